Source: an optimization exercise on an open RTL-to-GDS flow (aim: small area, a short achievable clock period and few clock cycles). Production flows keep margins and buffers that such runs may drop.
In this exercise RTL edits were held to simulation tests only and were not proved equivalent to the original.
The runs stand in the order in which they began. Some may have run side by side, so a run need not build on the results above it, and the first need not be the original design.
Not every run is shown, and edits may drop behaviour that the tests do not exercise.

==> design/flow/design.v <==
module csa_fa (
    input  logic a,
    input  logic b,
    input  logic c,
    output logic s,
    output logic k
);
    assign s = a ^ b ^ c;
    assign k = (a & b) | (a & c) | (b & c);
endmodule
module csa_ha (
    input  logic a,
    input  logic b,
    output logic s,
    output logic k
);
    assign s = a ^ b;
    assign k = a & b;
endmodule
module booth_enc (
    input  logic h,
    input  logic one,
    input  logic hm,
    output logic onp,
    output logic onn,
    output logic twp,
    output logic twn,
    output logic neg,
    output logic pos
);
    logic two;
    assign two = ~one & hm;              
    assign onp = one & ~h;
    assign onn = one & h;
    assign twp = two & ~h;
    assign twn = two & h;
    assign neg = h & (one | hm);         
    assign pos = ~neg;
endmodule
module matmul2x2 (
    input  logic         clk,
    input  logic         reset,
    input  logic [127:0] a,
    input  logic [127:0] b,
    output logic [255:0] c,
    output logic         ready
);
    reg [2:0] ph;
    reg rdy, pr, fin;
    reg [5:0] q;    
    reg nh0_0, no0_0, nx0_0;    
    reg nh0_1, no0_1, nx0_1;    
    reg nh0_2, no0_2, nx0_2;    
    reg nh1_0, no1_0, nx1_0;    
    reg nh1_1, no1_1, nx1_1;    
    reg nh1_2, no1_2, nx1_2;    
    reg nh2_0, no2_0, nx2_0;    
    reg nh2_1, no2_1, nx2_1;    
    reg nh2_2, no2_2, nx2_2;    
    reg nh3_0, no3_0, nx3_0;    
    reg nh3_1, no3_1, nx3_1;    
    reg nh3_2, no3_2, nx3_2;    
    wire q0 = q[0];
    wire q1 = q[1];
    wire q2 = q[2];
    wire q3 = q[3];
    wire q4 = q[4];
    wire q5 = q[5];
    wire ch0_0_0 = b[31];
    wire ch0_0_1 = b[25];
    wire ch0_0_2 = b[19];
    wire ch0_0_3 = b[13];
    wire ch0_0_4 = b[7];
    wire ch0_0_5 = b[1];
    wire dh0_0 = (q0 & ch0_0_0) | nh0_0;
    wire co0_0_0 = b[30] ^ b[29];
    wire co0_0_1 = b[24] ^ b[23];
    wire co0_0_2 = b[18] ^ b[17];
    wire co0_0_3 = b[12] ^ b[11];
    wire co0_0_4 = b[6] ^ b[5];
    wire co0_0_5 = b[0];
    wire do0_0 = (q0 & co0_0_0) | no0_0;
    wire cx0_0_0 = b[31] ^ b[30];
    wire cx0_0_1 = b[25] ^ b[24];
    wire cx0_0_2 = b[19] ^ b[18];
    wire cx0_0_3 = b[13] ^ b[12];
    wire cx0_0_4 = b[7] ^ b[6];
    wire cx0_0_5 = b[1] ^ b[0];
    wire dx0_0 = (q0 & cx0_0_0) | nx0_0;
    wire onp0_0_0_0, onn0_0_0_0, twp0_0_0_0, twn0_0_0_0, neg0_0_0_0, pqn0_0_0_0;
    booth_enc u_enc0_0_0_0 (.h(dh0_0), .one(do0_0), .hm(dx0_0), .onp(onp0_0_0_0), .onn(onn0_0_0_0), .twp(twp0_0_0_0), .twn(twn0_0_0_0), .neg(neg0_0_0_0), .pos(pqn0_0_0_0));
    wire onp0_0_1_0, onn0_0_1_0, twp0_0_1_0, twn0_0_1_0, neg0_0_1_0, pqn0_0_1_0;
    booth_enc u_enc0_0_1_0 (.h(dh0_0), .one(do0_0), .hm(dx0_0), .onp(onp0_0_1_0), .onn(onn0_0_1_0), .twp(twp0_0_1_0), .twn(twn0_0_1_0), .neg(neg0_0_1_0), .pos(pqn0_0_1_0));
    wire ch0_1_0 = 1'b0;
    wire ch0_1_1 = b[27];
    wire ch0_1_2 = b[21];
    wire ch0_1_3 = b[15];
    wire ch0_1_4 = b[9];
    wire ch0_1_5 = b[3];
    wire dh0_1 = (q0 & ch0_1_0) | nh0_1;
    wire co0_1_0 = b[31];
    wire co0_1_1 = b[26] ^ b[25];
    wire co0_1_2 = b[20] ^ b[19];
    wire co0_1_3 = b[14] ^ b[13];
    wire co0_1_4 = b[8] ^ b[7];
    wire co0_1_5 = b[2] ^ b[1];
    wire do0_1 = (q0 & co0_1_0) | no0_1;
    wire cx0_1_0 = 1'b0;
    wire cx0_1_1 = b[27] ^ b[26];
    wire cx0_1_2 = b[21] ^ b[20];
    wire cx0_1_3 = b[15] ^ b[14];
    wire cx0_1_4 = b[9] ^ b[8];
    wire cx0_1_5 = b[3] ^ b[2];
    wire dx0_1 = (q0 & cx0_1_0) | nx0_1;
    wire onp0_1_0_0, onn0_1_0_0, twp0_1_0_0, twn0_1_0_0, neg0_1_0_0, pqn0_1_0_0;
    booth_enc u_enc0_1_0_0 (.h(dh0_1), .one(do0_1), .hm(dx0_1), .onp(onp0_1_0_0), .onn(onn0_1_0_0), .twp(twp0_1_0_0), .twn(twn0_1_0_0), .neg(neg0_1_0_0), .pos(pqn0_1_0_0));
    wire onp0_1_1_0, onn0_1_1_0, twp0_1_1_0, twn0_1_1_0, neg0_1_1_0, pqn0_1_1_0;
    booth_enc u_enc0_1_1_0 (.h(dh0_1), .one(do0_1), .hm(dx0_1), .onp(onp0_1_1_0), .onn(onn0_1_1_0), .twp(twp0_1_1_0), .twn(twn0_1_1_0), .neg(neg0_1_1_0), .pos(pqn0_1_1_0));
    wire ch0_2_0 = 1'b0;
    wire ch0_2_1 = b[29];
    wire ch0_2_2 = b[23];
    wire ch0_2_3 = b[17];
    wire ch0_2_4 = b[11];
    wire ch0_2_5 = b[5];
    wire dh0_2 = (q0 & ch0_2_0) | nh0_2;
    wire co0_2_0 = 1'b0;
    wire co0_2_1 = b[28] ^ b[27];
    wire co0_2_2 = b[22] ^ b[21];
    wire co0_2_3 = b[16] ^ b[15];
    wire co0_2_4 = b[10] ^ b[9];
    wire co0_2_5 = b[4] ^ b[3];
    wire do0_2 = (q0 & co0_2_0) | no0_2;
    wire cx0_2_0 = 1'b0;
    wire cx0_2_1 = b[29] ^ b[28];
    wire cx0_2_2 = b[23] ^ b[22];
    wire cx0_2_3 = b[17] ^ b[16];
    wire cx0_2_4 = b[11] ^ b[10];
    wire cx0_2_5 = b[5] ^ b[4];
    wire dx0_2 = (q0 & cx0_2_0) | nx0_2;
    wire onp0_2_0_0, onn0_2_0_0, twp0_2_0_0, twn0_2_0_0, neg0_2_0_0, pqn0_2_0_0;
    booth_enc u_enc0_2_0_0 (.h(dh0_2), .one(do0_2), .hm(dx0_2), .onp(onp0_2_0_0), .onn(onn0_2_0_0), .twp(twp0_2_0_0), .twn(twn0_2_0_0), .neg(neg0_2_0_0), .pos(pqn0_2_0_0));
    wire onp0_2_1_0, onn0_2_1_0, twp0_2_1_0, twn0_2_1_0, neg0_2_1_0, pqn0_2_1_0;
    booth_enc u_enc0_2_1_0 (.h(dh0_2), .one(do0_2), .hm(dx0_2), .onp(onp0_2_1_0), .onn(onn0_2_1_0), .twp(twp0_2_1_0), .twn(twn0_2_1_0), .neg(neg0_2_1_0), .pos(pqn0_2_1_0));
    wire ch1_0_0 = b[63];
    wire ch1_0_1 = b[57];
    wire ch1_0_2 = b[51];
    wire ch1_0_3 = b[45];
    wire ch1_0_4 = b[39];
    wire ch1_0_5 = b[33];
    wire dh1_0 = (q0 & ch1_0_0) | nh1_0;
    wire co1_0_0 = b[62] ^ b[61];
    wire co1_0_1 = b[56] ^ b[55];
    wire co1_0_2 = b[50] ^ b[49];
    wire co1_0_3 = b[44] ^ b[43];
    wire co1_0_4 = b[38] ^ b[37];
    wire co1_0_5 = b[32];
    wire do1_0 = (q0 & co1_0_0) | no1_0;
    wire cx1_0_0 = b[63] ^ b[62];
    wire cx1_0_1 = b[57] ^ b[56];
    wire cx1_0_2 = b[51] ^ b[50];
    wire cx1_0_3 = b[45] ^ b[44];
    wire cx1_0_4 = b[39] ^ b[38];
    wire cx1_0_5 = b[33] ^ b[32];
    wire dx1_0 = (q0 & cx1_0_0) | nx1_0;
    wire onp1_0_0_0, onn1_0_0_0, twp1_0_0_0, twn1_0_0_0, neg1_0_0_0, pqn1_0_0_0;
    booth_enc u_enc1_0_0_0 (.h(dh1_0), .one(do1_0), .hm(dx1_0), .onp(onp1_0_0_0), .onn(onn1_0_0_0), .twp(twp1_0_0_0), .twn(twn1_0_0_0), .neg(neg1_0_0_0), .pos(pqn1_0_0_0));
    wire onp1_0_1_0, onn1_0_1_0, twp1_0_1_0, twn1_0_1_0, neg1_0_1_0, pqn1_0_1_0;
    booth_enc u_enc1_0_1_0 (.h(dh1_0), .one(do1_0), .hm(dx1_0), .onp(onp1_0_1_0), .onn(onn1_0_1_0), .twp(twp1_0_1_0), .twn(twn1_0_1_0), .neg(neg1_0_1_0), .pos(pqn1_0_1_0));
    wire ch1_1_0 = 1'b0;
    wire ch1_1_1 = b[59];
    wire ch1_1_2 = b[53];
    wire ch1_1_3 = b[47];
    wire ch1_1_4 = b[41];
    wire ch1_1_5 = b[35];
    wire dh1_1 = (q0 & ch1_1_0) | nh1_1;
    wire co1_1_0 = b[63];
    wire co1_1_1 = b[58] ^ b[57];
    wire co1_1_2 = b[52] ^ b[51];
    wire co1_1_3 = b[46] ^ b[45];
    wire co1_1_4 = b[40] ^ b[39];
    wire co1_1_5 = b[34] ^ b[33];
    wire do1_1 = (q0 & co1_1_0) | no1_1;
    wire cx1_1_0 = 1'b0;
    wire cx1_1_1 = b[59] ^ b[58];
    wire cx1_1_2 = b[53] ^ b[52];
    wire cx1_1_3 = b[47] ^ b[46];
    wire cx1_1_4 = b[41] ^ b[40];
    wire cx1_1_5 = b[35] ^ b[34];
    wire dx1_1 = (q0 & cx1_1_0) | nx1_1;
    wire onp1_1_0_0, onn1_1_0_0, twp1_1_0_0, twn1_1_0_0, neg1_1_0_0, pqn1_1_0_0;
    booth_enc u_enc1_1_0_0 (.h(dh1_1), .one(do1_1), .hm(dx1_1), .onp(onp1_1_0_0), .onn(onn1_1_0_0), .twp(twp1_1_0_0), .twn(twn1_1_0_0), .neg(neg1_1_0_0), .pos(pqn1_1_0_0));
    wire onp1_1_1_0, onn1_1_1_0, twp1_1_1_0, twn1_1_1_0, neg1_1_1_0, pqn1_1_1_0;
    booth_enc u_enc1_1_1_0 (.h(dh1_1), .one(do1_1), .hm(dx1_1), .onp(onp1_1_1_0), .onn(onn1_1_1_0), .twp(twp1_1_1_0), .twn(twn1_1_1_0), .neg(neg1_1_1_0), .pos(pqn1_1_1_0));
    wire ch1_2_0 = 1'b0;
    wire ch1_2_1 = b[61];
    wire ch1_2_2 = b[55];
    wire ch1_2_3 = b[49];
    wire ch1_2_4 = b[43];
    wire ch1_2_5 = b[37];
    wire dh1_2 = (q0 & ch1_2_0) | nh1_2;
    wire co1_2_0 = 1'b0;
    wire co1_2_1 = b[60] ^ b[59];
    wire co1_2_2 = b[54] ^ b[53];
    wire co1_2_3 = b[48] ^ b[47];
    wire co1_2_4 = b[42] ^ b[41];
    wire co1_2_5 = b[36] ^ b[35];
    wire do1_2 = (q0 & co1_2_0) | no1_2;
    wire cx1_2_0 = 1'b0;
    wire cx1_2_1 = b[61] ^ b[60];
    wire cx1_2_2 = b[55] ^ b[54];
    wire cx1_2_3 = b[49] ^ b[48];
    wire cx1_2_4 = b[43] ^ b[42];
    wire cx1_2_5 = b[37] ^ b[36];
    wire dx1_2 = (q0 & cx1_2_0) | nx1_2;
    wire onp1_2_0_0, onn1_2_0_0, twp1_2_0_0, twn1_2_0_0, neg1_2_0_0, pqn1_2_0_0;
    booth_enc u_enc1_2_0_0 (.h(dh1_2), .one(do1_2), .hm(dx1_2), .onp(onp1_2_0_0), .onn(onn1_2_0_0), .twp(twp1_2_0_0), .twn(twn1_2_0_0), .neg(neg1_2_0_0), .pos(pqn1_2_0_0));
    wire onp1_2_1_0, onn1_2_1_0, twp1_2_1_0, twn1_2_1_0, neg1_2_1_0, pqn1_2_1_0;
    booth_enc u_enc1_2_1_0 (.h(dh1_2), .one(do1_2), .hm(dx1_2), .onp(onp1_2_1_0), .onn(onn1_2_1_0), .twp(twp1_2_1_0), .twn(twn1_2_1_0), .neg(neg1_2_1_0), .pos(pqn1_2_1_0));
    wire ch2_0_0 = b[95];
    wire ch2_0_1 = b[89];
    wire ch2_0_2 = b[83];
    wire ch2_0_3 = b[77];
    wire ch2_0_4 = b[71];
    wire ch2_0_5 = b[65];
    wire dh2_0 = (q0 & ch2_0_0) | nh2_0;
    wire co2_0_0 = b[94] ^ b[93];
    wire co2_0_1 = b[88] ^ b[87];
    wire co2_0_2 = b[82] ^ b[81];
    wire co2_0_3 = b[76] ^ b[75];
    wire co2_0_4 = b[70] ^ b[69];
    wire co2_0_5 = b[64];
    wire do2_0 = (q0 & co2_0_0) | no2_0;
    wire cx2_0_0 = b[95] ^ b[94];
    wire cx2_0_1 = b[89] ^ b[88];
    wire cx2_0_2 = b[83] ^ b[82];
    wire cx2_0_3 = b[77] ^ b[76];
    wire cx2_0_4 = b[71] ^ b[70];
    wire cx2_0_5 = b[65] ^ b[64];
    wire dx2_0 = (q0 & cx2_0_0) | nx2_0;
    wire onp2_0_0_0, onn2_0_0_0, twp2_0_0_0, twn2_0_0_0, neg2_0_0_0, pqn2_0_0_0;
    booth_enc u_enc2_0_0_0 (.h(dh2_0), .one(do2_0), .hm(dx2_0), .onp(onp2_0_0_0), .onn(onn2_0_0_0), .twp(twp2_0_0_0), .twn(twn2_0_0_0), .neg(neg2_0_0_0), .pos(pqn2_0_0_0));
    wire onp2_0_1_0, onn2_0_1_0, twp2_0_1_0, twn2_0_1_0, neg2_0_1_0, pqn2_0_1_0;
    booth_enc u_enc2_0_1_0 (.h(dh2_0), .one(do2_0), .hm(dx2_0), .onp(onp2_0_1_0), .onn(onn2_0_1_0), .twp(twp2_0_1_0), .twn(twn2_0_1_0), .neg(neg2_0_1_0), .pos(pqn2_0_1_0));
    wire ch2_1_0 = 1'b0;
    wire ch2_1_1 = b[91];
    wire ch2_1_2 = b[85];
    wire ch2_1_3 = b[79];
    wire ch2_1_4 = b[73];
    wire ch2_1_5 = b[67];
    wire dh2_1 = (q0 & ch2_1_0) | nh2_1;
    wire co2_1_0 = b[95];
    wire co2_1_1 = b[90] ^ b[89];
    wire co2_1_2 = b[84] ^ b[83];
    wire co2_1_3 = b[78] ^ b[77];
    wire co2_1_4 = b[72] ^ b[71];
    wire co2_1_5 = b[66] ^ b[65];
    wire do2_1 = (q0 & co2_1_0) | no2_1;
    wire cx2_1_0 = 1'b0;
    wire cx2_1_1 = b[91] ^ b[90];
    wire cx2_1_2 = b[85] ^ b[84];
    wire cx2_1_3 = b[79] ^ b[78];
    wire cx2_1_4 = b[73] ^ b[72];
    wire cx2_1_5 = b[67] ^ b[66];
    wire dx2_1 = (q0 & cx2_1_0) | nx2_1;
    wire onp2_1_0_0, onn2_1_0_0, twp2_1_0_0, twn2_1_0_0, neg2_1_0_0, pqn2_1_0_0;
    booth_enc u_enc2_1_0_0 (.h(dh2_1), .one(do2_1), .hm(dx2_1), .onp(onp2_1_0_0), .onn(onn2_1_0_0), .twp(twp2_1_0_0), .twn(twn2_1_0_0), .neg(neg2_1_0_0), .pos(pqn2_1_0_0));
    wire onp2_1_1_0, onn2_1_1_0, twp2_1_1_0, twn2_1_1_0, neg2_1_1_0, pqn2_1_1_0;
    booth_enc u_enc2_1_1_0 (.h(dh2_1), .one(do2_1), .hm(dx2_1), .onp(onp2_1_1_0), .onn(onn2_1_1_0), .twp(twp2_1_1_0), .twn(twn2_1_1_0), .neg(neg2_1_1_0), .pos(pqn2_1_1_0));
    wire ch2_2_0 = 1'b0;
    wire ch2_2_1 = b[93];
    wire ch2_2_2 = b[87];
    wire ch2_2_3 = b[81];
    wire ch2_2_4 = b[75];
    wire ch2_2_5 = b[69];
    wire dh2_2 = (q0 & ch2_2_0) | nh2_2;
    wire co2_2_0 = 1'b0;
    wire co2_2_1 = b[92] ^ b[91];
    wire co2_2_2 = b[86] ^ b[85];
    wire co2_2_3 = b[80] ^ b[79];
    wire co2_2_4 = b[74] ^ b[73];
    wire co2_2_5 = b[68] ^ b[67];
    wire do2_2 = (q0 & co2_2_0) | no2_2;
    wire cx2_2_0 = 1'b0;
    wire cx2_2_1 = b[93] ^ b[92];
    wire cx2_2_2 = b[87] ^ b[86];
    wire cx2_2_3 = b[81] ^ b[80];
    wire cx2_2_4 = b[75] ^ b[74];
    wire cx2_2_5 = b[69] ^ b[68];
    wire dx2_2 = (q0 & cx2_2_0) | nx2_2;
    wire onp2_2_0_0, onn2_2_0_0, twp2_2_0_0, twn2_2_0_0, neg2_2_0_0, pqn2_2_0_0;
    booth_enc u_enc2_2_0_0 (.h(dh2_2), .one(do2_2), .hm(dx2_2), .onp(onp2_2_0_0), .onn(onn2_2_0_0), .twp(twp2_2_0_0), .twn(twn2_2_0_0), .neg(neg2_2_0_0), .pos(pqn2_2_0_0));
    wire onp2_2_1_0, onn2_2_1_0, twp2_2_1_0, twn2_2_1_0, neg2_2_1_0, pqn2_2_1_0;
    booth_enc u_enc2_2_1_0 (.h(dh2_2), .one(do2_2), .hm(dx2_2), .onp(onp2_2_1_0), .onn(onn2_2_1_0), .twp(twp2_2_1_0), .twn(twn2_2_1_0), .neg(neg2_2_1_0), .pos(pqn2_2_1_0));
    wire ch3_0_0 = b[127];
    wire ch3_0_1 = b[121];
    wire ch3_0_2 = b[115];
    wire ch3_0_3 = b[109];
    wire ch3_0_4 = b[103];
    wire ch3_0_5 = b[97];
    wire dh3_0 = (q0 & ch3_0_0) | nh3_0;
    wire co3_0_0 = b[126] ^ b[125];
    wire co3_0_1 = b[120] ^ b[119];
    wire co3_0_2 = b[114] ^ b[113];
    wire co3_0_3 = b[108] ^ b[107];
    wire co3_0_4 = b[102] ^ b[101];
    wire co3_0_5 = b[96];
    wire do3_0 = (q0 & co3_0_0) | no3_0;
    wire cx3_0_0 = b[127] ^ b[126];
    wire cx3_0_1 = b[121] ^ b[120];
    wire cx3_0_2 = b[115] ^ b[114];
    wire cx3_0_3 = b[109] ^ b[108];
    wire cx3_0_4 = b[103] ^ b[102];
    wire cx3_0_5 = b[97] ^ b[96];
    wire dx3_0 = (q0 & cx3_0_0) | nx3_0;
    wire onp3_0_0_0, onn3_0_0_0, twp3_0_0_0, twn3_0_0_0, neg3_0_0_0, pqn3_0_0_0;
    booth_enc u_enc3_0_0_0 (.h(dh3_0), .one(do3_0), .hm(dx3_0), .onp(onp3_0_0_0), .onn(onn3_0_0_0), .twp(twp3_0_0_0), .twn(twn3_0_0_0), .neg(neg3_0_0_0), .pos(pqn3_0_0_0));
    wire onp3_0_1_0, onn3_0_1_0, twp3_0_1_0, twn3_0_1_0, neg3_0_1_0, pqn3_0_1_0;
    booth_enc u_enc3_0_1_0 (.h(dh3_0), .one(do3_0), .hm(dx3_0), .onp(onp3_0_1_0), .onn(onn3_0_1_0), .twp(twp3_0_1_0), .twn(twn3_0_1_0), .neg(neg3_0_1_0), .pos(pqn3_0_1_0));
    wire ch3_1_0 = 1'b0;
    wire ch3_1_1 = b[123];
    wire ch3_1_2 = b[117];
    wire ch3_1_3 = b[111];
    wire ch3_1_4 = b[105];
    wire ch3_1_5 = b[99];
    wire dh3_1 = (q0 & ch3_1_0) | nh3_1;
    wire co3_1_0 = b[127];
    wire co3_1_1 = b[122] ^ b[121];
    wire co3_1_2 = b[116] ^ b[115];
    wire co3_1_3 = b[110] ^ b[109];
    wire co3_1_4 = b[104] ^ b[103];
    wire co3_1_5 = b[98] ^ b[97];
    wire do3_1 = (q0 & co3_1_0) | no3_1;
    wire cx3_1_0 = 1'b0;
    wire cx3_1_1 = b[123] ^ b[122];
    wire cx3_1_2 = b[117] ^ b[116];
    wire cx3_1_3 = b[111] ^ b[110];
    wire cx3_1_4 = b[105] ^ b[104];
    wire cx3_1_5 = b[99] ^ b[98];
    wire dx3_1 = (q0 & cx3_1_0) | nx3_1;
    wire onp3_1_0_0, onn3_1_0_0, twp3_1_0_0, twn3_1_0_0, neg3_1_0_0, pqn3_1_0_0;
    booth_enc u_enc3_1_0_0 (.h(dh3_1), .one(do3_1), .hm(dx3_1), .onp(onp3_1_0_0), .onn(onn3_1_0_0), .twp(twp3_1_0_0), .twn(twn3_1_0_0), .neg(neg3_1_0_0), .pos(pqn3_1_0_0));
    wire onp3_1_1_0, onn3_1_1_0, twp3_1_1_0, twn3_1_1_0, neg3_1_1_0, pqn3_1_1_0;
    booth_enc u_enc3_1_1_0 (.h(dh3_1), .one(do3_1), .hm(dx3_1), .onp(onp3_1_1_0), .onn(onn3_1_1_0), .twp(twp3_1_1_0), .twn(twn3_1_1_0), .neg(neg3_1_1_0), .pos(pqn3_1_1_0));
    wire ch3_2_0 = 1'b0;
    wire ch3_2_1 = b[125];
    wire ch3_2_2 = b[119];
    wire ch3_2_3 = b[113];
    wire ch3_2_4 = b[107];
    wire ch3_2_5 = b[101];
    wire dh3_2 = (q0 & ch3_2_0) | nh3_2;
    wire co3_2_0 = 1'b0;
    wire co3_2_1 = b[124] ^ b[123];
    wire co3_2_2 = b[118] ^ b[117];
    wire co3_2_3 = b[112] ^ b[111];
    wire co3_2_4 = b[106] ^ b[105];
    wire co3_2_5 = b[100] ^ b[99];
    wire do3_2 = (q0 & co3_2_0) | no3_2;
    wire cx3_2_0 = 1'b0;
    wire cx3_2_1 = b[125] ^ b[124];
    wire cx3_2_2 = b[119] ^ b[118];
    wire cx3_2_3 = b[113] ^ b[112];
    wire cx3_2_4 = b[107] ^ b[106];
    wire cx3_2_5 = b[101] ^ b[100];
    wire dx3_2 = (q0 & cx3_2_0) | nx3_2;
    wire onp3_2_0_0, onn3_2_0_0, twp3_2_0_0, twn3_2_0_0, neg3_2_0_0, pqn3_2_0_0;
    booth_enc u_enc3_2_0_0 (.h(dh3_2), .one(do3_2), .hm(dx3_2), .onp(onp3_2_0_0), .onn(onn3_2_0_0), .twp(twp3_2_0_0), .twn(twn3_2_0_0), .neg(neg3_2_0_0), .pos(pqn3_2_0_0));
    wire onp3_2_1_0, onn3_2_1_0, twp3_2_1_0, twn3_2_1_0, neg3_2_1_0, pqn3_2_1_0;
    booth_enc u_enc3_2_1_0 (.h(dh3_2), .one(do3_2), .hm(dx3_2), .onp(onp3_2_1_0), .onn(onn3_2_1_0), .twp(twp3_2_1_0), .twn(twn3_2_1_0), .neg(neg3_2_1_0), .pos(pqn3_2_1_0));
    reg [63:0] S0, C0;
    wire [63:0] sum0 = S0 + C0;
    reg [63:0] S1, C1;
    wire [63:0] sum1 = S1 + C1;
    reg [63:0] S2, C2;
    wire [63:0] sum2 = S2 + C2;
    reg [63:0] S3, C3;
    wire [63:0] sum3 = S3 + C3;
    wire pp1 = (onp0_0_0_0 & a[0]) | (onn0_0_0_0 & ~a[0]) | (twp0_0_0_0 & 1'b0) | (twn0_0_0_0 & 1'b1);
    wire pp2 = (onp0_0_0_0 & a[1]) | (onn0_0_0_0 & ~a[1]) | (twp0_0_0_0 & a[0]) | (twn0_0_0_0 & ~a[0]);
    wire pp3 = (onp0_0_0_0 & a[2]) | (onn0_0_0_0 & ~a[2]) | (twp0_0_0_0 & a[1]) | (twn0_0_0_0 & ~a[1]);
    wire pp4 = (onp0_0_0_0 & a[3]) | (onn0_0_0_0 & ~a[3]) | (twp0_0_0_0 & a[2]) | (twn0_0_0_0 & ~a[2]);
    wire pp5 = (onp0_0_0_0 & a[4]) | (onn0_0_0_0 & ~a[4]) | (twp0_0_0_0 & a[3]) | (twn0_0_0_0 & ~a[3]);
    wire pp6 = (onp0_0_0_0 & a[5]) | (onn0_0_0_0 & ~a[5]) | (twp0_0_0_0 & a[4]) | (twn0_0_0_0 & ~a[4]);
    wire pp7 = (onp0_0_0_0 & a[6]) | (onn0_0_0_0 & ~a[6]) | (twp0_0_0_0 & a[5]) | (twn0_0_0_0 & ~a[5]);
    wire pp8 = (onp0_0_0_0 & a[7]) | (onn0_0_0_0 & ~a[7]) | (twp0_0_0_0 & a[6]) | (twn0_0_0_0 & ~a[6]);
    wire pp9 = (onp0_0_0_0 & a[8]) | (onn0_0_0_0 & ~a[8]) | (twp0_0_0_0 & a[7]) | (twn0_0_0_0 & ~a[7]);
    wire pp10 = (onp0_0_0_0 & a[9]) | (onn0_0_0_0 & ~a[9]) | (twp0_0_0_0 & a[8]) | (twn0_0_0_0 & ~a[8]);
    wire pp11 = (onp0_0_0_0 & a[10]) | (onn0_0_0_0 & ~a[10]) | (twp0_0_0_0 & a[9]) | (twn0_0_0_0 & ~a[9]);
    wire pp12 = (onp0_0_0_0 & a[11]) | (onn0_0_0_0 & ~a[11]) | (twp0_0_0_0 & a[10]) | (twn0_0_0_0 & ~a[10]);
    wire pp13 = (onp0_0_0_0 & a[12]) | (onn0_0_0_0 & ~a[12]) | (twp0_0_0_0 & a[11]) | (twn0_0_0_0 & ~a[11]);
    wire pp14 = (onp0_0_0_0 & a[13]) | (onn0_0_0_0 & ~a[13]) | (twp0_0_0_0 & a[12]) | (twn0_0_0_0 & ~a[12]);
    wire pp15 = (onp0_0_0_0 & a[14]) | (onn0_0_0_0 & ~a[14]) | (twp0_0_0_0 & a[13]) | (twn0_0_0_0 & ~a[13]);
    wire pp16 = (onp0_0_0_0 & a[15]) | (onn0_0_0_0 & ~a[15]) | (twp0_0_0_0 & a[14]) | (twn0_0_0_0 & ~a[14]);
    wire pp17 = (onp0_0_0_0 & a[16]) | (onn0_0_0_0 & ~a[16]) | (twp0_0_0_0 & a[15]) | (twn0_0_0_0 & ~a[15]);
    wire pp18 = (onp0_0_0_0 & a[17]) | (onn0_0_0_0 & ~a[17]) | (twp0_0_0_0 & a[16]) | (twn0_0_0_0 & ~a[16]);
    wire pp19 = (onp0_0_0_0 & a[18]) | (onn0_0_0_0 & ~a[18]) | (twp0_0_0_0 & a[17]) | (twn0_0_0_0 & ~a[17]);
    wire pp20 = (onp0_0_0_0 & a[19]) | (onn0_0_0_0 & ~a[19]) | (twp0_0_0_0 & a[18]) | (twn0_0_0_0 & ~a[18]);
    wire pp21 = (onp0_0_0_0 & a[20]) | (onn0_0_0_0 & ~a[20]) | (twp0_0_0_0 & a[19]) | (twn0_0_0_0 & ~a[19]);
    wire pp22 = (onp0_0_0_0 & a[21]) | (onn0_0_0_0 & ~a[21]) | (twp0_0_0_0 & a[20]) | (twn0_0_0_0 & ~a[20]);
    wire pp23 = (onp0_0_0_0 & a[22]) | (onn0_0_0_0 & ~a[22]) | (twp0_0_0_0 & a[21]) | (twn0_0_0_0 & ~a[21]);
    wire pp24 = (onp0_0_0_0 & a[23]) | (onn0_0_0_0 & ~a[23]) | (twp0_0_0_0 & a[22]) | (twn0_0_0_0 & ~a[22]);
    wire pp25 = (onp0_0_0_0 & a[24]) | (onn0_0_0_0 & ~a[24]) | (twp0_0_0_0 & a[23]) | (twn0_0_0_0 & ~a[23]);
    wire pp26 = (onp0_0_0_0 & a[25]) | (onn0_0_0_0 & ~a[25]) | (twp0_0_0_0 & a[24]) | (twn0_0_0_0 & ~a[24]);
    wire pp27 = (onp0_0_0_0 & a[26]) | (onn0_0_0_0 & ~a[26]) | (twp0_0_0_0 & a[25]) | (twn0_0_0_0 & ~a[25]);
    wire pp28 = (onp0_0_0_0 & a[27]) | (onn0_0_0_0 & ~a[27]) | (twp0_0_0_0 & a[26]) | (twn0_0_0_0 & ~a[26]);
    wire pp29 = (onp0_0_0_0 & a[28]) | (onn0_0_0_0 & ~a[28]) | (twp0_0_0_0 & a[27]) | (twn0_0_0_0 & ~a[27]);
    wire pp30 = (onp0_0_0_0 & a[29]) | (onn0_0_0_0 & ~a[29]) | (twp0_0_0_0 & a[28]) | (twn0_0_0_0 & ~a[28]);
    wire pp31 = (onp0_0_0_0 & a[30]) | (onn0_0_0_0 & ~a[30]) | (twp0_0_0_0 & a[29]) | (twn0_0_0_0 & ~a[29]);
    wire pp32 = (onp0_0_0_0 & a[31]) | (onn0_0_0_0 & ~a[31]) | (twp0_0_0_0 & a[30]) | (twn0_0_0_0 & ~a[30]);
    wire pp33 = (onp0_0_0_0 & 1'b0) | (onn0_0_0_0 & 1'b1) | (twp0_0_0_0 & a[31]) | (twn0_0_0_0 & ~a[31]);
    wire pp34 = (onp0_1_0_0 & a[0]) | (onn0_1_0_0 & ~a[0]) | (twp0_1_0_0 & 1'b0) | (twn0_1_0_0 & 1'b1);
    wire pp35 = (onp0_1_0_0 & a[1]) | (onn0_1_0_0 & ~a[1]) | (twp0_1_0_0 & a[0]) | (twn0_1_0_0 & ~a[0]);
    wire pp36 = (onp0_1_0_0 & a[2]) | (onn0_1_0_0 & ~a[2]) | (twp0_1_0_0 & a[1]) | (twn0_1_0_0 & ~a[1]);
    wire pp37 = (onp0_1_0_0 & a[3]) | (onn0_1_0_0 & ~a[3]) | (twp0_1_0_0 & a[2]) | (twn0_1_0_0 & ~a[2]);
    wire pp38 = (onp0_1_0_0 & a[4]) | (onn0_1_0_0 & ~a[4]) | (twp0_1_0_0 & a[3]) | (twn0_1_0_0 & ~a[3]);
    wire pp39 = (onp0_1_0_0 & a[5]) | (onn0_1_0_0 & ~a[5]) | (twp0_1_0_0 & a[4]) | (twn0_1_0_0 & ~a[4]);
    wire pp40 = (onp0_1_0_0 & a[6]) | (onn0_1_0_0 & ~a[6]) | (twp0_1_0_0 & a[5]) | (twn0_1_0_0 & ~a[5]);
    wire pp41 = (onp0_1_0_0 & a[7]) | (onn0_1_0_0 & ~a[7]) | (twp0_1_0_0 & a[6]) | (twn0_1_0_0 & ~a[6]);
    wire pp42 = (onp0_1_0_0 & a[8]) | (onn0_1_0_0 & ~a[8]) | (twp0_1_0_0 & a[7]) | (twn0_1_0_0 & ~a[7]);
    wire pp43 = (onp0_1_0_0 & a[9]) | (onn0_1_0_0 & ~a[9]) | (twp0_1_0_0 & a[8]) | (twn0_1_0_0 & ~a[8]);
    wire pp44 = (onp0_1_0_0 & a[10]) | (onn0_1_0_0 & ~a[10]) | (twp0_1_0_0 & a[9]) | (twn0_1_0_0 & ~a[9]);
    wire pp45 = (onp0_1_0_0 & a[11]) | (onn0_1_0_0 & ~a[11]) | (twp0_1_0_0 & a[10]) | (twn0_1_0_0 & ~a[10]);
    wire pp46 = (onp0_1_0_0 & a[12]) | (onn0_1_0_0 & ~a[12]) | (twp0_1_0_0 & a[11]) | (twn0_1_0_0 & ~a[11]);
    wire pp47 = (onp0_1_0_0 & a[13]) | (onn0_1_0_0 & ~a[13]) | (twp0_1_0_0 & a[12]) | (twn0_1_0_0 & ~a[12]);
    wire pp48 = (onp0_1_0_0 & a[14]) | (onn0_1_0_0 & ~a[14]) | (twp0_1_0_0 & a[13]) | (twn0_1_0_0 & ~a[13]);
    wire pp49 = (onp0_1_0_0 & a[15]) | (onn0_1_0_0 & ~a[15]) | (twp0_1_0_0 & a[14]) | (twn0_1_0_0 & ~a[14]);
    wire pp50 = (onp0_1_0_0 & a[16]) | (onn0_1_0_0 & ~a[16]) | (twp0_1_0_0 & a[15]) | (twn0_1_0_0 & ~a[15]);
    wire pp51 = (onp0_1_0_0 & a[17]) | (onn0_1_0_0 & ~a[17]) | (twp0_1_0_0 & a[16]) | (twn0_1_0_0 & ~a[16]);
    wire pp52 = (onp0_1_0_0 & a[18]) | (onn0_1_0_0 & ~a[18]) | (twp0_1_0_0 & a[17]) | (twn0_1_0_0 & ~a[17]);
    wire pp53 = (onp0_1_0_0 & a[19]) | (onn0_1_0_0 & ~a[19]) | (twp0_1_0_0 & a[18]) | (twn0_1_0_0 & ~a[18]);
    wire pp54 = (onp0_1_0_0 & a[20]) | (onn0_1_0_0 & ~a[20]) | (twp0_1_0_0 & a[19]) | (twn0_1_0_0 & ~a[19]);
    wire pp55 = (onp0_1_0_0 & a[21]) | (onn0_1_0_0 & ~a[21]) | (twp0_1_0_0 & a[20]) | (twn0_1_0_0 & ~a[20]);
    wire pp56 = (onp0_1_0_0 & a[22]) | (onn0_1_0_0 & ~a[22]) | (twp0_1_0_0 & a[21]) | (twn0_1_0_0 & ~a[21]);
    wire pp57 = (onp0_1_0_0 & a[23]) | (onn0_1_0_0 & ~a[23]) | (twp0_1_0_0 & a[22]) | (twn0_1_0_0 & ~a[22]);
    wire pp58 = (onp0_1_0_0 & a[24]) | (onn0_1_0_0 & ~a[24]) | (twp0_1_0_0 & a[23]) | (twn0_1_0_0 & ~a[23]);
    wire pp59 = (onp0_1_0_0 & a[25]) | (onn0_1_0_0 & ~a[25]) | (twp0_1_0_0 & a[24]) | (twn0_1_0_0 & ~a[24]);
    wire pp60 = (onp0_1_0_0 & a[26]) | (onn0_1_0_0 & ~a[26]) | (twp0_1_0_0 & a[25]) | (twn0_1_0_0 & ~a[25]);
    wire pp61 = (onp0_1_0_0 & a[27]) | (onn0_1_0_0 & ~a[27]) | (twp0_1_0_0 & a[26]) | (twn0_1_0_0 & ~a[26]);
    wire pp62 = (onp0_1_0_0 & a[28]) | (onn0_1_0_0 & ~a[28]) | (twp0_1_0_0 & a[27]) | (twn0_1_0_0 & ~a[27]);
    wire pp63 = (onp0_1_0_0 & a[29]) | (onn0_1_0_0 & ~a[29]) | (twp0_1_0_0 & a[28]) | (twn0_1_0_0 & ~a[28]);
    wire pp64 = (onp0_1_0_0 & a[30]) | (onn0_1_0_0 & ~a[30]) | (twp0_1_0_0 & a[29]) | (twn0_1_0_0 & ~a[29]);
    wire pp65 = (onp0_1_0_0 & a[31]) | (onn0_1_0_0 & ~a[31]) | (twp0_1_0_0 & a[30]) | (twn0_1_0_0 & ~a[30]);
    wire pp66 = (onp0_1_0_0 & 1'b0) | (onn0_1_0_0 & 1'b1) | (twp0_1_0_0 & a[31]) | (twn0_1_0_0 & ~a[31]);
    wire pp67 = (onp0_2_0_0 & a[0]) | (onn0_2_0_0 & ~a[0]) | (twp0_2_0_0 & 1'b0) | (twn0_2_0_0 & 1'b1);
    wire pp68 = (onp0_2_0_0 & a[1]) | (onn0_2_0_0 & ~a[1]) | (twp0_2_0_0 & a[0]) | (twn0_2_0_0 & ~a[0]);
    wire pp69 = (onp0_2_0_0 & a[2]) | (onn0_2_0_0 & ~a[2]) | (twp0_2_0_0 & a[1]) | (twn0_2_0_0 & ~a[1]);
    wire pp70 = (onp0_2_0_0 & a[3]) | (onn0_2_0_0 & ~a[3]) | (twp0_2_0_0 & a[2]) | (twn0_2_0_0 & ~a[2]);
    wire pp71 = (onp0_2_0_0 & a[4]) | (onn0_2_0_0 & ~a[4]) | (twp0_2_0_0 & a[3]) | (twn0_2_0_0 & ~a[3]);
    wire pp72 = (onp0_2_0_0 & a[5]) | (onn0_2_0_0 & ~a[5]) | (twp0_2_0_0 & a[4]) | (twn0_2_0_0 & ~a[4]);
    wire pp73 = (onp0_2_0_0 & a[6]) | (onn0_2_0_0 & ~a[6]) | (twp0_2_0_0 & a[5]) | (twn0_2_0_0 & ~a[5]);
    wire pp74 = (onp0_2_0_0 & a[7]) | (onn0_2_0_0 & ~a[7]) | (twp0_2_0_0 & a[6]) | (twn0_2_0_0 & ~a[6]);
    wire pp75 = (onp0_2_0_0 & a[8]) | (onn0_2_0_0 & ~a[8]) | (twp0_2_0_0 & a[7]) | (twn0_2_0_0 & ~a[7]);
    wire pp76 = (onp0_2_0_0 & a[9]) | (onn0_2_0_0 & ~a[9]) | (twp0_2_0_0 & a[8]) | (twn0_2_0_0 & ~a[8]);
    wire pp77 = (onp0_2_0_0 & a[10]) | (onn0_2_0_0 & ~a[10]) | (twp0_2_0_0 & a[9]) | (twn0_2_0_0 & ~a[9]);
    wire pp78 = (onp0_2_0_0 & a[11]) | (onn0_2_0_0 & ~a[11]) | (twp0_2_0_0 & a[10]) | (twn0_2_0_0 & ~a[10]);
    wire pp79 = (onp0_2_0_0 & a[12]) | (onn0_2_0_0 & ~a[12]) | (twp0_2_0_0 & a[11]) | (twn0_2_0_0 & ~a[11]);
    wire pp80 = (onp0_2_0_0 & a[13]) | (onn0_2_0_0 & ~a[13]) | (twp0_2_0_0 & a[12]) | (twn0_2_0_0 & ~a[12]);
    wire pp81 = (onp0_2_0_0 & a[14]) | (onn0_2_0_0 & ~a[14]) | (twp0_2_0_0 & a[13]) | (twn0_2_0_0 & ~a[13]);
    wire pp82 = (onp0_2_0_0 & a[15]) | (onn0_2_0_0 & ~a[15]) | (twp0_2_0_0 & a[14]) | (twn0_2_0_0 & ~a[14]);
    wire pp83 = (onp0_2_0_0 & a[16]) | (onn0_2_0_0 & ~a[16]) | (twp0_2_0_0 & a[15]) | (twn0_2_0_0 & ~a[15]);
    wire pp84 = (onp0_2_0_0 & a[17]) | (onn0_2_0_0 & ~a[17]) | (twp0_2_0_0 & a[16]) | (twn0_2_0_0 & ~a[16]);
    wire pp85 = (onp0_2_0_0 & a[18]) | (onn0_2_0_0 & ~a[18]) | (twp0_2_0_0 & a[17]) | (twn0_2_0_0 & ~a[17]);
    wire pp86 = (onp0_2_0_0 & a[19]) | (onn0_2_0_0 & ~a[19]) | (twp0_2_0_0 & a[18]) | (twn0_2_0_0 & ~a[18]);
    wire pp87 = (onp0_2_0_0 & a[20]) | (onn0_2_0_0 & ~a[20]) | (twp0_2_0_0 & a[19]) | (twn0_2_0_0 & ~a[19]);
    wire pp88 = (onp0_2_0_0 & a[21]) | (onn0_2_0_0 & ~a[21]) | (twp0_2_0_0 & a[20]) | (twn0_2_0_0 & ~a[20]);
    wire pp89 = (onp0_2_0_0 & a[22]) | (onn0_2_0_0 & ~a[22]) | (twp0_2_0_0 & a[21]) | (twn0_2_0_0 & ~a[21]);
    wire pp90 = (onp0_2_0_0 & a[23]) | (onn0_2_0_0 & ~a[23]) | (twp0_2_0_0 & a[22]) | (twn0_2_0_0 & ~a[22]);
    wire pp91 = (onp0_2_0_0 & a[24]) | (onn0_2_0_0 & ~a[24]) | (twp0_2_0_0 & a[23]) | (twn0_2_0_0 & ~a[23]);
    wire pp92 = (onp0_2_0_0 & a[25]) | (onn0_2_0_0 & ~a[25]) | (twp0_2_0_0 & a[24]) | (twn0_2_0_0 & ~a[24]);
    wire pp93 = (onp0_2_0_0 & a[26]) | (onn0_2_0_0 & ~a[26]) | (twp0_2_0_0 & a[25]) | (twn0_2_0_0 & ~a[25]);
    wire pp94 = (onp0_2_0_0 & a[27]) | (onn0_2_0_0 & ~a[27]) | (twp0_2_0_0 & a[26]) | (twn0_2_0_0 & ~a[26]);
    wire pp95 = (onp0_2_0_0 & a[28]) | (onn0_2_0_0 & ~a[28]) | (twp0_2_0_0 & a[27]) | (twn0_2_0_0 & ~a[27]);
    wire pp96 = (onp0_2_0_0 & a[29]) | (onn0_2_0_0 & ~a[29]) | (twp0_2_0_0 & a[28]) | (twn0_2_0_0 & ~a[28]);
    wire pp97 = (onp0_2_0_0 & a[30]) | (onn0_2_0_0 & ~a[30]) | (twp0_2_0_0 & a[29]) | (twn0_2_0_0 & ~a[29]);
    wire pp98 = (onp0_2_0_0 & a[31]) | (onn0_2_0_0 & ~a[31]) | (twp0_2_0_0 & a[30]) | (twn0_2_0_0 & ~a[30]);
    wire pp99 = (onp0_2_0_0 & 1'b0) | (onn0_2_0_0 & 1'b1) | (twp0_2_0_0 & a[31]) | (twn0_2_0_0 & ~a[31]);
    wire pp100 = (onp2_0_0_0 & a[32]) | (onn2_0_0_0 & ~a[32]) | (twp2_0_0_0 & 1'b0) | (twn2_0_0_0 & 1'b1);
    wire pp101 = (onp2_0_0_0 & a[33]) | (onn2_0_0_0 & ~a[33]) | (twp2_0_0_0 & a[32]) | (twn2_0_0_0 & ~a[32]);
    wire pp102 = (onp2_0_0_0 & a[34]) | (onn2_0_0_0 & ~a[34]) | (twp2_0_0_0 & a[33]) | (twn2_0_0_0 & ~a[33]);
    wire pp103 = (onp2_0_0_0 & a[35]) | (onn2_0_0_0 & ~a[35]) | (twp2_0_0_0 & a[34]) | (twn2_0_0_0 & ~a[34]);
    wire pp104 = (onp2_0_0_0 & a[36]) | (onn2_0_0_0 & ~a[36]) | (twp2_0_0_0 & a[35]) | (twn2_0_0_0 & ~a[35]);
    wire pp105 = (onp2_0_0_0 & a[37]) | (onn2_0_0_0 & ~a[37]) | (twp2_0_0_0 & a[36]) | (twn2_0_0_0 & ~a[36]);
    wire pp106 = (onp2_0_0_0 & a[38]) | (onn2_0_0_0 & ~a[38]) | (twp2_0_0_0 & a[37]) | (twn2_0_0_0 & ~a[37]);
    wire pp107 = (onp2_0_0_0 & a[39]) | (onn2_0_0_0 & ~a[39]) | (twp2_0_0_0 & a[38]) | (twn2_0_0_0 & ~a[38]);
    wire pp108 = (onp2_0_0_0 & a[40]) | (onn2_0_0_0 & ~a[40]) | (twp2_0_0_0 & a[39]) | (twn2_0_0_0 & ~a[39]);
    wire pp109 = (onp2_0_0_0 & a[41]) | (onn2_0_0_0 & ~a[41]) | (twp2_0_0_0 & a[40]) | (twn2_0_0_0 & ~a[40]);
    wire pp110 = (onp2_0_0_0 & a[42]) | (onn2_0_0_0 & ~a[42]) | (twp2_0_0_0 & a[41]) | (twn2_0_0_0 & ~a[41]);
    wire pp111 = (onp2_0_0_0 & a[43]) | (onn2_0_0_0 & ~a[43]) | (twp2_0_0_0 & a[42]) | (twn2_0_0_0 & ~a[42]);
    wire pp112 = (onp2_0_0_0 & a[44]) | (onn2_0_0_0 & ~a[44]) | (twp2_0_0_0 & a[43]) | (twn2_0_0_0 & ~a[43]);
    wire pp113 = (onp2_0_0_0 & a[45]) | (onn2_0_0_0 & ~a[45]) | (twp2_0_0_0 & a[44]) | (twn2_0_0_0 & ~a[44]);
    wire pp114 = (onp2_0_0_0 & a[46]) | (onn2_0_0_0 & ~a[46]) | (twp2_0_0_0 & a[45]) | (twn2_0_0_0 & ~a[45]);
    wire pp115 = (onp2_0_0_0 & a[47]) | (onn2_0_0_0 & ~a[47]) | (twp2_0_0_0 & a[46]) | (twn2_0_0_0 & ~a[46]);
    wire pp116 = (onp2_0_0_0 & a[48]) | (onn2_0_0_0 & ~a[48]) | (twp2_0_0_0 & a[47]) | (twn2_0_0_0 & ~a[47]);
    wire pp117 = (onp2_0_0_0 & a[49]) | (onn2_0_0_0 & ~a[49]) | (twp2_0_0_0 & a[48]) | (twn2_0_0_0 & ~a[48]);
    wire pp118 = (onp2_0_0_0 & a[50]) | (onn2_0_0_0 & ~a[50]) | (twp2_0_0_0 & a[49]) | (twn2_0_0_0 & ~a[49]);
    wire pp119 = (onp2_0_0_0 & a[51]) | (onn2_0_0_0 & ~a[51]) | (twp2_0_0_0 & a[50]) | (twn2_0_0_0 & ~a[50]);
    wire pp120 = (onp2_0_0_0 & a[52]) | (onn2_0_0_0 & ~a[52]) | (twp2_0_0_0 & a[51]) | (twn2_0_0_0 & ~a[51]);
    wire pp121 = (onp2_0_0_0 & a[53]) | (onn2_0_0_0 & ~a[53]) | (twp2_0_0_0 & a[52]) | (twn2_0_0_0 & ~a[52]);
    wire pp122 = (onp2_0_0_0 & a[54]) | (onn2_0_0_0 & ~a[54]) | (twp2_0_0_0 & a[53]) | (twn2_0_0_0 & ~a[53]);
    wire pp123 = (onp2_0_0_0 & a[55]) | (onn2_0_0_0 & ~a[55]) | (twp2_0_0_0 & a[54]) | (twn2_0_0_0 & ~a[54]);
    wire pp124 = (onp2_0_0_0 & a[56]) | (onn2_0_0_0 & ~a[56]) | (twp2_0_0_0 & a[55]) | (twn2_0_0_0 & ~a[55]);
    wire pp125 = (onp2_0_0_0 & a[57]) | (onn2_0_0_0 & ~a[57]) | (twp2_0_0_0 & a[56]) | (twn2_0_0_0 & ~a[56]);
    wire pp126 = (onp2_0_0_0 & a[58]) | (onn2_0_0_0 & ~a[58]) | (twp2_0_0_0 & a[57]) | (twn2_0_0_0 & ~a[57]);
    wire pp127 = (onp2_0_0_0 & a[59]) | (onn2_0_0_0 & ~a[59]) | (twp2_0_0_0 & a[58]) | (twn2_0_0_0 & ~a[58]);
    wire pp128 = (onp2_0_0_0 & a[60]) | (onn2_0_0_0 & ~a[60]) | (twp2_0_0_0 & a[59]) | (twn2_0_0_0 & ~a[59]);
    wire pp129 = (onp2_0_0_0 & a[61]) | (onn2_0_0_0 & ~a[61]) | (twp2_0_0_0 & a[60]) | (twn2_0_0_0 & ~a[60]);
    wire pp130 = (onp2_0_0_0 & a[62]) | (onn2_0_0_0 & ~a[62]) | (twp2_0_0_0 & a[61]) | (twn2_0_0_0 & ~a[61]);
    wire pp131 = (onp2_0_0_0 & a[63]) | (onn2_0_0_0 & ~a[63]) | (twp2_0_0_0 & a[62]) | (twn2_0_0_0 & ~a[62]);
    wire pp132 = (onp2_0_0_0 & 1'b0) | (onn2_0_0_0 & 1'b1) | (twp2_0_0_0 & a[63]) | (twn2_0_0_0 & ~a[63]);
    wire pp133 = (onp2_1_0_0 & a[32]) | (onn2_1_0_0 & ~a[32]) | (twp2_1_0_0 & 1'b0) | (twn2_1_0_0 & 1'b1);
    wire pp134 = (onp2_1_0_0 & a[33]) | (onn2_1_0_0 & ~a[33]) | (twp2_1_0_0 & a[32]) | (twn2_1_0_0 & ~a[32]);
    wire pp135 = (onp2_1_0_0 & a[34]) | (onn2_1_0_0 & ~a[34]) | (twp2_1_0_0 & a[33]) | (twn2_1_0_0 & ~a[33]);
    wire pp136 = (onp2_1_0_0 & a[35]) | (onn2_1_0_0 & ~a[35]) | (twp2_1_0_0 & a[34]) | (twn2_1_0_0 & ~a[34]);
    wire pp137 = (onp2_1_0_0 & a[36]) | (onn2_1_0_0 & ~a[36]) | (twp2_1_0_0 & a[35]) | (twn2_1_0_0 & ~a[35]);
    wire pp138 = (onp2_1_0_0 & a[37]) | (onn2_1_0_0 & ~a[37]) | (twp2_1_0_0 & a[36]) | (twn2_1_0_0 & ~a[36]);
    wire pp139 = (onp2_1_0_0 & a[38]) | (onn2_1_0_0 & ~a[38]) | (twp2_1_0_0 & a[37]) | (twn2_1_0_0 & ~a[37]);
    wire pp140 = (onp2_1_0_0 & a[39]) | (onn2_1_0_0 & ~a[39]) | (twp2_1_0_0 & a[38]) | (twn2_1_0_0 & ~a[38]);
    wire pp141 = (onp2_1_0_0 & a[40]) | (onn2_1_0_0 & ~a[40]) | (twp2_1_0_0 & a[39]) | (twn2_1_0_0 & ~a[39]);
    wire pp142 = (onp2_1_0_0 & a[41]) | (onn2_1_0_0 & ~a[41]) | (twp2_1_0_0 & a[40]) | (twn2_1_0_0 & ~a[40]);
    wire pp143 = (onp2_1_0_0 & a[42]) | (onn2_1_0_0 & ~a[42]) | (twp2_1_0_0 & a[41]) | (twn2_1_0_0 & ~a[41]);
    wire pp144 = (onp2_1_0_0 & a[43]) | (onn2_1_0_0 & ~a[43]) | (twp2_1_0_0 & a[42]) | (twn2_1_0_0 & ~a[42]);
    wire pp145 = (onp2_1_0_0 & a[44]) | (onn2_1_0_0 & ~a[44]) | (twp2_1_0_0 & a[43]) | (twn2_1_0_0 & ~a[43]);
    wire pp146 = (onp2_1_0_0 & a[45]) | (onn2_1_0_0 & ~a[45]) | (twp2_1_0_0 & a[44]) | (twn2_1_0_0 & ~a[44]);
    wire pp147 = (onp2_1_0_0 & a[46]) | (onn2_1_0_0 & ~a[46]) | (twp2_1_0_0 & a[45]) | (twn2_1_0_0 & ~a[45]);
    wire pp148 = (onp2_1_0_0 & a[47]) | (onn2_1_0_0 & ~a[47]) | (twp2_1_0_0 & a[46]) | (twn2_1_0_0 & ~a[46]);
    wire pp149 = (onp2_1_0_0 & a[48]) | (onn2_1_0_0 & ~a[48]) | (twp2_1_0_0 & a[47]) | (twn2_1_0_0 & ~a[47]);
    wire pp150 = (onp2_1_0_0 & a[49]) | (onn2_1_0_0 & ~a[49]) | (twp2_1_0_0 & a[48]) | (twn2_1_0_0 & ~a[48]);
    wire pp151 = (onp2_1_0_0 & a[50]) | (onn2_1_0_0 & ~a[50]) | (twp2_1_0_0 & a[49]) | (twn2_1_0_0 & ~a[49]);
    wire pp152 = (onp2_1_0_0 & a[51]) | (onn2_1_0_0 & ~a[51]) | (twp2_1_0_0 & a[50]) | (twn2_1_0_0 & ~a[50]);
    wire pp153 = (onp2_1_0_0 & a[52]) | (onn2_1_0_0 & ~a[52]) | (twp2_1_0_0 & a[51]) | (twn2_1_0_0 & ~a[51]);
    wire pp154 = (onp2_1_0_0 & a[53]) | (onn2_1_0_0 & ~a[53]) | (twp2_1_0_0 & a[52]) | (twn2_1_0_0 & ~a[52]);
    wire pp155 = (onp2_1_0_0 & a[54]) | (onn2_1_0_0 & ~a[54]) | (twp2_1_0_0 & a[53]) | (twn2_1_0_0 & ~a[53]);
    wire pp156 = (onp2_1_0_0 & a[55]) | (onn2_1_0_0 & ~a[55]) | (twp2_1_0_0 & a[54]) | (twn2_1_0_0 & ~a[54]);
    wire pp157 = (onp2_1_0_0 & a[56]) | (onn2_1_0_0 & ~a[56]) | (twp2_1_0_0 & a[55]) | (twn2_1_0_0 & ~a[55]);
    wire pp158 = (onp2_1_0_0 & a[57]) | (onn2_1_0_0 & ~a[57]) | (twp2_1_0_0 & a[56]) | (twn2_1_0_0 & ~a[56]);
    wire pp159 = (onp2_1_0_0 & a[58]) | (onn2_1_0_0 & ~a[58]) | (twp2_1_0_0 & a[57]) | (twn2_1_0_0 & ~a[57]);
    wire pp160 = (onp2_1_0_0 & a[59]) | (onn2_1_0_0 & ~a[59]) | (twp2_1_0_0 & a[58]) | (twn2_1_0_0 & ~a[58]);
    wire pp161 = (onp2_1_0_0 & a[60]) | (onn2_1_0_0 & ~a[60]) | (twp2_1_0_0 & a[59]) | (twn2_1_0_0 & ~a[59]);
    wire pp162 = (onp2_1_0_0 & a[61]) | (onn2_1_0_0 & ~a[61]) | (twp2_1_0_0 & a[60]) | (twn2_1_0_0 & ~a[60]);
    wire pp163 = (onp2_1_0_0 & a[62]) | (onn2_1_0_0 & ~a[62]) | (twp2_1_0_0 & a[61]) | (twn2_1_0_0 & ~a[61]);
    wire pp164 = (onp2_1_0_0 & a[63]) | (onn2_1_0_0 & ~a[63]) | (twp2_1_0_0 & a[62]) | (twn2_1_0_0 & ~a[62]);
    wire pp165 = (onp2_1_0_0 & 1'b0) | (onn2_1_0_0 & 1'b1) | (twp2_1_0_0 & a[63]) | (twn2_1_0_0 & ~a[63]);
    wire pp166 = (onp2_2_0_0 & a[32]) | (onn2_2_0_0 & ~a[32]) | (twp2_2_0_0 & 1'b0) | (twn2_2_0_0 & 1'b1);
    wire pp167 = (onp2_2_0_0 & a[33]) | (onn2_2_0_0 & ~a[33]) | (twp2_2_0_0 & a[32]) | (twn2_2_0_0 & ~a[32]);
    wire pp168 = (onp2_2_0_0 & a[34]) | (onn2_2_0_0 & ~a[34]) | (twp2_2_0_0 & a[33]) | (twn2_2_0_0 & ~a[33]);
    wire pp169 = (onp2_2_0_0 & a[35]) | (onn2_2_0_0 & ~a[35]) | (twp2_2_0_0 & a[34]) | (twn2_2_0_0 & ~a[34]);
    wire pp170 = (onp2_2_0_0 & a[36]) | (onn2_2_0_0 & ~a[36]) | (twp2_2_0_0 & a[35]) | (twn2_2_0_0 & ~a[35]);
    wire pp171 = (onp2_2_0_0 & a[37]) | (onn2_2_0_0 & ~a[37]) | (twp2_2_0_0 & a[36]) | (twn2_2_0_0 & ~a[36]);
    wire pp172 = (onp2_2_0_0 & a[38]) | (onn2_2_0_0 & ~a[38]) | (twp2_2_0_0 & a[37]) | (twn2_2_0_0 & ~a[37]);
    wire pp173 = (onp2_2_0_0 & a[39]) | (onn2_2_0_0 & ~a[39]) | (twp2_2_0_0 & a[38]) | (twn2_2_0_0 & ~a[38]);
    wire pp174 = (onp2_2_0_0 & a[40]) | (onn2_2_0_0 & ~a[40]) | (twp2_2_0_0 & a[39]) | (twn2_2_0_0 & ~a[39]);
    wire pp175 = (onp2_2_0_0 & a[41]) | (onn2_2_0_0 & ~a[41]) | (twp2_2_0_0 & a[40]) | (twn2_2_0_0 & ~a[40]);
    wire pp176 = (onp2_2_0_0 & a[42]) | (onn2_2_0_0 & ~a[42]) | (twp2_2_0_0 & a[41]) | (twn2_2_0_0 & ~a[41]);
    wire pp177 = (onp2_2_0_0 & a[43]) | (onn2_2_0_0 & ~a[43]) | (twp2_2_0_0 & a[42]) | (twn2_2_0_0 & ~a[42]);
    wire pp178 = (onp2_2_0_0 & a[44]) | (onn2_2_0_0 & ~a[44]) | (twp2_2_0_0 & a[43]) | (twn2_2_0_0 & ~a[43]);
    wire pp179 = (onp2_2_0_0 & a[45]) | (onn2_2_0_0 & ~a[45]) | (twp2_2_0_0 & a[44]) | (twn2_2_0_0 & ~a[44]);
    wire pp180 = (onp2_2_0_0 & a[46]) | (onn2_2_0_0 & ~a[46]) | (twp2_2_0_0 & a[45]) | (twn2_2_0_0 & ~a[45]);
    wire pp181 = (onp2_2_0_0 & a[47]) | (onn2_2_0_0 & ~a[47]) | (twp2_2_0_0 & a[46]) | (twn2_2_0_0 & ~a[46]);
    wire pp182 = (onp2_2_0_0 & a[48]) | (onn2_2_0_0 & ~a[48]) | (twp2_2_0_0 & a[47]) | (twn2_2_0_0 & ~a[47]);
    wire pp183 = (onp2_2_0_0 & a[49]) | (onn2_2_0_0 & ~a[49]) | (twp2_2_0_0 & a[48]) | (twn2_2_0_0 & ~a[48]);
    wire pp184 = (onp2_2_0_0 & a[50]) | (onn2_2_0_0 & ~a[50]) | (twp2_2_0_0 & a[49]) | (twn2_2_0_0 & ~a[49]);
    wire pp185 = (onp2_2_0_0 & a[51]) | (onn2_2_0_0 & ~a[51]) | (twp2_2_0_0 & a[50]) | (twn2_2_0_0 & ~a[50]);
    wire pp186 = (onp2_2_0_0 & a[52]) | (onn2_2_0_0 & ~a[52]) | (twp2_2_0_0 & a[51]) | (twn2_2_0_0 & ~a[51]);
    wire pp187 = (onp2_2_0_0 & a[53]) | (onn2_2_0_0 & ~a[53]) | (twp2_2_0_0 & a[52]) | (twn2_2_0_0 & ~a[52]);
    wire pp188 = (onp2_2_0_0 & a[54]) | (onn2_2_0_0 & ~a[54]) | (twp2_2_0_0 & a[53]) | (twn2_2_0_0 & ~a[53]);
    wire pp189 = (onp2_2_0_0 & a[55]) | (onn2_2_0_0 & ~a[55]) | (twp2_2_0_0 & a[54]) | (twn2_2_0_0 & ~a[54]);
    wire pp190 = (onp2_2_0_0 & a[56]) | (onn2_2_0_0 & ~a[56]) | (twp2_2_0_0 & a[55]) | (twn2_2_0_0 & ~a[55]);
    wire pp191 = (onp2_2_0_0 & a[57]) | (onn2_2_0_0 & ~a[57]) | (twp2_2_0_0 & a[56]) | (twn2_2_0_0 & ~a[56]);
    wire pp192 = (onp2_2_0_0 & a[58]) | (onn2_2_0_0 & ~a[58]) | (twp2_2_0_0 & a[57]) | (twn2_2_0_0 & ~a[57]);
    wire pp193 = (onp2_2_0_0 & a[59]) | (onn2_2_0_0 & ~a[59]) | (twp2_2_0_0 & a[58]) | (twn2_2_0_0 & ~a[58]);
    wire pp194 = (onp2_2_0_0 & a[60]) | (onn2_2_0_0 & ~a[60]) | (twp2_2_0_0 & a[59]) | (twn2_2_0_0 & ~a[59]);
    wire pp195 = (onp2_2_0_0 & a[61]) | (onn2_2_0_0 & ~a[61]) | (twp2_2_0_0 & a[60]) | (twn2_2_0_0 & ~a[60]);
    wire pp196 = (onp2_2_0_0 & a[62]) | (onn2_2_0_0 & ~a[62]) | (twp2_2_0_0 & a[61]) | (twn2_2_0_0 & ~a[61]);
    wire pp197 = (onp2_2_0_0 & a[63]) | (onn2_2_0_0 & ~a[63]) | (twp2_2_0_0 & a[62]) | (twn2_2_0_0 & ~a[62]);
    wire pp198 = (onp2_2_0_0 & 1'b0) | (onn2_2_0_0 & 1'b1) | (twp2_2_0_0 & a[63]) | (twn2_2_0_0 & ~a[63]);
    wire ac199 = ~q0 & S0[0];
    wire ac200 = ~q0 & C0[0];
    wire ac201 = q0 | S0[1];
    wire ac202 = ~q0 & C0[1];
    wire ac203 = ~q0 & S0[2];
    wire ac204 = ~q0 & C0[2];
    wire ac205 = q0 | S0[3];
    wire ac206 = ~q0 & C0[3];
    wire ac207 = ~q0 & S0[4];
    wire ac208 = ~q0 & C0[4];
    wire ac209 = q0 | S0[5];
    wire ac210 = ~q0 & C0[5];
    wire ac211 = ~q0 & S0[6];
    wire ac212 = ~q0 & C0[6];
    wire ac213 = q0 | S0[7];
    wire ac214 = ~q0 & C0[7];
    wire ac215 = ~q0 & S0[8];
    wire ac216 = ~q0 & C0[8];
    wire ac217 = q0 | S0[9];
    wire ac218 = ~q0 & C0[9];
    wire ac219 = ~q0 & S0[10];
    wire ac220 = ~q0 & C0[10];
    wire ac221 = q0 | S0[11];
    wire ac222 = ~q0 & C0[11];
    wire ac223 = ~q0 & S0[12];
    wire ac224 = ~q0 & C0[12];
    wire ac225 = q0 | S0[13];
    wire ac226 = ~q0 & C0[13];
    wire ac227 = ~q0 & S0[14];
    wire ac228 = ~q0 & C0[14];
    wire ac229 = q0 | S0[15];
    wire ac230 = ~q0 & C0[15];
    wire ac231 = ~q0 & S0[16];
    wire ac232 = ~q0 & C0[16];
    wire ac233 = q0 | S0[17];
    wire ac234 = ~q0 & C0[17];
    wire ac235 = ~q0 & S0[18];
    wire ac236 = ~q0 & C0[18];
    wire ac237 = q0 | S0[19];
    wire ac238 = ~q0 & C0[19];
    wire ac239 = ~q0 & S0[20];
    wire ac240 = ~q0 & C0[20];
    wire ac241 = q0 | S0[21];
    wire ac242 = ~q0 & C0[21];
    wire ac243 = ~q0 & S0[22];
    wire ac244 = ~q0 & C0[22];
    wire ac245 = q0 | S0[23];
    wire ac246 = ~q0 & C0[23];
    wire ac247 = ~q0 & S0[24];
    wire ac248 = ~q0 & C0[24];
    wire ac249 = q0 | S0[25];
    wire ac250 = ~q0 & C0[25];
    wire ac251 = ~q0 & S0[26];
    wire ac252 = ~q0 & C0[26];
    wire ac253 = q0 | S0[27];
    wire ac254 = ~q0 & C0[27];
    wire ac255 = ~q0 & S0[28];
    wire ac256 = ~q0 & C0[28];
    wire ac257 = ~q0 & S0[29];
    wire ac258 = ~q0 & C0[29];
    wire ac259 = ~q0 & S0[30];
    wire ac260 = ~q0 & C0[30];
    wire ac261 = ~q0 & S0[31];
    wire ac262 = ~q0 & C0[31];
    wire ac263 = ~q0 & S0[32];
    wire ac264 = ~q0 & C0[32];
    wire ac265 = ~q0 & S0[33];
    wire ac266 = ~q0 & C0[33];
    wire ac267 = ~q0 & S0[34];
    wire ac268 = ~q0 & C0[34];
    wire ac269 = ~q0 & S0[35];
    wire ac270 = ~q0 & C0[35];
    wire ac271 = ~q0 & S0[36];
    wire ac272 = ~q0 & C0[36];
    wire ac273 = ~q0 & S0[37];
    wire ac274 = ~q0 & C0[37];
    wire ac275 = ~q0 & S0[38];
    wire ac276 = ~q0 & C0[38];
    wire ac277 = ~q0 & S0[39];
    wire ac278 = ~q0 & C0[39];
    wire ac279 = ~q0 & S0[40];
    wire ac280 = ~q0 & C0[40];
    wire ac281 = ~q0 & S0[41];
    wire ac282 = ~q0 & C0[41];
    wire ac283 = ~q0 & S0[42];
    wire ac284 = ~q0 & C0[42];
    wire ac285 = ~q0 & S0[43];
    wire ac286 = ~q0 & C0[43];
    wire ac287 = ~q0 & S0[44];
    wire ac288 = ~q0 & C0[44];
    wire ac289 = ~q0 & S0[45];
    wire ac290 = ~q0 & C0[45];
    wire ac291 = ~q0 & S0[46];
    wire ac292 = ~q0 & C0[46];
    wire ac293 = ~q0 & S0[47];
    wire ac294 = ~q0 & C0[47];
    wire ac295 = ~q0 & S0[48];
    wire ac296 = ~q0 & C0[48];
    wire ac297 = ~q0 & S0[49];
    wire ac298 = ~q0 & C0[49];
    wire ac299 = ~q0 & S0[50];
    wire ac300 = ~q0 & C0[50];
    wire ac301 = ~q0 & S0[51];
    wire ac302 = ~q0 & C0[51];
    wire ac303 = ~q0 & S0[52];
    wire ac304 = ~q0 & C0[52];
    wire ac305 = ~q0 & S0[53];
    wire ac306 = ~q0 & C0[53];
    wire ac307 = ~q0 & S0[54];
    wire ac308 = ~q0 & C0[54];
    wire ac309 = ~q0 & S0[55];
    wire ac310 = ~q0 & C0[55];
    wire ac311 = ~q0 & S0[56];
    wire ac312 = ~q0 & C0[56];
    wire ac313 = ~q0 & S0[57];
    wire ac314 = ~q0 & C0[57];
    wire fs315, fc316;
    csa_fa u_fs315 (.a(pp5), .b(pp36), .c(pp67), .s(fs315), .k(fc316));
    wire hs317, hc318;
    csa_ha u_hs317 (.a(pp6), .b(pp37), .s(hs317), .k(hc318));
    wire fs319, fc320;
    csa_fa u_fs319 (.a(pp7), .b(pp38), .c(pp69), .s(fs319), .k(fc320));
    wire hs321, hc322;
    csa_ha u_hs321 (.a(pp106), .b(pp137), .s(hs321), .k(hc322));
    wire fs323, fc324;
    csa_fa u_fs323 (.a(pp8), .b(pp39), .c(pp70), .s(fs323), .k(fc324));
    wire fs325, fc326;
    csa_fa u_fs325 (.a(pp107), .b(pp138), .c(pp169), .s(fs325), .k(fc326));
    wire fs327, fc328;
    csa_fa u_fs327 (.a(pp9), .b(pp40), .c(pp71), .s(fs327), .k(fc328));
    wire fs329, fc330;
    csa_fa u_fs329 (.a(pp108), .b(pp139), .c(pp170), .s(fs329), .k(fc330));
    wire fs331, fc332;
    csa_fa u_fs331 (.a(pp10), .b(pp41), .c(pp72), .s(fs331), .k(fc332));
    wire fs333, fc334;
    csa_fa u_fs333 (.a(pp109), .b(pp140), .c(pp171), .s(fs333), .k(fc334));
    wire fs335, fc336;
    csa_fa u_fs335 (.a(pp11), .b(pp42), .c(pp73), .s(fs335), .k(fc336));
    wire fs337, fc338;
    csa_fa u_fs337 (.a(pp110), .b(pp141), .c(pp172), .s(fs337), .k(fc338));
    wire fs339, fc340;
    csa_fa u_fs339 (.a(pp12), .b(pp43), .c(pp74), .s(fs339), .k(fc340));
    wire fs341, fc342;
    csa_fa u_fs341 (.a(pp111), .b(pp142), .c(pp173), .s(fs341), .k(fc342));
    wire fs343, fc344;
    csa_fa u_fs343 (.a(pp13), .b(pp44), .c(pp75), .s(fs343), .k(fc344));
    wire fs345, fc346;
    csa_fa u_fs345 (.a(pp112), .b(pp143), .c(pp174), .s(fs345), .k(fc346));
    wire fs347, fc348;
    csa_fa u_fs347 (.a(pp14), .b(pp45), .c(pp76), .s(fs347), .k(fc348));
    wire fs349, fc350;
    csa_fa u_fs349 (.a(pp113), .b(pp144), .c(pp175), .s(fs349), .k(fc350));
    wire fs351, fc352;
    csa_fa u_fs351 (.a(pp15), .b(pp46), .c(pp77), .s(fs351), .k(fc352));
    wire fs353, fc354;
    csa_fa u_fs353 (.a(pp114), .b(pp145), .c(pp176), .s(fs353), .k(fc354));
    wire fs355, fc356;
    csa_fa u_fs355 (.a(pp16), .b(pp47), .c(pp78), .s(fs355), .k(fc356));
    wire fs357, fc358;
    csa_fa u_fs357 (.a(pp115), .b(pp146), .c(pp177), .s(fs357), .k(fc358));
    wire fs359, fc360;
    csa_fa u_fs359 (.a(pp17), .b(pp48), .c(pp79), .s(fs359), .k(fc360));
    wire fs361, fc362;
    csa_fa u_fs361 (.a(pp116), .b(pp147), .c(pp178), .s(fs361), .k(fc362));
    wire fs363, fc364;
    csa_fa u_fs363 (.a(pp18), .b(pp49), .c(pp80), .s(fs363), .k(fc364));
    wire fs365, fc366;
    csa_fa u_fs365 (.a(pp117), .b(pp148), .c(pp179), .s(fs365), .k(fc366));
    wire fs367, fc368;
    csa_fa u_fs367 (.a(pp19), .b(pp50), .c(pp81), .s(fs367), .k(fc368));
    wire fs369, fc370;
    csa_fa u_fs369 (.a(pp118), .b(pp149), .c(pp180), .s(fs369), .k(fc370));
    wire fs371, fc372;
    csa_fa u_fs371 (.a(pp20), .b(pp51), .c(pp82), .s(fs371), .k(fc372));
    wire fs373, fc374;
    csa_fa u_fs373 (.a(pp119), .b(pp150), .c(pp181), .s(fs373), .k(fc374));
    wire fs375, fc376;
    csa_fa u_fs375 (.a(pp21), .b(pp52), .c(pp83), .s(fs375), .k(fc376));
    wire fs377, fc378;
    csa_fa u_fs377 (.a(pp120), .b(pp151), .c(pp182), .s(fs377), .k(fc378));
    wire fs379, fc380;
    csa_fa u_fs379 (.a(pp22), .b(pp53), .c(pp84), .s(fs379), .k(fc380));
    wire fs381, fc382;
    csa_fa u_fs381 (.a(pp121), .b(pp152), .c(pp183), .s(fs381), .k(fc382));
    wire fs383, fc384;
    csa_fa u_fs383 (.a(pp23), .b(pp54), .c(pp85), .s(fs383), .k(fc384));
    wire fs385, fc386;
    csa_fa u_fs385 (.a(pp122), .b(pp153), .c(pp184), .s(fs385), .k(fc386));
    wire fs387, fc388;
    csa_fa u_fs387 (.a(pp24), .b(pp55), .c(pp86), .s(fs387), .k(fc388));
    wire fs389, fc390;
    csa_fa u_fs389 (.a(pp123), .b(pp154), .c(pp185), .s(fs389), .k(fc390));
    wire fs391, fc392;
    csa_fa u_fs391 (.a(pp25), .b(pp56), .c(pp87), .s(fs391), .k(fc392));
    wire fs393, fc394;
    csa_fa u_fs393 (.a(pp124), .b(pp155), .c(pp186), .s(fs393), .k(fc394));
    wire fs395, fc396;
    csa_fa u_fs395 (.a(pp26), .b(pp57), .c(pp88), .s(fs395), .k(fc396));
    wire fs397, fc398;
    csa_fa u_fs397 (.a(pp125), .b(pp156), .c(pp187), .s(fs397), .k(fc398));
    wire fs399, fc400;
    csa_fa u_fs399 (.a(pp27), .b(pp58), .c(pp89), .s(fs399), .k(fc400));
    wire fs401, fc402;
    csa_fa u_fs401 (.a(pp126), .b(pp157), .c(pp188), .s(fs401), .k(fc402));
    wire fs403, fc404;
    csa_fa u_fs403 (.a(pp28), .b(pp59), .c(pp90), .s(fs403), .k(fc404));
    wire fs405, fc406;
    csa_fa u_fs405 (.a(pp127), .b(pp158), .c(pp189), .s(fs405), .k(fc406));
    wire fs407, fc408;
    csa_fa u_fs407 (.a(pp29), .b(pp60), .c(pp91), .s(fs407), .k(fc408));
    wire fs409, fc410;
    csa_fa u_fs409 (.a(pp128), .b(pp159), .c(pp190), .s(fs409), .k(fc410));
    wire fs411, fc412;
    csa_fa u_fs411 (.a(pp30), .b(pp61), .c(pp92), .s(fs411), .k(fc412));
    wire fs413, fc414;
    csa_fa u_fs413 (.a(pp129), .b(pp160), .c(pp191), .s(fs413), .k(fc414));
    wire fs415, fc416;
    csa_fa u_fs415 (.a(pp31), .b(pp62), .c(pp93), .s(fs415), .k(fc416));
    wire fs417, fc418;
    csa_fa u_fs417 (.a(pp130), .b(pp161), .c(pp192), .s(fs417), .k(fc418));
    wire fs419, fc420;
    csa_fa u_fs419 (.a(pp32), .b(pp63), .c(pp94), .s(fs419), .k(fc420));
    wire fs421, fc422;
    csa_fa u_fs421 (.a(pp131), .b(pp162), .c(pp193), .s(fs421), .k(fc422));
    wire fs423, fc424;
    csa_fa u_fs423 (.a(pp33), .b(pp64), .c(pp95), .s(fs423), .k(fc424));
    wire fs425, fc426;
    csa_fa u_fs425 (.a(pp132), .b(pp163), .c(pp194), .s(fs425), .k(fc426));
    wire fs427, fc428;
    csa_fa u_fs427 (.a(pqn0_0_0_0), .b(pp65), .c(pp96), .s(fs427), .k(fc428));
    wire fs429, fc430;
    csa_fa u_fs429 (.a(pqn2_0_0_0), .b(pp164), .c(pp195), .s(fs429), .k(fc430));
    wire fs431, fc432;
    csa_fa u_fs431 (.a(pp66), .b(pp97), .c(pp165), .s(fs431), .k(fc432));
    wire hs433, hc434;
    csa_ha u_hs433 (.a(pp196), .b(ac255), .s(hs433), .k(hc434));
    wire fs435, fc436;
    csa_fa u_fs435 (.a(pqn0_1_0_0), .b(pp98), .c(pqn2_1_0_0), .s(fs435), .k(fc436));
    wire hs437, hc438;
    csa_ha u_hs437 (.a(pp197), .b(ac257), .s(hs437), .k(hc438));
    wire fs439, fc440;
    csa_fa u_fs439 (.a(pp3), .b(pp34), .c(neg0_1_0_0), .s(fs439), .k(fc440));
    wire hs441, hc442;
    csa_ha u_hs441 (.a(pp4), .b(pp35), .s(hs441), .k(hc442));
    wire fs443, fc444;
    csa_fa u_fs443 (.a(neg0_2_0_0), .b(pp104), .c(pp135), .s(fs443), .k(fc444));
    wire hs445, hc446;
    csa_ha u_hs445 (.a(pp166), .b(neg2_2_0_0), .s(hs445), .k(hc446));
    wire fs447, fc448;
    csa_fa u_fs447 (.a(pp68), .b(pp105), .c(pp136), .s(fs447), .k(fc448));
    wire fs449, fc450;
    csa_fa u_fs449 (.a(pp167), .b(fc316), .c(hs317), .s(fs449), .k(fc450));
    wire fs451, fc452;
    csa_fa u_fs451 (.a(pp168), .b(ac199), .c(ac200), .s(fs451), .k(fc452));
    wire fs453, fc454;
    csa_fa u_fs453 (.a(hc318), .b(fs319), .c(hs321), .s(fs453), .k(fc454));
    wire fs455, fc456;
    csa_fa u_fs455 (.a(ac201), .b(ac202), .c(fc320), .s(fs455), .k(fc456));
    wire fs457, fc458;
    csa_fa u_fs457 (.a(hc322), .b(fs323), .c(fs325), .s(fs457), .k(fc458));
    wire fs459, fc460;
    csa_fa u_fs459 (.a(ac203), .b(ac204), .c(fc324), .s(fs459), .k(fc460));
    wire fs461, fc462;
    csa_fa u_fs461 (.a(fc326), .b(fs327), .c(fs329), .s(fs461), .k(fc462));
    wire fs463, fc464;
    csa_fa u_fs463 (.a(ac205), .b(ac206), .c(fc328), .s(fs463), .k(fc464));
    wire fs465, fc466;
    csa_fa u_fs465 (.a(fc330), .b(fs331), .c(fs333), .s(fs465), .k(fc466));
    wire fs467, fc468;
    csa_fa u_fs467 (.a(ac207), .b(ac208), .c(fc332), .s(fs467), .k(fc468));
    wire fs469, fc470;
    csa_fa u_fs469 (.a(fc334), .b(fs335), .c(fs337), .s(fs469), .k(fc470));
    wire fs471, fc472;
    csa_fa u_fs471 (.a(ac209), .b(ac210), .c(fc336), .s(fs471), .k(fc472));
    wire fs473, fc474;
    csa_fa u_fs473 (.a(fc338), .b(fs339), .c(fs341), .s(fs473), .k(fc474));
    wire fs475, fc476;
    csa_fa u_fs475 (.a(ac211), .b(ac212), .c(fc340), .s(fs475), .k(fc476));
    wire fs477, fc478;
    csa_fa u_fs477 (.a(fc342), .b(fs343), .c(fs345), .s(fs477), .k(fc478));
    wire fs479, fc480;
    csa_fa u_fs479 (.a(ac213), .b(ac214), .c(fc344), .s(fs479), .k(fc480));
    wire fs481, fc482;
    csa_fa u_fs481 (.a(fc346), .b(fs347), .c(fs349), .s(fs481), .k(fc482));
    wire fs483, fc484;
    csa_fa u_fs483 (.a(ac215), .b(ac216), .c(fc348), .s(fs483), .k(fc484));
    wire fs485, fc486;
    csa_fa u_fs485 (.a(fc350), .b(fs351), .c(fs353), .s(fs485), .k(fc486));
    wire fs487, fc488;
    csa_fa u_fs487 (.a(ac217), .b(ac218), .c(fc352), .s(fs487), .k(fc488));
    wire fs489, fc490;
    csa_fa u_fs489 (.a(fc354), .b(fs355), .c(fs357), .s(fs489), .k(fc490));
    wire fs491, fc492;
    csa_fa u_fs491 (.a(ac219), .b(ac220), .c(fc356), .s(fs491), .k(fc492));
    wire fs493, fc494;
    csa_fa u_fs493 (.a(fc358), .b(fs359), .c(fs361), .s(fs493), .k(fc494));
    wire fs495, fc496;
    csa_fa u_fs495 (.a(ac221), .b(ac222), .c(fc360), .s(fs495), .k(fc496));
    wire fs497, fc498;
    csa_fa u_fs497 (.a(fc362), .b(fs363), .c(fs365), .s(fs497), .k(fc498));
    wire fs499, fc500;
    csa_fa u_fs499 (.a(ac223), .b(ac224), .c(fc364), .s(fs499), .k(fc500));
    wire fs501, fc502;
    csa_fa u_fs501 (.a(fc366), .b(fs367), .c(fs369), .s(fs501), .k(fc502));
    wire fs503, fc504;
    csa_fa u_fs503 (.a(ac225), .b(ac226), .c(fc368), .s(fs503), .k(fc504));
    wire fs505, fc506;
    csa_fa u_fs505 (.a(fc370), .b(fs371), .c(fs373), .s(fs505), .k(fc506));
    wire fs507, fc508;
    csa_fa u_fs507 (.a(ac227), .b(ac228), .c(fc372), .s(fs507), .k(fc508));
    wire fs509, fc510;
    csa_fa u_fs509 (.a(fc374), .b(fs375), .c(fs377), .s(fs509), .k(fc510));
    wire fs511, fc512;
    csa_fa u_fs511 (.a(ac229), .b(ac230), .c(fc376), .s(fs511), .k(fc512));
    wire fs513, fc514;
    csa_fa u_fs513 (.a(fc378), .b(fs379), .c(fs381), .s(fs513), .k(fc514));
    wire fs515, fc516;
    csa_fa u_fs515 (.a(ac231), .b(ac232), .c(fc380), .s(fs515), .k(fc516));
    wire fs517, fc518;
    csa_fa u_fs517 (.a(fc382), .b(fs383), .c(fs385), .s(fs517), .k(fc518));
    wire fs519, fc520;
    csa_fa u_fs519 (.a(ac233), .b(ac234), .c(fc384), .s(fs519), .k(fc520));
    wire fs521, fc522;
    csa_fa u_fs521 (.a(fc386), .b(fs387), .c(fs389), .s(fs521), .k(fc522));
    wire fs523, fc524;
    csa_fa u_fs523 (.a(ac235), .b(ac236), .c(fc388), .s(fs523), .k(fc524));
    wire fs525, fc526;
    csa_fa u_fs525 (.a(fc390), .b(fs391), .c(fs393), .s(fs525), .k(fc526));
    wire fs527, fc528;
    csa_fa u_fs527 (.a(ac237), .b(ac238), .c(fc392), .s(fs527), .k(fc528));
    wire fs529, fc530;
    csa_fa u_fs529 (.a(fc394), .b(fs395), .c(fs397), .s(fs529), .k(fc530));
    wire fs531, fc532;
    csa_fa u_fs531 (.a(ac239), .b(ac240), .c(fc396), .s(fs531), .k(fc532));
    wire fs533, fc534;
    csa_fa u_fs533 (.a(fc398), .b(fs399), .c(fs401), .s(fs533), .k(fc534));
    wire fs535, fc536;
    csa_fa u_fs535 (.a(ac241), .b(ac242), .c(fc400), .s(fs535), .k(fc536));
    wire fs537, fc538;
    csa_fa u_fs537 (.a(fc402), .b(fs403), .c(fs405), .s(fs537), .k(fc538));
    wire fs539, fc540;
    csa_fa u_fs539 (.a(ac243), .b(ac244), .c(fc404), .s(fs539), .k(fc540));
    wire fs541, fc542;
    csa_fa u_fs541 (.a(fc406), .b(fs407), .c(fs409), .s(fs541), .k(fc542));
    wire fs543, fc544;
    csa_fa u_fs543 (.a(ac245), .b(ac246), .c(fc408), .s(fs543), .k(fc544));
    wire fs545, fc546;
    csa_fa u_fs545 (.a(fc410), .b(fs411), .c(fs413), .s(fs545), .k(fc546));
    wire fs547, fc548;
    csa_fa u_fs547 (.a(ac247), .b(ac248), .c(fc412), .s(fs547), .k(fc548));
    wire fs549, fc550;
    csa_fa u_fs549 (.a(fc414), .b(fs415), .c(fs417), .s(fs549), .k(fc550));
    wire fs551, fc552;
    csa_fa u_fs551 (.a(ac249), .b(ac250), .c(fc416), .s(fs551), .k(fc552));
    wire fs553, fc554;
    csa_fa u_fs553 (.a(fc418), .b(fs419), .c(fs421), .s(fs553), .k(fc554));
    wire fs555, fc556;
    csa_fa u_fs555 (.a(ac251), .b(ac252), .c(fc420), .s(fs555), .k(fc556));
    wire fs557, fc558;
    csa_fa u_fs557 (.a(fc422), .b(fs423), .c(fs425), .s(fs557), .k(fc558));
    wire fs559, fc560;
    csa_fa u_fs559 (.a(ac253), .b(ac254), .c(fc424), .s(fs559), .k(fc560));
    wire fs561, fc562;
    csa_fa u_fs561 (.a(fc426), .b(fs427), .c(fs429), .s(fs561), .k(fc562));
    wire fs563, fc564;
    csa_fa u_fs563 (.a(ac256), .b(q5), .c(fc428), .s(fs563), .k(fc564));
    wire fs565, fc566;
    csa_fa u_fs565 (.a(fc430), .b(fs431), .c(hs433), .s(fs565), .k(fc566));
    wire fs567, fc568;
    csa_fa u_fs567 (.a(ac258), .b(q5), .c(fc432), .s(fs567), .k(fc568));
    wire fs569, fc570;
    csa_fa u_fs569 (.a(hc434), .b(fs435), .c(hs437), .s(fs569), .k(fc570));
    wire fs571, fc572;
    csa_fa u_fs571 (.a(pp99), .b(pp198), .c(ac259), .s(fs571), .k(fc572));
    wire fs573, fc574;
    csa_fa u_fs573 (.a(ac260), .b(fc436), .c(hc438), .s(fs573), .k(fc574));
    wire fs575, fc576;
    csa_fa u_fs575 (.a(pqn0_2_0_0), .b(pqn2_2_0_0), .c(ac261), .s(fs575), .k(fc576));
    wire hs577, hc578;
    csa_ha u_hs577 (.a(pp1), .b(neg0_0_0_0), .s(hs577), .k(hc578));
    wire hs579, hc580;
    csa_ha u_hs579 (.a(pp102), .b(pp133), .s(hs579), .k(hc580));
    wire fs581, fc582;
    csa_fa u_fs581 (.a(pp103), .b(pp134), .c(fc440), .s(fs581), .k(fc582));
    wire fs583, fc584;
    csa_fa u_fs583 (.a(fs315), .b(hc442), .c(fs443), .s(fs583), .k(fc584));
    wire fs585, fc586;
    csa_fa u_fs585 (.a(fc444), .b(hc446), .c(fs447), .s(fs585), .k(fc586));
    wire fs587, fc588;
    csa_fa u_fs587 (.a(fc448), .b(fc450), .c(fs451), .s(fs587), .k(fc588));
    wire fs589, fc590;
    csa_fa u_fs589 (.a(fc452), .b(fc454), .c(fs455), .s(fs589), .k(fc590));
    wire fs591, fc592;
    csa_fa u_fs591 (.a(fc456), .b(fc458), .c(fs459), .s(fs591), .k(fc592));
    wire fs593, fc594;
    csa_fa u_fs593 (.a(fc460), .b(fc462), .c(fs463), .s(fs593), .k(fc594));
    wire fs595, fc596;
    csa_fa u_fs595 (.a(fc464), .b(fc466), .c(fs467), .s(fs595), .k(fc596));
    wire fs597, fc598;
    csa_fa u_fs597 (.a(fc468), .b(fc470), .c(fs471), .s(fs597), .k(fc598));
    wire fs599, fc600;
    csa_fa u_fs599 (.a(fc472), .b(fc474), .c(fs475), .s(fs599), .k(fc600));
    wire fs601, fc602;
    csa_fa u_fs601 (.a(fc476), .b(fc478), .c(fs479), .s(fs601), .k(fc602));
    wire fs603, fc604;
    csa_fa u_fs603 (.a(fc480), .b(fc482), .c(fs483), .s(fs603), .k(fc604));
    wire fs605, fc606;
    csa_fa u_fs605 (.a(fc484), .b(fc486), .c(fs487), .s(fs605), .k(fc606));
    wire fs607, fc608;
    csa_fa u_fs607 (.a(fc488), .b(fc490), .c(fs491), .s(fs607), .k(fc608));
    wire fs609, fc610;
    csa_fa u_fs609 (.a(fc492), .b(fc494), .c(fs495), .s(fs609), .k(fc610));
    wire fs611, fc612;
    csa_fa u_fs611 (.a(fc496), .b(fc498), .c(fs499), .s(fs611), .k(fc612));
    wire fs613, fc614;
    csa_fa u_fs613 (.a(fc500), .b(fc502), .c(fs503), .s(fs613), .k(fc614));
    wire fs615, fc616;
    csa_fa u_fs615 (.a(fc504), .b(fc506), .c(fs507), .s(fs615), .k(fc616));
    wire fs617, fc618;
    csa_fa u_fs617 (.a(fc508), .b(fc510), .c(fs511), .s(fs617), .k(fc618));
    wire fs619, fc620;
    csa_fa u_fs619 (.a(fc512), .b(fc514), .c(fs515), .s(fs619), .k(fc620));
    wire fs621, fc622;
    csa_fa u_fs621 (.a(fc516), .b(fc518), .c(fs519), .s(fs621), .k(fc622));
    wire fs623, fc624;
    csa_fa u_fs623 (.a(fc520), .b(fc522), .c(fs523), .s(fs623), .k(fc624));
    wire fs625, fc626;
    csa_fa u_fs625 (.a(fc524), .b(fc526), .c(fs527), .s(fs625), .k(fc626));
    wire fs627, fc628;
    csa_fa u_fs627 (.a(fc528), .b(fc530), .c(fs531), .s(fs627), .k(fc628));
    wire fs629, fc630;
    csa_fa u_fs629 (.a(fc532), .b(fc534), .c(fs535), .s(fs629), .k(fc630));
    wire fs631, fc632;
    csa_fa u_fs631 (.a(fc536), .b(fc538), .c(fs539), .s(fs631), .k(fc632));
    wire fs633, fc634;
    csa_fa u_fs633 (.a(fc540), .b(fc542), .c(fs543), .s(fs633), .k(fc634));
    wire fs635, fc636;
    csa_fa u_fs635 (.a(fc544), .b(fc546), .c(fs547), .s(fs635), .k(fc636));
    wire fs637, fc638;
    csa_fa u_fs637 (.a(fc548), .b(fc550), .c(fs551), .s(fs637), .k(fc638));
    wire fs639, fc640;
    csa_fa u_fs639 (.a(fc552), .b(fc554), .c(fs555), .s(fs639), .k(fc640));
    wire fs641, fc642;
    csa_fa u_fs641 (.a(fc556), .b(fc558), .c(fs559), .s(fs641), .k(fc642));
    wire fs643, fc644;
    csa_fa u_fs643 (.a(fc560), .b(fc562), .c(fs563), .s(fs643), .k(fc644));
    wire fs645, fc646;
    csa_fa u_fs645 (.a(fc564), .b(fc566), .c(fs567), .s(fs645), .k(fc646));
    wire fs647, fc648;
    csa_fa u_fs647 (.a(fc568), .b(fc570), .c(fs571), .s(fs647), .k(fc648));
    wire fs649, fc650;
    csa_fa u_fs649 (.a(ac262), .b(fc572), .c(fc574), .s(fs649), .k(fc650));
    wire hs651, hc652;
    csa_ha u_hs651 (.a(ac263), .b(ac264), .s(hs651), .k(hc652));
    wire hs653, hc654;
    csa_ha u_hs653 (.a(pp100), .b(neg2_0_0_0), .s(hs653), .k(hc654));
    wire fs655, fc656;
    csa_fa u_fs655 (.a(pp2), .b(pp101), .c(hc578), .s(fs655), .k(fc656));
    wire fs657, fc658;
    csa_fa u_fs657 (.a(neg2_1_0_0), .b(fs439), .c(hs579), .s(fs657), .k(fc658));
    wire fs659, fc660;
    csa_fa u_fs659 (.a(hs441), .b(hc580), .c(fs581), .s(fs659), .k(fc660));
    wire fs661, fc662;
    csa_fa u_fs661 (.a(hs445), .b(fc582), .c(fs583), .s(fs661), .k(fc662));
    wire fs663, fc664;
    csa_fa u_fs663 (.a(fs449), .b(fc584), .c(fs585), .s(fs663), .k(fc664));
    wire fs665, fc666;
    csa_fa u_fs665 (.a(fs453), .b(fc586), .c(fs587), .s(fs665), .k(fc666));
    wire fs667, fc668;
    csa_fa u_fs667 (.a(fs457), .b(fc588), .c(fs589), .s(fs667), .k(fc668));
    wire fs669, fc670;
    csa_fa u_fs669 (.a(fs461), .b(fc590), .c(fs591), .s(fs669), .k(fc670));
    wire fs671, fc672;
    csa_fa u_fs671 (.a(fs465), .b(fc592), .c(fs593), .s(fs671), .k(fc672));
    wire fs673, fc674;
    csa_fa u_fs673 (.a(fs469), .b(fc594), .c(fs595), .s(fs673), .k(fc674));
    wire fs675, fc676;
    csa_fa u_fs675 (.a(fs473), .b(fc596), .c(fs597), .s(fs675), .k(fc676));
    wire fs677, fc678;
    csa_fa u_fs677 (.a(fs477), .b(fc598), .c(fs599), .s(fs677), .k(fc678));
    wire fs679, fc680;
    csa_fa u_fs679 (.a(fs481), .b(fc600), .c(fs601), .s(fs679), .k(fc680));
    wire fs681, fc682;
    csa_fa u_fs681 (.a(fs485), .b(fc602), .c(fs603), .s(fs681), .k(fc682));
    wire fs683, fc684;
    csa_fa u_fs683 (.a(fs489), .b(fc604), .c(fs605), .s(fs683), .k(fc684));
    wire fs685, fc686;
    csa_fa u_fs685 (.a(fs493), .b(fc606), .c(fs607), .s(fs685), .k(fc686));
    wire fs687, fc688;
    csa_fa u_fs687 (.a(fs497), .b(fc608), .c(fs609), .s(fs687), .k(fc688));
    wire fs689, fc690;
    csa_fa u_fs689 (.a(fs501), .b(fc610), .c(fs611), .s(fs689), .k(fc690));
    wire fs691, fc692;
    csa_fa u_fs691 (.a(fs505), .b(fc612), .c(fs613), .s(fs691), .k(fc692));
    wire fs693, fc694;
    csa_fa u_fs693 (.a(fs509), .b(fc614), .c(fs615), .s(fs693), .k(fc694));
    wire fs695, fc696;
    csa_fa u_fs695 (.a(fs513), .b(fc616), .c(fs617), .s(fs695), .k(fc696));
    wire fs697, fc698;
    csa_fa u_fs697 (.a(fs517), .b(fc618), .c(fs619), .s(fs697), .k(fc698));
    wire fs699, fc700;
    csa_fa u_fs699 (.a(fs521), .b(fc620), .c(fs621), .s(fs699), .k(fc700));
    wire fs701, fc702;
    csa_fa u_fs701 (.a(fs525), .b(fc622), .c(fs623), .s(fs701), .k(fc702));
    wire fs703, fc704;
    csa_fa u_fs703 (.a(fs529), .b(fc624), .c(fs625), .s(fs703), .k(fc704));
    wire fs705, fc706;
    csa_fa u_fs705 (.a(fs533), .b(fc626), .c(fs627), .s(fs705), .k(fc706));
    wire fs707, fc708;
    csa_fa u_fs707 (.a(fs537), .b(fc628), .c(fs629), .s(fs707), .k(fc708));
    wire fs709, fc710;
    csa_fa u_fs709 (.a(fs541), .b(fc630), .c(fs631), .s(fs709), .k(fc710));
    wire fs711, fc712;
    csa_fa u_fs711 (.a(fs545), .b(fc632), .c(fs633), .s(fs711), .k(fc712));
    wire fs713, fc714;
    csa_fa u_fs713 (.a(fs549), .b(fc634), .c(fs635), .s(fs713), .k(fc714));
    wire fs715, fc716;
    csa_fa u_fs715 (.a(fs553), .b(fc636), .c(fs637), .s(fs715), .k(fc716));
    wire fs717, fc718;
    csa_fa u_fs717 (.a(fs557), .b(fc638), .c(fs639), .s(fs717), .k(fc718));
    wire fs719, fc720;
    csa_fa u_fs719 (.a(fs561), .b(fc640), .c(fs641), .s(fs719), .k(fc720));
    wire fs721, fc722;
    csa_fa u_fs721 (.a(fs565), .b(fc642), .c(fs643), .s(fs721), .k(fc722));
    wire fs723, fc724;
    csa_fa u_fs723 (.a(fs569), .b(fc644), .c(fs645), .s(fs723), .k(fc724));
    wire fs725, fc726;
    csa_fa u_fs725 (.a(fs573), .b(fc646), .c(fs647), .s(fs725), .k(fc726));
    wire fs727, fc728;
    csa_fa u_fs727 (.a(fs575), .b(fc648), .c(fs649), .s(fs727), .k(fc728));
    wire fs729, fc730;
    csa_fa u_fs729 (.a(fc576), .b(fc650), .c(hs651), .s(fs729), .k(fc730));
    wire fs731, fc732;
    csa_fa u_fs731 (.a(ac265), .b(ac266), .c(hc652), .s(fs731), .k(fc732));
    wire hs733, hc734;
    csa_ha u_hs733 (.a(ac267), .b(ac268), .s(hs733), .k(hc734));
    wire hs735, hc736;
    csa_ha u_hs735 (.a(ac269), .b(ac270), .s(hs735), .k(hc736));
    wire hs737, hc738;
    csa_ha u_hs737 (.a(ac271), .b(ac272), .s(hs737), .k(hc738));
    wire hs739, hc740;
    csa_ha u_hs739 (.a(ac273), .b(ac274), .s(hs739), .k(hc740));
    wire hs741, hc742;
    csa_ha u_hs741 (.a(ac275), .b(ac276), .s(hs741), .k(hc742));
    wire hs743, hc744;
    csa_ha u_hs743 (.a(ac277), .b(ac278), .s(hs743), .k(hc744));
    wire hs745, hc746;
    csa_ha u_hs745 (.a(ac279), .b(ac280), .s(hs745), .k(hc746));
    wire hs747, hc748;
    csa_ha u_hs747 (.a(ac281), .b(ac282), .s(hs747), .k(hc748));
    wire hs749, hc750;
    csa_ha u_hs749 (.a(ac283), .b(ac284), .s(hs749), .k(hc750));
    wire hs751, hc752;
    csa_ha u_hs751 (.a(ac285), .b(ac286), .s(hs751), .k(hc752));
    wire hs753, hc754;
    csa_ha u_hs753 (.a(ac287), .b(ac288), .s(hs753), .k(hc754));
    wire hs755, hc756;
    csa_ha u_hs755 (.a(ac289), .b(ac290), .s(hs755), .k(hc756));
    wire hs757, hc758;
    csa_ha u_hs757 (.a(ac291), .b(ac292), .s(hs757), .k(hc758));
    wire hs759, hc760;
    csa_ha u_hs759 (.a(ac293), .b(ac294), .s(hs759), .k(hc760));
    wire hs761, hc762;
    csa_ha u_hs761 (.a(ac295), .b(ac296), .s(hs761), .k(hc762));
    wire hs763, hc764;
    csa_ha u_hs763 (.a(ac297), .b(ac298), .s(hs763), .k(hc764));
    wire hs765, hc766;
    csa_ha u_hs765 (.a(ac299), .b(ac300), .s(hs765), .k(hc766));
    wire hs767, hc768;
    csa_ha u_hs767 (.a(ac301), .b(ac302), .s(hs767), .k(hc768));
    wire hs769, hc770;
    csa_ha u_hs769 (.a(ac303), .b(ac304), .s(hs769), .k(hc770));
    wire hs771, hc772;
    csa_ha u_hs771 (.a(ac305), .b(ac306), .s(hs771), .k(hc772));
    wire hs773, hc774;
    csa_ha u_hs773 (.a(ac307), .b(ac308), .s(hs773), .k(hc774));
    wire hs775, hc776;
    csa_ha u_hs775 (.a(ac309), .b(ac310), .s(hs775), .k(hc776));
    wire hs777, hc778;
    csa_ha u_hs777 (.a(ac311), .b(ac312), .s(hs777), .k(hc778));
    wire hs779, hc780;
    csa_ha u_hs779 (.a(ac313), .b(ac314), .s(hs779), .k(hc780));
    wire [63:0] ts0 = {hc778, hc776, hc774, hc772, hc770, hc768, hc766, hc764, hc762, hc760, hc758, hc756, hc754, hc752, hc750, hc748, hc746, hc744, hc742, hc740, hc738, hc736, hc734, fc732, fc730, fc728, fc726, fc724, fc722, fc720, fc718, fc716, fc714, fc712, fc710, fc708, fc706, fc704, fc702, fc700, fc698, fc696, fc694, fc692, fc690, fc688, fc686, fc684, fc682, fc680, fc678, fc676, fc674, fc672, fc670, fc668, fc666, fc664, fc662, fc660, fc658, fc656, hc654, hs577};
    wire [63:0] tc0 = {hs779, hs777, hs775, hs773, hs771, hs769, hs767, hs765, hs763, hs761, hs759, hs757, hs755, hs753, hs751, hs749, hs747, hs745, hs743, hs741, hs739, hs737, hs735, hs733, fs731, fs729, fs727, fs725, fs723, fs721, fs719, fs717, fs715, fs713, fs711, fs709, fs707, fs705, fs703, fs701, fs699, fs697, fs695, fs693, fs691, fs689, fs687, fs685, fs683, fs681, fs679, fs677, fs675, fs673, fs671, fs669, fs667, fs665, fs663, fs661, fs659, fs657, fs655, hs653};
    wire pp781 = (onp1_0_0_0 & a[0]) | (onn1_0_0_0 & ~a[0]) | (twp1_0_0_0 & 1'b0) | (twn1_0_0_0 & 1'b1);
    wire pp782 = (onp1_0_0_0 & a[1]) | (onn1_0_0_0 & ~a[1]) | (twp1_0_0_0 & a[0]) | (twn1_0_0_0 & ~a[0]);
    wire pp783 = (onp1_0_0_0 & a[2]) | (onn1_0_0_0 & ~a[2]) | (twp1_0_0_0 & a[1]) | (twn1_0_0_0 & ~a[1]);
    wire pp784 = (onp1_0_0_0 & a[3]) | (onn1_0_0_0 & ~a[3]) | (twp1_0_0_0 & a[2]) | (twn1_0_0_0 & ~a[2]);
    wire pp785 = (onp1_0_0_0 & a[4]) | (onn1_0_0_0 & ~a[4]) | (twp1_0_0_0 & a[3]) | (twn1_0_0_0 & ~a[3]);
    wire pp786 = (onp1_0_0_0 & a[5]) | (onn1_0_0_0 & ~a[5]) | (twp1_0_0_0 & a[4]) | (twn1_0_0_0 & ~a[4]);
    wire pp787 = (onp1_0_0_0 & a[6]) | (onn1_0_0_0 & ~a[6]) | (twp1_0_0_0 & a[5]) | (twn1_0_0_0 & ~a[5]);
    wire pp788 = (onp1_0_0_0 & a[7]) | (onn1_0_0_0 & ~a[7]) | (twp1_0_0_0 & a[6]) | (twn1_0_0_0 & ~a[6]);
    wire pp789 = (onp1_0_0_0 & a[8]) | (onn1_0_0_0 & ~a[8]) | (twp1_0_0_0 & a[7]) | (twn1_0_0_0 & ~a[7]);
    wire pp790 = (onp1_0_0_0 & a[9]) | (onn1_0_0_0 & ~a[9]) | (twp1_0_0_0 & a[8]) | (twn1_0_0_0 & ~a[8]);
    wire pp791 = (onp1_0_0_0 & a[10]) | (onn1_0_0_0 & ~a[10]) | (twp1_0_0_0 & a[9]) | (twn1_0_0_0 & ~a[9]);
    wire pp792 = (onp1_0_0_0 & a[11]) | (onn1_0_0_0 & ~a[11]) | (twp1_0_0_0 & a[10]) | (twn1_0_0_0 & ~a[10]);
    wire pp793 = (onp1_0_0_0 & a[12]) | (onn1_0_0_0 & ~a[12]) | (twp1_0_0_0 & a[11]) | (twn1_0_0_0 & ~a[11]);
    wire pp794 = (onp1_0_0_0 & a[13]) | (onn1_0_0_0 & ~a[13]) | (twp1_0_0_0 & a[12]) | (twn1_0_0_0 & ~a[12]);
    wire pp795 = (onp1_0_0_0 & a[14]) | (onn1_0_0_0 & ~a[14]) | (twp1_0_0_0 & a[13]) | (twn1_0_0_0 & ~a[13]);
    wire pp796 = (onp1_0_0_0 & a[15]) | (onn1_0_0_0 & ~a[15]) | (twp1_0_0_0 & a[14]) | (twn1_0_0_0 & ~a[14]);
    wire pp797 = (onp1_0_0_0 & a[16]) | (onn1_0_0_0 & ~a[16]) | (twp1_0_0_0 & a[15]) | (twn1_0_0_0 & ~a[15]);
    wire pp798 = (onp1_0_0_0 & a[17]) | (onn1_0_0_0 & ~a[17]) | (twp1_0_0_0 & a[16]) | (twn1_0_0_0 & ~a[16]);
    wire pp799 = (onp1_0_0_0 & a[18]) | (onn1_0_0_0 & ~a[18]) | (twp1_0_0_0 & a[17]) | (twn1_0_0_0 & ~a[17]);
    wire pp800 = (onp1_0_0_0 & a[19]) | (onn1_0_0_0 & ~a[19]) | (twp1_0_0_0 & a[18]) | (twn1_0_0_0 & ~a[18]);
    wire pp801 = (onp1_0_0_0 & a[20]) | (onn1_0_0_0 & ~a[20]) | (twp1_0_0_0 & a[19]) | (twn1_0_0_0 & ~a[19]);
    wire pp802 = (onp1_0_0_0 & a[21]) | (onn1_0_0_0 & ~a[21]) | (twp1_0_0_0 & a[20]) | (twn1_0_0_0 & ~a[20]);
    wire pp803 = (onp1_0_0_0 & a[22]) | (onn1_0_0_0 & ~a[22]) | (twp1_0_0_0 & a[21]) | (twn1_0_0_0 & ~a[21]);
    wire pp804 = (onp1_0_0_0 & a[23]) | (onn1_0_0_0 & ~a[23]) | (twp1_0_0_0 & a[22]) | (twn1_0_0_0 & ~a[22]);
    wire pp805 = (onp1_0_0_0 & a[24]) | (onn1_0_0_0 & ~a[24]) | (twp1_0_0_0 & a[23]) | (twn1_0_0_0 & ~a[23]);
    wire pp806 = (onp1_0_0_0 & a[25]) | (onn1_0_0_0 & ~a[25]) | (twp1_0_0_0 & a[24]) | (twn1_0_0_0 & ~a[24]);
    wire pp807 = (onp1_0_0_0 & a[26]) | (onn1_0_0_0 & ~a[26]) | (twp1_0_0_0 & a[25]) | (twn1_0_0_0 & ~a[25]);
    wire pp808 = (onp1_0_0_0 & a[27]) | (onn1_0_0_0 & ~a[27]) | (twp1_0_0_0 & a[26]) | (twn1_0_0_0 & ~a[26]);
    wire pp809 = (onp1_0_0_0 & a[28]) | (onn1_0_0_0 & ~a[28]) | (twp1_0_0_0 & a[27]) | (twn1_0_0_0 & ~a[27]);
    wire pp810 = (onp1_0_0_0 & a[29]) | (onn1_0_0_0 & ~a[29]) | (twp1_0_0_0 & a[28]) | (twn1_0_0_0 & ~a[28]);
    wire pp811 = (onp1_0_0_0 & a[30]) | (onn1_0_0_0 & ~a[30]) | (twp1_0_0_0 & a[29]) | (twn1_0_0_0 & ~a[29]);
    wire pp812 = (onp1_0_0_0 & a[31]) | (onn1_0_0_0 & ~a[31]) | (twp1_0_0_0 & a[30]) | (twn1_0_0_0 & ~a[30]);
    wire pp813 = (onp1_0_0_0 & 1'b0) | (onn1_0_0_0 & 1'b1) | (twp1_0_0_0 & a[31]) | (twn1_0_0_0 & ~a[31]);
    wire pp814 = (onp1_1_0_0 & a[0]) | (onn1_1_0_0 & ~a[0]) | (twp1_1_0_0 & 1'b0) | (twn1_1_0_0 & 1'b1);
    wire pp815 = (onp1_1_0_0 & a[1]) | (onn1_1_0_0 & ~a[1]) | (twp1_1_0_0 & a[0]) | (twn1_1_0_0 & ~a[0]);
    wire pp816 = (onp1_1_0_0 & a[2]) | (onn1_1_0_0 & ~a[2]) | (twp1_1_0_0 & a[1]) | (twn1_1_0_0 & ~a[1]);
    wire pp817 = (onp1_1_0_0 & a[3]) | (onn1_1_0_0 & ~a[3]) | (twp1_1_0_0 & a[2]) | (twn1_1_0_0 & ~a[2]);
    wire pp818 = (onp1_1_0_0 & a[4]) | (onn1_1_0_0 & ~a[4]) | (twp1_1_0_0 & a[3]) | (twn1_1_0_0 & ~a[3]);
    wire pp819 = (onp1_1_0_0 & a[5]) | (onn1_1_0_0 & ~a[5]) | (twp1_1_0_0 & a[4]) | (twn1_1_0_0 & ~a[4]);
    wire pp820 = (onp1_1_0_0 & a[6]) | (onn1_1_0_0 & ~a[6]) | (twp1_1_0_0 & a[5]) | (twn1_1_0_0 & ~a[5]);
    wire pp821 = (onp1_1_0_0 & a[7]) | (onn1_1_0_0 & ~a[7]) | (twp1_1_0_0 & a[6]) | (twn1_1_0_0 & ~a[6]);
    wire pp822 = (onp1_1_0_0 & a[8]) | (onn1_1_0_0 & ~a[8]) | (twp1_1_0_0 & a[7]) | (twn1_1_0_0 & ~a[7]);
    wire pp823 = (onp1_1_0_0 & a[9]) | (onn1_1_0_0 & ~a[9]) | (twp1_1_0_0 & a[8]) | (twn1_1_0_0 & ~a[8]);
    wire pp824 = (onp1_1_0_0 & a[10]) | (onn1_1_0_0 & ~a[10]) | (twp1_1_0_0 & a[9]) | (twn1_1_0_0 & ~a[9]);
    wire pp825 = (onp1_1_0_0 & a[11]) | (onn1_1_0_0 & ~a[11]) | (twp1_1_0_0 & a[10]) | (twn1_1_0_0 & ~a[10]);
    wire pp826 = (onp1_1_0_0 & a[12]) | (onn1_1_0_0 & ~a[12]) | (twp1_1_0_0 & a[11]) | (twn1_1_0_0 & ~a[11]);
    wire pp827 = (onp1_1_0_0 & a[13]) | (onn1_1_0_0 & ~a[13]) | (twp1_1_0_0 & a[12]) | (twn1_1_0_0 & ~a[12]);
    wire pp828 = (onp1_1_0_0 & a[14]) | (onn1_1_0_0 & ~a[14]) | (twp1_1_0_0 & a[13]) | (twn1_1_0_0 & ~a[13]);
    wire pp829 = (onp1_1_0_0 & a[15]) | (onn1_1_0_0 & ~a[15]) | (twp1_1_0_0 & a[14]) | (twn1_1_0_0 & ~a[14]);
    wire pp830 = (onp1_1_0_0 & a[16]) | (onn1_1_0_0 & ~a[16]) | (twp1_1_0_0 & a[15]) | (twn1_1_0_0 & ~a[15]);
    wire pp831 = (onp1_1_0_0 & a[17]) | (onn1_1_0_0 & ~a[17]) | (twp1_1_0_0 & a[16]) | (twn1_1_0_0 & ~a[16]);
    wire pp832 = (onp1_1_0_0 & a[18]) | (onn1_1_0_0 & ~a[18]) | (twp1_1_0_0 & a[17]) | (twn1_1_0_0 & ~a[17]);
    wire pp833 = (onp1_1_0_0 & a[19]) | (onn1_1_0_0 & ~a[19]) | (twp1_1_0_0 & a[18]) | (twn1_1_0_0 & ~a[18]);
    wire pp834 = (onp1_1_0_0 & a[20]) | (onn1_1_0_0 & ~a[20]) | (twp1_1_0_0 & a[19]) | (twn1_1_0_0 & ~a[19]);
    wire pp835 = (onp1_1_0_0 & a[21]) | (onn1_1_0_0 & ~a[21]) | (twp1_1_0_0 & a[20]) | (twn1_1_0_0 & ~a[20]);
    wire pp836 = (onp1_1_0_0 & a[22]) | (onn1_1_0_0 & ~a[22]) | (twp1_1_0_0 & a[21]) | (twn1_1_0_0 & ~a[21]);
    wire pp837 = (onp1_1_0_0 & a[23]) | (onn1_1_0_0 & ~a[23]) | (twp1_1_0_0 & a[22]) | (twn1_1_0_0 & ~a[22]);
    wire pp838 = (onp1_1_0_0 & a[24]) | (onn1_1_0_0 & ~a[24]) | (twp1_1_0_0 & a[23]) | (twn1_1_0_0 & ~a[23]);
    wire pp839 = (onp1_1_0_0 & a[25]) | (onn1_1_0_0 & ~a[25]) | (twp1_1_0_0 & a[24]) | (twn1_1_0_0 & ~a[24]);
    wire pp840 = (onp1_1_0_0 & a[26]) | (onn1_1_0_0 & ~a[26]) | (twp1_1_0_0 & a[25]) | (twn1_1_0_0 & ~a[25]);
    wire pp841 = (onp1_1_0_0 & a[27]) | (onn1_1_0_0 & ~a[27]) | (twp1_1_0_0 & a[26]) | (twn1_1_0_0 & ~a[26]);
    wire pp842 = (onp1_1_0_0 & a[28]) | (onn1_1_0_0 & ~a[28]) | (twp1_1_0_0 & a[27]) | (twn1_1_0_0 & ~a[27]);
    wire pp843 = (onp1_1_0_0 & a[29]) | (onn1_1_0_0 & ~a[29]) | (twp1_1_0_0 & a[28]) | (twn1_1_0_0 & ~a[28]);
    wire pp844 = (onp1_1_0_0 & a[30]) | (onn1_1_0_0 & ~a[30]) | (twp1_1_0_0 & a[29]) | (twn1_1_0_0 & ~a[29]);
    wire pp845 = (onp1_1_0_0 & a[31]) | (onn1_1_0_0 & ~a[31]) | (twp1_1_0_0 & a[30]) | (twn1_1_0_0 & ~a[30]);
    wire pp846 = (onp1_1_0_0 & 1'b0) | (onn1_1_0_0 & 1'b1) | (twp1_1_0_0 & a[31]) | (twn1_1_0_0 & ~a[31]);
    wire pp847 = (onp1_2_0_0 & a[0]) | (onn1_2_0_0 & ~a[0]) | (twp1_2_0_0 & 1'b0) | (twn1_2_0_0 & 1'b1);
    wire pp848 = (onp1_2_0_0 & a[1]) | (onn1_2_0_0 & ~a[1]) | (twp1_2_0_0 & a[0]) | (twn1_2_0_0 & ~a[0]);
    wire pp849 = (onp1_2_0_0 & a[2]) | (onn1_2_0_0 & ~a[2]) | (twp1_2_0_0 & a[1]) | (twn1_2_0_0 & ~a[1]);
    wire pp850 = (onp1_2_0_0 & a[3]) | (onn1_2_0_0 & ~a[3]) | (twp1_2_0_0 & a[2]) | (twn1_2_0_0 & ~a[2]);
    wire pp851 = (onp1_2_0_0 & a[4]) | (onn1_2_0_0 & ~a[4]) | (twp1_2_0_0 & a[3]) | (twn1_2_0_0 & ~a[3]);
    wire pp852 = (onp1_2_0_0 & a[5]) | (onn1_2_0_0 & ~a[5]) | (twp1_2_0_0 & a[4]) | (twn1_2_0_0 & ~a[4]);
    wire pp853 = (onp1_2_0_0 & a[6]) | (onn1_2_0_0 & ~a[6]) | (twp1_2_0_0 & a[5]) | (twn1_2_0_0 & ~a[5]);
    wire pp854 = (onp1_2_0_0 & a[7]) | (onn1_2_0_0 & ~a[7]) | (twp1_2_0_0 & a[6]) | (twn1_2_0_0 & ~a[6]);
    wire pp855 = (onp1_2_0_0 & a[8]) | (onn1_2_0_0 & ~a[8]) | (twp1_2_0_0 & a[7]) | (twn1_2_0_0 & ~a[7]);
    wire pp856 = (onp1_2_0_0 & a[9]) | (onn1_2_0_0 & ~a[9]) | (twp1_2_0_0 & a[8]) | (twn1_2_0_0 & ~a[8]);
    wire pp857 = (onp1_2_0_0 & a[10]) | (onn1_2_0_0 & ~a[10]) | (twp1_2_0_0 & a[9]) | (twn1_2_0_0 & ~a[9]);
    wire pp858 = (onp1_2_0_0 & a[11]) | (onn1_2_0_0 & ~a[11]) | (twp1_2_0_0 & a[10]) | (twn1_2_0_0 & ~a[10]);
    wire pp859 = (onp1_2_0_0 & a[12]) | (onn1_2_0_0 & ~a[12]) | (twp1_2_0_0 & a[11]) | (twn1_2_0_0 & ~a[11]);
    wire pp860 = (onp1_2_0_0 & a[13]) | (onn1_2_0_0 & ~a[13]) | (twp1_2_0_0 & a[12]) | (twn1_2_0_0 & ~a[12]);
    wire pp861 = (onp1_2_0_0 & a[14]) | (onn1_2_0_0 & ~a[14]) | (twp1_2_0_0 & a[13]) | (twn1_2_0_0 & ~a[13]);
    wire pp862 = (onp1_2_0_0 & a[15]) | (onn1_2_0_0 & ~a[15]) | (twp1_2_0_0 & a[14]) | (twn1_2_0_0 & ~a[14]);
    wire pp863 = (onp1_2_0_0 & a[16]) | (onn1_2_0_0 & ~a[16]) | (twp1_2_0_0 & a[15]) | (twn1_2_0_0 & ~a[15]);
    wire pp864 = (onp1_2_0_0 & a[17]) | (onn1_2_0_0 & ~a[17]) | (twp1_2_0_0 & a[16]) | (twn1_2_0_0 & ~a[16]);
    wire pp865 = (onp1_2_0_0 & a[18]) | (onn1_2_0_0 & ~a[18]) | (twp1_2_0_0 & a[17]) | (twn1_2_0_0 & ~a[17]);
    wire pp866 = (onp1_2_0_0 & a[19]) | (onn1_2_0_0 & ~a[19]) | (twp1_2_0_0 & a[18]) | (twn1_2_0_0 & ~a[18]);
    wire pp867 = (onp1_2_0_0 & a[20]) | (onn1_2_0_0 & ~a[20]) | (twp1_2_0_0 & a[19]) | (twn1_2_0_0 & ~a[19]);
    wire pp868 = (onp1_2_0_0 & a[21]) | (onn1_2_0_0 & ~a[21]) | (twp1_2_0_0 & a[20]) | (twn1_2_0_0 & ~a[20]);
    wire pp869 = (onp1_2_0_0 & a[22]) | (onn1_2_0_0 & ~a[22]) | (twp1_2_0_0 & a[21]) | (twn1_2_0_0 & ~a[21]);
    wire pp870 = (onp1_2_0_0 & a[23]) | (onn1_2_0_0 & ~a[23]) | (twp1_2_0_0 & a[22]) | (twn1_2_0_0 & ~a[22]);
    wire pp871 = (onp1_2_0_0 & a[24]) | (onn1_2_0_0 & ~a[24]) | (twp1_2_0_0 & a[23]) | (twn1_2_0_0 & ~a[23]);
    wire pp872 = (onp1_2_0_0 & a[25]) | (onn1_2_0_0 & ~a[25]) | (twp1_2_0_0 & a[24]) | (twn1_2_0_0 & ~a[24]);
    wire pp873 = (onp1_2_0_0 & a[26]) | (onn1_2_0_0 & ~a[26]) | (twp1_2_0_0 & a[25]) | (twn1_2_0_0 & ~a[25]);
    wire pp874 = (onp1_2_0_0 & a[27]) | (onn1_2_0_0 & ~a[27]) | (twp1_2_0_0 & a[26]) | (twn1_2_0_0 & ~a[26]);
    wire pp875 = (onp1_2_0_0 & a[28]) | (onn1_2_0_0 & ~a[28]) | (twp1_2_0_0 & a[27]) | (twn1_2_0_0 & ~a[27]);
    wire pp876 = (onp1_2_0_0 & a[29]) | (onn1_2_0_0 & ~a[29]) | (twp1_2_0_0 & a[28]) | (twn1_2_0_0 & ~a[28]);
    wire pp877 = (onp1_2_0_0 & a[30]) | (onn1_2_0_0 & ~a[30]) | (twp1_2_0_0 & a[29]) | (twn1_2_0_0 & ~a[29]);
    wire pp878 = (onp1_2_0_0 & a[31]) | (onn1_2_0_0 & ~a[31]) | (twp1_2_0_0 & a[30]) | (twn1_2_0_0 & ~a[30]);
    wire pp879 = (onp1_2_0_0 & 1'b0) | (onn1_2_0_0 & 1'b1) | (twp1_2_0_0 & a[31]) | (twn1_2_0_0 & ~a[31]);
    wire pp880 = (onp3_0_0_0 & a[32]) | (onn3_0_0_0 & ~a[32]) | (twp3_0_0_0 & 1'b0) | (twn3_0_0_0 & 1'b1);
    wire pp881 = (onp3_0_0_0 & a[33]) | (onn3_0_0_0 & ~a[33]) | (twp3_0_0_0 & a[32]) | (twn3_0_0_0 & ~a[32]);
    wire pp882 = (onp3_0_0_0 & a[34]) | (onn3_0_0_0 & ~a[34]) | (twp3_0_0_0 & a[33]) | (twn3_0_0_0 & ~a[33]);
    wire pp883 = (onp3_0_0_0 & a[35]) | (onn3_0_0_0 & ~a[35]) | (twp3_0_0_0 & a[34]) | (twn3_0_0_0 & ~a[34]);
    wire pp884 = (onp3_0_0_0 & a[36]) | (onn3_0_0_0 & ~a[36]) | (twp3_0_0_0 & a[35]) | (twn3_0_0_0 & ~a[35]);
    wire pp885 = (onp3_0_0_0 & a[37]) | (onn3_0_0_0 & ~a[37]) | (twp3_0_0_0 & a[36]) | (twn3_0_0_0 & ~a[36]);
    wire pp886 = (onp3_0_0_0 & a[38]) | (onn3_0_0_0 & ~a[38]) | (twp3_0_0_0 & a[37]) | (twn3_0_0_0 & ~a[37]);
    wire pp887 = (onp3_0_0_0 & a[39]) | (onn3_0_0_0 & ~a[39]) | (twp3_0_0_0 & a[38]) | (twn3_0_0_0 & ~a[38]);
    wire pp888 = (onp3_0_0_0 & a[40]) | (onn3_0_0_0 & ~a[40]) | (twp3_0_0_0 & a[39]) | (twn3_0_0_0 & ~a[39]);
    wire pp889 = (onp3_0_0_0 & a[41]) | (onn3_0_0_0 & ~a[41]) | (twp3_0_0_0 & a[40]) | (twn3_0_0_0 & ~a[40]);
    wire pp890 = (onp3_0_0_0 & a[42]) | (onn3_0_0_0 & ~a[42]) | (twp3_0_0_0 & a[41]) | (twn3_0_0_0 & ~a[41]);
    wire pp891 = (onp3_0_0_0 & a[43]) | (onn3_0_0_0 & ~a[43]) | (twp3_0_0_0 & a[42]) | (twn3_0_0_0 & ~a[42]);
    wire pp892 = (onp3_0_0_0 & a[44]) | (onn3_0_0_0 & ~a[44]) | (twp3_0_0_0 & a[43]) | (twn3_0_0_0 & ~a[43]);
    wire pp893 = (onp3_0_0_0 & a[45]) | (onn3_0_0_0 & ~a[45]) | (twp3_0_0_0 & a[44]) | (twn3_0_0_0 & ~a[44]);
    wire pp894 = (onp3_0_0_0 & a[46]) | (onn3_0_0_0 & ~a[46]) | (twp3_0_0_0 & a[45]) | (twn3_0_0_0 & ~a[45]);
    wire pp895 = (onp3_0_0_0 & a[47]) | (onn3_0_0_0 & ~a[47]) | (twp3_0_0_0 & a[46]) | (twn3_0_0_0 & ~a[46]);
    wire pp896 = (onp3_0_0_0 & a[48]) | (onn3_0_0_0 & ~a[48]) | (twp3_0_0_0 & a[47]) | (twn3_0_0_0 & ~a[47]);
    wire pp897 = (onp3_0_0_0 & a[49]) | (onn3_0_0_0 & ~a[49]) | (twp3_0_0_0 & a[48]) | (twn3_0_0_0 & ~a[48]);
    wire pp898 = (onp3_0_0_0 & a[50]) | (onn3_0_0_0 & ~a[50]) | (twp3_0_0_0 & a[49]) | (twn3_0_0_0 & ~a[49]);
    wire pp899 = (onp3_0_0_0 & a[51]) | (onn3_0_0_0 & ~a[51]) | (twp3_0_0_0 & a[50]) | (twn3_0_0_0 & ~a[50]);
    wire pp900 = (onp3_0_0_0 & a[52]) | (onn3_0_0_0 & ~a[52]) | (twp3_0_0_0 & a[51]) | (twn3_0_0_0 & ~a[51]);
    wire pp901 = (onp3_0_0_0 & a[53]) | (onn3_0_0_0 & ~a[53]) | (twp3_0_0_0 & a[52]) | (twn3_0_0_0 & ~a[52]);
    wire pp902 = (onp3_0_0_0 & a[54]) | (onn3_0_0_0 & ~a[54]) | (twp3_0_0_0 & a[53]) | (twn3_0_0_0 & ~a[53]);
    wire pp903 = (onp3_0_0_0 & a[55]) | (onn3_0_0_0 & ~a[55]) | (twp3_0_0_0 & a[54]) | (twn3_0_0_0 & ~a[54]);
    wire pp904 = (onp3_0_0_0 & a[56]) | (onn3_0_0_0 & ~a[56]) | (twp3_0_0_0 & a[55]) | (twn3_0_0_0 & ~a[55]);
    wire pp905 = (onp3_0_0_0 & a[57]) | (onn3_0_0_0 & ~a[57]) | (twp3_0_0_0 & a[56]) | (twn3_0_0_0 & ~a[56]);
    wire pp906 = (onp3_0_0_0 & a[58]) | (onn3_0_0_0 & ~a[58]) | (twp3_0_0_0 & a[57]) | (twn3_0_0_0 & ~a[57]);
    wire pp907 = (onp3_0_0_0 & a[59]) | (onn3_0_0_0 & ~a[59]) | (twp3_0_0_0 & a[58]) | (twn3_0_0_0 & ~a[58]);
    wire pp908 = (onp3_0_0_0 & a[60]) | (onn3_0_0_0 & ~a[60]) | (twp3_0_0_0 & a[59]) | (twn3_0_0_0 & ~a[59]);
    wire pp909 = (onp3_0_0_0 & a[61]) | (onn3_0_0_0 & ~a[61]) | (twp3_0_0_0 & a[60]) | (twn3_0_0_0 & ~a[60]);
    wire pp910 = (onp3_0_0_0 & a[62]) | (onn3_0_0_0 & ~a[62]) | (twp3_0_0_0 & a[61]) | (twn3_0_0_0 & ~a[61]);
    wire pp911 = (onp3_0_0_0 & a[63]) | (onn3_0_0_0 & ~a[63]) | (twp3_0_0_0 & a[62]) | (twn3_0_0_0 & ~a[62]);
    wire pp912 = (onp3_0_0_0 & 1'b0) | (onn3_0_0_0 & 1'b1) | (twp3_0_0_0 & a[63]) | (twn3_0_0_0 & ~a[63]);
    wire pp913 = (onp3_1_0_0 & a[32]) | (onn3_1_0_0 & ~a[32]) | (twp3_1_0_0 & 1'b0) | (twn3_1_0_0 & 1'b1);
    wire pp914 = (onp3_1_0_0 & a[33]) | (onn3_1_0_0 & ~a[33]) | (twp3_1_0_0 & a[32]) | (twn3_1_0_0 & ~a[32]);
    wire pp915 = (onp3_1_0_0 & a[34]) | (onn3_1_0_0 & ~a[34]) | (twp3_1_0_0 & a[33]) | (twn3_1_0_0 & ~a[33]);
    wire pp916 = (onp3_1_0_0 & a[35]) | (onn3_1_0_0 & ~a[35]) | (twp3_1_0_0 & a[34]) | (twn3_1_0_0 & ~a[34]);
    wire pp917 = (onp3_1_0_0 & a[36]) | (onn3_1_0_0 & ~a[36]) | (twp3_1_0_0 & a[35]) | (twn3_1_0_0 & ~a[35]);
    wire pp918 = (onp3_1_0_0 & a[37]) | (onn3_1_0_0 & ~a[37]) | (twp3_1_0_0 & a[36]) | (twn3_1_0_0 & ~a[36]);
    wire pp919 = (onp3_1_0_0 & a[38]) | (onn3_1_0_0 & ~a[38]) | (twp3_1_0_0 & a[37]) | (twn3_1_0_0 & ~a[37]);
    wire pp920 = (onp3_1_0_0 & a[39]) | (onn3_1_0_0 & ~a[39]) | (twp3_1_0_0 & a[38]) | (twn3_1_0_0 & ~a[38]);
    wire pp921 = (onp3_1_0_0 & a[40]) | (onn3_1_0_0 & ~a[40]) | (twp3_1_0_0 & a[39]) | (twn3_1_0_0 & ~a[39]);
    wire pp922 = (onp3_1_0_0 & a[41]) | (onn3_1_0_0 & ~a[41]) | (twp3_1_0_0 & a[40]) | (twn3_1_0_0 & ~a[40]);
    wire pp923 = (onp3_1_0_0 & a[42]) | (onn3_1_0_0 & ~a[42]) | (twp3_1_0_0 & a[41]) | (twn3_1_0_0 & ~a[41]);
    wire pp924 = (onp3_1_0_0 & a[43]) | (onn3_1_0_0 & ~a[43]) | (twp3_1_0_0 & a[42]) | (twn3_1_0_0 & ~a[42]);
    wire pp925 = (onp3_1_0_0 & a[44]) | (onn3_1_0_0 & ~a[44]) | (twp3_1_0_0 & a[43]) | (twn3_1_0_0 & ~a[43]);
    wire pp926 = (onp3_1_0_0 & a[45]) | (onn3_1_0_0 & ~a[45]) | (twp3_1_0_0 & a[44]) | (twn3_1_0_0 & ~a[44]);
    wire pp927 = (onp3_1_0_0 & a[46]) | (onn3_1_0_0 & ~a[46]) | (twp3_1_0_0 & a[45]) | (twn3_1_0_0 & ~a[45]);
    wire pp928 = (onp3_1_0_0 & a[47]) | (onn3_1_0_0 & ~a[47]) | (twp3_1_0_0 & a[46]) | (twn3_1_0_0 & ~a[46]);
    wire pp929 = (onp3_1_0_0 & a[48]) | (onn3_1_0_0 & ~a[48]) | (twp3_1_0_0 & a[47]) | (twn3_1_0_0 & ~a[47]);
    wire pp930 = (onp3_1_0_0 & a[49]) | (onn3_1_0_0 & ~a[49]) | (twp3_1_0_0 & a[48]) | (twn3_1_0_0 & ~a[48]);
    wire pp931 = (onp3_1_0_0 & a[50]) | (onn3_1_0_0 & ~a[50]) | (twp3_1_0_0 & a[49]) | (twn3_1_0_0 & ~a[49]);
    wire pp932 = (onp3_1_0_0 & a[51]) | (onn3_1_0_0 & ~a[51]) | (twp3_1_0_0 & a[50]) | (twn3_1_0_0 & ~a[50]);
    wire pp933 = (onp3_1_0_0 & a[52]) | (onn3_1_0_0 & ~a[52]) | (twp3_1_0_0 & a[51]) | (twn3_1_0_0 & ~a[51]);
    wire pp934 = (onp3_1_0_0 & a[53]) | (onn3_1_0_0 & ~a[53]) | (twp3_1_0_0 & a[52]) | (twn3_1_0_0 & ~a[52]);
    wire pp935 = (onp3_1_0_0 & a[54]) | (onn3_1_0_0 & ~a[54]) | (twp3_1_0_0 & a[53]) | (twn3_1_0_0 & ~a[53]);
    wire pp936 = (onp3_1_0_0 & a[55]) | (onn3_1_0_0 & ~a[55]) | (twp3_1_0_0 & a[54]) | (twn3_1_0_0 & ~a[54]);
    wire pp937 = (onp3_1_0_0 & a[56]) | (onn3_1_0_0 & ~a[56]) | (twp3_1_0_0 & a[55]) | (twn3_1_0_0 & ~a[55]);
    wire pp938 = (onp3_1_0_0 & a[57]) | (onn3_1_0_0 & ~a[57]) | (twp3_1_0_0 & a[56]) | (twn3_1_0_0 & ~a[56]);
    wire pp939 = (onp3_1_0_0 & a[58]) | (onn3_1_0_0 & ~a[58]) | (twp3_1_0_0 & a[57]) | (twn3_1_0_0 & ~a[57]);
    wire pp940 = (onp3_1_0_0 & a[59]) | (onn3_1_0_0 & ~a[59]) | (twp3_1_0_0 & a[58]) | (twn3_1_0_0 & ~a[58]);
    wire pp941 = (onp3_1_0_0 & a[60]) | (onn3_1_0_0 & ~a[60]) | (twp3_1_0_0 & a[59]) | (twn3_1_0_0 & ~a[59]);
    wire pp942 = (onp3_1_0_0 & a[61]) | (onn3_1_0_0 & ~a[61]) | (twp3_1_0_0 & a[60]) | (twn3_1_0_0 & ~a[60]);
    wire pp943 = (onp3_1_0_0 & a[62]) | (onn3_1_0_0 & ~a[62]) | (twp3_1_0_0 & a[61]) | (twn3_1_0_0 & ~a[61]);
    wire pp944 = (onp3_1_0_0 & a[63]) | (onn3_1_0_0 & ~a[63]) | (twp3_1_0_0 & a[62]) | (twn3_1_0_0 & ~a[62]);
    wire pp945 = (onp3_1_0_0 & 1'b0) | (onn3_1_0_0 & 1'b1) | (twp3_1_0_0 & a[63]) | (twn3_1_0_0 & ~a[63]);
    wire pp946 = (onp3_2_0_0 & a[32]) | (onn3_2_0_0 & ~a[32]) | (twp3_2_0_0 & 1'b0) | (twn3_2_0_0 & 1'b1);
    wire pp947 = (onp3_2_0_0 & a[33]) | (onn3_2_0_0 & ~a[33]) | (twp3_2_0_0 & a[32]) | (twn3_2_0_0 & ~a[32]);
    wire pp948 = (onp3_2_0_0 & a[34]) | (onn3_2_0_0 & ~a[34]) | (twp3_2_0_0 & a[33]) | (twn3_2_0_0 & ~a[33]);
    wire pp949 = (onp3_2_0_0 & a[35]) | (onn3_2_0_0 & ~a[35]) | (twp3_2_0_0 & a[34]) | (twn3_2_0_0 & ~a[34]);
    wire pp950 = (onp3_2_0_0 & a[36]) | (onn3_2_0_0 & ~a[36]) | (twp3_2_0_0 & a[35]) | (twn3_2_0_0 & ~a[35]);
    wire pp951 = (onp3_2_0_0 & a[37]) | (onn3_2_0_0 & ~a[37]) | (twp3_2_0_0 & a[36]) | (twn3_2_0_0 & ~a[36]);
    wire pp952 = (onp3_2_0_0 & a[38]) | (onn3_2_0_0 & ~a[38]) | (twp3_2_0_0 & a[37]) | (twn3_2_0_0 & ~a[37]);
    wire pp953 = (onp3_2_0_0 & a[39]) | (onn3_2_0_0 & ~a[39]) | (twp3_2_0_0 & a[38]) | (twn3_2_0_0 & ~a[38]);
    wire pp954 = (onp3_2_0_0 & a[40]) | (onn3_2_0_0 & ~a[40]) | (twp3_2_0_0 & a[39]) | (twn3_2_0_0 & ~a[39]);
    wire pp955 = (onp3_2_0_0 & a[41]) | (onn3_2_0_0 & ~a[41]) | (twp3_2_0_0 & a[40]) | (twn3_2_0_0 & ~a[40]);
    wire pp956 = (onp3_2_0_0 & a[42]) | (onn3_2_0_0 & ~a[42]) | (twp3_2_0_0 & a[41]) | (twn3_2_0_0 & ~a[41]);
    wire pp957 = (onp3_2_0_0 & a[43]) | (onn3_2_0_0 & ~a[43]) | (twp3_2_0_0 & a[42]) | (twn3_2_0_0 & ~a[42]);
    wire pp958 = (onp3_2_0_0 & a[44]) | (onn3_2_0_0 & ~a[44]) | (twp3_2_0_0 & a[43]) | (twn3_2_0_0 & ~a[43]);
    wire pp959 = (onp3_2_0_0 & a[45]) | (onn3_2_0_0 & ~a[45]) | (twp3_2_0_0 & a[44]) | (twn3_2_0_0 & ~a[44]);
    wire pp960 = (onp3_2_0_0 & a[46]) | (onn3_2_0_0 & ~a[46]) | (twp3_2_0_0 & a[45]) | (twn3_2_0_0 & ~a[45]);
    wire pp961 = (onp3_2_0_0 & a[47]) | (onn3_2_0_0 & ~a[47]) | (twp3_2_0_0 & a[46]) | (twn3_2_0_0 & ~a[46]);
    wire pp962 = (onp3_2_0_0 & a[48]) | (onn3_2_0_0 & ~a[48]) | (twp3_2_0_0 & a[47]) | (twn3_2_0_0 & ~a[47]);
    wire pp963 = (onp3_2_0_0 & a[49]) | (onn3_2_0_0 & ~a[49]) | (twp3_2_0_0 & a[48]) | (twn3_2_0_0 & ~a[48]);
    wire pp964 = (onp3_2_0_0 & a[50]) | (onn3_2_0_0 & ~a[50]) | (twp3_2_0_0 & a[49]) | (twn3_2_0_0 & ~a[49]);
    wire pp965 = (onp3_2_0_0 & a[51]) | (onn3_2_0_0 & ~a[51]) | (twp3_2_0_0 & a[50]) | (twn3_2_0_0 & ~a[50]);
    wire pp966 = (onp3_2_0_0 & a[52]) | (onn3_2_0_0 & ~a[52]) | (twp3_2_0_0 & a[51]) | (twn3_2_0_0 & ~a[51]);
    wire pp967 = (onp3_2_0_0 & a[53]) | (onn3_2_0_0 & ~a[53]) | (twp3_2_0_0 & a[52]) | (twn3_2_0_0 & ~a[52]);
    wire pp968 = (onp3_2_0_0 & a[54]) | (onn3_2_0_0 & ~a[54]) | (twp3_2_0_0 & a[53]) | (twn3_2_0_0 & ~a[53]);
    wire pp969 = (onp3_2_0_0 & a[55]) | (onn3_2_0_0 & ~a[55]) | (twp3_2_0_0 & a[54]) | (twn3_2_0_0 & ~a[54]);
    wire pp970 = (onp3_2_0_0 & a[56]) | (onn3_2_0_0 & ~a[56]) | (twp3_2_0_0 & a[55]) | (twn3_2_0_0 & ~a[55]);
    wire pp971 = (onp3_2_0_0 & a[57]) | (onn3_2_0_0 & ~a[57]) | (twp3_2_0_0 & a[56]) | (twn3_2_0_0 & ~a[56]);
    wire pp972 = (onp3_2_0_0 & a[58]) | (onn3_2_0_0 & ~a[58]) | (twp3_2_0_0 & a[57]) | (twn3_2_0_0 & ~a[57]);
    wire pp973 = (onp3_2_0_0 & a[59]) | (onn3_2_0_0 & ~a[59]) | (twp3_2_0_0 & a[58]) | (twn3_2_0_0 & ~a[58]);
    wire pp974 = (onp3_2_0_0 & a[60]) | (onn3_2_0_0 & ~a[60]) | (twp3_2_0_0 & a[59]) | (twn3_2_0_0 & ~a[59]);
    wire pp975 = (onp3_2_0_0 & a[61]) | (onn3_2_0_0 & ~a[61]) | (twp3_2_0_0 & a[60]) | (twn3_2_0_0 & ~a[60]);
    wire pp976 = (onp3_2_0_0 & a[62]) | (onn3_2_0_0 & ~a[62]) | (twp3_2_0_0 & a[61]) | (twn3_2_0_0 & ~a[61]);
    wire pp977 = (onp3_2_0_0 & a[63]) | (onn3_2_0_0 & ~a[63]) | (twp3_2_0_0 & a[62]) | (twn3_2_0_0 & ~a[62]);
    wire pp978 = (onp3_2_0_0 & 1'b0) | (onn3_2_0_0 & 1'b1) | (twp3_2_0_0 & a[63]) | (twn3_2_0_0 & ~a[63]);
    wire ac979 = ~q0 & S1[0];
    wire ac980 = ~q0 & C1[0];
    wire ac981 = q0 | S1[1];
    wire ac982 = ~q0 & C1[1];
    wire ac983 = ~q0 & S1[2];
    wire ac984 = ~q0 & C1[2];
    wire ac985 = q0 | S1[3];
    wire ac986 = ~q0 & C1[3];
    wire ac987 = ~q0 & S1[4];
    wire ac988 = ~q0 & C1[4];
    wire ac989 = q0 | S1[5];
    wire ac990 = ~q0 & C1[5];
    wire ac991 = ~q0 & S1[6];
    wire ac992 = ~q0 & C1[6];
    wire ac993 = q0 | S1[7];
    wire ac994 = ~q0 & C1[7];
    wire ac995 = ~q0 & S1[8];
    wire ac996 = ~q0 & C1[8];
    wire ac997 = q0 | S1[9];
    wire ac998 = ~q0 & C1[9];
    wire ac999 = ~q0 & S1[10];
    wire ac1000 = ~q0 & C1[10];
    wire ac1001 = q0 | S1[11];
    wire ac1002 = ~q0 & C1[11];
    wire ac1003 = ~q0 & S1[12];
    wire ac1004 = ~q0 & C1[12];
    wire ac1005 = q0 | S1[13];
    wire ac1006 = ~q0 & C1[13];
    wire ac1007 = ~q0 & S1[14];
    wire ac1008 = ~q0 & C1[14];
    wire ac1009 = q0 | S1[15];
    wire ac1010 = ~q0 & C1[15];
    wire ac1011 = ~q0 & S1[16];
    wire ac1012 = ~q0 & C1[16];
    wire ac1013 = q0 | S1[17];
    wire ac1014 = ~q0 & C1[17];
    wire ac1015 = ~q0 & S1[18];
    wire ac1016 = ~q0 & C1[18];
    wire ac1017 = q0 | S1[19];
    wire ac1018 = ~q0 & C1[19];
    wire ac1019 = ~q0 & S1[20];
    wire ac1020 = ~q0 & C1[20];
    wire ac1021 = q0 | S1[21];
    wire ac1022 = ~q0 & C1[21];
    wire ac1023 = ~q0 & S1[22];
    wire ac1024 = ~q0 & C1[22];
    wire ac1025 = q0 | S1[23];
    wire ac1026 = ~q0 & C1[23];
    wire ac1027 = ~q0 & S1[24];
    wire ac1028 = ~q0 & C1[24];
    wire ac1029 = q0 | S1[25];
    wire ac1030 = ~q0 & C1[25];
    wire ac1031 = ~q0 & S1[26];
    wire ac1032 = ~q0 & C1[26];
    wire ac1033 = q0 | S1[27];
    wire ac1034 = ~q0 & C1[27];
    wire ac1035 = ~q0 & S1[28];
    wire ac1036 = ~q0 & C1[28];
    wire ac1037 = ~q0 & S1[29];
    wire ac1038 = ~q0 & C1[29];
    wire ac1039 = ~q0 & S1[30];
    wire ac1040 = ~q0 & C1[30];
    wire ac1041 = ~q0 & S1[31];
    wire ac1042 = ~q0 & C1[31];
    wire ac1043 = ~q0 & S1[32];
    wire ac1044 = ~q0 & C1[32];
    wire ac1045 = ~q0 & S1[33];
    wire ac1046 = ~q0 & C1[33];
    wire ac1047 = ~q0 & S1[34];
    wire ac1048 = ~q0 & C1[34];
    wire ac1049 = ~q0 & S1[35];
    wire ac1050 = ~q0 & C1[35];
    wire ac1051 = ~q0 & S1[36];
    wire ac1052 = ~q0 & C1[36];
    wire ac1053 = ~q0 & S1[37];
    wire ac1054 = ~q0 & C1[37];
    wire ac1055 = ~q0 & S1[38];
    wire ac1056 = ~q0 & C1[38];
    wire ac1057 = ~q0 & S1[39];
    wire ac1058 = ~q0 & C1[39];
    wire ac1059 = ~q0 & S1[40];
    wire ac1060 = ~q0 & C1[40];
    wire ac1061 = ~q0 & S1[41];
    wire ac1062 = ~q0 & C1[41];
    wire ac1063 = ~q0 & S1[42];
    wire ac1064 = ~q0 & C1[42];
    wire ac1065 = ~q0 & S1[43];
    wire ac1066 = ~q0 & C1[43];
    wire ac1067 = ~q0 & S1[44];
    wire ac1068 = ~q0 & C1[44];
    wire ac1069 = ~q0 & S1[45];
    wire ac1070 = ~q0 & C1[45];
    wire ac1071 = ~q0 & S1[46];
    wire ac1072 = ~q0 & C1[46];
    wire ac1073 = ~q0 & S1[47];
    wire ac1074 = ~q0 & C1[47];
    wire ac1075 = ~q0 & S1[48];
    wire ac1076 = ~q0 & C1[48];
    wire ac1077 = ~q0 & S1[49];
    wire ac1078 = ~q0 & C1[49];
    wire ac1079 = ~q0 & S1[50];
    wire ac1080 = ~q0 & C1[50];
    wire ac1081 = ~q0 & S1[51];
    wire ac1082 = ~q0 & C1[51];
    wire ac1083 = ~q0 & S1[52];
    wire ac1084 = ~q0 & C1[52];
    wire ac1085 = ~q0 & S1[53];
    wire ac1086 = ~q0 & C1[53];
    wire ac1087 = ~q0 & S1[54];
    wire ac1088 = ~q0 & C1[54];
    wire ac1089 = ~q0 & S1[55];
    wire ac1090 = ~q0 & C1[55];
    wire ac1091 = ~q0 & S1[56];
    wire ac1092 = ~q0 & C1[56];
    wire ac1093 = ~q0 & S1[57];
    wire ac1094 = ~q0 & C1[57];
    wire fs1095, fc1096;
    csa_fa u_fs1095 (.a(pp785), .b(pp816), .c(pp847), .s(fs1095), .k(fc1096));
    wire hs1097, hc1098;
    csa_ha u_hs1097 (.a(pp786), .b(pp817), .s(hs1097), .k(hc1098));
    wire fs1099, fc1100;
    csa_fa u_fs1099 (.a(pp787), .b(pp818), .c(pp849), .s(fs1099), .k(fc1100));
    wire hs1101, hc1102;
    csa_ha u_hs1101 (.a(pp886), .b(pp917), .s(hs1101), .k(hc1102));
    wire fs1103, fc1104;
    csa_fa u_fs1103 (.a(pp788), .b(pp819), .c(pp850), .s(fs1103), .k(fc1104));
    wire fs1105, fc1106;
    csa_fa u_fs1105 (.a(pp887), .b(pp918), .c(pp949), .s(fs1105), .k(fc1106));
    wire fs1107, fc1108;
    csa_fa u_fs1107 (.a(pp789), .b(pp820), .c(pp851), .s(fs1107), .k(fc1108));
    wire fs1109, fc1110;
    csa_fa u_fs1109 (.a(pp888), .b(pp919), .c(pp950), .s(fs1109), .k(fc1110));
    wire fs1111, fc1112;
    csa_fa u_fs1111 (.a(pp790), .b(pp821), .c(pp852), .s(fs1111), .k(fc1112));
    wire fs1113, fc1114;
    csa_fa u_fs1113 (.a(pp889), .b(pp920), .c(pp951), .s(fs1113), .k(fc1114));
    wire fs1115, fc1116;
    csa_fa u_fs1115 (.a(pp791), .b(pp822), .c(pp853), .s(fs1115), .k(fc1116));
    wire fs1117, fc1118;
    csa_fa u_fs1117 (.a(pp890), .b(pp921), .c(pp952), .s(fs1117), .k(fc1118));
    wire fs1119, fc1120;
    csa_fa u_fs1119 (.a(pp792), .b(pp823), .c(pp854), .s(fs1119), .k(fc1120));
    wire fs1121, fc1122;
    csa_fa u_fs1121 (.a(pp891), .b(pp922), .c(pp953), .s(fs1121), .k(fc1122));
    wire fs1123, fc1124;
    csa_fa u_fs1123 (.a(pp793), .b(pp824), .c(pp855), .s(fs1123), .k(fc1124));
    wire fs1125, fc1126;
    csa_fa u_fs1125 (.a(pp892), .b(pp923), .c(pp954), .s(fs1125), .k(fc1126));
    wire fs1127, fc1128;
    csa_fa u_fs1127 (.a(pp794), .b(pp825), .c(pp856), .s(fs1127), .k(fc1128));
    wire fs1129, fc1130;
    csa_fa u_fs1129 (.a(pp893), .b(pp924), .c(pp955), .s(fs1129), .k(fc1130));
    wire fs1131, fc1132;
    csa_fa u_fs1131 (.a(pp795), .b(pp826), .c(pp857), .s(fs1131), .k(fc1132));
    wire fs1133, fc1134;
    csa_fa u_fs1133 (.a(pp894), .b(pp925), .c(pp956), .s(fs1133), .k(fc1134));
    wire fs1135, fc1136;
    csa_fa u_fs1135 (.a(pp796), .b(pp827), .c(pp858), .s(fs1135), .k(fc1136));
    wire fs1137, fc1138;
    csa_fa u_fs1137 (.a(pp895), .b(pp926), .c(pp957), .s(fs1137), .k(fc1138));
    wire fs1139, fc1140;
    csa_fa u_fs1139 (.a(pp797), .b(pp828), .c(pp859), .s(fs1139), .k(fc1140));
    wire fs1141, fc1142;
    csa_fa u_fs1141 (.a(pp896), .b(pp927), .c(pp958), .s(fs1141), .k(fc1142));
    wire fs1143, fc1144;
    csa_fa u_fs1143 (.a(pp798), .b(pp829), .c(pp860), .s(fs1143), .k(fc1144));
    wire fs1145, fc1146;
    csa_fa u_fs1145 (.a(pp897), .b(pp928), .c(pp959), .s(fs1145), .k(fc1146));
    wire fs1147, fc1148;
    csa_fa u_fs1147 (.a(pp799), .b(pp830), .c(pp861), .s(fs1147), .k(fc1148));
    wire fs1149, fc1150;
    csa_fa u_fs1149 (.a(pp898), .b(pp929), .c(pp960), .s(fs1149), .k(fc1150));
    wire fs1151, fc1152;
    csa_fa u_fs1151 (.a(pp800), .b(pp831), .c(pp862), .s(fs1151), .k(fc1152));
    wire fs1153, fc1154;
    csa_fa u_fs1153 (.a(pp899), .b(pp930), .c(pp961), .s(fs1153), .k(fc1154));
    wire fs1155, fc1156;
    csa_fa u_fs1155 (.a(pp801), .b(pp832), .c(pp863), .s(fs1155), .k(fc1156));
    wire fs1157, fc1158;
    csa_fa u_fs1157 (.a(pp900), .b(pp931), .c(pp962), .s(fs1157), .k(fc1158));
    wire fs1159, fc1160;
    csa_fa u_fs1159 (.a(pp802), .b(pp833), .c(pp864), .s(fs1159), .k(fc1160));
    wire fs1161, fc1162;
    csa_fa u_fs1161 (.a(pp901), .b(pp932), .c(pp963), .s(fs1161), .k(fc1162));
    wire fs1163, fc1164;
    csa_fa u_fs1163 (.a(pp803), .b(pp834), .c(pp865), .s(fs1163), .k(fc1164));
    wire fs1165, fc1166;
    csa_fa u_fs1165 (.a(pp902), .b(pp933), .c(pp964), .s(fs1165), .k(fc1166));
    wire fs1167, fc1168;
    csa_fa u_fs1167 (.a(pp804), .b(pp835), .c(pp866), .s(fs1167), .k(fc1168));
    wire fs1169, fc1170;
    csa_fa u_fs1169 (.a(pp903), .b(pp934), .c(pp965), .s(fs1169), .k(fc1170));
    wire fs1171, fc1172;
    csa_fa u_fs1171 (.a(pp805), .b(pp836), .c(pp867), .s(fs1171), .k(fc1172));
    wire fs1173, fc1174;
    csa_fa u_fs1173 (.a(pp904), .b(pp935), .c(pp966), .s(fs1173), .k(fc1174));
    wire fs1175, fc1176;
    csa_fa u_fs1175 (.a(pp806), .b(pp837), .c(pp868), .s(fs1175), .k(fc1176));
    wire fs1177, fc1178;
    csa_fa u_fs1177 (.a(pp905), .b(pp936), .c(pp967), .s(fs1177), .k(fc1178));
    wire fs1179, fc1180;
    csa_fa u_fs1179 (.a(pp807), .b(pp838), .c(pp869), .s(fs1179), .k(fc1180));
    wire fs1181, fc1182;
    csa_fa u_fs1181 (.a(pp906), .b(pp937), .c(pp968), .s(fs1181), .k(fc1182));
    wire fs1183, fc1184;
    csa_fa u_fs1183 (.a(pp808), .b(pp839), .c(pp870), .s(fs1183), .k(fc1184));
    wire fs1185, fc1186;
    csa_fa u_fs1185 (.a(pp907), .b(pp938), .c(pp969), .s(fs1185), .k(fc1186));
    wire fs1187, fc1188;
    csa_fa u_fs1187 (.a(pp809), .b(pp840), .c(pp871), .s(fs1187), .k(fc1188));
    wire fs1189, fc1190;
    csa_fa u_fs1189 (.a(pp908), .b(pp939), .c(pp970), .s(fs1189), .k(fc1190));
    wire fs1191, fc1192;
    csa_fa u_fs1191 (.a(pp810), .b(pp841), .c(pp872), .s(fs1191), .k(fc1192));
    wire fs1193, fc1194;
    csa_fa u_fs1193 (.a(pp909), .b(pp940), .c(pp971), .s(fs1193), .k(fc1194));
    wire fs1195, fc1196;
    csa_fa u_fs1195 (.a(pp811), .b(pp842), .c(pp873), .s(fs1195), .k(fc1196));
    wire fs1197, fc1198;
    csa_fa u_fs1197 (.a(pp910), .b(pp941), .c(pp972), .s(fs1197), .k(fc1198));
    wire fs1199, fc1200;
    csa_fa u_fs1199 (.a(pp812), .b(pp843), .c(pp874), .s(fs1199), .k(fc1200));
    wire fs1201, fc1202;
    csa_fa u_fs1201 (.a(pp911), .b(pp942), .c(pp973), .s(fs1201), .k(fc1202));
    wire fs1203, fc1204;
    csa_fa u_fs1203 (.a(pp813), .b(pp844), .c(pp875), .s(fs1203), .k(fc1204));
    wire fs1205, fc1206;
    csa_fa u_fs1205 (.a(pp912), .b(pp943), .c(pp974), .s(fs1205), .k(fc1206));
    wire fs1207, fc1208;
    csa_fa u_fs1207 (.a(pqn1_0_0_0), .b(pp845), .c(pp876), .s(fs1207), .k(fc1208));
    wire fs1209, fc1210;
    csa_fa u_fs1209 (.a(pqn3_0_0_0), .b(pp944), .c(pp975), .s(fs1209), .k(fc1210));
    wire fs1211, fc1212;
    csa_fa u_fs1211 (.a(pp846), .b(pp877), .c(pp945), .s(fs1211), .k(fc1212));
    wire hs1213, hc1214;
    csa_ha u_hs1213 (.a(pp976), .b(ac1035), .s(hs1213), .k(hc1214));
    wire fs1215, fc1216;
    csa_fa u_fs1215 (.a(pqn1_1_0_0), .b(pp878), .c(pqn3_1_0_0), .s(fs1215), .k(fc1216));
    wire hs1217, hc1218;
    csa_ha u_hs1217 (.a(pp977), .b(ac1037), .s(hs1217), .k(hc1218));
    wire fs1219, fc1220;
    csa_fa u_fs1219 (.a(pp783), .b(pp814), .c(neg1_1_0_0), .s(fs1219), .k(fc1220));
    wire hs1221, hc1222;
    csa_ha u_hs1221 (.a(pp784), .b(pp815), .s(hs1221), .k(hc1222));
    wire fs1223, fc1224;
    csa_fa u_fs1223 (.a(neg1_2_0_0), .b(pp884), .c(pp915), .s(fs1223), .k(fc1224));
    wire hs1225, hc1226;
    csa_ha u_hs1225 (.a(pp946), .b(neg3_2_0_0), .s(hs1225), .k(hc1226));
    wire fs1227, fc1228;
    csa_fa u_fs1227 (.a(pp848), .b(pp885), .c(pp916), .s(fs1227), .k(fc1228));
    wire fs1229, fc1230;
    csa_fa u_fs1229 (.a(pp947), .b(fc1096), .c(hs1097), .s(fs1229), .k(fc1230));
    wire fs1231, fc1232;
    csa_fa u_fs1231 (.a(pp948), .b(ac979), .c(ac980), .s(fs1231), .k(fc1232));
    wire fs1233, fc1234;
    csa_fa u_fs1233 (.a(hc1098), .b(fs1099), .c(hs1101), .s(fs1233), .k(fc1234));
    wire fs1235, fc1236;
    csa_fa u_fs1235 (.a(ac981), .b(ac982), .c(fc1100), .s(fs1235), .k(fc1236));
    wire fs1237, fc1238;
    csa_fa u_fs1237 (.a(hc1102), .b(fs1103), .c(fs1105), .s(fs1237), .k(fc1238));
    wire fs1239, fc1240;
    csa_fa u_fs1239 (.a(ac983), .b(ac984), .c(fc1104), .s(fs1239), .k(fc1240));
    wire fs1241, fc1242;
    csa_fa u_fs1241 (.a(fc1106), .b(fs1107), .c(fs1109), .s(fs1241), .k(fc1242));
    wire fs1243, fc1244;
    csa_fa u_fs1243 (.a(ac985), .b(ac986), .c(fc1108), .s(fs1243), .k(fc1244));
    wire fs1245, fc1246;
    csa_fa u_fs1245 (.a(fc1110), .b(fs1111), .c(fs1113), .s(fs1245), .k(fc1246));
    wire fs1247, fc1248;
    csa_fa u_fs1247 (.a(ac987), .b(ac988), .c(fc1112), .s(fs1247), .k(fc1248));
    wire fs1249, fc1250;
    csa_fa u_fs1249 (.a(fc1114), .b(fs1115), .c(fs1117), .s(fs1249), .k(fc1250));
    wire fs1251, fc1252;
    csa_fa u_fs1251 (.a(ac989), .b(ac990), .c(fc1116), .s(fs1251), .k(fc1252));
    wire fs1253, fc1254;
    csa_fa u_fs1253 (.a(fc1118), .b(fs1119), .c(fs1121), .s(fs1253), .k(fc1254));
    wire fs1255, fc1256;
    csa_fa u_fs1255 (.a(ac991), .b(ac992), .c(fc1120), .s(fs1255), .k(fc1256));
    wire fs1257, fc1258;
    csa_fa u_fs1257 (.a(fc1122), .b(fs1123), .c(fs1125), .s(fs1257), .k(fc1258));
    wire fs1259, fc1260;
    csa_fa u_fs1259 (.a(ac993), .b(ac994), .c(fc1124), .s(fs1259), .k(fc1260));
    wire fs1261, fc1262;
    csa_fa u_fs1261 (.a(fc1126), .b(fs1127), .c(fs1129), .s(fs1261), .k(fc1262));
    wire fs1263, fc1264;
    csa_fa u_fs1263 (.a(ac995), .b(ac996), .c(fc1128), .s(fs1263), .k(fc1264));
    wire fs1265, fc1266;
    csa_fa u_fs1265 (.a(fc1130), .b(fs1131), .c(fs1133), .s(fs1265), .k(fc1266));
    wire fs1267, fc1268;
    csa_fa u_fs1267 (.a(ac997), .b(ac998), .c(fc1132), .s(fs1267), .k(fc1268));
    wire fs1269, fc1270;
    csa_fa u_fs1269 (.a(fc1134), .b(fs1135), .c(fs1137), .s(fs1269), .k(fc1270));
    wire fs1271, fc1272;
    csa_fa u_fs1271 (.a(ac999), .b(ac1000), .c(fc1136), .s(fs1271), .k(fc1272));
    wire fs1273, fc1274;
    csa_fa u_fs1273 (.a(fc1138), .b(fs1139), .c(fs1141), .s(fs1273), .k(fc1274));
    wire fs1275, fc1276;
    csa_fa u_fs1275 (.a(ac1001), .b(ac1002), .c(fc1140), .s(fs1275), .k(fc1276));
    wire fs1277, fc1278;
    csa_fa u_fs1277 (.a(fc1142), .b(fs1143), .c(fs1145), .s(fs1277), .k(fc1278));
    wire fs1279, fc1280;
    csa_fa u_fs1279 (.a(ac1003), .b(ac1004), .c(fc1144), .s(fs1279), .k(fc1280));
    wire fs1281, fc1282;
    csa_fa u_fs1281 (.a(fc1146), .b(fs1147), .c(fs1149), .s(fs1281), .k(fc1282));
    wire fs1283, fc1284;
    csa_fa u_fs1283 (.a(ac1005), .b(ac1006), .c(fc1148), .s(fs1283), .k(fc1284));
    wire fs1285, fc1286;
    csa_fa u_fs1285 (.a(fc1150), .b(fs1151), .c(fs1153), .s(fs1285), .k(fc1286));
    wire fs1287, fc1288;
    csa_fa u_fs1287 (.a(ac1007), .b(ac1008), .c(fc1152), .s(fs1287), .k(fc1288));
    wire fs1289, fc1290;
    csa_fa u_fs1289 (.a(fc1154), .b(fs1155), .c(fs1157), .s(fs1289), .k(fc1290));
    wire fs1291, fc1292;
    csa_fa u_fs1291 (.a(ac1009), .b(ac1010), .c(fc1156), .s(fs1291), .k(fc1292));
    wire fs1293, fc1294;
    csa_fa u_fs1293 (.a(fc1158), .b(fs1159), .c(fs1161), .s(fs1293), .k(fc1294));
    wire fs1295, fc1296;
    csa_fa u_fs1295 (.a(ac1011), .b(ac1012), .c(fc1160), .s(fs1295), .k(fc1296));
    wire fs1297, fc1298;
    csa_fa u_fs1297 (.a(fc1162), .b(fs1163), .c(fs1165), .s(fs1297), .k(fc1298));
    wire fs1299, fc1300;
    csa_fa u_fs1299 (.a(ac1013), .b(ac1014), .c(fc1164), .s(fs1299), .k(fc1300));
    wire fs1301, fc1302;
    csa_fa u_fs1301 (.a(fc1166), .b(fs1167), .c(fs1169), .s(fs1301), .k(fc1302));
    wire fs1303, fc1304;
    csa_fa u_fs1303 (.a(ac1015), .b(ac1016), .c(fc1168), .s(fs1303), .k(fc1304));
    wire fs1305, fc1306;
    csa_fa u_fs1305 (.a(fc1170), .b(fs1171), .c(fs1173), .s(fs1305), .k(fc1306));
    wire fs1307, fc1308;
    csa_fa u_fs1307 (.a(ac1017), .b(ac1018), .c(fc1172), .s(fs1307), .k(fc1308));
    wire fs1309, fc1310;
    csa_fa u_fs1309 (.a(fc1174), .b(fs1175), .c(fs1177), .s(fs1309), .k(fc1310));
    wire fs1311, fc1312;
    csa_fa u_fs1311 (.a(ac1019), .b(ac1020), .c(fc1176), .s(fs1311), .k(fc1312));
    wire fs1313, fc1314;
    csa_fa u_fs1313 (.a(fc1178), .b(fs1179), .c(fs1181), .s(fs1313), .k(fc1314));
    wire fs1315, fc1316;
    csa_fa u_fs1315 (.a(ac1021), .b(ac1022), .c(fc1180), .s(fs1315), .k(fc1316));
    wire fs1317, fc1318;
    csa_fa u_fs1317 (.a(fc1182), .b(fs1183), .c(fs1185), .s(fs1317), .k(fc1318));
    wire fs1319, fc1320;
    csa_fa u_fs1319 (.a(ac1023), .b(ac1024), .c(fc1184), .s(fs1319), .k(fc1320));
    wire fs1321, fc1322;
    csa_fa u_fs1321 (.a(fc1186), .b(fs1187), .c(fs1189), .s(fs1321), .k(fc1322));
    wire fs1323, fc1324;
    csa_fa u_fs1323 (.a(ac1025), .b(ac1026), .c(fc1188), .s(fs1323), .k(fc1324));
    wire fs1325, fc1326;
    csa_fa u_fs1325 (.a(fc1190), .b(fs1191), .c(fs1193), .s(fs1325), .k(fc1326));
    wire fs1327, fc1328;
    csa_fa u_fs1327 (.a(ac1027), .b(ac1028), .c(fc1192), .s(fs1327), .k(fc1328));
    wire fs1329, fc1330;
    csa_fa u_fs1329 (.a(fc1194), .b(fs1195), .c(fs1197), .s(fs1329), .k(fc1330));
    wire fs1331, fc1332;
    csa_fa u_fs1331 (.a(ac1029), .b(ac1030), .c(fc1196), .s(fs1331), .k(fc1332));
    wire fs1333, fc1334;
    csa_fa u_fs1333 (.a(fc1198), .b(fs1199), .c(fs1201), .s(fs1333), .k(fc1334));
    wire fs1335, fc1336;
    csa_fa u_fs1335 (.a(ac1031), .b(ac1032), .c(fc1200), .s(fs1335), .k(fc1336));
    wire fs1337, fc1338;
    csa_fa u_fs1337 (.a(fc1202), .b(fs1203), .c(fs1205), .s(fs1337), .k(fc1338));
    wire fs1339, fc1340;
    csa_fa u_fs1339 (.a(ac1033), .b(ac1034), .c(fc1204), .s(fs1339), .k(fc1340));
    wire fs1341, fc1342;
    csa_fa u_fs1341 (.a(fc1206), .b(fs1207), .c(fs1209), .s(fs1341), .k(fc1342));
    wire fs1343, fc1344;
    csa_fa u_fs1343 (.a(ac1036), .b(q5), .c(fc1208), .s(fs1343), .k(fc1344));
    wire fs1345, fc1346;
    csa_fa u_fs1345 (.a(fc1210), .b(fs1211), .c(hs1213), .s(fs1345), .k(fc1346));
    wire fs1347, fc1348;
    csa_fa u_fs1347 (.a(ac1038), .b(q5), .c(fc1212), .s(fs1347), .k(fc1348));
    wire fs1349, fc1350;
    csa_fa u_fs1349 (.a(hc1214), .b(fs1215), .c(hs1217), .s(fs1349), .k(fc1350));
    wire fs1351, fc1352;
    csa_fa u_fs1351 (.a(pp879), .b(pp978), .c(ac1039), .s(fs1351), .k(fc1352));
    wire fs1353, fc1354;
    csa_fa u_fs1353 (.a(ac1040), .b(fc1216), .c(hc1218), .s(fs1353), .k(fc1354));
    wire fs1355, fc1356;
    csa_fa u_fs1355 (.a(pqn1_2_0_0), .b(pqn3_2_0_0), .c(ac1041), .s(fs1355), .k(fc1356));
    wire hs1357, hc1358;
    csa_ha u_hs1357 (.a(pp781), .b(neg1_0_0_0), .s(hs1357), .k(hc1358));
    wire hs1359, hc1360;
    csa_ha u_hs1359 (.a(pp882), .b(pp913), .s(hs1359), .k(hc1360));
    wire fs1361, fc1362;
    csa_fa u_fs1361 (.a(pp883), .b(pp914), .c(fc1220), .s(fs1361), .k(fc1362));
    wire fs1363, fc1364;
    csa_fa u_fs1363 (.a(fs1095), .b(hc1222), .c(fs1223), .s(fs1363), .k(fc1364));
    wire fs1365, fc1366;
    csa_fa u_fs1365 (.a(fc1224), .b(hc1226), .c(fs1227), .s(fs1365), .k(fc1366));
    wire fs1367, fc1368;
    csa_fa u_fs1367 (.a(fc1228), .b(fc1230), .c(fs1231), .s(fs1367), .k(fc1368));
    wire fs1369, fc1370;
    csa_fa u_fs1369 (.a(fc1232), .b(fc1234), .c(fs1235), .s(fs1369), .k(fc1370));
    wire fs1371, fc1372;
    csa_fa u_fs1371 (.a(fc1236), .b(fc1238), .c(fs1239), .s(fs1371), .k(fc1372));
    wire fs1373, fc1374;
    csa_fa u_fs1373 (.a(fc1240), .b(fc1242), .c(fs1243), .s(fs1373), .k(fc1374));
    wire fs1375, fc1376;
    csa_fa u_fs1375 (.a(fc1244), .b(fc1246), .c(fs1247), .s(fs1375), .k(fc1376));
    wire fs1377, fc1378;
    csa_fa u_fs1377 (.a(fc1248), .b(fc1250), .c(fs1251), .s(fs1377), .k(fc1378));
    wire fs1379, fc1380;
    csa_fa u_fs1379 (.a(fc1252), .b(fc1254), .c(fs1255), .s(fs1379), .k(fc1380));
    wire fs1381, fc1382;
    csa_fa u_fs1381 (.a(fc1256), .b(fc1258), .c(fs1259), .s(fs1381), .k(fc1382));
    wire fs1383, fc1384;
    csa_fa u_fs1383 (.a(fc1260), .b(fc1262), .c(fs1263), .s(fs1383), .k(fc1384));
    wire fs1385, fc1386;
    csa_fa u_fs1385 (.a(fc1264), .b(fc1266), .c(fs1267), .s(fs1385), .k(fc1386));
    wire fs1387, fc1388;
    csa_fa u_fs1387 (.a(fc1268), .b(fc1270), .c(fs1271), .s(fs1387), .k(fc1388));
    wire fs1389, fc1390;
    csa_fa u_fs1389 (.a(fc1272), .b(fc1274), .c(fs1275), .s(fs1389), .k(fc1390));
    wire fs1391, fc1392;
    csa_fa u_fs1391 (.a(fc1276), .b(fc1278), .c(fs1279), .s(fs1391), .k(fc1392));
    wire fs1393, fc1394;
    csa_fa u_fs1393 (.a(fc1280), .b(fc1282), .c(fs1283), .s(fs1393), .k(fc1394));
    wire fs1395, fc1396;
    csa_fa u_fs1395 (.a(fc1284), .b(fc1286), .c(fs1287), .s(fs1395), .k(fc1396));
    wire fs1397, fc1398;
    csa_fa u_fs1397 (.a(fc1288), .b(fc1290), .c(fs1291), .s(fs1397), .k(fc1398));
    wire fs1399, fc1400;
    csa_fa u_fs1399 (.a(fc1292), .b(fc1294), .c(fs1295), .s(fs1399), .k(fc1400));
    wire fs1401, fc1402;
    csa_fa u_fs1401 (.a(fc1296), .b(fc1298), .c(fs1299), .s(fs1401), .k(fc1402));
    wire fs1403, fc1404;
    csa_fa u_fs1403 (.a(fc1300), .b(fc1302), .c(fs1303), .s(fs1403), .k(fc1404));
    wire fs1405, fc1406;
    csa_fa u_fs1405 (.a(fc1304), .b(fc1306), .c(fs1307), .s(fs1405), .k(fc1406));
    wire fs1407, fc1408;
    csa_fa u_fs1407 (.a(fc1308), .b(fc1310), .c(fs1311), .s(fs1407), .k(fc1408));
    wire fs1409, fc1410;
    csa_fa u_fs1409 (.a(fc1312), .b(fc1314), .c(fs1315), .s(fs1409), .k(fc1410));
    wire fs1411, fc1412;
    csa_fa u_fs1411 (.a(fc1316), .b(fc1318), .c(fs1319), .s(fs1411), .k(fc1412));
    wire fs1413, fc1414;
    csa_fa u_fs1413 (.a(fc1320), .b(fc1322), .c(fs1323), .s(fs1413), .k(fc1414));
    wire fs1415, fc1416;
    csa_fa u_fs1415 (.a(fc1324), .b(fc1326), .c(fs1327), .s(fs1415), .k(fc1416));
    wire fs1417, fc1418;
    csa_fa u_fs1417 (.a(fc1328), .b(fc1330), .c(fs1331), .s(fs1417), .k(fc1418));
    wire fs1419, fc1420;
    csa_fa u_fs1419 (.a(fc1332), .b(fc1334), .c(fs1335), .s(fs1419), .k(fc1420));
    wire fs1421, fc1422;
    csa_fa u_fs1421 (.a(fc1336), .b(fc1338), .c(fs1339), .s(fs1421), .k(fc1422));
    wire fs1423, fc1424;
    csa_fa u_fs1423 (.a(fc1340), .b(fc1342), .c(fs1343), .s(fs1423), .k(fc1424));
    wire fs1425, fc1426;
    csa_fa u_fs1425 (.a(fc1344), .b(fc1346), .c(fs1347), .s(fs1425), .k(fc1426));
    wire fs1427, fc1428;
    csa_fa u_fs1427 (.a(fc1348), .b(fc1350), .c(fs1351), .s(fs1427), .k(fc1428));
    wire fs1429, fc1430;
    csa_fa u_fs1429 (.a(ac1042), .b(fc1352), .c(fc1354), .s(fs1429), .k(fc1430));
    wire hs1431, hc1432;
    csa_ha u_hs1431 (.a(ac1043), .b(ac1044), .s(hs1431), .k(hc1432));
    wire hs1433, hc1434;
    csa_ha u_hs1433 (.a(pp880), .b(neg3_0_0_0), .s(hs1433), .k(hc1434));
    wire fs1435, fc1436;
    csa_fa u_fs1435 (.a(pp782), .b(pp881), .c(hc1358), .s(fs1435), .k(fc1436));
    wire fs1437, fc1438;
    csa_fa u_fs1437 (.a(neg3_1_0_0), .b(fs1219), .c(hs1359), .s(fs1437), .k(fc1438));
    wire fs1439, fc1440;
    csa_fa u_fs1439 (.a(hs1221), .b(hc1360), .c(fs1361), .s(fs1439), .k(fc1440));
    wire fs1441, fc1442;
    csa_fa u_fs1441 (.a(hs1225), .b(fc1362), .c(fs1363), .s(fs1441), .k(fc1442));
    wire fs1443, fc1444;
    csa_fa u_fs1443 (.a(fs1229), .b(fc1364), .c(fs1365), .s(fs1443), .k(fc1444));
    wire fs1445, fc1446;
    csa_fa u_fs1445 (.a(fs1233), .b(fc1366), .c(fs1367), .s(fs1445), .k(fc1446));
    wire fs1447, fc1448;
    csa_fa u_fs1447 (.a(fs1237), .b(fc1368), .c(fs1369), .s(fs1447), .k(fc1448));
    wire fs1449, fc1450;
    csa_fa u_fs1449 (.a(fs1241), .b(fc1370), .c(fs1371), .s(fs1449), .k(fc1450));
    wire fs1451, fc1452;
    csa_fa u_fs1451 (.a(fs1245), .b(fc1372), .c(fs1373), .s(fs1451), .k(fc1452));
    wire fs1453, fc1454;
    csa_fa u_fs1453 (.a(fs1249), .b(fc1374), .c(fs1375), .s(fs1453), .k(fc1454));
    wire fs1455, fc1456;
    csa_fa u_fs1455 (.a(fs1253), .b(fc1376), .c(fs1377), .s(fs1455), .k(fc1456));
    wire fs1457, fc1458;
    csa_fa u_fs1457 (.a(fs1257), .b(fc1378), .c(fs1379), .s(fs1457), .k(fc1458));
    wire fs1459, fc1460;
    csa_fa u_fs1459 (.a(fs1261), .b(fc1380), .c(fs1381), .s(fs1459), .k(fc1460));
    wire fs1461, fc1462;
    csa_fa u_fs1461 (.a(fs1265), .b(fc1382), .c(fs1383), .s(fs1461), .k(fc1462));
    wire fs1463, fc1464;
    csa_fa u_fs1463 (.a(fs1269), .b(fc1384), .c(fs1385), .s(fs1463), .k(fc1464));
    wire fs1465, fc1466;
    csa_fa u_fs1465 (.a(fs1273), .b(fc1386), .c(fs1387), .s(fs1465), .k(fc1466));
    wire fs1467, fc1468;
    csa_fa u_fs1467 (.a(fs1277), .b(fc1388), .c(fs1389), .s(fs1467), .k(fc1468));
    wire fs1469, fc1470;
    csa_fa u_fs1469 (.a(fs1281), .b(fc1390), .c(fs1391), .s(fs1469), .k(fc1470));
    wire fs1471, fc1472;
    csa_fa u_fs1471 (.a(fs1285), .b(fc1392), .c(fs1393), .s(fs1471), .k(fc1472));
    wire fs1473, fc1474;
    csa_fa u_fs1473 (.a(fs1289), .b(fc1394), .c(fs1395), .s(fs1473), .k(fc1474));
    wire fs1475, fc1476;
    csa_fa u_fs1475 (.a(fs1293), .b(fc1396), .c(fs1397), .s(fs1475), .k(fc1476));
    wire fs1477, fc1478;
    csa_fa u_fs1477 (.a(fs1297), .b(fc1398), .c(fs1399), .s(fs1477), .k(fc1478));
    wire fs1479, fc1480;
    csa_fa u_fs1479 (.a(fs1301), .b(fc1400), .c(fs1401), .s(fs1479), .k(fc1480));
    wire fs1481, fc1482;
    csa_fa u_fs1481 (.a(fs1305), .b(fc1402), .c(fs1403), .s(fs1481), .k(fc1482));
    wire fs1483, fc1484;
    csa_fa u_fs1483 (.a(fs1309), .b(fc1404), .c(fs1405), .s(fs1483), .k(fc1484));
    wire fs1485, fc1486;
    csa_fa u_fs1485 (.a(fs1313), .b(fc1406), .c(fs1407), .s(fs1485), .k(fc1486));
    wire fs1487, fc1488;
    csa_fa u_fs1487 (.a(fs1317), .b(fc1408), .c(fs1409), .s(fs1487), .k(fc1488));
    wire fs1489, fc1490;
    csa_fa u_fs1489 (.a(fs1321), .b(fc1410), .c(fs1411), .s(fs1489), .k(fc1490));
    wire fs1491, fc1492;
    csa_fa u_fs1491 (.a(fs1325), .b(fc1412), .c(fs1413), .s(fs1491), .k(fc1492));
    wire fs1493, fc1494;
    csa_fa u_fs1493 (.a(fs1329), .b(fc1414), .c(fs1415), .s(fs1493), .k(fc1494));
    wire fs1495, fc1496;
    csa_fa u_fs1495 (.a(fs1333), .b(fc1416), .c(fs1417), .s(fs1495), .k(fc1496));
    wire fs1497, fc1498;
    csa_fa u_fs1497 (.a(fs1337), .b(fc1418), .c(fs1419), .s(fs1497), .k(fc1498));
    wire fs1499, fc1500;
    csa_fa u_fs1499 (.a(fs1341), .b(fc1420), .c(fs1421), .s(fs1499), .k(fc1500));
    wire fs1501, fc1502;
    csa_fa u_fs1501 (.a(fs1345), .b(fc1422), .c(fs1423), .s(fs1501), .k(fc1502));
    wire fs1503, fc1504;
    csa_fa u_fs1503 (.a(fs1349), .b(fc1424), .c(fs1425), .s(fs1503), .k(fc1504));
    wire fs1505, fc1506;
    csa_fa u_fs1505 (.a(fs1353), .b(fc1426), .c(fs1427), .s(fs1505), .k(fc1506));
    wire fs1507, fc1508;
    csa_fa u_fs1507 (.a(fs1355), .b(fc1428), .c(fs1429), .s(fs1507), .k(fc1508));
    wire fs1509, fc1510;
    csa_fa u_fs1509 (.a(fc1356), .b(fc1430), .c(hs1431), .s(fs1509), .k(fc1510));
    wire fs1511, fc1512;
    csa_fa u_fs1511 (.a(ac1045), .b(ac1046), .c(hc1432), .s(fs1511), .k(fc1512));
    wire hs1513, hc1514;
    csa_ha u_hs1513 (.a(ac1047), .b(ac1048), .s(hs1513), .k(hc1514));
    wire hs1515, hc1516;
    csa_ha u_hs1515 (.a(ac1049), .b(ac1050), .s(hs1515), .k(hc1516));
    wire hs1517, hc1518;
    csa_ha u_hs1517 (.a(ac1051), .b(ac1052), .s(hs1517), .k(hc1518));
    wire hs1519, hc1520;
    csa_ha u_hs1519 (.a(ac1053), .b(ac1054), .s(hs1519), .k(hc1520));
    wire hs1521, hc1522;
    csa_ha u_hs1521 (.a(ac1055), .b(ac1056), .s(hs1521), .k(hc1522));
    wire hs1523, hc1524;
    csa_ha u_hs1523 (.a(ac1057), .b(ac1058), .s(hs1523), .k(hc1524));
    wire hs1525, hc1526;
    csa_ha u_hs1525 (.a(ac1059), .b(ac1060), .s(hs1525), .k(hc1526));
    wire hs1527, hc1528;
    csa_ha u_hs1527 (.a(ac1061), .b(ac1062), .s(hs1527), .k(hc1528));
    wire hs1529, hc1530;
    csa_ha u_hs1529 (.a(ac1063), .b(ac1064), .s(hs1529), .k(hc1530));
    wire hs1531, hc1532;
    csa_ha u_hs1531 (.a(ac1065), .b(ac1066), .s(hs1531), .k(hc1532));
    wire hs1533, hc1534;
    csa_ha u_hs1533 (.a(ac1067), .b(ac1068), .s(hs1533), .k(hc1534));
    wire hs1535, hc1536;
    csa_ha u_hs1535 (.a(ac1069), .b(ac1070), .s(hs1535), .k(hc1536));
    wire hs1537, hc1538;
    csa_ha u_hs1537 (.a(ac1071), .b(ac1072), .s(hs1537), .k(hc1538));
    wire hs1539, hc1540;
    csa_ha u_hs1539 (.a(ac1073), .b(ac1074), .s(hs1539), .k(hc1540));
    wire hs1541, hc1542;
    csa_ha u_hs1541 (.a(ac1075), .b(ac1076), .s(hs1541), .k(hc1542));
    wire hs1543, hc1544;
    csa_ha u_hs1543 (.a(ac1077), .b(ac1078), .s(hs1543), .k(hc1544));
    wire hs1545, hc1546;
    csa_ha u_hs1545 (.a(ac1079), .b(ac1080), .s(hs1545), .k(hc1546));
    wire hs1547, hc1548;
    csa_ha u_hs1547 (.a(ac1081), .b(ac1082), .s(hs1547), .k(hc1548));
    wire hs1549, hc1550;
    csa_ha u_hs1549 (.a(ac1083), .b(ac1084), .s(hs1549), .k(hc1550));
    wire hs1551, hc1552;
    csa_ha u_hs1551 (.a(ac1085), .b(ac1086), .s(hs1551), .k(hc1552));
    wire hs1553, hc1554;
    csa_ha u_hs1553 (.a(ac1087), .b(ac1088), .s(hs1553), .k(hc1554));
    wire hs1555, hc1556;
    csa_ha u_hs1555 (.a(ac1089), .b(ac1090), .s(hs1555), .k(hc1556));
    wire hs1557, hc1558;
    csa_ha u_hs1557 (.a(ac1091), .b(ac1092), .s(hs1557), .k(hc1558));
    wire hs1559, hc1560;
    csa_ha u_hs1559 (.a(ac1093), .b(ac1094), .s(hs1559), .k(hc1560));
    wire [63:0] ts1 = {hc1558, hc1556, hc1554, hc1552, hc1550, hc1548, hc1546, hc1544, hc1542, hc1540, hc1538, hc1536, hc1534, hc1532, hc1530, hc1528, hc1526, hc1524, hc1522, hc1520, hc1518, hc1516, hc1514, fc1512, fc1510, fc1508, fc1506, fc1504, fc1502, fc1500, fc1498, fc1496, fc1494, fc1492, fc1490, fc1488, fc1486, fc1484, fc1482, fc1480, fc1478, fc1476, fc1474, fc1472, fc1470, fc1468, fc1466, fc1464, fc1462, fc1460, fc1458, fc1456, fc1454, fc1452, fc1450, fc1448, fc1446, fc1444, fc1442, fc1440, fc1438, fc1436, hc1434, hs1357};
    wire [63:0] tc1 = {hs1559, hs1557, hs1555, hs1553, hs1551, hs1549, hs1547, hs1545, hs1543, hs1541, hs1539, hs1537, hs1535, hs1533, hs1531, hs1529, hs1527, hs1525, hs1523, hs1521, hs1519, hs1517, hs1515, hs1513, fs1511, fs1509, fs1507, fs1505, fs1503, fs1501, fs1499, fs1497, fs1495, fs1493, fs1491, fs1489, fs1487, fs1485, fs1483, fs1481, fs1479, fs1477, fs1475, fs1473, fs1471, fs1469, fs1467, fs1465, fs1463, fs1461, fs1459, fs1457, fs1455, fs1453, fs1451, fs1449, fs1447, fs1445, fs1443, fs1441, fs1439, fs1437, fs1435, hs1433};
    wire pp1561 = (onp0_0_1_0 & a[64]) | (onn0_0_1_0 & ~a[64]) | (twp0_0_1_0 & 1'b0) | (twn0_0_1_0 & 1'b1);
    wire pp1562 = (onp0_0_1_0 & a[65]) | (onn0_0_1_0 & ~a[65]) | (twp0_0_1_0 & a[64]) | (twn0_0_1_0 & ~a[64]);
    wire pp1563 = (onp0_0_1_0 & a[66]) | (onn0_0_1_0 & ~a[66]) | (twp0_0_1_0 & a[65]) | (twn0_0_1_0 & ~a[65]);
    wire pp1564 = (onp0_0_1_0 & a[67]) | (onn0_0_1_0 & ~a[67]) | (twp0_0_1_0 & a[66]) | (twn0_0_1_0 & ~a[66]);
    wire pp1565 = (onp0_0_1_0 & a[68]) | (onn0_0_1_0 & ~a[68]) | (twp0_0_1_0 & a[67]) | (twn0_0_1_0 & ~a[67]);
    wire pp1566 = (onp0_0_1_0 & a[69]) | (onn0_0_1_0 & ~a[69]) | (twp0_0_1_0 & a[68]) | (twn0_0_1_0 & ~a[68]);
    wire pp1567 = (onp0_0_1_0 & a[70]) | (onn0_0_1_0 & ~a[70]) | (twp0_0_1_0 & a[69]) | (twn0_0_1_0 & ~a[69]);
    wire pp1568 = (onp0_0_1_0 & a[71]) | (onn0_0_1_0 & ~a[71]) | (twp0_0_1_0 & a[70]) | (twn0_0_1_0 & ~a[70]);
    wire pp1569 = (onp0_0_1_0 & a[72]) | (onn0_0_1_0 & ~a[72]) | (twp0_0_1_0 & a[71]) | (twn0_0_1_0 & ~a[71]);
    wire pp1570 = (onp0_0_1_0 & a[73]) | (onn0_0_1_0 & ~a[73]) | (twp0_0_1_0 & a[72]) | (twn0_0_1_0 & ~a[72]);
    wire pp1571 = (onp0_0_1_0 & a[74]) | (onn0_0_1_0 & ~a[74]) | (twp0_0_1_0 & a[73]) | (twn0_0_1_0 & ~a[73]);
    wire pp1572 = (onp0_0_1_0 & a[75]) | (onn0_0_1_0 & ~a[75]) | (twp0_0_1_0 & a[74]) | (twn0_0_1_0 & ~a[74]);
    wire pp1573 = (onp0_0_1_0 & a[76]) | (onn0_0_1_0 & ~a[76]) | (twp0_0_1_0 & a[75]) | (twn0_0_1_0 & ~a[75]);
    wire pp1574 = (onp0_0_1_0 & a[77]) | (onn0_0_1_0 & ~a[77]) | (twp0_0_1_0 & a[76]) | (twn0_0_1_0 & ~a[76]);
    wire pp1575 = (onp0_0_1_0 & a[78]) | (onn0_0_1_0 & ~a[78]) | (twp0_0_1_0 & a[77]) | (twn0_0_1_0 & ~a[77]);
    wire pp1576 = (onp0_0_1_0 & a[79]) | (onn0_0_1_0 & ~a[79]) | (twp0_0_1_0 & a[78]) | (twn0_0_1_0 & ~a[78]);
    wire pp1577 = (onp0_0_1_0 & a[80]) | (onn0_0_1_0 & ~a[80]) | (twp0_0_1_0 & a[79]) | (twn0_0_1_0 & ~a[79]);
    wire pp1578 = (onp0_0_1_0 & a[81]) | (onn0_0_1_0 & ~a[81]) | (twp0_0_1_0 & a[80]) | (twn0_0_1_0 & ~a[80]);
    wire pp1579 = (onp0_0_1_0 & a[82]) | (onn0_0_1_0 & ~a[82]) | (twp0_0_1_0 & a[81]) | (twn0_0_1_0 & ~a[81]);
    wire pp1580 = (onp0_0_1_0 & a[83]) | (onn0_0_1_0 & ~a[83]) | (twp0_0_1_0 & a[82]) | (twn0_0_1_0 & ~a[82]);
    wire pp1581 = (onp0_0_1_0 & a[84]) | (onn0_0_1_0 & ~a[84]) | (twp0_0_1_0 & a[83]) | (twn0_0_1_0 & ~a[83]);
    wire pp1582 = (onp0_0_1_0 & a[85]) | (onn0_0_1_0 & ~a[85]) | (twp0_0_1_0 & a[84]) | (twn0_0_1_0 & ~a[84]);
    wire pp1583 = (onp0_0_1_0 & a[86]) | (onn0_0_1_0 & ~a[86]) | (twp0_0_1_0 & a[85]) | (twn0_0_1_0 & ~a[85]);
    wire pp1584 = (onp0_0_1_0 & a[87]) | (onn0_0_1_0 & ~a[87]) | (twp0_0_1_0 & a[86]) | (twn0_0_1_0 & ~a[86]);
    wire pp1585 = (onp0_0_1_0 & a[88]) | (onn0_0_1_0 & ~a[88]) | (twp0_0_1_0 & a[87]) | (twn0_0_1_0 & ~a[87]);
    wire pp1586 = (onp0_0_1_0 & a[89]) | (onn0_0_1_0 & ~a[89]) | (twp0_0_1_0 & a[88]) | (twn0_0_1_0 & ~a[88]);
    wire pp1587 = (onp0_0_1_0 & a[90]) | (onn0_0_1_0 & ~a[90]) | (twp0_0_1_0 & a[89]) | (twn0_0_1_0 & ~a[89]);
    wire pp1588 = (onp0_0_1_0 & a[91]) | (onn0_0_1_0 & ~a[91]) | (twp0_0_1_0 & a[90]) | (twn0_0_1_0 & ~a[90]);
    wire pp1589 = (onp0_0_1_0 & a[92]) | (onn0_0_1_0 & ~a[92]) | (twp0_0_1_0 & a[91]) | (twn0_0_1_0 & ~a[91]);
    wire pp1590 = (onp0_0_1_0 & a[93]) | (onn0_0_1_0 & ~a[93]) | (twp0_0_1_0 & a[92]) | (twn0_0_1_0 & ~a[92]);
    wire pp1591 = (onp0_0_1_0 & a[94]) | (onn0_0_1_0 & ~a[94]) | (twp0_0_1_0 & a[93]) | (twn0_0_1_0 & ~a[93]);
    wire pp1592 = (onp0_0_1_0 & a[95]) | (onn0_0_1_0 & ~a[95]) | (twp0_0_1_0 & a[94]) | (twn0_0_1_0 & ~a[94]);
    wire pp1593 = (onp0_0_1_0 & 1'b0) | (onn0_0_1_0 & 1'b1) | (twp0_0_1_0 & a[95]) | (twn0_0_1_0 & ~a[95]);
    wire pp1594 = (onp0_1_1_0 & a[64]) | (onn0_1_1_0 & ~a[64]) | (twp0_1_1_0 & 1'b0) | (twn0_1_1_0 & 1'b1);
    wire pp1595 = (onp0_1_1_0 & a[65]) | (onn0_1_1_0 & ~a[65]) | (twp0_1_1_0 & a[64]) | (twn0_1_1_0 & ~a[64]);
    wire pp1596 = (onp0_1_1_0 & a[66]) | (onn0_1_1_0 & ~a[66]) | (twp0_1_1_0 & a[65]) | (twn0_1_1_0 & ~a[65]);
    wire pp1597 = (onp0_1_1_0 & a[67]) | (onn0_1_1_0 & ~a[67]) | (twp0_1_1_0 & a[66]) | (twn0_1_1_0 & ~a[66]);
    wire pp1598 = (onp0_1_1_0 & a[68]) | (onn0_1_1_0 & ~a[68]) | (twp0_1_1_0 & a[67]) | (twn0_1_1_0 & ~a[67]);
    wire pp1599 = (onp0_1_1_0 & a[69]) | (onn0_1_1_0 & ~a[69]) | (twp0_1_1_0 & a[68]) | (twn0_1_1_0 & ~a[68]);
    wire pp1600 = (onp0_1_1_0 & a[70]) | (onn0_1_1_0 & ~a[70]) | (twp0_1_1_0 & a[69]) | (twn0_1_1_0 & ~a[69]);
    wire pp1601 = (onp0_1_1_0 & a[71]) | (onn0_1_1_0 & ~a[71]) | (twp0_1_1_0 & a[70]) | (twn0_1_1_0 & ~a[70]);
    wire pp1602 = (onp0_1_1_0 & a[72]) | (onn0_1_1_0 & ~a[72]) | (twp0_1_1_0 & a[71]) | (twn0_1_1_0 & ~a[71]);
    wire pp1603 = (onp0_1_1_0 & a[73]) | (onn0_1_1_0 & ~a[73]) | (twp0_1_1_0 & a[72]) | (twn0_1_1_0 & ~a[72]);
    wire pp1604 = (onp0_1_1_0 & a[74]) | (onn0_1_1_0 & ~a[74]) | (twp0_1_1_0 & a[73]) | (twn0_1_1_0 & ~a[73]);
    wire pp1605 = (onp0_1_1_0 & a[75]) | (onn0_1_1_0 & ~a[75]) | (twp0_1_1_0 & a[74]) | (twn0_1_1_0 & ~a[74]);
    wire pp1606 = (onp0_1_1_0 & a[76]) | (onn0_1_1_0 & ~a[76]) | (twp0_1_1_0 & a[75]) | (twn0_1_1_0 & ~a[75]);
    wire pp1607 = (onp0_1_1_0 & a[77]) | (onn0_1_1_0 & ~a[77]) | (twp0_1_1_0 & a[76]) | (twn0_1_1_0 & ~a[76]);
    wire pp1608 = (onp0_1_1_0 & a[78]) | (onn0_1_1_0 & ~a[78]) | (twp0_1_1_0 & a[77]) | (twn0_1_1_0 & ~a[77]);
    wire pp1609 = (onp0_1_1_0 & a[79]) | (onn0_1_1_0 & ~a[79]) | (twp0_1_1_0 & a[78]) | (twn0_1_1_0 & ~a[78]);
    wire pp1610 = (onp0_1_1_0 & a[80]) | (onn0_1_1_0 & ~a[80]) | (twp0_1_1_0 & a[79]) | (twn0_1_1_0 & ~a[79]);
    wire pp1611 = (onp0_1_1_0 & a[81]) | (onn0_1_1_0 & ~a[81]) | (twp0_1_1_0 & a[80]) | (twn0_1_1_0 & ~a[80]);
    wire pp1612 = (onp0_1_1_0 & a[82]) | (onn0_1_1_0 & ~a[82]) | (twp0_1_1_0 & a[81]) | (twn0_1_1_0 & ~a[81]);
    wire pp1613 = (onp0_1_1_0 & a[83]) | (onn0_1_1_0 & ~a[83]) | (twp0_1_1_0 & a[82]) | (twn0_1_1_0 & ~a[82]);
    wire pp1614 = (onp0_1_1_0 & a[84]) | (onn0_1_1_0 & ~a[84]) | (twp0_1_1_0 & a[83]) | (twn0_1_1_0 & ~a[83]);
    wire pp1615 = (onp0_1_1_0 & a[85]) | (onn0_1_1_0 & ~a[85]) | (twp0_1_1_0 & a[84]) | (twn0_1_1_0 & ~a[84]);
    wire pp1616 = (onp0_1_1_0 & a[86]) | (onn0_1_1_0 & ~a[86]) | (twp0_1_1_0 & a[85]) | (twn0_1_1_0 & ~a[85]);
    wire pp1617 = (onp0_1_1_0 & a[87]) | (onn0_1_1_0 & ~a[87]) | (twp0_1_1_0 & a[86]) | (twn0_1_1_0 & ~a[86]);
    wire pp1618 = (onp0_1_1_0 & a[88]) | (onn0_1_1_0 & ~a[88]) | (twp0_1_1_0 & a[87]) | (twn0_1_1_0 & ~a[87]);
    wire pp1619 = (onp0_1_1_0 & a[89]) | (onn0_1_1_0 & ~a[89]) | (twp0_1_1_0 & a[88]) | (twn0_1_1_0 & ~a[88]);
    wire pp1620 = (onp0_1_1_0 & a[90]) | (onn0_1_1_0 & ~a[90]) | (twp0_1_1_0 & a[89]) | (twn0_1_1_0 & ~a[89]);
    wire pp1621 = (onp0_1_1_0 & a[91]) | (onn0_1_1_0 & ~a[91]) | (twp0_1_1_0 & a[90]) | (twn0_1_1_0 & ~a[90]);
    wire pp1622 = (onp0_1_1_0 & a[92]) | (onn0_1_1_0 & ~a[92]) | (twp0_1_1_0 & a[91]) | (twn0_1_1_0 & ~a[91]);
    wire pp1623 = (onp0_1_1_0 & a[93]) | (onn0_1_1_0 & ~a[93]) | (twp0_1_1_0 & a[92]) | (twn0_1_1_0 & ~a[92]);
    wire pp1624 = (onp0_1_1_0 & a[94]) | (onn0_1_1_0 & ~a[94]) | (twp0_1_1_0 & a[93]) | (twn0_1_1_0 & ~a[93]);
    wire pp1625 = (onp0_1_1_0 & a[95]) | (onn0_1_1_0 & ~a[95]) | (twp0_1_1_0 & a[94]) | (twn0_1_1_0 & ~a[94]);
    wire pp1626 = (onp0_1_1_0 & 1'b0) | (onn0_1_1_0 & 1'b1) | (twp0_1_1_0 & a[95]) | (twn0_1_1_0 & ~a[95]);
    wire pp1627 = (onp0_2_1_0 & a[64]) | (onn0_2_1_0 & ~a[64]) | (twp0_2_1_0 & 1'b0) | (twn0_2_1_0 & 1'b1);
    wire pp1628 = (onp0_2_1_0 & a[65]) | (onn0_2_1_0 & ~a[65]) | (twp0_2_1_0 & a[64]) | (twn0_2_1_0 & ~a[64]);
    wire pp1629 = (onp0_2_1_0 & a[66]) | (onn0_2_1_0 & ~a[66]) | (twp0_2_1_0 & a[65]) | (twn0_2_1_0 & ~a[65]);
    wire pp1630 = (onp0_2_1_0 & a[67]) | (onn0_2_1_0 & ~a[67]) | (twp0_2_1_0 & a[66]) | (twn0_2_1_0 & ~a[66]);
    wire pp1631 = (onp0_2_1_0 & a[68]) | (onn0_2_1_0 & ~a[68]) | (twp0_2_1_0 & a[67]) | (twn0_2_1_0 & ~a[67]);
    wire pp1632 = (onp0_2_1_0 & a[69]) | (onn0_2_1_0 & ~a[69]) | (twp0_2_1_0 & a[68]) | (twn0_2_1_0 & ~a[68]);
    wire pp1633 = (onp0_2_1_0 & a[70]) | (onn0_2_1_0 & ~a[70]) | (twp0_2_1_0 & a[69]) | (twn0_2_1_0 & ~a[69]);
    wire pp1634 = (onp0_2_1_0 & a[71]) | (onn0_2_1_0 & ~a[71]) | (twp0_2_1_0 & a[70]) | (twn0_2_1_0 & ~a[70]);
    wire pp1635 = (onp0_2_1_0 & a[72]) | (onn0_2_1_0 & ~a[72]) | (twp0_2_1_0 & a[71]) | (twn0_2_1_0 & ~a[71]);
    wire pp1636 = (onp0_2_1_0 & a[73]) | (onn0_2_1_0 & ~a[73]) | (twp0_2_1_0 & a[72]) | (twn0_2_1_0 & ~a[72]);
    wire pp1637 = (onp0_2_1_0 & a[74]) | (onn0_2_1_0 & ~a[74]) | (twp0_2_1_0 & a[73]) | (twn0_2_1_0 & ~a[73]);
    wire pp1638 = (onp0_2_1_0 & a[75]) | (onn0_2_1_0 & ~a[75]) | (twp0_2_1_0 & a[74]) | (twn0_2_1_0 & ~a[74]);
    wire pp1639 = (onp0_2_1_0 & a[76]) | (onn0_2_1_0 & ~a[76]) | (twp0_2_1_0 & a[75]) | (twn0_2_1_0 & ~a[75]);
    wire pp1640 = (onp0_2_1_0 & a[77]) | (onn0_2_1_0 & ~a[77]) | (twp0_2_1_0 & a[76]) | (twn0_2_1_0 & ~a[76]);
    wire pp1641 = (onp0_2_1_0 & a[78]) | (onn0_2_1_0 & ~a[78]) | (twp0_2_1_0 & a[77]) | (twn0_2_1_0 & ~a[77]);
    wire pp1642 = (onp0_2_1_0 & a[79]) | (onn0_2_1_0 & ~a[79]) | (twp0_2_1_0 & a[78]) | (twn0_2_1_0 & ~a[78]);
    wire pp1643 = (onp0_2_1_0 & a[80]) | (onn0_2_1_0 & ~a[80]) | (twp0_2_1_0 & a[79]) | (twn0_2_1_0 & ~a[79]);
    wire pp1644 = (onp0_2_1_0 & a[81]) | (onn0_2_1_0 & ~a[81]) | (twp0_2_1_0 & a[80]) | (twn0_2_1_0 & ~a[80]);
    wire pp1645 = (onp0_2_1_0 & a[82]) | (onn0_2_1_0 & ~a[82]) | (twp0_2_1_0 & a[81]) | (twn0_2_1_0 & ~a[81]);
    wire pp1646 = (onp0_2_1_0 & a[83]) | (onn0_2_1_0 & ~a[83]) | (twp0_2_1_0 & a[82]) | (twn0_2_1_0 & ~a[82]);
    wire pp1647 = (onp0_2_1_0 & a[84]) | (onn0_2_1_0 & ~a[84]) | (twp0_2_1_0 & a[83]) | (twn0_2_1_0 & ~a[83]);
    wire pp1648 = (onp0_2_1_0 & a[85]) | (onn0_2_1_0 & ~a[85]) | (twp0_2_1_0 & a[84]) | (twn0_2_1_0 & ~a[84]);
    wire pp1649 = (onp0_2_1_0 & a[86]) | (onn0_2_1_0 & ~a[86]) | (twp0_2_1_0 & a[85]) | (twn0_2_1_0 & ~a[85]);
    wire pp1650 = (onp0_2_1_0 & a[87]) | (onn0_2_1_0 & ~a[87]) | (twp0_2_1_0 & a[86]) | (twn0_2_1_0 & ~a[86]);
    wire pp1651 = (onp0_2_1_0 & a[88]) | (onn0_2_1_0 & ~a[88]) | (twp0_2_1_0 & a[87]) | (twn0_2_1_0 & ~a[87]);
    wire pp1652 = (onp0_2_1_0 & a[89]) | (onn0_2_1_0 & ~a[89]) | (twp0_2_1_0 & a[88]) | (twn0_2_1_0 & ~a[88]);
    wire pp1653 = (onp0_2_1_0 & a[90]) | (onn0_2_1_0 & ~a[90]) | (twp0_2_1_0 & a[89]) | (twn0_2_1_0 & ~a[89]);
    wire pp1654 = (onp0_2_1_0 & a[91]) | (onn0_2_1_0 & ~a[91]) | (twp0_2_1_0 & a[90]) | (twn0_2_1_0 & ~a[90]);
    wire pp1655 = (onp0_2_1_0 & a[92]) | (onn0_2_1_0 & ~a[92]) | (twp0_2_1_0 & a[91]) | (twn0_2_1_0 & ~a[91]);
    wire pp1656 = (onp0_2_1_0 & a[93]) | (onn0_2_1_0 & ~a[93]) | (twp0_2_1_0 & a[92]) | (twn0_2_1_0 & ~a[92]);
    wire pp1657 = (onp0_2_1_0 & a[94]) | (onn0_2_1_0 & ~a[94]) | (twp0_2_1_0 & a[93]) | (twn0_2_1_0 & ~a[93]);
    wire pp1658 = (onp0_2_1_0 & a[95]) | (onn0_2_1_0 & ~a[95]) | (twp0_2_1_0 & a[94]) | (twn0_2_1_0 & ~a[94]);
    wire pp1659 = (onp0_2_1_0 & 1'b0) | (onn0_2_1_0 & 1'b1) | (twp0_2_1_0 & a[95]) | (twn0_2_1_0 & ~a[95]);
    wire pp1660 = (onp2_0_1_0 & a[96]) | (onn2_0_1_0 & ~a[96]) | (twp2_0_1_0 & 1'b0) | (twn2_0_1_0 & 1'b1);
    wire pp1661 = (onp2_0_1_0 & a[97]) | (onn2_0_1_0 & ~a[97]) | (twp2_0_1_0 & a[96]) | (twn2_0_1_0 & ~a[96]);
    wire pp1662 = (onp2_0_1_0 & a[98]) | (onn2_0_1_0 & ~a[98]) | (twp2_0_1_0 & a[97]) | (twn2_0_1_0 & ~a[97]);
    wire pp1663 = (onp2_0_1_0 & a[99]) | (onn2_0_1_0 & ~a[99]) | (twp2_0_1_0 & a[98]) | (twn2_0_1_0 & ~a[98]);
    wire pp1664 = (onp2_0_1_0 & a[100]) | (onn2_0_1_0 & ~a[100]) | (twp2_0_1_0 & a[99]) | (twn2_0_1_0 & ~a[99]);
    wire pp1665 = (onp2_0_1_0 & a[101]) | (onn2_0_1_0 & ~a[101]) | (twp2_0_1_0 & a[100]) | (twn2_0_1_0 & ~a[100]);
    wire pp1666 = (onp2_0_1_0 & a[102]) | (onn2_0_1_0 & ~a[102]) | (twp2_0_1_0 & a[101]) | (twn2_0_1_0 & ~a[101]);
    wire pp1667 = (onp2_0_1_0 & a[103]) | (onn2_0_1_0 & ~a[103]) | (twp2_0_1_0 & a[102]) | (twn2_0_1_0 & ~a[102]);
    wire pp1668 = (onp2_0_1_0 & a[104]) | (onn2_0_1_0 & ~a[104]) | (twp2_0_1_0 & a[103]) | (twn2_0_1_0 & ~a[103]);
    wire pp1669 = (onp2_0_1_0 & a[105]) | (onn2_0_1_0 & ~a[105]) | (twp2_0_1_0 & a[104]) | (twn2_0_1_0 & ~a[104]);
    wire pp1670 = (onp2_0_1_0 & a[106]) | (onn2_0_1_0 & ~a[106]) | (twp2_0_1_0 & a[105]) | (twn2_0_1_0 & ~a[105]);
    wire pp1671 = (onp2_0_1_0 & a[107]) | (onn2_0_1_0 & ~a[107]) | (twp2_0_1_0 & a[106]) | (twn2_0_1_0 & ~a[106]);
    wire pp1672 = (onp2_0_1_0 & a[108]) | (onn2_0_1_0 & ~a[108]) | (twp2_0_1_0 & a[107]) | (twn2_0_1_0 & ~a[107]);
    wire pp1673 = (onp2_0_1_0 & a[109]) | (onn2_0_1_0 & ~a[109]) | (twp2_0_1_0 & a[108]) | (twn2_0_1_0 & ~a[108]);
    wire pp1674 = (onp2_0_1_0 & a[110]) | (onn2_0_1_0 & ~a[110]) | (twp2_0_1_0 & a[109]) | (twn2_0_1_0 & ~a[109]);
    wire pp1675 = (onp2_0_1_0 & a[111]) | (onn2_0_1_0 & ~a[111]) | (twp2_0_1_0 & a[110]) | (twn2_0_1_0 & ~a[110]);
    wire pp1676 = (onp2_0_1_0 & a[112]) | (onn2_0_1_0 & ~a[112]) | (twp2_0_1_0 & a[111]) | (twn2_0_1_0 & ~a[111]);
    wire pp1677 = (onp2_0_1_0 & a[113]) | (onn2_0_1_0 & ~a[113]) | (twp2_0_1_0 & a[112]) | (twn2_0_1_0 & ~a[112]);
    wire pp1678 = (onp2_0_1_0 & a[114]) | (onn2_0_1_0 & ~a[114]) | (twp2_0_1_0 & a[113]) | (twn2_0_1_0 & ~a[113]);
    wire pp1679 = (onp2_0_1_0 & a[115]) | (onn2_0_1_0 & ~a[115]) | (twp2_0_1_0 & a[114]) | (twn2_0_1_0 & ~a[114]);
    wire pp1680 = (onp2_0_1_0 & a[116]) | (onn2_0_1_0 & ~a[116]) | (twp2_0_1_0 & a[115]) | (twn2_0_1_0 & ~a[115]);
    wire pp1681 = (onp2_0_1_0 & a[117]) | (onn2_0_1_0 & ~a[117]) | (twp2_0_1_0 & a[116]) | (twn2_0_1_0 & ~a[116]);
    wire pp1682 = (onp2_0_1_0 & a[118]) | (onn2_0_1_0 & ~a[118]) | (twp2_0_1_0 & a[117]) | (twn2_0_1_0 & ~a[117]);
    wire pp1683 = (onp2_0_1_0 & a[119]) | (onn2_0_1_0 & ~a[119]) | (twp2_0_1_0 & a[118]) | (twn2_0_1_0 & ~a[118]);
    wire pp1684 = (onp2_0_1_0 & a[120]) | (onn2_0_1_0 & ~a[120]) | (twp2_0_1_0 & a[119]) | (twn2_0_1_0 & ~a[119]);
    wire pp1685 = (onp2_0_1_0 & a[121]) | (onn2_0_1_0 & ~a[121]) | (twp2_0_1_0 & a[120]) | (twn2_0_1_0 & ~a[120]);
    wire pp1686 = (onp2_0_1_0 & a[122]) | (onn2_0_1_0 & ~a[122]) | (twp2_0_1_0 & a[121]) | (twn2_0_1_0 & ~a[121]);
    wire pp1687 = (onp2_0_1_0 & a[123]) | (onn2_0_1_0 & ~a[123]) | (twp2_0_1_0 & a[122]) | (twn2_0_1_0 & ~a[122]);
    wire pp1688 = (onp2_0_1_0 & a[124]) | (onn2_0_1_0 & ~a[124]) | (twp2_0_1_0 & a[123]) | (twn2_0_1_0 & ~a[123]);
    wire pp1689 = (onp2_0_1_0 & a[125]) | (onn2_0_1_0 & ~a[125]) | (twp2_0_1_0 & a[124]) | (twn2_0_1_0 & ~a[124]);
    wire pp1690 = (onp2_0_1_0 & a[126]) | (onn2_0_1_0 & ~a[126]) | (twp2_0_1_0 & a[125]) | (twn2_0_1_0 & ~a[125]);
    wire pp1691 = (onp2_0_1_0 & a[127]) | (onn2_0_1_0 & ~a[127]) | (twp2_0_1_0 & a[126]) | (twn2_0_1_0 & ~a[126]);
    wire pp1692 = (onp2_0_1_0 & 1'b0) | (onn2_0_1_0 & 1'b1) | (twp2_0_1_0 & a[127]) | (twn2_0_1_0 & ~a[127]);
    wire pp1693 = (onp2_1_1_0 & a[96]) | (onn2_1_1_0 & ~a[96]) | (twp2_1_1_0 & 1'b0) | (twn2_1_1_0 & 1'b1);
    wire pp1694 = (onp2_1_1_0 & a[97]) | (onn2_1_1_0 & ~a[97]) | (twp2_1_1_0 & a[96]) | (twn2_1_1_0 & ~a[96]);
    wire pp1695 = (onp2_1_1_0 & a[98]) | (onn2_1_1_0 & ~a[98]) | (twp2_1_1_0 & a[97]) | (twn2_1_1_0 & ~a[97]);
    wire pp1696 = (onp2_1_1_0 & a[99]) | (onn2_1_1_0 & ~a[99]) | (twp2_1_1_0 & a[98]) | (twn2_1_1_0 & ~a[98]);
    wire pp1697 = (onp2_1_1_0 & a[100]) | (onn2_1_1_0 & ~a[100]) | (twp2_1_1_0 & a[99]) | (twn2_1_1_0 & ~a[99]);
    wire pp1698 = (onp2_1_1_0 & a[101]) | (onn2_1_1_0 & ~a[101]) | (twp2_1_1_0 & a[100]) | (twn2_1_1_0 & ~a[100]);
    wire pp1699 = (onp2_1_1_0 & a[102]) | (onn2_1_1_0 & ~a[102]) | (twp2_1_1_0 & a[101]) | (twn2_1_1_0 & ~a[101]);
    wire pp1700 = (onp2_1_1_0 & a[103]) | (onn2_1_1_0 & ~a[103]) | (twp2_1_1_0 & a[102]) | (twn2_1_1_0 & ~a[102]);
    wire pp1701 = (onp2_1_1_0 & a[104]) | (onn2_1_1_0 & ~a[104]) | (twp2_1_1_0 & a[103]) | (twn2_1_1_0 & ~a[103]);
    wire pp1702 = (onp2_1_1_0 & a[105]) | (onn2_1_1_0 & ~a[105]) | (twp2_1_1_0 & a[104]) | (twn2_1_1_0 & ~a[104]);
    wire pp1703 = (onp2_1_1_0 & a[106]) | (onn2_1_1_0 & ~a[106]) | (twp2_1_1_0 & a[105]) | (twn2_1_1_0 & ~a[105]);
    wire pp1704 = (onp2_1_1_0 & a[107]) | (onn2_1_1_0 & ~a[107]) | (twp2_1_1_0 & a[106]) | (twn2_1_1_0 & ~a[106]);
    wire pp1705 = (onp2_1_1_0 & a[108]) | (onn2_1_1_0 & ~a[108]) | (twp2_1_1_0 & a[107]) | (twn2_1_1_0 & ~a[107]);
    wire pp1706 = (onp2_1_1_0 & a[109]) | (onn2_1_1_0 & ~a[109]) | (twp2_1_1_0 & a[108]) | (twn2_1_1_0 & ~a[108]);
    wire pp1707 = (onp2_1_1_0 & a[110]) | (onn2_1_1_0 & ~a[110]) | (twp2_1_1_0 & a[109]) | (twn2_1_1_0 & ~a[109]);
    wire pp1708 = (onp2_1_1_0 & a[111]) | (onn2_1_1_0 & ~a[111]) | (twp2_1_1_0 & a[110]) | (twn2_1_1_0 & ~a[110]);
    wire pp1709 = (onp2_1_1_0 & a[112]) | (onn2_1_1_0 & ~a[112]) | (twp2_1_1_0 & a[111]) | (twn2_1_1_0 & ~a[111]);
    wire pp1710 = (onp2_1_1_0 & a[113]) | (onn2_1_1_0 & ~a[113]) | (twp2_1_1_0 & a[112]) | (twn2_1_1_0 & ~a[112]);
    wire pp1711 = (onp2_1_1_0 & a[114]) | (onn2_1_1_0 & ~a[114]) | (twp2_1_1_0 & a[113]) | (twn2_1_1_0 & ~a[113]);
    wire pp1712 = (onp2_1_1_0 & a[115]) | (onn2_1_1_0 & ~a[115]) | (twp2_1_1_0 & a[114]) | (twn2_1_1_0 & ~a[114]);
    wire pp1713 = (onp2_1_1_0 & a[116]) | (onn2_1_1_0 & ~a[116]) | (twp2_1_1_0 & a[115]) | (twn2_1_1_0 & ~a[115]);
    wire pp1714 = (onp2_1_1_0 & a[117]) | (onn2_1_1_0 & ~a[117]) | (twp2_1_1_0 & a[116]) | (twn2_1_1_0 & ~a[116]);
    wire pp1715 = (onp2_1_1_0 & a[118]) | (onn2_1_1_0 & ~a[118]) | (twp2_1_1_0 & a[117]) | (twn2_1_1_0 & ~a[117]);
    wire pp1716 = (onp2_1_1_0 & a[119]) | (onn2_1_1_0 & ~a[119]) | (twp2_1_1_0 & a[118]) | (twn2_1_1_0 & ~a[118]);
    wire pp1717 = (onp2_1_1_0 & a[120]) | (onn2_1_1_0 & ~a[120]) | (twp2_1_1_0 & a[119]) | (twn2_1_1_0 & ~a[119]);
    wire pp1718 = (onp2_1_1_0 & a[121]) | (onn2_1_1_0 & ~a[121]) | (twp2_1_1_0 & a[120]) | (twn2_1_1_0 & ~a[120]);
    wire pp1719 = (onp2_1_1_0 & a[122]) | (onn2_1_1_0 & ~a[122]) | (twp2_1_1_0 & a[121]) | (twn2_1_1_0 & ~a[121]);
    wire pp1720 = (onp2_1_1_0 & a[123]) | (onn2_1_1_0 & ~a[123]) | (twp2_1_1_0 & a[122]) | (twn2_1_1_0 & ~a[122]);
    wire pp1721 = (onp2_1_1_0 & a[124]) | (onn2_1_1_0 & ~a[124]) | (twp2_1_1_0 & a[123]) | (twn2_1_1_0 & ~a[123]);
    wire pp1722 = (onp2_1_1_0 & a[125]) | (onn2_1_1_0 & ~a[125]) | (twp2_1_1_0 & a[124]) | (twn2_1_1_0 & ~a[124]);
    wire pp1723 = (onp2_1_1_0 & a[126]) | (onn2_1_1_0 & ~a[126]) | (twp2_1_1_0 & a[125]) | (twn2_1_1_0 & ~a[125]);
    wire pp1724 = (onp2_1_1_0 & a[127]) | (onn2_1_1_0 & ~a[127]) | (twp2_1_1_0 & a[126]) | (twn2_1_1_0 & ~a[126]);
    wire pp1725 = (onp2_1_1_0 & 1'b0) | (onn2_1_1_0 & 1'b1) | (twp2_1_1_0 & a[127]) | (twn2_1_1_0 & ~a[127]);
    wire pp1726 = (onp2_2_1_0 & a[96]) | (onn2_2_1_0 & ~a[96]) | (twp2_2_1_0 & 1'b0) | (twn2_2_1_0 & 1'b1);
    wire pp1727 = (onp2_2_1_0 & a[97]) | (onn2_2_1_0 & ~a[97]) | (twp2_2_1_0 & a[96]) | (twn2_2_1_0 & ~a[96]);
    wire pp1728 = (onp2_2_1_0 & a[98]) | (onn2_2_1_0 & ~a[98]) | (twp2_2_1_0 & a[97]) | (twn2_2_1_0 & ~a[97]);
    wire pp1729 = (onp2_2_1_0 & a[99]) | (onn2_2_1_0 & ~a[99]) | (twp2_2_1_0 & a[98]) | (twn2_2_1_0 & ~a[98]);
    wire pp1730 = (onp2_2_1_0 & a[100]) | (onn2_2_1_0 & ~a[100]) | (twp2_2_1_0 & a[99]) | (twn2_2_1_0 & ~a[99]);
    wire pp1731 = (onp2_2_1_0 & a[101]) | (onn2_2_1_0 & ~a[101]) | (twp2_2_1_0 & a[100]) | (twn2_2_1_0 & ~a[100]);
    wire pp1732 = (onp2_2_1_0 & a[102]) | (onn2_2_1_0 & ~a[102]) | (twp2_2_1_0 & a[101]) | (twn2_2_1_0 & ~a[101]);
    wire pp1733 = (onp2_2_1_0 & a[103]) | (onn2_2_1_0 & ~a[103]) | (twp2_2_1_0 & a[102]) | (twn2_2_1_0 & ~a[102]);
    wire pp1734 = (onp2_2_1_0 & a[104]) | (onn2_2_1_0 & ~a[104]) | (twp2_2_1_0 & a[103]) | (twn2_2_1_0 & ~a[103]);
    wire pp1735 = (onp2_2_1_0 & a[105]) | (onn2_2_1_0 & ~a[105]) | (twp2_2_1_0 & a[104]) | (twn2_2_1_0 & ~a[104]);
    wire pp1736 = (onp2_2_1_0 & a[106]) | (onn2_2_1_0 & ~a[106]) | (twp2_2_1_0 & a[105]) | (twn2_2_1_0 & ~a[105]);
    wire pp1737 = (onp2_2_1_0 & a[107]) | (onn2_2_1_0 & ~a[107]) | (twp2_2_1_0 & a[106]) | (twn2_2_1_0 & ~a[106]);
    wire pp1738 = (onp2_2_1_0 & a[108]) | (onn2_2_1_0 & ~a[108]) | (twp2_2_1_0 & a[107]) | (twn2_2_1_0 & ~a[107]);
    wire pp1739 = (onp2_2_1_0 & a[109]) | (onn2_2_1_0 & ~a[109]) | (twp2_2_1_0 & a[108]) | (twn2_2_1_0 & ~a[108]);
    wire pp1740 = (onp2_2_1_0 & a[110]) | (onn2_2_1_0 & ~a[110]) | (twp2_2_1_0 & a[109]) | (twn2_2_1_0 & ~a[109]);
    wire pp1741 = (onp2_2_1_0 & a[111]) | (onn2_2_1_0 & ~a[111]) | (twp2_2_1_0 & a[110]) | (twn2_2_1_0 & ~a[110]);
    wire pp1742 = (onp2_2_1_0 & a[112]) | (onn2_2_1_0 & ~a[112]) | (twp2_2_1_0 & a[111]) | (twn2_2_1_0 & ~a[111]);
    wire pp1743 = (onp2_2_1_0 & a[113]) | (onn2_2_1_0 & ~a[113]) | (twp2_2_1_0 & a[112]) | (twn2_2_1_0 & ~a[112]);
    wire pp1744 = (onp2_2_1_0 & a[114]) | (onn2_2_1_0 & ~a[114]) | (twp2_2_1_0 & a[113]) | (twn2_2_1_0 & ~a[113]);
    wire pp1745 = (onp2_2_1_0 & a[115]) | (onn2_2_1_0 & ~a[115]) | (twp2_2_1_0 & a[114]) | (twn2_2_1_0 & ~a[114]);
    wire pp1746 = (onp2_2_1_0 & a[116]) | (onn2_2_1_0 & ~a[116]) | (twp2_2_1_0 & a[115]) | (twn2_2_1_0 & ~a[115]);
    wire pp1747 = (onp2_2_1_0 & a[117]) | (onn2_2_1_0 & ~a[117]) | (twp2_2_1_0 & a[116]) | (twn2_2_1_0 & ~a[116]);
    wire pp1748 = (onp2_2_1_0 & a[118]) | (onn2_2_1_0 & ~a[118]) | (twp2_2_1_0 & a[117]) | (twn2_2_1_0 & ~a[117]);
    wire pp1749 = (onp2_2_1_0 & a[119]) | (onn2_2_1_0 & ~a[119]) | (twp2_2_1_0 & a[118]) | (twn2_2_1_0 & ~a[118]);
    wire pp1750 = (onp2_2_1_0 & a[120]) | (onn2_2_1_0 & ~a[120]) | (twp2_2_1_0 & a[119]) | (twn2_2_1_0 & ~a[119]);
    wire pp1751 = (onp2_2_1_0 & a[121]) | (onn2_2_1_0 & ~a[121]) | (twp2_2_1_0 & a[120]) | (twn2_2_1_0 & ~a[120]);
    wire pp1752 = (onp2_2_1_0 & a[122]) | (onn2_2_1_0 & ~a[122]) | (twp2_2_1_0 & a[121]) | (twn2_2_1_0 & ~a[121]);
    wire pp1753 = (onp2_2_1_0 & a[123]) | (onn2_2_1_0 & ~a[123]) | (twp2_2_1_0 & a[122]) | (twn2_2_1_0 & ~a[122]);
    wire pp1754 = (onp2_2_1_0 & a[124]) | (onn2_2_1_0 & ~a[124]) | (twp2_2_1_0 & a[123]) | (twn2_2_1_0 & ~a[123]);
    wire pp1755 = (onp2_2_1_0 & a[125]) | (onn2_2_1_0 & ~a[125]) | (twp2_2_1_0 & a[124]) | (twn2_2_1_0 & ~a[124]);
    wire pp1756 = (onp2_2_1_0 & a[126]) | (onn2_2_1_0 & ~a[126]) | (twp2_2_1_0 & a[125]) | (twn2_2_1_0 & ~a[125]);
    wire pp1757 = (onp2_2_1_0 & a[127]) | (onn2_2_1_0 & ~a[127]) | (twp2_2_1_0 & a[126]) | (twn2_2_1_0 & ~a[126]);
    wire pp1758 = (onp2_2_1_0 & 1'b0) | (onn2_2_1_0 & 1'b1) | (twp2_2_1_0 & a[127]) | (twn2_2_1_0 & ~a[127]);
    wire ac1759 = ~q0 & S2[0];
    wire ac1760 = ~q0 & C2[0];
    wire ac1761 = q0 | S2[1];
    wire ac1762 = ~q0 & C2[1];
    wire ac1763 = ~q0 & S2[2];
    wire ac1764 = ~q0 & C2[2];
    wire ac1765 = q0 | S2[3];
    wire ac1766 = ~q0 & C2[3];
    wire ac1767 = ~q0 & S2[4];
    wire ac1768 = ~q0 & C2[4];
    wire ac1769 = q0 | S2[5];
    wire ac1770 = ~q0 & C2[5];
    wire ac1771 = ~q0 & S2[6];
    wire ac1772 = ~q0 & C2[6];
    wire ac1773 = q0 | S2[7];
    wire ac1774 = ~q0 & C2[7];
    wire ac1775 = ~q0 & S2[8];
    wire ac1776 = ~q0 & C2[8];
    wire ac1777 = q0 | S2[9];
    wire ac1778 = ~q0 & C2[9];
    wire ac1779 = ~q0 & S2[10];
    wire ac1780 = ~q0 & C2[10];
    wire ac1781 = q0 | S2[11];
    wire ac1782 = ~q0 & C2[11];
    wire ac1783 = ~q0 & S2[12];
    wire ac1784 = ~q0 & C2[12];
    wire ac1785 = q0 | S2[13];
    wire ac1786 = ~q0 & C2[13];
    wire ac1787 = ~q0 & S2[14];
    wire ac1788 = ~q0 & C2[14];
    wire ac1789 = q0 | S2[15];
    wire ac1790 = ~q0 & C2[15];
    wire ac1791 = ~q0 & S2[16];
    wire ac1792 = ~q0 & C2[16];
    wire ac1793 = q0 | S2[17];
    wire ac1794 = ~q0 & C2[17];
    wire ac1795 = ~q0 & S2[18];
    wire ac1796 = ~q0 & C2[18];
    wire ac1797 = q0 | S2[19];
    wire ac1798 = ~q0 & C2[19];
    wire ac1799 = ~q0 & S2[20];
    wire ac1800 = ~q0 & C2[20];
    wire ac1801 = q0 | S2[21];
    wire ac1802 = ~q0 & C2[21];
    wire ac1803 = ~q0 & S2[22];
    wire ac1804 = ~q0 & C2[22];
    wire ac1805 = q0 | S2[23];
    wire ac1806 = ~q0 & C2[23];
    wire ac1807 = ~q0 & S2[24];
    wire ac1808 = ~q0 & C2[24];
    wire ac1809 = q0 | S2[25];
    wire ac1810 = ~q0 & C2[25];
    wire ac1811 = ~q0 & S2[26];
    wire ac1812 = ~q0 & C2[26];
    wire ac1813 = q0 | S2[27];
    wire ac1814 = ~q0 & C2[27];
    wire ac1815 = ~q0 & S2[28];
    wire ac1816 = ~q0 & C2[28];
    wire ac1817 = ~q0 & S2[29];
    wire ac1818 = ~q0 & C2[29];
    wire ac1819 = ~q0 & S2[30];
    wire ac1820 = ~q0 & C2[30];
    wire ac1821 = ~q0 & S2[31];
    wire ac1822 = ~q0 & C2[31];
    wire ac1823 = ~q0 & S2[32];
    wire ac1824 = ~q0 & C2[32];
    wire ac1825 = ~q0 & S2[33];
    wire ac1826 = ~q0 & C2[33];
    wire ac1827 = ~q0 & S2[34];
    wire ac1828 = ~q0 & C2[34];
    wire ac1829 = ~q0 & S2[35];
    wire ac1830 = ~q0 & C2[35];
    wire ac1831 = ~q0 & S2[36];
    wire ac1832 = ~q0 & C2[36];
    wire ac1833 = ~q0 & S2[37];
    wire ac1834 = ~q0 & C2[37];
    wire ac1835 = ~q0 & S2[38];
    wire ac1836 = ~q0 & C2[38];
    wire ac1837 = ~q0 & S2[39];
    wire ac1838 = ~q0 & C2[39];
    wire ac1839 = ~q0 & S2[40];
    wire ac1840 = ~q0 & C2[40];
    wire ac1841 = ~q0 & S2[41];
    wire ac1842 = ~q0 & C2[41];
    wire ac1843 = ~q0 & S2[42];
    wire ac1844 = ~q0 & C2[42];
    wire ac1845 = ~q0 & S2[43];
    wire ac1846 = ~q0 & C2[43];
    wire ac1847 = ~q0 & S2[44];
    wire ac1848 = ~q0 & C2[44];
    wire ac1849 = ~q0 & S2[45];
    wire ac1850 = ~q0 & C2[45];
    wire ac1851 = ~q0 & S2[46];
    wire ac1852 = ~q0 & C2[46];
    wire ac1853 = ~q0 & S2[47];
    wire ac1854 = ~q0 & C2[47];
    wire ac1855 = ~q0 & S2[48];
    wire ac1856 = ~q0 & C2[48];
    wire ac1857 = ~q0 & S2[49];
    wire ac1858 = ~q0 & C2[49];
    wire ac1859 = ~q0 & S2[50];
    wire ac1860 = ~q0 & C2[50];
    wire ac1861 = ~q0 & S2[51];
    wire ac1862 = ~q0 & C2[51];
    wire ac1863 = ~q0 & S2[52];
    wire ac1864 = ~q0 & C2[52];
    wire ac1865 = ~q0 & S2[53];
    wire ac1866 = ~q0 & C2[53];
    wire ac1867 = ~q0 & S2[54];
    wire ac1868 = ~q0 & C2[54];
    wire ac1869 = ~q0 & S2[55];
    wire ac1870 = ~q0 & C2[55];
    wire ac1871 = ~q0 & S2[56];
    wire ac1872 = ~q0 & C2[56];
    wire ac1873 = ~q0 & S2[57];
    wire ac1874 = ~q0 & C2[57];
    wire fs1875, fc1876;
    csa_fa u_fs1875 (.a(pp1565), .b(pp1596), .c(pp1627), .s(fs1875), .k(fc1876));
    wire hs1877, hc1878;
    csa_ha u_hs1877 (.a(pp1566), .b(pp1597), .s(hs1877), .k(hc1878));
    wire fs1879, fc1880;
    csa_fa u_fs1879 (.a(pp1567), .b(pp1598), .c(pp1629), .s(fs1879), .k(fc1880));
    wire hs1881, hc1882;
    csa_ha u_hs1881 (.a(pp1666), .b(pp1697), .s(hs1881), .k(hc1882));
    wire fs1883, fc1884;
    csa_fa u_fs1883 (.a(pp1568), .b(pp1599), .c(pp1630), .s(fs1883), .k(fc1884));
    wire fs1885, fc1886;
    csa_fa u_fs1885 (.a(pp1667), .b(pp1698), .c(pp1729), .s(fs1885), .k(fc1886));
    wire fs1887, fc1888;
    csa_fa u_fs1887 (.a(pp1569), .b(pp1600), .c(pp1631), .s(fs1887), .k(fc1888));
    wire fs1889, fc1890;
    csa_fa u_fs1889 (.a(pp1668), .b(pp1699), .c(pp1730), .s(fs1889), .k(fc1890));
    wire fs1891, fc1892;
    csa_fa u_fs1891 (.a(pp1570), .b(pp1601), .c(pp1632), .s(fs1891), .k(fc1892));
    wire fs1893, fc1894;
    csa_fa u_fs1893 (.a(pp1669), .b(pp1700), .c(pp1731), .s(fs1893), .k(fc1894));
    wire fs1895, fc1896;
    csa_fa u_fs1895 (.a(pp1571), .b(pp1602), .c(pp1633), .s(fs1895), .k(fc1896));
    wire fs1897, fc1898;
    csa_fa u_fs1897 (.a(pp1670), .b(pp1701), .c(pp1732), .s(fs1897), .k(fc1898));
    wire fs1899, fc1900;
    csa_fa u_fs1899 (.a(pp1572), .b(pp1603), .c(pp1634), .s(fs1899), .k(fc1900));
    wire fs1901, fc1902;
    csa_fa u_fs1901 (.a(pp1671), .b(pp1702), .c(pp1733), .s(fs1901), .k(fc1902));
    wire fs1903, fc1904;
    csa_fa u_fs1903 (.a(pp1573), .b(pp1604), .c(pp1635), .s(fs1903), .k(fc1904));
    wire fs1905, fc1906;
    csa_fa u_fs1905 (.a(pp1672), .b(pp1703), .c(pp1734), .s(fs1905), .k(fc1906));
    wire fs1907, fc1908;
    csa_fa u_fs1907 (.a(pp1574), .b(pp1605), .c(pp1636), .s(fs1907), .k(fc1908));
    wire fs1909, fc1910;
    csa_fa u_fs1909 (.a(pp1673), .b(pp1704), .c(pp1735), .s(fs1909), .k(fc1910));
    wire fs1911, fc1912;
    csa_fa u_fs1911 (.a(pp1575), .b(pp1606), .c(pp1637), .s(fs1911), .k(fc1912));
    wire fs1913, fc1914;
    csa_fa u_fs1913 (.a(pp1674), .b(pp1705), .c(pp1736), .s(fs1913), .k(fc1914));
    wire fs1915, fc1916;
    csa_fa u_fs1915 (.a(pp1576), .b(pp1607), .c(pp1638), .s(fs1915), .k(fc1916));
    wire fs1917, fc1918;
    csa_fa u_fs1917 (.a(pp1675), .b(pp1706), .c(pp1737), .s(fs1917), .k(fc1918));
    wire fs1919, fc1920;
    csa_fa u_fs1919 (.a(pp1577), .b(pp1608), .c(pp1639), .s(fs1919), .k(fc1920));
    wire fs1921, fc1922;
    csa_fa u_fs1921 (.a(pp1676), .b(pp1707), .c(pp1738), .s(fs1921), .k(fc1922));
    wire fs1923, fc1924;
    csa_fa u_fs1923 (.a(pp1578), .b(pp1609), .c(pp1640), .s(fs1923), .k(fc1924));
    wire fs1925, fc1926;
    csa_fa u_fs1925 (.a(pp1677), .b(pp1708), .c(pp1739), .s(fs1925), .k(fc1926));
    wire fs1927, fc1928;
    csa_fa u_fs1927 (.a(pp1579), .b(pp1610), .c(pp1641), .s(fs1927), .k(fc1928));
    wire fs1929, fc1930;
    csa_fa u_fs1929 (.a(pp1678), .b(pp1709), .c(pp1740), .s(fs1929), .k(fc1930));
    wire fs1931, fc1932;
    csa_fa u_fs1931 (.a(pp1580), .b(pp1611), .c(pp1642), .s(fs1931), .k(fc1932));
    wire fs1933, fc1934;
    csa_fa u_fs1933 (.a(pp1679), .b(pp1710), .c(pp1741), .s(fs1933), .k(fc1934));
    wire fs1935, fc1936;
    csa_fa u_fs1935 (.a(pp1581), .b(pp1612), .c(pp1643), .s(fs1935), .k(fc1936));
    wire fs1937, fc1938;
    csa_fa u_fs1937 (.a(pp1680), .b(pp1711), .c(pp1742), .s(fs1937), .k(fc1938));
    wire fs1939, fc1940;
    csa_fa u_fs1939 (.a(pp1582), .b(pp1613), .c(pp1644), .s(fs1939), .k(fc1940));
    wire fs1941, fc1942;
    csa_fa u_fs1941 (.a(pp1681), .b(pp1712), .c(pp1743), .s(fs1941), .k(fc1942));
    wire fs1943, fc1944;
    csa_fa u_fs1943 (.a(pp1583), .b(pp1614), .c(pp1645), .s(fs1943), .k(fc1944));
    wire fs1945, fc1946;
    csa_fa u_fs1945 (.a(pp1682), .b(pp1713), .c(pp1744), .s(fs1945), .k(fc1946));
    wire fs1947, fc1948;
    csa_fa u_fs1947 (.a(pp1584), .b(pp1615), .c(pp1646), .s(fs1947), .k(fc1948));
    wire fs1949, fc1950;
    csa_fa u_fs1949 (.a(pp1683), .b(pp1714), .c(pp1745), .s(fs1949), .k(fc1950));
    wire fs1951, fc1952;
    csa_fa u_fs1951 (.a(pp1585), .b(pp1616), .c(pp1647), .s(fs1951), .k(fc1952));
    wire fs1953, fc1954;
    csa_fa u_fs1953 (.a(pp1684), .b(pp1715), .c(pp1746), .s(fs1953), .k(fc1954));
    wire fs1955, fc1956;
    csa_fa u_fs1955 (.a(pp1586), .b(pp1617), .c(pp1648), .s(fs1955), .k(fc1956));
    wire fs1957, fc1958;
    csa_fa u_fs1957 (.a(pp1685), .b(pp1716), .c(pp1747), .s(fs1957), .k(fc1958));
    wire fs1959, fc1960;
    csa_fa u_fs1959 (.a(pp1587), .b(pp1618), .c(pp1649), .s(fs1959), .k(fc1960));
    wire fs1961, fc1962;
    csa_fa u_fs1961 (.a(pp1686), .b(pp1717), .c(pp1748), .s(fs1961), .k(fc1962));
    wire fs1963, fc1964;
    csa_fa u_fs1963 (.a(pp1588), .b(pp1619), .c(pp1650), .s(fs1963), .k(fc1964));
    wire fs1965, fc1966;
    csa_fa u_fs1965 (.a(pp1687), .b(pp1718), .c(pp1749), .s(fs1965), .k(fc1966));
    wire fs1967, fc1968;
    csa_fa u_fs1967 (.a(pp1589), .b(pp1620), .c(pp1651), .s(fs1967), .k(fc1968));
    wire fs1969, fc1970;
    csa_fa u_fs1969 (.a(pp1688), .b(pp1719), .c(pp1750), .s(fs1969), .k(fc1970));
    wire fs1971, fc1972;
    csa_fa u_fs1971 (.a(pp1590), .b(pp1621), .c(pp1652), .s(fs1971), .k(fc1972));
    wire fs1973, fc1974;
    csa_fa u_fs1973 (.a(pp1689), .b(pp1720), .c(pp1751), .s(fs1973), .k(fc1974));
    wire fs1975, fc1976;
    csa_fa u_fs1975 (.a(pp1591), .b(pp1622), .c(pp1653), .s(fs1975), .k(fc1976));
    wire fs1977, fc1978;
    csa_fa u_fs1977 (.a(pp1690), .b(pp1721), .c(pp1752), .s(fs1977), .k(fc1978));
    wire fs1979, fc1980;
    csa_fa u_fs1979 (.a(pp1592), .b(pp1623), .c(pp1654), .s(fs1979), .k(fc1980));
    wire fs1981, fc1982;
    csa_fa u_fs1981 (.a(pp1691), .b(pp1722), .c(pp1753), .s(fs1981), .k(fc1982));
    wire fs1983, fc1984;
    csa_fa u_fs1983 (.a(pp1593), .b(pp1624), .c(pp1655), .s(fs1983), .k(fc1984));
    wire fs1985, fc1986;
    csa_fa u_fs1985 (.a(pp1692), .b(pp1723), .c(pp1754), .s(fs1985), .k(fc1986));
    wire fs1987, fc1988;
    csa_fa u_fs1987 (.a(pqn0_0_1_0), .b(pp1625), .c(pp1656), .s(fs1987), .k(fc1988));
    wire fs1989, fc1990;
    csa_fa u_fs1989 (.a(pqn2_0_1_0), .b(pp1724), .c(pp1755), .s(fs1989), .k(fc1990));
    wire fs1991, fc1992;
    csa_fa u_fs1991 (.a(pp1626), .b(pp1657), .c(pp1725), .s(fs1991), .k(fc1992));
    wire hs1993, hc1994;
    csa_ha u_hs1993 (.a(pp1756), .b(ac1815), .s(hs1993), .k(hc1994));
    wire fs1995, fc1996;
    csa_fa u_fs1995 (.a(pqn0_1_1_0), .b(pp1658), .c(pqn2_1_1_0), .s(fs1995), .k(fc1996));
    wire hs1997, hc1998;
    csa_ha u_hs1997 (.a(pp1757), .b(ac1817), .s(hs1997), .k(hc1998));
    wire fs1999, fc2000;
    csa_fa u_fs1999 (.a(pp1563), .b(pp1594), .c(neg0_1_1_0), .s(fs1999), .k(fc2000));
    wire hs2001, hc2002;
    csa_ha u_hs2001 (.a(pp1564), .b(pp1595), .s(hs2001), .k(hc2002));
    wire fs2003, fc2004;
    csa_fa u_fs2003 (.a(neg0_2_1_0), .b(pp1664), .c(pp1695), .s(fs2003), .k(fc2004));
    wire hs2005, hc2006;
    csa_ha u_hs2005 (.a(pp1726), .b(neg2_2_1_0), .s(hs2005), .k(hc2006));
    wire fs2007, fc2008;
    csa_fa u_fs2007 (.a(pp1628), .b(pp1665), .c(pp1696), .s(fs2007), .k(fc2008));
    wire fs2009, fc2010;
    csa_fa u_fs2009 (.a(pp1727), .b(fc1876), .c(hs1877), .s(fs2009), .k(fc2010));
    wire fs2011, fc2012;
    csa_fa u_fs2011 (.a(pp1728), .b(ac1759), .c(ac1760), .s(fs2011), .k(fc2012));
    wire fs2013, fc2014;
    csa_fa u_fs2013 (.a(hc1878), .b(fs1879), .c(hs1881), .s(fs2013), .k(fc2014));
    wire fs2015, fc2016;
    csa_fa u_fs2015 (.a(ac1761), .b(ac1762), .c(fc1880), .s(fs2015), .k(fc2016));
    wire fs2017, fc2018;
    csa_fa u_fs2017 (.a(hc1882), .b(fs1883), .c(fs1885), .s(fs2017), .k(fc2018));
    wire fs2019, fc2020;
    csa_fa u_fs2019 (.a(ac1763), .b(ac1764), .c(fc1884), .s(fs2019), .k(fc2020));
    wire fs2021, fc2022;
    csa_fa u_fs2021 (.a(fc1886), .b(fs1887), .c(fs1889), .s(fs2021), .k(fc2022));
    wire fs2023, fc2024;
    csa_fa u_fs2023 (.a(ac1765), .b(ac1766), .c(fc1888), .s(fs2023), .k(fc2024));
    wire fs2025, fc2026;
    csa_fa u_fs2025 (.a(fc1890), .b(fs1891), .c(fs1893), .s(fs2025), .k(fc2026));
    wire fs2027, fc2028;
    csa_fa u_fs2027 (.a(ac1767), .b(ac1768), .c(fc1892), .s(fs2027), .k(fc2028));
    wire fs2029, fc2030;
    csa_fa u_fs2029 (.a(fc1894), .b(fs1895), .c(fs1897), .s(fs2029), .k(fc2030));
    wire fs2031, fc2032;
    csa_fa u_fs2031 (.a(ac1769), .b(ac1770), .c(fc1896), .s(fs2031), .k(fc2032));
    wire fs2033, fc2034;
    csa_fa u_fs2033 (.a(fc1898), .b(fs1899), .c(fs1901), .s(fs2033), .k(fc2034));
    wire fs2035, fc2036;
    csa_fa u_fs2035 (.a(ac1771), .b(ac1772), .c(fc1900), .s(fs2035), .k(fc2036));
    wire fs2037, fc2038;
    csa_fa u_fs2037 (.a(fc1902), .b(fs1903), .c(fs1905), .s(fs2037), .k(fc2038));
    wire fs2039, fc2040;
    csa_fa u_fs2039 (.a(ac1773), .b(ac1774), .c(fc1904), .s(fs2039), .k(fc2040));
    wire fs2041, fc2042;
    csa_fa u_fs2041 (.a(fc1906), .b(fs1907), .c(fs1909), .s(fs2041), .k(fc2042));
    wire fs2043, fc2044;
    csa_fa u_fs2043 (.a(ac1775), .b(ac1776), .c(fc1908), .s(fs2043), .k(fc2044));
    wire fs2045, fc2046;
    csa_fa u_fs2045 (.a(fc1910), .b(fs1911), .c(fs1913), .s(fs2045), .k(fc2046));
    wire fs2047, fc2048;
    csa_fa u_fs2047 (.a(ac1777), .b(ac1778), .c(fc1912), .s(fs2047), .k(fc2048));
    wire fs2049, fc2050;
    csa_fa u_fs2049 (.a(fc1914), .b(fs1915), .c(fs1917), .s(fs2049), .k(fc2050));
    wire fs2051, fc2052;
    csa_fa u_fs2051 (.a(ac1779), .b(ac1780), .c(fc1916), .s(fs2051), .k(fc2052));
    wire fs2053, fc2054;
    csa_fa u_fs2053 (.a(fc1918), .b(fs1919), .c(fs1921), .s(fs2053), .k(fc2054));
    wire fs2055, fc2056;
    csa_fa u_fs2055 (.a(ac1781), .b(ac1782), .c(fc1920), .s(fs2055), .k(fc2056));
    wire fs2057, fc2058;
    csa_fa u_fs2057 (.a(fc1922), .b(fs1923), .c(fs1925), .s(fs2057), .k(fc2058));
    wire fs2059, fc2060;
    csa_fa u_fs2059 (.a(ac1783), .b(ac1784), .c(fc1924), .s(fs2059), .k(fc2060));
    wire fs2061, fc2062;
    csa_fa u_fs2061 (.a(fc1926), .b(fs1927), .c(fs1929), .s(fs2061), .k(fc2062));
    wire fs2063, fc2064;
    csa_fa u_fs2063 (.a(ac1785), .b(ac1786), .c(fc1928), .s(fs2063), .k(fc2064));
    wire fs2065, fc2066;
    csa_fa u_fs2065 (.a(fc1930), .b(fs1931), .c(fs1933), .s(fs2065), .k(fc2066));
    wire fs2067, fc2068;
    csa_fa u_fs2067 (.a(ac1787), .b(ac1788), .c(fc1932), .s(fs2067), .k(fc2068));
    wire fs2069, fc2070;
    csa_fa u_fs2069 (.a(fc1934), .b(fs1935), .c(fs1937), .s(fs2069), .k(fc2070));
    wire fs2071, fc2072;
    csa_fa u_fs2071 (.a(ac1789), .b(ac1790), .c(fc1936), .s(fs2071), .k(fc2072));
    wire fs2073, fc2074;
    csa_fa u_fs2073 (.a(fc1938), .b(fs1939), .c(fs1941), .s(fs2073), .k(fc2074));
    wire fs2075, fc2076;
    csa_fa u_fs2075 (.a(ac1791), .b(ac1792), .c(fc1940), .s(fs2075), .k(fc2076));
    wire fs2077, fc2078;
    csa_fa u_fs2077 (.a(fc1942), .b(fs1943), .c(fs1945), .s(fs2077), .k(fc2078));
    wire fs2079, fc2080;
    csa_fa u_fs2079 (.a(ac1793), .b(ac1794), .c(fc1944), .s(fs2079), .k(fc2080));
    wire fs2081, fc2082;
    csa_fa u_fs2081 (.a(fc1946), .b(fs1947), .c(fs1949), .s(fs2081), .k(fc2082));
    wire fs2083, fc2084;
    csa_fa u_fs2083 (.a(ac1795), .b(ac1796), .c(fc1948), .s(fs2083), .k(fc2084));
    wire fs2085, fc2086;
    csa_fa u_fs2085 (.a(fc1950), .b(fs1951), .c(fs1953), .s(fs2085), .k(fc2086));
    wire fs2087, fc2088;
    csa_fa u_fs2087 (.a(ac1797), .b(ac1798), .c(fc1952), .s(fs2087), .k(fc2088));
    wire fs2089, fc2090;
    csa_fa u_fs2089 (.a(fc1954), .b(fs1955), .c(fs1957), .s(fs2089), .k(fc2090));
    wire fs2091, fc2092;
    csa_fa u_fs2091 (.a(ac1799), .b(ac1800), .c(fc1956), .s(fs2091), .k(fc2092));
    wire fs2093, fc2094;
    csa_fa u_fs2093 (.a(fc1958), .b(fs1959), .c(fs1961), .s(fs2093), .k(fc2094));
    wire fs2095, fc2096;
    csa_fa u_fs2095 (.a(ac1801), .b(ac1802), .c(fc1960), .s(fs2095), .k(fc2096));
    wire fs2097, fc2098;
    csa_fa u_fs2097 (.a(fc1962), .b(fs1963), .c(fs1965), .s(fs2097), .k(fc2098));
    wire fs2099, fc2100;
    csa_fa u_fs2099 (.a(ac1803), .b(ac1804), .c(fc1964), .s(fs2099), .k(fc2100));
    wire fs2101, fc2102;
    csa_fa u_fs2101 (.a(fc1966), .b(fs1967), .c(fs1969), .s(fs2101), .k(fc2102));
    wire fs2103, fc2104;
    csa_fa u_fs2103 (.a(ac1805), .b(ac1806), .c(fc1968), .s(fs2103), .k(fc2104));
    wire fs2105, fc2106;
    csa_fa u_fs2105 (.a(fc1970), .b(fs1971), .c(fs1973), .s(fs2105), .k(fc2106));
    wire fs2107, fc2108;
    csa_fa u_fs2107 (.a(ac1807), .b(ac1808), .c(fc1972), .s(fs2107), .k(fc2108));
    wire fs2109, fc2110;
    csa_fa u_fs2109 (.a(fc1974), .b(fs1975), .c(fs1977), .s(fs2109), .k(fc2110));
    wire fs2111, fc2112;
    csa_fa u_fs2111 (.a(ac1809), .b(ac1810), .c(fc1976), .s(fs2111), .k(fc2112));
    wire fs2113, fc2114;
    csa_fa u_fs2113 (.a(fc1978), .b(fs1979), .c(fs1981), .s(fs2113), .k(fc2114));
    wire fs2115, fc2116;
    csa_fa u_fs2115 (.a(ac1811), .b(ac1812), .c(fc1980), .s(fs2115), .k(fc2116));
    wire fs2117, fc2118;
    csa_fa u_fs2117 (.a(fc1982), .b(fs1983), .c(fs1985), .s(fs2117), .k(fc2118));
    wire fs2119, fc2120;
    csa_fa u_fs2119 (.a(ac1813), .b(ac1814), .c(fc1984), .s(fs2119), .k(fc2120));
    wire fs2121, fc2122;
    csa_fa u_fs2121 (.a(fc1986), .b(fs1987), .c(fs1989), .s(fs2121), .k(fc2122));
    wire fs2123, fc2124;
    csa_fa u_fs2123 (.a(ac1816), .b(q5), .c(fc1988), .s(fs2123), .k(fc2124));
    wire fs2125, fc2126;
    csa_fa u_fs2125 (.a(fc1990), .b(fs1991), .c(hs1993), .s(fs2125), .k(fc2126));
    wire fs2127, fc2128;
    csa_fa u_fs2127 (.a(ac1818), .b(q5), .c(fc1992), .s(fs2127), .k(fc2128));
    wire fs2129, fc2130;
    csa_fa u_fs2129 (.a(hc1994), .b(fs1995), .c(hs1997), .s(fs2129), .k(fc2130));
    wire fs2131, fc2132;
    csa_fa u_fs2131 (.a(pp1659), .b(pp1758), .c(ac1819), .s(fs2131), .k(fc2132));
    wire fs2133, fc2134;
    csa_fa u_fs2133 (.a(ac1820), .b(fc1996), .c(hc1998), .s(fs2133), .k(fc2134));
    wire fs2135, fc2136;
    csa_fa u_fs2135 (.a(pqn0_2_1_0), .b(pqn2_2_1_0), .c(ac1821), .s(fs2135), .k(fc2136));
    wire hs2137, hc2138;
    csa_ha u_hs2137 (.a(pp1561), .b(neg0_0_1_0), .s(hs2137), .k(hc2138));
    wire hs2139, hc2140;
    csa_ha u_hs2139 (.a(pp1662), .b(pp1693), .s(hs2139), .k(hc2140));
    wire fs2141, fc2142;
    csa_fa u_fs2141 (.a(pp1663), .b(pp1694), .c(fc2000), .s(fs2141), .k(fc2142));
    wire fs2143, fc2144;
    csa_fa u_fs2143 (.a(fs1875), .b(hc2002), .c(fs2003), .s(fs2143), .k(fc2144));
    wire fs2145, fc2146;
    csa_fa u_fs2145 (.a(fc2004), .b(hc2006), .c(fs2007), .s(fs2145), .k(fc2146));
    wire fs2147, fc2148;
    csa_fa u_fs2147 (.a(fc2008), .b(fc2010), .c(fs2011), .s(fs2147), .k(fc2148));
    wire fs2149, fc2150;
    csa_fa u_fs2149 (.a(fc2012), .b(fc2014), .c(fs2015), .s(fs2149), .k(fc2150));
    wire fs2151, fc2152;
    csa_fa u_fs2151 (.a(fc2016), .b(fc2018), .c(fs2019), .s(fs2151), .k(fc2152));
    wire fs2153, fc2154;
    csa_fa u_fs2153 (.a(fc2020), .b(fc2022), .c(fs2023), .s(fs2153), .k(fc2154));
    wire fs2155, fc2156;
    csa_fa u_fs2155 (.a(fc2024), .b(fc2026), .c(fs2027), .s(fs2155), .k(fc2156));
    wire fs2157, fc2158;
    csa_fa u_fs2157 (.a(fc2028), .b(fc2030), .c(fs2031), .s(fs2157), .k(fc2158));
    wire fs2159, fc2160;
    csa_fa u_fs2159 (.a(fc2032), .b(fc2034), .c(fs2035), .s(fs2159), .k(fc2160));
    wire fs2161, fc2162;
    csa_fa u_fs2161 (.a(fc2036), .b(fc2038), .c(fs2039), .s(fs2161), .k(fc2162));
    wire fs2163, fc2164;
    csa_fa u_fs2163 (.a(fc2040), .b(fc2042), .c(fs2043), .s(fs2163), .k(fc2164));
    wire fs2165, fc2166;
    csa_fa u_fs2165 (.a(fc2044), .b(fc2046), .c(fs2047), .s(fs2165), .k(fc2166));
    wire fs2167, fc2168;
    csa_fa u_fs2167 (.a(fc2048), .b(fc2050), .c(fs2051), .s(fs2167), .k(fc2168));
    wire fs2169, fc2170;
    csa_fa u_fs2169 (.a(fc2052), .b(fc2054), .c(fs2055), .s(fs2169), .k(fc2170));
    wire fs2171, fc2172;
    csa_fa u_fs2171 (.a(fc2056), .b(fc2058), .c(fs2059), .s(fs2171), .k(fc2172));
    wire fs2173, fc2174;
    csa_fa u_fs2173 (.a(fc2060), .b(fc2062), .c(fs2063), .s(fs2173), .k(fc2174));
    wire fs2175, fc2176;
    csa_fa u_fs2175 (.a(fc2064), .b(fc2066), .c(fs2067), .s(fs2175), .k(fc2176));
    wire fs2177, fc2178;
    csa_fa u_fs2177 (.a(fc2068), .b(fc2070), .c(fs2071), .s(fs2177), .k(fc2178));
    wire fs2179, fc2180;
    csa_fa u_fs2179 (.a(fc2072), .b(fc2074), .c(fs2075), .s(fs2179), .k(fc2180));
    wire fs2181, fc2182;
    csa_fa u_fs2181 (.a(fc2076), .b(fc2078), .c(fs2079), .s(fs2181), .k(fc2182));
    wire fs2183, fc2184;
    csa_fa u_fs2183 (.a(fc2080), .b(fc2082), .c(fs2083), .s(fs2183), .k(fc2184));
    wire fs2185, fc2186;
    csa_fa u_fs2185 (.a(fc2084), .b(fc2086), .c(fs2087), .s(fs2185), .k(fc2186));
    wire fs2187, fc2188;
    csa_fa u_fs2187 (.a(fc2088), .b(fc2090), .c(fs2091), .s(fs2187), .k(fc2188));
    wire fs2189, fc2190;
    csa_fa u_fs2189 (.a(fc2092), .b(fc2094), .c(fs2095), .s(fs2189), .k(fc2190));
    wire fs2191, fc2192;
    csa_fa u_fs2191 (.a(fc2096), .b(fc2098), .c(fs2099), .s(fs2191), .k(fc2192));
    wire fs2193, fc2194;
    csa_fa u_fs2193 (.a(fc2100), .b(fc2102), .c(fs2103), .s(fs2193), .k(fc2194));
    wire fs2195, fc2196;
    csa_fa u_fs2195 (.a(fc2104), .b(fc2106), .c(fs2107), .s(fs2195), .k(fc2196));
    wire fs2197, fc2198;
    csa_fa u_fs2197 (.a(fc2108), .b(fc2110), .c(fs2111), .s(fs2197), .k(fc2198));
    wire fs2199, fc2200;
    csa_fa u_fs2199 (.a(fc2112), .b(fc2114), .c(fs2115), .s(fs2199), .k(fc2200));
    wire fs2201, fc2202;
    csa_fa u_fs2201 (.a(fc2116), .b(fc2118), .c(fs2119), .s(fs2201), .k(fc2202));
    wire fs2203, fc2204;
    csa_fa u_fs2203 (.a(fc2120), .b(fc2122), .c(fs2123), .s(fs2203), .k(fc2204));
    wire fs2205, fc2206;
    csa_fa u_fs2205 (.a(fc2124), .b(fc2126), .c(fs2127), .s(fs2205), .k(fc2206));
    wire fs2207, fc2208;
    csa_fa u_fs2207 (.a(fc2128), .b(fc2130), .c(fs2131), .s(fs2207), .k(fc2208));
    wire fs2209, fc2210;
    csa_fa u_fs2209 (.a(ac1822), .b(fc2132), .c(fc2134), .s(fs2209), .k(fc2210));
    wire hs2211, hc2212;
    csa_ha u_hs2211 (.a(ac1823), .b(ac1824), .s(hs2211), .k(hc2212));
    wire hs2213, hc2214;
    csa_ha u_hs2213 (.a(pp1660), .b(neg2_0_1_0), .s(hs2213), .k(hc2214));
    wire fs2215, fc2216;
    csa_fa u_fs2215 (.a(pp1562), .b(pp1661), .c(hc2138), .s(fs2215), .k(fc2216));
    wire fs2217, fc2218;
    csa_fa u_fs2217 (.a(neg2_1_1_0), .b(fs1999), .c(hs2139), .s(fs2217), .k(fc2218));
    wire fs2219, fc2220;
    csa_fa u_fs2219 (.a(hs2001), .b(hc2140), .c(fs2141), .s(fs2219), .k(fc2220));
    wire fs2221, fc2222;
    csa_fa u_fs2221 (.a(hs2005), .b(fc2142), .c(fs2143), .s(fs2221), .k(fc2222));
    wire fs2223, fc2224;
    csa_fa u_fs2223 (.a(fs2009), .b(fc2144), .c(fs2145), .s(fs2223), .k(fc2224));
    wire fs2225, fc2226;
    csa_fa u_fs2225 (.a(fs2013), .b(fc2146), .c(fs2147), .s(fs2225), .k(fc2226));
    wire fs2227, fc2228;
    csa_fa u_fs2227 (.a(fs2017), .b(fc2148), .c(fs2149), .s(fs2227), .k(fc2228));
    wire fs2229, fc2230;
    csa_fa u_fs2229 (.a(fs2021), .b(fc2150), .c(fs2151), .s(fs2229), .k(fc2230));
    wire fs2231, fc2232;
    csa_fa u_fs2231 (.a(fs2025), .b(fc2152), .c(fs2153), .s(fs2231), .k(fc2232));
    wire fs2233, fc2234;
    csa_fa u_fs2233 (.a(fs2029), .b(fc2154), .c(fs2155), .s(fs2233), .k(fc2234));
    wire fs2235, fc2236;
    csa_fa u_fs2235 (.a(fs2033), .b(fc2156), .c(fs2157), .s(fs2235), .k(fc2236));
    wire fs2237, fc2238;
    csa_fa u_fs2237 (.a(fs2037), .b(fc2158), .c(fs2159), .s(fs2237), .k(fc2238));
    wire fs2239, fc2240;
    csa_fa u_fs2239 (.a(fs2041), .b(fc2160), .c(fs2161), .s(fs2239), .k(fc2240));
    wire fs2241, fc2242;
    csa_fa u_fs2241 (.a(fs2045), .b(fc2162), .c(fs2163), .s(fs2241), .k(fc2242));
    wire fs2243, fc2244;
    csa_fa u_fs2243 (.a(fs2049), .b(fc2164), .c(fs2165), .s(fs2243), .k(fc2244));
    wire fs2245, fc2246;
    csa_fa u_fs2245 (.a(fs2053), .b(fc2166), .c(fs2167), .s(fs2245), .k(fc2246));
    wire fs2247, fc2248;
    csa_fa u_fs2247 (.a(fs2057), .b(fc2168), .c(fs2169), .s(fs2247), .k(fc2248));
    wire fs2249, fc2250;
    csa_fa u_fs2249 (.a(fs2061), .b(fc2170), .c(fs2171), .s(fs2249), .k(fc2250));
    wire fs2251, fc2252;
    csa_fa u_fs2251 (.a(fs2065), .b(fc2172), .c(fs2173), .s(fs2251), .k(fc2252));
    wire fs2253, fc2254;
    csa_fa u_fs2253 (.a(fs2069), .b(fc2174), .c(fs2175), .s(fs2253), .k(fc2254));
    wire fs2255, fc2256;
    csa_fa u_fs2255 (.a(fs2073), .b(fc2176), .c(fs2177), .s(fs2255), .k(fc2256));
    wire fs2257, fc2258;
    csa_fa u_fs2257 (.a(fs2077), .b(fc2178), .c(fs2179), .s(fs2257), .k(fc2258));
    wire fs2259, fc2260;
    csa_fa u_fs2259 (.a(fs2081), .b(fc2180), .c(fs2181), .s(fs2259), .k(fc2260));
    wire fs2261, fc2262;
    csa_fa u_fs2261 (.a(fs2085), .b(fc2182), .c(fs2183), .s(fs2261), .k(fc2262));
    wire fs2263, fc2264;
    csa_fa u_fs2263 (.a(fs2089), .b(fc2184), .c(fs2185), .s(fs2263), .k(fc2264));
    wire fs2265, fc2266;
    csa_fa u_fs2265 (.a(fs2093), .b(fc2186), .c(fs2187), .s(fs2265), .k(fc2266));
    wire fs2267, fc2268;
    csa_fa u_fs2267 (.a(fs2097), .b(fc2188), .c(fs2189), .s(fs2267), .k(fc2268));
    wire fs2269, fc2270;
    csa_fa u_fs2269 (.a(fs2101), .b(fc2190), .c(fs2191), .s(fs2269), .k(fc2270));
    wire fs2271, fc2272;
    csa_fa u_fs2271 (.a(fs2105), .b(fc2192), .c(fs2193), .s(fs2271), .k(fc2272));
    wire fs2273, fc2274;
    csa_fa u_fs2273 (.a(fs2109), .b(fc2194), .c(fs2195), .s(fs2273), .k(fc2274));
    wire fs2275, fc2276;
    csa_fa u_fs2275 (.a(fs2113), .b(fc2196), .c(fs2197), .s(fs2275), .k(fc2276));
    wire fs2277, fc2278;
    csa_fa u_fs2277 (.a(fs2117), .b(fc2198), .c(fs2199), .s(fs2277), .k(fc2278));
    wire fs2279, fc2280;
    csa_fa u_fs2279 (.a(fs2121), .b(fc2200), .c(fs2201), .s(fs2279), .k(fc2280));
    wire fs2281, fc2282;
    csa_fa u_fs2281 (.a(fs2125), .b(fc2202), .c(fs2203), .s(fs2281), .k(fc2282));
    wire fs2283, fc2284;
    csa_fa u_fs2283 (.a(fs2129), .b(fc2204), .c(fs2205), .s(fs2283), .k(fc2284));
    wire fs2285, fc2286;
    csa_fa u_fs2285 (.a(fs2133), .b(fc2206), .c(fs2207), .s(fs2285), .k(fc2286));
    wire fs2287, fc2288;
    csa_fa u_fs2287 (.a(fs2135), .b(fc2208), .c(fs2209), .s(fs2287), .k(fc2288));
    wire fs2289, fc2290;
    csa_fa u_fs2289 (.a(fc2136), .b(fc2210), .c(hs2211), .s(fs2289), .k(fc2290));
    wire fs2291, fc2292;
    csa_fa u_fs2291 (.a(ac1825), .b(ac1826), .c(hc2212), .s(fs2291), .k(fc2292));
    wire hs2293, hc2294;
    csa_ha u_hs2293 (.a(ac1827), .b(ac1828), .s(hs2293), .k(hc2294));
    wire hs2295, hc2296;
    csa_ha u_hs2295 (.a(ac1829), .b(ac1830), .s(hs2295), .k(hc2296));
    wire hs2297, hc2298;
    csa_ha u_hs2297 (.a(ac1831), .b(ac1832), .s(hs2297), .k(hc2298));
    wire hs2299, hc2300;
    csa_ha u_hs2299 (.a(ac1833), .b(ac1834), .s(hs2299), .k(hc2300));
    wire hs2301, hc2302;
    csa_ha u_hs2301 (.a(ac1835), .b(ac1836), .s(hs2301), .k(hc2302));
    wire hs2303, hc2304;
    csa_ha u_hs2303 (.a(ac1837), .b(ac1838), .s(hs2303), .k(hc2304));
    wire hs2305, hc2306;
    csa_ha u_hs2305 (.a(ac1839), .b(ac1840), .s(hs2305), .k(hc2306));
    wire hs2307, hc2308;
    csa_ha u_hs2307 (.a(ac1841), .b(ac1842), .s(hs2307), .k(hc2308));
    wire hs2309, hc2310;
    csa_ha u_hs2309 (.a(ac1843), .b(ac1844), .s(hs2309), .k(hc2310));
    wire hs2311, hc2312;
    csa_ha u_hs2311 (.a(ac1845), .b(ac1846), .s(hs2311), .k(hc2312));
    wire hs2313, hc2314;
    csa_ha u_hs2313 (.a(ac1847), .b(ac1848), .s(hs2313), .k(hc2314));
    wire hs2315, hc2316;
    csa_ha u_hs2315 (.a(ac1849), .b(ac1850), .s(hs2315), .k(hc2316));
    wire hs2317, hc2318;
    csa_ha u_hs2317 (.a(ac1851), .b(ac1852), .s(hs2317), .k(hc2318));
    wire hs2319, hc2320;
    csa_ha u_hs2319 (.a(ac1853), .b(ac1854), .s(hs2319), .k(hc2320));
    wire hs2321, hc2322;
    csa_ha u_hs2321 (.a(ac1855), .b(ac1856), .s(hs2321), .k(hc2322));
    wire hs2323, hc2324;
    csa_ha u_hs2323 (.a(ac1857), .b(ac1858), .s(hs2323), .k(hc2324));
    wire hs2325, hc2326;
    csa_ha u_hs2325 (.a(ac1859), .b(ac1860), .s(hs2325), .k(hc2326));
    wire hs2327, hc2328;
    csa_ha u_hs2327 (.a(ac1861), .b(ac1862), .s(hs2327), .k(hc2328));
    wire hs2329, hc2330;
    csa_ha u_hs2329 (.a(ac1863), .b(ac1864), .s(hs2329), .k(hc2330));
    wire hs2331, hc2332;
    csa_ha u_hs2331 (.a(ac1865), .b(ac1866), .s(hs2331), .k(hc2332));
    wire hs2333, hc2334;
    csa_ha u_hs2333 (.a(ac1867), .b(ac1868), .s(hs2333), .k(hc2334));
    wire hs2335, hc2336;
    csa_ha u_hs2335 (.a(ac1869), .b(ac1870), .s(hs2335), .k(hc2336));
    wire hs2337, hc2338;
    csa_ha u_hs2337 (.a(ac1871), .b(ac1872), .s(hs2337), .k(hc2338));
    wire hs2339, hc2340;
    csa_ha u_hs2339 (.a(ac1873), .b(ac1874), .s(hs2339), .k(hc2340));
    wire [63:0] ts2 = {hc2338, hc2336, hc2334, hc2332, hc2330, hc2328, hc2326, hc2324, hc2322, hc2320, hc2318, hc2316, hc2314, hc2312, hc2310, hc2308, hc2306, hc2304, hc2302, hc2300, hc2298, hc2296, hc2294, fc2292, fc2290, fc2288, fc2286, fc2284, fc2282, fc2280, fc2278, fc2276, fc2274, fc2272, fc2270, fc2268, fc2266, fc2264, fc2262, fc2260, fc2258, fc2256, fc2254, fc2252, fc2250, fc2248, fc2246, fc2244, fc2242, fc2240, fc2238, fc2236, fc2234, fc2232, fc2230, fc2228, fc2226, fc2224, fc2222, fc2220, fc2218, fc2216, hc2214, hs2137};
    wire [63:0] tc2 = {hs2339, hs2337, hs2335, hs2333, hs2331, hs2329, hs2327, hs2325, hs2323, hs2321, hs2319, hs2317, hs2315, hs2313, hs2311, hs2309, hs2307, hs2305, hs2303, hs2301, hs2299, hs2297, hs2295, hs2293, fs2291, fs2289, fs2287, fs2285, fs2283, fs2281, fs2279, fs2277, fs2275, fs2273, fs2271, fs2269, fs2267, fs2265, fs2263, fs2261, fs2259, fs2257, fs2255, fs2253, fs2251, fs2249, fs2247, fs2245, fs2243, fs2241, fs2239, fs2237, fs2235, fs2233, fs2231, fs2229, fs2227, fs2225, fs2223, fs2221, fs2219, fs2217, fs2215, hs2213};
    wire pp2341 = (onp1_0_1_0 & a[64]) | (onn1_0_1_0 & ~a[64]) | (twp1_0_1_0 & 1'b0) | (twn1_0_1_0 & 1'b1);
    wire pp2342 = (onp1_0_1_0 & a[65]) | (onn1_0_1_0 & ~a[65]) | (twp1_0_1_0 & a[64]) | (twn1_0_1_0 & ~a[64]);
    wire pp2343 = (onp1_0_1_0 & a[66]) | (onn1_0_1_0 & ~a[66]) | (twp1_0_1_0 & a[65]) | (twn1_0_1_0 & ~a[65]);
    wire pp2344 = (onp1_0_1_0 & a[67]) | (onn1_0_1_0 & ~a[67]) | (twp1_0_1_0 & a[66]) | (twn1_0_1_0 & ~a[66]);
    wire pp2345 = (onp1_0_1_0 & a[68]) | (onn1_0_1_0 & ~a[68]) | (twp1_0_1_0 & a[67]) | (twn1_0_1_0 & ~a[67]);
    wire pp2346 = (onp1_0_1_0 & a[69]) | (onn1_0_1_0 & ~a[69]) | (twp1_0_1_0 & a[68]) | (twn1_0_1_0 & ~a[68]);
    wire pp2347 = (onp1_0_1_0 & a[70]) | (onn1_0_1_0 & ~a[70]) | (twp1_0_1_0 & a[69]) | (twn1_0_1_0 & ~a[69]);
    wire pp2348 = (onp1_0_1_0 & a[71]) | (onn1_0_1_0 & ~a[71]) | (twp1_0_1_0 & a[70]) | (twn1_0_1_0 & ~a[70]);
    wire pp2349 = (onp1_0_1_0 & a[72]) | (onn1_0_1_0 & ~a[72]) | (twp1_0_1_0 & a[71]) | (twn1_0_1_0 & ~a[71]);
    wire pp2350 = (onp1_0_1_0 & a[73]) | (onn1_0_1_0 & ~a[73]) | (twp1_0_1_0 & a[72]) | (twn1_0_1_0 & ~a[72]);
    wire pp2351 = (onp1_0_1_0 & a[74]) | (onn1_0_1_0 & ~a[74]) | (twp1_0_1_0 & a[73]) | (twn1_0_1_0 & ~a[73]);
    wire pp2352 = (onp1_0_1_0 & a[75]) | (onn1_0_1_0 & ~a[75]) | (twp1_0_1_0 & a[74]) | (twn1_0_1_0 & ~a[74]);
    wire pp2353 = (onp1_0_1_0 & a[76]) | (onn1_0_1_0 & ~a[76]) | (twp1_0_1_0 & a[75]) | (twn1_0_1_0 & ~a[75]);
    wire pp2354 = (onp1_0_1_0 & a[77]) | (onn1_0_1_0 & ~a[77]) | (twp1_0_1_0 & a[76]) | (twn1_0_1_0 & ~a[76]);
    wire pp2355 = (onp1_0_1_0 & a[78]) | (onn1_0_1_0 & ~a[78]) | (twp1_0_1_0 & a[77]) | (twn1_0_1_0 & ~a[77]);
    wire pp2356 = (onp1_0_1_0 & a[79]) | (onn1_0_1_0 & ~a[79]) | (twp1_0_1_0 & a[78]) | (twn1_0_1_0 & ~a[78]);
    wire pp2357 = (onp1_0_1_0 & a[80]) | (onn1_0_1_0 & ~a[80]) | (twp1_0_1_0 & a[79]) | (twn1_0_1_0 & ~a[79]);
    wire pp2358 = (onp1_0_1_0 & a[81]) | (onn1_0_1_0 & ~a[81]) | (twp1_0_1_0 & a[80]) | (twn1_0_1_0 & ~a[80]);
    wire pp2359 = (onp1_0_1_0 & a[82]) | (onn1_0_1_0 & ~a[82]) | (twp1_0_1_0 & a[81]) | (twn1_0_1_0 & ~a[81]);
    wire pp2360 = (onp1_0_1_0 & a[83]) | (onn1_0_1_0 & ~a[83]) | (twp1_0_1_0 & a[82]) | (twn1_0_1_0 & ~a[82]);
    wire pp2361 = (onp1_0_1_0 & a[84]) | (onn1_0_1_0 & ~a[84]) | (twp1_0_1_0 & a[83]) | (twn1_0_1_0 & ~a[83]);
    wire pp2362 = (onp1_0_1_0 & a[85]) | (onn1_0_1_0 & ~a[85]) | (twp1_0_1_0 & a[84]) | (twn1_0_1_0 & ~a[84]);
    wire pp2363 = (onp1_0_1_0 & a[86]) | (onn1_0_1_0 & ~a[86]) | (twp1_0_1_0 & a[85]) | (twn1_0_1_0 & ~a[85]);
    wire pp2364 = (onp1_0_1_0 & a[87]) | (onn1_0_1_0 & ~a[87]) | (twp1_0_1_0 & a[86]) | (twn1_0_1_0 & ~a[86]);
    wire pp2365 = (onp1_0_1_0 & a[88]) | (onn1_0_1_0 & ~a[88]) | (twp1_0_1_0 & a[87]) | (twn1_0_1_0 & ~a[87]);
    wire pp2366 = (onp1_0_1_0 & a[89]) | (onn1_0_1_0 & ~a[89]) | (twp1_0_1_0 & a[88]) | (twn1_0_1_0 & ~a[88]);
    wire pp2367 = (onp1_0_1_0 & a[90]) | (onn1_0_1_0 & ~a[90]) | (twp1_0_1_0 & a[89]) | (twn1_0_1_0 & ~a[89]);
    wire pp2368 = (onp1_0_1_0 & a[91]) | (onn1_0_1_0 & ~a[91]) | (twp1_0_1_0 & a[90]) | (twn1_0_1_0 & ~a[90]);
    wire pp2369 = (onp1_0_1_0 & a[92]) | (onn1_0_1_0 & ~a[92]) | (twp1_0_1_0 & a[91]) | (twn1_0_1_0 & ~a[91]);
    wire pp2370 = (onp1_0_1_0 & a[93]) | (onn1_0_1_0 & ~a[93]) | (twp1_0_1_0 & a[92]) | (twn1_0_1_0 & ~a[92]);
    wire pp2371 = (onp1_0_1_0 & a[94]) | (onn1_0_1_0 & ~a[94]) | (twp1_0_1_0 & a[93]) | (twn1_0_1_0 & ~a[93]);
    wire pp2372 = (onp1_0_1_0 & a[95]) | (onn1_0_1_0 & ~a[95]) | (twp1_0_1_0 & a[94]) | (twn1_0_1_0 & ~a[94]);
    wire pp2373 = (onp1_0_1_0 & 1'b0) | (onn1_0_1_0 & 1'b1) | (twp1_0_1_0 & a[95]) | (twn1_0_1_0 & ~a[95]);
    wire pp2374 = (onp1_1_1_0 & a[64]) | (onn1_1_1_0 & ~a[64]) | (twp1_1_1_0 & 1'b0) | (twn1_1_1_0 & 1'b1);
    wire pp2375 = (onp1_1_1_0 & a[65]) | (onn1_1_1_0 & ~a[65]) | (twp1_1_1_0 & a[64]) | (twn1_1_1_0 & ~a[64]);
    wire pp2376 = (onp1_1_1_0 & a[66]) | (onn1_1_1_0 & ~a[66]) | (twp1_1_1_0 & a[65]) | (twn1_1_1_0 & ~a[65]);
    wire pp2377 = (onp1_1_1_0 & a[67]) | (onn1_1_1_0 & ~a[67]) | (twp1_1_1_0 & a[66]) | (twn1_1_1_0 & ~a[66]);
    wire pp2378 = (onp1_1_1_0 & a[68]) | (onn1_1_1_0 & ~a[68]) | (twp1_1_1_0 & a[67]) | (twn1_1_1_0 & ~a[67]);
    wire pp2379 = (onp1_1_1_0 & a[69]) | (onn1_1_1_0 & ~a[69]) | (twp1_1_1_0 & a[68]) | (twn1_1_1_0 & ~a[68]);
    wire pp2380 = (onp1_1_1_0 & a[70]) | (onn1_1_1_0 & ~a[70]) | (twp1_1_1_0 & a[69]) | (twn1_1_1_0 & ~a[69]);
    wire pp2381 = (onp1_1_1_0 & a[71]) | (onn1_1_1_0 & ~a[71]) | (twp1_1_1_0 & a[70]) | (twn1_1_1_0 & ~a[70]);
    wire pp2382 = (onp1_1_1_0 & a[72]) | (onn1_1_1_0 & ~a[72]) | (twp1_1_1_0 & a[71]) | (twn1_1_1_0 & ~a[71]);
    wire pp2383 = (onp1_1_1_0 & a[73]) | (onn1_1_1_0 & ~a[73]) | (twp1_1_1_0 & a[72]) | (twn1_1_1_0 & ~a[72]);
    wire pp2384 = (onp1_1_1_0 & a[74]) | (onn1_1_1_0 & ~a[74]) | (twp1_1_1_0 & a[73]) | (twn1_1_1_0 & ~a[73]);
    wire pp2385 = (onp1_1_1_0 & a[75]) | (onn1_1_1_0 & ~a[75]) | (twp1_1_1_0 & a[74]) | (twn1_1_1_0 & ~a[74]);
    wire pp2386 = (onp1_1_1_0 & a[76]) | (onn1_1_1_0 & ~a[76]) | (twp1_1_1_0 & a[75]) | (twn1_1_1_0 & ~a[75]);
    wire pp2387 = (onp1_1_1_0 & a[77]) | (onn1_1_1_0 & ~a[77]) | (twp1_1_1_0 & a[76]) | (twn1_1_1_0 & ~a[76]);
    wire pp2388 = (onp1_1_1_0 & a[78]) | (onn1_1_1_0 & ~a[78]) | (twp1_1_1_0 & a[77]) | (twn1_1_1_0 & ~a[77]);
    wire pp2389 = (onp1_1_1_0 & a[79]) | (onn1_1_1_0 & ~a[79]) | (twp1_1_1_0 & a[78]) | (twn1_1_1_0 & ~a[78]);
    wire pp2390 = (onp1_1_1_0 & a[80]) | (onn1_1_1_0 & ~a[80]) | (twp1_1_1_0 & a[79]) | (twn1_1_1_0 & ~a[79]);
    wire pp2391 = (onp1_1_1_0 & a[81]) | (onn1_1_1_0 & ~a[81]) | (twp1_1_1_0 & a[80]) | (twn1_1_1_0 & ~a[80]);
    wire pp2392 = (onp1_1_1_0 & a[82]) | (onn1_1_1_0 & ~a[82]) | (twp1_1_1_0 & a[81]) | (twn1_1_1_0 & ~a[81]);
    wire pp2393 = (onp1_1_1_0 & a[83]) | (onn1_1_1_0 & ~a[83]) | (twp1_1_1_0 & a[82]) | (twn1_1_1_0 & ~a[82]);
    wire pp2394 = (onp1_1_1_0 & a[84]) | (onn1_1_1_0 & ~a[84]) | (twp1_1_1_0 & a[83]) | (twn1_1_1_0 & ~a[83]);
    wire pp2395 = (onp1_1_1_0 & a[85]) | (onn1_1_1_0 & ~a[85]) | (twp1_1_1_0 & a[84]) | (twn1_1_1_0 & ~a[84]);
    wire pp2396 = (onp1_1_1_0 & a[86]) | (onn1_1_1_0 & ~a[86]) | (twp1_1_1_0 & a[85]) | (twn1_1_1_0 & ~a[85]);
    wire pp2397 = (onp1_1_1_0 & a[87]) | (onn1_1_1_0 & ~a[87]) | (twp1_1_1_0 & a[86]) | (twn1_1_1_0 & ~a[86]);
    wire pp2398 = (onp1_1_1_0 & a[88]) | (onn1_1_1_0 & ~a[88]) | (twp1_1_1_0 & a[87]) | (twn1_1_1_0 & ~a[87]);
    wire pp2399 = (onp1_1_1_0 & a[89]) | (onn1_1_1_0 & ~a[89]) | (twp1_1_1_0 & a[88]) | (twn1_1_1_0 & ~a[88]);
    wire pp2400 = (onp1_1_1_0 & a[90]) | (onn1_1_1_0 & ~a[90]) | (twp1_1_1_0 & a[89]) | (twn1_1_1_0 & ~a[89]);
    wire pp2401 = (onp1_1_1_0 & a[91]) | (onn1_1_1_0 & ~a[91]) | (twp1_1_1_0 & a[90]) | (twn1_1_1_0 & ~a[90]);
    wire pp2402 = (onp1_1_1_0 & a[92]) | (onn1_1_1_0 & ~a[92]) | (twp1_1_1_0 & a[91]) | (twn1_1_1_0 & ~a[91]);
    wire pp2403 = (onp1_1_1_0 & a[93]) | (onn1_1_1_0 & ~a[93]) | (twp1_1_1_0 & a[92]) | (twn1_1_1_0 & ~a[92]);
    wire pp2404 = (onp1_1_1_0 & a[94]) | (onn1_1_1_0 & ~a[94]) | (twp1_1_1_0 & a[93]) | (twn1_1_1_0 & ~a[93]);
    wire pp2405 = (onp1_1_1_0 & a[95]) | (onn1_1_1_0 & ~a[95]) | (twp1_1_1_0 & a[94]) | (twn1_1_1_0 & ~a[94]);
    wire pp2406 = (onp1_1_1_0 & 1'b0) | (onn1_1_1_0 & 1'b1) | (twp1_1_1_0 & a[95]) | (twn1_1_1_0 & ~a[95]);
    wire pp2407 = (onp1_2_1_0 & a[64]) | (onn1_2_1_0 & ~a[64]) | (twp1_2_1_0 & 1'b0) | (twn1_2_1_0 & 1'b1);
    wire pp2408 = (onp1_2_1_0 & a[65]) | (onn1_2_1_0 & ~a[65]) | (twp1_2_1_0 & a[64]) | (twn1_2_1_0 & ~a[64]);
    wire pp2409 = (onp1_2_1_0 & a[66]) | (onn1_2_1_0 & ~a[66]) | (twp1_2_1_0 & a[65]) | (twn1_2_1_0 & ~a[65]);
    wire pp2410 = (onp1_2_1_0 & a[67]) | (onn1_2_1_0 & ~a[67]) | (twp1_2_1_0 & a[66]) | (twn1_2_1_0 & ~a[66]);
    wire pp2411 = (onp1_2_1_0 & a[68]) | (onn1_2_1_0 & ~a[68]) | (twp1_2_1_0 & a[67]) | (twn1_2_1_0 & ~a[67]);
    wire pp2412 = (onp1_2_1_0 & a[69]) | (onn1_2_1_0 & ~a[69]) | (twp1_2_1_0 & a[68]) | (twn1_2_1_0 & ~a[68]);
    wire pp2413 = (onp1_2_1_0 & a[70]) | (onn1_2_1_0 & ~a[70]) | (twp1_2_1_0 & a[69]) | (twn1_2_1_0 & ~a[69]);
    wire pp2414 = (onp1_2_1_0 & a[71]) | (onn1_2_1_0 & ~a[71]) | (twp1_2_1_0 & a[70]) | (twn1_2_1_0 & ~a[70]);
    wire pp2415 = (onp1_2_1_0 & a[72]) | (onn1_2_1_0 & ~a[72]) | (twp1_2_1_0 & a[71]) | (twn1_2_1_0 & ~a[71]);
    wire pp2416 = (onp1_2_1_0 & a[73]) | (onn1_2_1_0 & ~a[73]) | (twp1_2_1_0 & a[72]) | (twn1_2_1_0 & ~a[72]);
    wire pp2417 = (onp1_2_1_0 & a[74]) | (onn1_2_1_0 & ~a[74]) | (twp1_2_1_0 & a[73]) | (twn1_2_1_0 & ~a[73]);
    wire pp2418 = (onp1_2_1_0 & a[75]) | (onn1_2_1_0 & ~a[75]) | (twp1_2_1_0 & a[74]) | (twn1_2_1_0 & ~a[74]);
    wire pp2419 = (onp1_2_1_0 & a[76]) | (onn1_2_1_0 & ~a[76]) | (twp1_2_1_0 & a[75]) | (twn1_2_1_0 & ~a[75]);
    wire pp2420 = (onp1_2_1_0 & a[77]) | (onn1_2_1_0 & ~a[77]) | (twp1_2_1_0 & a[76]) | (twn1_2_1_0 & ~a[76]);
    wire pp2421 = (onp1_2_1_0 & a[78]) | (onn1_2_1_0 & ~a[78]) | (twp1_2_1_0 & a[77]) | (twn1_2_1_0 & ~a[77]);
    wire pp2422 = (onp1_2_1_0 & a[79]) | (onn1_2_1_0 & ~a[79]) | (twp1_2_1_0 & a[78]) | (twn1_2_1_0 & ~a[78]);
    wire pp2423 = (onp1_2_1_0 & a[80]) | (onn1_2_1_0 & ~a[80]) | (twp1_2_1_0 & a[79]) | (twn1_2_1_0 & ~a[79]);
    wire pp2424 = (onp1_2_1_0 & a[81]) | (onn1_2_1_0 & ~a[81]) | (twp1_2_1_0 & a[80]) | (twn1_2_1_0 & ~a[80]);
    wire pp2425 = (onp1_2_1_0 & a[82]) | (onn1_2_1_0 & ~a[82]) | (twp1_2_1_0 & a[81]) | (twn1_2_1_0 & ~a[81]);
    wire pp2426 = (onp1_2_1_0 & a[83]) | (onn1_2_1_0 & ~a[83]) | (twp1_2_1_0 & a[82]) | (twn1_2_1_0 & ~a[82]);
    wire pp2427 = (onp1_2_1_0 & a[84]) | (onn1_2_1_0 & ~a[84]) | (twp1_2_1_0 & a[83]) | (twn1_2_1_0 & ~a[83]);
    wire pp2428 = (onp1_2_1_0 & a[85]) | (onn1_2_1_0 & ~a[85]) | (twp1_2_1_0 & a[84]) | (twn1_2_1_0 & ~a[84]);
    wire pp2429 = (onp1_2_1_0 & a[86]) | (onn1_2_1_0 & ~a[86]) | (twp1_2_1_0 & a[85]) | (twn1_2_1_0 & ~a[85]);
    wire pp2430 = (onp1_2_1_0 & a[87]) | (onn1_2_1_0 & ~a[87]) | (twp1_2_1_0 & a[86]) | (twn1_2_1_0 & ~a[86]);
    wire pp2431 = (onp1_2_1_0 & a[88]) | (onn1_2_1_0 & ~a[88]) | (twp1_2_1_0 & a[87]) | (twn1_2_1_0 & ~a[87]);
    wire pp2432 = (onp1_2_1_0 & a[89]) | (onn1_2_1_0 & ~a[89]) | (twp1_2_1_0 & a[88]) | (twn1_2_1_0 & ~a[88]);
    wire pp2433 = (onp1_2_1_0 & a[90]) | (onn1_2_1_0 & ~a[90]) | (twp1_2_1_0 & a[89]) | (twn1_2_1_0 & ~a[89]);
    wire pp2434 = (onp1_2_1_0 & a[91]) | (onn1_2_1_0 & ~a[91]) | (twp1_2_1_0 & a[90]) | (twn1_2_1_0 & ~a[90]);
    wire pp2435 = (onp1_2_1_0 & a[92]) | (onn1_2_1_0 & ~a[92]) | (twp1_2_1_0 & a[91]) | (twn1_2_1_0 & ~a[91]);
    wire pp2436 = (onp1_2_1_0 & a[93]) | (onn1_2_1_0 & ~a[93]) | (twp1_2_1_0 & a[92]) | (twn1_2_1_0 & ~a[92]);
    wire pp2437 = (onp1_2_1_0 & a[94]) | (onn1_2_1_0 & ~a[94]) | (twp1_2_1_0 & a[93]) | (twn1_2_1_0 & ~a[93]);
    wire pp2438 = (onp1_2_1_0 & a[95]) | (onn1_2_1_0 & ~a[95]) | (twp1_2_1_0 & a[94]) | (twn1_2_1_0 & ~a[94]);
    wire pp2439 = (onp1_2_1_0 & 1'b0) | (onn1_2_1_0 & 1'b1) | (twp1_2_1_0 & a[95]) | (twn1_2_1_0 & ~a[95]);
    wire pp2440 = (onp3_0_1_0 & a[96]) | (onn3_0_1_0 & ~a[96]) | (twp3_0_1_0 & 1'b0) | (twn3_0_1_0 & 1'b1);
    wire pp2441 = (onp3_0_1_0 & a[97]) | (onn3_0_1_0 & ~a[97]) | (twp3_0_1_0 & a[96]) | (twn3_0_1_0 & ~a[96]);
    wire pp2442 = (onp3_0_1_0 & a[98]) | (onn3_0_1_0 & ~a[98]) | (twp3_0_1_0 & a[97]) | (twn3_0_1_0 & ~a[97]);
    wire pp2443 = (onp3_0_1_0 & a[99]) | (onn3_0_1_0 & ~a[99]) | (twp3_0_1_0 & a[98]) | (twn3_0_1_0 & ~a[98]);
    wire pp2444 = (onp3_0_1_0 & a[100]) | (onn3_0_1_0 & ~a[100]) | (twp3_0_1_0 & a[99]) | (twn3_0_1_0 & ~a[99]);
    wire pp2445 = (onp3_0_1_0 & a[101]) | (onn3_0_1_0 & ~a[101]) | (twp3_0_1_0 & a[100]) | (twn3_0_1_0 & ~a[100]);
    wire pp2446 = (onp3_0_1_0 & a[102]) | (onn3_0_1_0 & ~a[102]) | (twp3_0_1_0 & a[101]) | (twn3_0_1_0 & ~a[101]);
    wire pp2447 = (onp3_0_1_0 & a[103]) | (onn3_0_1_0 & ~a[103]) | (twp3_0_1_0 & a[102]) | (twn3_0_1_0 & ~a[102]);
    wire pp2448 = (onp3_0_1_0 & a[104]) | (onn3_0_1_0 & ~a[104]) | (twp3_0_1_0 & a[103]) | (twn3_0_1_0 & ~a[103]);
    wire pp2449 = (onp3_0_1_0 & a[105]) | (onn3_0_1_0 & ~a[105]) | (twp3_0_1_0 & a[104]) | (twn3_0_1_0 & ~a[104]);
    wire pp2450 = (onp3_0_1_0 & a[106]) | (onn3_0_1_0 & ~a[106]) | (twp3_0_1_0 & a[105]) | (twn3_0_1_0 & ~a[105]);
    wire pp2451 = (onp3_0_1_0 & a[107]) | (onn3_0_1_0 & ~a[107]) | (twp3_0_1_0 & a[106]) | (twn3_0_1_0 & ~a[106]);
    wire pp2452 = (onp3_0_1_0 & a[108]) | (onn3_0_1_0 & ~a[108]) | (twp3_0_1_0 & a[107]) | (twn3_0_1_0 & ~a[107]);
    wire pp2453 = (onp3_0_1_0 & a[109]) | (onn3_0_1_0 & ~a[109]) | (twp3_0_1_0 & a[108]) | (twn3_0_1_0 & ~a[108]);
    wire pp2454 = (onp3_0_1_0 & a[110]) | (onn3_0_1_0 & ~a[110]) | (twp3_0_1_0 & a[109]) | (twn3_0_1_0 & ~a[109]);
    wire pp2455 = (onp3_0_1_0 & a[111]) | (onn3_0_1_0 & ~a[111]) | (twp3_0_1_0 & a[110]) | (twn3_0_1_0 & ~a[110]);
    wire pp2456 = (onp3_0_1_0 & a[112]) | (onn3_0_1_0 & ~a[112]) | (twp3_0_1_0 & a[111]) | (twn3_0_1_0 & ~a[111]);
    wire pp2457 = (onp3_0_1_0 & a[113]) | (onn3_0_1_0 & ~a[113]) | (twp3_0_1_0 & a[112]) | (twn3_0_1_0 & ~a[112]);
    wire pp2458 = (onp3_0_1_0 & a[114]) | (onn3_0_1_0 & ~a[114]) | (twp3_0_1_0 & a[113]) | (twn3_0_1_0 & ~a[113]);
    wire pp2459 = (onp3_0_1_0 & a[115]) | (onn3_0_1_0 & ~a[115]) | (twp3_0_1_0 & a[114]) | (twn3_0_1_0 & ~a[114]);
    wire pp2460 = (onp3_0_1_0 & a[116]) | (onn3_0_1_0 & ~a[116]) | (twp3_0_1_0 & a[115]) | (twn3_0_1_0 & ~a[115]);
    wire pp2461 = (onp3_0_1_0 & a[117]) | (onn3_0_1_0 & ~a[117]) | (twp3_0_1_0 & a[116]) | (twn3_0_1_0 & ~a[116]);
    wire pp2462 = (onp3_0_1_0 & a[118]) | (onn3_0_1_0 & ~a[118]) | (twp3_0_1_0 & a[117]) | (twn3_0_1_0 & ~a[117]);
    wire pp2463 = (onp3_0_1_0 & a[119]) | (onn3_0_1_0 & ~a[119]) | (twp3_0_1_0 & a[118]) | (twn3_0_1_0 & ~a[118]);
    wire pp2464 = (onp3_0_1_0 & a[120]) | (onn3_0_1_0 & ~a[120]) | (twp3_0_1_0 & a[119]) | (twn3_0_1_0 & ~a[119]);
    wire pp2465 = (onp3_0_1_0 & a[121]) | (onn3_0_1_0 & ~a[121]) | (twp3_0_1_0 & a[120]) | (twn3_0_1_0 & ~a[120]);
    wire pp2466 = (onp3_0_1_0 & a[122]) | (onn3_0_1_0 & ~a[122]) | (twp3_0_1_0 & a[121]) | (twn3_0_1_0 & ~a[121]);
    wire pp2467 = (onp3_0_1_0 & a[123]) | (onn3_0_1_0 & ~a[123]) | (twp3_0_1_0 & a[122]) | (twn3_0_1_0 & ~a[122]);
    wire pp2468 = (onp3_0_1_0 & a[124]) | (onn3_0_1_0 & ~a[124]) | (twp3_0_1_0 & a[123]) | (twn3_0_1_0 & ~a[123]);
    wire pp2469 = (onp3_0_1_0 & a[125]) | (onn3_0_1_0 & ~a[125]) | (twp3_0_1_0 & a[124]) | (twn3_0_1_0 & ~a[124]);
    wire pp2470 = (onp3_0_1_0 & a[126]) | (onn3_0_1_0 & ~a[126]) | (twp3_0_1_0 & a[125]) | (twn3_0_1_0 & ~a[125]);
    wire pp2471 = (onp3_0_1_0 & a[127]) | (onn3_0_1_0 & ~a[127]) | (twp3_0_1_0 & a[126]) | (twn3_0_1_0 & ~a[126]);
    wire pp2472 = (onp3_0_1_0 & 1'b0) | (onn3_0_1_0 & 1'b1) | (twp3_0_1_0 & a[127]) | (twn3_0_1_0 & ~a[127]);
    wire pp2473 = (onp3_1_1_0 & a[96]) | (onn3_1_1_0 & ~a[96]) | (twp3_1_1_0 & 1'b0) | (twn3_1_1_0 & 1'b1);
    wire pp2474 = (onp3_1_1_0 & a[97]) | (onn3_1_1_0 & ~a[97]) | (twp3_1_1_0 & a[96]) | (twn3_1_1_0 & ~a[96]);
    wire pp2475 = (onp3_1_1_0 & a[98]) | (onn3_1_1_0 & ~a[98]) | (twp3_1_1_0 & a[97]) | (twn3_1_1_0 & ~a[97]);
    wire pp2476 = (onp3_1_1_0 & a[99]) | (onn3_1_1_0 & ~a[99]) | (twp3_1_1_0 & a[98]) | (twn3_1_1_0 & ~a[98]);
    wire pp2477 = (onp3_1_1_0 & a[100]) | (onn3_1_1_0 & ~a[100]) | (twp3_1_1_0 & a[99]) | (twn3_1_1_0 & ~a[99]);
    wire pp2478 = (onp3_1_1_0 & a[101]) | (onn3_1_1_0 & ~a[101]) | (twp3_1_1_0 & a[100]) | (twn3_1_1_0 & ~a[100]);
    wire pp2479 = (onp3_1_1_0 & a[102]) | (onn3_1_1_0 & ~a[102]) | (twp3_1_1_0 & a[101]) | (twn3_1_1_0 & ~a[101]);
    wire pp2480 = (onp3_1_1_0 & a[103]) | (onn3_1_1_0 & ~a[103]) | (twp3_1_1_0 & a[102]) | (twn3_1_1_0 & ~a[102]);
    wire pp2481 = (onp3_1_1_0 & a[104]) | (onn3_1_1_0 & ~a[104]) | (twp3_1_1_0 & a[103]) | (twn3_1_1_0 & ~a[103]);
    wire pp2482 = (onp3_1_1_0 & a[105]) | (onn3_1_1_0 & ~a[105]) | (twp3_1_1_0 & a[104]) | (twn3_1_1_0 & ~a[104]);
    wire pp2483 = (onp3_1_1_0 & a[106]) | (onn3_1_1_0 & ~a[106]) | (twp3_1_1_0 & a[105]) | (twn3_1_1_0 & ~a[105]);
    wire pp2484 = (onp3_1_1_0 & a[107]) | (onn3_1_1_0 & ~a[107]) | (twp3_1_1_0 & a[106]) | (twn3_1_1_0 & ~a[106]);
    wire pp2485 = (onp3_1_1_0 & a[108]) | (onn3_1_1_0 & ~a[108]) | (twp3_1_1_0 & a[107]) | (twn3_1_1_0 & ~a[107]);
    wire pp2486 = (onp3_1_1_0 & a[109]) | (onn3_1_1_0 & ~a[109]) | (twp3_1_1_0 & a[108]) | (twn3_1_1_0 & ~a[108]);
    wire pp2487 = (onp3_1_1_0 & a[110]) | (onn3_1_1_0 & ~a[110]) | (twp3_1_1_0 & a[109]) | (twn3_1_1_0 & ~a[109]);
    wire pp2488 = (onp3_1_1_0 & a[111]) | (onn3_1_1_0 & ~a[111]) | (twp3_1_1_0 & a[110]) | (twn3_1_1_0 & ~a[110]);
    wire pp2489 = (onp3_1_1_0 & a[112]) | (onn3_1_1_0 & ~a[112]) | (twp3_1_1_0 & a[111]) | (twn3_1_1_0 & ~a[111]);
    wire pp2490 = (onp3_1_1_0 & a[113]) | (onn3_1_1_0 & ~a[113]) | (twp3_1_1_0 & a[112]) | (twn3_1_1_0 & ~a[112]);
    wire pp2491 = (onp3_1_1_0 & a[114]) | (onn3_1_1_0 & ~a[114]) | (twp3_1_1_0 & a[113]) | (twn3_1_1_0 & ~a[113]);
    wire pp2492 = (onp3_1_1_0 & a[115]) | (onn3_1_1_0 & ~a[115]) | (twp3_1_1_0 & a[114]) | (twn3_1_1_0 & ~a[114]);
    wire pp2493 = (onp3_1_1_0 & a[116]) | (onn3_1_1_0 & ~a[116]) | (twp3_1_1_0 & a[115]) | (twn3_1_1_0 & ~a[115]);
    wire pp2494 = (onp3_1_1_0 & a[117]) | (onn3_1_1_0 & ~a[117]) | (twp3_1_1_0 & a[116]) | (twn3_1_1_0 & ~a[116]);
    wire pp2495 = (onp3_1_1_0 & a[118]) | (onn3_1_1_0 & ~a[118]) | (twp3_1_1_0 & a[117]) | (twn3_1_1_0 & ~a[117]);
    wire pp2496 = (onp3_1_1_0 & a[119]) | (onn3_1_1_0 & ~a[119]) | (twp3_1_1_0 & a[118]) | (twn3_1_1_0 & ~a[118]);
    wire pp2497 = (onp3_1_1_0 & a[120]) | (onn3_1_1_0 & ~a[120]) | (twp3_1_1_0 & a[119]) | (twn3_1_1_0 & ~a[119]);
    wire pp2498 = (onp3_1_1_0 & a[121]) | (onn3_1_1_0 & ~a[121]) | (twp3_1_1_0 & a[120]) | (twn3_1_1_0 & ~a[120]);
    wire pp2499 = (onp3_1_1_0 & a[122]) | (onn3_1_1_0 & ~a[122]) | (twp3_1_1_0 & a[121]) | (twn3_1_1_0 & ~a[121]);
    wire pp2500 = (onp3_1_1_0 & a[123]) | (onn3_1_1_0 & ~a[123]) | (twp3_1_1_0 & a[122]) | (twn3_1_1_0 & ~a[122]);
    wire pp2501 = (onp3_1_1_0 & a[124]) | (onn3_1_1_0 & ~a[124]) | (twp3_1_1_0 & a[123]) | (twn3_1_1_0 & ~a[123]);
    wire pp2502 = (onp3_1_1_0 & a[125]) | (onn3_1_1_0 & ~a[125]) | (twp3_1_1_0 & a[124]) | (twn3_1_1_0 & ~a[124]);
    wire pp2503 = (onp3_1_1_0 & a[126]) | (onn3_1_1_0 & ~a[126]) | (twp3_1_1_0 & a[125]) | (twn3_1_1_0 & ~a[125]);
    wire pp2504 = (onp3_1_1_0 & a[127]) | (onn3_1_1_0 & ~a[127]) | (twp3_1_1_0 & a[126]) | (twn3_1_1_0 & ~a[126]);
    wire pp2505 = (onp3_1_1_0 & 1'b0) | (onn3_1_1_0 & 1'b1) | (twp3_1_1_0 & a[127]) | (twn3_1_1_0 & ~a[127]);
    wire pp2506 = (onp3_2_1_0 & a[96]) | (onn3_2_1_0 & ~a[96]) | (twp3_2_1_0 & 1'b0) | (twn3_2_1_0 & 1'b1);
    wire pp2507 = (onp3_2_1_0 & a[97]) | (onn3_2_1_0 & ~a[97]) | (twp3_2_1_0 & a[96]) | (twn3_2_1_0 & ~a[96]);
    wire pp2508 = (onp3_2_1_0 & a[98]) | (onn3_2_1_0 & ~a[98]) | (twp3_2_1_0 & a[97]) | (twn3_2_1_0 & ~a[97]);
    wire pp2509 = (onp3_2_1_0 & a[99]) | (onn3_2_1_0 & ~a[99]) | (twp3_2_1_0 & a[98]) | (twn3_2_1_0 & ~a[98]);
    wire pp2510 = (onp3_2_1_0 & a[100]) | (onn3_2_1_0 & ~a[100]) | (twp3_2_1_0 & a[99]) | (twn3_2_1_0 & ~a[99]);
    wire pp2511 = (onp3_2_1_0 & a[101]) | (onn3_2_1_0 & ~a[101]) | (twp3_2_1_0 & a[100]) | (twn3_2_1_0 & ~a[100]);
    wire pp2512 = (onp3_2_1_0 & a[102]) | (onn3_2_1_0 & ~a[102]) | (twp3_2_1_0 & a[101]) | (twn3_2_1_0 & ~a[101]);
    wire pp2513 = (onp3_2_1_0 & a[103]) | (onn3_2_1_0 & ~a[103]) | (twp3_2_1_0 & a[102]) | (twn3_2_1_0 & ~a[102]);
    wire pp2514 = (onp3_2_1_0 & a[104]) | (onn3_2_1_0 & ~a[104]) | (twp3_2_1_0 & a[103]) | (twn3_2_1_0 & ~a[103]);
    wire pp2515 = (onp3_2_1_0 & a[105]) | (onn3_2_1_0 & ~a[105]) | (twp3_2_1_0 & a[104]) | (twn3_2_1_0 & ~a[104]);
    wire pp2516 = (onp3_2_1_0 & a[106]) | (onn3_2_1_0 & ~a[106]) | (twp3_2_1_0 & a[105]) | (twn3_2_1_0 & ~a[105]);
    wire pp2517 = (onp3_2_1_0 & a[107]) | (onn3_2_1_0 & ~a[107]) | (twp3_2_1_0 & a[106]) | (twn3_2_1_0 & ~a[106]);
    wire pp2518 = (onp3_2_1_0 & a[108]) | (onn3_2_1_0 & ~a[108]) | (twp3_2_1_0 & a[107]) | (twn3_2_1_0 & ~a[107]);
    wire pp2519 = (onp3_2_1_0 & a[109]) | (onn3_2_1_0 & ~a[109]) | (twp3_2_1_0 & a[108]) | (twn3_2_1_0 & ~a[108]);
    wire pp2520 = (onp3_2_1_0 & a[110]) | (onn3_2_1_0 & ~a[110]) | (twp3_2_1_0 & a[109]) | (twn3_2_1_0 & ~a[109]);
    wire pp2521 = (onp3_2_1_0 & a[111]) | (onn3_2_1_0 & ~a[111]) | (twp3_2_1_0 & a[110]) | (twn3_2_1_0 & ~a[110]);
    wire pp2522 = (onp3_2_1_0 & a[112]) | (onn3_2_1_0 & ~a[112]) | (twp3_2_1_0 & a[111]) | (twn3_2_1_0 & ~a[111]);
    wire pp2523 = (onp3_2_1_0 & a[113]) | (onn3_2_1_0 & ~a[113]) | (twp3_2_1_0 & a[112]) | (twn3_2_1_0 & ~a[112]);
    wire pp2524 = (onp3_2_1_0 & a[114]) | (onn3_2_1_0 & ~a[114]) | (twp3_2_1_0 & a[113]) | (twn3_2_1_0 & ~a[113]);
    wire pp2525 = (onp3_2_1_0 & a[115]) | (onn3_2_1_0 & ~a[115]) | (twp3_2_1_0 & a[114]) | (twn3_2_1_0 & ~a[114]);
    wire pp2526 = (onp3_2_1_0 & a[116]) | (onn3_2_1_0 & ~a[116]) | (twp3_2_1_0 & a[115]) | (twn3_2_1_0 & ~a[115]);
    wire pp2527 = (onp3_2_1_0 & a[117]) | (onn3_2_1_0 & ~a[117]) | (twp3_2_1_0 & a[116]) | (twn3_2_1_0 & ~a[116]);
    wire pp2528 = (onp3_2_1_0 & a[118]) | (onn3_2_1_0 & ~a[118]) | (twp3_2_1_0 & a[117]) | (twn3_2_1_0 & ~a[117]);
    wire pp2529 = (onp3_2_1_0 & a[119]) | (onn3_2_1_0 & ~a[119]) | (twp3_2_1_0 & a[118]) | (twn3_2_1_0 & ~a[118]);
    wire pp2530 = (onp3_2_1_0 & a[120]) | (onn3_2_1_0 & ~a[120]) | (twp3_2_1_0 & a[119]) | (twn3_2_1_0 & ~a[119]);
    wire pp2531 = (onp3_2_1_0 & a[121]) | (onn3_2_1_0 & ~a[121]) | (twp3_2_1_0 & a[120]) | (twn3_2_1_0 & ~a[120]);
    wire pp2532 = (onp3_2_1_0 & a[122]) | (onn3_2_1_0 & ~a[122]) | (twp3_2_1_0 & a[121]) | (twn3_2_1_0 & ~a[121]);
    wire pp2533 = (onp3_2_1_0 & a[123]) | (onn3_2_1_0 & ~a[123]) | (twp3_2_1_0 & a[122]) | (twn3_2_1_0 & ~a[122]);
    wire pp2534 = (onp3_2_1_0 & a[124]) | (onn3_2_1_0 & ~a[124]) | (twp3_2_1_0 & a[123]) | (twn3_2_1_0 & ~a[123]);
    wire pp2535 = (onp3_2_1_0 & a[125]) | (onn3_2_1_0 & ~a[125]) | (twp3_2_1_0 & a[124]) | (twn3_2_1_0 & ~a[124]);
    wire pp2536 = (onp3_2_1_0 & a[126]) | (onn3_2_1_0 & ~a[126]) | (twp3_2_1_0 & a[125]) | (twn3_2_1_0 & ~a[125]);
    wire pp2537 = (onp3_2_1_0 & a[127]) | (onn3_2_1_0 & ~a[127]) | (twp3_2_1_0 & a[126]) | (twn3_2_1_0 & ~a[126]);
    wire pp2538 = (onp3_2_1_0 & 1'b0) | (onn3_2_1_0 & 1'b1) | (twp3_2_1_0 & a[127]) | (twn3_2_1_0 & ~a[127]);
    wire ac2539 = ~q0 & S3[0];
    wire ac2540 = ~q0 & C3[0];
    wire ac2541 = q0 | S3[1];
    wire ac2542 = ~q0 & C3[1];
    wire ac2543 = ~q0 & S3[2];
    wire ac2544 = ~q0 & C3[2];
    wire ac2545 = q0 | S3[3];
    wire ac2546 = ~q0 & C3[3];
    wire ac2547 = ~q0 & S3[4];
    wire ac2548 = ~q0 & C3[4];
    wire ac2549 = q0 | S3[5];
    wire ac2550 = ~q0 & C3[5];
    wire ac2551 = ~q0 & S3[6];
    wire ac2552 = ~q0 & C3[6];
    wire ac2553 = q0 | S3[7];
    wire ac2554 = ~q0 & C3[7];
    wire ac2555 = ~q0 & S3[8];
    wire ac2556 = ~q0 & C3[8];
    wire ac2557 = q0 | S3[9];
    wire ac2558 = ~q0 & C3[9];
    wire ac2559 = ~q0 & S3[10];
    wire ac2560 = ~q0 & C3[10];
    wire ac2561 = q0 | S3[11];
    wire ac2562 = ~q0 & C3[11];
    wire ac2563 = ~q0 & S3[12];
    wire ac2564 = ~q0 & C3[12];
    wire ac2565 = q0 | S3[13];
    wire ac2566 = ~q0 & C3[13];
    wire ac2567 = ~q0 & S3[14];
    wire ac2568 = ~q0 & C3[14];
    wire ac2569 = q0 | S3[15];
    wire ac2570 = ~q0 & C3[15];
    wire ac2571 = ~q0 & S3[16];
    wire ac2572 = ~q0 & C3[16];
    wire ac2573 = q0 | S3[17];
    wire ac2574 = ~q0 & C3[17];
    wire ac2575 = ~q0 & S3[18];
    wire ac2576 = ~q0 & C3[18];
    wire ac2577 = q0 | S3[19];
    wire ac2578 = ~q0 & C3[19];
    wire ac2579 = ~q0 & S3[20];
    wire ac2580 = ~q0 & C3[20];
    wire ac2581 = q0 | S3[21];
    wire ac2582 = ~q0 & C3[21];
    wire ac2583 = ~q0 & S3[22];
    wire ac2584 = ~q0 & C3[22];
    wire ac2585 = q0 | S3[23];
    wire ac2586 = ~q0 & C3[23];
    wire ac2587 = ~q0 & S3[24];
    wire ac2588 = ~q0 & C3[24];
    wire ac2589 = q0 | S3[25];
    wire ac2590 = ~q0 & C3[25];
    wire ac2591 = ~q0 & S3[26];
    wire ac2592 = ~q0 & C3[26];
    wire ac2593 = q0 | S3[27];
    wire ac2594 = ~q0 & C3[27];
    wire ac2595 = ~q0 & S3[28];
    wire ac2596 = ~q0 & C3[28];
    wire ac2597 = ~q0 & S3[29];
    wire ac2598 = ~q0 & C3[29];
    wire ac2599 = ~q0 & S3[30];
    wire ac2600 = ~q0 & C3[30];
    wire ac2601 = ~q0 & S3[31];
    wire ac2602 = ~q0 & C3[31];
    wire ac2603 = ~q0 & S3[32];
    wire ac2604 = ~q0 & C3[32];
    wire ac2605 = ~q0 & S3[33];
    wire ac2606 = ~q0 & C3[33];
    wire ac2607 = ~q0 & S3[34];
    wire ac2608 = ~q0 & C3[34];
    wire ac2609 = ~q0 & S3[35];
    wire ac2610 = ~q0 & C3[35];
    wire ac2611 = ~q0 & S3[36];
    wire ac2612 = ~q0 & C3[36];
    wire ac2613 = ~q0 & S3[37];
    wire ac2614 = ~q0 & C3[37];
    wire ac2615 = ~q0 & S3[38];
    wire ac2616 = ~q0 & C3[38];
    wire ac2617 = ~q0 & S3[39];
    wire ac2618 = ~q0 & C3[39];
    wire ac2619 = ~q0 & S3[40];
    wire ac2620 = ~q0 & C3[40];
    wire ac2621 = ~q0 & S3[41];
    wire ac2622 = ~q0 & C3[41];
    wire ac2623 = ~q0 & S3[42];
    wire ac2624 = ~q0 & C3[42];
    wire ac2625 = ~q0 & S3[43];
    wire ac2626 = ~q0 & C3[43];
    wire ac2627 = ~q0 & S3[44];
    wire ac2628 = ~q0 & C3[44];
    wire ac2629 = ~q0 & S3[45];
    wire ac2630 = ~q0 & C3[45];
    wire ac2631 = ~q0 & S3[46];
    wire ac2632 = ~q0 & C3[46];
    wire ac2633 = ~q0 & S3[47];
    wire ac2634 = ~q0 & C3[47];
    wire ac2635 = ~q0 & S3[48];
    wire ac2636 = ~q0 & C3[48];
    wire ac2637 = ~q0 & S3[49];
    wire ac2638 = ~q0 & C3[49];
    wire ac2639 = ~q0 & S3[50];
    wire ac2640 = ~q0 & C3[50];
    wire ac2641 = ~q0 & S3[51];
    wire ac2642 = ~q0 & C3[51];
    wire ac2643 = ~q0 & S3[52];
    wire ac2644 = ~q0 & C3[52];
    wire ac2645 = ~q0 & S3[53];
    wire ac2646 = ~q0 & C3[53];
    wire ac2647 = ~q0 & S3[54];
    wire ac2648 = ~q0 & C3[54];
    wire ac2649 = ~q0 & S3[55];
    wire ac2650 = ~q0 & C3[55];
    wire ac2651 = ~q0 & S3[56];
    wire ac2652 = ~q0 & C3[56];
    wire ac2653 = ~q0 & S3[57];
    wire ac2654 = ~q0 & C3[57];
    wire fs2655, fc2656;
    csa_fa u_fs2655 (.a(pp2345), .b(pp2376), .c(pp2407), .s(fs2655), .k(fc2656));
    wire hs2657, hc2658;
    csa_ha u_hs2657 (.a(pp2346), .b(pp2377), .s(hs2657), .k(hc2658));
    wire fs2659, fc2660;
    csa_fa u_fs2659 (.a(pp2347), .b(pp2378), .c(pp2409), .s(fs2659), .k(fc2660));
    wire hs2661, hc2662;
    csa_ha u_hs2661 (.a(pp2446), .b(pp2477), .s(hs2661), .k(hc2662));
    wire fs2663, fc2664;
    csa_fa u_fs2663 (.a(pp2348), .b(pp2379), .c(pp2410), .s(fs2663), .k(fc2664));
    wire fs2665, fc2666;
    csa_fa u_fs2665 (.a(pp2447), .b(pp2478), .c(pp2509), .s(fs2665), .k(fc2666));
    wire fs2667, fc2668;
    csa_fa u_fs2667 (.a(pp2349), .b(pp2380), .c(pp2411), .s(fs2667), .k(fc2668));
    wire fs2669, fc2670;
    csa_fa u_fs2669 (.a(pp2448), .b(pp2479), .c(pp2510), .s(fs2669), .k(fc2670));
    wire fs2671, fc2672;
    csa_fa u_fs2671 (.a(pp2350), .b(pp2381), .c(pp2412), .s(fs2671), .k(fc2672));
    wire fs2673, fc2674;
    csa_fa u_fs2673 (.a(pp2449), .b(pp2480), .c(pp2511), .s(fs2673), .k(fc2674));
    wire fs2675, fc2676;
    csa_fa u_fs2675 (.a(pp2351), .b(pp2382), .c(pp2413), .s(fs2675), .k(fc2676));
    wire fs2677, fc2678;
    csa_fa u_fs2677 (.a(pp2450), .b(pp2481), .c(pp2512), .s(fs2677), .k(fc2678));
    wire fs2679, fc2680;
    csa_fa u_fs2679 (.a(pp2352), .b(pp2383), .c(pp2414), .s(fs2679), .k(fc2680));
    wire fs2681, fc2682;
    csa_fa u_fs2681 (.a(pp2451), .b(pp2482), .c(pp2513), .s(fs2681), .k(fc2682));
    wire fs2683, fc2684;
    csa_fa u_fs2683 (.a(pp2353), .b(pp2384), .c(pp2415), .s(fs2683), .k(fc2684));
    wire fs2685, fc2686;
    csa_fa u_fs2685 (.a(pp2452), .b(pp2483), .c(pp2514), .s(fs2685), .k(fc2686));
    wire fs2687, fc2688;
    csa_fa u_fs2687 (.a(pp2354), .b(pp2385), .c(pp2416), .s(fs2687), .k(fc2688));
    wire fs2689, fc2690;
    csa_fa u_fs2689 (.a(pp2453), .b(pp2484), .c(pp2515), .s(fs2689), .k(fc2690));
    wire fs2691, fc2692;
    csa_fa u_fs2691 (.a(pp2355), .b(pp2386), .c(pp2417), .s(fs2691), .k(fc2692));
    wire fs2693, fc2694;
    csa_fa u_fs2693 (.a(pp2454), .b(pp2485), .c(pp2516), .s(fs2693), .k(fc2694));
    wire fs2695, fc2696;
    csa_fa u_fs2695 (.a(pp2356), .b(pp2387), .c(pp2418), .s(fs2695), .k(fc2696));
    wire fs2697, fc2698;
    csa_fa u_fs2697 (.a(pp2455), .b(pp2486), .c(pp2517), .s(fs2697), .k(fc2698));
    wire fs2699, fc2700;
    csa_fa u_fs2699 (.a(pp2357), .b(pp2388), .c(pp2419), .s(fs2699), .k(fc2700));
    wire fs2701, fc2702;
    csa_fa u_fs2701 (.a(pp2456), .b(pp2487), .c(pp2518), .s(fs2701), .k(fc2702));
    wire fs2703, fc2704;
    csa_fa u_fs2703 (.a(pp2358), .b(pp2389), .c(pp2420), .s(fs2703), .k(fc2704));
    wire fs2705, fc2706;
    csa_fa u_fs2705 (.a(pp2457), .b(pp2488), .c(pp2519), .s(fs2705), .k(fc2706));
    wire fs2707, fc2708;
    csa_fa u_fs2707 (.a(pp2359), .b(pp2390), .c(pp2421), .s(fs2707), .k(fc2708));
    wire fs2709, fc2710;
    csa_fa u_fs2709 (.a(pp2458), .b(pp2489), .c(pp2520), .s(fs2709), .k(fc2710));
    wire fs2711, fc2712;
    csa_fa u_fs2711 (.a(pp2360), .b(pp2391), .c(pp2422), .s(fs2711), .k(fc2712));
    wire fs2713, fc2714;
    csa_fa u_fs2713 (.a(pp2459), .b(pp2490), .c(pp2521), .s(fs2713), .k(fc2714));
    wire fs2715, fc2716;
    csa_fa u_fs2715 (.a(pp2361), .b(pp2392), .c(pp2423), .s(fs2715), .k(fc2716));
    wire fs2717, fc2718;
    csa_fa u_fs2717 (.a(pp2460), .b(pp2491), .c(pp2522), .s(fs2717), .k(fc2718));
    wire fs2719, fc2720;
    csa_fa u_fs2719 (.a(pp2362), .b(pp2393), .c(pp2424), .s(fs2719), .k(fc2720));
    wire fs2721, fc2722;
    csa_fa u_fs2721 (.a(pp2461), .b(pp2492), .c(pp2523), .s(fs2721), .k(fc2722));
    wire fs2723, fc2724;
    csa_fa u_fs2723 (.a(pp2363), .b(pp2394), .c(pp2425), .s(fs2723), .k(fc2724));
    wire fs2725, fc2726;
    csa_fa u_fs2725 (.a(pp2462), .b(pp2493), .c(pp2524), .s(fs2725), .k(fc2726));
    wire fs2727, fc2728;
    csa_fa u_fs2727 (.a(pp2364), .b(pp2395), .c(pp2426), .s(fs2727), .k(fc2728));
    wire fs2729, fc2730;
    csa_fa u_fs2729 (.a(pp2463), .b(pp2494), .c(pp2525), .s(fs2729), .k(fc2730));
    wire fs2731, fc2732;
    csa_fa u_fs2731 (.a(pp2365), .b(pp2396), .c(pp2427), .s(fs2731), .k(fc2732));
    wire fs2733, fc2734;
    csa_fa u_fs2733 (.a(pp2464), .b(pp2495), .c(pp2526), .s(fs2733), .k(fc2734));
    wire fs2735, fc2736;
    csa_fa u_fs2735 (.a(pp2366), .b(pp2397), .c(pp2428), .s(fs2735), .k(fc2736));
    wire fs2737, fc2738;
    csa_fa u_fs2737 (.a(pp2465), .b(pp2496), .c(pp2527), .s(fs2737), .k(fc2738));
    wire fs2739, fc2740;
    csa_fa u_fs2739 (.a(pp2367), .b(pp2398), .c(pp2429), .s(fs2739), .k(fc2740));
    wire fs2741, fc2742;
    csa_fa u_fs2741 (.a(pp2466), .b(pp2497), .c(pp2528), .s(fs2741), .k(fc2742));
    wire fs2743, fc2744;
    csa_fa u_fs2743 (.a(pp2368), .b(pp2399), .c(pp2430), .s(fs2743), .k(fc2744));
    wire fs2745, fc2746;
    csa_fa u_fs2745 (.a(pp2467), .b(pp2498), .c(pp2529), .s(fs2745), .k(fc2746));
    wire fs2747, fc2748;
    csa_fa u_fs2747 (.a(pp2369), .b(pp2400), .c(pp2431), .s(fs2747), .k(fc2748));
    wire fs2749, fc2750;
    csa_fa u_fs2749 (.a(pp2468), .b(pp2499), .c(pp2530), .s(fs2749), .k(fc2750));
    wire fs2751, fc2752;
    csa_fa u_fs2751 (.a(pp2370), .b(pp2401), .c(pp2432), .s(fs2751), .k(fc2752));
    wire fs2753, fc2754;
    csa_fa u_fs2753 (.a(pp2469), .b(pp2500), .c(pp2531), .s(fs2753), .k(fc2754));
    wire fs2755, fc2756;
    csa_fa u_fs2755 (.a(pp2371), .b(pp2402), .c(pp2433), .s(fs2755), .k(fc2756));
    wire fs2757, fc2758;
    csa_fa u_fs2757 (.a(pp2470), .b(pp2501), .c(pp2532), .s(fs2757), .k(fc2758));
    wire fs2759, fc2760;
    csa_fa u_fs2759 (.a(pp2372), .b(pp2403), .c(pp2434), .s(fs2759), .k(fc2760));
    wire fs2761, fc2762;
    csa_fa u_fs2761 (.a(pp2471), .b(pp2502), .c(pp2533), .s(fs2761), .k(fc2762));
    wire fs2763, fc2764;
    csa_fa u_fs2763 (.a(pp2373), .b(pp2404), .c(pp2435), .s(fs2763), .k(fc2764));
    wire fs2765, fc2766;
    csa_fa u_fs2765 (.a(pp2472), .b(pp2503), .c(pp2534), .s(fs2765), .k(fc2766));
    wire fs2767, fc2768;
    csa_fa u_fs2767 (.a(pqn1_0_1_0), .b(pp2405), .c(pp2436), .s(fs2767), .k(fc2768));
    wire fs2769, fc2770;
    csa_fa u_fs2769 (.a(pqn3_0_1_0), .b(pp2504), .c(pp2535), .s(fs2769), .k(fc2770));
    wire fs2771, fc2772;
    csa_fa u_fs2771 (.a(pp2406), .b(pp2437), .c(pp2505), .s(fs2771), .k(fc2772));
    wire hs2773, hc2774;
    csa_ha u_hs2773 (.a(pp2536), .b(ac2595), .s(hs2773), .k(hc2774));
    wire fs2775, fc2776;
    csa_fa u_fs2775 (.a(pqn1_1_1_0), .b(pp2438), .c(pqn3_1_1_0), .s(fs2775), .k(fc2776));
    wire hs2777, hc2778;
    csa_ha u_hs2777 (.a(pp2537), .b(ac2597), .s(hs2777), .k(hc2778));
    wire fs2779, fc2780;
    csa_fa u_fs2779 (.a(pp2343), .b(pp2374), .c(neg1_1_1_0), .s(fs2779), .k(fc2780));
    wire hs2781, hc2782;
    csa_ha u_hs2781 (.a(pp2344), .b(pp2375), .s(hs2781), .k(hc2782));
    wire fs2783, fc2784;
    csa_fa u_fs2783 (.a(neg1_2_1_0), .b(pp2444), .c(pp2475), .s(fs2783), .k(fc2784));
    wire hs2785, hc2786;
    csa_ha u_hs2785 (.a(pp2506), .b(neg3_2_1_0), .s(hs2785), .k(hc2786));
    wire fs2787, fc2788;
    csa_fa u_fs2787 (.a(pp2408), .b(pp2445), .c(pp2476), .s(fs2787), .k(fc2788));
    wire fs2789, fc2790;
    csa_fa u_fs2789 (.a(pp2507), .b(fc2656), .c(hs2657), .s(fs2789), .k(fc2790));
    wire fs2791, fc2792;
    csa_fa u_fs2791 (.a(pp2508), .b(ac2539), .c(ac2540), .s(fs2791), .k(fc2792));
    wire fs2793, fc2794;
    csa_fa u_fs2793 (.a(hc2658), .b(fs2659), .c(hs2661), .s(fs2793), .k(fc2794));
    wire fs2795, fc2796;
    csa_fa u_fs2795 (.a(ac2541), .b(ac2542), .c(fc2660), .s(fs2795), .k(fc2796));
    wire fs2797, fc2798;
    csa_fa u_fs2797 (.a(hc2662), .b(fs2663), .c(fs2665), .s(fs2797), .k(fc2798));
    wire fs2799, fc2800;
    csa_fa u_fs2799 (.a(ac2543), .b(ac2544), .c(fc2664), .s(fs2799), .k(fc2800));
    wire fs2801, fc2802;
    csa_fa u_fs2801 (.a(fc2666), .b(fs2667), .c(fs2669), .s(fs2801), .k(fc2802));
    wire fs2803, fc2804;
    csa_fa u_fs2803 (.a(ac2545), .b(ac2546), .c(fc2668), .s(fs2803), .k(fc2804));
    wire fs2805, fc2806;
    csa_fa u_fs2805 (.a(fc2670), .b(fs2671), .c(fs2673), .s(fs2805), .k(fc2806));
    wire fs2807, fc2808;
    csa_fa u_fs2807 (.a(ac2547), .b(ac2548), .c(fc2672), .s(fs2807), .k(fc2808));
    wire fs2809, fc2810;
    csa_fa u_fs2809 (.a(fc2674), .b(fs2675), .c(fs2677), .s(fs2809), .k(fc2810));
    wire fs2811, fc2812;
    csa_fa u_fs2811 (.a(ac2549), .b(ac2550), .c(fc2676), .s(fs2811), .k(fc2812));
    wire fs2813, fc2814;
    csa_fa u_fs2813 (.a(fc2678), .b(fs2679), .c(fs2681), .s(fs2813), .k(fc2814));
    wire fs2815, fc2816;
    csa_fa u_fs2815 (.a(ac2551), .b(ac2552), .c(fc2680), .s(fs2815), .k(fc2816));
    wire fs2817, fc2818;
    csa_fa u_fs2817 (.a(fc2682), .b(fs2683), .c(fs2685), .s(fs2817), .k(fc2818));
    wire fs2819, fc2820;
    csa_fa u_fs2819 (.a(ac2553), .b(ac2554), .c(fc2684), .s(fs2819), .k(fc2820));
    wire fs2821, fc2822;
    csa_fa u_fs2821 (.a(fc2686), .b(fs2687), .c(fs2689), .s(fs2821), .k(fc2822));
    wire fs2823, fc2824;
    csa_fa u_fs2823 (.a(ac2555), .b(ac2556), .c(fc2688), .s(fs2823), .k(fc2824));
    wire fs2825, fc2826;
    csa_fa u_fs2825 (.a(fc2690), .b(fs2691), .c(fs2693), .s(fs2825), .k(fc2826));
    wire fs2827, fc2828;
    csa_fa u_fs2827 (.a(ac2557), .b(ac2558), .c(fc2692), .s(fs2827), .k(fc2828));
    wire fs2829, fc2830;
    csa_fa u_fs2829 (.a(fc2694), .b(fs2695), .c(fs2697), .s(fs2829), .k(fc2830));
    wire fs2831, fc2832;
    csa_fa u_fs2831 (.a(ac2559), .b(ac2560), .c(fc2696), .s(fs2831), .k(fc2832));
    wire fs2833, fc2834;
    csa_fa u_fs2833 (.a(fc2698), .b(fs2699), .c(fs2701), .s(fs2833), .k(fc2834));
    wire fs2835, fc2836;
    csa_fa u_fs2835 (.a(ac2561), .b(ac2562), .c(fc2700), .s(fs2835), .k(fc2836));
    wire fs2837, fc2838;
    csa_fa u_fs2837 (.a(fc2702), .b(fs2703), .c(fs2705), .s(fs2837), .k(fc2838));
    wire fs2839, fc2840;
    csa_fa u_fs2839 (.a(ac2563), .b(ac2564), .c(fc2704), .s(fs2839), .k(fc2840));
    wire fs2841, fc2842;
    csa_fa u_fs2841 (.a(fc2706), .b(fs2707), .c(fs2709), .s(fs2841), .k(fc2842));
    wire fs2843, fc2844;
    csa_fa u_fs2843 (.a(ac2565), .b(ac2566), .c(fc2708), .s(fs2843), .k(fc2844));
    wire fs2845, fc2846;
    csa_fa u_fs2845 (.a(fc2710), .b(fs2711), .c(fs2713), .s(fs2845), .k(fc2846));
    wire fs2847, fc2848;
    csa_fa u_fs2847 (.a(ac2567), .b(ac2568), .c(fc2712), .s(fs2847), .k(fc2848));
    wire fs2849, fc2850;
    csa_fa u_fs2849 (.a(fc2714), .b(fs2715), .c(fs2717), .s(fs2849), .k(fc2850));
    wire fs2851, fc2852;
    csa_fa u_fs2851 (.a(ac2569), .b(ac2570), .c(fc2716), .s(fs2851), .k(fc2852));
    wire fs2853, fc2854;
    csa_fa u_fs2853 (.a(fc2718), .b(fs2719), .c(fs2721), .s(fs2853), .k(fc2854));
    wire fs2855, fc2856;
    csa_fa u_fs2855 (.a(ac2571), .b(ac2572), .c(fc2720), .s(fs2855), .k(fc2856));
    wire fs2857, fc2858;
    csa_fa u_fs2857 (.a(fc2722), .b(fs2723), .c(fs2725), .s(fs2857), .k(fc2858));
    wire fs2859, fc2860;
    csa_fa u_fs2859 (.a(ac2573), .b(ac2574), .c(fc2724), .s(fs2859), .k(fc2860));
    wire fs2861, fc2862;
    csa_fa u_fs2861 (.a(fc2726), .b(fs2727), .c(fs2729), .s(fs2861), .k(fc2862));
    wire fs2863, fc2864;
    csa_fa u_fs2863 (.a(ac2575), .b(ac2576), .c(fc2728), .s(fs2863), .k(fc2864));
    wire fs2865, fc2866;
    csa_fa u_fs2865 (.a(fc2730), .b(fs2731), .c(fs2733), .s(fs2865), .k(fc2866));
    wire fs2867, fc2868;
    csa_fa u_fs2867 (.a(ac2577), .b(ac2578), .c(fc2732), .s(fs2867), .k(fc2868));
    wire fs2869, fc2870;
    csa_fa u_fs2869 (.a(fc2734), .b(fs2735), .c(fs2737), .s(fs2869), .k(fc2870));
    wire fs2871, fc2872;
    csa_fa u_fs2871 (.a(ac2579), .b(ac2580), .c(fc2736), .s(fs2871), .k(fc2872));
    wire fs2873, fc2874;
    csa_fa u_fs2873 (.a(fc2738), .b(fs2739), .c(fs2741), .s(fs2873), .k(fc2874));
    wire fs2875, fc2876;
    csa_fa u_fs2875 (.a(ac2581), .b(ac2582), .c(fc2740), .s(fs2875), .k(fc2876));
    wire fs2877, fc2878;
    csa_fa u_fs2877 (.a(fc2742), .b(fs2743), .c(fs2745), .s(fs2877), .k(fc2878));
    wire fs2879, fc2880;
    csa_fa u_fs2879 (.a(ac2583), .b(ac2584), .c(fc2744), .s(fs2879), .k(fc2880));
    wire fs2881, fc2882;
    csa_fa u_fs2881 (.a(fc2746), .b(fs2747), .c(fs2749), .s(fs2881), .k(fc2882));
    wire fs2883, fc2884;
    csa_fa u_fs2883 (.a(ac2585), .b(ac2586), .c(fc2748), .s(fs2883), .k(fc2884));
    wire fs2885, fc2886;
    csa_fa u_fs2885 (.a(fc2750), .b(fs2751), .c(fs2753), .s(fs2885), .k(fc2886));
    wire fs2887, fc2888;
    csa_fa u_fs2887 (.a(ac2587), .b(ac2588), .c(fc2752), .s(fs2887), .k(fc2888));
    wire fs2889, fc2890;
    csa_fa u_fs2889 (.a(fc2754), .b(fs2755), .c(fs2757), .s(fs2889), .k(fc2890));
    wire fs2891, fc2892;
    csa_fa u_fs2891 (.a(ac2589), .b(ac2590), .c(fc2756), .s(fs2891), .k(fc2892));
    wire fs2893, fc2894;
    csa_fa u_fs2893 (.a(fc2758), .b(fs2759), .c(fs2761), .s(fs2893), .k(fc2894));
    wire fs2895, fc2896;
    csa_fa u_fs2895 (.a(ac2591), .b(ac2592), .c(fc2760), .s(fs2895), .k(fc2896));
    wire fs2897, fc2898;
    csa_fa u_fs2897 (.a(fc2762), .b(fs2763), .c(fs2765), .s(fs2897), .k(fc2898));
    wire fs2899, fc2900;
    csa_fa u_fs2899 (.a(ac2593), .b(ac2594), .c(fc2764), .s(fs2899), .k(fc2900));
    wire fs2901, fc2902;
    csa_fa u_fs2901 (.a(fc2766), .b(fs2767), .c(fs2769), .s(fs2901), .k(fc2902));
    wire fs2903, fc2904;
    csa_fa u_fs2903 (.a(ac2596), .b(q5), .c(fc2768), .s(fs2903), .k(fc2904));
    wire fs2905, fc2906;
    csa_fa u_fs2905 (.a(fc2770), .b(fs2771), .c(hs2773), .s(fs2905), .k(fc2906));
    wire fs2907, fc2908;
    csa_fa u_fs2907 (.a(ac2598), .b(q5), .c(fc2772), .s(fs2907), .k(fc2908));
    wire fs2909, fc2910;
    csa_fa u_fs2909 (.a(hc2774), .b(fs2775), .c(hs2777), .s(fs2909), .k(fc2910));
    wire fs2911, fc2912;
    csa_fa u_fs2911 (.a(pp2439), .b(pp2538), .c(ac2599), .s(fs2911), .k(fc2912));
    wire fs2913, fc2914;
    csa_fa u_fs2913 (.a(ac2600), .b(fc2776), .c(hc2778), .s(fs2913), .k(fc2914));
    wire fs2915, fc2916;
    csa_fa u_fs2915 (.a(pqn1_2_1_0), .b(pqn3_2_1_0), .c(ac2601), .s(fs2915), .k(fc2916));
    wire hs2917, hc2918;
    csa_ha u_hs2917 (.a(pp2341), .b(neg1_0_1_0), .s(hs2917), .k(hc2918));
    wire hs2919, hc2920;
    csa_ha u_hs2919 (.a(pp2442), .b(pp2473), .s(hs2919), .k(hc2920));
    wire fs2921, fc2922;
    csa_fa u_fs2921 (.a(pp2443), .b(pp2474), .c(fc2780), .s(fs2921), .k(fc2922));
    wire fs2923, fc2924;
    csa_fa u_fs2923 (.a(fs2655), .b(hc2782), .c(fs2783), .s(fs2923), .k(fc2924));
    wire fs2925, fc2926;
    csa_fa u_fs2925 (.a(fc2784), .b(hc2786), .c(fs2787), .s(fs2925), .k(fc2926));
    wire fs2927, fc2928;
    csa_fa u_fs2927 (.a(fc2788), .b(fc2790), .c(fs2791), .s(fs2927), .k(fc2928));
    wire fs2929, fc2930;
    csa_fa u_fs2929 (.a(fc2792), .b(fc2794), .c(fs2795), .s(fs2929), .k(fc2930));
    wire fs2931, fc2932;
    csa_fa u_fs2931 (.a(fc2796), .b(fc2798), .c(fs2799), .s(fs2931), .k(fc2932));
    wire fs2933, fc2934;
    csa_fa u_fs2933 (.a(fc2800), .b(fc2802), .c(fs2803), .s(fs2933), .k(fc2934));
    wire fs2935, fc2936;
    csa_fa u_fs2935 (.a(fc2804), .b(fc2806), .c(fs2807), .s(fs2935), .k(fc2936));
    wire fs2937, fc2938;
    csa_fa u_fs2937 (.a(fc2808), .b(fc2810), .c(fs2811), .s(fs2937), .k(fc2938));
    wire fs2939, fc2940;
    csa_fa u_fs2939 (.a(fc2812), .b(fc2814), .c(fs2815), .s(fs2939), .k(fc2940));
    wire fs2941, fc2942;
    csa_fa u_fs2941 (.a(fc2816), .b(fc2818), .c(fs2819), .s(fs2941), .k(fc2942));
    wire fs2943, fc2944;
    csa_fa u_fs2943 (.a(fc2820), .b(fc2822), .c(fs2823), .s(fs2943), .k(fc2944));
    wire fs2945, fc2946;
    csa_fa u_fs2945 (.a(fc2824), .b(fc2826), .c(fs2827), .s(fs2945), .k(fc2946));
    wire fs2947, fc2948;
    csa_fa u_fs2947 (.a(fc2828), .b(fc2830), .c(fs2831), .s(fs2947), .k(fc2948));
    wire fs2949, fc2950;
    csa_fa u_fs2949 (.a(fc2832), .b(fc2834), .c(fs2835), .s(fs2949), .k(fc2950));
    wire fs2951, fc2952;
    csa_fa u_fs2951 (.a(fc2836), .b(fc2838), .c(fs2839), .s(fs2951), .k(fc2952));
    wire fs2953, fc2954;
    csa_fa u_fs2953 (.a(fc2840), .b(fc2842), .c(fs2843), .s(fs2953), .k(fc2954));
    wire fs2955, fc2956;
    csa_fa u_fs2955 (.a(fc2844), .b(fc2846), .c(fs2847), .s(fs2955), .k(fc2956));
    wire fs2957, fc2958;
    csa_fa u_fs2957 (.a(fc2848), .b(fc2850), .c(fs2851), .s(fs2957), .k(fc2958));
    wire fs2959, fc2960;
    csa_fa u_fs2959 (.a(fc2852), .b(fc2854), .c(fs2855), .s(fs2959), .k(fc2960));
    wire fs2961, fc2962;
    csa_fa u_fs2961 (.a(fc2856), .b(fc2858), .c(fs2859), .s(fs2961), .k(fc2962));
    wire fs2963, fc2964;
    csa_fa u_fs2963 (.a(fc2860), .b(fc2862), .c(fs2863), .s(fs2963), .k(fc2964));
    wire fs2965, fc2966;
    csa_fa u_fs2965 (.a(fc2864), .b(fc2866), .c(fs2867), .s(fs2965), .k(fc2966));
    wire fs2967, fc2968;
    csa_fa u_fs2967 (.a(fc2868), .b(fc2870), .c(fs2871), .s(fs2967), .k(fc2968));
    wire fs2969, fc2970;
    csa_fa u_fs2969 (.a(fc2872), .b(fc2874), .c(fs2875), .s(fs2969), .k(fc2970));
    wire fs2971, fc2972;
    csa_fa u_fs2971 (.a(fc2876), .b(fc2878), .c(fs2879), .s(fs2971), .k(fc2972));
    wire fs2973, fc2974;
    csa_fa u_fs2973 (.a(fc2880), .b(fc2882), .c(fs2883), .s(fs2973), .k(fc2974));
    wire fs2975, fc2976;
    csa_fa u_fs2975 (.a(fc2884), .b(fc2886), .c(fs2887), .s(fs2975), .k(fc2976));
    wire fs2977, fc2978;
    csa_fa u_fs2977 (.a(fc2888), .b(fc2890), .c(fs2891), .s(fs2977), .k(fc2978));
    wire fs2979, fc2980;
    csa_fa u_fs2979 (.a(fc2892), .b(fc2894), .c(fs2895), .s(fs2979), .k(fc2980));
    wire fs2981, fc2982;
    csa_fa u_fs2981 (.a(fc2896), .b(fc2898), .c(fs2899), .s(fs2981), .k(fc2982));
    wire fs2983, fc2984;
    csa_fa u_fs2983 (.a(fc2900), .b(fc2902), .c(fs2903), .s(fs2983), .k(fc2984));
    wire fs2985, fc2986;
    csa_fa u_fs2985 (.a(fc2904), .b(fc2906), .c(fs2907), .s(fs2985), .k(fc2986));
    wire fs2987, fc2988;
    csa_fa u_fs2987 (.a(fc2908), .b(fc2910), .c(fs2911), .s(fs2987), .k(fc2988));
    wire fs2989, fc2990;
    csa_fa u_fs2989 (.a(ac2602), .b(fc2912), .c(fc2914), .s(fs2989), .k(fc2990));
    wire hs2991, hc2992;
    csa_ha u_hs2991 (.a(ac2603), .b(ac2604), .s(hs2991), .k(hc2992));
    wire hs2993, hc2994;
    csa_ha u_hs2993 (.a(pp2440), .b(neg3_0_1_0), .s(hs2993), .k(hc2994));
    wire fs2995, fc2996;
    csa_fa u_fs2995 (.a(pp2342), .b(pp2441), .c(hc2918), .s(fs2995), .k(fc2996));
    wire fs2997, fc2998;
    csa_fa u_fs2997 (.a(neg3_1_1_0), .b(fs2779), .c(hs2919), .s(fs2997), .k(fc2998));
    wire fs2999, fc3000;
    csa_fa u_fs2999 (.a(hs2781), .b(hc2920), .c(fs2921), .s(fs2999), .k(fc3000));
    wire fs3001, fc3002;
    csa_fa u_fs3001 (.a(hs2785), .b(fc2922), .c(fs2923), .s(fs3001), .k(fc3002));
    wire fs3003, fc3004;
    csa_fa u_fs3003 (.a(fs2789), .b(fc2924), .c(fs2925), .s(fs3003), .k(fc3004));
    wire fs3005, fc3006;
    csa_fa u_fs3005 (.a(fs2793), .b(fc2926), .c(fs2927), .s(fs3005), .k(fc3006));
    wire fs3007, fc3008;
    csa_fa u_fs3007 (.a(fs2797), .b(fc2928), .c(fs2929), .s(fs3007), .k(fc3008));
    wire fs3009, fc3010;
    csa_fa u_fs3009 (.a(fs2801), .b(fc2930), .c(fs2931), .s(fs3009), .k(fc3010));
    wire fs3011, fc3012;
    csa_fa u_fs3011 (.a(fs2805), .b(fc2932), .c(fs2933), .s(fs3011), .k(fc3012));
    wire fs3013, fc3014;
    csa_fa u_fs3013 (.a(fs2809), .b(fc2934), .c(fs2935), .s(fs3013), .k(fc3014));
    wire fs3015, fc3016;
    csa_fa u_fs3015 (.a(fs2813), .b(fc2936), .c(fs2937), .s(fs3015), .k(fc3016));
    wire fs3017, fc3018;
    csa_fa u_fs3017 (.a(fs2817), .b(fc2938), .c(fs2939), .s(fs3017), .k(fc3018));
    wire fs3019, fc3020;
    csa_fa u_fs3019 (.a(fs2821), .b(fc2940), .c(fs2941), .s(fs3019), .k(fc3020));
    wire fs3021, fc3022;
    csa_fa u_fs3021 (.a(fs2825), .b(fc2942), .c(fs2943), .s(fs3021), .k(fc3022));
    wire fs3023, fc3024;
    csa_fa u_fs3023 (.a(fs2829), .b(fc2944), .c(fs2945), .s(fs3023), .k(fc3024));
    wire fs3025, fc3026;
    csa_fa u_fs3025 (.a(fs2833), .b(fc2946), .c(fs2947), .s(fs3025), .k(fc3026));
    wire fs3027, fc3028;
    csa_fa u_fs3027 (.a(fs2837), .b(fc2948), .c(fs2949), .s(fs3027), .k(fc3028));
    wire fs3029, fc3030;
    csa_fa u_fs3029 (.a(fs2841), .b(fc2950), .c(fs2951), .s(fs3029), .k(fc3030));
    wire fs3031, fc3032;
    csa_fa u_fs3031 (.a(fs2845), .b(fc2952), .c(fs2953), .s(fs3031), .k(fc3032));
    wire fs3033, fc3034;
    csa_fa u_fs3033 (.a(fs2849), .b(fc2954), .c(fs2955), .s(fs3033), .k(fc3034));
    wire fs3035, fc3036;
    csa_fa u_fs3035 (.a(fs2853), .b(fc2956), .c(fs2957), .s(fs3035), .k(fc3036));
    wire fs3037, fc3038;
    csa_fa u_fs3037 (.a(fs2857), .b(fc2958), .c(fs2959), .s(fs3037), .k(fc3038));
    wire fs3039, fc3040;
    csa_fa u_fs3039 (.a(fs2861), .b(fc2960), .c(fs2961), .s(fs3039), .k(fc3040));
    wire fs3041, fc3042;
    csa_fa u_fs3041 (.a(fs2865), .b(fc2962), .c(fs2963), .s(fs3041), .k(fc3042));
    wire fs3043, fc3044;
    csa_fa u_fs3043 (.a(fs2869), .b(fc2964), .c(fs2965), .s(fs3043), .k(fc3044));
    wire fs3045, fc3046;
    csa_fa u_fs3045 (.a(fs2873), .b(fc2966), .c(fs2967), .s(fs3045), .k(fc3046));
    wire fs3047, fc3048;
    csa_fa u_fs3047 (.a(fs2877), .b(fc2968), .c(fs2969), .s(fs3047), .k(fc3048));
    wire fs3049, fc3050;
    csa_fa u_fs3049 (.a(fs2881), .b(fc2970), .c(fs2971), .s(fs3049), .k(fc3050));
    wire fs3051, fc3052;
    csa_fa u_fs3051 (.a(fs2885), .b(fc2972), .c(fs2973), .s(fs3051), .k(fc3052));
    wire fs3053, fc3054;
    csa_fa u_fs3053 (.a(fs2889), .b(fc2974), .c(fs2975), .s(fs3053), .k(fc3054));
    wire fs3055, fc3056;
    csa_fa u_fs3055 (.a(fs2893), .b(fc2976), .c(fs2977), .s(fs3055), .k(fc3056));
    wire fs3057, fc3058;
    csa_fa u_fs3057 (.a(fs2897), .b(fc2978), .c(fs2979), .s(fs3057), .k(fc3058));
    wire fs3059, fc3060;
    csa_fa u_fs3059 (.a(fs2901), .b(fc2980), .c(fs2981), .s(fs3059), .k(fc3060));
    wire fs3061, fc3062;
    csa_fa u_fs3061 (.a(fs2905), .b(fc2982), .c(fs2983), .s(fs3061), .k(fc3062));
    wire fs3063, fc3064;
    csa_fa u_fs3063 (.a(fs2909), .b(fc2984), .c(fs2985), .s(fs3063), .k(fc3064));
    wire fs3065, fc3066;
    csa_fa u_fs3065 (.a(fs2913), .b(fc2986), .c(fs2987), .s(fs3065), .k(fc3066));
    wire fs3067, fc3068;
    csa_fa u_fs3067 (.a(fs2915), .b(fc2988), .c(fs2989), .s(fs3067), .k(fc3068));
    wire fs3069, fc3070;
    csa_fa u_fs3069 (.a(fc2916), .b(fc2990), .c(hs2991), .s(fs3069), .k(fc3070));
    wire fs3071, fc3072;
    csa_fa u_fs3071 (.a(ac2605), .b(ac2606), .c(hc2992), .s(fs3071), .k(fc3072));
    wire hs3073, hc3074;
    csa_ha u_hs3073 (.a(ac2607), .b(ac2608), .s(hs3073), .k(hc3074));
    wire hs3075, hc3076;
    csa_ha u_hs3075 (.a(ac2609), .b(ac2610), .s(hs3075), .k(hc3076));
    wire hs3077, hc3078;
    csa_ha u_hs3077 (.a(ac2611), .b(ac2612), .s(hs3077), .k(hc3078));
    wire hs3079, hc3080;
    csa_ha u_hs3079 (.a(ac2613), .b(ac2614), .s(hs3079), .k(hc3080));
    wire hs3081, hc3082;
    csa_ha u_hs3081 (.a(ac2615), .b(ac2616), .s(hs3081), .k(hc3082));
    wire hs3083, hc3084;
    csa_ha u_hs3083 (.a(ac2617), .b(ac2618), .s(hs3083), .k(hc3084));
    wire hs3085, hc3086;
    csa_ha u_hs3085 (.a(ac2619), .b(ac2620), .s(hs3085), .k(hc3086));
    wire hs3087, hc3088;
    csa_ha u_hs3087 (.a(ac2621), .b(ac2622), .s(hs3087), .k(hc3088));
    wire hs3089, hc3090;
    csa_ha u_hs3089 (.a(ac2623), .b(ac2624), .s(hs3089), .k(hc3090));
    wire hs3091, hc3092;
    csa_ha u_hs3091 (.a(ac2625), .b(ac2626), .s(hs3091), .k(hc3092));
    wire hs3093, hc3094;
    csa_ha u_hs3093 (.a(ac2627), .b(ac2628), .s(hs3093), .k(hc3094));
    wire hs3095, hc3096;
    csa_ha u_hs3095 (.a(ac2629), .b(ac2630), .s(hs3095), .k(hc3096));
    wire hs3097, hc3098;
    csa_ha u_hs3097 (.a(ac2631), .b(ac2632), .s(hs3097), .k(hc3098));
    wire hs3099, hc3100;
    csa_ha u_hs3099 (.a(ac2633), .b(ac2634), .s(hs3099), .k(hc3100));
    wire hs3101, hc3102;
    csa_ha u_hs3101 (.a(ac2635), .b(ac2636), .s(hs3101), .k(hc3102));
    wire hs3103, hc3104;
    csa_ha u_hs3103 (.a(ac2637), .b(ac2638), .s(hs3103), .k(hc3104));
    wire hs3105, hc3106;
    csa_ha u_hs3105 (.a(ac2639), .b(ac2640), .s(hs3105), .k(hc3106));
    wire hs3107, hc3108;
    csa_ha u_hs3107 (.a(ac2641), .b(ac2642), .s(hs3107), .k(hc3108));
    wire hs3109, hc3110;
    csa_ha u_hs3109 (.a(ac2643), .b(ac2644), .s(hs3109), .k(hc3110));
    wire hs3111, hc3112;
    csa_ha u_hs3111 (.a(ac2645), .b(ac2646), .s(hs3111), .k(hc3112));
    wire hs3113, hc3114;
    csa_ha u_hs3113 (.a(ac2647), .b(ac2648), .s(hs3113), .k(hc3114));
    wire hs3115, hc3116;
    csa_ha u_hs3115 (.a(ac2649), .b(ac2650), .s(hs3115), .k(hc3116));
    wire hs3117, hc3118;
    csa_ha u_hs3117 (.a(ac2651), .b(ac2652), .s(hs3117), .k(hc3118));
    wire hs3119, hc3120;
    csa_ha u_hs3119 (.a(ac2653), .b(ac2654), .s(hs3119), .k(hc3120));
    wire [63:0] ts3 = {hc3118, hc3116, hc3114, hc3112, hc3110, hc3108, hc3106, hc3104, hc3102, hc3100, hc3098, hc3096, hc3094, hc3092, hc3090, hc3088, hc3086, hc3084, hc3082, hc3080, hc3078, hc3076, hc3074, fc3072, fc3070, fc3068, fc3066, fc3064, fc3062, fc3060, fc3058, fc3056, fc3054, fc3052, fc3050, fc3048, fc3046, fc3044, fc3042, fc3040, fc3038, fc3036, fc3034, fc3032, fc3030, fc3028, fc3026, fc3024, fc3022, fc3020, fc3018, fc3016, fc3014, fc3012, fc3010, fc3008, fc3006, fc3004, fc3002, fc3000, fc2998, fc2996, hc2994, hs2917};
    wire [63:0] tc3 = {hs3119, hs3117, hs3115, hs3113, hs3111, hs3109, hs3107, hs3105, hs3103, hs3101, hs3099, hs3097, hs3095, hs3093, hs3091, hs3089, hs3087, hs3085, hs3083, hs3081, hs3079, hs3077, hs3075, hs3073, fs3071, fs3069, fs3067, fs3065, fs3063, fs3061, fs3059, fs3057, fs3055, fs3053, fs3051, fs3049, fs3047, fs3045, fs3043, fs3041, fs3039, fs3037, fs3035, fs3033, fs3031, fs3029, fs3027, fs3025, fs3023, fs3021, fs3019, fs3017, fs3015, fs3013, fs3011, fs3009, fs3007, fs3005, fs3003, fs3001, fs2999, fs2997, fs2995, hs2993};
    wire [2:0] ph_n = reset ? ((ph == 3'd0 && !pr) ? 3'd1 : 3'd0)
                    : (!rdy && !fin) ? ((ph >= 3'd5) ? 3'd0 : ph + 3'd1) : 3'd0;
    always_ff @(posedge clk) begin
        pr <= reset;
        ph <= ph_n;
        q[0] <= (ph_n == 3'd0);
        q[1] <= (ph_n == 3'd1);
        q[2] <= (ph_n == 3'd2);
        q[3] <= (ph_n == 3'd3);
        q[4] <= (ph_n == 3'd4);
        q[5] <= (ph_n == 3'd5);
        nh0_0 <= (ph_n == 3'd1) ? ch0_0_1 : (ph_n == 3'd2) ? ch0_0_2 : (ph_n == 3'd3) ? ch0_0_3 : (ph_n == 3'd4) ? ch0_0_4 : (ph_n == 3'd5) ? ch0_0_5 : 1'b0;
        no0_0 <= (ph_n == 3'd1) ? co0_0_1 : (ph_n == 3'd2) ? co0_0_2 : (ph_n == 3'd3) ? co0_0_3 : (ph_n == 3'd4) ? co0_0_4 : (ph_n == 3'd5) ? co0_0_5 : 1'b0;
        nx0_0 <= (ph_n == 3'd1) ? cx0_0_1 : (ph_n == 3'd2) ? cx0_0_2 : (ph_n == 3'd3) ? cx0_0_3 : (ph_n == 3'd4) ? cx0_0_4 : (ph_n == 3'd5) ? cx0_0_5 : 1'b0;
        nh0_1 <= (ph_n == 3'd1) ? ch0_1_1 : (ph_n == 3'd2) ? ch0_1_2 : (ph_n == 3'd3) ? ch0_1_3 : (ph_n == 3'd4) ? ch0_1_4 : (ph_n == 3'd5) ? ch0_1_5 : 1'b0;
        no0_1 <= (ph_n == 3'd1) ? co0_1_1 : (ph_n == 3'd2) ? co0_1_2 : (ph_n == 3'd3) ? co0_1_3 : (ph_n == 3'd4) ? co0_1_4 : (ph_n == 3'd5) ? co0_1_5 : 1'b0;
        nx0_1 <= (ph_n == 3'd1) ? cx0_1_1 : (ph_n == 3'd2) ? cx0_1_2 : (ph_n == 3'd3) ? cx0_1_3 : (ph_n == 3'd4) ? cx0_1_4 : (ph_n == 3'd5) ? cx0_1_5 : 1'b0;
        nh0_2 <= (ph_n == 3'd1) ? ch0_2_1 : (ph_n == 3'd2) ? ch0_2_2 : (ph_n == 3'd3) ? ch0_2_3 : (ph_n == 3'd4) ? ch0_2_4 : (ph_n == 3'd5) ? ch0_2_5 : 1'b0;
        no0_2 <= (ph_n == 3'd1) ? co0_2_1 : (ph_n == 3'd2) ? co0_2_2 : (ph_n == 3'd3) ? co0_2_3 : (ph_n == 3'd4) ? co0_2_4 : (ph_n == 3'd5) ? co0_2_5 : 1'b0;
        nx0_2 <= (ph_n == 3'd1) ? cx0_2_1 : (ph_n == 3'd2) ? cx0_2_2 : (ph_n == 3'd3) ? cx0_2_3 : (ph_n == 3'd4) ? cx0_2_4 : (ph_n == 3'd5) ? cx0_2_5 : 1'b0;
        nh1_0 <= (ph_n == 3'd1) ? ch1_0_1 : (ph_n == 3'd2) ? ch1_0_2 : (ph_n == 3'd3) ? ch1_0_3 : (ph_n == 3'd4) ? ch1_0_4 : (ph_n == 3'd5) ? ch1_0_5 : 1'b0;
        no1_0 <= (ph_n == 3'd1) ? co1_0_1 : (ph_n == 3'd2) ? co1_0_2 : (ph_n == 3'd3) ? co1_0_3 : (ph_n == 3'd4) ? co1_0_4 : (ph_n == 3'd5) ? co1_0_5 : 1'b0;
        nx1_0 <= (ph_n == 3'd1) ? cx1_0_1 : (ph_n == 3'd2) ? cx1_0_2 : (ph_n == 3'd3) ? cx1_0_3 : (ph_n == 3'd4) ? cx1_0_4 : (ph_n == 3'd5) ? cx1_0_5 : 1'b0;
        nh1_1 <= (ph_n == 3'd1) ? ch1_1_1 : (ph_n == 3'd2) ? ch1_1_2 : (ph_n == 3'd3) ? ch1_1_3 : (ph_n == 3'd4) ? ch1_1_4 : (ph_n == 3'd5) ? ch1_1_5 : 1'b0;
        no1_1 <= (ph_n == 3'd1) ? co1_1_1 : (ph_n == 3'd2) ? co1_1_2 : (ph_n == 3'd3) ? co1_1_3 : (ph_n == 3'd4) ? co1_1_4 : (ph_n == 3'd5) ? co1_1_5 : 1'b0;
        nx1_1 <= (ph_n == 3'd1) ? cx1_1_1 : (ph_n == 3'd2) ? cx1_1_2 : (ph_n == 3'd3) ? cx1_1_3 : (ph_n == 3'd4) ? cx1_1_4 : (ph_n == 3'd5) ? cx1_1_5 : 1'b0;
        nh1_2 <= (ph_n == 3'd1) ? ch1_2_1 : (ph_n == 3'd2) ? ch1_2_2 : (ph_n == 3'd3) ? ch1_2_3 : (ph_n == 3'd4) ? ch1_2_4 : (ph_n == 3'd5) ? ch1_2_5 : 1'b0;
        no1_2 <= (ph_n == 3'd1) ? co1_2_1 : (ph_n == 3'd2) ? co1_2_2 : (ph_n == 3'd3) ? co1_2_3 : (ph_n == 3'd4) ? co1_2_4 : (ph_n == 3'd5) ? co1_2_5 : 1'b0;
        nx1_2 <= (ph_n == 3'd1) ? cx1_2_1 : (ph_n == 3'd2) ? cx1_2_2 : (ph_n == 3'd3) ? cx1_2_3 : (ph_n == 3'd4) ? cx1_2_4 : (ph_n == 3'd5) ? cx1_2_5 : 1'b0;
        nh2_0 <= (ph_n == 3'd1) ? ch2_0_1 : (ph_n == 3'd2) ? ch2_0_2 : (ph_n == 3'd3) ? ch2_0_3 : (ph_n == 3'd4) ? ch2_0_4 : (ph_n == 3'd5) ? ch2_0_5 : 1'b0;
        no2_0 <= (ph_n == 3'd1) ? co2_0_1 : (ph_n == 3'd2) ? co2_0_2 : (ph_n == 3'd3) ? co2_0_3 : (ph_n == 3'd4) ? co2_0_4 : (ph_n == 3'd5) ? co2_0_5 : 1'b0;
        nx2_0 <= (ph_n == 3'd1) ? cx2_0_1 : (ph_n == 3'd2) ? cx2_0_2 : (ph_n == 3'd3) ? cx2_0_3 : (ph_n == 3'd4) ? cx2_0_4 : (ph_n == 3'd5) ? cx2_0_5 : 1'b0;
        nh2_1 <= (ph_n == 3'd1) ? ch2_1_1 : (ph_n == 3'd2) ? ch2_1_2 : (ph_n == 3'd3) ? ch2_1_3 : (ph_n == 3'd4) ? ch2_1_4 : (ph_n == 3'd5) ? ch2_1_5 : 1'b0;
        no2_1 <= (ph_n == 3'd1) ? co2_1_1 : (ph_n == 3'd2) ? co2_1_2 : (ph_n == 3'd3) ? co2_1_3 : (ph_n == 3'd4) ? co2_1_4 : (ph_n == 3'd5) ? co2_1_5 : 1'b0;
        nx2_1 <= (ph_n == 3'd1) ? cx2_1_1 : (ph_n == 3'd2) ? cx2_1_2 : (ph_n == 3'd3) ? cx2_1_3 : (ph_n == 3'd4) ? cx2_1_4 : (ph_n == 3'd5) ? cx2_1_5 : 1'b0;
        nh2_2 <= (ph_n == 3'd1) ? ch2_2_1 : (ph_n == 3'd2) ? ch2_2_2 : (ph_n == 3'd3) ? ch2_2_3 : (ph_n == 3'd4) ? ch2_2_4 : (ph_n == 3'd5) ? ch2_2_5 : 1'b0;
        no2_2 <= (ph_n == 3'd1) ? co2_2_1 : (ph_n == 3'd2) ? co2_2_2 : (ph_n == 3'd3) ? co2_2_3 : (ph_n == 3'd4) ? co2_2_4 : (ph_n == 3'd5) ? co2_2_5 : 1'b0;
        nx2_2 <= (ph_n == 3'd1) ? cx2_2_1 : (ph_n == 3'd2) ? cx2_2_2 : (ph_n == 3'd3) ? cx2_2_3 : (ph_n == 3'd4) ? cx2_2_4 : (ph_n == 3'd5) ? cx2_2_5 : 1'b0;
        nh3_0 <= (ph_n == 3'd1) ? ch3_0_1 : (ph_n == 3'd2) ? ch3_0_2 : (ph_n == 3'd3) ? ch3_0_3 : (ph_n == 3'd4) ? ch3_0_4 : (ph_n == 3'd5) ? ch3_0_5 : 1'b0;
        no3_0 <= (ph_n == 3'd1) ? co3_0_1 : (ph_n == 3'd2) ? co3_0_2 : (ph_n == 3'd3) ? co3_0_3 : (ph_n == 3'd4) ? co3_0_4 : (ph_n == 3'd5) ? co3_0_5 : 1'b0;
        nx3_0 <= (ph_n == 3'd1) ? cx3_0_1 : (ph_n == 3'd2) ? cx3_0_2 : (ph_n == 3'd3) ? cx3_0_3 : (ph_n == 3'd4) ? cx3_0_4 : (ph_n == 3'd5) ? cx3_0_5 : 1'b0;
        nh3_1 <= (ph_n == 3'd1) ? ch3_1_1 : (ph_n == 3'd2) ? ch3_1_2 : (ph_n == 3'd3) ? ch3_1_3 : (ph_n == 3'd4) ? ch3_1_4 : (ph_n == 3'd5) ? ch3_1_5 : 1'b0;
        no3_1 <= (ph_n == 3'd1) ? co3_1_1 : (ph_n == 3'd2) ? co3_1_2 : (ph_n == 3'd3) ? co3_1_3 : (ph_n == 3'd4) ? co3_1_4 : (ph_n == 3'd5) ? co3_1_5 : 1'b0;
        nx3_1 <= (ph_n == 3'd1) ? cx3_1_1 : (ph_n == 3'd2) ? cx3_1_2 : (ph_n == 3'd3) ? cx3_1_3 : (ph_n == 3'd4) ? cx3_1_4 : (ph_n == 3'd5) ? cx3_1_5 : 1'b0;
        nh3_2 <= (ph_n == 3'd1) ? ch3_2_1 : (ph_n == 3'd2) ? ch3_2_2 : (ph_n == 3'd3) ? ch3_2_3 : (ph_n == 3'd4) ? ch3_2_4 : (ph_n == 3'd5) ? ch3_2_5 : 1'b0;
        no3_2 <= (ph_n == 3'd1) ? co3_2_1 : (ph_n == 3'd2) ? co3_2_2 : (ph_n == 3'd3) ? co3_2_3 : (ph_n == 3'd4) ? co3_2_4 : (ph_n == 3'd5) ? co3_2_5 : 1'b0;
        nx3_2 <= (ph_n == 3'd1) ? cx3_2_1 : (ph_n == 3'd2) ? cx3_2_2 : (ph_n == 3'd3) ? cx3_2_3 : (ph_n == 3'd4) ? cx3_2_4 : (ph_n == 3'd5) ? cx3_2_5 : 1'b0;
        fin <= !reset && !rdy && !fin && (ph == 3'd5);
        if (reset) rdy <= 1'b0;
        else if (!rdy) rdy <= fin;
        if (reset | ~rdy) begin
            S0 <= (fin & ~reset) ? sum0 : ts0; C0 <= (fin & ~reset) ? 64'd0 : tc0;
            S1 <= (fin & ~reset) ? sum1 : ts1; C1 <= (fin & ~reset) ? 64'd0 : tc1;
            S2 <= (fin & ~reset) ? sum2 : ts2; C2 <= (fin & ~reset) ? 64'd0 : tc2;
            S3 <= (fin & ~reset) ? sum3 : ts3; C3 <= (fin & ~reset) ? 64'd0 : tc3;
        end
    end
    assign ready = rdy;
    assign c[0 +: 64] = S0;
    assign c[64 +: 64] = S1;
    assign c[128 +: 64] = S2;
    assign c[192 +: 64] = S3;
endmodule
==> design/flow/flow/run.sh <==
#!/bin/bash
# The standard layout (standard.sh, unchanged synthesis), except that the
# ports are buffered with plain sky130_fd_sc_hd__buf_4 cells instead of the
# delay cells ORFS picks by default.  The whole make output goes to
# flow_standard.log in this folder.
set -euo pipefail
bash standard.sh 'BUFFER_PORTS_ARGS=-buffer_cell sky130_fd_sc_hd__buf_4' finish > flow_standard.log 2>&1
==> design/flow/standard.sh <==
#!/bin/bash
# synth_recipe.tcl (not shown) runs the flow's synth.tcl, then flattens the netlist and writes it again
# the make line also repeats each setting of config.mk as NAME=value (left out here)
make -C /OpenROAD-flow-scripts/flow DESIGN_CONFIG=/design/flow/config.mk WORK_HOME=/design/flow/orfs CLKGATE_MAP_FILE= SYNTH_SCRIPT=/design/flow/synth_recipe.tcl "${@:-finish}"
==> design/flow/config.mk <==
export PLATFORM = sky130hd
export DESIGN_NAME = matmul2x2
export DESIGN_NICKNAME = matmul2x2
export VERILOG_FILES = /design/flow/design.v
export SDC_FILE = /design/flow/constraint.sdc
export NUM_CORES = 4
export LEC_CHECK = 0
export CAP_MARGIN = 20
export CORE_MARGIN = 2
export CORE_UTILIZATION = 55
export PLACE_DENSITY = 0.65
export SLEW_MARGIN = 20
export SYNTH_HIERARCHICAL = 1
export SYNTH_MINIMUM_KEEP_SIZE = 0
==> design/flow/constraint.sdc <==
create_clock -name core_clock -period 5.0 [get_ports {clk}]
set_input_delay 1.0000 -clock core_clock [delete_from_list [all_inputs] [get_ports {clk}]]
set_output_delay 1.0000 -clock core_clock [all_outputs]
set_load 0.01 [all_outputs]
==> flow_summary.toml, run 1 <==
[cts]
path_clk_slew_ns = 0.06
cts_buffer_depth = 3
htree_levels = 3
cts_inserted_buffers = 75
cts_setup_buffers = 0
cts_root_buf = "clkbuf_16"
postCtsHoldBufs = 0
cts_tree = "done"
clkLatencyLatePin_ns = 0.70
cts.sinks = 556
post_cts_resized = 0

[floorplan]
dieArea_sq_um = 148000
initial_core_util_pct = 55.5
die_w_microns = 385
io_pins = 515
rows = 139
core_sq_um = 144000
die_h_microns = 385

[logic_synthesis]
synthXorXnorAreaFrac_pct = 3.91
synth-simple-area-share_pct = 16.0
netlist_area_sq_um = 79700
ys_ff_latch = 556
synth_ff_type = "edfxtp_1"
synth_compound_area_share_pct = 10.9
synthCells = 8382
async_flop_share_pct = 0
synth-warning-count = 7
yosys.cell_types.count = 86
synth_mux_area_share_pct = 18.7
synth_top_family_by_area = "adder cells"
synth_edf_count = 512
synthAdderAreaFrac_pct = 26.2
syn_avg_cell_area_sq_um = 9.51
synth-seq-area-share_pct = 20.4

[timing]
finalHoldViolCount = 0
clock_skew_ns = 0.0256
rsz0062_at_grt = "no"
fin_crit_ns = 4.76
slew_viol_final = 0
period_share_pct = 95.3
max_freq_mhz = 210
timing.slew.headroom_pct = 26.4
setup_viol = 0
worst_pin_slew_ns = 1.09

[worst_setup_path]
r2r_setup_slack_ns = 0.24
cp_num_buf_inv = 0
max_stage_delay_ns = 0.74
critPathCaptureType = "flop"
cp.arrival_ns = 5.20
worst_path_max_delay_cell = "nor4_1"
critPathLaunchType = "flop"
crit_type = "flop to flop"
cp_max_fo = 8
crit_family = "simple AND/OR/NAND/NOR gates"
crit_chain = "ha_1 > nand4_1 > nor4_1 > nand4_1 > a31oi_1 > nor3_1 > nor3b_1 > or2_2 > o31ai_1 > a31oi_1 > xor2_1 > o21ai_0"
critical_path_required_ns = 5.44

[global_route]
grt_antenna_before_repair = 25
grt_pass1_vias = 65800
grt_max_degree = 183
grt_pass1_wl_microns = 421000
grt_usage_pct = 37.5
overflow = 0

[placement]
place_inst = 10300
numPortBuffers = 514
gp_congestion = 0.999
dp_hpwl_microns = 216000

[finish]
fin_cells = 10400
area_delta_synth_final_pct = 10.9
drive_gt1_share_pct = 11.8
final_nets = 9896

[drt]
via_count = 65900
dr.pass1.iters = 6
wl_microns = 282000
viasPerCell = 6.32
drc_errors = 0
ant_nets = 0
wl_per_cell_microns = 27.0
first_iter_violations = 6978

[min_path]
min-delay-path-class = "input port to flop"

[status]
status = "finished clean"

[flow_run]
maxCapViolCount = 0
-- per-module statistics from Yosys (local to each module, per instance) --
| module | area (sq um) | copies in the design | cells inside |
|---|---|---|---|
| booth_enc | 41.3 | 24 | 6 |
| matmul2x2 | 61100 | 1 | 7306 |
| csa_fa | 20.0 | 796 | 1 |
| csa_ha | 12.5 | 136 | 1 |
-- cells in the mapped netlist (19+ instances only) --
| master | n | area share [%] |
|---|---|---|
| o21ai_0 | 433 | 2.7 |
| ha_1 | 391 | 6.1 |
| edfxtp_1 | 512 | 19 |
| and3_1 | 25 | 0.20 |
| a31oi_1 | 28 | 0.22 |
| a21oi_1 | 342 | 2.1 |
| o22ai_1 | 46 | 0.36 |
| xnor2_1 | 208 | 2.3 |
| inv_1 | 72 | 0.34 |
| fa_1 | 800 | 20 |
| and3b_1 | 24 | 0.26 |
| or2_2 | 67 | 0.53 |
| o21a_1 | 59 | 0.56 |
| nand3_1 | 58 | 0.36 |
| clkbuf_1 | 571 | 2.7 |
| nor3b_1 | 28 | 0.26 |
| nand2_1 | 1262 | 5.9 |
| nand4_1 | 73 | 0.57 |
| xor2_1 | 148 | 1.6 |
| nand2b_1 | 20 | 0.16 |
| nor3_1 | 49 | 0.31 |
| a211o_1 | 54 | 0.59 |
| a211oi_1 | 21 | 0.20 |
| buf_1 | 160 | 0.75 |
| nor2_1 | 132 | 0.62 |
| a21o_1 | 190 | 1.8 |
| mux2i_1 | 1489 | 19 |
| dfxtp_1 | 44 | 1.1 |
| and2_1 | 300 | 2.4 |
| o21bai_1 | 50 | 0.47 |
| o31ai_1 | 25 | 0.24 |
| a221oi_1 | 19 | 0.21 |
| nor2b_1 | 504 | 4.0 |
-- worst reg2reg max path: cells and delay by family (launching register included) --
kind / cells / cell delay, ns
and+or+nand+nor: 6 / 1.99
AOI/OAI and AO/OA: 4 / 1.32
adders and majority gates: 1 / 0.55
DFF: 1 / 0.49
xor gates and xnor gates: 1 / 0.16
-- cells in the final DEF, fill, tap and decap left out, types with 15 or more instances in the layout --
cell type  count
nor3_1        47
or2_2         67
and3_1        25
nand3_1       58
a221oi_1      19
a211oi_1      21
o211ai_1      15
nor3b_2       24
a211o_1       54
o22ai_1       46
o31ai_1       25
nor2b_1      479
fa_1         800
xor2_1       148
buf_12        65
ha_1         391
nor2b_2       21
a31oi_1       28
nand4_1       73
mux2i_1     1489
edfxtp_1     512
buf_4        661
and2_1       298
nand2_1     1262
nand2b_1      18
o21a_1        59
clkbuf_16     79
xnor2_1      208
inv_1         72
and3b_1       23
dfxtp_1       42
a21o_1       190
o21bai_1      50
nor2_1       131
o21ai_0      432
a21oi_1      342
-- final cells by class --
type / instances / area (sq um)
flip-flops and latches: 556 / 16300
inverters: 72 / 270
multi-input cells: 7016 / 60600
clock inverters: 40 / 450
clock buffers: 93 / 2070
repair buffers: 726 / 6260
well taps: 1903 / 2380
fillers: 12200 / 55300
diodes: 13 / 32.5
-- routing by layer --
metal / wire [microns] / vias to the layer above / global-route usage [%]
met5: 117 / - / 0
met4: 11200 / 20 / 14.0
met3: 26900 / 499 / 8.13
met2: 126000 / 3248 / 57.7
met1: 118000 / 32700 / 51.9
li1: - / 29400 / -
-- cell families (layout without fill, tap and decap cells) --
logic type,Yosys count,count (layout)
AO/OA/AOI/OAI,1385,1385
XOR/XNOR,356,356
adder cells (fa/ha/maj),1191,1191
buffers and inverters,810,931
flip-flops,556,556
multiplexers,1490,1490
other,0,13
AND/OR/NAND/NOR,2594,2594
-- stage by stage --
stage	TNS (ns)	util (%)	instance area (sq um)	hold WS, ns	setup WS (ns)
2_1_floorplan	-19.10	-	79700	0.515	-0.0373
3_3_place_gp	-17.07	59.7	85800	0.532	-0.240
3_5_place_dp	-0.0827	59.7	85800	0.538	-0.0483
4_1_cts	0	61.5	88300	0.435	0.461
5_1_grt	0	61.5	88400	0.458	0.255
6_report	0	61.5	88400	0.477	0.236
-- sequential cells by signal (all words and copies together) (netlist names), 2 cells and up --
signal,count
C2,64
S0,64
S2,64
C3,64
q,2
C0,64
S3,64
ph,3
C1,64
S1,64
-- worst paths after layout --
| check | start | to | cells past startpoint |
|---|---|---|---|
| setup reg to reg | S0[27] | S0[57] | 12 |
| hold / removal | reset | pr | 1 |
| hold reg to reg | ph[2] | fin | 1 |
| setup / recovery | S0[27] | S0[57] | 12 |
Testbench counts, summed over its fixed seeds: cycles 2,696.
Power of run 1 is not shown: default switching activity piles up to over one toggle a cycle in this logic, so the estimate is an artifact.
--- run 2: outline of the changes from run 1 ---
design/flow/design.v: 3567 -> 5259 lines; modules unchanged: 3
  matmul2x2: edited, 3528 -> 5220 lines, shown in part
==> module matmul2x2, changes in run 2, first 60 of 7875 lines <==
@@ -6,327 +6,413 @@
     output logic [255:0] c,
     output logic         ready
 );
-    reg [2:0] ph;
+    reg [1:0] ph;
     reg rdy, pr, fin;
-    reg [5:0] q;    
+    reg [3:0] q;    
     reg nh0_0, no0_0, nx0_0;    
     reg nh0_1, no0_1, nx0_1;    
     reg nh0_2, no0_2, nx0_2;    
+    reg nh0_3, no0_3, nx0_3;    
+    reg nh0_4, no0_4, nx0_4;    
     reg nh1_0, no1_0, nx1_0;    
     reg nh1_1, no1_1, nx1_1;    
     reg nh1_2, no1_2, nx1_2;    
+    reg nh1_3, no1_3, nx1_3;    
+    reg nh1_4, no1_4, nx1_4;    
     reg nh2_0, no2_0, nx2_0;    
     reg nh2_1, no2_1, nx2_1;    
     reg nh2_2, no2_2, nx2_2;    
+    reg nh2_3, no2_3, nx2_3;    
+    reg nh2_4, no2_4, nx2_4;    
     reg nh3_0, no3_0, nx3_0;    
     reg nh3_1, no3_1, nx3_1;    
     reg nh3_2, no3_2, nx3_2;    
+    reg nh3_3, no3_3, nx3_3;    
+    reg nh3_4, no3_4, nx3_4;    
     wire q0 = q[0];
     wire q1 = q[1];
     wire q2 = q[2];
     wire q3 = q[3];
-    wire q4 = q[4];
-    wire q5 = q[5];
     wire ch0_0_0 = b[31];
-    wire ch0_0_1 = b[25];
-    wire ch0_0_2 = b[19];
-    wire ch0_0_3 = b[13];
-    wire ch0_0_4 = b[7];
-    wire ch0_0_5 = b[1];
+    wire ch0_0_1 = b[21];
+    wire ch0_0_2 = b[11];
+    wire ch0_0_3 = b[1];
     wire dh0_0 = (q0 & ch0_0_0) | nh0_0;
     wire co0_0_0 = b[30] ^ b[29];
-    wire co0_0_1 = b[24] ^ b[23];
-    wire co0_0_2 = b[18] ^ b[17];
-    wire co0_0_3 = b[12] ^ b[11];
-    wire co0_0_4 = b[6] ^ b[5];
-    wire co0_0_5 = b[0];
+    wire co0_0_1 = b[20] ^ b[19];
+    wire co0_0_2 = b[10] ^ b[9];
+    wire co0_0_3 = b[0];
     wire do0_0 = (q0 & co0_0_0) | no0_0;
     wire cx0_0_0 = b[31] ^ b[30];
-    wire cx0_0_1 = b[25] ^ b[24];
-    wire cx0_0_2 = b[19] ^ b[18];
-    wire cx0_0_3 = b[13] ^ b[12];
-    wire cx0_0_4 = b[7] ^ b[6];
==> run 2 against run 1 <==
Critical endpoint is now C1[34]. Wire length grew 46%. Setup slack worse by 0.065 ns. Register-to-register slack got worse by 0.06 ns. Largest cell class unchanged. Critical path type unchanged.
==> flow_summary.toml, run 2 <==
[worst_setup_path]
worst_path_max_delay_cell = "o21ai_0"
critical_path_required_ns = 5.50
critPathLaunchType = "flop"
critPathCaptureType = "flop"
crit_top_cell = "fa_1"
cp_max_fo = 15
max_stage_delay_ns = 0.64
crit_type = "flop to flop"
crit_family = "adder cells"
crit_chain = "buf_4 > a21o_1 > buf_4 > buf_4 > o21ai_0 > buf_4 > fa_1 > fa_1 > fa_1 > fa_1 > fa_1 > and2_1"
cp.arrival_ns = 5.33
cp_num_buf_inv = 4

[global_route]
grt_max_degree = 188
grt_usage_pct = 41.0
grt_pass1_vias = 87600
overflow = 0
grt_pass1_wl_microns = 601000
grt_antenna_before_repair = 28

[finish]
layout_common_cells = "mux2i_1, nand2_1, fa_1"
final_core_util_pct = 60.8
area_delta_synth_final_pct = 9.76
drive_gt1_share_pct = 11.7
final_nets = 12800
fillCellCount = 16300
fin_cells = 13400
layout_commonest_cell = "mux2i_1"

[timing]
setup_viol = 0
slew_viol_final = 0
clock_skew_ns = 0.0479
max_freq_mhz = 207
fin_crit_ns = 4.83
finalHoldViolCount = 0
rsz0062_at_grt = "no"
timing.slew.headroom_pct = 21.8
worst_pin_slew_ns = 1.17
period_share_pct = 96.6

[logic_synthesis]
ys_ff_latch = 579
synthCells = 10900
synth_top_area_share_pct = 25.4
synth.most_common_cell = "mux2i_1"
synth_area_leader_cell = "fa_1"
synth_edf_count = 512
syn_avg_cell_area_sq_um = 9.67
yosys.cell_types.count = 106
async_flop_share_pct = 0
synthTopCellsByCount = "mux2i_1, nand2_1, fa_1, clkbuf_1, nor2b_1"
synth-seq-area-share_pct = 15.9
ys_top_cells_by_area = "fa_1, mux2i_1, edfxtp_1"
synth-warning-count = 7
netlist_area_sq_um = 105000
synth_ff_type = "edfxtp_1"

[placement]
numPortBuffers = 514
dp_hpwl_microns = 311000
place_inst = 13300
gp_congestion = 1.01

[cts]
cts.sinks = 579
cts_setup_buffers = 0
postCtsHoldBufs = 0
cts_buffer_depth = 3
htree_levels = 3
cts_root_buf = "clkbuf_16"
cts_tree = "done"
path_clk_slew_ns = 0.06
post_cts_resized = 0
clkLatencyLatePin_ns = 0.77
cts_inserted_buffers = 75

[floorplan]
initial_core_util_pct = 55.4
die_w_microns = 442
io_pins = 515
die_h_microns = 442
dieArea_sq_um = 195000
core_sq_um = 190000
rows = 160

[drt]
viasPerCell = 6.54
ant_nets = 0
via_count = 87900
wl_per_cell_microns = 30.5
dr.pass1.iters = 6
first_iter_violations = 10700
drc_errors = 0
wl_microns = 410000

[flow_run]
maxCapViolCount = 0

[status]
status = "finished clean"

[min_path]
min-delay-path-class = "input port to flop"
==> run 2: cell types whose count changed after synthesis, moves of 20 or more <==
| cell | before | now |
|---|---|---|
| mux2i_1 | 1489 | 2502 |
| fa_1 | 800 | 1336 |
| clkbuf_1 | 571 | 1042 |
| nand2_1 | 1262 | 1732 |
| buf_1 | 160 | 15 |
| o22ai_1 | 46 | 6 |
| a21oi_1 | 342 | 306 |
| a211o_1 | 54 | 87 |
| dfxtp_1 | 44 | 67 |
| nor2b_1 | 504 | 527 |
| xnor2_1 | 208 | 185 |
| o31ai_1 | 25 | 45 |
==> run 2: kinds of logic after synthesis <==
logic type | synth area share [%]
compound gates | 8.86
mux | 23.8
simple gates | 14.4
fa+ha+maj | 30.1
buf+inv | 4.21
xor+xnor | 2.82
flops | 15.9
==> run 2: layout make-up <==
cell class | count | area (sq um) | area share (%)
Antenna cell | 24 | 60.1 | 0.0519
Clock buffer | 98 | 1960 | 1.70
Clock inverter | 38 | 483 | 0.417
Inverter | 69 | 259 | 0.224
Multi-Input combinational cell | 9169 | 84700 | 73.2
Sequential cell | 579 | 16700 | 14.4
Tap cell | 2511 | 3140 | 2.71
Timing Repair Buffer | 952 | 8440 | 7.29
==> run 2: final timing paths <==
| check | from | to | slack (ns) | cells after the start |
|---|---|---|---|---|
| setup / recovery | q[0] | C1[34] | 0.17 | 12 |
| hold / removal | reset | pr | 0.46 | 1 |
| setup reg to reg | q[0] | C1[34] | 0.17 | 12 |
| hold reg to reg | ph[1] | fin | 0.65 | 2 |
==> run 2: Yosys stat by module (local to each module, per instance) <==
module,copies in the design,cells inside,flip-flops and latches
csa_fa,1332,1,0
booth_enc,40,6,0
csa_ha,144,1,0
matmul2x2,1,9189,579
==> run 2: routing by layer <==
metal | part of all wire, % | wire (microns) | GRT usage, %
met1 | 41 | 167000 | 56.6
met3 | 11 | 47100 | 11.4
met5 | 0.050 | 204 | 0.440
met4 | 6.0 | 24800 | 21.3
met2 | 42 | 171000 | 58.5
==> run 2: worst register-to-register path, cell delays in order, from the launching register on <==
cell     delay [ns]
dfxtp_4        0.42
buf_4          0.18
a21o_1         0.22
buf_4          0.18
buf_4          0.14
o21ai_0        0.64
buf_4          0.30
fa_1           0.45
fa_1           0.56
fa_1           0.42
fa_1           0.54
fa_1           0.40
and2_1         0.14
==> run 2: through the flow <==
stage,hold slack (ns),setup TNS [ns],setup WS [ns],cell area (sq um)
detailed placement,0.622,-99.44,-0.703,113000
global route,0.439,0,0.0820,116000
CTS,0.408,0,0.0388,116000
floorplan,0.586,-19.12,-0.0373,105000
finish,0.456,0,0.171,116000
global placement,0.594,-117.83,-0.762,113000
Testbench counts for the RTL of run 2, summed over its fixed seeds: cycles 1,928.
Power of run 2 is left out for the same reason.
==> inputs of run 3 (changes only) <==
==> design/flow/design.v: back to that of run 1 <==
--- a/design/flow/config.mk
+++ b/design/flow/config.mk
@@ -9,6 +9,7 @@
 export CORE_MARGIN = 2
 export CORE_UTILIZATION = 55
 export PLACE_DENSITY = 0.65
+export SETUP_SLACK_MARGIN = 0.4
 export SLEW_MARGIN = 20
 export SYNTH_HIERARCHICAL = 1
 export SYNTH_MINIMUM_KEEP_SIZE = 0
==> run 3 against run 2 <==
First-iteration DRC count shrank 37%. Worst hold slack gained 0.048 ns. Wire length shrank 32%. Critical path type unchanged.
==> flow_summary.toml, run 3 <==
[logic_synthesis]
synthAdderAreaFrac_pct = 26.2
syn_avg_cell_area_sq_um = 9.51
synth_ff_type = "edfxtp_1"
ys_top_cells_by_area = "fa_1, edfxtp_1, mux2i_1"
ys_ff_latch = 556
synth_area_leader_cell = "fa_1"
synth_top_area_share_pct = 20.1
synth_mux_area_share_pct = 18.7
async_flop_share_pct = 0
synthTopCellsByCount = "mux2i_1, nand2_1, fa_1, clkbuf_1, edfxtp_1"
synth_edf_count = 512
yosys.cell_types.count = 86
synthCells = 8382
netlist_area_sq_um = 79700
synth-simple-area-share_pct = 16.0
synth_compound_area_share_pct = 10.9
synth-warning-count = 7
synth_top_family_by_area = "adder cells"
synth.most_common_cell = "mux2i_1"
synthXorXnorAreaFrac_pct = 3.91
synth-seq-area-share_pct = 20.4

[floorplan]
core_sq_um = 144000
die_h_microns = 385
io_pins = 515
initial_core_util_pct = 55.5
rows = 139
die_w_microns = 385
dieArea_sq_um = 148000

[min_path]
min-delay-path-class = "input port to flop"

[cts]
cts_tree = "done"
cts_root_buf = "clkbuf_16"
cts_inserted_buffers = 73
cts_buffer_depth = 3
cts.sinks = 556
path_clk_slew_ns = 0.06
clkLatencyLatePin_ns = 0.67
htree_levels = 3
cts_setup_buffers = 0

[drt]
wl_microns = 278000
drc_errors = 0
viasPerCell = 6.27
wl_per_cell_microns = 26.6
ant_nets = 0
dr.pass1.iters = 5
via_count = 65400
first_iter_violations = 6681

[timing]
clock_skew_ns = 0.0348
hold_ws_ns = 0.504
setup_viol = 0
slew_viol_final = 0
fin_crit_ns = 4.49
rsz0062_at_grt = "no"
timing.slew.headroom_pct = 28.3
max_freq_mhz = 223
setup-tns-final_ns = 0
finalHoldViolCount = 0
period_share_pct = 89.9
worst_pin_slew_ns = 1.06

[worst_setup_path]
critPathCaptureType = "flop"
cp_num_buf_inv = 1
r2r_setup_slack_ns = 0.51
cp_max_fo = 28
reg2reg_from = "q[0]"
r2r_cells = 10
cp.arrival_ns = 4.90
critPathLaunchType = "flop"
crit_chain = "a21o_1 > and3b_1 > buf_4 > mux2i_1 > nand2_1 > fa_1 > fa_1 > fa_1 > fa_1 > and2_1"
worstSetupEndpoint = "C3[22]"
crit_family = "adder cells"
crit_type = "flop to flop"
worst_path_max_delay_cell = "a21o_1"
max_stage_delay_ns = 0.65
crit_path_start = "q[0]"
critical_path_required_ns = 5.41
crit_top_cell = "fa_1"
path_depth = 10
r2r-end = "C3[22]"

[placement]
gp_congestion = 1.01
dp_hpwl_microns = 215000
numPortBuffers = 514

[global_route]
grt_usage_pct = 36.8
grt_max_degree = 149
grt_pass1_vias = 65100
grt_pass1_wl_microns = 414000
grt_antenna_before_repair = 22
overflow = 0

[finish]
layout_commonest_cell = "mux2i_1"
layout_common_cells = "mux2i_1, nand2_1, fa_1"
final_core_util_pct = 61.5
area_delta_synth_final_pct = 10.9
final_nets = 9901
drive_gt1_share_pct = 11.9

[status]
status = "finished clean"

[flow_run]
maxCapViolCount = 0
[run 3: cell type report]
class | instances | area, sq um
tap | 1903 | 2380
fill | 12200 | 55300
inverter | 72 | 270
multi-input combinational | 7016 | 60700
clock inverter | 45 | 494
sequential | 556 | 16300
antenna | 13 | 32.5
timing repair buffer | 733 | 6300
clock buffer | 89 | 2000
[run 3: through the flow]
step / std cells / setup WS [ns] / instance area, sq um
global placement: 10300 / -0.319 / 85800
global route: 10400 / 0.437 / 88400
CTS: 10400 / 0.511 / 88300
detailed placement: 10300 / -0.148 / 85900
finish: 10400 / 0.507 / 88400
floorplan: 8382 / -0.0372 / 79700
[run 3: worst min path at each step]
stage | startpoint | end | depth (start not counted)
3_5_place_dp | ph[2] | fin | 1
4_1_cts | reset | pr | 1
6_report | reset | pr | 1
5_1_grt | reset | pr | 1
3_3_place_gp | ph[2] | fin | 1
2_1_floorplan | ph[2] | fin | 1
[run 3: logic make-up after synthesis]
family | after synthesis
xor+xnor | 356
compound gates | 1385
mux | 1490
flops | 556
fa+ha+maj | 1191
simple gates | 2594
buf+inv | 810
[run 3: layer usage]
metal	track usage [%]	vias to the layer above	wire length [microns]
li1	-	29300	-
met2	57.1	3081	125000
met3	7.68	502	25300
met1	50.7	32500	116000
met5	0	-	126
met4	13.9	18	11200
[run 3: Yosys stat by module (local to each module, per instance)]
module	times used	flops+latches	area (sq um)	cells inside
csa_fa	796	0	20.0	1
booth_enc	24	0	41.3	6
matmul2x2	1	556	61100	7306
csa_ha	136	0	12.5	1
[run 3: timing repair]
item	4_1_cts	5_1_grt
hold buffers	0	0
endpoints found under the setup margin	0	31
gates resized for setup	0	3
Testbench counts for the RTL of run 3, summed over its fixed seeds: cycles 2,696.
Power of run 3 is left out for the same reason.
==> inputs of run 4 (changes only) <==
--- a/design/flow/config.mk
+++ b/design/flow/config.mk
@@ -9,7 +9,7 @@
 export CORE_MARGIN = 2
 export CORE_UTILIZATION = 55
 export PLACE_DENSITY = 0.65
-export SETUP_SLACK_MARGIN = 0.4
+export SETUP_SLACK_MARGIN = 0.75
 export SLEW_MARGIN = 20
 export SYNTH_HIERARCHICAL = 1
 export SYNTH_MINIMUM_KEEP_SIZE = 0
==> run 4 against run 3 <==
Sequential cell count is the same. Global-route usage up 0.40 points. Critical path depth did not move. Critical path type unchanged. Clock skew up 0.0076 ns. Setup slack improved by 0.28 ns. Final area grew 0.41%. Wire length up 0.95%. Sequential share of layout area fell by 0.069 points. Synthesized cell count did not move.
==> flow_summary.toml, run 4 <==
[logic_synthesis]
synth.most_common_cell = "mux2i_1"
ys_top_cells_by_area = "fa_1, edfxtp_1, mux2i_1"
synth_edf_count = 512
synthCells = 8382
synth_top_area_share_pct = 20.1
async_flop_share_pct = 0
synth_ff_type = "edfxtp_1"
syn_avg_cell_area_sq_um = 9.51
synth-warning-count = 7
yosys.cell_types.count = 86
synth_area_leader_cell = "fa_1"
synthTopCellsByCount = "mux2i_1, nand2_1, fa_1, clkbuf_1, edfxtp_1"
netlist_area_sq_um = 79700
ys_ff_latch = 556
synth-seq-area-share_pct = 20.4

[cts]
postCtsHoldBufs = 0
cts_inserted_buffers = 73
cts_root_buf = "clkbuf_16"
cts_buffer_depth = 3
clkLatencyLatePin_ns = 0.69
path_clk_slew_ns = 0.06
cts_tree = "done"
htree_levels = 3
cts.sinks = 556

[placement]
place_inst = 10300
numPortBuffers = 514
gp_congestion = 0.977
dp_hpwl_microns = 215000

[min_path]
worstHoldStart = "reset"
min-delay-path-class = "input port to flop"
whs_path_depth = 1
min_to = "pr"

[drt]
viasPerCell = 6.28
drc_errors = 0
via_count = 65400
dr.pass1.iters = 6
wl_microns = 280000
first_iter_violations = 6451
wl_per_cell_microns = 26.9
ant_nets = 0

[finish]
fin_cells = 10400
regArea_sq_um = 16300
area_delta_synth_final_pct = 11.3
fillCellCount = 12200
multi_input_area_sq_um = 61200
final_nets = 9893
final_core_util_pct = 61.8
drive_gt1_share_pct = 13.5
layout_common_cells = "mux2i_1, nand2_1, fa_1"
layout_commonest_cell = "mux2i_1"

[floorplan]
core_sq_um = 144000
initial_core_util_pct = 55.5
io_pins = 515
rows = 139
die_h_microns = 385
die_w_microns = 385
dieArea_sq_um = 148000

[status]
status = "finished clean"

[timing]
slew_viol_final = 0
worst_pin_slew_ns = 1.07
max_freq_mhz = 238
setup_viol = 0
period_share_pct = 84.2
clock_skew_ns = 0.0424
finalHoldViolCount = 0
timing.slew.headroom_pct = 28.0
fin_crit_ns = 4.21
rsz0062_at_grt = "yes"

[global_route]
overflow = 0
grt_antenna_before_repair = 19
grt_pass1_vias = 64900
grt_max_degree = 136
grt_pass1_wl_microns = 419000
grt_usage_pct = 37.2

[worst_setup_path]
r2r-end = "S2[34]"
reg2reg_from = "no0_2"
critical_path_required_ns = 5.39
r2r_cells = 10
r2r_setup_slack_ns = 0.79
critPathCaptureType = "flop"
critPathLaunchType = "flop"
crit_type = "flop to flop"
cp_max_fo = 12
cp.arrival_ns = 4.60

[flow_run]
maxCapViolCount = 0
run 4: cell counts after synthesis:
No cell type changed its count.
run 4: area by class of cell:
| cell class | count | share of cell area (%) |
|---|---|---|
| diodes | 7 | 0.0197 |
| clock buffers | 96 | 2.26 |
| clock inverters | 33 | 0.293 |
| inverters | 72 | 0.304 |
| multi-input cells | 7016 | 68.9 |
| flip-flops and latches | 556 | 18.3 |
| well taps | 1903 | 2.68 |
| repair buffers | 725 | 7.17 |
run 4: per-stage QoR:
stage | cell area, sq um | worst slack (ns) | hold slack, ns | TNS, ns
2_1_floorplan | 80200 | -0.0372 | 0.515 | -19.05
3_3_place_gp | 86200 | 0.108 | 0.531 | 0
3_5_place_dp | 86200 | 0.0249 | 0.539 | 0
4_1_cts | 88500 | 0.764 | 0.478 | 0
5_1_grt | 88800 | 0.739 | 0.503 | 0
6_report | 88800 | 0.790 | 0.513 | 0
run 4: timing repair:
action                                  CTS  global route
endpoints found under the hold margin     0             0
gates cloned                              0             1
gates resized for setup                  18            42
pin swaps                                 0             5
endpoints found under the setup margin  220           187
buffers inserted                          0             5
run 4: worst max-delay path by stage:
stage | from | to | slack, ns | cells past startpoint
after floorplan | reset | C0[0] | -0.04 | 1
after global placement | b[30] | S2[35] | 0.11 | 13
after detailed placement | b[127] | C1[8] | 0.02 | 11
final | no0_2 | S2[34] | 0.79 | 10
after global routing | S0[39] | S0[57] | 0.74 | 13
after CTS | nh1_2 | C3[19] | 0.76 | 9
run 4: per-module statistics from Yosys (local to each module, per instance):
module     cell area, sq um  times used
csa_fa                 20.0         796
booth_enc              41.3          24
matmul2x2             61100           1
csa_ha                 12.5         136
run 4: logic make-up (layout without fill, tap and decap cells):
logic type	after synthesis	count (layout)	synth area share (%)
AOI/OAI and AO/OA	1385	1385	10.9
xor gates and xnor gates	356	356	3.91
and+or+nand+nor	2594	2594	16.0
buffers and inverters	810	926	3.83
other	0	7	0
muxes	1490	1490	18.7
DFF	556	556	20.4
adders and majority gates	1191	1191	26.2
run 4: worst max-delay path, cell delays in order (launching register included):
cell and delay [ns]:
dfxtp_1 0.74, nor2b_2 0.62, buf_4 0.30, mux2i_1 0.10, nand2_1 0.13, fa_2 0.47, fa_2 0.42, fa_1 0.48
fa_1 0.39, nand2_1 0.15, o21ai_0 0.12
run 4: layer usage:
metal | part of all wire, % | global-route usage (%) | vias up
li1 | - | - | 29300
met1 | 42 | 51.7 | 32500
met2 | 45 | 57.2 | 3116
met3 | 10 | 9.71 | 428
met4 | 2.9 | 11.0 | 18
met5 | 0.041 | 0 | -
Power of run 4 is left out for the same reason.

-- port drivers added, routing unchanged --
How much do the figures lean on ideal ports? The routed layouts below were timed once more, with nothing changed but the port constraints. Step 1: set_driving_cell puts a clkbuf_16 on clk and a buf_2 on each other input, an assumption about the parent block. Step 2, shift: input delay + t, output delay - t, t = (earliest + latest rising clock arrival at the registers) / 2. This alone moves slack from input paths to output paths. a / b / c = ideal / step 1 / step 2; a / b = the first two.
| run | t (ns) | slack for setup (ns) | worst register clock-pin slew, ns |
|---|---|---|---|
| run 1 | 0.770 | 0.236 / 0.236 / -0.133 | 0.07 / 0.07 |
| run 2 | 0.834 | 0.171 / 0.171 / -0.580 | 0.08 / 0.08 |
| run 3 | 0.726 | 0.507 / 0.507 / -0.065 | 0.07 / 0.07 |
| run 4 | 0.766 | 0.790 / 0.790 / 0.128 | 0.07 / 0.07 |
With both steps, setup timing fails in run 1, run 2 and run 3, where it was met with ideal ports. The setup slack of run 2, which loses most, moves by 0.000 ns with the drivers and by -0.751 ns with both steps.
